Context: an optimization exercise on an open-source flow, tuned for small area and a short achievable clock period. The choices shown serve that exercise and are no tape-out recipe.
RTL that was checked went through simulation tests only; none was proved equivalent to the original.
Order is by start time. A run may have started before the one above it ended, and the first run may already hold edits.
Not every run is shown, and edits may drop behaviour that the tests do not exercise.
Only the layout flow was run in runs 3 to 7, 16, 18, 19 and 26; the RTL was not checked for function there.
Power figures rest on the tool's default switching activity, not on a simulated workload.

--- flow/config.mk ---
export PLATFORM = sky130hd
export DESIGN_NAME = main
export DESIGN_NICKNAME = main
export VERILOG_FILES = /design/flow/design.v
export SDC_FILE = /design/flow/constraint.sdc
export NUM_CORES = 4
export LEC_CHECK = 0
export CAP_MARGIN = 20
export CORE_MARGIN = 2
export CORE_UTILIZATION = 40
export SLEW_MARGIN = 20
--- flow/constraint.sdc ---
create_clock -name core_clock -period 15.0 [get_ports {clk}]
set_input_delay 3.0000 -clock core_clock [delete_from_list [all_inputs] [get_ports {clk}]]
set_output_delay 3.0000 -clock core_clock [all_outputs]
set_load 0.01 [all_outputs]
--- flow/design.v ---
`timescale 1ns / 1ps
module main(
	 input clk, 
	 input [19:0] data,
	 output reg [7:0] result_Ra,
	 output reg [7:0] result_Rb,
	 output reg [7:0] result_Rc,
	 output reg [7:0] result_Rd,
	 output reg [15:0] result_bFloat,
	 output reg SF,
	 output reg ZF
    );
	 reg [7:0] Ra;
	 reg [7:0] Rb;
	 reg [7:0] Rc;
	 reg [7:0] Rd;
	 reg [15:0]result_mul;
	 parameter Ra_flag = 8'b00000001;
	 parameter Rb_flag = 8'b00000010;
	 parameter Rc_flag = 8'b00000100;
	 parameter Rd_flag = 8'b00001000;
	 parameter save_op = 4'b0001;
	 parameter save_reg = 4'b0010;
	 parameter sum_op = 4'b0011;
	 parameter sum_reg = 4'b0100;
	 parameter sub_op = 4'b0101;
	 parameter sub_reg = 4'b0110;
	 parameter mul_op = 4'b0111;
	 parameter mul_reg = 4'b1000;
	 parameter shift_r = 4'b1011;
	 parameter shift_l = 4'b1100;
	 parameter bFloat = 4'b1101;
	 integer i;
	 reg [12:0]floating_point_3digit;
	 reg [15:0] binary_floating_point;
	 reg [7:0] exp_value; 
	 reg [7:0] decimal_point;
	 reg condition;
	 always @ (posedge clk) begin
	    case(data[19:16])
			  save_op: begin
				   case(data[15:8])
					    Ra_flag: begin
						     Ra = data[7:0];
							  if (Ra[7] == 1)
									SF = 1;
							  else
									SF = 0;
							  if (Ra == 0)
									ZF = 1;
							  else
									ZF = 0;
						 end
						 Rb_flag: begin
						     Rb = data[7:0];
							  if (Rb[7] == 1)
									SF = 1;
							  else
									SF = 0;
							  if (Rb == 0)
									ZF = 1;
							  else
									ZF = 0;
						 end
						 Rc_flag: begin
						     Rc = data[7:0];
							  if (Rc[7] == 1)
									SF = 1;
							  else
									SF = 0;
							  if (Rc == 0)
									ZF = 1;
							  else
									ZF = 0;
						 end
						 Rd_flag: begin
						     Rd = data[7:0];
							  if (Rd[7] == 1)
									SF = 1;
							  else
									SF = 0;
							  if (Rd == 0)
									ZF = 1;
							  else
									ZF = 0;
						 end
					endcase
			  end
			  save_reg: begin
				   case(data[15:8])
						 Ra_flag: begin
						     case(data[7:0])
							      Rb_flag: begin
									    Ra = Rb;
									end
									Rc_flag: begin
									    Ra = Rc;
									end
									Rd_flag: begin
									    Ra = Rd;
									end
							  endcase
							  if (Ra[7] == 1)
									SF = 1;
							  else
									SF = 0;
							  if (Ra == 0)
									ZF = 1;
							  else
									ZF = 0;
						 end
						 Rb_flag: begin
						     case(data[7:0])
							      Ra_flag: begin
									    Rb = Ra;
									end
									Rc_flag: begin
									    Rb = Rc;
									end
									Rd_flag: begin
									    Rb = Rd;
									end
							  endcase
							  if (Rb[7] == 1)
									SF = 1;
							  else
									SF = 0;
							  if (Rb == 0)
									ZF = 1;
							  else
									ZF = 0;
						 end
						 Rc_flag: begin
						     case(data[7:0])
							      Ra_flag: begin
									    Rc = Ra;
									end
									Rb_flag: begin
									    Rc = Rb;
									end
									Rd_flag: begin
									    Rc = Rd;
									end
							  endcase
							  if (Rc[7] == 1)
									SF = 1;
							  else
									SF = 0;
							  if (Rc == 0)
									ZF = 1;
							  else
									ZF = 0;
						 end
						 Rd_flag: begin
						     case(data[7:0])
							      Ra_flag: begin
									    Rd = Ra;
									end
									Rb_flag: begin
									    Rd = Rb;
									end
									Rc_flag: begin
									    Rd = Rc;
									end
							  endcase
							  if (Rd[7] == 1)
									SF = 1;
							  else
									SF = 0;
							  if (Rd == 0)
									ZF = 1;
							  else
									ZF = 0;
						 end
					endcase
			  end
			  sum_op: begin
			      case(data[15:8])
						 Ra_flag: begin
						     Ra = Ra + data[7:0];
							  if (Ra[7] == 1)
									SF = 1;
							  else
									SF = 0;
							  if (Ra == 0)
									ZF = 1;
							  else
									ZF = 0;
						 end
						 Rb_flag: begin
						     Rb = Rb + data[7:0];
							  if (Rb[7] == 1)
									SF = 1;
							  else
									SF = 0;
							  if (Rb == 0)
									ZF = 1;
							  else
									ZF = 0;
						 end
						 Rc_flag: begin
						     Rc = Rc + data[7:0];
							  if (Rc[7] == 1)
									SF = 1;
							  else
									SF = 0;
							  if (Rc == 0)
									ZF = 1;
							  else
									ZF = 0;
						 end
						 Rd_flag: begin
						     Rd = Rd + data[7:0];
							  if (Rd[7] == 1)
									SF = 1;
							  else
									SF = 0;
							  if (Rd == 0)
									ZF = 1;
							  else
									ZF = 0;
						 end
					endcase
			  end
			  sum_reg: begin
			      case(data[15:8])
						 Ra_flag: begin
						     case(data[7:0])
									Ra_flag: begin
										 Ra = Ra + Ra;
									end
							      Rb_flag: begin
									    Ra = Ra + Rb;
									end
									Rc_flag: begin
									    Ra = Ra + Rc;
									end
									Rd_flag: begin
									    Ra = Ra + Rd;
									end
							  endcase
							  if (Ra[7] == 1)
									SF = 1;
							  else
									SF = 0;
							  if (Ra == 0)
									ZF = 1;
							  else
									ZF = 0;
						 end
						 Rb_flag: begin
						     case(data[7:0])
							      Ra_flag: begin
									    Rb = Rb + Ra;
									end
									Rc_flag: begin
									    Rb = Rb + Rc;
									end
									Rd_flag: begin
									    Rb = Rb + Rd;
									end
							  endcase
							  if (Rb[7] == 1)
									SF = 1;
							  else
									SF = 0;
							  if (Rb == 0)
									ZF = 1;
							  else
									ZF = 0;
						 end
						 Rc_flag: begin
						     case(data[7:0])
							      Ra_flag: begin
									    Rc = Rc + Ra;
									end
									Rb_flag: begin
									    Rc = Rc + Rb;
									end
									Rd_flag: begin
									    Rc = Rc + Rd;
									end
							  endcase
							  if (Rc[7] == 1)
									SF = 1;
							  else
									SF = 0;
							  if (Rc == 0)
									ZF = 1;
							  else
									ZF = 0;
						 end
						 Rd_flag: begin
						     case(data[7:0])
							      Ra_flag: begin
									    Rd = Rd + Ra;
									end
									Rb_flag: begin
									    Rd = Rd + Rb;
									end
									Rc_flag: begin
									    Rd = Rd + Rc;
									end
							  endcase
							  if (Rd[7] == 1)
									SF = 1;
							  else
									SF = 0;
							  if (Rd == 0)
									ZF = 1;
							  else
									ZF = 0;
						 end
					endcase
			  end
			  sub_op: begin
			      case(data[15:8])
						 Ra_flag: begin
						     Ra = Ra - data[7:0];
							  if (Ra[7] == 1)
									SF = 1;
							  else
									SF = 0;
							  if (Ra == 0)
									ZF = 1;
							  else
									ZF = 0;
						 end
						 Rb_flag: begin
						     Rb = Rb - data[7:0];
							  if (Rb[7] == 1)
									SF = 1;
							  else
									SF = 0;
							  if (Rb == 0)
									ZF = 1;
							  else
									ZF = 0;
						 end
						 Rc_flag: begin
						     Rc = Rc - data[7:0];
							  if (Rc[7] == 1)
									SF = 1;
							  else
									SF = 0;
							  if (Rc == 0)
									ZF = 1;
							  else
									ZF = 0;
						 end
						 Rd_flag: begin
						     Rd = Rd - data[7:0];
							  if (Rd[7] == 1)
									SF = 1;
							  else
									SF = 0;
							  if (Rd == 0)
									ZF = 1;
							  else
									ZF = 0;
						 end
					endcase
			  end
			  sub_reg: begin
			      case(data[15:8])
						 Ra_flag: begin
						     case(data[7:0])
							      Rb_flag: begin
									    Ra = Ra - Rb;
									end
									Rc_flag: begin
									    Ra = Ra - Rc;
									end
									Rd_flag: begin
									    Ra = Ra - Rd;
									end
							  endcase
							  if (Ra[7] == 1)
									SF = 1;
							  else
									SF = 0;
							  if (Ra == 0)
									ZF = 1;
							  else
									ZF = 0;
						 end
						 Rb_flag: begin
						     case(data[7:0])
							      Ra_flag: begin
									    Rb = Rb - Ra;
									end
									Rc_flag: begin
									    Rb = Rb - Rc;
									end
									Rd_flag: begin
									    Rb = Rb - Rd;
									end
							  endcase
							  if (Rb[7] == 1)
									SF = 1;
							  else
									SF = 0;
							  if (Rb == 0)
									ZF = 1;
							  else
									ZF = 0;
						 end
						 Rc_flag: begin
						     case(data[7:0])
							      Ra_flag: begin
									    Rc = Rc - Ra;
									end
									Rb_flag: begin
									    Rc = Rc - Rb;
									end
									Rd_flag: begin
									    Rc = Rc - Rd;
									end
							  endcase
							  if (Rc[7] == 1)
									SF = 1;
							  else
									SF = 0;
							  if (Rc == 0)
									ZF = 1;
							  else
									ZF = 0;
						 end
						 Rd_flag: begin
						     case(data[7:0])
							      Ra_flag: begin
									    Rd = Rd - Ra;
									end
									Rb_flag: begin
									    Rd = Rd - Rb;
									end
									Rc_flag: begin
									    Rd = Rd - Rc;
									end
							  endcase
							  if (Rd[7] == 1)
									SF = 1;
							  else
									SF = 0;
							  if (Rd == 0)
									ZF = 1;
							  else
									ZF = 0;
						 end
					endcase
			  end
			  mul_op: begin
			      case(data[15:8])
						 Ra_flag: begin
						     result_mul = Ra * data[7:0];
						 end
						 Rb_flag: begin
						     result_mul = Rb * data[7:0];
						 end
						 Rc_flag: begin
						     result_mul = Rc * data[7:0];
						 end
						 Rd_flag: begin
						     result_mul = Rd * data[7:0];
						 end
					endcase
					Ra = result_mul[7:0];
					Rd = result_mul[15:8];
					if (Rd[7] == 1)
						 SF = 1;
					else
						 SF = 0;
					if (Rd == 0 && Ra == 0)
						 ZF = 1;
					else
						 ZF = 0;
			  end
			  mul_reg: begin
			      case(data[15:8])
						 Ra_flag: begin
						     case(data[7:0])
							      Rb_flag: begin
									    result_mul = Ra * Rb;
									end
									Rc_flag: begin
									    result_mul = Ra * Rc;
									end
									Rd_flag: begin
									    result_mul = Ra * Rd;
									end
							  endcase
						 end
						 Rb_flag: begin
						     case(data[7:0])
							      Ra_flag: begin
									    result_mul = Rb * Ra;
									end
									Rc_flag: begin
									    result_mul = Rb * Rc;
									end
									Rd_flag: begin
									    result_mul = Rb * Rd;
									end
							  endcase
						 end
						 Rc_flag: begin
						     case(data[7:0])
							      Ra_flag: begin
									    result_mul = Rc * Ra;
									end
									Rb_flag: begin
									    result_mul = Rc * Rb;
									end
									Rd_flag: begin
									    result_mul = Rc * Rd;
									end
							  endcase
						 end
						 Rd_flag: begin
						     case(data[7:0])
							      Ra_flag: begin
									    result_mul = Rd * Ra;
									end
									Rb_flag: begin
									    result_mul = Rd * Rb;
									end
									Rc_flag: begin
									    result_mul = Rd * Rc;
									end
							  endcase
						 end
					endcase
					Ra = result_mul[7:0];
					Rd = result_mul[15:8];
					if (Rd[7] == 1)
						 SF = 1;
					else
						 SF = 0;
					if (Rd == 0 && Ra == 0)
						 ZF = 1;
					else
						 ZF = 0;
			  end
			  shift_r: begin
			      case(data[15:8])
						 Ra_flag: begin
						     for (i=0;i<255;i = i+1)
							      if (i < data[7:0]) Ra = Ra/2;
							  if (Ra[7] == 1)
									SF = 1;
							  else
									SF = 0;
							  if (Ra == 0)
									ZF = 1;
							  else
									ZF = 0;
						 end
						 Rb_flag: begin
						     for (i=0;i<255;i = i+1)
							      if (i < data[7:0]) Rb = Rb/2;
							  if (Rb[7] == 1)
									SF = 1;
							  else
									SF = 0;
							  if (Rb == 0)
									ZF = 1;
							  else
									ZF = 0;
						 end
						 Rc_flag: begin
						     for (i=0;i<255;i = i+1)
							      if (i < data[7:0]) Rc = Rc/2;
							  if (Rc[7] == 1)
									SF = 1;
							  else
									SF = 0;
							  if (Rc == 0)
									ZF = 1;
							  else
									ZF = 0;
						 end
						 Rd_flag: begin
						     for (i=0;i<255;i = i+1)
							      if (i < data[7:0]) Rd = Rd/2;
							  if (Rd[7] == 1)
									SF = 1;
							  else
									SF = 0;
							  if (Rd == 0)
									ZF = 1;
							  else
									ZF = 0;
						 end
					endcase
			  end
			  shift_l: begin
			      case(data[15:8])
						 Ra_flag: begin
						     for (i=0;i<255;i = i+1)
							      if (i < data[7:0]) Ra = Ra*2;
							  if (Ra[7] == 1)
									SF = 1;
							  else
									SF = 0;
							  if (Ra == 0)
									ZF = 1;
							  else
									ZF = 0;
						 end
						 Rb_flag: begin
						     for (i=0;i<255;i = i+1)
							      if (i < data[7:0]) Rb = Rb*2;
							  if (Rb[7] == 1)
									SF = 1;
							  else
									SF = 0;
							  if (Rb == 0)
									ZF = 1;
							  else
									ZF = 0;
						 end
						 Rc_flag: begin
						     for (i=0;i<255;i = i+1)
							      if (i < data[7:0]) Rc = Rc*2;
							  if (Rc[7] == 1)
									SF = 1;
							  else
									SF = 0;
							  if (Rc == 0)
									ZF = 1;
							  else
									ZF = 0;
						 end
						 Rd_flag: begin
						     for (i=0;i<255;i = i+1)
							      if (i < data[7:0]) Rd = Rd*2;
							  if (Rd[7] == 1)
									SF = 1;
							  else
									SF = 0;
							  if (Rd == 0)
									ZF = 1;
							  else
									ZF = 0;
						 end
					endcase
			  end
			  bFloat: begin
			      Rb[6:0] = 0;
					binary_floating_point = 0;
					exp_value = 0;
					Rc = 0;
					decimal_point = data[15:8];
					if(data[7:0] < 10) 
						floating_point_3digit = data[7:0] * 100;
					else if(data[7:0] < 100)
						floating_point_3digit = data[7:0] * 10;
					else
						floating_point_3digit = data[7:0];
					for(i = 0; i < 16; i = i + 1) begin 
						floating_point_3digit = floating_point_3digit * 2;				
						if (floating_point_3digit >= 1000) begin
							binary_floating_point[15 - i] = 1;
							floating_point_3digit = floating_point_3digit - 1000;
						end
						else
							binary_floating_point[15 - i] = 0;
					end
					SF = 0;
					if(decimal_point[7]) begin
						SF = 1;
						decimal_point = ~decimal_point + 1;
					end
					exp_value = -1; 
					for(i = 0; i < 8; i = i + 1)  
						if(decimal_point[i]) 
							exp_value = i;
					condition = 1;
					if(exp_value[7])
						for(i = 0; i < 8; i = i + 1)
							if(binary_floating_point[15 - i] == 0 & condition)  
								exp_value = -1 * i - 2;
							else
								condition = 0;
					Rc = 127 + exp_value; 
					case(exp_value) 
						8'b11111001: Rb[6 : 0] = binary_floating_point[8:2];
						8'b11111010: Rb[6 : 0] = binary_floating_point[9:3];
						8'b11111011: Rb[6 : 0] = binary_floating_point[10:4];
						8'b11111100: Rb[6 : 0] = binary_floating_point[11:5];
						8'b11111101: Rb[6 : 0] = binary_floating_point[12:6];
						8'b11111110: Rb[6 : 0] = binary_floating_point[13:7];
						8'b11111111: Rb[6 : 0] = binary_floating_point[14:8];
						0: begin 
							Rb[6 : 0] = binary_floating_point[15 : 9];
						end
						1: begin 
							Rb[6 : 6] = decimal_point[0:0]; 
							Rb[5 : 0] = binary_floating_point[15 : 10];
						end
						2: begin 
							Rb[6 : 5] = decimal_point[1:0]; 
							Rb[4 : 0] = binary_floating_point[15 : 11];
						end
						3: begin 
							Rb[6 : 4] = decimal_point[2:0]; 
							Rb[3 : 0] = binary_floating_point[15 : 12];
						end
						4: begin 
							Rb[6 : 3] = decimal_point[3:0]; 
							Rb[2 : 0] = binary_floating_point[15 : 13];
						end
						5: begin 
							Rb[6 : 2] = decimal_point[4:0]; 
							Rb[1 : 0] = binary_floating_point[15 : 14];
						end
						6: begin 
							Rb[6 : 1] = decimal_point[5:0]; 
							Rb[0 : 0] = binary_floating_point[15 : 15];
						end
					endcase
					if(decimal_point == 0 && data[7:0] == 0)begin  
						Rb[6:0] = 0;
						Rc = 0;
						ZF = 1;
					end
					else
						ZF = 0;
					Rb[7] = SF;
					result_bFloat[15] = SF;
					result_bFloat[14:7] = Rc;
					result_bFloat[6:0] = Rb[6:0];
			  end
			  default: begin
			  end
		 endcase
		 result_Ra = Ra;
		 result_Rb = Rb;
		 result_Rc = Rc;
		 result_Rd = Rd;
	 end
endmodule
--- flow/run.sh ---
#!/bin/bash
# synth_recipe.tcl (not shown) runs the flow's synth.tcl, then flattens the netlist and writes it again
# the make line also repeats each setting of config.mk as NAME=value (left out here)
make -C /OpenROAD-flow-scripts/flow DESIGN_CONFIG=/design/flow/config.mk WORK_HOME=/design/flow/orfs CLKGATE_MAP_FILE= SYNTH_SCRIPT=/design/flow/synth_recipe.tcl finish
==> impl_metrics.toml, run 1 <==
[status]
status = "complete, no violations"

[placed_design]
dp_hpwl_um = 214000
dpl-instance-area_sq_um = 60500
placed_cells = 9990
gp_congestion = 1.08
port_buffers = 70

[pwr]
power_frac_seq = 0.037
ir_worst_vdd_uv = 217
p_clk_frac = 0.043
pwr-share-comb = 0.921
swShare = 0.606
power.internal_mw = 2.51
power.total_mw = 6.38
power_switching_mw = 3.87
power_density_nw_per_um2 = 105
power_leakage_nw = 24.9

[global_routing]
grt_max_degree = 67
antenna_found_initial = 6
grt_pass1_wl_um = 421000
grt_pass1_vias = 63000
gr-usage-all-layers = 0.375
globalRouteOverflowTotal = 0

[synth]
netlist.area_leader.share = 0.133
synth_common_cells = "nand2_1 (887), a21oi_1 (773), nor2_1 (718)"
syn-instance-count = 8373
synth-main-ff-cell = "edfxtp_1"
synth.area.top_cells = "fa_1 (13%), ha_1 (12%), a21oi_1 (6.7%)"
yosys.area.top_type = "fa_1"
syn_area_sq_um = 57300
yosysSeqAreaShare = 0.0346
ys_ff_latch = 66
yosysMostFrequentCell = "nand2_1"
synth_edf_count = 66
avgSynthCellArea_sq_um = 6.85
synth.distinct_cells = 131
synthArstFlopShare = 0
ys_warn_count = 1
synth_fp_nets = 9331

[die]
die_area_sq_um = 146000
die_w_um = 383
io_pins = 71
core_area_sq_um = 142000
die-height_um = 383
start_util = 0.404
row_count = 138

[sta]
fin_skew_ps = 26.3
tns_ps = 0
max_freq_mhz = 70.5
finalHoldViolCount = 0
final-max-slew-violation-count = 0
worst_pin_slew_ps = 1400
hold_slack_ps = 868
min_period_ps = 14180
post-route-period-util = 0.945
slew_headroom = 0.0698
setup_viol = 0

[critical_path]
slowest_stage = "or4_1"
path_max_fanout = 34
path_class = "in2reg"
end_kind = "register"
start_kind = "input pin"
required_ps = 15120
critPathMaxStageDelay_ps = 580
cpMostUsedCell = "buf_4"
worst_ep_arrival_time_ps = 14300

[worst_hold_path]
hp-class = "reg2reg"

[clock_tree]
numCtsBuffers = 9
insertion_delay_ps = 400
holdBufCountCts = 0
cts_tree = "done"
cts.reportedPaths.clkPinSlew_ps = 70
htreeDepth = 3
cts.path.max_buffers = 2
cts_root_buf = "clkbuf_16"
clock-sinks = 66

[detailed_routing]
route.detailed.drc = 0
routed_wl_um = 285000
vias_per_cell = 6.73
wl_per_cell_um = 28.4
ant_nets = 0
dr.pass1.iters = 10
vias = 67400
first_iter_violations = 9230

[final_layout]
area_delta_synth_final_pct = 6.28
fin_cells = 10000
drive_above_1_share = 0.0662
post-route-cell-area_sq_um = 60900
fin_nets = 9074

[job]
drv_cap = 0
## final timing paths
path	from	to	slack, ps	depth (start not counted)
max	data[2]	result_Rb[0]	820	48
min	result_mul[5]	result_mul[5]	870	2
max reg2reg	result_Rc[3]	SF	5330	28
min reg2reg	result_mul[5]	result_mul[5]	870	2
## placed cells by master, fill, tap and decap left out, types with 30 or more instances in the layout
cell type        instances
xor2_1                  45
buf_4                  300
o221ai_1                49
o22ai_1                130
nor3_1                 175
nand2_1                885
a31oi_1                140
xnor2_1                225
a221oi_1                55
nand4_1                 37
and2_1                 374
a222oi_1                42
ha_1                   551
nand2b_1                51
o31ai_1                 82
o21a_1                  35
a221o_1                 30
nor4_1                  43
a21oi_1                759
inv_1                  670
and3_1                  36
o21bai_1               114
a21o_1                 103
nor2_1                 704
mux2i_1                 76
a22oi_1                124
fa_1                   382
clkdlybuf4s50_1         62
o211ai_1               198
a311oi_1                32
nand3_1                243
o21ai_0                542
edfxtp_1                66
a211oi_1               130
o311ai_0                40
a22o_1                  31
or2_2                   33
## routing by layer
layer / up-vias / track usage / part of all wire
met1: 32600 / 0.516 / 0.41
li1: 29700 / - / -
met2: 4355 / 0.572 / 0.43
met5: - / 0 / 0.000056
met4: 2 / 0.178 / 0.058
met3: 786 / 0.0575 / 0.10
## power by group through the flow
stage | combinational, mW | clock [mW] | sequential, mW
6_report | 5.87 | 0.274 | 0.233
5_1_grt | 6.41 | 0.280 | 0.233
4_1_cts | 5.72 | 0.272 | 0.232
3_5_place_dp | 5.68 | 0 | 0.236
3_3_place_gp | 5.64 | 0 | 0.236
2_1_floorplan | 3.98 | 0 | 0.242
## metrics by stage
step / worst slack (ps) / utilization
detailed placement: 93.6 / 0.426
global route: -22.6 / 0.429
finish: 822 / 0.429
global placement: 113 / 0.426
CTS: 417 / 0.428
floorplan: 45.4 / -
## critical path: cells and delay by family
family	cells	cell delay, ps
buffers and inverters	8	1610
adder cells (fa/ha/maj)	5	1450
AND/OR/NAND/NOR	8	1650
AO/OA/AOI/OAI	23	5260
multiplexers	2	770
XOR/XNOR	2	520
## area by class of cell
class,count,area [sq um]
inverter,679,2560
clock inverter,7,125
timing repair buffer,371,2960
antenna,3,7.51
sequential,66,1980
clock buffer,9,225
tap,1890,2360
fill,15100,81000
multi-input combinational,6989,50700
## flip-flops by register name, indices dropped and copies added (netlist names)
register,flops
ZF,1
result_Rd,8
result_Rb,8
result_mul,16
result_bFloat,16
result_Rc,8
SF,1
result_Ra,8
## cell families (layout without fill, tap and decap cells)
logic type,after synthesis,count (layout),share of synthesized area
adder cells (fa/ha/maj),937,937,0.254
flip-flops,66,66,0.0346
other,0,3,0
buffers and inverters,1318,1066,0.0878
XOR/XNOR,272,272,0.0418
multiplexers,104,104,0.0191
AO/OA/AOI/OAI,2942,2942,0.339
AND/OR/NAND/NOR,2734,2734,0.223
## what timing repair did
action,CTS,global route
endpoints found under the setup margin,0,14
buffers inserted,0,5
resized for setup,0,18
endpoints found under the hold margin,0,0
==> run 2, diff against run 1 <==
==> flow/design.v (replaced) <==
module main(
    input clk,
    input [19:0] data,
    output reg [7:0] result_Ra,
    output reg [7:0] result_Rb,
    output reg [7:0] result_Rc,
    output reg [7:0] result_Rd,
    output reg [15:0] result_bFloat,
    output reg SF,
    output reg ZF
    );
    reg [15:0] result_mul;
    wire [3:0] op = data[19:16];
    wire [7:0] f1 = data[15:8];
    wire [7:0] f2 = data[7:0];
    wire d_a = f1 == 8'h01, d_b = f1 == 8'h02, d_c = f1 == 8'h04, d_d = f1 == 8'h08;
    wire s_a = f2 == 8'h01, s_b = f2 == 8'h02, s_c = f2 == 8'h04, s_d = f2 == 8'h08;
    wire d_ok = d_a | d_b | d_c | d_d;
    wire s_ok = s_a | s_b | s_c | s_d;
    wire same = f1 == f2;
    wire op_save_op  = op == 4'b0001;
    wire op_save_reg = op == 4'b0010;
    wire op_sum_op   = op == 4'b0011;
    wire op_sum_reg  = op == 4'b0100;
    wire op_sub_op   = op == 4'b0101;
    wire op_sub_reg  = op == 4'b0110;
    wire op_mul_op   = op == 4'b0111;
    wire op_mul_reg  = op == 4'b1000;
    wire op_shr      = op == 4'b1011;
    wire op_shl      = op == 4'b1100;
    wire op_bf       = op == 4'b1101;
    wire [7:0] opa = ({8{f1[0]}} & result_Ra) | ({8{f1[1]}} & result_Rb) |
                     ({8{f1[2]}} & result_Rc) | ({8{f1[3]}} & result_Rd);
    wire [7:0] srcv = ({8{f2[0]}} & result_Ra) | ({8{f2[1]}} & result_Rb) |
                      ({8{f2[2]}} & result_Rc) | ({8{f2[3]}} & result_Rd);
    wire reg_form = op_save_reg | op_sum_reg | op_sub_reg | op_mul_reg;
    wire [7:0] opb = reg_form ? srcv : f2;
    wire keep = (op_save_reg | op_sum_reg | op_sub_reg) &
                (~s_ok | (same & ~(op_sum_reg & d_a)));
    wire [7:0] sum = opa + opb;
    wire [7:0] dif = opa - opb;
    wire [7:0] shr = (f2[7:3] != 0) ? 8'd0 : (opa >> f2[2:0]);
    wire [7:0] shl = (f2[7:3] != 0) ? 8'd0 : (opa << f2[2:0]);
    reg [7:0] alu;
    always @* begin
        if (keep) alu = opa;
        else if (op_save_op | op_save_reg) alu = opb;
        else if (op_sum_op | op_sum_reg) alu = sum;
        else if (op_sub_op | op_sub_reg) alu = dif;
        else if (op_shr) alu = shr;
        else alu = shl;
    end
    wire alu_op = op_save_op | op_save_reg | op_sum_op | op_sum_reg |
                  op_sub_op | op_sub_reg | op_shr | op_shl;
    wire alu_wr = alu_op & d_ok;
    wire mul_op = op_mul_op | op_mul_reg;
    wire mul_ld = d_ok & (op_mul_op | (op_mul_reg & s_ok & ~same));
    wire [15:0] prod = opa * opb;
    wire [15:0] pnew = mul_ld ? prod : result_mul;
    wire pzero = mul_ld ? (opa == 8'd0 || opb == 8'd0) : (result_mul == 16'd0);
    reg [6:0] bf_hi;      
    reg [10:0] bf_z;      
    always @* begin
        case (f2)
        8'd0: bf_hi = 7'h00;
        8'd1: bf_hi = 7'h0c;
        8'd2: bf_hi = 7'h19;
        8'd3: bf_hi = 7'h26;
        8'd4: bf_hi = 7'h33;
        8'd5: bf_hi = 7'h40;
        8'd6: bf_hi = 7'h4c;
        8'd7: bf_hi = 7'h59;
        8'd8: bf_hi = 7'h66;
        8'd9: bf_hi = 7'h73;
        8'd10: bf_hi = 7'h0c;
        8'd11: bf_hi = 7'h0e;
        8'd12: bf_hi = 7'h0f;
        8'd13: bf_hi = 7'h10;
        8'd14: bf_hi = 7'h11;
        8'd15: bf_hi = 7'h13;
        8'd16: bf_hi = 7'h14;
        8'd17: bf_hi = 7'h15;
        8'd18: bf_hi = 7'h17;
        8'd19: bf_hi = 7'h18;
        8'd20: bf_hi = 7'h19;
        8'd21: bf_hi = 7'h1a;
        8'd22: bf_hi = 7'h1c;
        8'd23: bf_hi = 7'h1d;
        8'd24: bf_hi = 7'h1e;
        8'd25: bf_hi = 7'h20;
        8'd26: bf_hi = 7'h21;
        8'd27: bf_hi = 7'h22;
        8'd28: bf_hi = 7'h23;
        8'd29: bf_hi = 7'h25;
        8'd30: bf_hi = 7'h26;
        8'd31: bf_hi = 7'h27;
        8'd32: bf_hi = 7'h28;
        8'd33: bf_hi = 7'h2a;
        8'd34: bf_hi = 7'h2b;
        8'd35: bf_hi = 7'h2c;
        8'd36: bf_hi = 7'h2e;
        8'd37: bf_hi = 7'h2f;
        8'd38: bf_hi = 7'h30;
        8'd39: bf_hi = 7'h31;
        8'd40: bf_hi = 7'h33;
        8'd41: bf_hi = 7'h34;
        8'd42: bf_hi = 7'h35;
        8'd43: bf_hi = 7'h37;
        8'd44: bf_hi = 7'h38;
        8'd45: bf_hi = 7'h39;
        8'd46: bf_hi = 7'h3a;
        8'd47: bf_hi = 7'h3c;
        8'd48: bf_hi = 7'h3d;
        8'd49: bf_hi = 7'h3e;
        8'd50: bf_hi = 7'h40;
        8'd51: bf_hi = 7'h41;
        8'd52: bf_hi = 7'h42;
        8'd53: bf_hi = 7'h43;
        8'd54: bf_hi = 7'h45;
        8'd55: bf_hi = 7'h46;
        8'd56: bf_hi = 7'h47;
        8'd57: bf_hi = 7'h48;
        8'd58: bf_hi = 7'h4a;
        8'd59: bf_hi = 7'h4b;
        8'd60: bf_hi = 7'h4c;
        8'd61: bf_hi = 7'h4e;
        8'd62: bf_hi = 7'h4f;
        8'd63: bf_hi = 7'h50;
        8'd64: bf_hi = 7'h51;
        8'd65: bf_hi = 7'h53;
        8'd66: bf_hi = 7'h54;
        8'd67: bf_hi = 7'h55;
        8'd68: bf_hi = 7'h57;
        8'd69: bf_hi = 7'h58;
        8'd70: bf_hi = 7'h59;
        8'd71: bf_hi = 7'h5a;
        8'd72: bf_hi = 7'h5c;
        8'd73: bf_hi = 7'h5d;
        8'd74: bf_hi = 7'h5e;
        8'd75: bf_hi = 7'h60;
        8'd76: bf_hi = 7'h61;
        8'd77: bf_hi = 7'h62;
        8'd78: bf_hi = 7'h63;
        8'd79: bf_hi = 7'h65;
        8'd80: bf_hi = 7'h66;
        8'd81: bf_hi = 7'h67;
        8'd82: bf_hi = 7'h68;
        8'd83: bf_hi = 7'h6a;
        8'd84: bf_hi = 7'h6b;
        8'd85: bf_hi = 7'h6c;
        8'd86: bf_hi = 7'h6e;
        8'd87: bf_hi = 7'h6f;
        8'd88: bf_hi = 7'h70;
        8'd89: bf_hi = 7'h71;
        8'd90: bf_hi = 7'h73;
        8'd91: bf_hi = 7'h74;
        8'd92: bf_hi = 7'h75;
        8'd93: bf_hi = 7'h77;
        8'd94: bf_hi = 7'h78;
        8'd95: bf_hi = 7'h79;
        8'd96: bf_hi = 7'h7a;
        8'd97: bf_hi = 7'h7c;
        8'd98: bf_hi = 7'h7d;
        8'd99: bf_hi = 7'h7e;
        8'd100: bf_hi = 7'h0c;
        8'd101: bf_hi = 7'h0c;
        8'd102: bf_hi = 7'h0d;
        8'd103: bf_hi = 7'h0d;
        8'd104: bf_hi = 7'h0d;
        8'd105: bf_hi = 7'h0d;
        8'd106: bf_hi = 7'h0d;
        8'd107: bf_hi = 7'h0d;
        8'd108: bf_hi = 7'h0d;
        8'd109: bf_hi = 7'h0d;
        8'd110: bf_hi = 7'h0e;
        8'd111: bf_hi = 7'h0e;
        8'd112: bf_hi = 7'h0e;
        8'd113: bf_hi = 7'h0e;
        8'd114: bf_hi = 7'h0e;
        8'd115: bf_hi = 7'h0e;
        8'd116: bf_hi = 7'h0e;
        8'd117: bf_hi = 7'h0e;
        8'd118: bf_hi = 7'h0f;
        8'd119: bf_hi = 7'h0f;
        8'd120: bf_hi = 7'h0f;
        8'd121: bf_hi = 7'h0f;
        8'd122: bf_hi = 7'h0f;
        8'd123: bf_hi = 7'h0f;
        8'd124: bf_hi = 7'h0f;
        8'd125: bf_hi = 7'h10;
        8'd126: bf_hi = 7'h10;
        8'd127: bf_hi = 7'h10;
        8'd128: bf_hi = 7'h10;
        8'd129: bf_hi = 7'h10;
        8'd130: bf_hi = 7'h10;
        8'd131: bf_hi = 7'h10;
        8'd132: bf_hi = 7'h10;
        8'd133: bf_hi = 7'h11;
        8'd134: bf_hi = 7'h11;
        8'd135: bf_hi = 7'h11;
        8'd136: bf_hi = 7'h11;
        8'd137: bf_hi = 7'h11;
        8'd138: bf_hi = 7'h11;
        8'd139: bf_hi = 7'h11;
        8'd140: bf_hi = 7'h11;
        8'd141: bf_hi = 7'h12;
        8'd142: bf_hi = 7'h12;
        8'd143: bf_hi = 7'h12;
        8'd144: bf_hi = 7'h12;
        8'd145: bf_hi = 7'h12;
        8'd146: bf_hi = 7'h12;
        8'd147: bf_hi = 7'h12;
        8'd148: bf_hi = 7'h12;
        8'd149: bf_hi = 7'h13;
        8'd150: bf_hi = 7'h13;
        8'd151: bf_hi = 7'h13;
        8'd152: bf_hi = 7'h13;
        8'd153: bf_hi = 7'h13;
        8'd154: bf_hi = 7'h13;
        8'd155: bf_hi = 7'h13;
        8'd156: bf_hi = 7'h13;
        8'd157: bf_hi = 7'h14;
        8'd158: bf_hi = 7'h14;
        8'd159: bf_hi = 7'h14;
        8'd160: bf_hi = 7'h14;
        8'd161: bf_hi = 7'h14;
        8'd162: bf_hi = 7'h14;
        8'd163: bf_hi = 7'h14;
        8'd164: bf_hi = 7'h14;
        8'd165: bf_hi = 7'h15;
        8'd166: bf_hi = 7'h15;
        8'd167: bf_hi = 7'h15;
        8'd168: bf_hi = 7'h15;
        8'd169: bf_hi = 7'h15;
        8'd170: bf_hi = 7'h15;
        8'd171: bf_hi = 7'h15;
        8'd172: bf_hi = 7'h16;
        8'd173: bf_hi = 7'h16;
        8'd174: bf_hi = 7'h16;
        8'd175: bf_hi = 7'h16;
        8'd176: bf_hi = 7'h16;
        8'd177: bf_hi = 7'h16;
        8'd178: bf_hi = 7'h16;
        8'd179: bf_hi = 7'h16;
        8'd180: bf_hi = 7'h17;
        8'd181: bf_hi = 7'h17;
        8'd182: bf_hi = 7'h17;
        8'd183: bf_hi = 7'h17;
        8'd184: bf_hi = 7'h17;
        8'd185: bf_hi = 7'h17;
        8'd186: bf_hi = 7'h17;
        8'd187: bf_hi = 7'h17;
        8'd188: bf_hi = 7'h18;
        8'd189: bf_hi = 7'h18;
        8'd190: bf_hi = 7'h18;
        8'd191: bf_hi = 7'h18;
        8'd192: bf_hi = 7'h18;
        8'd193: bf_hi = 7'h18;
        8'd194: bf_hi = 7'h18;
        8'd195: bf_hi = 7'h18;
        8'd196: bf_hi = 7'h19;
        8'd197: bf_hi = 7'h19;
        8'd198: bf_hi = 7'h19;
        8'd199: bf_hi = 7'h19;
        8'd200: bf_hi = 7'h19;
        8'd201: bf_hi = 7'h19;
        8'd202: bf_hi = 7'h19;
        8'd203: bf_hi = 7'h19;
        8'd204: bf_hi = 7'h1a;
        8'd205: bf_hi = 7'h1a;
        8'd206: bf_hi = 7'h1a;
        8'd207: bf_hi = 7'h1a;
        8'd208: bf_hi = 7'h1a;
        8'd209: bf_hi = 7'h1a;
        8'd210: bf_hi = 7'h1a;
        8'd211: bf_hi = 7'h1b;
        8'd212: bf_hi = 7'h1b;
        8'd213: bf_hi = 7'h1b;
        8'd214: bf_hi = 7'h1b;
        8'd215: bf_hi = 7'h1b;
        8'd216: bf_hi = 7'h1b;
        8'd217: bf_hi = 7'h1b;
        8'd218: bf_hi = 7'h1b;
        8'd219: bf_hi = 7'h1c;
        8'd220: bf_hi = 7'h1c;
        8'd221: bf_hi = 7'h1c;
        8'd222: bf_hi = 7'h1c;
        8'd223: bf_hi = 7'h1c;
        8'd224: bf_hi = 7'h1c;
        8'd225: bf_hi = 7'h1c;
        8'd226: bf_hi = 7'h1c;
        8'd227: bf_hi = 7'h1d;
        8'd228: bf_hi = 7'h1d;
        8'd229: bf_hi = 7'h1d;
        8'd230: bf_hi = 7'h1d;
        8'd231: bf_hi = 7'h1d;
        8'd232: bf_hi = 7'h1d;
        8'd233: bf_hi = 7'h1d;
        8'd234: bf_hi = 7'h1d;
        8'd235: bf_hi = 7'h1e;
        8'd236: bf_hi = 7'h1e;
        8'd237: bf_hi = 7'h1e;
        8'd238: bf_hi = 7'h1e;
        8'd239: bf_hi = 7'h1e;
        8'd240: bf_hi = 7'h1e;
        8'd241: bf_hi = 7'h1e;
        8'd242: bf_hi = 7'h1e;
        8'd243: bf_hi = 7'h1f;
        8'd244: bf_hi = 7'h1f;
        8'd245: bf_hi = 7'h1f;
        8'd246: bf_hi = 7'h1f;
        8'd247: bf_hi = 7'h1f;
        8'd248: bf_hi = 7'h1f;
        8'd249: bf_hi = 7'h1f;
        8'd250: bf_hi = 7'h20;
        8'd251: bf_hi = 7'h20;
        8'd252: bf_hi = 7'h20;
        8'd253: bf_hi = 7'h20;
        8'd254: bf_hi = 7'h20;
        8'd255: bf_hi = 7'h20;
        endcase
    end
    always @* begin
        case (f2)
        8'd0: bf_z = {4'd8, 7'h00};
        8'd1: bf_z = {4'd3, 7'h4c};
        8'd2: bf_z = {4'd2, 7'h4c};
        8'd3: bf_z = {4'd1, 7'h19};
        8'd4: bf_z = {4'd1, 7'h4c};
        8'd5: bf_z = {4'd0, 7'h00};
        8'd6: bf_z = {4'd0, 7'h19};
        8'd7: bf_z = {4'd0, 7'h33};
        8'd8: bf_z = {4'd0, 7'h4c};
        8'd9: bf_z = {4'd0, 7'h66};
        8'd10: bf_z = {4'd3, 7'h4c};
        8'd11: bf_z = {4'd3, 7'h61};
        8'd12: bf_z = {4'd3, 7'h75};
        8'd13: bf_z = {4'd2, 7'h05};
        8'd14: bf_z = {4'd2, 7'h0f};
        8'd15: bf_z = {4'd2, 7'h19};
        8'd16: bf_z = {4'd2, 7'h23};
        8'd17: bf_z = {4'd2, 7'h2e};
        8'd18: bf_z = {4'd2, 7'h38};
        8'd19: bf_z = {4'd2, 7'h42};
        8'd20: bf_z = {4'd2, 7'h4c};
        8'd21: bf_z = {4'd2, 7'h57};
        8'd22: bf_z = {4'd2, 7'h61};
        8'd23: bf_z = {4'd2, 7'h6b};
        8'd24: bf_z = {4'd2, 7'h75};
        8'd25: bf_z = {4'd1, 7'h00};
        8'd26: bf_z = {4'd1, 7'h05};
        8'd27: bf_z = {4'd1, 7'h0a};
        8'd28: bf_z = {4'd1, 7'h0f};
        8'd29: bf_z = {4'd1, 7'h14};
        8'd30: bf_z = {4'd1, 7'h19};
        8'd31: bf_z = {4'd1, 7'h1e};
        8'd32: bf_z = {4'd1, 7'h23};
        8'd33: bf_z = {4'd1, 7'h28};
        8'd34: bf_z = {4'd1, 7'h2e};
        8'd35: bf_z = {4'd1, 7'h33};
        8'd36: bf_z = {4'd1, 7'h38};
        8'd37: bf_z = {4'd1, 7'h3d};
        8'd38: bf_z = {4'd1, 7'h42};
        8'd39: bf_z = {4'd1, 7'h47};
        8'd40: bf_z = {4'd1, 7'h4c};
        8'd41: bf_z = {4'd1, 7'h51};
        8'd42: bf_z = {4'd1, 7'h57};
        8'd43: bf_z = {4'd1, 7'h5c};
        8'd44: bf_z = {4'd1, 7'h61};
        8'd45: bf_z = {4'd1, 7'h66};
        8'd46: bf_z = {4'd1, 7'h6b};
        8'd47: bf_z = {4'd1, 7'h70};
        8'd48: bf_z = {4'd1, 7'h75};
        8'd49: bf_z = {4'd1, 7'h7a};
        8'd50: bf_z = {4'd0, 7'h00};
        8'd51: bf_z = {4'd0, 7'h02};
        8'd52: bf_z = {4'd0, 7'h05};
        8'd53: bf_z = {4'd0, 7'h07};
        8'd54: bf_z = {4'd0, 7'h0a};
        8'd55: bf_z = {4'd0, 7'h0c};
        8'd56: bf_z = {4'd0, 7'h0f};
        8'd57: bf_z = {4'd0, 7'h11};
        8'd58: bf_z = {4'd0, 7'h14};
        8'd59: bf_z = {4'd0, 7'h17};
        8'd60: bf_z = {4'd0, 7'h19};
        8'd61: bf_z = {4'd0, 7'h1c};
        8'd62: bf_z = {4'd0, 7'h1e};
        8'd63: bf_z = {4'd0, 7'h21};
        8'd64: bf_z = {4'd0, 7'h23};
        8'd65: bf_z = {4'd0, 7'h26};
        8'd66: bf_z = {4'd0, 7'h28};
        8'd67: bf_z = {4'd0, 7'h2b};
        8'd68: bf_z = {4'd0, 7'h2e};
        8'd69: bf_z = {4'd0, 7'h30};
        8'd70: bf_z = {4'd0, 7'h33};
        8'd71: bf_z = {4'd0, 7'h35};
        8'd72: bf_z = {4'd0, 7'h38};
        8'd73: bf_z = {4'd0, 7'h3a};
        8'd74: bf_z = {4'd0, 7'h3d};
        8'd75: bf_z = {4'd0, 7'h40};
        8'd76: bf_z = {4'd0, 7'h42};
        8'd77: bf_z = {4'd0, 7'h45};
        8'd78: bf_z = {4'd0, 7'h47};
        8'd79: bf_z = {4'd0, 7'h4a};
        8'd80: bf_z = {4'd0, 7'h4c};
        8'd81: bf_z = {4'd0, 7'h4f};
        8'd82: bf_z = {4'd0, 7'h51};
        8'd83: bf_z = {4'd0, 7'h54};
        8'd84: bf_z = {4'd0, 7'h57};
        8'd85: bf_z = {4'd0, 7'h59};
        8'd86: bf_z = {4'd0, 7'h5c};
        8'd87: bf_z = {4'd0, 7'h5e};
        8'd88: bf_z = {4'd0, 7'h61};
        8'd89: bf_z = {4'd0, 7'h63};
        8'd90: bf_z = {4'd0, 7'h66};
        8'd91: bf_z = {4'd0, 7'h68};
        8'd92: bf_z = {4'd0, 7'h6b};
        8'd93: bf_z = {4'd0, 7'h6e};
        8'd94: bf_z = {4'd0, 7'h70};
        8'd95: bf_z = {4'd0, 7'h73};
        8'd96: bf_z = {4'd0, 7'h75};
        8'd97: bf_z = {4'd0, 7'h78};
        8'd98: bf_z = {4'd0, 7'h7a};
        8'd99: bf_z = {4'd0, 7'h7d};
        8'd100: bf_z = {4'd3, 7'h4c};
        8'd101: bf_z = {4'd3, 7'h4e};
        8'd102: bf_z = {4'd3, 7'h50};
        8'd103: bf_z = {4'd3, 7'h52};
        8'd104: bf_z = {4'd3, 7'h54};
        8'd105: bf_z = {4'd3, 7'h57};
        8'd106: bf_z = {4'd3, 7'h59};
        8'd107: bf_z = {4'd3, 7'h5b};
        8'd108: bf_z = {4'd3, 7'h5d};
        8'd109: bf_z = {4'd3, 7'h5f};
        8'd110: bf_z = {4'd3, 7'h61};
        8'd111: bf_z = {4'd3, 7'h63};
        8'd112: bf_z = {4'd3, 7'h65};
        8'd113: bf_z = {4'd3, 7'h67};
        8'd114: bf_z = {4'd3, 7'h69};
        8'd115: bf_z = {4'd3, 7'h6b};
        8'd116: bf_z = {4'd3, 7'h6d};
        8'd117: bf_z = {4'd3, 7'h6f};
        8'd118: bf_z = {4'd3, 7'h71};
        8'd119: bf_z = {4'd3, 7'h73};
        8'd120: bf_z = {4'd3, 7'h75};
        8'd121: bf_z = {4'd3, 7'h77};
        8'd122: bf_z = {4'd3, 7'h79};
        8'd123: bf_z = {4'd3, 7'h7b};
        8'd124: bf_z = {4'd3, 7'h7d};
        8'd125: bf_z = {4'd2, 7'h00};
        8'd126: bf_z = {4'd2, 7'h01};
        8'd127: bf_z = {4'd2, 7'h02};
        8'd128: bf_z = {4'd2, 7'h03};
        8'd129: bf_z = {4'd2, 7'h04};
        8'd130: bf_z = {4'd2, 7'h05};
        8'd131: bf_z = {4'd2, 7'h06};
        8'd132: bf_z = {4'd2, 7'h07};
        8'd133: bf_z = {4'd2, 7'h08};
        8'd134: bf_z = {4'd2, 7'h09};
        8'd135: bf_z = {4'd2, 7'h0a};
        8'd136: bf_z = {4'd2, 7'h0b};
        8'd137: bf_z = {4'd2, 7'h0c};
        8'd138: bf_z = {4'd2, 7'h0d};
        8'd139: bf_z = {4'd2, 7'h0e};
        8'd140: bf_z = {4'd2, 7'h0f};
        8'd141: bf_z = {4'd2, 7'h10};
        8'd142: bf_z = {4'd2, 7'h11};
        8'd143: bf_z = {4'd2, 7'h12};
        8'd144: bf_z = {4'd2, 7'h13};
        8'd145: bf_z = {4'd2, 7'h14};
        8'd146: bf_z = {4'd2, 7'h15};
        8'd147: bf_z = {4'd2, 7'h16};
        8'd148: bf_z = {4'd2, 7'h17};
        8'd149: bf_z = {4'd2, 7'h18};
        8'd150: bf_z = {4'd2, 7'h19};
        8'd151: bf_z = {4'd2, 7'h1a};
        8'd152: bf_z = {4'd2, 7'h1b};
        8'd153: bf_z = {4'd2, 7'h1c};
        8'd154: bf_z = {4'd2, 7'h1d};
        8'd155: bf_z = {4'd2, 7'h1e};
        8'd156: bf_z = {4'd2, 7'h1f};
        8'd157: bf_z = {4'd2, 7'h20};
        8'd158: bf_z = {4'd2, 7'h21};
        8'd159: bf_z = {4'd2, 7'h22};
        8'd160: bf_z = {4'd2, 7'h23};
        8'd161: bf_z = {4'd2, 7'h24};
        8'd162: bf_z = {4'd2, 7'h25};
        8'd163: bf_z = {4'd2, 7'h26};
        8'd164: bf_z = {4'd2, 7'h27};
        8'd165: bf_z = {4'd2, 7'h28};
        8'd166: bf_z = {4'd2, 7'h29};
        8'd167: bf_z = {4'd2, 7'h2b};
        8'd168: bf_z = {4'd2, 7'h2c};
        8'd169: bf_z = {4'd2, 7'h2d};
        8'd170: bf_z = {4'd2, 7'h2e};
        8'd171: bf_z = {4'd2, 7'h2f};
        8'd172: bf_z = {4'd2, 7'h30};
        8'd173: bf_z = {4'd2, 7'h31};
        8'd174: bf_z = {4'd2, 7'h32};
        8'd175: bf_z = {4'd2, 7'h33};
        8'd176: bf_z = {4'd2, 7'h34};
        8'd177: bf_z = {4'd2, 7'h35};
        8'd178: bf_z = {4'd2, 7'h36};
        8'd179: bf_z = {4'd2, 7'h37};
        8'd180: bf_z = {4'd2, 7'h38};
        8'd181: bf_z = {4'd2, 7'h39};
        8'd182: bf_z = {4'd2, 7'h3a};
        8'd183: bf_z = {4'd2, 7'h3b};
        8'd184: bf_z = {4'd2, 7'h3c};
        8'd185: bf_z = {4'd2, 7'h3d};
        8'd186: bf_z = {4'd2, 7'h3e};
        8'd187: bf_z = {4'd2, 7'h3f};
        8'd188: bf_z = {4'd2, 7'h40};
        8'd189: bf_z = {4'd2, 7'h41};
        8'd190: bf_z = {4'd2, 7'h42};
        8'd191: bf_z = {4'd2, 7'h43};
        8'd192: bf_z = {4'd2, 7'h44};
        8'd193: bf_z = {4'd2, 7'h45};
        8'd194: bf_z = {4'd2, 7'h46};
        8'd195: bf_z = {4'd2, 7'h47};
        8'd196: bf_z = {4'd2, 7'h48};
        8'd197: bf_z = {4'd2, 7'h49};
        8'd198: bf_z = {4'd2, 7'h4a};
        8'd199: bf_z = {4'd2, 7'h4b};
        8'd200: bf_z = {4'd2, 7'h4c};
        8'd201: bf_z = {4'd2, 7'h4d};
        8'd202: bf_z = {4'd2, 7'h4e};
        8'd203: bf_z = {4'd2, 7'h4f};
        8'd204: bf_z = {4'd2, 7'h50};
        8'd205: bf_z = {4'd2, 7'h51};
        8'd206: bf_z = {4'd2, 7'h52};
        8'd207: bf_z = {4'd2, 7'h53};
        8'd208: bf_z = {4'd2, 7'h54};
        8'd209: bf_z = {4'd2, 7'h56};
        8'd210: bf_z = {4'd2, 7'h57};
        8'd211: bf_z = {4'd2, 7'h58};
        8'd212: bf_z = {4'd2, 7'h59};
        8'd213: bf_z = {4'd2, 7'h5a};
        8'd214: bf_z = {4'd2, 7'h5b};
        8'd215: bf_z = {4'd2, 7'h5c};
        8'd216: bf_z = {4'd2, 7'h5d};
        8'd217: bf_z = {4'd2, 7'h5e};
        8'd218: bf_z = {4'd2, 7'h5f};
        8'd219: bf_z = {4'd2, 7'h60};
        8'd220: bf_z = {4'd2, 7'h61};
        8'd221: bf_z = {4'd2, 7'h62};
        8'd222: bf_z = {4'd2, 7'h63};
        8'd223: bf_z = {4'd2, 7'h64};
        8'd224: bf_z = {4'd2, 7'h65};
        8'd225: bf_z = {4'd2, 7'h66};
        8'd226: bf_z = {4'd2, 7'h67};
        8'd227: bf_z = {4'd2, 7'h68};
        8'd228: bf_z = {4'd2, 7'h69};
        8'd229: bf_z = {4'd2, 7'h6a};
        8'd230: bf_z = {4'd2, 7'h6b};
        8'd231: bf_z = {4'd2, 7'h6c};
        8'd232: bf_z = {4'd2, 7'h6d};
        8'd233: bf_z = {4'd2, 7'h6e};
        8'd234: bf_z = {4'd2, 7'h6f};
        8'd235: bf_z = {4'd2, 7'h70};
        8'd236: bf_z = {4'd2, 7'h71};
        8'd237: bf_z = {4'd2, 7'h72};
        8'd238: bf_z = {4'd2, 7'h73};
        8'd239: bf_z = {4'd2, 7'h74};
        8'd240: bf_z = {4'd2, 7'h75};
        8'd241: bf_z = {4'd2, 7'h76};
        8'd242: bf_z = {4'd2, 7'h77};
        8'd243: bf_z = {4'd2, 7'h78};
        8'd244: bf_z = {4'd2, 7'h79};
        8'd245: bf_z = {4'd2, 7'h7a};
        8'd246: bf_z = {4'd2, 7'h7b};
        8'd247: bf_z = {4'd2, 7'h7c};
        8'd248: bf_z = {4'd2, 7'h7d};
        8'd249: bf_z = {4'd2, 7'h7e};
        8'd250: bf_z = {4'd1, 7'h00};
        8'd251: bf_z = {4'd1, 7'h00};
        8'd252: bf_z = {4'd1, 7'h01};
        8'd253: bf_z = {4'd1, 7'h01};
        8'd254: bf_z = {4'd1, 7'h02};
        8'd255: bf_z = {4'd1, 7'h02};
        endcase
    end
    wire bs = f1[7];
    wire [7:0] mag = bs ? -f1 : f1;
    reg [2:0] e;
    always @* begin
        casez (mag)
        8'b1???????: e = 3'd7;
        8'b01??????: e = 3'd6;
        8'b001?????: e = 3'd5;
        8'b0001????: e = 3'd4;
        8'b00001???: e = 3'd3;
        8'b000001??: e = 3'd2;
        8'b0000001?: e = 3'd1;
        default:     e = 3'd0;
        endcase
    end
    wire [13:0] y = {mag[6:0], bf_hi};
    wire [13:0] ysh = y >> e;
    wire izero = f1 == 8'd0;
    wire bzero = izero & (f2 == 8'd0);
    wire [6:0] bman = bzero ? 7'd0 : izero ? bf_z[6:0] : ysh[6:0];
    wire [7:0] bexp = bzero ? 8'd0 : izero ? (8'd126 - {4'd0, bf_z[10:7]}) : (8'd127 + {5'd0, e});
    always @(posedge clk) begin
        if (alu_wr) begin
            if (d_a) result_Ra <= alu;
            if (d_b) result_Rb <= alu;
            if (d_c) result_Rc <= alu;
            if (d_d) result_Rd <= alu;
            SF <= alu[7];
            ZF <= alu == 8'd0;
        end
        if (mul_op) begin
            result_mul <= pnew;
            result_Ra <= pnew[7:0];
            result_Rd <= pnew[15:8];
            SF <= pnew[15];
            ZF <= pzero;
        end
        if (op_bf) begin
            result_Rb <= {bs, bman};
            result_Rc <= bexp;
            result_bFloat <= {bs, bexp, bman};
            SF <= bs;
            ZF <= bzero;
        end
    end
endmodule
==> run 2 against run 1 <==
  * Still clean on timing, DRC and antenna
  * Count of clock-buffer cells in the layout stayed put
  * Via count is 84% lower
  * First-iteration DRC count is 82% lower
  * Global-route usage is 10 points lower
==> impl_metrics.toml, run 2 <==
[status]
status = "complete, no violations"

[final_layout]
area_delta_synth_final_pct = 10.4
multi_input_area_sq_um = 7730
ff_latch_area_sq_um = 1950
largest_reg_flops = 16
n_fill_cell = 2630
drive_above_1_share = 0.0811
final_cell_mix = "nor2_1 (118), nand2_1 (112), inv_1 (92)"
n_antenna_cell = 0
fin_nets = 1460
final_common_cell = "nor2_1"
top_register = "result_mul"

[synth]
synth_edf_count = 65
yosysMostFrequentCell = "nor2_1"
synth_common_cells = "nor2_1 (118), nand2_1 (112), inv_1 (92)"
yosys.area.top_type = "edfxtp_1"
netlist.area_leader.share = 0.185
syn-instance-count = 1328
yosysSeqAreaShare = 0.185
synth.distinct_cells = 95
syn_area_sq_um = 10500
ys_warn_count = 1
synth_fp_nets = 1462
synthArstFlopShare = 0
synth.area.top_cells = "edfxtp_1 (19%), ha_1 (8.9%), fa_1 (7.2%)"
synth-main-ff-cell = "edfxtp_1"
ys_ff_latch = 65
avgSynthCellArea_sq_um = 7.94

[critical_path]
cp_cell_sequence = "clkdlybuf4s50_1 > nor3_1 > or3_1 > o21ai_1 > inv_1 > nand2_1 > fa_1 > fa_1 > inv_1 > fa_1 > inv_1 > fa_1 > inv_1 > ha_1 > o21a_1 > o31a_1 > o41ai_1 > o2111ai_1 > a21o_1 > a21oi_1 > xnor2_1 > a221oi_1 > a211o_1"
path_max_fanout = 25
worst_ep_arrival_time_ps = 10150
required_ps = 15090
path_class = "in2reg"
critPathMaxStageDelay_ps = 980
cp_num_buf_inv = 5
end_kind = "register"
critical_path.top_delay_family = "adder cells"
start_kind = "input pin"
slowest_stage = "clkdlybuf4s50_1"

[pwr]
power_leakage_nw = 4.50
ir_worst_vdd_uv = 152
power_switching_mw = 0.582
power_density_nw_per_um2 = 108
power_frac_seq = 0.174
p_clk_frac = 0.165
power.internal_mw = 0.677
swShare = 0.462
power.total_mw = 1.26
pwr-share-comb = 0.660

[global_routing]
grt_pass1_wl_um = 60300
gr-usage-all-layers = 0.276
grt_pass1_vias = 9984
globalRouteOverflowTotal = 0
grt_max_degree = 77
antenna_found_initial = 0

[clock_tree]
cts_tree = "done"
htreeDepth = 3
clock-sinks = 65
cts_setup_buffers = 0
ctsResizeCount = 0
insertion_delay_ps = 330
holdBufCountCts = 0
cts.path.max_buffers = 2
cts.reportedPaths.clkPinSlew_ps = 60
cts_root_buf = "clkbuf_16"
numCtsBuffers = 9

[sta]
rsz0062_at_grt = "false"
finalWorstSetupSlack_ps = 4940
worst_pin_slew_ps = 1110
post-route-period-util = 0.671
min_period_ps = 10060
fin_skew_ps = 5.20
slew_headroom = 0.253
max_freq_mhz = 99.4
setup_viol = 0
finalHoldViolCount = 0
tns_ps = 0
final-max-slew-violation-count = 0
hold_slack_ps = 607

[job]
drv_cap = 0

[die]
core_area_sq_um = 26000
io_pins = 71
start_util = 0.406
die_w_um = 166
die_area_sq_um = 27700
row_count = 59
die-height_um = 166

[detailed_routing]
dr.pass1.iters = 6
routed_wl_um = 39300
vias_per_cell = 6.47
route.detailed.drc = 0
first_iter_violations = 1694
wl_per_cell_um = 23.6
ant_nets = 0
vias = 10800

[worst_hold_path]
hp-class = "reg2reg"

[placed_design]
dp_hpwl_um = 29600
port_buffers = 70
gp_congestion = 0.980
pre_cts_ws_ps = 4640
-- run 2: cell count changes after synthesis, moves of 475 or more --
cell,delta
a21oi_1,-686
nand2_1,-775
clkbuf_1,-475
inv_1,-579
ha_1,-480
nor2_1,-600
-- run 2: cells by family (layout without fill, tap and decap cells) --
kind of cell | after synthesis | after routing | share of synthesized area
buf+inv | 209 | 212 | 0.0816
compound gates | 430 | 430 | 0.278
mux | 56 | 56 | 0.0684
flops | 65 | 65 | 0.185
simple gates | 416 | 416 | 0.192
fa+ha+maj | 113 | 113 | 0.161
xor+xnor | 39 | 39 | 0.0331
-- run 2: layout make-up --
class	count	share of cell area
multi-input combinational	1054	0.664
tap	335	0.0360
inverter	102	0.0333
clock buffer	9	0.0194
clock inverter	7	0.00591
timing repair buffer	94	0.0732
sequential	65	0.168
-- run 2: path summary, 6_finish.rpt --
kind                        from        endpoint  slack, ps  cells after the start
setup / recovery        data[18]              SF       4940                     23
hold / removal    result_mul[12]  result_mul[12]        610                      1
setup reg to reg    result_Ra[3]              SF       8550                     20
hold reg to reg   result_mul[12]  result_mul[12]        610                      1
-- run 2: routing by layer --
metal | global-route usage | wire, um | vias up
met3 | 0.0312 | 3180 | 105
met1 | 0.391 | 16800 | 5156
li1 | - | - | 4875
met2 | 0.435 | 17800 | 642
met4 | 0.0997 | 1540 | 0
met5 | 0 | 0 | -
-- run 2: power by group through the flow --
stage	sequential, mW	clock [mW]	combinational, mW
6_report	0.220	0.208	0.832
5_1_grt	0.220	0.219	0.930
4_1_cts	0.219	0.211	0.832
3_5_place_dp	0.223	0	0.824
3_3_place_gp	0.223	0	0.826
2_1_floorplan	0.222	0	0.608
-- run 2: worst register-to-register path, cell delays in order (launching register included) --
cell and delay [ps]:
edfxtp_1 470, a222oi_1 460, o22a_1 460, inv_1 140, ha_1 300, fa_1 460, fa_1 510, fa_1 500
inv_1 60, fa_1 530, inv_1 40, ha_1 330, o21a_1 120, o31a_1 130, o41ai_1 430, o2111ai_1 250
a21o_1 220, a21oi_1 170, xnor2_1 210, a221oi_1 160, a211o_1 280
-- run 2: through the flow --
step,utilization,instance area [sq um],std cells
3_3_place_gp,0.436,11300,1649
6_report,0.448,11600,1666
3_5_place_dp,0.436,11300,1649
5_1_grt,0.448,11600,1666
4_1_cts,0.448,11600,1665
2_1_floorplan,-,10500,1328
==> run 3, diff against run 2 <==
--- a/flow/design.v
+++ b/flow/design.v
@@ -16,17 +16,13 @@
     wire d_a = f1 == 8'h01, d_b = f1 == 8'h02, d_c = f1 == 8'h04, d_d = f1 == 8'h08;
-    wire s_a = f2 == 8'h01, s_b = f2 == 8'h02, s_c = f2 == 8'h04, s_d = f2 == 8'h08;
+    wire s_ok = f2 == 8'h01 || f2 == 8'h02 || f2 == 8'h04 || f2 == 8'h08;
     wire d_ok = d_a | d_b | d_c | d_d;
-    wire s_ok = s_a | s_b | s_c | s_d;
     wire same = f1 == f2;
-    wire op_save_op  = op == 4'b0001;
-    wire op_save_reg = op == 4'b0010;
-    wire op_sum_op   = op == 4'b0011;
-    wire op_sum_reg  = op == 4'b0100;
-    wire op_sub_op   = op == 4'b0101;
-    wire op_sub_reg  = op == 4'b0110;
-    wire op_mul_op   = op == 4'b0111;
-    wire op_mul_reg  = op == 4'b1000;
-    wire op_shr      = op == 4'b1011;
-    wire op_shl      = op == 4'b1100;
-    wire op_bf       = op == 4'b1101;
+    wire op_save = op == 4'b0001 || op == 4'b0010;
+    wire op_sum  = op == 4'b0011 || op == 4'b0100;
+    wire op_sub  = op == 4'b0101 || op == 4'b0110;
+    wire op_reg  = op == 4'b0010 || op == 4'b0100 || op == 4'b0110;
+    wire op_shr  = op == 4'b1011;
+    wire op_shl  = op == 4'b1100;
+    wire op_mul  = op == 4'b0111 || op == 4'b1000;
+    wire op_bf   = op == 4'b1101;
     wire [7:0] opa = ({8{f1[0]}} & result_Ra) | ({8{f1[1]}} & result_Rb) |
@@ -35,10 +31,8 @@
                       ({8{f2[2]}} & result_Rc) | ({8{f2[3]}} & result_Rd);
-    wire reg_form = op_save_reg | op_sum_reg | op_sub_reg | op_mul_reg;
-    wire [7:0] opb = reg_form ? srcv : f2;
-    wire keep = (op_save_reg | op_sum_reg | op_sub_reg) &
-                (~s_ok | (same & ~(op_sum_reg & d_a)));
-    wire [7:0] sum = opa + opb;
-    wire [7:0] dif = opa - opb;
-    wire [7:0] shr = (f2[7:3] != 0) ? 8'd0 : (opa >> f2[2:0]);
-    wire [7:0] shl = (f2[7:3] != 0) ? 8'd0 : (opa << f2[2:0]);
+    wire [7:0] opb = op[0] ? f2 : srcv;
+    wire keep = op_reg & (~s_ok | (same & ~(op == 4'b0100 & d_a)));
+    wire [7:0] addsub = opa + (opb ^ {8{op_sub}}) + {7'd0, op_sub};
+    wire big = f2[7:3] != 5'd0;
+    wire [7:0] shr = big ? 8'd0 : (opa >> f2[2:0]);
+    wire [7:0] shl = big ? 8'd0 : (opa << f2[2:0]);
     reg [7:0] alu;
@@ -46,15 +40,10 @@
         if (keep) alu = opa;
-        else if (op_save_op | op_save_reg) alu = opb;
-        else if (op_sum_op | op_sum_reg) alu = sum;
-        else if (op_sub_op | op_sub_reg) alu = dif;
+        else if (op_save) alu = opb;
         else if (op_shr) alu = shr;
-        else alu = shl;
+        else if (op_shl) alu = shl;
+        else alu = addsub;
     end
-    wire alu_op = op_save_op | op_save_reg | op_sum_op | op_sum_reg |
-                  op_sub_op | op_sub_reg | op_shr | op_shl;
-    wire alu_wr = alu_op & d_ok;
-    wire mul_op = op_mul_op | op_mul_reg;
-    wire mul_ld = d_ok & (op_mul_op | (op_mul_reg & s_ok & ~same));
+    wire alu_wr = (op_save | op_sum | op_sub | op_shr | op_shl) & d_ok;
+    wire mul_ld = op_mul & d_ok & (~op[3] | (s_ok & ~same));
     wire [15:0] prod = opa * opb;
-    wire [15:0] pnew = mul_ld ? prod : result_mul;
     wire pzero = mul_ld ? (opa == 8'd0 || opb == 8'd0) : (result_mul == 16'd0);
@@ -603,25 +592,22 @@
     wire [7:0] bexp = bzero ? 8'd0 : izero ? (8'd126 - {4'd0, bf_z[10:7]}) : (8'd127 + {5'd0, e});
+    wire wa = op_mul | (alu_wr & d_a);
+    wire wb = op_bf  | (alu_wr & d_b);
+    wire wc = op_bf  | (alu_wr & d_c);
+    wire wd = op_mul | (alu_wr & d_d);
+    wire wf = op_mul | op_bf | alu_wr;
+    wire [7:0] na0 = op_mul ? result_mul[7:0]  : alu;
+    wire [7:0] nd0 = op_mul ? result_mul[15:8] : alu;
+    wire sf0 = op_mul ? result_mul[15] : op_bf ? bs : alu[7];
+    wire zf0 = op_mul ? pzero : op_bf ? bzero : (alu == 8'd0);
     always @(posedge clk) begin
-        if (alu_wr) begin
-            if (d_a) result_Ra <= alu;
-            if (d_b) result_Rb <= alu;
-            if (d_c) result_Rc <= alu;
-            if (d_d) result_Rd <= alu;
-            SF <= alu[7];
-            ZF <= alu == 8'd0;
-        end
-        if (mul_op) begin
-            result_mul <= pnew;
-            result_Ra <= pnew[7:0];
-            result_Rd <= pnew[15:8];
-            SF <= pnew[15];
-            ZF <= pzero;
-        end
-        if (op_bf) begin
-            result_Rb <= {bs, bman};
-            result_Rc <= bexp;
-            result_bFloat <= {bs, bexp, bman};
-            SF <= bs;
-            ZF <= bzero;
+        if (mul_ld) result_mul <= prod;
+        if (wa) result_Ra <= mul_ld ? prod[7:0] : na0;
+        if (wd) result_Rd <= mul_ld ? prod[15:8] : nd0;
+        if (wb) result_Rb <= op_bf ? {bs, bman} : alu;
+        if (wc) result_Rc <= op_bf ? bexp : alu;
+        if (wf) begin
+            SF <= mul_ld ? prod[15] : sf0;
+            ZF <= zf0;
         end
+        if (op_bf) result_bFloat <= {bs, bexp, bman};
     end
==> flow/flow/run.sh (new file) <==
#!/bin/bash
# Own layout flow: the standard ORFS flow, with two changes:
#  - synthesis leaves adders to ABC (no full/half adder cell extraction), which gives faster logic;
#  - repair_timing aims for a setup slack margin, so the resizer works on the critical paths.
set -euo pipefail
MARGIN=${MARGIN:-8}
bash standard.sh ADDER_MAP_FILE= SETUP_SLACK_MARGIN=$MARGIN finish > standard_flow.log 2>&1
==> flow/standard.sh (new file) <==
#!/bin/bash
# synth_recipe.tcl (not shown) runs the flow's synth.tcl, then flattens the netlist and writes it again
# the make line also repeats each setting of config.mk as NAME=value (left out here)
make -C /OpenROAD-flow-scripts/flow DESIGN_CONFIG=/design/flow/config.mk WORK_HOME=/design/flow/orfs CLKGATE_MAP_FILE= SYNTH_SCRIPT=/design/flow/synth_recipe.tcl "${@:-finish}"
removed: flow/run.sh
==> run 3 against run 2 <==
  * First-iteration DRC count grew 17%
  * Clock skew grew 4.6 ps
  * Flip-flop and latch count is the same
  * Critical path depth shrank 4
  * Combinational power grew 71%
  * Area after synthesis shrank 0.20%
  * Critical endpoint is now result_Rd[5]
  * Sequential power grew 15%
  * Critical path type unchanged
  * Maximum frequency grew 42%
  * Design area grew 14%
  * Final cell count grew 16%
  * Core utilization grew 6.6 points
  * Sequential share of layout area shrank 2.1 points
==> impl_metrics.toml, run 3 <==
[synth]
synth_fp_nets = 1550
muxShareOfSynthArea = 0.0205
ys_warn_count = 1
synth.distinct_cells = 96
synth_common_cells = "nand2_1 (199), nor2_1 (178), a21oi_1 (161)"
synth-main-ff-cell = "edfxtp_1"
synth_top_family_by_area = "compound AO/OA/AOI/OAI gates"
syn_area_sq_um = 10500
yosys.area_share.simple = 0.220
yosysSeqAreaShare = 0.185
synth-adder-area-share = 0.0232
syn-instance-count = 1529
synthArstFlopShare = 0
netlist.area_leader.share = 0.185
synth_edf_count = 65
synth_compound_area_frac = 0.362
synth.area.top_cells = "edfxtp_1 (19%), a21oi_1 (7.7%), o21ai_0 (7.5%)"
avgSynthCellArea_sq_um = 6.88
yosysMostFrequentCell = "nand2_1"
yosys.area.top_type = "edfxtp_1"
ys_ff_latch = 65
synth-xor-area-share = 0.120

[clock_tree]
cts.reportedPaths.clkPinSlew_ps = 50
clock-sinks = 65
cts.path.max_buffers = 2
numCtsBuffers = 9
cts_tree = "done"
htreeDepth = 3
cts_root_buf = "clkbuf_16"
insertion_delay_ps = 340

[detailed_routing]
first_iter_violations = 1988
ant_nets = 0
route.detailed.drc = 0
routed_wl_um = 44400
met2_length_um = 19300
wl_met3_um = 4520
dr.max_layer_used = "met4"
wl_per_cell_um = 23.0
dr.pass1.iters = 8
vias_per_cell = 6.62
met1Wirelength_um = 17500
vias = 12800

[pwr]
p_clk_frac = 0.102
power_density_nw_per_um2 = 139
power_leakage_nw = 4.94
power_switching_mw = 0.860
pwr-share-comb = 0.762
power_frac_seq = 0.136
power.internal_mw = 0.997
swShare = 0.463
ir_worst_vdd_uv = 350

[sta]
tns_ps = 0
finalHoldViolCount = 0
max_freq_mhz = 141
rsz0062_at_grt = "true"
min_period_ps = 7080
setup_viol = 0
fin_skew_ps = 9.78
post-route-period-util = 0.472
worst_pin_slew_ps = 959
final-max-slew-violation-count = 0
slew_headroom = 0.359

[final_layout]
largest_reg_flops = 16
n_antenna_cell = 0
top_register = "result_mul"
final_common_cell = "nand2_1"
fin_cells = 1931
n_fill_cell = 2491
drive_above_1_share = 0.192
area_delta_synth_final_pct = 26.5
fin_util = 0.514
fin_nets = 1613
final_cell_mix = "nand2_1 (186), nor2_1 (166), o21ai_0 (154)"

[worst_hold_path]
hold_end = "result_Rd[6]"
hp-class = "reg2reg"
min-delay-start = "result_mul[14]"
holdPathStages = 2

[die]
die_w_um = 166
io_pins = 71
core_area_sq_um = 25900
start_util = 0.406
die-height_um = 166
die_area_sq_um = 27600
row_count = 59

[global_routing]
grt_pass1_wl_um = 67300
globalRouteOverflowTotal = 0
antenna_found_initial = 0
grt_pass1_vias = 11600
grt_max_degree = 83
gr-usage-all-layers = 0.303

[placed_design]
port_buffers = 70
dp_hpwl_um = 28700
gp_congestion = 0.943
placed_cells = 1826

[critical_path]
slowest_stage = "xnor3_1"
reg2regPathDepth = 22
cp_cell_sequence = "buf_12 > buf_12 > a22o_4 > o31a_4 > nand2_2 > xnor3_1 > buf_4 > xnor2_1 > xor2_1 > xnor2_1 > maj3_2 > buf_4 > xnor2_2 > o221ai_4 > a211oi_2 > maj3_2 > or2_4 > xnor2_2 > a22o_1"
end_kind = "register"
required_ps = 15090
r2r_end = "result_Rd[3]"
ff2ff_setup_slack_ps = 10280
path_class = "in2reg"
critPathMaxStageDelay_ps = 430
r2r_start = "result_Rb[2]"
path_max_fanout = 11
start_kind = "input pin"
worst_ep_arrival_time_ps = 7170

[job]
drv_cap = 0

[status]
status = "complete, no violations"
==> run 3: cell count changes after synthesis, sizes merged, moves of 21 or more <==
cell    before  now
nor2       119  180
xnor2       31   89
maj3         0   24
ha          75    0
clkbuf      55   88
fa          38    0
o21ai       86  172
nand2      113  200
mux2        25    4
inv         98   35
a21oi       87  161
==> run 3: power groups by stage <==
stage	combinational, mW	clock (mW)	sequential [mW]
floorplan	0.773	0	0.253
detailed placement	0.992	0	0.254
global placement	0.978	0	0.254
global route	1.50	0.198	0.252
finish	1.42	0.190	0.252
CTS	1.17	0.191	0.251
==> run 3: per-stage QoR <==
stage	setup WS, ps	power [mW]	cell area, sq um	hold slack [ps]
floorplan	7930	1.03	10600	588
global placement	6430	1.23	11300	615
detailed placement	6270	1.25	11300	646
CTS	8000	1.61	12800	658
global route	7790	1.95	13300	720
finish	7920	1.86	13300	645
==> run 3: worst max-delay path by stage <==
stage              endpoint     start  slack, ps  depth (start not counted)
2_1_floorplan  result_Rd[5]   data[1]       7930                         18
3_3_place_gp             SF  data[10]       6430                         17
3_5_place_dp             SF  data[10]       6270                         17
4_1_cts                  SF  data[16]       8000                         18
5_1_grt        result_Rd[3]   data[0]       7790                         24
6_report       result_Rd[5]   data[1]       7920                         19
==> run 3: cells by family (layout without fill, tap and decap cells) <==
group,Yosys count,count (layout)
buffers and inverters,173,238
AND/OR/NAND/NOR,528,528
AO/OA/AOI/OAI,593,595
XOR/XNOR,125,125
flip-flops,65,65
adder cells (fa/ha/maj),24,24
multiplexers,21,21
==> run 3: worst max-delay path, delay by kind of cell <==
kind	cells	cell delay (ps)
adder cells (fa/ha/maj)	2	650
XOR/XNOR	6	1360
AND/OR/NAND/NOR	2	330
AO/OA/AOI/OAI	5	1230
buffers and inverters	4	590
==> run 3: cell type report <==
| type | instances | area [sq um] | share of cell area |
|---|---|---|---|
| clock buffers | 9 | 225 | 0.0169 |
| repair buffers | 187 | 1950 | 0.146 |
| clock inverters | 6 | 36.3 | 0.00273 |
| well taps | 335 | 419 | 0.0315 |
| inverters | 36 | 136 | 0.0102 |
| flip-flops and latches | 65 | 1950 | 0.147 |
| multi-input cells | 1293 | 8600 | 0.646 |
==> run 3: per-layer routing <==
metal,vias to the layer above,track usage
li1,5772,-
met5,-,0.00696
met4,0,0.171
met1,5908,0.406
met2,858,0.458
met3,244,0.0574
==> run 3: what timing repair did <==
item | in CTS | in global routing
cloned | 12 | 0
resized for setup | 155 | 82
hold buffers | 0 | 0
setup endpoints to repair | 36 | 25
buffers inserted | 51 | 27
pin swaps | 41 | 40
==> run 4, diff against run 3 <==
==> flow/design.v (replaced) <==
module main(
    input clk,
    input [19:0] data,
    output reg [7:0] result_Ra,
    output reg [7:0] result_Rb,
    output reg [7:0] result_Rc,
    output reg [7:0] result_Rd,
    output reg [15:0] result_bFloat,
    output reg SF,
    output reg ZF
    );
    reg [15:0] result_mul;
    wire [3:0] op = data[19:16];
    wire [7:0] f1 = data[15:8];
    wire [7:0] f2 = data[7:0];
    wire d_a = f1 == 8'h01, d_b = f1 == 8'h02, d_c = f1 == 8'h04, d_d = f1 == 8'h08;
    wire s_ok = f2 == 8'h01 || f2 == 8'h02 || f2 == 8'h04 || f2 == 8'h08;
    wire d_ok = d_a | d_b | d_c | d_d;
    wire same = f1 == f2;
    wire op_save = op == 4'b0001 || op == 4'b0010;
    wire op_sum  = op == 4'b0011 || op == 4'b0100;
    wire op_sub  = op == 4'b0101 || op == 4'b0110;
    wire op_reg  = op == 4'b0010 || op == 4'b0100 || op == 4'b0110;
    wire op_shr  = op == 4'b1011;
    wire op_shl  = op == 4'b1100;
    wire op_mul  = op == 4'b0111 || op == 4'b1000;
    wire op_bf   = op == 4'b1101;
    wire [7:0] opa = ({8{f1[0]}} & result_Ra) | ({8{f1[1]}} & result_Rb) |
                     ({8{f1[2]}} & result_Rc) | ({8{f1[3]}} & result_Rd);
    wire [7:0] srcv = ({8{f2[0]}} & result_Ra) | ({8{f2[1]}} & result_Rb) |
                      ({8{f2[2]}} & result_Rc) | ({8{f2[3]}} & result_Rd);
    wire [7:0] opb = op[0] ? f2 : srcv;
    wire keep = op_reg & (~s_ok | (same & ~(op == 4'b0100 & d_a)));
    wire [7:0] addsub = opa + (opb ^ {8{op_sub}}) + {7'd0, op_sub};
    wire big = f2[7:3] != 5'd0;
    wire [7:0] shr = big ? 8'd0 : (opa >> f2[2:0]);
    wire [7:0] shl = big ? 8'd0 : (opa << f2[2:0]);
    reg [7:0] alu;
    always @* begin
        if (keep) alu = opa;
        else if (op_save) alu = opb;
        else if (op_shr) alu = shr;
        else if (op_shl) alu = shl;
        else alu = addsub;
    end
    wire alu_wr = (op_save | op_sum | op_sub | op_shr | op_shl) & d_ok;
    wire mul_ld = op_mul & d_ok & (~op[3] | (s_ok & ~same));
    wire [15:0] prod = opa * opb;
    wire pzero = mul_ld ? (opa == 8'd0 || opb == 8'd0) : (result_mul == 16'd0);
    wire ltA = f2 < 8'd10;
    wire ltB = f2 < 8'd100;
    reg [10:0] uA;                   
    always @* begin
        case (f2[3:0])
        4'd1: uA = 11'd204;
        4'd2: uA = 11'd409;
        4'd3: uA = 11'd614;
        4'd4: uA = 11'd819;
        4'd5: uA = 11'd1024;
        4'd6: uA = 11'd1228;
        4'd7: uA = 11'd1433;
        4'd8: uA = 11'd1638;
        4'd9: uA = 11'd1843;
        default: uA = 11'd0;
        endcase
    end
    wire [1:0] cB = f2[0] ? ((f2 > 8'd75) ? 2'd2 : (f2 > 8'd25) ? 2'd1 : 2'd0)
                          : ((f2 > 8'd50) ? 2'd2 : 2'd1);
    wire [10:0] uB = {f2[6:0], 4'd0} + {2'd0, f2[6:0], 2'd0} + {5'd0, f2[6:1]} - {9'd0, cB};
    wire t1 = f2 >= 8'd105, t2 = f2 >= 8'd125, t3 = f2 >= 8'd146, t4 = f2 >= 8'd167;
    wire t5 = f2 >= 8'd188, t6 = f2 >= 8'd209, t7 = f2 >= 8'd230, t8 = f2 >= 8'd250;
    wire [3:0] nC = {t8, t4 & ~t8, (t2 & ~t4) | (t6 & ~t8),
                     (t1 & ~t2) | (t3 & ~t4) | (t5 & ~t6) | (t7 & ~t8)};
    wire [10:0] uC = {2'd0, f2, 1'b0} + {7'd0, nC} + 11'd4;
    wire [10:0] u = ltA ? uA : ltB ? uB : uC;
    wire [6:0] bf_hi = u[10:4];      
    wire [1:0] zk = u[10] ? 2'd0 : u[9] ? 2'd1 : u[8] ? 2'd2 : 2'd3;
    wire [6:0] zm = u[10] ? u[9:3] : u[9] ? u[8:2] : u[8] ? u[7:1] : u[6:0];
    wire bs = f1[7];
    wire [7:0] mag = bs ? -f1 : f1;
    reg [2:0] e;
    always @* begin
        casez (mag)
        8'b1???????: e = 3'd7;
        8'b01??????: e = 3'd6;
        8'b001?????: e = 3'd5;
        8'b0001????: e = 3'd4;
        8'b00001???: e = 3'd3;
        8'b000001??: e = 3'd2;
        8'b0000001?: e = 3'd1;
        default:     e = 3'd0;
        endcase
    end
    wire [13:0] y = {mag[6:0], bf_hi};
    wire [13:0] ysh = y >> e;
    wire izero = f1 == 8'd0;
    wire bzero = izero & (f2 == 8'd0);
    wire [6:0] bman = bzero ? 7'd0 : izero ? zm : ysh[6:0];
    wire [7:0] bexp = bzero ? 8'd0 : izero ? (8'd126 - {6'd0, zk}) : (8'd127 + {5'd0, e});
    wire wa = op_mul | (alu_wr & d_a);
    wire wb = op_bf  | (alu_wr & d_b);
    wire wc = op_bf  | (alu_wr & d_c);
    wire wd = op_mul | (alu_wr & d_d);
    wire wf = op_mul | op_bf | alu_wr;
    wire [7:0] na0 = op_mul ? result_mul[7:0]  : alu;
    wire [7:0] nd0 = op_mul ? result_mul[15:8] : alu;
    wire sf0 = op_mul ? result_mul[15] : op_bf ? bs : alu[7];
    wire zf0 = op_mul ? pzero : op_bf ? bzero : (alu == 8'd0);
    always @(posedge clk) begin
        if (mul_ld) result_mul <= prod;
        if (wa) result_Ra <= mul_ld ? prod[7:0] : na0;
        if (wd) result_Rd <= mul_ld ? prod[15:8] : nd0;
        if (wb) result_Rb <= op_bf ? {bs, bman} : alu;
        if (wc) result_Rc <= op_bf ? bexp : alu;
        if (wf) begin
            SF <= mul_ld ? prod[15] : sf0;
            ZF <= zf0;
        end
        if (op_bf) result_bFloat <= {bs, bexp, bman};
    end
endmodule
==> flow/flow/run.sh (replaced) <==
#!/bin/bash
set -euo pipefail
bash standard.sh ADDER_MAP_FILE= finish > standard_flow.log 2>&1
==> run 4 against run 3 <==
  * Count of clock-buffer cells in the layout is 1 higher
  * Worst setup slack got worse by 1200 ps
  * Largest power group unchanged
  * Total power decreased by 23%
  * Highest routed layer unchanged
  * Clock power rose by 7%
  * Register-to-register slack lost 200 ps
  * Maximum frequency shrank 14%
  * Area after synthesis is 8.5% lower
  * Still clean on timing, DRC and antenna
  * Final cell count is 13% lower
  * Critical path type unchanged
  * Via count decreased by 20%
  * Worst hold slack improved by 1.3 ps
  * Non-clock buffer count down 97
==> impl_metrics.toml, run 4 <==
[synth]
avgSynthCellArea_sq_um = 7.12
netlist.area_leader.share = 0.200
yosys.area.top_type = "edfxtp_1"
synth.distinct_cells = 89
synth_common_cells = "nand2_1 (200), nor2_1 (169), xnor2_1 (98)"
yosysSeqAreaShare = 0.200
syn_area_sq_um = 9630
ys_ff_latch = 64
yosysMostFrequentCell = "nand2_1"
synth-main-ff-cell = "edfxtp_1"
syn-instance-count = 1353
synthArstFlopShare = 0
ys_warn_count = 1
synth_edf_count = 64
synth.area.top_cells = "edfxtp_1 (20%), xnor2_1 (8.9%), nand2_1 (7.8%)"
synth_fp_nets = 1374

[status]
status = "complete, no violations"

[sta]
min_period_ps = 8250
post-route-period-util = 0.550
max_freq_mhz = 121
setup_viol = 0
finalHoldViolCount = 0
fin_skew_ps = 5.64
rsz0062_at_grt = "false"
hold_slack_ps = 646
worst_pin_slew_ps = 1040
tns_ps = 0
final-max-slew-violation-count = 0
slew_headroom = 0.303

[critical_path]
required_ps = 15090
end_kind = "register"
cp_cell_sequence = "clkdlybuf4s50_1 > a21oi_1 > a21oi_2 > nand2_1 > xor3_1 > xor2_2 > xnor2_2 > xnor3_2 > xnor2_2 > xnor2_2 > nor3b_1 > or4_4 > a31o_2 > a21oi_4 > a211oi_1 > o21ba_1"
worst_ep_arrival_time_ps = 8340
cp_num_buf_inv = 1
slowest_stage = "clkdlybuf4s50_1"
ff2ff_setup_slack_ps = 10080
path_class = "in2reg"
crit_path_start = "data[16]"
cpMostUsedCell = "xnor2_2"
r2r_start = "result_Rd[4]"
reg2regPathDepth = 15
r2r_end = "result_Rd[5]"
critical_path.top_delay_family = "XOR/XNOR gates"
path_max_fanout = 29
start_kind = "input pin"
critPathMaxStageDelay_ps = 1130

[final_layout]
final_common_cell = "nand2_1"
final_cell_mix = "nand2_1 (200), nor2_1 (169), xnor2_1 (98)"
post-route-cell-area_sq_um = 10700
fin_nets = 1370
largest_reg_flops = 16
multi_input_area_sq_um = 7130
drive_above_1_share = 0.0679
n_fill_cell = 2410
top_register = "result_mul"
area_delta_synth_final_pct = 11.2
ff_latch_area_sq_um = 1920

[global_routing]
grt_max_degree = 70
gr-usage-all-layers = 0.257
antenna_found_initial = 1
grt_pass1_vias = 9143
grt_pass1_wl_um = 52100
globalRouteOverflowTotal = 0

[clock_tree]
numCtsBuffers = 9
cts_setup_buffers = 0
holdBufCountCts = 0
cts_root_buf = "clkbuf_16"
ctsResizeCount = 0
cts.reportedPaths.clkPinSlew_ps = 60
clock-sinks = 64
htreeDepth = 3
cts.path.max_buffers = 2
cts_tree = "done"
insertion_delay_ps = 330

[die]
die-height_um = 159
die_w_um = 159
row_count = 56
core_area_sq_um = 23500
die_area_sq_um = 25300
io_pins = 71
start_util = 0.409

[worst_hold_path]
hp-class = "reg2reg"
hold_end = "result_Ra[6]"
min-delay-start = "result_mul[6]"
holdPathStages = 2

[detailed_routing]
first_iter_violations = 1329
vias = 10200
vias_per_cell = 6.07
dr.pass1.iters = 6
route.detailed.drc = 0
routed_wl_um = 33600
wl_per_cell_um = 20.1
ant_nets = 0

[pwr]
power_density_nw_per_um2 = 134
power_leakage_nw = 3.89
power.total_mw = 1.44
ir_worst_vdd_uv = 195

[placed_design]
gp_congestion = 0.936
dpl-instance-area_sq_um = 10400
dp_hpwl_um = 25000
port_buffers = 70

[job]
drv_cap = 0
run 4: cell types whose count changed after synthesis, sizes merged, moves of 12 or more:
cell / before / now
o21ai: 172 / 102
a21oi: 161 / 97
clkbuf: 88 / 63
mux2i: 17 / 32
nor3: 40 / 26
xnor2: 89 / 103
a221oi: 16 / 4
run 4: worst reg2reg max path: stages, from the launching register on:
cell	delay (ps)
edfxtp_1	490
a222oi_1	150
a21oi_2	600
nand2_1	210
xor3_1	450
xor2_2	180
xnor2_2	230
xnor3_2	510
xnor2_2	170
xnor2_2	250
nor3b_1	100
or4_4	540
a31o_2	290
a21oi_4	200
a211oi_1	110
o21ba_1	190
run 4: final cells by class:
cell class              instances  share of cell area
clock inverters                 6             0.00561
inverters                      34              0.0119
clock buffers                  10              0.0214
flip-flops and latches         64               0.179
diodes                          1            0.000234
multi-input cells            1150               0.666
repair buffers                 90              0.0781
well taps                     319              0.0373
run 4: per-stage QoR:
step                      instances  setup slack, ps   util
final                          1674             6750  0.455
after global routing           1673             6390  0.455
after floorplan                1353             8130      -
after CTS                      1673             6780  0.455
after detailed placement       1657             6440  0.442
after global placement         1657             6580  0.442
run 4: worst max path at each step:
stage / to / slack (ps) / depth (start not counted)
floorplan: result_Rd[5] / 8130 / 16
global placement: result_Rd[5] / 6580 / 16
detailed placement: result_Rd[5] / 6440 / 16
CTS: result_Rd[5] / 6780 / 16
global route: result_Rd[7] / 6390 / 16
finish: result_Rd[5] / 6750 / 16
run 4: cells by family (layout without fill, tap and decap cells):
family	count (synthesis)	count (layout)	synth area share
AND/OR/NAND/NOR	526	526	0.243
AO/OA/AOI/OAI	414	414	0.284
XOR/XNOR	142	142	0.141
buffers and inverters	139	140	0.0608
flip-flops	64	64	0.200
multiplexers	37	37	0.0391
adder cells (fa/ha/maj)	31	31	0.0330
other	0	1	0
run 4: power breakdown:
part	internal, mW	total [mW]	switching (mW)
Combinational	0.386	0.984	0.598
Sequential	0.242	0.249	0.00700
Clock	0.128	0.203	0.0758
run 4: layer usage:
layer	part of all wire	wire, um	track usage
met1	0.42	14000	0.341
met2	0.46	15300	0.411
met3	0.091	3050	0.0495
met4	0.037	1240	0.104
met5	0	0	0
==> run 5, diff against run 4 <==
==> flow/flow/run.sh (replaced) <==
#!/bin/bash
set -euo pipefail
bash standard.sh ADDER_MAP_FILE= "BUFFER_PORTS_ARGS=-buffer_cell sky130_fd_sc_hd__buf_1" finish > standard_flow.log 2>&1
==> run 5 against run 4 <==
  * Die area unchanged
  * Worst hold slack better by 10 ps
  * Flip-flop and latch count unchanged
  * Wire length about the same
  * Largest cell class unchanged
  * Highest routed layer unchanged
==> impl_metrics.toml, run 5 <==
[status]
status = "complete, no violations"

[synth]
synth_edf_count = 64
yosysSeqAreaShare = 0.200
netlist.area_leader.share = 0.200
synth_common_cells = "nand2_1 (200), nor2_1 (169), xnor2_1 (98)"
ys_ff_latch = 64
synth.area.top_cells = "edfxtp_1 (20%), xnor2_1 (8.9%), nand2_1 (7.8%)"
ys_warn_count = 1
avgSynthCellArea_sq_um = 7.12
synth_fp_nets = 1374
synth.distinct_cells = 89
syn_area_sq_um = 9630
yosys.area.top_type = "edfxtp_1"
synthArstFlopShare = 0
synth-main-ff-cell = "edfxtp_1"
yosysMostFrequentCell = "nand2_1"
syn-instance-count = 1353

[pwr]
power_frac_seq = 0.172
power_switching_mw = 0.680
power_density_nw_per_um2 = 139
ir_worst_vdd_uv = 186
swShare = 0.471
power_leakage_nw = 3.74
pwr-share-comb = 0.674
power.internal_mw = 0.765
p_clk_frac = 0.153

[global_routing]
grt_max_degree = 69
grt_pass1_wl_um = 52500
grt_pass1_vias = 9343
antenna_found_initial = 3
gr-usage-all-layers = 0.257
globalRouteOverflowTotal = 0

[placed_design]
gp_congestion = 0.954
dpl-instance-area_sq_um = 10000
dp_hpwl_um = 24600
port_buffers = 70

[final_layout]
n_fill_cell = 2485
top_register = "result_mul"
drive_above_1_share = 0.0722
largest_reg_flops = 16
final_cell_mix = "nand2_1 (200), nor2_1 (169), xnor2_1 (98)"
post-route-cell-area_sq_um = 10400
area_delta_synth_final_pct = 7.72
fin_nets = 1374
final_common_cell = "nand2_1"

[detailed_routing]
routed_wl_um = 33600
vias = 10400
route.detailed.drc = 0
first_iter_violations = 1351
ant_nets = 0
dr.pass1.iters = 9
vias_per_cell = 6.16
wl_per_cell_um = 20.0

[sta]
setup_viol = 0
rsz0062_at_grt = "false"
worst_pin_slew_ps = 1020
slew_headroom = 0.321
tns_ps = 0
min_period_ps = 7900
post-route-period-util = 0.527
max_freq_mhz = 127
finalHoldViolCount = 0
fin_skew_ps = 6.54
final-max-slew-violation-count = 0

[clock_tree]
insertion_delay_ps = 330
cts_root_buf = "clkbuf_16"
holdBufCountCts = 0
cts.reportedPaths.clkPinSlew_ps = 60
clock-sinks = 64
cts_setup_buffers = 0
ctsResizeCount = 0
numCtsBuffers = 9
cts.path.max_buffers = 2
cts_tree = "done"
htreeDepth = 3

[critical_path]
end_kind = "register"
start_kind = "input pin"
path_max_fanout = 67
path_class = "in2reg"
required_ps = 15080
worst_ep_arrival_time_ps = 7990

[die]
start_util = 0.409
die_area_sq_um = 25300
die-height_um = 159
row_count = 56
io_pins = 71
die_w_um = 159
core_area_sq_um = 23500

[worst_hold_path]
hp-class = "reg2reg"

[job]
drv_cap = 0
-- run 5: cell counts after synthesis --
Identical to the previous run, type by type.
-- run 5: through the flow --
stage          setup slack, ps  total power, mW  utilization  hold WS, ps  cells
2_1_floorplan             8130             1.00            -          575   1353
3_3_place_gp              6650             1.20        0.426          632   1661
3_5_place_dp              6570             1.21        0.426          637   1661
4_1_cts                   6900             1.44        0.440          649   1677
5_1_grt                   6740             1.56        0.441          690   1680
6_report                  7100             1.44        0.441          656   1680
-- run 5: power by group through the flow --
| stage | Combinational [mW] | Sequential, mW | Clock [mW] |
|---|---|---|---|
| floorplan | 0.748 | 0.252 | 0 |
| global placement | 0.946 | 0.252 | 0 |
| detailed placement | 0.960 | 0.252 | 0 |
| CTS | 0.965 | 0.249 | 0.223 |
| global route | 1.07 | 0.249 | 0.231 |
| finish | 0.974 | 0.249 | 0.222 |
-- run 5: worst max-delay path, stage by stage --
cell and delay, ps:
clkbuf_2 80, buf_4 530, a22oi_1 240, a31oi_2 610
nand2_1 260, maj3_2 410, xor2_2 200, xnor2_2 240
xnor3_2 510, xnor2_2 170, xnor2_2 260, nor3b_1 90
or4_4 540, a31o_2 290, a21oi_4 200, a211oi_1 120
o21ba_1 200
-- run 5: worst paths after layout --
path / startpoint / endpoint / slack, ps / cells after the start
hold reg to reg: result_mul[0] / result_Ra[0] / 660 / 2
setup reg to reg: result_Rd[7] / result_Rd[5] / 10010 / 15
hold / removal: result_mul[0] / result_Ra[0] / 660 / 2
setup / recovery: data[2] / result_Rd[5] / 7100 / 17
-- run 5: logic make-up after synthesis --
kind of cell,Yosys count,share of synthesized area
xor gates and xnor gates,142,0.141
muxes,37,0.0391
adders and majority gates,31,0.0330
DFF,64,0.200
AOI/OAI and AO/OA,414,0.284
buffers and inverters,139,0.0608
and+or+nand+nor,526,0.243
-- run 5: cell type report --
class | instances | area (sq um) | share of cell area
multi-input combinational | 1150 | 7150 | 0.689
tap | 319 | 399 | 0.0385
clock inverter | 7 | 96.3 | 0.00929
clock buffer | 9 | 225 | 0.0217
inverter | 34 | 128 | 0.0123
sequential | 64 | 1920 | 0.185
antenna | 3 | 7.51 | 0.000724
timing repair buffer | 94 | 448 | 0.0432
-- run 5: metal layers --
layer,track usage,up-vias,share of wire
met5,0,-,0
met4,0.118,0,0.046
met3,0.0529,103,0.083
met2,0.408,508,0.45
met1,0.335,4840,0.42
li1,-,4901,-
==> run 6, diff against run 5 <==
==> flow/flow/run.sh (replaced) <==
#!/bin/bash
set -euo pipefail
bash standard.sh ADDER_MAP_FILE= "BUFFER_PORTS_ARGS=-buffer_cell sky130_fd_sc_hd__buf_1" SETUP_SLACK_MARGIN=7.5 finish > standard_flow.log 2>&1
==> run 6 against run 5 <==
  * Via count increased by 0.93%
  * Non-clock buffer count increased by 9
  * Clock power about the same
  * Combinational power increased by 2%
  * Worst hold slack improved by 5.3 ps
  * First-iteration DRC count decreased by 2.9%
  * Critical path type unchanged
  * Largest cell class unchanged
==> impl_metrics.toml, run 6 <==
[synth]
synth_fp_nets = 1374
yosysSeqAreaShare = 0.200
syn-instance-count = 1353
netlist.area_leader.share = 0.200
synth.distinct_cells = 89
synth-main-ff-cell = "edfxtp_1"
synthArstFlopShare = 0
synth.area.top_cells = "edfxtp_1 (20%), xnor2_1 (8.9%), nand2_1 (7.8%)"
yosysMostFrequentCell = "nand2_1"
ys_warn_count = 1
yosys.area.top_type = "edfxtp_1"
synth_common_cells = "nand2_1 (200), nor2_1 (169), xnor2_1 (98)"
ys_ff_latch = 64
synth_edf_count = 64
avgSynthCellArea_sq_um = 7.12
syn_area_sq_um = 9630

[worst_hold_path]
holdPathStages = 2
hold_end = "result_Ra[0]"
min-delay-start = "result_mul[0]"
hp-class = "reg2reg"

[global_routing]
grt_pass1_vias = 9363
grt_pass1_wl_um = 52500
antenna_found_initial = 3
grt_max_degree = 69
globalRouteOverflowTotal = 0
gr-usage-all-layers = 0.257

[final_layout]
post-route-cell-area_sq_um = 10600
largest_reg_flops = 16
fin_nets = 1384
final_cell_mix = "nand2_1 (194), nor2_1 (166), xnor2_1 (98)"
top_register = "result_mul"
drive_above_1_share = 0.0906
fin_util = 0.450
final_common_cell = "nand2_1"
area_delta_synth_final_pct = 10.1

[sta]
slew_headroom = 0.310
post-route-period-util = 0.487
finalHoldViolCount = 0
tns_ps = 0
max_freq_mhz = 137
rsz0062_at_grt = "false"
final-max-slew-violation-count = 0
min_period_ps = 7310
fin_skew_ps = 5.94
worst_pin_slew_ps = 1040
hold_slack_ps = 662
setup_viol = 0

[die]
core_area_sq_um = 23500
die_area_sq_um = 25300
die_w_um = 159
row_count = 56
die-height_um = 159
io_pins = 71
start_util = 0.409

[clock_tree]
holdBufCountCts = 0
cts_tree = "done"
cts.reportedPaths.clkPinSlew_ps = 60
numCtsBuffers = 9
clock-sinks = 64
cts.path.max_buffers = 2
htreeDepth = 3
insertion_delay_ps = 330
cts_root_buf = "clkbuf_16"

[critical_path]
worst_ep_arrival_time_ps = 7390
slowest_stage = "or4_4"
critical_path.top_delay_family = "compound AO/OA/AOI/OAI gates"
path_max_fanout = 28
required_ps = 15080
reg2regPathDepth = 15
r2r_start = "result_Rc[5]"
r2r_end = "result_Rd[5]"
end_kind = "register"
cp_num_buf_inv = 2
critPathMaxStageDelay_ps = 540
start_kind = "input pin"
ff2ff_setup_slack_ps = 10180
path_class = "in2reg"
cp_cell_sequence = "buf_1 > buf_4 > a22oi_1 > and2_1 > nor2_1 > xnor2_1 > xnor2_1 > o2bb2ai_1 > xnor3_2 > xnor2_2 > xnor2_2 > nor3b_1 > or4_4 > a31o_2 > a21oi_4 > a211oi_1 > o21ba_1"

[placed_design]
dpl-instance-area_sq_um = 10000
gp_congestion = 0.954
dp_hpwl_um = 24600
port_buffers = 70

[detailed_routing]
dr.pass1.iters = 7
vias_per_cell = 6.18
vias = 10400
wl_per_cell_um = 20.2
route.detailed.drc = 0
ant_nets = 0
first_iter_violations = 1312
routed_wl_um = 34100

[job]
drv_cap = 0

[pwr]
ir_worst_vdd_uv = 189
power.total_mw = 1.46
power_leakage_nw = 3.82
power_density_nw_per_um2 = 138

[status]
status = "complete, no violations"
-- run 6: cell type report --
cell class              instances  area [sq um]
diodes                          3          7.51
clock buffers                   9           225
clock inverters                 7          96.3
fillers                      2458         12900
inverters                      34           131
multi-input cells            1150          7230
flip-flops and latches         64          1920
well taps                     319           399
repair buffers                103           587
repair inverters                1          5.00
-- run 6: how the worst max path moves through the flow --
| stage | end | slack [ps] | depth (start not counted) | from |
|---|---|---|---|---|
| floorplan | result_Rd[5] | 8130 | 16 | data[10] |
| global placement | result_Rd[5] | 6650 | 17 | data[2] |
| detailed placement | result_Rd[5] | 6570 | 17 | data[2] |
| CTS | result_Rd[5] | 7490 | 17 | data[0] |
| global route | result_Rd[5] | 7470 | 17 | data[1] |
| finish | result_Rd[5] | 7690 | 17 | data[10] |
-- run 6: where the power goes --
group	switching (mW)	internal [mW]	total [mW]	leakage [nW]
registers	0.00697	0.242	0.249	0.582
logic	0.605	0.386	0.991	3.09
clock network	0.0760	0.145	0.221	0.149
total	0.688	0.773	1.46	3.82
-- run 6: logic make-up (layout without fill, tap and decap cells) --
kind of cell | after synthesis | in the layout | share of synthesized area
compound gates | 414 | 414 | 0.284
xor+xnor | 142 | 142 | 0.141
fa+ha+maj | 31 | 31 | 0.0330
buf+inv | 139 | 154 | 0.0608
flops | 64 | 64 | 0.200
mux | 37 | 37 | 0.0391
other cells | 0 | 3 | 0
simple gates | 526 | 526 | 0.243
-- run 6: routing by layer --
layer | up-vias | wire length (um) | global-route usage
met2 | 556 | 15200 | 0.406
met3 | 117 | 3130 | 0.0547
li1 | 4922 | - | -
met5 | - | 0 | 0
met4 | 0 | 1700 | 0.122
met1 | 4853 | 14000 | 0.334
-- run 6: stage by stage --
step                setup slack (ps)  std cells
floorplan                       8130       1353
global placement                6650       1661
detailed placement              6570       1661
CTS                             7490       1677
global route                    7470       1690
finish                          7690       1690
-- run 6: tightest hold or removal path, delay by kind of cell, from the launching register on --
family	cells	cell delay, ps
AOI/OAI and AO/OA	2	170
DFF	1	380
-- run 6: what timing repair did --
| item | CTS | global route |
|---|---|---|
| endpoints found under the setup margin | 23 | 29 |
| buffers inserted | 0 | 8 |
| pin swaps | 0 | 5 |
| gates cloned | 0 | 2 |
| resized for setup | 8 | 28 |
| hold endpoints to repair | 0 | 0 |
==> run 7, diff against run 6 <==
==> flow/flow/run.sh (replaced) <==
#!/bin/bash
set -euo pipefail
bash standard.sh ADDER_MAP_FILE= "BUFFER_PORTS_ARGS=-buffer_cell sky130_fd_sc_hd__buf_1" CORE_UTILIZATION=65 PLACE_DENSITY=0.8 finish > standard_flow.log 2>&1
==> run 7 against run 6 <==
  * Clock power increased by 6%
  * Critical endpoint is now result_Rd[6]
  * Highest routed layer is now met5
  * Area after synthesis unchanged
  * Count of clock-buffer cells in the layout unchanged
  * Synthesized cell count did not move
  * Combinational power shrank 2.8%
  * Flip-flop and latch count stayed put
  * Sequential power hardly changed
  * Maximum frequency is 8.4% lower
  * Critical path depth shrank 1
  * Non-clock buffer count down 15
  * Worst hold slack got worse by 35 ps
==> impl_metrics.toml, run 7 <==
[status]
status = "complete, no violations"

[die]
die-height_um = 126
die_area_sq_um = 15800
row_count = 44
die_w_um = 126
start_util = 0.665
io_pins = 71
core_area_sq_um = 14500

[final_layout]
n_antenna_cell = 0
n_fill_cell = 1250
drive_above_1_share = 0.0680
largest_reg_flops = 16
area_delta_synth_final_pct = 5.63
top_register = "result_mul"
fin_cells = 1536
fin_nets = 1368
final_cell_mix = "nand2_1 (200), nor2_1 (169), xnor2_1 (98)"
final_common_cell = "nand2_1"

[detailed_routing]
first_iter_violations = 1613
wl_per_cell_um = 20.8
dr.max_layer_used = "met5"
ant_nets = 0
dr.pass1.iters = 6
vias_per_cell = 6.81
routed_wl_um = 32000
vias = 10500
met2_length_um = 14500
route.detailed.drc = 0
wl_met3_um = 2820
met1Wirelength_um = 12600

[synth]
ys_ff_latch = 64
synth_common_cells = "nand2_1 (200), nor2_1 (169), xnor2_1 (98)"
avgSynthCellArea_sq_um = 7.12
netlist.area_leader.share = 0.200
yosys.area.top_type = "edfxtp_1"
synth.area.top_cells = "edfxtp_1 (20%), xnor2_1 (8.9%), nand2_1 (7.8%)"
synth-main-ff-cell = "edfxtp_1"
syn_area_sq_um = 9630
yosysMostFrequentCell = "nand2_1"
yosysSeqAreaShare = 0.200
synth_fp_nets = 1374
synth.distinct_cells = 89
ys_warn_count = 1
synthArstFlopShare = 0
syn-instance-count = 1353
synth_edf_count = 64

[critical_path]
end_kind = "register"
start_kind = "input pin"
required_ps = 15120
worst_ep_arrival_time_ps = 8090
path_class = "in2reg"
path_max_fanout = 42

[pwr]
power.total_mw = 1.45
power_leakage_nw = 3.72
power_density_nw_per_um2 = 142
ir_worst_vdd_uv = 238

[sta]
rsz0062_at_grt = "false"
finalHoldViolCount = 0
final-max-slew-violation-count = 0
max_freq_mhz = 125
min_period_ps = 7970
setup_viol = 0
slew_headroom = 0.250
fin_skew_ps = 7.15
post-route-period-util = 0.531
tns_ps = 0
worst_pin_slew_ps = 1120

[global_routing]
globalRouteOverflowTotal = 0
antenna_found_initial = 1
gr-usage-all-layers = 0.389
grt_pass1_wl_um = 50100
grt_max_degree = 70
grt_pass1_vias = 9486

[clock_tree]
cts.path.max_buffers = 2
insertion_delay_ps = 340
holdBufCountCts = 0
cts.reportedPaths.clkPinSlew_ps = 60
htreeDepth = 3
cts_tree = "done"
numCtsBuffers = 9
cts_root_buf = "clkbuf_16"
cts_setup_buffers = 0
ctsResizeCount = 0
clock-sinks = 64

[worst_hold_path]
hp-class = "reg2reg"

[placed_design]
port_buffers = 70
gp_congestion = 1.03
dp_hpwl_um = 22900
placed_cells = 1519

[job]
drv_cap = 0
[run 7: cell counts after synthesis]
Identical to the previous run, type by type.
[run 7: kinds of logic (layout without fill, tap and decap cells)]
| group | after synthesis | in the layout | synth area share |
|---|---|---|---|
| multiplexers | 37 | 37 | 0.0391 |
| adder cells (fa/ha/maj) | 31 | 31 | 0.0330 |
| XOR/XNOR | 142 | 142 | 0.141 |
| flip-flops | 64 | 64 | 0.200 |
| buffers and inverters | 139 | 138 | 0.0608 |
| AND/OR/NAND/NOR | 526 | 526 | 0.243 |
| AO/OA/AOI/OAI | 414 | 414 | 0.284 |
[run 7: worst max-delay path: stages]
cell and delay (ps):
clkbuf_2 650, nand2b_1 300, o221ai_1 830, nand2_1 240, xor2_1 230, xnor2_1 360
xnor2_2 190, xor2_1 290, xor2_1 210, maj3_4 230, a21oi_1 70, or4_4 550
o211ai_2 90, a21oi_1 140, o31a_1 330, o31ai_1 360
[run 7: where the power goes]
part / internal, mW / switching (mW) / total [mW]
logic: 0.376 / 0.587 / 0.963
registers: 0.242 / 0.00672 / 0.249
clock network: 0.147 / 0.0863 / 0.234
[run 7: per-stage QoR]
step                utilization  setup WS [ps]  hold WS, ps  cell area, sq um
CTS                       0.700           7140          624             10100
global placement          0.677           6930          594              9810
detailed placement        0.677           6860          620              9810
global route              0.702           6650          665             10200
floorplan                     -           8130          575              9630
finish                    0.702           7030          626             10200
[run 7: routing by layer]
layer  vias up  global-route usage
met3       148              0.0624
li1       4888                   -
met4         2               0.204
met1      4781               0.510
met5         -                   0
met2       644               0.620
[run 7: final timing paths]
path | startpoint | to | slack (ps) | depth (start not counted)
setup / recovery | data[3] | result_Rd[6] | 7030 | 16
hold / removal | result_mul[0] | result_Ra[0] | 630 | 2
setup reg to reg | result_Ra[5] | result_Rd[6] | 9950 | 15
hold reg to reg | result_mul[0] | result_Ra[0] | 630 | 2
[run 7: final cells by class]
type,instances,area (sq um),share of cell area
Clock buffer,9,225,0.0221
Timing Repair Buffer,88,423,0.0416
Multi-Input combinational cell,1150,7140,0.702
Sequential cell,64,1920,0.189
Inverter,34,128,0.0125
Tap cell,184,230,0.0226
Clock inverter,7,103,0.0101
==> run 8, diff against run 7 <==
--- a/flow/design.v
+++ b/flow/design.v
@@ -47,3 +47,98 @@
     wire mul_ld = op_mul & d_ok & (~op[3] | (s_ok & ~same));
-    wire [15:0] prod = opa * opb;
+    wire [15:0] mul_s, mul_c;
+    wire [7:0] pp0 = opa & {8{opb[0]}};
+    wire [7:0] pp1 = opa & {8{opb[1]}};
+    wire [7:0] pp2 = opa & {8{opb[2]}};
+    wire [7:0] pp3 = opa & {8{opb[3]}};
+    wire [7:0] pp4 = opa & {8{opb[4]}};
+    wire [7:0] pp5 = opa & {8{opb[5]}};
+    wire [7:0] pp6 = opa & {8{opb[6]}};
+    wire [7:0] pp7 = opa & {8{opb[7]}};
+    wire mt1 = pp0[6] ^ pp1[5];
+    wire mt2 = pp0[6] & pp1[5];
+    wire mt3 = pp0[7] ^ pp1[6] ^ pp2[5];
+    wire mt4 = (pp0[7] & pp1[6]) | (pp2[5] & (pp0[7] ^ pp1[6]));
+    wire mt5 = pp3[4] ^ pp4[3];
+    wire mt6 = pp3[4] & pp4[3];
+    wire mt7 = pp1[7] ^ pp2[6] ^ pp3[5];
+    wire mt8 = (pp1[7] & pp2[6]) | (pp3[5] & (pp1[7] ^ pp2[6]));
+    wire mt9 = pp4[4] ^ pp5[3];
+    wire mt10 = pp4[4] & pp5[3];
+    wire mt11 = pp2[7] ^ pp3[6] ^ pp4[5];
+    wire mt12 = (pp2[7] & pp3[6]) | (pp4[5] & (pp2[7] ^ pp3[6]));
+    wire mt13 = pp0[4] ^ pp1[3];
+    wire mt14 = pp0[4] & pp1[3];
+    wire mt15 = pp0[5] ^ pp1[4] ^ pp2[3];
+    wire mt16 = (pp0[5] & pp1[4]) | (pp2[3] & (pp0[5] ^ pp1[4]));
+    wire mt17 = pp3[2] ^ pp4[1];
+    wire mt18 = pp3[2] & pp4[1];
+    wire mt19 = pp2[4] ^ pp3[3] ^ pp4[2];
+    wire mt20 = (pp2[4] & pp3[3]) | (pp4[2] & (pp2[4] ^ pp3[3]));
+    wire mt21 = pp5[1] ^ pp6[0] ^ mt1;
+    wire mt22 = (pp5[1] & pp6[0]) | (mt1 & (pp5[1] ^ pp6[0]));
+    wire mt23 = pp5[2] ^ pp6[1] ^ pp7[0];
+    wire mt24 = (pp5[2] & pp6[1]) | (pp7[0] & (pp5[2] ^ pp6[1]));
+    wire mt25 = mt3 ^ mt5 ^ mt2;
+    wire mt26 = (mt3 & mt5) | (mt2 & (mt3 ^ mt5));
+    wire mt27 = pp6[2] ^ pp7[1] ^ mt7;
+    wire mt28 = (pp6[2] & pp7[1]) | (mt7 & (pp6[2] ^ pp7[1]));
+    wire mt29 = mt9 ^ mt4 ^ mt6;
+    wire mt30 = (mt9 & mt4) | (mt6 & (mt9 ^ mt4));
+    wire mt31 = pp5[4] ^ pp6[3] ^ pp7[2];
+    wire mt32 = (pp5[4] & pp6[3]) | (pp7[2] & (pp5[4] ^ pp6[3]));
+    wire mt33 = mt11 ^ mt8 ^ mt10;
+    wire mt34 = (mt11 & mt8) | (mt10 & (mt11 ^ mt8));
+    wire mt35 = pp3[7] ^ pp4[6] ^ pp5[5];
+    wire mt36 = (pp3[7] & pp4[6]) | (pp5[5] & (pp3[7] ^ pp4[6]));
+    wire mt37 = pp6[4] ^ pp7[3] ^ mt12;
+    wire mt38 = (pp6[4] & pp7[3]) | (mt12 & (pp6[4] ^ pp7[3]));
+    wire mt39 = pp4[7] ^ pp5[6] ^ pp6[5];
+    wire mt40 = (pp4[7] & pp5[6]) | (pp6[5] & (pp4[7] ^ pp5[6]));
+    wire mt41 = pp0[3] ^ pp1[2];
+    wire mt42 = pp0[3] & pp1[2];
+    wire mt43 = pp2[2] ^ pp3[1] ^ pp4[0];
+    wire mt44 = (pp2[2] & pp3[1]) | (pp4[0] & (pp2[2] ^ pp3[1]));
+    wire mt45 = pp5[0] ^ mt15 ^ mt17;
+    wire mt46 = (pp5[0] & mt15) | (mt17 & (pp5[0] ^ mt15));
+    wire mt47 = mt19 ^ mt21 ^ mt16;
+    wire mt48 = (mt19 & mt21) | (mt16 & (mt19 ^ mt21));
+    wire mt49 = mt23 ^ mt25 ^ mt20;
+    wire mt50 = (mt23 & mt25) | (mt20 & (mt23 ^ mt25));
+    wire mt51 = mt27 ^ mt29 ^ mt24;
+    wire mt52 = (mt27 & mt29) | (mt24 & (mt27 ^ mt29));
+    wire mt53 = mt31 ^ mt33 ^ mt28;
+    wire mt54 = (mt31 & mt33) | (mt28 & (mt31 ^ mt33));
+    wire mt55 = mt35 ^ mt37 ^ mt32;
+    wire mt56 = (mt35 & mt37) | (mt32 & (mt35 ^ mt37));
+    wire mt57 = pp7[4] ^ mt39 ^ mt36;
+    wire mt58 = (pp7[4] & mt39) | (mt36 & (pp7[4] ^ mt39));
+    wire mt59 = pp5[7] ^ pp6[6] ^ pp7[5];
+    wire mt60 = (pp5[7] & pp6[6]) | (pp7[5] & (pp5[7] ^ pp6[6]));
+    wire mt61 = pp0[2] ^ pp1[1];
+    wire mt62 = pp0[2] & pp1[1];
+    wire mt63 = pp2[1] ^ pp3[0] ^ mt41;
+    wire mt64 = (pp2[1] & pp3[0]) | (mt41 & (pp2[1] ^ pp3[0]));
+    wire mt65 = mt13 ^ mt43 ^ mt42;
+    wire mt66 = (mt13 & mt43) | (mt42 & (mt13 ^ mt43));
+    wire mt67 = mt14 ^ mt45 ^ mt44;
+    wire mt68 = (mt14 & mt45) | (mt44 & (mt14 ^ mt45));
+    wire mt69 = mt18 ^ mt47 ^ mt46;
+    wire mt70 = (mt18 & mt47) | (mt46 & (mt18 ^ mt47));
+    wire mt71 = mt22 ^ mt49 ^ mt48;
+    wire mt72 = (mt22 & mt49) | (mt48 & (mt22 ^ mt49));
+    wire mt73 = mt26 ^ mt51 ^ mt50;
+    wire mt74 = (mt26 & mt51) | (mt50 & (mt26 ^ mt51));
+    wire mt75 = mt30 ^ mt53 ^ mt52;
+    wire mt76 = (mt30 & mt53) | (mt52 & (mt30 ^ mt53));
+    wire mt77 = mt34 ^ mt55 ^ mt54;
+    wire mt78 = (mt34 & mt55) | (mt54 & (mt34 ^ mt55));
+    wire mt79 = mt38 ^ mt57 ^ mt56;
+    wire mt80 = (mt38 & mt57) | (mt56 & (mt38 ^ mt57));
+    wire mt81 = mt40 ^ mt59 ^ mt58;
+    wire mt82 = (mt40 & mt59) | (mt58 & (mt40 ^ mt59));
+    wire mt83 = pp6[7] ^ pp7[6] ^ mt60;
+    wire mt84 = (pp6[7] & pp7[6]) | (mt60 & (pp6[7] ^ pp7[6]));
+    assign mul_s = {1'b0, pp7[7], mt83, mt81, mt79, mt77, mt75, mt73, mt71, mt69, mt67, mt65, mt63, pp2[0], pp0[1], pp0[0]};
+    assign mul_c = {1'b0, mt84, mt82, mt80, mt78, mt76, mt74, mt72, mt70, mt68, mt66, mt64, mt62, mt61, pp1[0], 1'b0};
+    wire [15:0] prod = mul_s + mul_c;
     wire pzero = mul_ld ? (opa == 8'd0 || opb == 8'd0) : (result_mul == 16'd0);
==> flow/flow/run.sh (replaced) <==
#!/bin/bash
# Own layout flow: the standard ORFS flow (standard.sh) with these changes:
#  - synthesis leaves the adders to ABC instead of extracting full/half adder cells,
#    and ABC runs its area script (ABC_AREA=1), which here also gives the shorter paths;
#  - the port buffers are buf_1 cells instead of the slow clkdlybuf4s50_1 (the resizer
#    then sizes them as it does any cell).
set -euo pipefail
bash standard.sh ADDER_MAP_FILE= ABC_AREA=1 \
  "BUFFER_PORTS_ARGS=-buffer_cell sky130_fd_sc_hd__buf_1" finish > standard_flow.log 2>&1
==> run 8 against run 7 <==
  * Critical path type unchanged
  * Critical path depth up 10
  * Synthesized cell count up 18%
  * Still clean
  * Clock power down 13%
  * Total power down 23%
  * Via count up 0.74%
  * Final cell count up 28%
  * Flip-flop and latch count unchanged
  * Largest power group unchanged
  * Combinational power down about 30%
  * Wire length up 0.26%
  * Clock skew down 1.8 ps
==> impl_metrics.toml, run 8 <==
[synth]
synth_common_cells = "nand2_1 (568), inv_1 (164), nand3_1 (157)"
synth_edf_count = 64
netlist.area_leader.share = 0.229
synth.distinct_cells = 55
synthArstFlopShare = 0
yosys.area.top_type = "nand2_1"
synth_fp_nets = 1621
yosysSeqAreaShare = 0.206
avgSynthCellArea_sq_um = 5.83
yosysMostFrequentCell = "nand2_1"
ys_warn_count = 1
synth.area.top_cells = "nand2_1 (23%), edfxtp_1 (21%), nand3_1 (8.4%)"
synth-main-ff-cell = "edfxtp_1"
ys_ff_latch = 64
syn-instance-count = 1600
syn_area_sq_um = 9320

[clock_tree]
cts_tree = "done"
clock-sinks = 64
cts.path.max_buffers = 2
numCtsBuffers = 9
cts.reportedPaths.clkPinSlew_ps = 50
holdBufCountCts = 0
insertion_delay_ps = 330
htreeDepth = 3
cts_setup_buffers = 0
ctsResizeCount = 0
cts_root_buf = "clkbuf_16"

[global_routing]
grt_use_met3 = 0.0233
gr-usage-all-layers = 0.263
grt_use_met2 = 0.446
use_met1 = 0.354
grt_max_degree = 30
antenna_found_initial = 0
grt_pass1_wl_um = 51200
globalRouteOverflowTotal = 0
grt_busiest_layer = "met2"
grt_pass1_vias = 9688

[critical_path]
critPathMaxStageDelay_ps = 480
end_kind = "register"
path_class = "in2reg"
cp_num_buf_inv = 5
path_max_fanout = 12
cpMostUsedCell = "nand2_1"
critical_path.top_delay_family = "simple AND/OR/NAND/NOR gates"
start_kind = "input pin"
slowest_stage = "buf_1"
required_ps = 15090
worst_ep_arrival_time_ps = 6750

[pwr]
power_density_nw_per_um2 = 110
ir_worst_vdd_uv = 131
power_leakage_nw = 4.98

[die]
core_area_sq_um = 22800
die_area_sq_um = 24500
row_count = 55
die-height_um = 157
io_pins = 71
start_util = 0.409
die_w_um = 157

[sta]
rsz0062_at_grt = "false"
finalWorstSetupSlack_ps = 8330
min_period_ps = 6670
finalHoldViolCount = 0
tns_ps = 0
setup_viol = 0
max_freq_mhz = 150
fin_skew_ps = 5.31
worst_pin_slew_ps = 829
post-route-period-util = 0.445
final-max-slew-violation-count = 0
slew_headroom = 0.442
hold_slack_ps = 659

[placed_design]
pre_cts_ws_ps = 8050
gp_congestion = 0.965
dp_hpwl_um = 25800
port_buffers = 70

[final_layout]
n_antenna_cell = 0
fin_util = 0.442
largest_reg_flops = 16
final_common_cell = "nand2_1"
top_register = "result_mul"
ff_latch_area_sq_um = 1920
area_delta_synth_final_pct = 7.89
final_cell_mix = "nand2_1 (568), inv_1 (164), nand3_1 (157)"
multi_input_area_sq_um = 6340
n_fill_cell = 2542
drive_above_1_share = 0.104
fin_nets = 1670

[detailed_routing]
vias_per_cell = 5.36
ant_nets = 0
routed_wl_um = 32100
vias = 10500
first_iter_violations = 942
dr.pass1.iters = 6
route.detailed.drc = 0
wl_per_cell_um = 16.3

[job]
drv_cap = 0

[worst_hold_path]
hp-class = "reg2reg"

[status]
status = "complete, no violations"
## run 8: metrics by stage
step	power, mW	instance area, sq um	instances
global placement	0.893	9770	1951
CTS	1.10	10100	1967
detailed placement	0.900	9770	1951
floorplan	0.745	9320	1600
finish	1.11	10100	1967
global route	1.20	10100	1967
## run 8: final timing paths
kind             startpoint           end  slack (ps)  cells past startpoint
max reg2reg    result_Rb[6]  result_Rd[7]       11080                     23
min          result_mul[10]  result_Rd[2]         660                      2
min reg2reg  result_mul[10]  result_Rd[2]         660                      2
max                 data[4]  result_Rb[1]        8330                     26
## run 8: cells by family after synthesis
group | share of synthesized area
flip-flops | 0.206
AND/OR/NAND/NOR | 0.492
multiplexers | 0.00322
buffers and inverters | 0.114
AO/OA/AOI/OAI | 0.145
XOR/XNOR | 0.0403
## run 8: layout make-up
| cell class | count | share of cell area |
|---|---|---|
| clock inverters | 6 | 0.00597 |
| inverters | 208 | 0.0779 |
| clock buffers | 10 | 0.0228 |
| multi-input cells | 1287 | 0.631 |
| flip-flops and latches | 64 | 0.191 |
| repair buffers | 79 | 0.0328 |
| well taps | 313 | 0.0389 |
## run 8: per-layer routing
| layer | vias to the layer above | routed length, um |
|---|---|---|
| li1 | 5338 | - |
| met1 | 4766 | 14300 |
| met2 | 361 | 15000 |
| met3 | 75 | 1770 |
| met4 | 0 | 1010 |
| met5 | - | 0 |
## run 8: worst min-delay path, cell delays in order, from the launching register on
cell	delay (ps)
edfxtp_1	350
a21boi_0	100
o21ai_1	100
## run 8: power by group
part	internal, mW	switching (mW)	total (mW)	leakage, nW
Sequential	0.225	0.00546	0.230	0.584
Clock	0.128	0.0759	0.203	0.138
Combinational	0.208	0.465	0.673	4.26
Total	0.560	0.547	1.11	4.98
==> run 9, diff against run 8 <==
--- a/flow/flow/run.sh
+++ b/flow/flow/run.sh
@@ -7,3 +7,3 @@
 set -euo pipefail
-bash standard.sh ADDER_MAP_FILE= ABC_AREA=1 \
+bash standard.sh ADDER_MAP_FILE= ABC_AREA=1 SETUP_SLACK_MARGIN=8.7 \
   "BUFFER_PORTS_ARGS=-buffer_cell sky130_fd_sc_hd__buf_1" finish > standard_flow.log 2>&1
==> run 9 against run 8 <==
  * Wire length grew 1.2%
  * Maximum frequency grew 11%
  * Clock power is essentially flat
  * Design area grew 2.9%
  * Combinational power grew 2%
  * Sequential power is essentially flat
  * Sequential share of layout area shrank 0.55 points
  * Highest routed layer unchanged
  * Global-route usage grew 0.088 points
  * Largest power group unchanged
  * Flip-flop and latch count is the same
  * Total power grew 1.4%
  * Core utilization grew 1.3 points
  * Critical path depth is the same
==> impl_metrics.toml, run 9 <==
[global_routing]
grt_pass1_wl_um = 51500
grt_pass1_vias = 9717
gr-usage-all-layers = 0.263
globalRouteOverflowTotal = 0
grt_max_degree = 30
antenna_found_initial = 0

[synth]
synthArstFlopShare = 0
yosysMostFrequentCell = "nand2_1"
syn-instance-count = 1600
synth_fp_nets = 1621
synth_edf_count = 64
syn_area_sq_um = 9320
netlist.area_leader.share = 0.229
avgSynthCellArea_sq_um = 5.83
ys_ff_latch = 64
synth.distinct_cells = 55
synth_common_cells = "nand2_1 (568), inv_1 (164), nand3_1 (157)"
synth.area.top_cells = "nand2_1 (23%), edfxtp_1 (21%), nand3_1 (8.4%)"
yosys.area.top_type = "nand2_1"
yosysSeqAreaShare = 0.206
ys_warn_count = 1
synth-main-ff-cell = "edfxtp_1"

[placed_design]
dpl-instance-area_sq_um = 9770
dp_hpwl_um = 25800
pre_cts_ws_ps = 8050
gp_congestion = 0.965
port_buffers = 70
placed_cells = 1951

[pwr]
ir_worst_vdd_uv = 133
power_leakage_nw = 5.10
power_density_nw_per_um2 = 108
power.total_mw = 1.12

[detailed_routing]
vias = 10600
routed_wl_um = 32400
wl_per_cell_um = 16.4
vias_per_cell = 5.36
first_iter_violations = 961
route.detailed.drc = 0
ant_nets = 0
dr.pass1.iters = 6

[worst_hold_path]
hp-class = "reg2reg"

[critical_path]
ff2ff_setup_slack_ps = 11460
start_kind = "input pin"
path_max_fanout = 21
required_ps = 15090
worst_ep_arrival_time_ps = 6100
path_class = "in2reg"
end_kind = "register"

[clock_tree]
numCtsBuffers = 9
cts_root_buf = "clkbuf_16"
cts_tree = "done"
cts.reportedPaths.clkPinSlew_ps = 50
insertion_delay_ps = 330
clock-sinks = 64
cts.path.max_buffers = 2
htreeDepth = 3

[status]
status = "complete, no violations"

[sta]
worst_pin_slew_ps = 805
max_freq_mhz = 166
final-max-slew-violation-count = 0
tns_ps = 0
fin_skew_ps = 5.07
finalWorstSetupSlack_ps = 8990
rsz0062_at_grt = "false"
min_period_ps = 6010
slew_headroom = 0.459
setup_viol = 0
hold_slack_ps = 657
post-route-period-util = 0.401
finalHoldViolCount = 0

[final_layout]
n_antenna_cell = 0
top_register = "result_mul"
n_fill_cell = 2525
largest_reg_flops = 16
fin_nets = 1683
post-route-cell-area_sq_um = 10400
area_delta_synth_final_pct = 11.1
fin_cells = 1980
final_cell_mix = "nand2_1 (558), inv_1 (160), nand3_1 (155)"
drive_above_1_share = 0.130
final_common_cell = "nand2_1"
fin_util = 0.455

[die]
die-height_um = 157
start_util = 0.409
row_count = 55
core_area_sq_um = 22800
io_pins = 71
die_w_um = 157
die_area_sq_um = 24500

[job]
drv_cap = 0
## run 9: final timing paths
path,startpoint,end,cells past startpoint
setup / recovery,data[1],result_Rb[4],26
hold / removal,result_mul[10],result_Rd[2],2
setup reg to reg,result_Rd[3],result_Rd[5],24
hold reg to reg,result_mul[10],result_Rd[2],2
## run 9: where the power goes
part           switching (mW)  internal [mW]
clock                  0.0760          0.128
combinational           0.472          0.215
sequential            0.00545          0.225
total                   0.554          0.568
## run 9: final cells by class
class	instances	area [sq um]	share of cell area
clock inverter	6	60.1	0.00580
timing repair buffer	92	507	0.0489
inverter	208	803	0.0776
sequential	64	1920	0.186
clock buffer	10	229	0.0221
tap	313	392	0.0378
multi-input combinational	1287	6440	0.622
## run 9: cells by family (layout without fill, tap and decap cells)
logic type / count (synthesis) / count (layout) / synth area share
multiplexers: 3 / 3 / 0.00322
flip-flops: 64 / 64 / 0.206
AO/OA/AOI/OAI: 231 / 231 / 0.145
buffers and inverters: 249 / 316 / 0.114
AND/OR/NAND/NOR: 1011 / 1011 / 0.492
XOR/XNOR: 42 / 42 / 0.0403
## run 9: layer usage
| metal | up-vias | part of all wire | track usage |
|---|---|---|---|
| met4 | 0 | 0.028 | 0.0743 |
| met5 | - | 0 | 0 |
| li1 | 5371 | - | - |
| met3 | 67 | 0.048 | 0.0244 |
| met1 | 4867 | 0.45 | 0.355 |
| met2 | 316 | 0.47 | 0.450 |
## run 9: worst max-delay path, stage by stage
cell        delay, ps
buf_1             150
buf_12            200
clkinvlp_4        130
buf_4             150
nand2_1            90
nand2_1            60
nand2_1            50
nand2_1            70
xor2_1            150
or2_1             230
inv_1              90
o21ai_1            90
o21ai_0           150
inv_1              70
a21oi_1           170
o22ai_1           100
nand2_1           100
nand2_2           220
inv_1             250
nand2_1            70
nand3_1            90
nand2_1            60
nand2_1            90
nand3_1           110
nand2_1            80
nand2_1            50
## run 9: what timing repair did
action	in CTS	in global routing
cloned	0	1
endpoints found under the setup margin	31	48
hold buffers	0	0
pin swaps	0	4
gates resized for setup	11	50
buffers inserted	4	8
hold endpoints to repair	0	0
==> run 10, diff against run 9 <==
--- a/flow/flow/run.sh
+++ b/flow/flow/run.sh
@@ -7,3 +7,3 @@
 set -euo pipefail
-bash standard.sh ADDER_MAP_FILE= ABC_AREA=1 SETUP_SLACK_MARGIN=8.7 \
+bash standard.sh ADDER_MAP_FILE= ABC_AREA=1 SETUP_SLACK_MARGIN=9.3 \
   "BUFFER_PORTS_ARGS=-buffer_cell sky130_fd_sc_hd__buf_1" finish > standard_flow.log 2>&1
==> run 10 against run 9 <==
  * Still clean
  * Clock skew hardly changed
  * Via count up 11%
  * Count of clock-buffer cells in the layout is the same
  * Design area is 30% higher
  * Non-clock buffer count grew 131
  * Core utilization up 14 points
  * Final cell count grew 7.1%
  * Critical path type unchanged
  * Critical endpoint is now result_mul[14]
==> impl_metrics.toml, run 10 <==
[sta]
worst_pin_slew_ps = 803
max_freq_mhz = 170
slew_headroom = 0.461
tns_ps = 0
final-max-slew-violation-count = 0
min_period_ps = 5870
finalHoldViolCount = 0
setup_viol = 0
finalWorstSetupSlack_ps = 9130
fin_skew_ps = 5.52
post-route-period-util = 0.391
rsz0062_at_grt = "true"

[final_layout]
fin_nets = 1823
largest_reg_flops = 16
n_antenna_cell = 0
post-route-cell-area_sq_um = 13500
drive_above_1_share = 0.372
final_cell_mix = "nand2_1 (413), inv_1 (143), nand2_2 (141)"
area_delta_synth_final_pct = 44.9
fin_cells = 2120
final_common_cell = "nand2_1"
top_register = "result_mul"

[detailed_routing]
vias_per_cell = 5.57
route.detailed.drc = 0
routed_wl_um = 37800
dr.pass1.iters = 8
first_iter_violations = 1139
wl_per_cell_um = 17.8
ant_nets = 0
vias = 11800

[critical_path]
worst_ep_arrival_time_ps = 5970
ff2ff_setup_slack_ps = 11480
path_class = "in2reg"
cp-endpoint = "result_mul[14]"
start_kind = "input pin"
end_kind = "register"
crit_path_start = "data[2]"
r2r_start = "result_Rc[5]"
path_max_fanout = 6
required_ps = 15100
reg2regPathDepth = 23
r2r_end = "result_mul[14]"

[synth]
synth_edf_count = 64
synth.distinct_cells = 55
avgSynthCellArea_sq_um = 5.83
synth.area.top_cells = "nand2_1 (23%), edfxtp_1 (21%), nand3_1 (8.4%)"
synth_fp_nets = 1621
synth-main-ff-cell = "edfxtp_1"
syn_area_sq_um = 9320
netlist.area_leader.share = 0.229
muxShareOfSynthArea = 0.00322
syn-instance-count = 1600
yosysSeqAreaShare = 0.206
ys_warn_count = 1
synth-adder-area-share = 0
synth_compound_area_frac = 0.145
yosys.area.top_type = "nand2_1"
synthArstFlopShare = 0
synth_top_family_by_area = "simple AND/OR/NAND/NOR gates"
synth_common_cells = "nand2_1 (568), inv_1 (164), nand3_1 (157)"
yosysMostFrequentCell = "nand2_1"
yosys.area_share.simple = 0.492
synth-xor-area-share = 0.0403
ys_ff_latch = 64

[global_routing]
grt_pass1_vias = 10400
antenna_found_initial = 0
use_met1 = 0.366
grt_pass1_wl_um = 55900
globalRouteOverflowTotal = 0
gr-usage-all-layers = 0.289
grt_use_met2 = 0.505
grt_busiest_layer = "met2"
grt_max_degree = 29
grt_use_met3 = 0.0410

[die]
die_w_um = 157
core_area_sq_um = 22800
row_count = 55
start_util = 0.409
die-height_um = 157
io_pins = 71
die_area_sq_um = 24500

[pwr]
power.internal_mw = 0.714
power_switching_mw = 0.705
p_clk_frac = 0.144
power_density_nw_per_um2 = 105
power_leakage_nw = 6.33
ir_worst_vdd_uv = 148
swShare = 0.497
pwr-share-comb = 0.693
power_frac_seq = 0.163

[clock_tree]
insertion_delay_ps = 340
cts.path.max_buffers = 2
cts_root_buf = "clkbuf_16"
cts_tree = "done"
clock-sinks = 64
cts.reportedPaths.clkPinSlew_ps = 60
htreeDepth = 3
numCtsBuffers = 9

[placed_design]
placed_cells = 1951
dp_hpwl_um = 25800
port_buffers = 70
pre_cts_ws_ps = 8050
gp_congestion = 0.965
dpl-instance-area_sq_um = 9770

[status]
status = "complete, no violations"

[job]
drv_cap = 0

[worst_hold_path]
hp-class = "reg2reg"
## run 10: cell count changes in the layout (fill, tap and decap cells not counted), moves of 18 or more
cell / before / now
o21ai_0: 74 / 56
nor2_1: 127 / 103
nand2_2: 40 / 141
nand2_4: 10 / 52
buf_6: 1 / 19
nand3_1: 155 / 91
buf_4: 17 / 124
nand2_1: 558 / 413
nand3_2: 16 / 65
## run 10: per-stage QoR
step	util	hold WS, ps	total power [mW]
4_1_cts	0.507	662	1.23
2_1_floorplan	-	586	0.745
6_report	0.593	651	1.42
3_3_place_gp	0.429	658	0.893
5_1_grt	0.593	705	1.51
3_5_place_dp	0.429	651	0.900
## run 10: critical path, stage by stage
cell and delay (ps):
buf_8 100, buf_12 130, buf_12 140, a21oi_4 140, nand4_4 210, nand2_8 170
buf_4 130, nor2_1 60, nand3b_1 180, nand2_2 100, nand3_2 100, a21boi_1 150
nand3b_1 210, nand2_1 180, nand2_1 90, nand2_2 140, nand3_1 130, nor2_2 160
nand3_1 110, nand3_1 80, nand2_1 70, and2_1 150
## run 10: how the worst min path moves through the flow
| stage | start | endpoint | cells after the start |
|---|---|---|---|
| 6_report | result_mul[7] | result_Ra[7] | 2 |
| 3_3_place_gp | result_mul[4] | result_Ra[4] | 4 |
| 4_1_cts | result_mul[10] | result_Rd[2] | 2 |
| 5_1_grt | result_mul[7] | result_Ra[7] | 2 |
| 3_5_place_dp | result_mul[10] | result_Rd[2] | 2 |
| 2_1_floorplan | result_mul[12] | result_Rd[4] | 2 |
## run 10: routing by layer
metal  up-vias  part of all wire
met4         0             0.039
met1      5564              0.41
met3       106             0.062
li1       5662                 -
met2       485              0.49
met5         -                 0
## run 10: cell type report
| cell class | count | area, sq um |
|---|---|---|
| sequential | 64 | 1920 |
| multi-input combinational | 1294 | 8160 |
| tap | 313 | 392 |
| timing repair inverter | 2 | 11.3 |
| clock inverter | 6 | 60.1 |
| fill | 2150 | 9270 |
| timing repair buffer | 223 | 1840 |
| clock buffer | 10 | 229 |
| inverter | 208 | 892 |
## run 10: kinds of logic (layout without fill, tap and decap cells)
logic type,count (synthesis),in the layout
multiplexers,3,3
AO/OA/AOI/OAI,231,231
XOR/XNOR,42,42
flip-flops,64,64
buffers and inverters,249,449
AND/OR/NAND/NOR,1011,1018
## run 10: timing repair
action,4_1_cts,5_1_grt
hold buffers,0,0
hold endpoints to repair,0,0
gates resized for setup,236,345
setup buffers,49,90
gates cloned,11,3
setup endpoints to repair,73,49
pin swaps,44,111
## run 10: power groups by stage
stage          Clock, mW  Combinational, mW  Sequential [mW]
6_report           0.205              0.983            0.231
5_1_grt            0.211               1.07            0.231
4_1_cts            0.204              0.795            0.230
3_5_place_dp           0              0.666            0.234
3_3_place_gp           0              0.659            0.234
2_1_floorplan          0              0.511            0.234
==> run 11, diff against run 10 <==
--- a/flow/flow/run.sh
+++ b/flow/flow/run.sh
@@ -7,3 +7,3 @@
 set -euo pipefail
-bash standard.sh ADDER_MAP_FILE= ABC_AREA=1 SETUP_SLACK_MARGIN=9.3 \
+bash standard.sh ADDER_MAP_FILE= ABC_AREA=1 SETUP_SLACK_MARGIN=8.5 \
   "BUFFER_PORTS_ARGS=-buffer_cell sky130_fd_sc_hd__buf_1" finish > standard_flow.log 2>&1
==> run 11 against run 10 <==
  * Total power decreased by 22%
  * Non-clock buffer count decreased by 136
  * Sequential power about the same
  * Combinational power decreased by 31%
  * Clock skew decreased by 0.66 ps
  * First-iteration DRC count decreased by 16%
  * Flip-flop and latch count unchanged
  * Maximum frequency decreased by 4.6%
  * Sequential share of layout area increased by 4.6 points
  * Via count decreased by 10%
  * Area after synthesis unchanged
  * Critical path type unchanged
==> impl_metrics.toml, run 11 <==
[critical_path]
critical_path.top_delay_family = "simple AND/OR/NAND/NOR gates"
cpMostUsedCell = "nand2_1"
worst_ep_arrival_time_ps = 6240
path_class = "in2reg"
r2r_start = "result_Rb[6]"
slowest_stage = "clkinvlp_4"
required_ps = 15090
reg2regPathDepth = 20
path_max_fanout = 20
cp_num_buf_inv = 3
end_kind = "register"
r2r_end = "result_Rd[6]"
ff2ff_setup_slack_ps = 11400
critPathMaxStageDelay_ps = 320
start_kind = "input pin"

[placed_design]
placed_cells = 1951
pre_cts_ws_ps = 8050
dp_hpwl_um = 25800
gp_congestion = 0.965
port_buffers = 70

[synth]
netlist.area_leader.share = 0.229
synth_common_cells = "nand2_1 (568), inv_1 (164), nand3_1 (157)"
synth.area.top_cells = "nand2_1 (23%), edfxtp_1 (21%), nand3_1 (8.4%)"
syn-instance-count = 1600
syn_area_sq_um = 9320
synth_edf_count = 64
synthArstFlopShare = 0
ys_warn_count = 1
yosysSeqAreaShare = 0.206
yosys.area.top_type = "nand2_1"
synth-main-ff-cell = "edfxtp_1"
yosysMostFrequentCell = "nand2_1"
synth_fp_nets = 1621
avgSynthCellArea_sq_um = 5.83
ys_ff_latch = 64
synth.distinct_cells = 55

[pwr]
ir_worst_vdd_uv = 132
power_leakage_nw = 5.03
power_density_nw_per_um2 = 109

[clock_tree]
cts.reportedPaths.clkPinSlew_ps = 50
numCtsBuffers = 9
htreeDepth = 3
holdBufCountCts = 0
cts_root_buf = "clkbuf_16"
insertion_delay_ps = 330
cts.path.max_buffers = 2
cts_tree = "done"
clock-sinks = 64

[final_layout]
multi_input_area_sq_um = 6370
final_common_cell = "nand2_1"
fin_nets = 1679
top_register = "result_mul"
area_delta_synth_final_pct = 9.30
fin_cells = 1976
largest_reg_flops = 16
final_cell_mix = "nand2_1 (566), inv_1 (161), nand3_1 (157)"
n_fill_cell = 2535
drive_above_1_share = 0.118
n_antenna_cell = 0
ff_latch_area_sq_um = 1920

[detailed_routing]
first_iter_violations = 956
vias_per_cell = 5.35
dr.pass1.iters = 5
ant_nets = 0
vias = 10600
wl_per_cell_um = 16.3
route.detailed.drc = 0
routed_wl_um = 32200

[sta]
slew_headroom = 0.428
setup_viol = 0
min_period_ps = 6150
worst_pin_slew_ps = 850
finalHoldViolCount = 0
post-route-period-util = 0.410
fin_skew_ps = 4.86
max_freq_mhz = 162
finalWorstSetupSlack_ps = 8850
rsz0062_at_grt = "false"
final-max-slew-violation-count = 0
tns_ps = 0

[worst_hold_path]
hp-class = "reg2reg"
hold_end = "result_Rd[2]"
min-delay-start = "result_mul[10]"
holdPathStages = 2

[global_routing]
grt_pass1_wl_um = 51300
antenna_found_initial = 0
grt_pass1_vias = 9701
gr-usage-all-layers = 0.263
grt_max_degree = 30
globalRouteOverflowTotal = 0

[die]
die_area_sq_um = 24500
row_count = 55
start_util = 0.409
die_w_um = 157
die-height_um = 157
io_pins = 71
core_area_sq_um = 22800

[job]
drv_cap = 0

[status]
status = "complete, no violations"
[run 11: changes by cell type in the layout (fill, tap and decap cells not counted), moves of 14 or more]
cell and delta:
a21oi_1 +14, buf_4 -109, buf_6 -18, inv_1 +18
nand2_1 +153, nand2_2 -104, nand2_4 -47, nand3_1 +66
nand3_2 -51, nand3_4 -15, nor2_1 +24, nor2_4 -18
o21ai_0 +18, o21ai_2 -17
[run 11: repair_timing]
action	4_1_cts	5_1_grt
setup endpoints to repair	5	45
pin swaps	0	2
gates cloned	0	1
resized for setup	3	20
buffers inserted	1	7
[run 11: area by class of cell]
class,count,area share
multi-input combinational,1287,0.625
sequential,64,0.189
inverter,208,0.0783
timing repair buffer,87,0.0403
tap,313,0.0384
clock buffer,10,0.0225
clock inverter,6,0.00589
timing repair inverter,1,0.000491
[run 11: worst max-delay path by stage]
stage	endpoint	cells after the start	from	slack, ps
global route	result_Rb[5]	28	data[1]	8490
global placement	result_Rb[1]	27	data[2]	8050
detailed placement	result_Rb[1]	26	data[4]	8050
finish	result_Rb[4]	25	data[0]	8850
floorplan	result_mul[12]	29	data[0]	9470
CTS	result_Rb[1]	28	data[1]	8480
[run 11: worst reg2reg max path, cell delays in order, from the launching register on]
cell	delay (ps)
edfxtp_1	470
a21oi_1	160
nand4_1	270
nand2_2	310
nor2_1	110
nand2_1	110
nand2_1	80
o21ai_1	220
nand3_1	130
nand3_1	160
nand3_1	140
nand2_1	190
nand2_1	70
nand2_1	200
nand3_1	130
nor2_1	170
nand3_1	120
nand3_1	100
nand2_1	60
nand3_1	80
nand2_1	60
[run 11: metrics by stage]
| step | util | total power, mW | hold WS [ps] | area (sq um) |
|---|---|---|---|---|
| 6_report | 0.447 | 1.11 | 660 | 10200 |
| 3_5_place_dp | 0.429 | 0.900 | 651 | 9770 |
| 3_3_place_gp | 0.429 | 0.893 | 658 | 9770 |
| 4_1_cts | 0.442 | 1.10 | 662 | 10100 |
| 2_1_floorplan | - | 0.745 | 586 | 9320 |
| 5_1_grt | 0.447 | 1.21 | 722 | 10200 |
[run 11: where the power goes]
part	switching (mW)	total [mW]	leakage [nW]	internal [mW]
Sequential	0.00544	0.230	0.584	0.225
Combinational	0.467	0.677	4.31	0.210
Clock	0.0765	0.204	0.138	0.128
Total	0.549	1.11	5.03	0.563
[run 11: logic make-up (layout without fill, tap and decap cells)]
logic type / after synthesis / count (layout) / share of synthesized area
mux: 3 / 3 / 0.00322
flops: 64 / 64 / 0.206
xor+xnor: 42 / 42 / 0.0403
simple gates: 1011 / 1011 / 0.492
compound gates: 231 / 231 / 0.145
buf+inv: 249 / 312 / 0.114
[run 11: layer usage]
metal,vias up,GRT usage,routed length [um]
met5,-,0,0
met4,0,0.0782,914
met3,63,0.0241,1580
met2,341,0.446,15300
met1,4823,0.354,14500
li1,5354,-,-
==> run 12, diff against run 11 <==
--- a/flow/flow/run.sh
+++ b/flow/flow/run.sh
@@ -7,3 +7,3 @@
 set -euo pipefail
-bash standard.sh ADDER_MAP_FILE= ABC_AREA=1 SETUP_SLACK_MARGIN=8.5 \
+bash standard.sh ADDER_MAP_FILE= ABC_AREA=1 SETUP_SLACK_MARGIN=8.9 \
   "BUFFER_PORTS_ARGS=-buffer_cell sky130_fd_sc_hd__buf_1" finish > standard_flow.log 2>&1
==> run 12 against run 11 <==
  * Register-to-register slack better by 120 ps
  * Worst setup slack improved by 240 ps
  * Count of clock-buffer cells in the layout stayed put
  * Synthesized cell count did not move
  * Non-clock buffer count rose by 28
  * Combinational power rose by about 10%
  * Via count up 2.9%
  * Sequential power hardly changed
  * Sequential share of layout area decreased by 1.4 points
  * Global-route usage up 0.053 points
==> impl_metrics.toml, run 12 <==
[critical_path]
path_class = "in2reg"
end_kind = "register"
worst_ep_arrival_time_ps = 6000
path_max_fanout = 8
ff2ff_setup_slack_ps = 11520
start_kind = "input pin"
required_ps = 15090

[die]
core_area_sq_um = 22800
die_w_um = 157
die_area_sq_um = 24500
start_util = 0.409
row_count = 55
die-height_um = 157
io_pins = 71

[global_routing]
grt_pass1_vias = 9723
grt_pass1_wl_um = 51400
antenna_found_initial = 0
globalRouteOverflowTotal = 0
gr-usage-all-layers = 0.263
grt_max_degree = 30

[sta]
slew_headroom = 0.502
finalHoldViolCount = 0
max_freq_mhz = 169
final-max-slew-violation-count = 0
min_period_ps = 5910
tns_ps = 0
setup_viol = 0
post-route-period-util = 0.394
fin_skew_ps = 5.08
finalWorstSetupSlack_ps = 9090
worst_pin_slew_ps = 742
hold_slack_ps = 663
rsz0062_at_grt = "true"

[pwr]
power_leakage_nw = 5.36
ir_worst_vdd_uv = 134
power_density_nw_per_um2 = 107
power.total_mw = 1.18

[synth]
syn_area_sq_um = 9320
yosysMostFrequentCell = "nand2_1"
synth-main-ff-cell = "edfxtp_1"
synth-xor-area-share = 0.0403
yosysSeqAreaShare = 0.206
synth.area.top_cells = "nand2_1 (23%), edfxtp_1 (21%), nand3_1 (8.4%)"
muxShareOfSynthArea = 0.00322
ys_ff_latch = 64
yosys.area_share.simple = 0.492
synth_common_cells = "nand2_1 (568), inv_1 (164), nand3_1 (157)"
yosys.area.top_type = "nand2_1"
synth_fp_nets = 1621
ys_warn_count = 1
synth.distinct_cells = 55
synthArstFlopShare = 0
synth-adder-area-share = 0
synth_edf_count = 64
netlist.area_leader.share = 0.229
synth_top_family_by_area = "simple AND/OR/NAND/NOR gates"
synth_compound_area_frac = 0.145
syn-instance-count = 1600
avgSynthCellArea_sq_um = 5.83

[clock_tree]
numCtsBuffers = 9
cts.path.max_buffers = 2
clock-sinks = 64
cts_tree = "done"
cts_root_buf = "clkbuf_16"
insertion_delay_ps = 330
cts.reportedPaths.clkPinSlew_ps = 50
htreeDepth = 3

[final_layout]
fin_util = 0.484
final_common_cell = "nand2_1"
area_delta_synth_final_pct = 18.2
fin_cells = 2004
multi_input_area_sq_um = 6800
fin_nets = 1707
largest_reg_flops = 16
top_register = "result_mul"
drive_above_1_share = 0.182
final_cell_mix = "nand2_1 (534), inv_1 (157), nand3_1 (137)"
post-route-cell-area_sq_um = 11000
n_antenna_cell = 0
ff_latch_area_sq_um = 1920
n_fill_cell = 2444

[placed_design]
dpl-instance-area_sq_um = 9770
pre_cts_ws_ps = 8050
dp_hpwl_um = 25800
placed_cells = 1951
gp_congestion = 0.965
port_buffers = 70

[detailed_routing]
routed_wl_um = 33800
vias = 10900
route.detailed.drc = 0
wl_per_cell_um = 16.9
first_iter_violations = 993
dr.pass1.iters = 7
vias_per_cell = 5.43
ant_nets = 0

[worst_hold_path]
hp-class = "reg2reg"

[job]
drv_cap = 0

[status]
status = "complete, no violations"
[run 12: cell counts after synthesis]
Identical to the previous run, type by type.
[run 12: power breakdown]
part	leakage, nW	internal [mW]	switching (mW)	total (mW)
registers	0.584	0.225	0.00551	0.230
clock network	0.138	0.128	0.0770	0.205
logic	4.64	0.243	0.504	0.747
total	5.36	0.596	0.586	1.18
[run 12: cell families (layout without fill, tap and decap cells)]
group	count (synthesis)	in the layout
and+or+nand+nor	1011	1012
AOI/OAI and AO/OA	231	231
muxes	3	3
DFF	64	64
xor gates and xnor gates	42	42
buffers and inverters	249	339
[run 12: final cells by class]
cell class | count | area share
timing repair buffer | 115 | 0.0732
clock buffer | 10 | 0.0208
sequential | 64 | 0.174
tap | 313 | 0.0355
multi-input combinational | 1288 | 0.617
inverter | 208 | 0.0739
clock inverter | 6 | 0.00545
[run 12: worst max-delay path, cell delays in order]
cell        delay, ps
buf_4             150
buf_12            150
clkinvlp_4        120
buf_4             190
nand2_2           100
nor2_1             90
o31ai_2           250
nand2_1            90
o21ai_1           190
nand2_1           160
nor2_1            120
nand2_1            90
nand2_1            60
nand2_1           100
nand2_2           100
a21oi_1            70
a21oi_1           190
nand2_1            90
nand2_2           140
nand2_1            70
nand3_1            90
nand2_1            60
nand2_1            80
nand3_1           110
nand2_1            80
nand2_1            50
[run 12: repair_timing]
item,in CTS,in global routing
gates cloned,0,7
buffers inserted,4,26
pin swaps,0,23
setup endpoints to repair,59,47
gates resized for setup,20,154
hold buffers,0,0
[run 12: worst paths after layout]
check | start | to | cells after the start
worst min register to register | result_mul[10] | result_Rd[2] | 2
worst max register to register | result_Rc[2] | ZF | 25
worst min-delay path | result_mul[10] | result_Rd[2] | 2
worst max-delay path | data[1] | result_Rb[4] | 26
[run 12: layer usage]
layer / track usage / vias to the layer above / routed length, um
met5: 0 / - / 0
met4: 0.0769 / 0 / 1250
met3: 0.0238 / 88 / 2110
met2: 0.449 / 394 / 16000
met1: 0.354 / 4980 / 14500
li1: - / 5425 / -
==> run 13, diff against run 12 <==
--- a/flow/flow/run.sh
+++ b/flow/flow/run.sh
@@ -7,3 +7,3 @@
 set -euo pipefail
-bash standard.sh ADDER_MAP_FILE= ABC_AREA=1 SETUP_SLACK_MARGIN=8.9 \
+bash standard.sh ADDER_MAP_FILE= ABC_AREA=1 SETUP_SLACK_MARGIN=8.7 CORE_UTILIZATION=60 PLACE_DENSITY=0.75 \
   "BUFFER_PORTS_ARGS=-buffer_cell sky130_fd_sc_hd__buf_1" finish > standard_flow.log 2>&1
==> run 13 against run 12 <==
  * Worst setup slack worse by 170 ps
  * Total power down 2.6%
  * Sequential power is essentially flat
  * Worst hold slack got worse by 5.3 ps
  * Highest routed layer unchanged
==> impl_metrics.toml, run 13 <==
[critical_path]
cpMostUsedCell = "nand2_1"
start_kind = "input pin"
slowest_stage = "buf_8"
end_kind = "register"
required_ps = 15090
path_max_fanout = 21
worst_ep_arrival_time_ps = 6170
path_class = "in2reg"
critPathMaxStageDelay_ps = 200

[global_routing]
grt_pass1_vias = 9597
grt_max_degree = 30
grt_pass1_wl_um = 47300
gr-usage-all-layers = 0.357
globalRouteOverflowTotal = 0
antenna_found_initial = 0

[status]
status = "complete, no violations"

[synth]
syn_area_sq_um = 9320
synth-main-ff-cell = "edfxtp_1"
ys_warn_count = 1
yosysSeqAreaShare = 0.206
syn-instance-count = 1600
synth_common_cells = "nand2_1 (568), inv_1 (164), nand3_1 (157)"
synth.distinct_cells = 55
synth.area.top_cells = "nand2_1 (23%), edfxtp_1 (21%), nand3_1 (8.4%)"
yosysMostFrequentCell = "nand2_1"
synth_edf_count = 64
ys_ff_latch = 64
synth_fp_nets = 1621
yosys.area.top_type = "nand2_1"
synthArstFlopShare = 0
netlist.area_leader.share = 0.229
avgSynthCellArea_sq_um = 5.83

[job]
drv_cap = 0

[placed_design]
dpl-instance-area_sq_um = 9610
gp_congestion = 1.01
placed_cells = 1826
port_buffers = 70
dp_hpwl_um = 23600

[sta]
min_period_ps = 6080
worst_pin_slew_ps = 792
tns_ps = 0
finalHoldViolCount = 0
slew_headroom = 0.467
max_freq_mhz = 164
final-max-slew-violation-count = 0
post-route-period-util = 0.405
fin_skew_ps = 4.68
rsz0062_at_grt = "true"
setup_viol = 0

[die]
row_count = 45
die_area_sq_um = 16500
core_area_sq_um = 15200
die_w_um = 129
io_pins = 71
die-height_um = 129
start_util = 0.613

[final_layout]
area_delta_synth_final_pct = 9.65
n_antenna_cell = 0
drive_above_1_share = 0.127
final_cell_mix = "nand2_1 (564), inv_1 (160), nand3_1 (155)"
fin_cells = 1857
largest_reg_flops = 16
final_common_cell = "nand2_1"
post-route-cell-area_sq_um = 10200
top_register = "result_mul"
fin_nets = 1685

[clock_tree]
cts.path.max_buffers = 2
cts.reportedPaths.clkPinSlew_ps = 50
numCtsBuffers = 9
cts_tree = "done"
holdBufCountCts = 0
cts_root_buf = "clkbuf_16"
clock-sinks = 64
htreeDepth = 3
insertion_delay_ps = 330

[pwr]
power_density_nw_per_um2 = 113
ir_worst_vdd_uv = 114
power_leakage_nw = 5.12

[detailed_routing]
wl_per_cell_um = 16.2
route.detailed.drc = 0
vias = 10700
dr.pass1.iters = 6
first_iter_violations = 1199
routed_wl_um = 30100
vias_per_cell = 5.79
ant_nets = 0

[worst_hold_path]
hp-class = "reg2reg"
[run 13: cell counts after synthesis]
Identical to the previous run, type by type.
[run 13: final timing paths]
check / startpoint / endpoint / slack, ps / depth (start not counted)
setup / recovery: data[1] / result_Rb[5] / 8920 / 31
hold / removal: result_mul[2] / result_Ra[2] / 660 / 2
setup reg to reg: result_Rb[1] / SF / 11420 / 20
hold reg to reg: result_mul[2] / result_Ra[2] / 660 / 2
[run 13: area by class of cell]
class	count	area, sq um
Multi-Input combinational cell	1287	6410
Fill cell	1463	4980
Sequential cell	64	1920
Inverter	208	801
Timing Repair Buffer	94	504
Tap cell	188	235
Clock buffer	9	225
Clock inverter	7	120
[run 13: kinds of logic after synthesis]
| logic type | after synthesis | synth area share |
|---|---|---|
| multiplexers | 3 | 0.00322 |
| flip-flops | 64 | 0.206 |
| AO/OA/AOI/OAI | 231 | 0.145 |
| buffers and inverters | 249 | 0.114 |
| AND/OR/NAND/NOR | 1011 | 0.492 |
| XOR/XNOR | 42 | 0.0403 |
[run 13: metal layers]
| metal | wire length (um) | vias to the layer above | track usage |
|---|---|---|---|
| met4 | 1480 | 0 | 0.161 |
| met2 | 14000 | 500 | 0.609 |
| met1 | 12400 | 4785 | 0.451 |
| met5 | 0 | - | 0 |
| li1 | - | 5354 | - |
| met3 | 2200 | 107 | 0.0482 |
[run 13: critical path, delay by kind of cell]
family / cells / cell delay [ps]
and+or+nand+nor: 23 / 2260
AOI/OAI and AO/OA: 1 / 150
buffers and inverters: 7 / 720
[run 13: timing repair]
| action | in CTS | in global routing |
|---|---|---|
| cloned | 0 | 1 |
| pin swaps | 0 | 2 |
| gates resized for setup | 7 | 37 |
| setup endpoints to repair | 13 | 45 |
| setup buffers | 4 | 10 |
| endpoints found under the hold margin | 0 | 0 |
[run 13: stage by stage]
| stage | total power, mW | setup WS (ps) | util | hold slack (ps) |
|---|---|---|---|---|
| 2_1_floorplan | 0.745 | 9470 | - | 586 |
| 3_3_place_gp | 0.881 | 8210 | 0.632 | 647 |
| 3_5_place_dp | 0.891 | 8200 | 0.632 | 637 |
| 4_1_cts | 1.13 | 8720 | 0.658 | 653 |
| 5_1_grt | 1.24 | 8670 | 0.672 | 687 |
| 6_report | 1.15 | 8920 | 0.672 | 657 |
[run 13: power breakdown]
group	switching [mW]	internal, mW	total, mW
Sequential	0.00571	0.225	0.231
Combinational	0.467	0.214	0.681
Clock	0.0771	0.162	0.239
Total	0.550	0.602	1.15
==> run 14, diff against run 13 <==
--- a/flow/flow/run.sh
+++ b/flow/flow/run.sh
@@ -7,3 +7,3 @@
 set -euo pipefail
-bash standard.sh ADDER_MAP_FILE= ABC_AREA=1 SETUP_SLACK_MARGIN=8.7 CORE_UTILIZATION=60 PLACE_DENSITY=0.75 \
+bash standard.sh ADDER_MAP_FILE= ABC_AREA=1 SETUP_SLACK_MARGIN=8.7 CAP_MARGIN=0 SLEW_MARGIN=0 \
   "BUFFER_PORTS_ARGS=-buffer_cell sky130_fd_sc_hd__buf_1" finish > standard_flow.log 2>&1
==> run 14 against run 13 <==
  * Design area rose by 1.7%
  * Final cell count increased by 6.9%
  * Non-clock buffer count rose by 4
  * Sequential share of layout area is 0.32 points lower
  * Synthesized cell count unchanged
  * Clock power shrank 15%
  * Wire length increased by 7.8%
  * Core utilization is 22 points lower
  * Clock skew about the same
  * Area after synthesis unchanged
  * Register-to-register slack about the same
  * Worst hold slack gained 17 ps
==> impl_metrics.toml, run 14 <==
[sta]
finalHoldViolCount = 0
rsz0062_at_grt = "false"
slew_headroom = 0.162
setup_viol = 0
post-route-period-util = 0.401
max_freq_mhz = 166
min_period_ps = 6010
fin_skew_ps = 4.51
final-max-slew-violation-count = 0
finalWorstSetupSlack_ps = 8990
tns_ps = 0
worst_pin_slew_ps = 1240
hold_slack_ps = 674

[placed_design]
pre_cts_ws_ps = 8070
port_buffers = 70
dpl-instance-area_sq_um = 9770
dp_hpwl_um = 25800
placed_cells = 1951
gp_congestion = 0.965

[synth]
ys_warn_count = 1
syn_area_sq_um = 9320
synth-main-ff-cell = "edfxtp_1"
synth_fp_nets = 1621
netlist.area_leader.share = 0.229
yosys.area.top_type = "nand2_1"
synth_compound_area_frac = 0.145
synth_top_family_by_area = "simple AND/OR/NAND/NOR gates"
ys_ff_latch = 64
synth.distinct_cells = 55
synth-xor-area-share = 0.0403
synth-adder-area-share = 0
yosys.area_share.simple = 0.492
yosysSeqAreaShare = 0.206
muxShareOfSynthArea = 0.00322
avgSynthCellArea_sq_um = 5.83
synth_edf_count = 64
synthArstFlopShare = 0
synth.area.top_cells = "nand2_1 (23%), edfxtp_1 (21%), nand3_1 (8.4%)"
yosysMostFrequentCell = "nand2_1"
syn-instance-count = 1600
synth_common_cells = "nand2_1 (568), inv_1 (164), nand3_1 (157)"

[critical_path]
path_max_fanout = 21
ff2ff_setup_slack_ps = 11420
worst_ep_arrival_time_ps = 6080
cp_cell_sequence = "buf_1 > buf_12 > a21oi_1 > nand4_1 > nand3_1 > inv_2 > nand3_1 > a21boi_0 > inv_1 > nand3_1 > nand3_1 > nand3_1 > nand2_2 > nor2_2 > nor2_4 > nand2_1 > nor2_1 > nand3_1 > nand3_2 > nand2_1 > o21ai_1"
r2r_end = "result_Rd[7]"
reg2regPathDepth = 19
critPathMaxStageDelay_ps = 450
cpMostUsedCell = "nand3_1"
start_kind = "input pin"
r2r_start = "result_Rc[5]"
slowest_stage = "a21boi_0"
end_kind = "register"
required_ps = 15070
path_class = "in2reg"

[final_layout]
area_delta_synth_final_pct = 11.5
final_cell_mix = "nand2_1 (558), inv_1 (160), nand3_1 (155)"
top_register = "result_mul"
fin_nets = 1689
n_antenna_cell = 0
final_common_cell = "nand2_1"
fin_util = 0.456
largest_reg_flops = 16
drive_above_1_share = 0.133
post-route-cell-area_sq_um = 10400
fin_cells = 1986

[detailed_routing]
routed_wl_um = 32400
dr.pass1.iters = 6
ant_nets = 0
vias_per_cell = 5.33
wl_per_cell_um = 16.3
first_iter_violations = 954
vias = 10600
route.detailed.drc = 0

[status]
status = "complete, no violations"

[clock_tree]
htreeDepth = 3
cts_tree = "done"
clock-sinks = 64
cts_root_buf = "clkbuf_16"
numCtsBuffers = 9
cts.path.max_buffers = 2
insertion_delay_ps = 330
cts.reportedPaths.clkPinSlew_ps = 50

[die]
start_util = 0.409
core_area_sq_um = 22800
io_pins = 71
row_count = 55
die_area_sq_um = 24500
die_w_um = 157
die-height_um = 157

[global_routing]
grt_pass1_wl_um = 51500
antenna_found_initial = 0
grt_max_degree = 30
grt_pass1_vias = 9743
gr-usage-all-layers = 0.265
globalRouteOverflowTotal = 0

[worst_hold_path]
holdPathStages = 2
hp-class = "reg2reg"
min-delay-start = "result_mul[7]"
hold_end = "result_Ra[7]"

[job]
drv_cap = 0

[pwr]
ir_worst_vdd_uv = 122
power.total_mw = 1.12
power_density_nw_per_um2 = 108
power_leakage_nw = 5.12
==> run 14: cell count changes in the layout (fill, tap and decap cells not counted), sizes merged <==
| cell | delta |
|---|---|
| buf | +4 |
| clkbuf | +1 |
| clkinvlp | +1 |
| bufinv | -2 |
==> run 14: worst max-delay path by stage <==
stage / from / endpoint / slack [ps] / cells after the start
after floorplan: data[0] / result_mul[12] / 9470 / 29
after global placement: data[2] / result_Rb[1] / 8050 / 27
after detailed placement: data[0] / ZF / 8070 / 14
after CTS: data[8] / ZF / 8750 / 28
after global routing: data[3] / result_Rd[6] / 8690 / 24
final: data[1] / result_Rd[7] / 8990 / 21
==> run 14: where the power goes <==
group | switching, mW | leakage (nW) | internal (mW) | total [mW]
Sequential | 0.00546 | 0.584 | 0.225 | 0.231
Combinational | 0.470 | 4.40 | 0.217 | 0.687
Clock | 0.0744 | 0.138 | 0.127 | 0.202
Total | 0.550 | 5.12 | 0.569 | 1.12
==> run 14: what timing repair did <==
| action | 4_1_cts | 5_1_grt |
|---|---|---|
| resized for setup | 12 | 47 |
| hold buffers | 0 | 0 |
| pin swaps | 0 | 4 |
| buffers inserted | 4 | 14 |
| gates cloned | 0 | 1 |
| setup endpoints to repair | 30 | 44 |
==> run 14: layer usage <==
metal  GRT usage  share of wire  vias up  routed length, um
li1            -              -     5374                  -
met3      0.0294          0.053       53               1720
met1       0.352           0.44     4835              14300
met2       0.451           0.48      319              15600
met5           0              0        -                  0
met4      0.0778          0.025        0                803
==> run 14: kinds of logic after synthesis <==
group / count (synthesis)
DFF: 64
muxes: 3
AOI/OAI and AO/OA: 231
xor gates and xnor gates: 42
buffers and inverters: 249
and+or+nand+nor: 1011
==> run 14: final cells by class <==
| class | count | area (sq um) |
|---|---|---|
| Timing Repair Buffer | 98 | 553 |
| Sequential cell | 64 | 1920 |
| Multi-Input combinational cell | 1287 | 6440 |
| Clock inverter | 6 | 60.1 |
| Fill cell | 2516 | 12400 |
| Tap cell | 313 | 392 |
| Clock buffer | 10 | 229 |
| Inverter | 208 | 803 |
==> run 14: worst max-delay path, delay by kind of cell <==
kind | cells | cell delay (ps)
buf+inv | 4 | 450
compound gates | 3 | 680
simple gates | 14 | 1910
==> run 15, diff against run 14 <==
--- a/flow/flow/run.sh
+++ b/flow/flow/run.sh
@@ -5,5 +5,6 @@
 #  - the port buffers are buf_1 cells instead of the slow clkdlybuf4s50_1 (the resizer
-#    then sizes them as it does any cell).
+#    then sizes them as it does any cell);
+#  - repair_timing aims for 8.7 ns of setup slack, so it sizes up the critical paths.
 set -euo pipefail
-bash standard.sh ADDER_MAP_FILE= ABC_AREA=1 SETUP_SLACK_MARGIN=8.7 CAP_MARGIN=0 SLEW_MARGIN=0 \
+bash standard.sh ADDER_MAP_FILE= ABC_AREA=1 SETUP_SLACK_MARGIN=8.7 \
   "BUFFER_PORTS_ARGS=-buffer_cell sky130_fd_sc_hd__buf_1" finish > standard_flow.log 2>&1
==> run 15 against run 14 <==
  * Largest cell class unchanged
  * Total power rose by 0.21%
  * Area after synthesis did not move
  * Worst setup slack barely moved
  * Highest routed layer unchanged
  * Largest power group unchanged
  * Clock skew rose by 0.56 ps
  * Worst hold slack got worse by 17 ps
  * Register-to-register slack improved by 40 ps
  * Global-route usage fell by 0.11 points
  * Still clean on timing, DRC and antenna
  * Critical endpoint is now result_Rb[4]
  * Clock power barely moved
  * Combinational power barely moved
==> impl_metrics.toml, run 15 <==
[detailed_routing]
met1Wirelength_um = 14600
routed_wl_um = 32400
dr.max_layer_used = "met4"
ant_nets = 0
wl_per_cell_um = 16.4
met2_length_um = 15400
vias = 10600
first_iter_violations = 961
wl_met3_um = 1550
route.detailed.drc = 0
dr.pass1.iters = 6
vias_per_cell = 5.36

[global_routing]
grt_max_degree = 30
gr-usage-all-layers = 0.263
globalRouteOverflowTotal = 0
grt_pass1_vias = 9717
grt_pass1_wl_um = 51500
antenna_found_initial = 0

[critical_path]
slowest_stage = "inv_1"
path_max_fanout = 21
ff2ff_setup_slack_ps = 11460
r2r_end = "result_Rd[5]"
worst_ep_arrival_time_ps = 6100
end_kind = "register"
crit_path_start = "data[1]"
reg2regPathDepth = 24
r2r_start = "result_Rd[3]"
required_ps = 15090
cpMostUsedCell = "nand2_1"
start_kind = "input pin"
critPathMaxStageDelay_ps = 250
path_class = "in2reg"

[sta]
finalWorstSetupSlack_ps = 8990
final-max-slew-violation-count = 0
max_freq_mhz = 166
finalHoldViolCount = 0
min_period_ps = 6010
fin_skew_ps = 5.07
post-route-period-util = 0.401
hold_slack_ps = 657
worst_pin_slew_ps = 805
rsz0062_at_grt = "false"
setup_viol = 0
tns_ps = 0
slew_headroom = 0.459

[die]
io_pins = 71
die_w_um = 157
core_area_sq_um = 22800
row_count = 55
die-height_um = 157
die_area_sq_um = 24500
start_util = 0.409

[clock_tree]
cts.path.max_buffers = 2
holdBufCountCts = 0
cts.reportedPaths.clkPinSlew_ps = 50
numCtsBuffers = 9
cts_tree = "done"
htreeDepth = 3
clock-sinks = 64
cts_root_buf = "clkbuf_16"
insertion_delay_ps = 330

[placed_design]
gp_congestion = 0.965
dpl-instance-area_sq_um = 9770
pre_cts_ws_ps = 8050
dp_hpwl_um = 25800
placed_cells = 1951
port_buffers = 70

[final_layout]
area_delta_synth_final_pct = 11.1
n_antenna_cell = 0
fin_util = 0.455
n_fill_cell = 2525
largest_reg_flops = 16
fin_cells = 1980
top_register = "result_mul"
fin_nets = 1683
post-route-cell-area_sq_um = 10400
drive_above_1_share = 0.130
final_common_cell = "nand2_1"
final_cell_mix = "nand2_1 (558), inv_1 (160), nand3_1 (155)"

[synth]
synth-xor-area-share = 0.0403
synth-adder-area-share = 0
ys_warn_count = 1
synthArstFlopShare = 0
ys_ff_latch = 64
netlist.area_leader.share = 0.229
synth_edf_count = 64
muxShareOfSynthArea = 0.00322
synth.area.top_cells = "nand2_1 (23%), edfxtp_1 (21%), nand3_1 (8.4%)"
synth_common_cells = "nand2_1 (568), inv_1 (164), nand3_1 (157)"
yosys.area_share.simple = 0.492
syn_area_sq_um = 9320
avgSynthCellArea_sq_um = 5.83
yosysMostFrequentCell = "nand2_1"
synth_compound_area_frac = 0.145
yosysSeqAreaShare = 0.206
yosys.area.top_type = "nand2_1"
synth_fp_nets = 1621
synth_top_family_by_area = "simple AND/OR/NAND/NOR gates"
syn-instance-count = 1600
synth-main-ff-cell = "edfxtp_1"
synth.distinct_cells = 55

[pwr]
power_leakage_nw = 5.10
power_density_nw_per_um2 = 108
power.total_mw = 1.12
ir_worst_vdd_uv = 133

[worst_hold_path]
hp-class = "reg2reg"
hold_end = "result_Rd[2]"
holdPathStages = 2
min-delay-start = "result_mul[10]"

[job]
drv_cap = 0

[status]
status = "complete, no violations"
==> run 15: how the worst max path moves through the flow <==
stage / end / slack (ps) / depth (start not counted)
after CTS: result_Rd[6] / 8700 / 24
after floorplan: result_mul[12] / 9470 / 29
after global routing: result_Rb[6] / 8690 / 28
after detailed placement: result_Rb[1] / 8050 / 26
final: result_Rb[4] / 8990 / 26
after global placement: result_Rb[1] / 8050 / 27
==> run 15: final cells by class <==
class                      instances  area (sq um)  area share
clock buffer                      10           229      0.0221
inverter                         208           803      0.0776
timing repair buffer              92           507      0.0489
clock inverter                     6          60.1     0.00580
multi-input combinational       1287          6440       0.622
tap                              313           392      0.0378
sequential                        64          1920       0.186
==> run 15: critical path: cells and delay by family <==
| family | cells | cell delay [ps] |
|---|---|---|
| simple gates | 14 | 1370 |
| buf+inv | 7 | 1040 |
| compound gates | 4 | 510 |
| xor+xnor | 1 | 150 |
==> run 15: kinds of logic after synthesis <==
family	Yosys count
and+or+nand+nor	1011
AOI/OAI and AO/OA	231
muxes	3
buffers and inverters	249
DFF	64
xor gates and xnor gates	42
==> run 15: routing by layer <==
metal,vias up,global-route usage
met3,67,0.0244
met5,-,0
met4,0,0.0743
li1,5371,-
met2,316,0.450
met1,4867,0.355
==> run 15: power breakdown <==
part	total, mW	internal [mW]	leakage [nW]	switching [mW]
Sequential	0.230	0.225	0.584	0.00545
Clock	0.204	0.128	0.138	0.0760
Combinational	0.688	0.215	4.38	0.472
Total	1.12	0.568	5.10	0.554
==> run 15: repair_timing <==
action | in CTS | in global routing
buffers inserted | 4 | 8
gates cloned | 0 | 1
resized for setup | 11 | 50
setup endpoints to repair | 31 | 48
pin swaps | 0 | 4
==> run 16, diff against run 15 <==
--- a/flow/design.v
+++ b/flow/design.v
@@ -202,3 +202,15 @@
     wire sf0 = op_mul ? result_mul[15] : op_bf ? bs : alu[7];
-    wire zf0 = op_mul ? pzero : op_bf ? bzero : (alu == 8'd0);
+    wire zsum = (opa ^ opb) == {opa[6:0] | opb[6:0], 1'b0};
+    wire zshr = big | ((opa >> f2[2:0]) == 8'd0);
+    wire zshl = big | ((opa << f2[2:0]) == 8'd0);
+    reg zalu;
+    always @* begin
+        if (keep) zalu = opa == 8'd0;
+        else if (op_save) zalu = opb == 8'd0;
+        else if (op_shr) zalu = zshr;
+        else if (op_shl) zalu = zshl;
+        else if (op_sub) zalu = opa == opb;
+        else zalu = zsum;
+    end
+    wire zf0 = op_mul ? pzero : op_bf ? bzero : zalu;
     always @(posedge clk) begin
==> run 16 against run 15 <==
  * Clock skew is 2.9 ps higher
  * Final cell count is 2.9% higher
  * Via count is 4.3% higher
  * Count of clock-buffer cells in the layout is 1 lower
  * Sequential power hardly changed
  * Total power is 3.8% higher
  * Worst setup slack worse by 29 ps
  * Highest routed layer unchanged
  * Area after synthesis is 4.5% higher
  * First-iteration DRC count is 8.2% higher
  * Design area is 5.0% higher
  * Register-to-register slack worse by 80 ps
  * Die area is 4.3% higher
==> impl_metrics.toml, run 16 <==
[sta]
worst_pin_slew_ps = 917
max_freq_mhz = 166
fin_skew_ps = 7.97
rsz0062_at_grt = "true"
final-max-slew-violation-count = 0
finalHoldViolCount = 0
tns_ps = 0
setup_viol = 0
post-route-period-util = 0.403
slew_headroom = 0.382
min_period_ps = 6040
finalWorstSetupSlack_ps = 8960

[detailed_routing]
route.detailed.drc = 0
wl_per_cell_um = 17.2
dr.pass1.iters = 7
routed_wl_um = 35100
first_iter_violations = 1040
ant_nets = 0
vias = 11100
vias_per_cell = 5.44

[synth]
synth-main-ff-cell = "edfxtp_1"
synth_fp_nets = 1663
synth.area.top_cells = "nand2_1 (23%), edfxtp_1 (20%), nand3_1 (6.9%)"
synthArstFlopShare = 0
ys_ff_latch = 64
avgSynthCellArea_sq_um = 5.93
synth_edf_count = 64
synth.distinct_cells = 64
ys_warn_count = 1
synth_common_cells = "nand2_1 (587), inv_1 (176), nand3_1 (135)"
yosys.area.top_type = "nand2_1"
netlist.area_leader.share = 0.226
syn-instance-count = 1642
syn_area_sq_um = 9740
yosysSeqAreaShare = 0.197
yosysMostFrequentCell = "nand2_1"

[critical_path]
path_class = "in2reg"
required_ps = 15090
critPathMaxStageDelay_ps = 290
r2r_start = "result_Rd[5]"
end_kind = "register"
start_kind = "input pin"
worst_ep_arrival_time_ps = 6130
critical_path.top_delay_family = "simple AND/OR/NAND/NOR gates"
cpMostUsedCell = "nand3_1"
cp_cell_sequence = "buf_2 > clkinvlp_4 > nand2_2 > nand2_4 > o22ai_1 > nand3_1 > nand3_1 > nand3b_2 > nand2_1 > nand3_1 > nand2_1 > or2_1 > nand2_1 > nor2_2 > clkinv_1 > nor2_1 > nand3_1 > nand3_1 > nand2_1 > nand3_1 > nand2_1"
slowest_stage = "clkinvlp_4"
cp_num_buf_inv = 3
crit_path_start = "data[4]"
path_max_fanout = 12

[global_routing]
grt_pass1_vias = 10200
grt_max_degree = 28
gr-usage-all-layers = 0.265
antenna_found_initial = 1
globalRouteOverflowTotal = 0
grt_pass1_wl_um = 54300

[clock_tree]
htreeDepth = 3
cts.reportedPaths.clkPinSlew_ps = 50
cts.path.max_buffers = 2
cts_root_buf = "clkbuf_16"
clock-sinks = 64
numCtsBuffers = 9
insertion_delay_ps = 340
cts_tree = "done"
holdBufCountCts = 0

[placed_design]
dp_hpwl_um = 27300
gp_congestion = 0.940
placed_cells = 1996
port_buffers = 70
dpl-instance-area_sq_um = 10100
pre_cts_ws_ps = 7670

[final_layout]
area_delta_synth_final_pct = 11.6
post-route-cell-area_sq_um = 10900
final_cell_mix = "nand2_1 (581), inv_1 (172), nand3_1 (134)"
fin_nets = 1728
largest_reg_flops = 16
drive_above_1_share = 0.146
final_common_cell = "nand2_1"
fin_cells = 2037
top_register = "result_mul"

[worst_hold_path]
min-delay-start = "result_mul[3]"
hp-class = "reg2reg"

[pwr]
ir_worst_vdd_uv = 89.8
power.total_mw = 1.16
power_leakage_nw = 5.27
power_density_nw_per_um2 = 107

[die]
die_area_sq_um = 25600
die-height_um = 160
die_w_um = 160
core_area_sq_um = 24100
io_pins = 71
start_util = 0.404
row_count = 57

[status]
status = "complete, no violations"

[job]
drv_cap = 0
[run 16: changes by cell type after synthesis, moves of 12 or more]
cell,previous run,this run
inv_2,41,24
nor2_1,128,110
inv_1,164,176
nand3_1,157,135
o21ai_0,75,87
nand3_2,14,26
nand2_1,568,587
xor2_1,24,37
[run 16: layer usage]
| layer | wire length (um) | track usage | up-vias |
|---|---|---|---|
| met3 | 2330 | 0.0304 | 79 |
| met4 | 1400 | 0.109 | 0 |
| li1 | - | - | 5526 |
| met5 | 0 | 0 | - |
| met1 | 14700 | 0.338 | 5055 |
| met2 | 16700 | 0.454 | 421 |
[run 16: stage by stage]
step | hold WS [ps] | utilization
after global routing | 712 | 0.451
after global placement | 648 | 0.420
after floorplan | 592 | -
after detailed placement | 649 | 0.420
after CTS | 666 | 0.436
final | 670 | 0.451
[run 16: power by group]
group          internal [mW]  switching [mW]
Clock                  0.145          0.0783
Combinational          0.230           0.480
Sequential             0.226         0.00586
Total                  0.601           0.564
[run 16: layout make-up]
class	count	area [sq um]
flip-flops and latches	64	1920
well taps	324	405
inverters	206	805
repair buffers	104	612
multi-input cells	1322	6800
clock buffers	9	225
diodes	1	2.50
clock inverters	7	96.3
fillers	2663	13200
[run 16: worst paths after layout]
path / endpoint / slack, ps / cells after the start
worst max-delay path: result_Rd[6] / 8960 / 21
worst min-delay path: result_Ra[3] / 670 / 2
worst max register to register: result_Rd[3] / 11380 / 25
worst min register to register: result_Ra[3] / 670 / 2
[run 16: logic make-up (layout without fill, tap and decap cells)]
logic type,count (synthesis),count (layout),share of synthesized area
flip-flops,64,64,0.197
XOR/XNOR,47,47,0.0438
AND/OR/NAND/NOR,1020,1021,0.485
AO/OA/AOI/OAI,252,252,0.155
buffers and inverters,257,326,0.117
multiplexers,2,2,0.00206
other,0,1,0
[run 16: tightest hold or removal path, stage by stage (launching register included)]
cell      delay, ps
edfxtp_1        350
nand2_1          60
a31oi_1         150
[run 16: repair_timing]
item,in CTS,in global routing
endpoints found under the setup margin,36,41
cloned,0,3
pin swaps,1,8
buffers inserted,4,17
resized for setup,13,56
==> run 17, diff against run 16 <==
--- a/flow/design.v
+++ b/flow/design.v
@@ -202,15 +202,3 @@
     wire sf0 = op_mul ? result_mul[15] : op_bf ? bs : alu[7];
-    wire zsum = (opa ^ opb) == {opa[6:0] | opb[6:0], 1'b0};
-    wire zshr = big | ((opa >> f2[2:0]) == 8'd0);
-    wire zshl = big | ((opa << f2[2:0]) == 8'd0);
-    reg zalu;
-    always @* begin
-        if (keep) zalu = opa == 8'd0;
-        else if (op_save) zalu = opb == 8'd0;
-        else if (op_shr) zalu = zshr;
-        else if (op_shl) zalu = zshl;
-        else if (op_sub) zalu = opa == opb;
-        else zalu = zsum;
-    end
-    wire zf0 = op_mul ? pzero : op_bf ? bzero : zalu;
+    wire zf0 = op_mul ? pzero : op_bf ? bzero : (alu == 8'd0);
     always @(posedge clk) begin
==> flow/flow/run.sh (replaced) <==
#!/bin/bash
# Own layout flow: the standard ORFS flow (standard.sh) with these changes:
#  - synthesis leaves the adders to ABC instead of extracting full/half adder cells, and
#    ABC maps with flow/abc_map.script (area-recovering mapping under a delay target).
#    Only the ABC step differs from synth_recipe.tcl: the registers are mapped before it.
#  - the port buffers are buf_1 cells instead of the slow clkdlybuf4s50_1 (the resizer
#    then sizes them as it does any cell);
#  - repair_timing aims for 8.7 ns of setup slack, so it sizes up the critical paths.
set -euo pipefail
W=$PWD
mkdir -p "$W/own"
sed "s#^  log_cmd abc {\*}\$abc_args#  log_cmd abc -script $W/flow/abc_map.script {*}[lrange \$abc_args 2 end]#" \
  "$FLOW_HOME/scripts/synth.tcl" > "$W/own/synth_own.tcl"
grep -q "abc_map.script" "$W/own/synth_own.tcl"
sed "s#source \$::env(SCRIPTS_DIR)/synth.tcl#source $W/own/synth_own.tcl#" \
  "$W/synth_recipe.tcl" > "$W/own/synth_recipe_own.tcl"
grep -q "synth_own.tcl" "$W/own/synth_recipe_own.tcl"
bash standard.sh SYNTH_SCRIPT="$W/own/synth_recipe_own.tcl" ADDER_MAP_FILE= ABC_AREA=1 SETUP_SLACK_MARGIN=8.7 \
  "BUFFER_PORTS_ARGS=-buffer_cell sky130_fd_sc_hd__buf_1" finish > standard_flow.log 2>&1
==> flow/flow/abc_map.script (new file) <==
strash
dch
map -D 2600
topo
stime -c
buffer -c
upsize -c
dnsize -c
==> run 17 against run 16 <==
  * Critical path depth grew 2
  * Sequential power rose by 2%
  * Global-route usage up 3.9 points
  * Flip-flop and latch count did not move
  * Maximum frequency down 6.2%
  * Synthesized cell count shrank 17%
  * Total power grew 47%
  * Final cell count shrank 8.9%
  * Area after synthesis decreased by 9.8%
  * Worst hold slack got worse by 7.8 ps
  * Critical path type unchanged
==> impl_metrics.toml, run 17 <==
[sta]
max_freq_mhz = 155
finalHoldViolCount = 0
setup_viol = 0
fin_skew_ps = 4.85
hold_slack_ps = 662
final-max-slew-violation-count = 0
tns_ps = 0
post-route-period-util = 0.429
finalWorstSetupSlack_ps = 8560
min_period_ps = 6440
worst_pin_slew_ps = 867
slew_headroom = 0.418
rsz0062_at_grt = "true"

[synth]
synth_edf_count = 64
yosys.area_share.simple = 0.336
syn-instance-count = 1359
synthArstFlopShare = 0
synth_fp_nets = 1380
yosysSeqAreaShare = 0.219
synth_top_family_by_area = "simple AND/OR/NAND/NOR gates"
synth-xor-area-share = 0.0732
ys_warn_count = 1
synth-main-ff-cell = "edfxtp_1"
muxShareOfSynthArea = 0
syn_area_sq_um = 8780
ys_ff_latch = 64
synth-adder-area-share = 0.00356
synth_compound_area_frac = 0.268
yosysMostFrequentCell = "nand2_1"
yosys.area.top_type = "edfxtp_1"
netlist.area_leader.share = 0.219
synth_common_cells = "nand2_1 (294), nor2_1 (181), inv_1 (141)"
synth.distinct_cells = 86
avgSynthCellArea_sq_um = 6.46
synth.area.top_cells = "edfxtp_1 (22%), nand2_1 (13%), nor2_1 (7.7%)"

[critical_path]
slowest_stage = "a21o_2"
ff2ff_setup_slack_ps = 10900
r2r_start = "result_Rb[1]"
critPathMaxStageDelay_ps = 320
path_class = "in2reg"
start_kind = "input pin"
cp_cell_sequence = "buf_8 > buf_12 > a22oi_2 > o2111ai_4 > o21a_4 > buf_6 > buf_6 > nand4_4 > nand4_1 > a21o_2 > nand2_2 > nand2_2 > nand2_4 > xnor3_1 > and2_1 > o21ai_2 > nand3b_1 > nand2_4 > buf_4 > buf_4 > inv_1 > or2_1 > a32oi_2"
end_kind = "register"
required_ps = 15170
path_max_fanout = 6
worst_ep_arrival_time_ps = 6610
reg2regPathDepth = 21
r2r_end = "result_Rd[1]"

[detailed_routing]
ant_nets = 0
routed_wl_um = 38000
vias_per_cell = 6.00
first_iter_violations = 1052
vias = 11100
wl_per_cell_um = 20.5
route.detailed.drc = 0
dr.pass1.iters = 7

[pwr]
power_density_nw_per_um2 = 134
power_leakage_nw = 5.40
ir_worst_vdd_uv = 282

[die]
row_count = 54
die-height_um = 152
io_pins = 71
die_w_um = 152
start_util = 0.405
die_area_sq_um = 23200
core_area_sq_um = 21700

[clock_tree]
cts.path.max_buffers = 2
numCtsBuffers = 9
insertion_delay_ps = 330
htreeDepth = 3
cts_root_buf = "clkbuf_16"
cts.reportedPaths.clkPinSlew_ps = 50
cts_tree = "done"
clock-sinks = 64

[worst_hold_path]
hold_end = "result_Ra[3]"
hp-class = "reg2reg"
min-delay-start = "result_mul[3]"
holdPathStages = 2

[final_layout]
top_register = "result_mul"
multi_input_area_sq_um = 7430
ff_latch_area_sq_um = 1920
final_cell_mix = "nand2_1 (250), nor2_1 (149), buf_4 (135)"
n_fill_cell = 1977
final_common_cell = "nand2_1"
area_delta_synth_final_pct = 44.9
drive_above_1_share = 0.334
fin_nets = 1592
n_antenna_cell = 0
largest_reg_flops = 16

[placed_design]
dp_hpwl_um = 25100
pre_cts_ws_ps = 7380
port_buffers = 70
gp_congestion = 0.989

[global_routing]
grt_max_degree = 44
globalRouteOverflowTotal = 0
antenna_found_initial = 0
gr-usage-all-layers = 0.303
grt_pass1_wl_um = 56200
grt_pass1_vias = 10300

[job]
drv_cap = 0

[status]
status = "complete, no violations"
## run 17: cell types whose count changed after synthesis, moves of 11 or more
cell / previous run / this run
nand2_1: 587 / 294
a22oi_1: 1 / 15
nand3_1: 135 / 59
nand2_2: 45 / 9
nor2_1: 110 / 181
nand3_2: 26 / 3
inv_1: 176 / 141
buf_6: 14 / 3
a21oi_1: 49 / 72
nor2_2: 22 / 9
## run 17: how the worst max path moves through the flow
stage | end | cells past startpoint | slack, ps | startpoint
2_1_floorplan | result_Rd[5] | 21 | 8860 | data[11]
3_3_place_gp | result_Rb[6] | 27 | 7610 | data[2]
3_5_place_dp | result_Rb[6] | 27 | 7380 | data[2]
4_1_cts | result_Rd[1] | 20 | 8620 | data[3]
5_1_grt | result_Rd[2] | 23 | 8410 | data[1]
6_report | result_Rd[1] | 23 | 8560 | data[0]
## run 17: cell type report
class	instances	share of cell area
Timing Repair Buffer	245	0.161
Sequential cell	64	0.151
Tap cell	280	0.0275
Multi-Input combinational cell	1085	0.584
Inverter	166	0.0563
Clock inverter	5	0.00187
Clock buffer	11	0.0183
## run 17: critical path: cells and delay by family
kind,cells,cell delay [ps]
and+or+nand+nor,9,1270
buffers and inverters,7,780
AOI/OAI and AO/OA,6,1270
xor gates and xnor gates,1,260
## run 17: cells by family (layout without fill, tap and decap cells)
group / count (synthesis) / count (layout)
AO/OA/AOI/OAI: 358 / 360
XOR/XNOR: 67 / 67
adder cells (fa/ha/maj): 3 / 3
buffers and inverters: 212 / 427
flip-flops: 64 / 64
AND/OR/NAND/NOR: 655 / 655
## run 17: metal layers
| layer | track usage | routed length (um) | up-vias |
|---|---|---|---|
| li1 | - | - | 5122 |
| met1 | 0.371 | 14600 | 5199 |
| met2 | 0.513 | 17900 | 614 |
| met3 | 0.0441 | 2860 | 193 |
| met4 | 0.171 | 2700 | 0 |
| met5 | 0 | 0 | - |
## run 17: what timing repair did
| item | in CTS | in global routing |
|---|---|---|
| pin swaps | 75 | 88 |
| hold buffers | 0 | 0 |
| buffers inserted | 100 | 55 |
| gates resized for setup | 208 | 226 |
| gates cloned | 8 | 0 |
| hold endpoints to repair | 0 | 0 |
| endpoints found under the setup margin | 52 | 47 |
## run 17: power by group
group | total [mW] | internal, mW | switching [mW]
Clock | 0.182 | 0.110 | 0.0727
Combinational | 1.29 | 0.524 | 0.767
Sequential | 0.236 | 0.230 | 0.00635
## run 17: through the flow
step	instance area [sq um]	utilization	power (mW)	std cells
5_1_grt	12700	0.587	1.81	1856
3_3_place_gp	9260	0.427	1.04	1677
4_1_cts	11300	0.523	1.50	1801
2_1_floorplan	8780	-	0.850	1359
6_report	12700	0.587	1.71	1856
3_5_place_dp	9260	0.427	1.04	1677
==> run 18, diff against run 17 <==
--- a/flow/design.v
+++ b/flow/design.v
@@ -171,4 +171,14 @@
     wire [6:0] bf_hi = u[10:4];      
-    wire [1:0] zk = u[10] ? 2'd0 : u[9] ? 2'd1 : u[8] ? 2'd2 : 2'd3;
-    wire [6:0] zm = u[10] ? u[9:3] : u[9] ? u[8:2] : u[8] ? u[7:1] : u[6:0];
+    wire [1:0] zk = ltA ? ((f2[3:0] == 4'd1) ? 2'd3 : (f2[3:0] == 4'd2) ? 2'd2 : (f2[3:0] < 4'd5) ? 2'd1 : 2'd0)
+                  : ltB ? ((f2 < 8'd13) ? 2'd3 : (f2 < 8'd25) ? 2'd2 : (f2 < 8'd50) ? 2'd1 : 2'd0)
+                  : ((f2 < 8'd125) ? 2'd3 : (f2 < 8'd250) ? 2'd2 : 2'd1);
+    reg [6:0] zm;
+    always @* begin
+        case (zk)
+        2'd0: zm = u[9:3];
+        2'd1: zm = u[8:2];
+        2'd2: zm = u[7:1];
+        default: zm = u[6:0];
+        endcase
+    end
     wire bs = f1[7];
==> flow/flow/run.sh (replaced) <==
#!/bin/bash
# Own layout flow: the standard ORFS flow (standard.sh) with these changes:
#  - synthesis leaves the adders to ABC instead of extracting full/half adder cells,
#    and ABC runs its area script (ABC_AREA=1), which here also gives the shorter paths;
#  - the port buffers are buf_1 cells instead of the slow clkdlybuf4s50_1 (the resizer
#    then sizes them as it does any cell);
#  - repair_timing aims for 8.7 ns of setup slack, so it sizes up the critical paths.
set -euo pipefail
bash standard.sh ADDER_MAP_FILE= ABC_AREA=1 SETUP_SLACK_MARGIN=8.7 \
  "BUFFER_PORTS_ARGS=-buffer_cell sky130_fd_sc_hd__buf_1" finish > standard_flow.log 2>&1
removed: flow/flow/abc_map.script
==> run 18 against run 17 <==
  * Highest routed layer unchanged
  * Flip-flop and latch count stayed put
  * Clock power is 31% higher
  * Total power is 34% lower
  * First-iteration DRC count is 17% lower
  * Maximum frequency is 6.7% higher
  * Clock skew is 0.71 ps lower
  * Worst hold slack worse by 9.7 ps
  * Sequential power is 2% lower
  * Area after synthesis is 2.7% higher
  * Wire length is 16% lower
  * Critical path type unchanged
  * Core utilization is 11 points lower
==> impl_metrics.toml, run 18 <==
[final_layout]
n_antenna_cell = 0
fin_nets = 1689
final_common_cell = "nand2_1"
area_delta_synth_final_pct = 15.7
top_register = "result_mul"
drive_above_1_share = 0.132
largest_reg_flops = 16
final_cell_mix = "nand2_1 (558), inv_1 (169), nand3_1 (153)"

[detailed_routing]
routed_wl_um = 32100
first_iter_violations = 874
wl_per_cell_um = 16.4
route.detailed.drc = 0
dr.pass1.iters = 6
vias_per_cell = 5.48
vias = 10700
ant_nets = 0

[synth]
yosysMostFrequentCell = "nand2_1"
avgSynthCellArea_sq_um = 5.68
yosysSeqAreaShare = 0.213
synth_fp_nets = 1608
yosys.area.top_type = "nand2_1"
synthArstFlopShare = 0
synth-xor-area-share = 0.0445
synth-main-ff-cell = "edfxtp_1"
syn-instance-count = 1587
synth.distinct_cells = 56
netlist.area_leader.share = 0.239
synth_compound_area_frac = 0.148
synth.area.top_cells = "nand2_1 (24%), edfxtp_1 (21%), nand3_1 (9.1%)"
yosys.area_share.simple = 0.475
syn_area_sq_um = 9020
ys_warn_count = 1
synth_edf_count = 64
synth_common_cells = "nand2_1 (574), inv_1 (174), nand3_1 (164)"
muxShareOfSynthArea = 0.00111
synth_top_family_by_area = "simple AND/OR/NAND/NOR gates"
synth-adder-area-share = 0
ys_ff_latch = 64

[sta]
post-route-period-util = 0.402
final-max-slew-violation-count = 0
min_period_ps = 6040
fin_skew_ps = 4.13
finalHoldViolCount = 0
setup_viol = 0
slew_headroom = 0.372
tns_ps = 0
worst_pin_slew_ps = 931
rsz0062_at_grt = "true"
max_freq_mhz = 166

[die]
row_count = 54
die-height_um = 154
start_util = 0.411
die_area_sq_um = 23800
die_w_um = 154
io_pins = 71
core_area_sq_um = 22000

[critical_path]
critPathMaxStageDelay_ps = 250
crit_path_start = "data[1]"
cp_cell_sequence = "clkbuf_2 > buf_12 > a21oi_1 > nand4_2 > nand2_4 > buf_4 > nor2_1 > nand2_1 > nand4_1 > nand3_1 > nand3_1 > nand3_1 > nand3_2 > nand2_1 > nand3_1 > nand2_1 > inv_2 > nand2_1 > inv_2 > nand2_1 > nand2_2 > nand2_1 > nand3_1 > and2_1"
cpMostUsedCell = "nand2_1"
critical_path.top_delay_family = "simple AND/OR/NAND/NOR gates"
slowest_stage = "nand4_2"
path_class = "in2reg"
start_kind = "input pin"
worst_ep_arrival_time_ps = 6130
path_max_fanout = 12
r2r_start = "result_Rb[5]"
required_ps = 15100
end_kind = "register"
cp_num_buf_inv = 5

[placed_design]
gp_congestion = 0.953
dp_hpwl_um = 24800
port_buffers = 70

[clock_tree]
holdBufCountCts = 0
cts.path.max_buffers = 2
numCtsBuffers = 9
htreeDepth = 3
clock-sinks = 64
insertion_delay_ps = 340
cts_tree = "done"
cts.reportedPaths.clkPinSlew_ps = 50
cts_root_buf = "clkbuf_16"

[pwr]
power_frac_seq = 0.205
swShare = 0.467
ir_worst_vdd_uv = 95.6
power_switching_mw = 0.526
power_density_nw_per_um2 = 108
power.internal_mw = 0.601
power_leakage_nw = 5.17
power.total_mw = 1.13
p_clk_frac = 0.211
pwr-share-comb = 0.584

[global_routing]
grt_pass1_wl_um = 50000
antenna_found_initial = 0
globalRouteOverflowTotal = 0
grt_max_degree = 32
gr-usage-all-layers = 0.263
grt_pass1_vias = 9786

[worst_hold_path]
min-delay-start = "result_mul[9]"
hp-class = "reg2reg"

[status]
status = "complete, no violations"

[job]
drv_cap = 0
[run 18: cell type report]
cell class              count  area (sq um)
fillers                  2385         11500
repair buffers            115           724
well taps                 280           350
clock inverters             6           108
multi-input cells        1266          6270
flip-flops and latches     64          1920
inverters                 212           832
clock buffers              10           229
[run 18: worst paths after layout]
check / slack, ps / end / cells after the start
setup reg to reg: 11410 / result_mul[11] / 22
hold reg to reg: 650 / result_Rd[1] / 2
setup / recovery: 8960 / result_mul[11] / 24
hold / removal: 650 / result_Rd[1] / 2
[run 18: per-stage QoR]
stage               setup WS (ps)  utilization  cells  hold WS (ps)  instance area [sq um]
CTS                          8730        0.451   1926           648                   9900
global route                 8630        0.475   1953           682                  10400
finish                       8960        0.475   1953           653                  10400
floorplan                    9320            -   1587           586                   9020
global placement             8100        0.430   1902           620                   9450
detailed placement           8120        0.430   1902           637                   9450
[run 18: logic make-up after synthesis]
| logic type | count (synthesis) |
|---|---|
| muxes | 1 |
| AOI/OAI and AO/OA | 233 |
| xor gates and xnor gates | 45 |
| and+or+nand+nor | 987 |
| DFF | 64 |
| buffers and inverters | 257 |
[run 18: repair_timing]
item	in CTS	in global routing
setup buffers	8	25
endpoints found under the setup margin	31	53
resized for setup	14	89
gates cloned	0	2
pin swaps	3	12
[run 18: per-layer routing]
| layer | global-route usage | part of all wire |
|---|---|---|
| met5 | 0 | 0 |
| met4 | 0.107 | 0.037 |
| met3 | 0.0366 | 0.070 |
| met2 | 0.445 | 0.47 |
| met1 | 0.337 | 0.42 |
[run 18: tightest hold or removal path: cells and delay by family, from the launching register on]
kind / cells / cell delay (ps)
compound gates: 2 / 190
flops: 1 / 350
[run 18: power groups by stage]
stage          Sequential (mW)  Clock (mW)  Combinational, mW
2_1_floorplan            0.235           0              0.469
3_3_place_gp             0.235           0              0.608
3_5_place_dp             0.234           0              0.611
4_1_cts                  0.231       0.240              0.618
5_1_grt                  0.231       0.246              0.749
6_report                 0.231       0.238              0.658
==> run 19, diff against run 18 <==
==> flow/flow/run.sh (replaced) <==
#!/bin/bash
# Own layout flow: the standard ORFS flow (standard.sh) with these changes:
#  - synthesis leaves the adders to ABC instead of extracting full/half adder cells, and
#    ABC maps with flow/abc_map.script (area-recovering mapping under a delay target).
#    Only the ABC step differs from synth_recipe.tcl: the registers are mapped before it.
#  - the port buffers are buf_1 cells instead of the slow clkdlybuf4s50_1 (the resizer
#    then sizes them as it does any cell);
#  - repair_timing aims for 8.7 ns of setup slack, so it sizes up the critical paths.
set -euo pipefail
W=$PWD
mkdir -p "$W/own"
sed "s#^  log_cmd abc {\*}\$abc_args#  log_cmd abc -script $W/flow/abc_map.script {*}[lrange \$abc_args 2 end]#" \
  "$FLOW_HOME/scripts/synth.tcl" > "$W/own/synth_own.tcl"
grep -q "abc_map.script" "$W/own/synth_own.tcl"
sed "s#source \$::env(SCRIPTS_DIR)/synth.tcl#source $W/own/synth_own.tcl#" \
  "$W/synth_recipe.tcl" > "$W/own/synth_recipe_own.tcl"
grep -q "synth_own.tcl" "$W/own/synth_recipe_own.tcl"
bash standard.sh SYNTH_SCRIPT="$W/own/synth_recipe_own.tcl" ADDER_MAP_FILE= ABC_AREA=1 SETUP_SLACK_MARGIN=8.7 \
  "BUFFER_PORTS_ARGS=-buffer_cell sky130_fd_sc_hd__buf_1" finish > standard_flow.log 2>&1
==> flow/flow/abc_map.script (new file) <==
strash
balance
rewrite
refactor
balance
rewrite
rewrite -z
balance
refactor -z
rewrite -z
balance
dch -f
map -B 0.9
topo
stime -c
buffer -c
upsize -c
dnsize -c
==> run 19 against run 18 <==
  * Still clean
  * Wire length rose by 0.32%
  * Sequential share of layout area grew 0.16 points
  * Worst hold slack got worse by 55 ps
  * Maximum frequency down 0.38%
  * Sequential power about the same
  * Worst setup slack worse by 23 ps
  * Total power down 5.8%
  * Flip-flop and latch count unchanged
  * Count of clock-buffer cells in the layout is 1 lower
  * Clock skew is 0.69 ps higher
  * Non-clock buffer count is 16 lower
==> impl_metrics.toml, run 19 <==
[status]
status = "complete, no violations"

[synth]
syn-instance-count = 1604
synth_compound_area_frac = 0.152
synth_fp_nets = 1625
syn_area_sq_um = 9320
netlist.area_leader.share = 0.239
synth-adder-area-share = 0
synth-xor-area-share = 0.0281
avgSynthCellArea_sq_um = 5.81
yosysSeqAreaShare = 0.206
synth-main-ff-cell = "edfxtp_1"
muxShareOfSynthArea = 0
yosys.area.top_type = "nand2_1"
synth_edf_count = 64
synth.area.top_cells = "nand2_1 (24%), edfxtp_1 (21%), inv_1 (7.7%)"
synth_common_cells = "nand2_1 (593), inv_1 (191), nand3_1 (142)"
synth.distinct_cells = 62
yosys.area_share.simple = 0.487
ys_ff_latch = 64
ys_warn_count = 1
synth_top_family_by_area = "simple AND/OR/NAND/NOR gates"
synthArstFlopShare = 0
yosysMostFrequentCell = "nand2_1"

[clock_tree]
clock-sinks = 64
cts_root_buf = "clkbuf_16"
insertion_delay_ps = 330
cts.path.max_buffers = 2
cts_tree = "done"
cts.reportedPaths.clkPinSlew_ps = 60
numCtsBuffers = 9
htreeDepth = 3
holdBufCountCts = 0

[final_layout]
top_register = "result_mul"
area_delta_synth_final_pct = 11.1
fin_util = 0.454
final_cell_mix = "nand2_1 (583), inv_1 (189), nand3_1 (140)"
final_common_cell = "nand2_1"
drive_above_1_share = 0.121
largest_reg_flops = 16
fin_nets = 1688
fin_cells = 1986

[pwr]
power_leakage_nw = 5.26
power_density_nw_per_um2 = 103
ir_worst_vdd_uv = 138

[sta]
final-max-slew-violation-count = 0
fin_skew_ps = 4.83
max_freq_mhz = 165
slew_headroom = 0.320
finalHoldViolCount = 0
setup_viol = 0
rsz0062_at_grt = "true"
min_period_ps = 6060
post-route-period-util = 0.404
finalWorstSetupSlack_ps = 8940
tns_ps = 0
worst_pin_slew_ps = 1010

[die]
io_pins = 71
die_area_sq_um = 24500
start_util = 0.409
die_w_um = 157
core_area_sq_um = 22800
row_count = 55
die-height_um = 157

[global_routing]
grt_pass1_vias = 9414
grt_pass1_wl_um = 50000
grt_max_degree = 30
globalRouteOverflowTotal = 0
gr-usage-all-layers = 0.257
antenna_found_initial = 1

[worst_hold_path]
hold_end = "result_Rd[2]"
min-delay-start = "result_mul[10]"
holdPathStages = 2
hp-class = "reg2reg"

[placed_design]
port_buffers = 70
gp_congestion = 0.968
dp_hpwl_um = 25300
placed_cells = 1945
pre_cts_ws_ps = 8160

[detailed_routing]
vias = 10700
wl_met3_um = 2530
first_iter_violations = 1097
dr.max_layer_used = "met4"
route.detailed.drc = 0
met2_length_um = 15000
met1Wirelength_um = 13700
wl_per_cell_um = 16.2
routed_wl_um = 32200
vias_per_cell = 5.39
ant_nets = 0
dr.pass1.iters = 8

[critical_path]
path_class = "in2reg"
r2r_start = "result_Rb[6]"
ff2ff_setup_slack_ps = 11410
path_max_fanout = 12
reg2regPathDepth = 23
end_kind = "register"
required_ps = 15090
worst_ep_arrival_time_ps = 6150
start_kind = "input pin"
r2r_end = "result_Rd[6]"

[job]
drv_cap = 0
[run 19: kinds of logic (layout without fill, tap and decap cells)]
group,Yosys count,after routing
buffers and inverters,263,330
other,0,1
and+or+nand+nor,1012,1013
AOI/OAI and AO/OA,236,236
DFF,64,64
xor gates and xnor gates,29,29
[run 19: stage by stage]
stage          hold WS (ps)  total power [mW]  area, sq um
6_report                598              1.06        10300
2_1_floorplan           549             0.717         9320
3_5_place_dp            585             0.852         9670
4_1_cts                 599              1.04        10000
5_1_grt                 638              1.16        10300
3_3_place_gp            581             0.844         9670
[run 19: worst max path at each step]
stage / from / endpoint / slack [ps] / cells after the start
floorplan: data[0] / result_Rd[4] / 9470 / 30
global placement: data[10] / ZF / 8240 / 24
detailed placement: data[4] / result_Rd[5] / 8160 / 23
CTS: data[10] / result_Rd[5] / 8700 / 24
global route: data[1] / result_Rb[6] / 8630 / 28
finish: data[5] / result_Rd[6] / 8940 / 23
[run 19: routing by layer]
layer  vias to the layer above  track usage
met5                         -            0
met3                        69       0.0404
li1                       5358            -
met4                         0       0.0629
met1                      4814        0.345
met2                       468        0.431
[run 19: worst max-delay path, stage by stage]
cell and delay (ps):
buf_2 260, clkinvlp_4 300, nand2_2 230, nand2_8 120, nor2_2 140, nand2_2 90, nand2_1 70, o21ai_0 160
nand2_1 110, nand2_1 90, nand2_1 60, nand2_1 70, nand3_1 140, nand3b_1 240, nand3_1 230, nand2_2 120
nor2_1 130, nor3b_2 180, nand2_1 90, nand3_1 90, nand3_1 90, nand2_1 90, inv_1 40
[run 19: area by class of cell]
cell class / count / area (sq um)
well taps: 313 / 392
inverters: 215 / 836
repair buffers: 99 / 558
clock inverters: 7 / 38.8
clock buffers: 9 / 225
multi-input cells: 1278 / 6380
diodes: 1 / 2.50
flip-flops and latches: 64 / 1920
fillers: 2466 / 12400
[run 19: what timing repair did]
item                                    in CTS  in global routing
pin swaps                                    2                  8
setup buffers                                5                 17
gates resized for setup                      8                 61
endpoints found under the setup margin      24                 43
gates cloned                                 0                  2
[run 19: power breakdown]
part	total (mW)	switching (mW)	leakage [nW]	internal (mW)
Clock	0.185	0.0754	0.120	0.110
Sequential	0.231	0.00521	0.580	0.225
Combinational	0.646	0.441	4.56	0.205
Total	1.06	0.521	5.26	0.540
==> run 20, diff against run 19 <==
--- a/flow/design.v
+++ b/flow/design.v
@@ -171,14 +171,4 @@
     wire [6:0] bf_hi = u[10:4];      
-    wire [1:0] zk = ltA ? ((f2[3:0] == 4'd1) ? 2'd3 : (f2[3:0] == 4'd2) ? 2'd2 : (f2[3:0] < 4'd5) ? 2'd1 : 2'd0)
-                  : ltB ? ((f2 < 8'd13) ? 2'd3 : (f2 < 8'd25) ? 2'd2 : (f2 < 8'd50) ? 2'd1 : 2'd0)
-                  : ((f2 < 8'd125) ? 2'd3 : (f2 < 8'd250) ? 2'd2 : 2'd1);
-    reg [6:0] zm;
-    always @* begin
-        case (zk)
-        2'd0: zm = u[9:3];
-        2'd1: zm = u[8:2];
-        2'd2: zm = u[7:1];
-        default: zm = u[6:0];
-        endcase
-    end
+    wire [1:0] zk = u[10] ? 2'd0 : u[9] ? 2'd1 : u[8] ? 2'd2 : 2'd3;
+    wire [6:0] zm = u[10] ? u[9:3] : u[9] ? u[8:2] : u[8] ? u[7:1] : u[6:0];
     wire bs = f1[7];
==> flow/flow/run.sh (replaced) <==
#!/bin/bash
# Own layout flow: the standard ORFS flow (standard.sh) with these changes:
#  - synthesis leaves the adders to ABC instead of extracting full/half adder cells,
#    and ABC runs its area script (ABC_AREA=1), which here also gives the shorter paths;
#  - the port buffers are buf_1 cells instead of the slow clkdlybuf4s50_1 (the resizer
#    then sizes them as it does any cell);
#  - repair_timing aims for 8.7 ns of setup slack, so it sizes up the critical paths.
set -euo pipefail
bash standard.sh ADDER_MAP_FILE= ABC_AREA=1 SETUP_SLACK_MARGIN=8.7 CTS_BUF_LIST=sky130_fd_sc_hd__clkbuf_8 CTS_CLUSTER_SIZE=32 \
  "BUFFER_PORTS_ARGS=-buffer_cell sky130_fd_sc_hd__buf_1" finish > standard_flow.log 2>&1
removed: flow/flow/abc_map.script
==> run 20 against run 19 <==
  * Maximum frequency rose by 0.17%
  * Still clean
  * Final cell count fell by 0.30%
  * Critical path type unchanged
  * Sequential share of layout area rose by 0.25 points
==> impl_metrics.toml, run 20 <==
[clock_tree]
numCtsBuffers = 9
cts_tree = "done"
clock-sinks = 64
cts_root_buf = "clkbuf_8"
insertion_delay_ps = 350
cts.reportedPaths.clkPinSlew_ps = 70
cts.path.max_buffers = 2
htreeDepth = 3
holdBufCountCts = 0

[die]
die-height_um = 157
die_area_sq_um = 24500
die_w_um = 157
start_util = 0.409
core_area_sq_um = 22800
row_count = 55
io_pins = 71

[worst_hold_path]
hp-class = "reg2reg"

[final_layout]
area_delta_synth_final_pct = 9.56
top_register = "result_mul"
final_common_cell = "nand2_1"
n_fill_cell = 2542
final_cell_mix = "nand2_1 (562), inv_1 (161), nand3_1 (157)"
fin_nets = 1683
post-route-cell-area_sq_um = 10200
largest_reg_flops = 16
drive_above_1_share = 0.126
ff_latch_area_sq_um = 1920
n_antenna_cell = 0
multi_input_area_sq_um = 6400

[global_routing]
grt_pass1_vias = 9738
grt_pass1_wl_um = 51400
globalRouteOverflowTotal = 0
gr-usage-all-layers = 0.263
grt_max_degree = 30
antenna_found_initial = 0

[sta]
slew_headroom = 0.467
finalHoldViolCount = 0
rsz0062_at_grt = "false"
min_period_ps = 6050
tns_ps = 0
setup_viol = 0
max_freq_mhz = 165
hold_slack_ps = 656
worst_pin_slew_ps = 795
finalWorstSetupSlack_ps = 8950
final-max-slew-violation-count = 0
fin_skew_ps = 12.5
post-route-period-util = 0.403

[placed_design]
pre_cts_ws_ps = 8050
dpl-instance-area_sq_um = 9770
port_buffers = 70
gp_congestion = 0.965
dp_hpwl_um = 25800

[synth]
synth_edf_count = 64
synth_fp_nets = 1621
avgSynthCellArea_sq_um = 5.83
synth.distinct_cells = 55
yosysMostFrequentCell = "nand2_1"
ys_warn_count = 1
yosysSeqAreaShare = 0.206
ys_ff_latch = 64
yosys.area.top_type = "nand2_1"
syn_area_sq_um = 9320
synthArstFlopShare = 0
synth-main-ff-cell = "edfxtp_1"
synth_common_cells = "nand2_1 (568), inv_1 (164), nand3_1 (157)"
netlist.area_leader.share = 0.229
synth.area.top_cells = "nand2_1 (23%), edfxtp_1 (21%), nand3_1 (8.4%)"
syn-instance-count = 1600

[critical_path]
path_max_fanout = 21
start_kind = "input pin"
end_kind = "register"
cpMostUsedCell = "nand2_1"
required_ps = 15100
slowest_stage = "o31ai_2"
path_class = "in2reg"
critPathMaxStageDelay_ps = 230
worst_ep_arrival_time_ps = 6150

[detailed_routing]
routed_wl_um = 32300
wl_per_cell_um = 16.3
route.detailed.drc = 0
vias = 10700
ant_nets = 0
dr.pass1.iters = 7
vias_per_cell = 5.38
first_iter_violations = 1082

[pwr]
ir_worst_vdd_uv = 137
power_leakage_nw = 5.05
power_density_nw_per_um2 = 103
power.total_mw = 1.06

[status]
status = "complete, no violations"

[job]
drv_cap = 0
-- run 20: cell types whose count changed in the layout (fill, tap and decap cells not counted), sizes merged, moves of 6 or more --
| cell | before | now |
|---|---|---|
| xnor2 | 4 | 17 |
| o22ai | 15 | 8 |
| nor2 | 158 | 150 |
| nor3 | 8 | 17 |
| nand2 | 632 | 608 |
| buf | 91 | 84 |
| inv | 211 | 204 |
| nand4 | 20 | 33 |
| or2 | 7 | 13 |
-- run 20: what timing repair did --
action,CTS,global route
hold endpoints to repair,0,0
setup buffers,4,8
resized for setup,11,40
pin swaps,0,4
endpoints found under the setup margin,28,46
gates cloned,0,1
-- run 20: logic make-up (layout without fill, tap and decap cells) --
kind of cell	after synthesis	after routing	synth area share
and+or+nand+nor	1011	1011	0.492
buffers and inverters	249	316	0.114
AOI/OAI and AO/OA	231	231	0.145
DFF	64	64	0.206
xor gates and xnor gates	42	42	0.0403
muxes	3	3	0.00322
-- run 20: routing by layer --
layer  part of all wire  track usage  vias up
li1                   -            -     5364
met1               0.44        0.353     4904
met2               0.48        0.451      337
met3              0.054       0.0258       57
met4              0.025       0.0695        0
met5                  0            0        -
-- run 20: worst max-delay path: cells and delay by family --
family	cells	cell delay, ps
AND/OR/NAND/NOR	18	1810
AO/OA/AOI/OAI	4	660
buffers and inverters	4	660
-- run 20: path summary, 6_finish.rpt --
kind | start | end | slack (ps) | cells after the start
max reg2reg | result_Rd[3] | result_Rd[6] | 11460 | 22
min | result_mul[10] | result_Rd[2] | 660 | 2
max | data[1] | result_Rb[4] | 8950 | 26
min reg2reg | result_mul[10] | result_Rd[2] | 660 | 2
-- run 20: layout make-up --
class	count	share of cell area
Tap cell	313	0.0383
Multi-Input combinational cell	1287	0.627
Inverter	208	0.0787
Sequential cell	64	0.188
Clock inverter	7	0.00625
Timing Repair Buffer	92	0.0496
Clock buffer	9	0.0121
-- run 20: where the power goes --
part	internal [mW]	total (mW)	switching, mW
logic	0.214	0.685	0.471
registers	0.225	0.230	0.00545
clock network	0.0751	0.141	0.0658
-- run 20: metrics by stage --
stage / cells / util
after floorplan: 1600 / -
after global placement: 1951 / 0.429
after global routing: 1980 / 0.448
after CTS: 1971 / 0.440
after detailed placement: 1951 / 0.429
final: 1980 / 0.448
==> run 21, diff against run 20 <==
--- a/flow/flow/run.sh
+++ b/flow/flow/run.sh
@@ -8,3 +8,3 @@
 set -euo pipefail
-bash standard.sh ADDER_MAP_FILE= ABC_AREA=1 SETUP_SLACK_MARGIN=8.7 CTS_BUF_LIST=sky130_fd_sc_hd__clkbuf_8 CTS_CLUSTER_SIZE=32 \
+bash standard.sh ADDER_MAP_FILE= ABC_AREA=1 SETUP_SLACK_MARGIN=8.7 CTS_BUF_LIST=sky130_fd_sc_hd__clkbuf_4 \
   "BUFFER_PORTS_ARGS=-buffer_cell sky130_fd_sc_hd__buf_1" finish > standard_flow.log 2>&1
==> run 21 against run 20 <==
  * Global-route usage is 0.063 points lower
  * Final cell count is 0.25% lower
  * Synthesized cell count stayed put
  * Worst setup slack better by 58 ps
  * Design area is 1.6% lower
  * Clock power is 18% lower
  * Still clean
  * Maximum frequency is 0.97% higher
  * Critical path type unchanged
  * Worst hold slack better by 9.5 ps
  * Area after synthesis stayed put
  * Die area stayed put
  * Wire length is 0.63% lower
==> impl_metrics.toml, run 21 <==
[synth]
syn_area_sq_um = 9320
synth_fp_nets = 1621
synth-main-ff-cell = "edfxtp_1"
yosysSeqAreaShare = 0.206
syn-instance-count = 1600
synth.area.top_cells = "nand2_1 (23%), edfxtp_1 (21%), nand3_1 (8.4%)"
yosys.area.top_type = "nand2_1"
ys_warn_count = 1
synth.distinct_cells = 55
yosysMostFrequentCell = "nand2_1"
synth_common_cells = "nand2_1 (568), inv_1 (164), nand3_1 (157)"
avgSynthCellArea_sq_um = 5.83
synth_edf_count = 64
netlist.area_leader.share = 0.229
synthArstFlopShare = 0
ys_ff_latch = 64

[clock_tree]
numCtsBuffers = 9
cts_root_buf = "clkbuf_4"
htreeDepth = 3
clock-sinks = 64
cts.reportedPaths.clkPinSlew_ps = 100
cts.path.max_buffers = 2
insertion_delay_ps = 420
cts_tree = "done"

[placed_design]
dp_hpwl_um = 25800
placed_cells = 1951
port_buffers = 70
gp_congestion = 0.965

[pwr]
ir_worst_vdd_uv = 135
power.total_mw = 1.02
power_density_nw_per_um2 = 102
power_leakage_nw = 4.97

[sta]
hold_slack_ps = 666
final-max-slew-violation-count = 0
worst_pin_slew_ps = 802
tns_ps = 0
min_period_ps = 5990
rsz0062_at_grt = "true"
max_freq_mhz = 167
post-route-period-util = 0.399
fin_skew_ps = 20.1
finalHoldViolCount = 0
slew_headroom = 0.460
setup_viol = 0

[die]
core_area_sq_um = 22800
start_util = 0.409
die_w_um = 157
die_area_sq_um = 24500
io_pins = 71
row_count = 55
die-height_um = 157

[global_routing]
grt_max_degree = 30
grt_pass1_vias = 9743
gr-usage-all-layers = 0.262
grt_busiest_layer = "met2"
globalRouteOverflowTotal = 0
grt_use_met2 = 0.454
use_met1 = 0.349
antenna_found_initial = 1
grt_pass1_wl_um = 51300
grt_use_met3 = 0.0260

[detailed_routing]
route.detailed.drc = 0
ant_nets = 0
vias = 10600
vias_per_cell = 5.38
wl_per_cell_um = 16.3
routed_wl_um = 32100
dr.pass1.iters = 5
first_iter_violations = 948

[critical_path]
worst_ep_arrival_time_ps = 6170
ff2ff_setup_slack_ps = 11390
r2r_end = "result_Rd[7]"
required_ps = 15180
start_kind = "input pin"
path_class = "in2reg"
path_max_fanout = 21
reg2regPathDepth = 21
end_kind = "register"
r2r_start = "result_Rd[3]"

[final_layout]
area_delta_synth_final_pct = 7.76
fin_nets = 1677
largest_reg_flops = 16
fin_cells = 1975
n_fill_cell = 2557
fin_util = 0.441
final_cell_mix = "nand2_1 (565), inv_1 (161), nand3_1 (157)"
drive_above_1_share = 0.119
top_register = "result_mul"
final_common_cell = "nand2_1"

[worst_hold_path]
min-delay-start = "result_mul[10]"
hp-class = "reg2reg"
hold_end = "result_Rd[2]"
holdPathStages = 2

[status]
status = "complete, no violations"

[job]
drv_cap = 0
[run 21: cell counts after synthesis]
No cell type changed its count.
[run 21: report_power, final]
| part | internal [mW] | leakage (nW) | switching, mW | total (mW) |
|---|---|---|---|---|
| logic | 0.211 | 4.32 | 0.468 | 0.678 |
| clock network | 0.0517 | 0.0722 | 0.0635 | 0.115 |
| registers | 0.225 | 0.584 | 0.00547 | 0.230 |
| total | 0.487 | 4.97 | 0.536 | 1.02 |
[run 21: final cells by class]
class	instances	area, sq um	share of cell area
clock inverter	6	60.1	0.00598
sequential	64	1920	0.191
inverter	208	797	0.0793
tap	313	392	0.0390
clock buffer	10	75.1	0.00747
multi-input combinational	1287	6380	0.635
timing repair buffer	86	417	0.0415
antenna	1	2.50	0.000249
[run 21: critical path, stage by stage]
cell and delay (ps):
buf_1 110, buf_6 250, clkinvlp_4 170, buf_4 190, nand2_1 150, nor2_1 100
o31ai_2 230, nand2_1 80, o21ai_1 180, nand2_1 150, nor2_1 130, nand2_1 90
nand2_1 60, nand2_1 90, nand2_2 100, a21oi_1 70, a21oi_1 180, nand2_1 60
nand2_1 200, nand3_1 110, nand3_1 100, nand2_1 50, nand2_1 90, nand3_1 110
nand2_1 80, nand2_1 50
[run 21: through the flow]
stage	cell area, sq um	setup WS [ps]
CTS	9950	8710
finish	10000	9010
floorplan	9320	9470
global route	10000	8680
global placement	9770	8050
detailed placement	9770	8050
[run 21: metal layers]
layer	wire [um]	vias to the layer above
met1	14400	4900
met5	0	-
met2	15400	299
met4	774	0
li1	-	5365
met3	1530	55
[run 21: what timing repair did]
| item | CTS | global route |
|---|---|---|
| hold buffers | 0 | 0 |
| setup endpoints to repair | 16 | 44 |
| gates resized for setup | 7 | 24 |
| setup buffers | 4 | 3 |
| pin swaps | 0 | 2 |
[run 21: cells by family after synthesis]
| logic type | after synthesis | share of synthesized area |
|---|---|---|
| simple gates | 1011 | 0.492 |
| buf+inv | 249 | 0.114 |
| compound gates | 231 | 0.145 |
| flops | 64 | 0.206 |
| xor+xnor | 42 | 0.0403 |
| mux | 3 | 0.00322 |
[run 21: how the worst max path moves through the flow]
stage	slack (ps)	end	from
floorplan	9470	result_mul[12]	data[0]
global placement	8050	result_Rb[1]	data[2]
detailed placement	8050	result_Rb[1]	data[4]
CTS	8710	result_Rb[1]	data[6]
global route	8680	result_Rb[5]	data[4]
finish	9010	result_Rb[5]	data[1]
==> run 22, diff against run 21 <==
--- a/flow/flow/run.sh
+++ b/flow/flow/run.sh
@@ -8,3 +8,3 @@
 set -euo pipefail
-bash standard.sh ADDER_MAP_FILE= ABC_AREA=1 SETUP_SLACK_MARGIN=8.7 CTS_BUF_LIST=sky130_fd_sc_hd__clkbuf_4 \
+bash standard.sh ADDER_MAP_FILE= ABC_AREA=1 SETUP_SLACK_MARGIN=8.7 TNS_END_PERCENT=10 \
   "BUFFER_PORTS_ARGS=-buffer_cell sky130_fd_sc_hd__buf_1" finish > standard_flow.log 2>&1
==> run 22 against run 21 <==
  * Critical endpoint is now result_Rd[5]
  * Final cell count up 0.20%
  * Register-to-register slack worse by 40 ps
  * Critical path type unchanged
  * Still clean on timing, DRC and antenna
  * Critical path depth down 3
  * Wire length up 0.79%
  * Global-route usage up 0.13 points
  * First-iteration DRC count up 1.7%
  * Total power up 9.1%
  * Flip-flop and latch count unchanged
  * Maximum frequency down 1.1%
  * Via count down 0.24%
  * Sequential power about the same
  * Count of clock-buffer cells in the layout unchanged
==> impl_metrics.toml, run 22 <==
[status]
status = "complete, no violations"

[global_routing]
antenna_found_initial = 0
globalRouteOverflowTotal = 0
grt_max_degree = 30
grt_pass1_vias = 9720
grt_pass1_wl_um = 51500
gr-usage-all-layers = 0.263

[synth]
ys_ff_latch = 64
synth_fp_nets = 1621
yosysMostFrequentCell = "nand2_1"
ys_warn_count = 1
yosys.area.top_type = "nand2_1"
synth.area.top_cells = "nand2_1 (23%), edfxtp_1 (21%), nand3_1 (8.4%)"
synth.distinct_cells = 55
netlist.area_leader.share = 0.229
yosysSeqAreaShare = 0.206
syn-instance-count = 1600
syn_area_sq_um = 9320
synth_edf_count = 64
avgSynthCellArea_sq_um = 5.83
synthArstFlopShare = 0
synth_common_cells = "nand2_1 (568), inv_1 (164), nand3_1 (157)"
synth-main-ff-cell = "edfxtp_1"

[die]
row_count = 55
die_area_sq_um = 24500
core_area_sq_um = 22800
start_util = 0.409
die_w_um = 157
io_pins = 71
die-height_um = 157

[sta]
max_freq_mhz = 165
final-max-slew-violation-count = 0
rsz0062_at_grt = "true"
finalHoldViolCount = 0
tns_ps = 0
worst_pin_slew_ps = 821
slew_headroom = 0.448
setup_viol = 0
min_period_ps = 6060
hold_slack_ps = 658
post-route-period-util = 0.404
fin_skew_ps = 6.97

[final_layout]
largest_reg_flops = 16
final_common_cell = "nand2_1"
post-route-cell-area_sq_um = 10300
area_delta_synth_final_pct = 10.4
drive_above_1_share = 0.124
top_register = "result_mul"
fin_nets = 1682
final_cell_mix = "nand2_1 (564), inv_1 (160), nand3_1 (157)"
n_antenna_cell = 0

[critical_path]
critical_path.top_delay_family = "simple AND/OR/NAND/NOR gates"
worst_ep_arrival_time_ps = 6130
cp.depth = 23
cp_num_buf_inv = 2
start_kind = "input pin"
cpMostUsedCell = "nand2_1"
path_max_fanout = 16
required_ps = 15080
end_kind = "register"
r2r_start = "result_Rd[3]"
slowest_stage = "o21ai_0"
crit_path_start = "data[16]"
path_class = "in2reg"
critPathMaxStageDelay_ps = 380
cp_cell_sequence = "clkbuf_4 > o21ai_0 > nand2_4 > inv_1 > nor2_2 > a21oi_2 > nand3_1 > nand3_1 > nand2_1 > nand2_2 > nand3_2 > nand2_1 > nand3_1 > nand2_1 > nand2_1 > nand2_1 > nand2_1 > nor2_2 > nand3_1 > nand3b_1 > nand2_1 > nand3_1 > nand2_1"
reg2regPathDepth = 22

[clock_tree]
clock-sinks = 64
cts.path.max_buffers = 2
numCtsBuffers = 9
cts_tree = "done"
htreeDepth = 3
cts_root_buf = "clkbuf_16"
insertion_delay_ps = 330
cts.reportedPaths.clkPinSlew_ps = 50

[worst_hold_path]
holdPathStages = 2
min-delay-start = "result_mul[10]"
hp-class = "reg2reg"

[detailed_routing]
wl_met3_um = 1600
route.detailed.drc = 0
wl_per_cell_um = 16.4
ant_nets = 0
dr.max_layer_used = "met4"
first_iter_violations = 964
met1Wirelength_um = 14500
vias = 10600
met2_length_um = 15300
routed_wl_um = 32400
vias_per_cell = 5.35
dr.pass1.iters = 6

[pwr]
power_density_nw_per_um2 = 109
ir_worst_vdd_uv = 134
power_leakage_nw = 5.08

[placed_design]
dp_hpwl_um = 25800
gp_congestion = 0.965
port_buffers = 70
dpl-instance-area_sq_um = 9770

[job]
drv_cap = 0
-- run 22: worst min-delay path, delay by kind of cell, from the launching register on --
kind	cells	cell delay, ps
DFF	1	350
AOI/OAI and AO/OA	2	200
-- run 22: metal layers --
metal  global-route usage  up-vias
met3               0.0244       66
li1                     -     5363
met5                    0        -
met1                0.355     4864
met2                0.450      301
met4               0.0743        0
-- run 22: cells by family after synthesis --
group,synth area share
muxes,0.00322
buffers and inverters,0.114
AOI/OAI and AO/OA,0.145
and+or+nand+nor,0.492
xor gates and xnor gates,0.0403
DFF,0.206
-- run 22: layout make-up --
type                            instances  area (sq um)
Fill cell                            2530         12500
Timing Repair Buffer                   91           495
Clock inverter                          6          60.1
Clock buffer                           10           229
Sequential cell                        64          1920
Tap cell                              313           392
Inverter                              208           803
Multi-Input combinational cell       1287          6390
-- run 22: repair_timing --
item | CTS | global route
gates cloned | 0 | 1
setup buffers | 4 | 7
endpoints found under the setup margin | 31 | 49
pin swaps | 0 | 4
resized for setup | 10 | 36
hold buffers | 0 | 0
-- run 22: power breakdown --
part / leakage, nW / total (mW) / internal (mW) / switching, mW
Sequential: 0.584 / 0.230 / 0.225 / 0.00542
Clock: 0.138 / 0.204 / 0.128 / 0.0765
Combinational: 4.36 / 0.682 / 0.213 / 0.469
-- run 22: worst paths after layout --
path | endpoint | slack (ps)
setup / recovery | result_Rd[5] | 8940
hold / removal | result_Rd[2] | 660
setup reg to reg | result_Rd[5] | 11350
hold reg to reg | result_Rd[2] | 660
-- run 22: through the flow --
stage          cells  setup WS [ps]   util  power (mW)
6_report        1979           8940  0.452        1.12
5_1_grt         1979           8640  0.452        1.21
4_1_cts         1971           8590  0.444        1.10
3_5_place_dp    1951           8050  0.429       0.900
2_1_floorplan   1600           9470      -       0.745
3_3_place_gp    1951           8050  0.429       0.893
==> run 23, diff against run 22 <==
--- a/flow/flow/run.sh
+++ b/flow/flow/run.sh
@@ -8,3 +8,3 @@
 set -euo pipefail
-bash standard.sh ADDER_MAP_FILE= ABC_AREA=1 SETUP_SLACK_MARGIN=8.7 TNS_END_PERCENT=10 \
+bash standard.sh ADDER_MAP_FILE= ABC_AREA=1 SETUP_SLACK_MARGIN=8.7 GPL_TIMING_DRIVEN=0 \
   "BUFFER_PORTS_ARGS=-buffer_cell sky130_fd_sc_hd__buf_1" finish > standard_flow.log 2>&1
==> run 23 against run 22 <==
  * Wire length fell by 0.83%
  * Still clean on timing, DRC and antenna
  * Combinational power rose by 1%
  * Highest routed layer unchanged
  * Clock power increased by 9%
  * Sequential share of layout area is 0.27 points lower
  * Maximum frequency up 1.4%
==> impl_metrics.toml, run 23 <==
[sta]
post-route-period-util = 0.398
final-max-slew-violation-count = 0
tns_ps = 0
worst_pin_slew_ps = 817
setup_viol = 0
min_period_ps = 5970
finalHoldViolCount = 0
rsz0062_at_grt = "false"
fin_skew_ps = 6.97
max_freq_mhz = 167
slew_headroom = 0.452

[synth]
yosys.area.top_type = "nand2_1"
syn_area_sq_um = 9320
syn-instance-count = 1600
ys_warn_count = 1
netlist.area_leader.share = 0.229
avgSynthCellArea_sq_um = 5.83
ys_ff_latch = 64
yosysSeqAreaShare = 0.206
synth-main-ff-cell = "edfxtp_1"
synth.area.top_cells = "nand2_1 (23%), edfxtp_1 (21%), nand3_1 (8.4%)"
yosysMostFrequentCell = "nand2_1"
synthArstFlopShare = 0
synth.distinct_cells = 55
synth_edf_count = 64
synth_fp_nets = 1621
synth_common_cells = "nand2_1 (568), inv_1 (164), nand3_1 (157)"

[final_layout]
post-route-cell-area_sq_um = 10400
top_register = "result_mul"
final_cell_mix = "nand2_1 (566), inv_1 (163), nand3_1 (157)"
final_common_cell = "nand2_1"
ff_latch_area_sq_um = 1920
n_antenna_cell = 0
area_delta_synth_final_pct = 12.0
largest_reg_flops = 16
fin_nets = 1706
drive_above_1_share = 0.130
n_fill_cell = 2473
multi_input_area_sq_um = 6420

[global_routing]
grt_pass1_wl_um = 51500
antenna_found_initial = 0
grt_pass1_vias = 9875
grt_max_degree = 24
globalRouteOverflowTotal = 0
gr-usage-all-layers = 0.264

[die]
die_w_um = 157
core_area_sq_um = 22800
die-height_um = 157
row_count = 55
die_area_sq_um = 24500
io_pins = 71
start_util = 0.409

[detailed_routing]
dr.pass1.iters = 6
route.detailed.drc = 0
first_iter_violations = 1037
ant_nets = 0
wl_per_cell_um = 16.0
vias_per_cell = 5.37
routed_wl_um = 32100
vias = 10800

[critical_path]
required_ps = 15080
end_kind = "register"
critical_path.top_delay_family = "simple AND/OR/NAND/NOR gates"
cpMostUsedCell = "nand2_1"
slowest_stage = "buf_4"
cp_num_buf_inv = 5
cp_cell_sequence = "buf_1 > buf_4 > nand2_2 > nand4_4 > inv_2 > nor2_1 > nand2_1 > nand2_1 > nand2_1 > nand3_1 > a21boi_1 > nand3b_1 > nand2_1 > or2_1 > nand2_1 > inv_2 > nand2_1 > inv_1 > a21oi_1 > nand4_1 > nand3_1 > nand2_1"
start_kind = "input pin"
worst_ep_arrival_time_ps = 6050
path_class = "in2reg"
critPathMaxStageDelay_ps = 260
path_max_fanout = 10

[pwr]
power_leakage_nw = 5.18
power_density_nw_per_um2 = 109
ir_worst_vdd_uv = 120

[clock_tree]
cts_tree = "done"
cts.path.max_buffers = 2
htreeDepth = 3
cts_root_buf = "clkbuf_16"
holdBufCountCts = 0
insertion_delay_ps = 330
clock-sinks = 64
cts.reportedPaths.clkPinSlew_ps = 60
numCtsBuffers = 9

[status]
status = "complete, no violations"

[placed_design]
dp_hpwl_um = 26100
dpl-instance-area_sq_um = 9970
port_buffers = 68
gp_congestion = 0.976

[worst_hold_path]
hp-class = "reg2reg"

[job]
drv_cap = 0
-- run 23: changes by cell type in the layout (fill, tap and decap cells not counted), sizes merged --
cell | previous run | this run
buf | 83 | 98
bufinv | 1 | 2
clkbuf | 18 | 26
clkinvlp | 6 | 2
inv | 203 | 206
clkinv | 4 | 5
-- run 23: worst paths after layout --
path | from | to | slack [ps] | cells past startpoint
max | data[11] | result_Rd[6] | 9030 | 22
min | result_mul[12] | result_Rd[4] | 640 | 2
min reg2reg | result_mul[12] | result_Rd[4] | 640 | 2
max reg2reg | result_Rc[2] | ZF | 11440 | 23
-- run 23: timing repair --
item | CTS | global route
resized for setup | 0 | 32
setup buffers | 0 | 5
endpoints found under the setup margin | 0 | 31
-- run 23: power by group --
part / internal [mW] / switching (mW)
logic: 0.219 / 0.470
clock network: 0.145 / 0.0775
registers: 0.225 / 0.00521
total: 0.590 / 0.553
-- run 23: metal layers --
| layer | up-vias | share of wire | global-route usage |
|---|---|---|---|
| met3 | 73 | 0.069 | 0.0335 |
| met1 | 4862 | 0.43 | 0.348 |
| met2 | 415 | 0.47 | 0.457 |
| met4 | 0 | 0.029 | 0.0673 |
| li1 | 5405 | - | - |
| met5 | - | 0 | 0 |
-- run 23: final cells by class --
class,count,area share
multi-input combinational,1287,0.615
clock buffer,9,0.0216
clock inverter,7,0.00923
buffer,41,0.0281
timing repair buffer,74,0.0292
sequential,64,0.184
tap,313,0.0375
inverter,208,0.0750
-- run 23: kinds of logic after synthesis --
logic type,count (synthesis),synth area share
simple gates,1011,0.492
buf+inv,249,0.114
mux,3,0.00322
flops,64,0.206
xor+xnor,42,0.0403
compound gates,231,0.145
-- run 23: worst register-to-register path, stage by stage, from the launching register on --
cell	delay [ps]
edfxtp_1	490
o21ai_0	240
nand2_2	150
buf_4	220
xor2_1	160
or2_2	300
nand2_1	60
inv_1	50
nand2_1	90
nand2_2	90
nand2_1	90
nand2_1	70
nand2_1	80
nand2_1	60
nand2_1	80
nand2_1	50
o21ai_1	210
o211ai_1	110
o21ai_1	300
nor2_1	140
nand3_1	90
nand2_1	50
nand2_1	60
nand2_1	60
-- run 23: through the flow --
step                std cells  hold WS [ps]   util  setup slack, ps  power, mW
finish                   2003           643  0.458             9030       1.14
global route             2003           738  0.458             8700       1.25
CTS                      1998           642  0.452             8820       1.13
detailed placement       1982           631  0.438             8480      0.906
global placement         1981           634  0.438             8510      0.897
floorplan                1600           586      -             9470      0.745
==> run 24, diff against run 23 <==
==> flow/flow/run.sh (replaced) <==
#!/bin/bash
# Own layout flow: the standard ORFS flow (standard.sh) with these changes:
#  - synthesis leaves the adders to ABC instead of extracting full/half adder cells, and
#    ABC maps with flow/abc_map.script (area-recovering mapping under a delay target).
#    Only the ABC step differs from synth_recipe.tcl: the registers are mapped before it.
#  - the port buffers are buf_1 cells instead of the slow clkdlybuf4s50_1 (the resizer
#    then sizes them as it does any cell);
#  - repair_timing aims for 8.7 ns of setup slack, so it sizes up the critical paths.
set -euo pipefail
W=$PWD
mkdir -p "$W/own"
sed "s#^  log_cmd abc {\*}\$abc_args#  log_cmd abc -script $W/flow/abc_map.script {*}[lrange \$abc_args 2 end]#" \
  "$FLOW_HOME/scripts/synth.tcl" > "$W/own/synth_own.tcl"
grep -q "abc_map.script" "$W/own/synth_own.tcl"
sed "s#source \$::env(SCRIPTS_DIR)/synth.tcl#source $W/own/synth_own.tcl#" \
  "$W/synth_recipe.tcl" > "$W/own/synth_recipe_own.tcl"
grep -q "synth_own.tcl" "$W/own/synth_recipe_own.tcl"
bash standard.sh SYNTH_SCRIPT="$W/own/synth_recipe_own.tcl" ADDER_MAP_FILE= ABC_AREA=1 SETUP_SLACK_MARGIN=8.3 CTS_BUF_LIST=sky130_fd_sc_hd__clkbuf_8 \
  "BUFFER_PORTS_ARGS=-buffer_cell sky130_fd_sc_hd__buf_1" finish > standard_flow.log 2>&1
==> flow/flow/abc_map.script (new file) <==
strash
dch
map -D 2600
topo
stime -c
buffer -c
upsize -c
dnsize -c
==> run 24 against run 23 <==
  * Area after synthesis down 5.8%
  * Non-clock buffer count is 32 higher
  * Design area rose by 1.4%
  * Register-to-register slack lost 590 ps
==> impl_metrics.toml, run 24 <==
[critical_path]
slowest_stage = "a21boi_4"
critical_path.top_delay_family = "simple AND/OR/NAND/NOR gates"
end_kind = "register"
path_max_fanout = 7
cpMostUsedCell = "nand2_2"
worst_ep_arrival_time_ps = 6630
path_class = "in2reg"
cp_cell_sequence = "buf_2 > buf_12 > clkinvlp_4 > buf_8 > nand2_1 > a21boi_4 > buf_12 > nand2_1 > o21ai_1 > xor2_1 > nand3_1 > nand3b_2 > nand2_2 > xnor3_1 > nor2_2 > o21a_1 > nand3b_4 > nand2_2 > nor2_2 > a31oi_1 > nand3_1 > nand2_2 > a32oi_1"
cp_num_buf_inv = 5
required_ps = 15060
critPathMaxStageDelay_ps = 340
start_kind = "input pin"
ff2ff_setup_slack_ps = 10850

[synth]
yosysSeqAreaShare = 0.219
syn-instance-count = 1359
syn_area_sq_um = 8780
synthArstFlopShare = 0
synth.area.top_cells = "edfxtp_1 (22%), nand2_1 (13%), nor2_1 (7.7%)"
synth_fp_nets = 1380
synth.distinct_cells = 86
ys_ff_latch = 64
yosysMostFrequentCell = "nand2_1"
netlist.area_leader.share = 0.219
synth_edf_count = 64
synth-main-ff-cell = "edfxtp_1"
avgSynthCellArea_sq_um = 6.46
ys_warn_count = 1
yosys.area.top_type = "edfxtp_1"
synth_common_cells = "nand2_1 (294), nor2_1 (181), inv_1 (141)"

[sta]
slew_headroom = 0.396
finalWorstSetupSlack_ps = 8440
tns_ps = 0
worst_pin_slew_ps = 903
min_period_ps = 6560
fin_skew_ps = 9.21
final-max-slew-violation-count = 0
post-route-period-util = 0.438
rsz0062_at_grt = "true"
finalHoldViolCount = 0
setup_viol = 0
max_freq_mhz = 152

[pwr]
power_leakage_nw = 4.56
power_frac_seq = 0.180
swShare = 0.525
power.internal_mw = 0.622
power_density_nw_per_um2 = 124
pwr-share-comb = 0.726
ir_worst_vdd_uv = 176
power.total_mw = 1.31
power_switching_mw = 0.688
p_clk_frac = 0.094

[detailed_routing]
first_iter_violations = 1019
route.detailed.drc = 0
wl_per_cell_um = 19.4
vias = 10400
ant_nets = 0
dr.pass1.iters = 6
routed_wl_um = 34200
vias_per_cell = 5.90

[placed_design]
gp_congestion = 0.989
port_buffers = 70
pre_cts_ws_ps = 7380
dp_hpwl_um = 25100

[clock_tree]
numCtsBuffers = 9
htreeDepth = 3
clock-sinks = 64
insertion_delay_ps = 350
cts.reportedPaths.clkPinSlew_ps = 70
cts_root_buf = "clkbuf_8"
cts_tree = "done"
cts.path.max_buffers = 2

[final_layout]
largest_reg_flops = 16
drive_above_1_share = 0.191
n_antenna_cell = 0
final_common_cell = "nand2_1"
fin_nets = 1494
final_cell_mix = "nand2_1 (281), nor2_1 (169), inv_1 (139)"
top_register = "result_mul"
area_delta_synth_final_pct = 20.6

[job]
drv_cap = 0

[global_routing]
grt_pass1_wl_um = 51000
globalRouteOverflowTotal = 0
grt_pass1_vias = 9459
antenna_found_initial = 0
gr-usage-all-layers = 0.274
grt_max_degree = 44

[die]
start_util = 0.405
die-height_um = 152
core_area_sq_um = 21700
row_count = 54
io_pins = 71
die_area_sq_um = 23200
die_w_um = 152

[worst_hold_path]
hp-class = "reg2reg"

[status]
status = "complete, no violations"
-- run 24: repair_timing --
action,in CTS,in global routing
buffers inserted,14,45
pin swaps,5,31
setup endpoints to repair,40,45
gates resized for setup,23,133
endpoints found under the hold margin,0,0
hold buffers,0,0
cloned,0,6
-- run 24: power by group through the flow --
| stage | clock network (mW) | logic (mW) | registers [mW] |
|---|---|---|---|
| floorplan | 0 | 0.611 | 0.239 |
| global placement | 0 | 0.798 | 0.239 |
| detailed placement | 0 | 0.797 | 0.239 |
| CTS | 0.124 | 0.810 | 0.235 |
| global route | 0.132 | 1.04 | 0.236 |
| finish | 0.123 | 0.951 | 0.236 |
-- run 24: metrics by stage --
step           hold slack, ps  utilization  area [sq um]  instances
2_1_floorplan             563            -          8780       1359
3_3_place_gp              623        0.427          9260       1677
3_5_place_dp              639        0.427          9260       1677
4_1_cts                   657        0.443          9610       1707
5_1_grt                   697        0.488         10600       1758
6_report                  657        0.488         10600       1758
-- run 24: path summary, 6_finish.rpt --
path | end | cells past startpoint | start
setup / recovery | result_Rd[4] | 23 | data[3]
hold / removal | result_Ra[3] | 2 | result_mul[3]
setup reg to reg | result_Rd[3] | 19 | result_Rb[1]
hold reg to reg | result_Ra[3] | 2 | result_mul[3]
-- run 24: per-layer routing --
layer,GRT usage,vias to the layer above,wire length (um)
li1,-,4923,-
met1,0.344,4820,13700
met2,0.468,516,16100
met3,0.0353,116,2500
met4,0.127,0,1830
met5,0,-,0
-- run 24: worst reg2reg max path: cells and delay by family (launching register included) --
family	cells	cell delay, ps
compound gates	6	1360
simple gates	8	1080
flops	1	500
buf+inv	3	380
fa+ha+maj	1	370
xor+xnor	1	150
-- run 24: layout make-up --
type	instances	area [sq um]
Tap cell	280	350
Timing Repair Buffer	147	1040
Clock buffer	9	124
Fill cell	2282	11100
Multi-Input combinational cell	1085	6450
Sequential cell	64	1920
Inverter	166	676
Clock inverter	7	31.3
-- run 24: logic make-up (layout without fill, tap and decap cells) --
logic type / Yosys count / in the layout / synth area share
buffers and inverters: 212 / 329 / 0.100
adder cells (fa/ha/maj): 3 / 3 / 0.00356
flip-flops: 64 / 64 / 0.219
AND/OR/NAND/NOR: 655 / 655 / 0.336
AO/OA/AOI/OAI: 358 / 360 / 0.268
XOR/XNOR: 67 / 67 / 0.0732
==> run 25, diff against run 24 <==
--- a/flow/design.v
+++ b/flow/design.v
@@ -194,21 +194,24 @@
     wire [7:0] bexp = bzero ? 8'd0 : izero ? (8'd126 - {6'd0, zk}) : (8'd127 + {5'd0, e});
-    wire wa = op_mul | (alu_wr & d_a);
-    wire wb = op_bf  | (alu_wr & d_b);
-    wire wc = op_bf  | (alu_wr & d_c);
-    wire wd = op_mul | (alu_wr & d_d);
-    wire wf = op_mul | op_bf | alu_wr;
-    wire [7:0] na0 = op_mul ? result_mul[7:0]  : alu;
-    wire [7:0] nd0 = op_mul ? result_mul[15:8] : alu;
-    wire sf0 = op_mul ? result_mul[15] : op_bf ? bs : alu[7];
-    wire zf0 = op_mul ? pzero : op_bf ? bzero : (alu == 8'd0);
+    wire p_old = op_mul & ~mul_ld;                  
+    wire a_alu = alu_wr & d_a, b_alu = alu_wr & d_b, c_alu = alu_wr & d_c, d_alu = alu_wr & d_d;
+    wire a_hold = ~(op_mul | a_alu), d_hold = ~(op_mul | d_alu);
+    wire b_hold = ~(op_bf | b_alu), c_hold = ~(op_bf | c_alu);
+    wire f_hold = ~(op_mul | op_bf | alu_wr);
+    wire [7:0] ra_next = ({8{mul_ld}} & prod[7:0]) | ({8{p_old}} & result_mul[7:0]) |
+                         ({8{a_alu}} & alu) | ({8{a_hold}} & result_Ra);
+    wire [7:0] rd_next = ({8{mul_ld}} & prod[15:8]) | ({8{p_old}} & result_mul[15:8]) |
+                         ({8{d_alu}} & alu) | ({8{d_hold}} & result_Rd);
+    wire [7:0] rb_next = ({8{op_bf}} & {bs, bman}) | ({8{b_alu}} & alu) | ({8{b_hold}} & result_Rb);
+    wire [7:0] rc_next = ({8{op_bf}} & bexp) | ({8{c_alu}} & alu) | ({8{c_hold}} & result_Rc);
+    wire sf_next = (mul_ld & prod[15]) | (p_old & result_mul[15]) | (op_bf & bs) |
+                   (alu_wr & alu[7]) | (f_hold & SF);
+    wire zf_next = (op_mul & pzero) | (op_bf & bzero) | (alu_wr & (alu == 8'd0)) | (f_hold & ZF);
     always @(posedge clk) begin
         if (mul_ld) result_mul <= prod;
-        if (wa) result_Ra <= mul_ld ? prod[7:0] : na0;
-        if (wd) result_Rd <= mul_ld ? prod[15:8] : nd0;
-        if (wb) result_Rb <= op_bf ? {bs, bman} : alu;
-        if (wc) result_Rc <= op_bf ? bexp : alu;
-        if (wf) begin
-            SF <= mul_ld ? prod[15] : sf0;
-            ZF <= zf0;
-        end
+        result_Ra <= ra_next;
+        result_Rd <= rd_next;
+        result_Rb <= rb_next;
+        result_Rc <= rc_next;
+        SF <= sf_next;
+        ZF <= zf_next;
         if (op_bf) result_bFloat <= {bs, bexp, bman};
==> flow/flow/run.sh (replaced) <==
#!/bin/bash
# Own layout flow: the standard ORFS flow (standard.sh) with these changes:
#  - synthesis leaves the adders to ABC instead of extracting full/half adder cells,
#    and ABC runs its area script (ABC_AREA=1), which here also gives the shorter paths;
#  - the port buffers are buf_1 cells instead of the slow clkdlybuf4s50_1 (the resizer
#    then sizes them as it does any cell);
#  - repair_timing aims for 8.7 ns of setup slack, so it sizes up the critical paths.
set -euo pipefail
bash standard.sh ADDER_MAP_FILE= ABC_AREA=1 SETUP_SLACK_MARGIN=8.7 CTS_BUF_LIST=sky130_fd_sc_hd__clkbuf_8 \
  "BUFFER_PORTS_ARGS=-buffer_cell sky130_fd_sc_hd__buf_1" finish > standard_flow.log 2>&1
removed: flow/flow/abc_map.script
==> run 25 against run 24 <==
  * Die area up 3.4%
  * Still clean
  * Critical path depth up 3
  * Total power up 16%
  * Clock power up 26%
  * Wire length down 5.4%
  * Clock skew down 4.3 ps
  * First-iteration DRC count down 8.9%
  * Sequential share of layout area down 2.4 points
  * Flip-flop and latch count unchanged
  * Register-to-register slack better by 550 ps
==> impl_metrics.toml, run 25 <==
[status]
status = "complete, no violations"

[synth]
ys_ff_latch = 64
synth_common_cells = "nand2_1 (641), inv_1 (175), nand3_1 (146)"
synth-main-ff-cell = "dfxtp_1"
synthArstFlopShare = 0
yosysMostFrequentCell = "nand2_1"
ys_warn_count = 1
syn-instance-count = 1665
synth.distinct_cells = 57
synth_fp_nets = 1686
netlist.area_leader.share = 0.265
synth.area.top_cells = "nand2_1 (26%), edfxtp_1 (9.9%), nand3_1 (8.0%)"
syn_area_sq_um = 9090
yosys.area.top_type = "nand2_1"
yosysSeqAreaShare = 0.174
avgSynthCellArea_sq_um = 5.46
synth_edf_count = 30

[global_routing]
grt_max_degree = 34
grt_pass1_wl_um = 52300
globalRouteOverflowTotal = 0
antenna_found_initial = 0
gr-usage-all-layers = 0.270
grt_pass1_vias = 10300

[sta]
worst_pin_slew_ps = 957
slew_headroom = 0.355
post-route-period-util = 0.406
max_freq_mhz = 164
min_period_ps = 6090
finalHoldViolCount = 0
final-max-slew-violation-count = 0
setup_viol = 0
rsz0062_at_grt = "false"
tns_ps = 0
fin_skew_ps = 4.93

[detailed_routing]
routed_wl_um = 32300
first_iter_violations = 928
dr.pass1.iters = 5
route.detailed.drc = 0
ant_nets = 0
vias = 11000
vias_per_cell = 5.42
wl_per_cell_um = 16.0

[critical_path]
end_kind = "register"
path_max_fanout = 12
start_kind = "input pin"
required_ps = 15110
path_class = "in2reg"
worst_ep_arrival_time_ps = 6190

[final_layout]
fin_nets = 1754
n_fill_cell = 2489
final_cell_mix = "nand2_1 (637), inv_1 (174), nand3_1 (144)"
area_delta_synth_final_pct = 10.7
drive_above_1_share = 0.105
largest_reg_flops = 16
n_antenna_cell = 0
top_register = "result_mul"
multi_input_area_sq_um = 6550
final_common_cell = "nand2_1"
ff_latch_area_sq_um = 1580

[die]
die_area_sq_um = 23900
io_pins = 71
die-height_um = 155
start_util = 0.405
row_count = 55
die_w_um = 155
core_area_sq_um = 22400

[clock_tree]
cts.path.max_buffers = 2
clock-sinks = 64
cts_root_buf = "clkbuf_8"
cts.reportedPaths.clkPinSlew_ps = 70
numCtsBuffers = 9
cts_tree = "done"
htreeDepth = 3
insertion_delay_ps = 350
holdBufCountCts = 0

[placed_design]
dp_hpwl_um = 25600
port_buffers = 70
gp_congestion = 0.969

[pwr]
pwr-share-comb = 0.727
ir_worst_vdd_uv = 199
power_switching_mw = 0.850
power_frac_seq = 0.170
swShare = 0.561
power_density_nw_per_um2 = 151
power_leakage_nw = 5.05
power.total_mw = 1.51
p_clk_frac = 0.102
power.internal_mw = 0.665

[worst_hold_path]
hp-class = "reg2reg"

[job]
drv_cap = 0
==> run 25: cell types whose count changed in the layout (fill, tap and decap cells not counted), sizes merged, moves of 9 or more <==
cell    previous run  this run
inv              159       209
a211oi            11         2
a31oi             26         5
dfxtp              0        34
edfxtp            64        30
buf              134        95
nand2            304       666
nor2             191       147
xor2              45        29
nand3             62       161
o22ai             19         8
o21ai            127       102
==> run 25: through the flow <==
stage          utilization  std cells  setup slack (ps)  cell area, sq um  hold slack [ps]
3_3_place_gp         0.424       1985              8190              9520              478
6_report             0.448       2023              8910             10100              503
5_1_grt              0.448       2023              8700             10100              526
3_5_place_dp         0.424       1985              8180              9520              483
2_1_floorplan            -       1665              9410              9090              462
4_1_cts              0.437       2010              8710              9810              493
==> run 25: metal layers <==
metal,vias up,share of wire,track usage
met5,-,0,0
met4,0,0.032,0.0899
met3,67,0.068,0.0305
met2,435,0.46,0.458
met1,4933,0.44,0.357
li1,5532,-,-
==> run 25: area by class of cell <==
type,count,share of cell area
Multi-Input combinational cell,1343,0.651
Sequential cell,64,0.157
Inverter,214,0.0814
Timing Repair Buffer,100,0.0540
Tap cell,285,0.0355
Clock buffer,9,0.0123
Clock inverter,7,0.00796
Timing Repair inverter,1,0.000498
==> run 25: kinds of logic after synthesis <==
kind of cell	synth area share
AOI/OAI and AO/OA	0.160
DFF	0.174
buffers and inverters	0.117
and+or+nand+nor	0.505
xor gates and xnor gates	0.0432
==> run 25: power groups by stage <==
stage | clock network [mW] | registers (mW) | logic [mW]
2_1_floorplan | 0 | 0.258 | 0.794
3_5_place_dp | 0 | 0.260 | 1.05
4_1_cts | 0.156 | 0.256 | 1.07
5_1_grt | 0.164 | 0.259 | 1.25
3_3_place_gp | 0 | 0.260 | 1.04
6_report | 0.155 | 0.258 | 1.10
==> run 25: critical path: stages <==
cell        delay (ps)
buf_2              260
nand2_1            140
nand4_4            230
clkinvlp_4         230
buf_4              210
nor2_2             150
inv_2               60
nor2_2             120
nor2_1              70
nand3_1            130
nand2_1             70
nand2_1             90
nand2_1             60
nand2_1             70
nand3_1            130
nand2_1             90
nand2_1            110
nand2_1             80
nand2_1             80
nand2_1            100
nand3_1            110
o21ai_2            170
nand2_1            100
nand2_1             70
nand2_1            100
and2_1             160
==> run 25: timing repair <==
| item | CTS | global route |
|---|---|---|
| setup buffers | 9 | 12 |
| pin swaps | 3 | 1 |
| gates cloned | 0 | 1 |
| resized for setup | 5 | 41 |
| endpoints found under the setup margin | 19 | 45 |
==> run 25: final timing paths <==
kind / start / end / slack, ps / cells past startpoint
min: result_mul[6] / result_Ra[6] / 500 / 2
max: data[11] / result_mul[12] / 8910 / 26
max reg2reg: result_Rd[2] / result_mul[12] / 11400 / 25
min reg2reg: result_mul[6] / result_Ra[6] / 500 / 2
==> run 26, diff against run 25 <==
--- a/flow/design.v
+++ b/flow/design.v
@@ -56,88 +56,100 @@
     wire [7:0] pp7 = opa & {8{opb[7]}};
-    wire mt1 = pp0[6] ^ pp1[5];
-    wire mt2 = pp0[6] & pp1[5];
-    wire mt3 = pp0[7] ^ pp1[6] ^ pp2[5];
-    wire mt4 = (pp0[7] & pp1[6]) | (pp2[5] & (pp0[7] ^ pp1[6]));
-    wire mt5 = pp3[4] ^ pp4[3];
-    wire mt6 = pp3[4] & pp4[3];
-    wire mt7 = pp1[7] ^ pp2[6] ^ pp3[5];
-    wire mt8 = (pp1[7] & pp2[6]) | (pp3[5] & (pp1[7] ^ pp2[6]));
-    wire mt9 = pp4[4] ^ pp5[3];
-    wire mt10 = pp4[4] & pp5[3];
-    wire mt11 = pp2[7] ^ pp3[6] ^ pp4[5];
-    wire mt12 = (pp2[7] & pp3[6]) | (pp4[5] & (pp2[7] ^ pp3[6]));
-    wire mt13 = pp0[4] ^ pp1[3];
-    wire mt14 = pp0[4] & pp1[3];
-    wire mt15 = pp0[5] ^ pp1[4] ^ pp2[3];
-    wire mt16 = (pp0[5] & pp1[4]) | (pp2[3] & (pp0[5] ^ pp1[4]));
-    wire mt17 = pp3[2] ^ pp4[1];
-    wire mt18 = pp3[2] & pp4[1];
-    wire mt19 = pp2[4] ^ pp3[3] ^ pp4[2];
-    wire mt20 = (pp2[4] & pp3[3]) | (pp4[2] & (pp2[4] ^ pp3[3]));
-    wire mt21 = pp5[1] ^ pp6[0] ^ mt1;
-    wire mt22 = (pp5[1] & pp6[0]) | (mt1 & (pp5[1] ^ pp6[0]));
-    wire mt23 = pp5[2] ^ pp6[1] ^ pp7[0];
-    wire mt24 = (pp5[2] & pp6[1]) | (pp7[0] & (pp5[2] ^ pp6[1]));
-    wire mt25 = mt3 ^ mt5 ^ mt2;
-    wire mt26 = (mt3 & mt5) | (mt2 & (mt3 ^ mt5));
-    wire mt27 = pp6[2] ^ pp7[1] ^ mt7;
-    wire mt28 = (pp6[2] & pp7[1]) | (mt7 & (pp6[2] ^ pp7[1]));
-    wire mt29 = mt9 ^ mt4 ^ mt6;
-    wire mt30 = (mt9 & mt4) | (mt6 & (mt9 ^ mt4));
-    wire mt31 = pp5[4] ^ pp6[3] ^ pp7[2];
-    wire mt32 = (pp5[4] & pp6[3]) | (pp7[2] & (pp5[4] ^ pp6[3]));
-    wire mt33 = mt11 ^ mt8 ^ mt10;
-    wire mt34 = (mt11 & mt8) | (mt10 & (mt11 ^ mt8));
-    wire mt35 = pp3[7] ^ pp4[6] ^ pp5[5];
-    wire mt36 = (pp3[7] & pp4[6]) | (pp5[5] & (pp3[7] ^ pp4[6]));
-    wire mt37 = pp6[4] ^ pp7[3] ^ mt12;
-    wire mt38 = (pp6[4] & pp7[3]) | (mt12 & (pp6[4] ^ pp7[3]));
-    wire mt39 = pp4[7] ^ pp5[6] ^ pp6[5];
-    wire mt40 = (pp4[7] & pp5[6]) | (pp6[5] & (pp4[7] ^ pp5[6]));
-    wire mt41 = pp0[3] ^ pp1[2];
-    wire mt42 = pp0[3] & pp1[2];
-    wire mt43 = pp2[2] ^ pp3[1] ^ pp4[0];
-    wire mt44 = (pp2[2] & pp3[1]) | (pp4[0] & (pp2[2] ^ pp3[1]));
-    wire mt45 = pp5[0] ^ mt15 ^ mt17;
-    wire mt46 = (pp5[0] & mt15) | (mt17 & (pp5[0] ^ mt15));
-    wire mt47 = mt19 ^ mt21 ^ mt16;
-    wire mt48 = (mt19 & mt21) | (mt16 & (mt19 ^ mt21));
-    wire mt49 = mt23 ^ mt25 ^ mt20;
-    wire mt50 = (mt23 & mt25) | (mt20 & (mt23 ^ mt25));
-    wire mt51 = mt27 ^ mt29 ^ mt24;
-    wire mt52 = (mt27 & mt29) | (mt24 & (mt27 ^ mt29));
-    wire mt53 = mt31 ^ mt33 ^ mt28;
-    wire mt54 = (mt31 & mt33) | (mt28 & (mt31 ^ mt33));
-    wire mt55 = mt35 ^ mt37 ^ mt32;
-    wire mt56 = (mt35 & mt37) | (mt32 & (mt35 ^ mt37));
-    wire mt57 = pp7[4] ^ mt39 ^ mt36;
-    wire mt58 = (pp7[4] & mt39) | (mt36 & (pp7[4] ^ mt39));
-    wire mt59 = pp5[7] ^ pp6[6] ^ pp7[5];
-    wire mt60 = (pp5[7] & pp6[6]) | (pp7[5] & (pp5[7] ^ pp6[6]));
-    wire mt61 = pp0[2] ^ pp1[1];
-    wire mt62 = pp0[2] & pp1[1];
-    wire mt63 = pp2[1] ^ pp3[0] ^ mt41;
-    wire mt64 = (pp2[1] & pp3[0]) | (mt41 & (pp2[1] ^ pp3[0]));
-    wire mt65 = mt13 ^ mt43 ^ mt42;
-    wire mt66 = (mt13 & mt43) | (mt42 & (mt13 ^ mt43));
-    wire mt67 = mt14 ^ mt45 ^ mt44;
-    wire mt68 = (mt14 & mt45) | (mt44 & (mt14 ^ mt45));
-    wire mt69 = mt18 ^ mt47 ^ mt46;
-    wire mt70 = (mt18 & mt47) | (mt46 & (mt18 ^ mt47));
-    wire mt71 = mt22 ^ mt49 ^ mt48;
-    wire mt72 = (mt22 & mt49) | (mt48 & (mt22 ^ mt49));
-    wire mt73 = mt26 ^ mt51 ^ mt50;
-    wire mt74 = (mt26 & mt51) | (mt50 & (mt26 ^ mt51));
-    wire mt75 = mt30 ^ mt53 ^ mt52;
-    wire mt76 = (mt30 & mt53) | (mt52 & (mt30 ^ mt53));
-    wire mt77 = mt34 ^ mt55 ^ mt54;
-    wire mt78 = (mt34 & mt55) | (mt54 & (mt34 ^ mt55));
-    wire mt79 = mt38 ^ mt57 ^ mt56;
-    wire mt80 = (mt38 & mt57) | (mt56 & (mt38 ^ mt57));
-    wire mt81 = mt40 ^ mt59 ^ mt58;
-    wire mt82 = (mt40 & mt59) | (mt58 & (mt40 ^ mt59));
-    wire mt83 = pp6[7] ^ pp7[6] ^ mt60;
-    wire mt84 = (pp6[7] & pp7[6]) | (mt60 & (pp6[7] ^ pp7[6]));
-    assign mul_s = {1'b0, pp7[7], mt83, mt81, mt79, mt77, mt75, mt73, mt71, mt69, mt67, mt65, mt63, pp2[0], pp0[1], pp0[0]};
-    assign mul_c = {1'b0, mt84, mt82, mt80, mt78, mt76, mt74, mt72, mt70, mt68, mt66, mt64, mt62, mt61, pp1[0], 1'b0};
+    wire mt1 = pp0[2] ^ pp1[1] ^ pp2[0];
+    wire mt2 = (pp0[2] & pp1[1]) | (pp2[0] & (pp0[2] ^ pp1[1]));
+    wire mt3 = pp0[3] ^ pp1[2] ^ pp2[1];
+    wire mt4 = (pp0[3] & pp1[2]) | (pp2[1] & (pp0[3] ^ pp1[2]));
+    wire mt5 = pp0[4] ^ pp1[3] ^ pp2[2];
+    wire mt6 = (pp0[4] & pp1[3]) | (pp2[2] & (pp0[4] ^ pp1[3]));
+    wire mt7 = pp3[1] ^ pp4[0];
+    wire mt8 = pp3[1] & pp4[0];
+    wire mt9 = pp0[5] ^ pp1[4] ^ pp2[3];
+    wire mt10 = (pp0[5] & pp1[4]) | (pp2[3] & (pp0[5] ^ pp1[4]));
+    wire mt11 = pp3[2] ^ pp4[1] ^ pp5[0];
+    wire mt12 = (pp3[2] & pp4[1]) | (pp5[0] & (pp3[2] ^ pp4[1]));
+    wire mt13 = pp0[6] ^ pp1[5] ^ pp2[4];
+    wire mt14 = (pp0[6] & pp1[5]) | (pp2[4] & (pp0[6] ^ pp1[5]));
+    wire mt15 = pp3[3] ^ pp4[2] ^ pp5[1];
+    wire mt16 = (pp3[3] & pp4[2]) | (pp5[1] & (pp3[3] ^ pp4[2]));
+    wire mt17 = pp0[7] ^ pp1[6] ^ pp2[5];
+    wire mt18 = (pp0[7] & pp1[6]) | (pp2[5] & (pp0[7] ^ pp1[6]));
+    wire mt19 = pp3[4] ^ pp4[3] ^ pp5[2];
+    wire mt20 = (pp3[4] & pp4[3]) | (pp5[2] & (pp3[4] ^ pp4[3]));
+    wire mt21 = pp6[1] ^ pp7[0];
+    wire mt22 = pp6[1] & pp7[0];
+    wire mt23 = pp1[7] ^ pp2[6] ^ pp3[5];
+    wire mt24 = (pp1[7] & pp2[6]) | (pp3[5] & (pp1[7] ^ pp2[6]));
+    wire mt25 = pp4[4] ^ pp5[3] ^ pp6[2];
+    wire mt26 = (pp4[4] & pp5[3]) | (pp6[2] & (pp4[4] ^ pp5[3]));
+    wire mt27 = pp2[7] ^ pp3[6] ^ pp4[5];
+    wire mt28 = (pp2[7] & pp3[6]) | (pp4[5] & (pp2[7] ^ pp3[6]));
+    wire mt29 = pp5[4] ^ pp6[3] ^ pp7[2];
+    wire mt30 = (pp5[4] & pp6[3]) | (pp7[2] & (pp5[4] ^ pp6[3]));
+    wire mt31 = pp3[7] ^ pp4[6] ^ pp5[5];
+    wire mt32 = (pp3[7] & pp4[6]) | (pp5[5] & (pp3[7] ^ pp4[6]));
+    wire mt33 = pp6[4] ^ pp7[3];
+    wire mt34 = pp6[4] & pp7[3];
+    wire mt35 = pp4[7] ^ pp5[6] ^ pp6[5];
+    wire mt36 = (pp4[7] & pp5[6]) | (pp6[5] & (pp4[7] ^ pp5[6]));
+    wire mt37 = pp5[7] ^ pp6[6] ^ pp7[5];
+    wire mt38 = (pp5[7] & pp6[6]) | (pp7[5] & (pp5[7] ^ pp6[6]));
+    wire mt39 = mt2 ^ mt3 ^ pp3[0];
+    wire mt40 = (mt2 & mt3) | (pp3[0] & (mt2 ^ mt3));
+    wire mt41 = mt4 ^ mt5 ^ mt7;
+    wire mt42 = (mt4 & mt5) | (mt7 & (mt4 ^ mt5));
+    wire mt43 = mt6 ^ mt8 ^ mt9;
+    wire mt44 = (mt6 & mt8) | (mt9 & (mt6 ^ mt8));
+    wire mt45 = mt10 ^ mt12 ^ mt13;
+    wire mt46 = (mt10 & mt12) | (mt13 & (mt10 ^ mt12));
+    wire mt47 = mt15 ^ pp6[0];
+    wire mt48 = mt15 & pp6[0];
+    wire mt49 = mt14 ^ mt16 ^ mt17;
+    wire mt50 = (mt14 & mt16) | (mt17 & (mt14 ^ mt16));
+    wire mt51 = mt19 ^ mt21;
+    wire mt52 = mt19 & mt21;
+    wire mt53 = mt18 ^ mt20 ^ mt22;
+    wire mt54 = (mt18 & mt20) | (mt22 & (mt18 ^ mt20));
+    wire mt55 = mt23 ^ mt25 ^ pp7[1];
+    wire mt56 = (mt23 & mt25) | (pp7[1] & (mt23 ^ mt25));
+    wire mt57 = mt24 ^ mt26 ^ mt27;
+    wire mt58 = (mt24 & mt26) | (mt27 & (mt24 ^ mt26));
+    wire mt59 = mt28 ^ mt30 ^ mt31;
+    wire mt60 = (mt28 & mt30) | (mt31 & (mt28 ^ mt30));
+    wire mt61 = mt32 ^ mt34 ^ mt35;
+    wire mt62 = (mt32 & mt34) | (mt35 & (mt32 ^ mt34));
+    wire mt63 = mt38 ^ pp6[7] ^ pp7[6];
+    wire mt64 = (mt38 & pp6[7]) | (pp7[6] & (mt38 ^ pp6[7]));
+    wire mt65 = mt42 ^ mt43 ^ mt11;
+    wire mt66 = (mt42 & mt43) | (mt11 & (mt42 ^ mt43));
+    wire mt67 = mt44 ^ mt45 ^ mt47;
+    wire mt68 = (mt44 & mt45) | (mt47 & (mt44 ^ mt45));
+    wire mt69 = mt46 ^ mt48 ^ mt49;
+    wire mt70 = (mt46 & mt48) | (mt49 & (mt46 ^ mt48));
+    wire mt71 = mt50 ^ mt52 ^ mt53;
+    wire mt72 = (mt50 & mt52) | (mt53 & (mt50 ^ mt52));
+    wire mt73 = mt54 ^ mt56 ^ mt57;
+    wire mt74 = (mt54 & mt56) | (mt57 & (mt54 ^ mt56));
+    wire mt75 = mt58 ^ mt59 ^ mt33;
+    wire mt76 = (mt58 & mt59) | (mt33 & (mt58 ^ mt59));
+    wire mt77 = mt60 ^ mt61 ^ pp7[4];
+    wire mt78 = (mt60 & mt61) | (pp7[4] & (mt60 ^ mt61));
+    wire mt79 = mt62 ^ mt36 ^ mt37;
+    wire mt80 = (mt62 & mt36) | (mt37 & (mt62 ^ mt36));
+    wire mt81 = mt68 ^ mt69 ^ mt51;
+    wire mt82 = (mt68 & mt69) | (mt51 & (mt68 ^ mt69));
+    wire mt83 = mt70 ^ mt71 ^ mt55;
+    wire mt84 = (mt70 & mt71) | (mt55 & (mt70 ^ mt71));
+    wire mt85 = mt72 ^ mt73 ^ mt29;
+    wire mt86 = (mt72 & mt73) | (mt29 & (mt72 ^ mt73));
+    wire mt87 = mt86 ^ mt74 ^ mt75;
+    wire mt88 = (mt86 & mt74) | (mt75 & (mt86 ^ mt74));
+    wire mt89 = mt88 ^ mt76 ^ mt77;
+    wire mt90 = (mt88 & mt76) | (mt77 & (mt88 ^ mt76));
+    wire mt91 = mt90 ^ mt78 ^ mt79;
+    wire mt92 = (mt90 & mt78) | (mt79 & (mt90 ^ mt78));
+    wire mt93 = mt92 ^ mt80 ^ mt63;
+    wire mt94 = (mt92 & mt80) | (mt63 & (mt92 ^ mt80));
+    wire mt95 = mt94 ^ mt64 ^ pp7[7];
+    wire mt96 = (mt94 & mt64) | (pp7[7] & (mt94 ^ mt64));
+    assign mul_s = {mt96, mt95, mt93, mt91, mt89, mt87, mt84, mt82, mt81, mt66, mt65, mt40, mt39, mt1, pp0[1], pp0[0]};
+    assign mul_c = {1'b0, 1'b0, 1'b0, 1'b0, 1'b0, 1'b0, mt85, mt83, 1'b0, mt67, 1'b0, mt41, 1'b0, 1'b0, pp1[0], 1'b0};
     wire [15:0] prod = mul_s + mul_c;
==> run 26 against run 25 <==
  * Highest routed layer unchanged
  * Total power grew 34%
  * Largest power group unchanged
  * Worst hold slack worse by 17 ps
  * Via count increased by 1.1%
  * Non-clock buffer count up 91
  * Largest cell class unchanged
  * Final cell count decreased by 2.7%
  * Worst setup slack lost 310 ps
  * Critical path type unchanged
  * Global-route usage is 1.6 points higher
  * Flip-flop and latch count did not move
  * Die area fell by 4.0%
  * Clock power increased by 9.7%
  * Count of clock-buffer cells in the layout grew 1
  * Area after synthesis fell by 4.1%
  * Still clean on timing, DRC and antenna
==> impl_metrics.toml, run 26 <==
[global_routing]
grt_pass1_vias = 9528
grt_pass1_wl_um = 51300
globalRouteOverflowTotal = 0
grt_max_degree = 34
antenna_found_initial = 0
gr-usage-all-layers = 0.286

[final_layout]
drive_above_1_share = 0.299
top_register = "result_mul"
final_cell_mix = "nand2_1 (415), inv_1 (145), nor2_1 (126)"
area_delta_synth_final_pct = 38.0
fin_util = 0.556
n_antenna_cell = 0
fin_nets = 1704
largest_reg_flops = 16
final_common_cell = "nand2_1"

[sta]
finalHoldViolCount = 0
worst_pin_slew_ps = 830
rsz0062_at_grt = "true"
slew_headroom = 0.442
final-max-slew-violation-count = 0
max_freq_mhz = 156
min_period_ps = 6400
setup_viol = 0
tns_ps = 0
post-route-period-util = 0.426
fin_skew_ps = 9.37

[die]
row_count = 54
die_area_sq_um = 23000
die_w_um = 152
io_pins = 71
die-height_um = 152
start_util = 0.403
core_area_sq_um = 21600

[critical_path]
end_kind = "register"
critPathMaxStageDelay_ps = 220
cp_num_buf_inv = 6
cpMostUsedCell = "nand2_2"
worst_ep_arrival_time_ps = 6520
critical_path.top_delay_family = "simple AND/OR/NAND/NOR gates"
required_ps = 15120
start_kind = "input pin"
path_class = "in2reg"
slowest_stage = "clkinvlp_4"
path_max_fanout = 12

[synth]
yosysSeqAreaShare = 0.181
synthArstFlopShare = 0
synth_common_cells = "nand2_1 (511), nor2_1 (171), inv_1 (167)"
yosysMostFrequentCell = "nand2_1"
synth_fp_nets = 1542
synth-main-ff-cell = "dfxtp_1"
ys_warn_count = 1
netlist.area_leader.share = 0.220
yosys.area.top_type = "nand2_1"
synth.area.top_cells = "nand2_1 (22%), edfxtp_1 (10%), dfxtp_1 (7.8%)"
syn_area_sq_um = 8710
synth_edf_count = 30
avgSynthCellArea_sq_um = 5.73
synth.distinct_cells = 69
ys_ff_latch = 64
syn-instance-count = 1521

[detailed_routing]
dr.pass1.iters = 6
wl_per_cell_um = 18.8
ant_nets = 0
vias_per_cell = 5.64
vias = 11100
routed_wl_um = 36900
first_iter_violations = 1073
route.detailed.drc = 0

[pwr]
power_density_nw_per_um2 = 169
ir_worst_vdd_uv = 259
power.total_mw = 2.03
power_leakage_nw = 5.44

[clock_tree]
htreeDepth = 3
insertion_delay_ps = 360
cts.path.max_buffers = 2
cts.reportedPaths.clkPinSlew_ps = 80
cts_tree = "done"
clock-sinks = 64
cts_root_buf = "clkbuf_8"
numCtsBuffers = 9

[worst_hold_path]
hp-class = "reg2reg"

[placed_design]
gp_congestion = 0.998
dp_hpwl_um = 24600
port_buffers = 70

[status]
status = "complete, no violations"

[job]
drv_cap = 0
[run 26: worst paths after layout]
path / depth (start not counted) / start / to / slack [ps]
max: 26 / data[11] / result_mul[14] / 8600
min: 2 / result_mul[2] / result_Ra[2] / 490
max reg2reg: 25 / result_Rd[5] / result_mul[14] / 10860
min reg2reg: 2 / result_mul[2] / result_Ra[2] / 490
[run 26: cell type report]
cell class / count / area (sq um)
clock buffer: 10 / 138
clock inverter: 6 / 92.6
fill: 2126 / 9600
inverter: 195 / 821
multi-input combinational: 1222 / 7500
sequential: 64 / 1580
tap: 280 / 350
timing repair buffer: 191 / 1540
[run 26: tightest hold or removal path: stages, from the launching register on]
cell       delay, ps
edfxtp_1         340
nand2_1           50
o2111ai_1         60
[run 26: per-layer routing]
metal,up-vias,GRT usage,wire length [um]
li1,5315,-,-
met3,151,0.0437,2980
met4,0,0.0995,1970
met2,549,0.482,17300
met1,5078,0.371,14600
met5,-,0,0
[run 26: power by group]
group	switching (mW)	total, mW	leakage (nW)	internal (mW)
Clock	0.0717	0.170	0.109	0.0985
Combinational	0.956	1.59	4.77	0.629
Sequential	0.0363	0.273	0.555	0.237
[run 26: repair_timing]
action | in CTS | in global routing
gates resized for setup | 90 | 374
setup endpoints to repair | 50 | 41
pin swaps | 20 | 142
cloned | 2 | 6
hold endpoints to repair | 0 | 0
hold buffers | 0 | 0
setup buffers | 31 | 75
[run 26: cell families after synthesis]
family	count (synthesis)	share of synthesized area
AOI/OAI and AO/OA	273	0.201
and+or+nand+nor	881	0.436
DFF	64	0.181
xor gates and xnor gates	67	0.0682
buffers and inverters	236	0.113
[run 26: per-stage QoR]
step	area (sq um)	hold WS [ps]	cells	setup slack, ps
after floorplan	8710	457	1521	8870
after global placement	9150	468	1838	7680
after detailed placement	9150	470	1838	7620
after CTS	9980	485	1887	8650
after global routing	12000	514	1968	8440
final	12000	486	1968	8600
==> run 27, diff against run 26 <==
--- a/flow/design.v
+++ b/flow/design.v
@@ -56,101 +56,154 @@
     wire [7:0] pp7 = opa & {8{opb[7]}};
-    wire mt1 = pp0[2] ^ pp1[1] ^ pp2[0];
-    wire mt2 = (pp0[2] & pp1[1]) | (pp2[0] & (pp0[2] ^ pp1[1]));
-    wire mt3 = pp0[3] ^ pp1[2] ^ pp2[1];
-    wire mt4 = (pp0[3] & pp1[2]) | (pp2[1] & (pp0[3] ^ pp1[2]));
-    wire mt5 = pp0[4] ^ pp1[3] ^ pp2[2];
-    wire mt6 = (pp0[4] & pp1[3]) | (pp2[2] & (pp0[4] ^ pp1[3]));
-    wire mt7 = pp3[1] ^ pp4[0];
-    wire mt8 = pp3[1] & pp4[0];
-    wire mt9 = pp0[5] ^ pp1[4] ^ pp2[3];
-    wire mt10 = (pp0[5] & pp1[4]) | (pp2[3] & (pp0[5] ^ pp1[4]));
-    wire mt11 = pp3[2] ^ pp4[1] ^ pp5[0];
-    wire mt12 = (pp3[2] & pp4[1]) | (pp5[0] & (pp3[2] ^ pp4[1]));
-    wire mt13 = pp0[6] ^ pp1[5] ^ pp2[4];
-    wire mt14 = (pp0[6] & pp1[5]) | (pp2[4] & (pp0[6] ^ pp1[5]));
-    wire mt15 = pp3[3] ^ pp4[2] ^ pp5[1];
-    wire mt16 = (pp3[3] & pp4[2]) | (pp5[1] & (pp3[3] ^ pp4[2]));
-    wire mt17 = pp0[7] ^ pp1[6] ^ pp2[5];
-    wire mt18 = (pp0[7] & pp1[6]) | (pp2[5] & (pp0[7] ^ pp1[6]));
-    wire mt19 = pp3[4] ^ pp4[3] ^ pp5[2];
-    wire mt20 = (pp3[4] & pp4[3]) | (pp5[2] & (pp3[4] ^ pp4[3]));
-    wire mt21 = pp6[1] ^ pp7[0];
-    wire mt22 = pp6[1] & pp7[0];
-    wire mt23 = pp1[7] ^ pp2[6] ^ pp3[5];
-    wire mt24 = (pp1[7] & pp2[6]) | (pp3[5] & (pp1[7] ^ pp2[6]));
-    wire mt25 = pp4[4] ^ pp5[3] ^ pp6[2];
-    wire mt26 = (pp4[4] & pp5[3]) | (pp6[2] & (pp4[4] ^ pp5[3]));
-    wire mt27 = pp2[7] ^ pp3[6] ^ pp4[5];
-    wire mt28 = (pp2[7] & pp3[6]) | (pp4[5] & (pp2[7] ^ pp3[6]));
-    wire mt29 = pp5[4] ^ pp6[3] ^ pp7[2];
-    wire mt30 = (pp5[4] & pp6[3]) | (pp7[2] & (pp5[4] ^ pp6[3]));
-    wire mt31 = pp3[7] ^ pp4[6] ^ pp5[5];
-    wire mt32 = (pp3[7] & pp4[6]) | (pp5[5] & (pp3[7] ^ pp4[6]));
-    wire mt33 = pp6[4] ^ pp7[3];
-    wire mt34 = pp6[4] & pp7[3];
-    wire mt35 = pp4[7] ^ pp5[6] ^ pp6[5];
-    wire mt36 = (pp4[7] & pp5[6]) | (pp6[5] & (pp4[7] ^ pp5[6]));
-    wire mt37 = pp5[7] ^ pp6[6] ^ pp7[5];
-    wire mt38 = (pp5[7] & pp6[6]) | (pp7[5] & (pp5[7] ^ pp6[6]));
-    wire mt39 = mt2 ^ mt3 ^ pp3[0];
-    wire mt40 = (mt2 & mt3) | (pp3[0] & (mt2 ^ mt3));
-    wire mt41 = mt4 ^ mt5 ^ mt7;
-    wire mt42 = (mt4 & mt5) | (mt7 & (mt4 ^ mt5));
-    wire mt43 = mt6 ^ mt8 ^ mt9;
-    wire mt44 = (mt6 & mt8) | (mt9 & (mt6 ^ mt8));
-    wire mt45 = mt10 ^ mt12 ^ mt13;
-    wire mt46 = (mt10 & mt12) | (mt13 & (mt10 ^ mt12));
-    wire mt47 = mt15 ^ pp6[0];
-    wire mt48 = mt15 & pp6[0];
-    wire mt49 = mt14 ^ mt16 ^ mt17;
-    wire mt50 = (mt14 & mt16) | (mt17 & (mt14 ^ mt16));
-    wire mt51 = mt19 ^ mt21;
-    wire mt52 = mt19 & mt21;
-    wire mt53 = mt18 ^ mt20 ^ mt22;
-    wire mt54 = (mt18 & mt20) | (mt22 & (mt18 ^ mt20));
-    wire mt55 = mt23 ^ mt25 ^ pp7[1];
-    wire mt56 = (mt23 & mt25) | (pp7[1] & (mt23 ^ mt25));
-    wire mt57 = mt24 ^ mt26 ^ mt27;
-    wire mt58 = (mt24 & mt26) | (mt27 & (mt24 ^ mt26));
-    wire mt59 = mt28 ^ mt30 ^ mt31;
-    wire mt60 = (mt28 & mt30) | (mt31 & (mt28 ^ mt30));
-    wire mt61 = mt32 ^ mt34 ^ mt35;
-    wire mt62 = (mt32 & mt34) | (mt35 & (mt32 ^ mt34));
-    wire mt63 = mt38 ^ pp6[7] ^ pp7[6];
-    wire mt64 = (mt38 & pp6[7]) | (pp7[6] & (mt38 ^ pp6[7]));
-    wire mt65 = mt42 ^ mt43 ^ mt11;
-    wire mt66 = (mt42 & mt43) | (mt11 & (mt42 ^ mt43));
-    wire mt67 = mt44 ^ mt45 ^ mt47;
-    wire mt68 = (mt44 & mt45) | (mt47 & (mt44 ^ mt45));
-    wire mt69 = mt46 ^ mt48 ^ mt49;
-    wire mt70 = (mt46 & mt48) | (mt49 & (mt46 ^ mt48));
-    wire mt71 = mt50 ^ mt52 ^ mt53;
-    wire mt72 = (mt50 & mt52) | (mt53 & (mt50 ^ mt52));
-    wire mt73 = mt54 ^ mt56 ^ mt57;
-    wire mt74 = (mt54 & mt56) | (mt57 & (mt54 ^ mt56));
-    wire mt75 = mt58 ^ mt59 ^ mt33;
-    wire mt76 = (mt58 & mt59) | (mt33 & (mt58 ^ mt59));
-    wire mt77 = mt60 ^ mt61 ^ pp7[4];
-    wire mt78 = (mt60 & mt61) | (pp7[4] & (mt60 ^ mt61));
-    wire mt79 = mt62 ^ mt36 ^ mt37;
-    wire mt80 = (mt62 & mt36) | (mt37 & (mt62 ^ mt36));
-    wire mt81 = mt68 ^ mt69 ^ mt51;
-    wire mt82 = (mt68 & mt69) | (mt51 & (mt68 ^ mt69));
-    wire mt83 = mt70 ^ mt71 ^ mt55;
-    wire mt84 = (mt70 & mt71) | (mt55 & (mt70 ^ mt71));
-    wire mt85 = mt72 ^ mt73 ^ mt29;
-    wire mt86 = (mt72 & mt73) | (mt29 & (mt72 ^ mt73));
-    wire mt87 = mt86 ^ mt74 ^ mt75;
-    wire mt88 = (mt86 & mt74) | (mt75 & (mt86 ^ mt74));
-    wire mt89 = mt88 ^ mt76 ^ mt77;
-    wire mt90 = (mt88 & mt76) | (mt77 & (mt88 ^ mt76));
-    wire mt91 = mt90 ^ mt78 ^ mt79;
-    wire mt92 = (mt90 & mt78) | (mt79 & (mt90 ^ mt78));
-    wire mt93 = mt92 ^ mt80 ^ mt63;
-    wire mt94 = (mt92 & mt80) | (mt63 & (mt92 ^ mt80));
-    wire mt95 = mt94 ^ mt64 ^ pp7[7];
-    wire mt96 = (mt94 & mt64) | (pp7[7] & (mt94 ^ mt64));
-    assign mul_s = {mt96, mt95, mt93, mt91, mt89, mt87, mt84, mt82, mt81, mt66, mt65, mt40, mt39, mt1, pp0[1], pp0[0]};
-    assign mul_c = {1'b0, 1'b0, 1'b0, 1'b0, 1'b0, 1'b0, mt85, mt83, 1'b0, mt67, 1'b0, mt41, 1'b0, 1'b0, pp1[0], 1'b0};
-    wire [15:0] prod = mul_s + mul_c;
+    wire mt1 = pp0[6] ^ pp1[5];
+    wire mt2 = pp0[6] & pp1[5];
+    wire mt3 = pp0[7] ^ pp1[6] ^ pp2[5];
+    wire mt4 = (pp0[7] & pp1[6]) | (pp2[5] & (pp0[7] ^ pp1[6]));
+    wire mt5 = pp3[4] ^ pp4[3];
+    wire mt6 = pp3[4] & pp4[3];
+    wire mt7 = pp1[7] ^ pp2[6] ^ pp3[5];
+    wire mt8 = (pp1[7] & pp2[6]) | (pp3[5] & (pp1[7] ^ pp2[6]));
+    wire mt9 = pp4[4] ^ pp5[3];
+    wire mt10 = pp4[4] & pp5[3];
+    wire mt11 = pp2[7] ^ pp3[6] ^ pp4[5];
+    wire mt12 = (pp2[7] & pp3[6]) | (pp4[5] & (pp2[7] ^ pp3[6]));
+    wire mt13 = pp0[4] ^ pp1[3];
+    wire mt14 = pp0[4] & pp1[3];
+    wire mt15 = pp0[5] ^ pp1[4] ^ pp2[3];
+    wire mt16 = (pp0[5] & pp1[4]) | (pp2[3] & (pp0[5] ^ pp1[4]));
+    wire mt17 = pp3[2] ^ pp4[1];
+    wire mt18 = pp3[2] & pp4[1];
+    wire mt19 = pp2[4] ^ pp3[3] ^ pp4[2];
+    wire mt20 = (pp2[4] & pp3[3]) | (pp4[2] & (pp2[4] ^ pp3[3]));
+    wire mt21 = pp5[1] ^ pp6[0] ^ mt1;
+    wire mt22 = (pp5[1] & pp6[0]) | (mt1 & (pp5[1] ^ pp6[0]));
+    wire mt23 = pp5[2] ^ pp6[1] ^ pp7[0];
+    wire mt24 = (pp5[2] & pp6[1]) | (pp7[0] & (pp5[2] ^ pp6[1]));
+    wire mt25 = mt3 ^ mt5 ^ mt2;
+    wire mt26 = (mt3 & mt5) | (mt2 & (mt3 ^ mt5));
+    wire mt27 = pp6[2] ^ pp7[1] ^ mt7;
+    wire mt28 = (pp6[2] & pp7[1]) | (mt7 & (pp6[2] ^ pp7[1]));
+    wire mt29 = mt9 ^ mt4 ^ mt6;
+    wire mt30 = (mt9 & mt4) | (mt6 & (mt9 ^ mt4));
+    wire mt31 = pp5[4] ^ pp6[3] ^ pp7[2];
+    wire mt32 = (pp5[4] & pp6[3]) | (pp7[2] & (pp5[4] ^ pp6[3]));
+    wire mt33 = mt11 ^ mt8 ^ mt10;
+    wire mt34 = (mt11 & mt8) | (mt10 & (mt11 ^ mt8));
+    wire mt35 = pp3[7] ^ pp4[6] ^ pp5[5];
+    wire mt36 = (pp3[7] & pp4[6]) | (pp5[5] & (pp3[7] ^ pp4[6]));
+    wire mt37 = pp6[4] ^ pp7[3] ^ mt12;
+    wire mt38 = (pp6[4] & pp7[3]) | (mt12 & (pp6[4] ^ pp7[3]));
+    wire mt39 = pp4[7] ^ pp5[6] ^ pp6[5];
+    wire mt40 = (pp4[7] & pp5[6]) | (pp6[5] & (pp4[7] ^ pp5[6]));
+    wire mt41 = pp0[3] ^ pp1[2];
+    wire mt42 = pp0[3] & pp1[2];
+    wire mt43 = pp2[2] ^ pp3[1] ^ pp4[0];
+    wire mt44 = (pp2[2] & pp3[1]) | (pp4[0] & (pp2[2] ^ pp3[1]));
+    wire mt45 = pp5[0] ^ mt15 ^ mt17;
+    wire mt46 = (pp5[0] & mt15) | (mt17 & (pp5[0] ^ mt15));
+    wire mt47 = mt19 ^ mt21 ^ mt16;
+    wire mt48 = (mt19 & mt21) | (mt16 & (mt19 ^ mt21));
+    wire mt49 = mt23 ^ mt25 ^ mt20;
+    wire mt50 = (mt23 & mt25) | (mt20 & (mt23 ^ mt25));
+    wire mt51 = mt27 ^ mt29 ^ mt24;
+    wire mt52 = (mt27 & mt29) | (mt24 & (mt27 ^ mt29));
+    wire mt53 = mt31 ^ mt33 ^ mt28;
+    wire mt54 = (mt31 & mt33) | (mt28 & (mt31 ^ mt33));
+    wire mt55 = mt35 ^ mt37 ^ mt32;
+    wire mt56 = (mt35 & mt37) | (mt32 & (mt35 ^ mt37));
+    wire mt57 = pp7[4] ^ mt39 ^ mt36;
+    wire mt58 = (pp7[4] & mt39) | (mt36 & (pp7[4] ^ mt39));
+    wire mt59 = pp5[7] ^ pp6[6] ^ pp7[5];
+    wire mt60 = (pp5[7] & pp6[6]) | (pp7[5] & (pp5[7] ^ pp6[6]));
+    wire mt61 = pp0[2] ^ pp1[1];
+    wire mt62 = pp0[2] & pp1[1];
+    wire mt63 = pp2[1] ^ pp3[0] ^ mt41;
+    wire mt64 = (pp2[1] & pp3[0]) | (mt41 & (pp2[1] ^ pp3[0]));
+    wire mt65 = mt13 ^ mt43 ^ mt42;
+    wire mt66 = (mt13 & mt43) | (mt42 & (mt13 ^ mt43));
+    wire mt67 = mt14 ^ mt45 ^ mt44;
+    wire mt68 = (mt14 & mt45) | (mt44 & (mt14 ^ mt45));
+    wire mt69 = mt18 ^ mt47 ^ mt46;
+    wire mt70 = (mt18 & mt47) | (mt46 & (mt18 ^ mt47));
+    wire mt71 = mt22 ^ mt49 ^ mt48;
+    wire mt72 = (mt22 & mt49) | (mt48 & (mt22 ^ mt49));
+    wire mt73 = mt26 ^ mt51 ^ mt50;
+    wire mt74 = (mt26 & mt51) | (mt50 & (mt26 ^ mt51));
+    wire mt75 = mt30 ^ mt53 ^ mt52;
+    wire mt76 = (mt30 & mt53) | (mt52 & (mt30 ^ mt53));
+    wire mt77 = mt34 ^ mt55 ^ mt54;
+    wire mt78 = (mt34 & mt55) | (mt54 & (mt34 ^ mt55));
+    wire mt79 = mt38 ^ mt57 ^ mt56;
+    wire mt80 = (mt38 & mt57) | (mt56 & (mt38 ^ mt57));
+    wire mt81 = mt40 ^ mt59 ^ mt58;
+    wire mt82 = (mt40 & mt59) | (mt58 & (mt40 ^ mt59));
+    wire mt83 = pp6[7] ^ pp7[6] ^ mt60;
+    wire mt84 = (pp6[7] & pp7[6]) | (mt60 & (pp6[7] ^ pp7[6]));
+    assign mul_s = {1'b0, pp7[7], mt83, mt81, mt79, mt77, mt75, mt73, mt71, mt69, mt67, mt65, mt63, pp2[0], pp0[1], pp0[0]};
+    assign mul_c = {1'b0, mt84, mt82, mt80, mt78, mt76, mt74, mt72, mt70, mt68, mt66, mt64, mt62, mt61, pp1[0], 1'b0};
+    wire [15:0] ks_g0 = mul_s & mul_c, ks_p0 = mul_s ^ mul_c;
+    wire sg1_1 = ks_g0[1] | (ks_p0[1] & ks_g0[0]);
+    wire sp1_1 = ks_p0[1] & ks_p0[0];
+    wire sg1_3 = ks_g0[3] | (ks_p0[3] & ks_g0[2]);
+    wire sp1_3 = ks_p0[3] & ks_p0[2];
+    wire sg1_5 = ks_g0[5] | (ks_p0[5] & ks_g0[4]);
+    wire sp1_5 = ks_p0[5] & ks_p0[4];
+    wire sg1_7 = ks_g0[7] | (ks_p0[7] & ks_g0[6]);
+    wire sp1_7 = ks_p0[7] & ks_p0[6];
+    wire sg1_9 = ks_g0[9] | (ks_p0[9] & ks_g0[8]);
+    wire sp1_9 = ks_p0[9] & ks_p0[8];
+    wire sg1_11 = ks_g0[11] | (ks_p0[11] & ks_g0[10]);
+    wire sp1_11 = ks_p0[11] & ks_p0[10];
+    wire sg1_13 = ks_g0[13] | (ks_p0[13] & ks_g0[12]);
+    wire sp1_13 = ks_p0[13] & ks_p0[12];
+    wire sg1_15 = ks_g0[15] | (ks_p0[15] & ks_g0[14]);
+    wire sp1_15 = ks_p0[15] & ks_p0[14];
+    wire sg2_2 = ks_g0[2] | (ks_p0[2] & sg1_1);
+    wire sp2_2 = ks_p0[2] & sp1_1;
+    wire sg2_3 = sg1_3 | (sp1_3 & sg1_1);
+    wire sp2_3 = sp1_3 & sp1_1;
+    wire sg2_6 = ks_g0[6] | (ks_p0[6] & sg1_5);
+    wire sp2_6 = ks_p0[6] & sp1_5;
+    wire sg2_7 = sg1_7 | (sp1_7 & sg1_5);
+    wire sp2_7 = sp1_7 & sp1_5;
+    wire sg2_10 = ks_g0[10] | (ks_p0[10] & sg1_9);
+    wire sp2_10 = ks_p0[10] & sp1_9;
+    wire sg2_11 = sg1_11 | (sp1_11 & sg1_9);
+    wire sp2_11 = sp1_11 & sp1_9;
+    wire sg2_14 = ks_g0[14] | (ks_p0[14] & sg1_13);
+    wire sp2_14 = ks_p0[14] & sp1_13;
+    wire sg2_15 = sg1_15 | (sp1_15 & sg1_13);
+    wire sp2_15 = sp1_15 & sp1_13;
+    wire sg3_4 = ks_g0[4] | (ks_p0[4] & sg2_3);
+    wire sp3_4 = ks_p0[4] & sp2_3;
+    wire sg3_5 = sg1_5 | (sp1_5 & sg2_3);
+    wire sp3_5 = sp1_5 & sp2_3;
+    wire sg3_6 = sg2_6 | (sp2_6 & sg2_3);
+    wire sp3_6 = sp2_6 & sp2_3;
+    wire sg3_7 = sg2_7 | (sp2_7 & sg2_3);
+    wire sp3_7 = sp2_7 & sp2_3;
+    wire sg3_12 = ks_g0[12] | (ks_p0[12] & sg2_11);
+    wire sp3_12 = ks_p0[12] & sp2_11;
+    wire sg3_13 = sg1_13 | (sp1_13 & sg2_11);
+    wire sp3_13 = sp1_13 & sp2_11;
+    wire sg3_14 = sg2_14 | (sp2_14 & sg2_11);
+    wire sp3_14 = sp2_14 & sp2_11;
+    wire sg3_15 = sg2_15 | (sp2_15 & sg2_11);
+    wire sp3_15 = sp2_15 & sp2_11;
+    wire sg4_8 = ks_g0[8] | (ks_p0[8] & sg3_7);
+    wire sp4_8 = ks_p0[8] & sp3_7;
+    wire sg4_9 = sg1_9 | (sp1_9 & sg3_7);
+    wire sp4_9 = sp1_9 & sp3_7;
+    wire sg4_10 = sg2_10 | (sp2_10 & sg3_7);
+    wire sp4_10 = sp2_10 & sp3_7;
+    wire sg4_11 = sg2_11 | (sp2_11 & sg3_7);
+    wire sp4_11 = sp2_11 & sp3_7;
+    wire sg4_12 = sg3_12 | (sp3_12 & sg3_7);
+    wire sp4_12 = sp3_12 & sp3_7;
+    wire sg4_13 = sg3_13 | (sp3_13 & sg3_7);
+    wire sp4_13 = sp3_13 & sp3_7;
+    wire sg4_14 = sg3_14 | (sp3_14 & sg3_7);
+    wire sp4_14 = sp3_14 & sp3_7;
+    wire sg4_15 = sg3_15 | (sp3_15 & sg3_7);
+    wire sp4_15 = sp3_15 & sp3_7;
+    wire [15:0] prod = ks_p0 ^ {sg4_14, sg4_13, sg4_12, sg4_11, sg4_10, sg4_9, sg4_8, sg3_7, sg3_6, sg3_5, sg3_4, sg2_3, sg2_2, sg1_1, ks_g0[0], 1'b0};
     wire pzero = mul_ld ? (opa == 8'd0 || opb == 8'd0) : (result_mul == 16'd0);
==> run 27 against run 26 <==
  * Flip-flop and latch count unchanged
  * Total power down 27%
  * Wire length is 13% lower
  * Highest routed layer unchanged
  * Largest power group unchanged
  * Still clean
==> impl_metrics.toml, run 27 <==
[critical_path]
cpMostUsedCell = "nand2_1"
end_kind = "register"
start_kind = "input pin"
path_class = "in2reg"
critPathMaxStageDelay_ps = 350
reg2regPathDepth = 28
r2r_start = "result_Rb[0]"
r2r_end = "SF"
ff2ff_setup_slack_ps = 11560
worst_ep_arrival_time_ps = 6130
required_ps = 15110
path_max_fanout = 22
slowest_stage = "o41ai_2"

[die]
core_area_sq_um = 22600
io_pins = 71
row_count = 55
start_util = 0.406
die_w_um = 155
die_area_sq_um = 24200
die-height_um = 155

[clock_tree]
numCtsBuffers = 9
htreeDepth = 3
cts_root_buf = "clkbuf_8"
holdBufCountCts = 0
insertion_delay_ps = 350
clock-sinks = 64
cts_tree = "done"
cts.reportedPaths.clkPinSlew_ps = 80
cts.path.max_buffers = 2

[detailed_routing]
vias_per_cell = 5.40
met1Wirelength_um = 14600
vias = 10900
wl_per_cell_um = 16.0
wl_met3_um = 2210
ant_nets = 0
route.detailed.drc = 0
dr.pass1.iters = 5
routed_wl_um = 32300
first_iter_violations = 978
dr.max_layer_used = "met4"
met2_length_um = 14400

[synth]
synth_edf_count = 30
synthArstFlopShare = 0
synth.distinct_cells = 58
synth.area.top_cells = "nand2_1 (27%), edfxtp_1 (9.8%), nand3_1 (8.9%)"
synth_fp_nets = 1669
syn_area_sq_um = 9170
syn-instance-count = 1648
yosysMostFrequentCell = "nand2_1"
netlist.area_leader.share = 0.265
ys_warn_count = 1
ys_ff_latch = 64
yosys.area.top_type = "nand2_1"
synth-main-ff-cell = "dfxtp_1"
synth_common_cells = "nand2_1 (648), inv_1 (188), nand3_1 (164)"
avgSynthCellArea_sq_um = 5.57
yosysSeqAreaShare = 0.172

[final_layout]
largest_reg_flops = 16
final_common_cell = "nand2_1"
drive_above_1_share = 0.115
area_delta_synth_final_pct = 9.75
fin_nets = 1741
fin_util = 0.446
n_antenna_cell = 0
top_register = "result_mul"
final_cell_mix = "nand2_1 (644), inv_1 (185), nand3_1 (164)"

[worst_hold_path]
holdPathStages = 2
hold_end = "result_Ra[0]"
hp-class = "reg2reg"
min-delay-start = "result_mul[0]"

[sta]
finalHoldViolCount = 0
setup_viol = 0
hold_slack_ps = 498
final-max-slew-violation-count = 0
max_freq_mhz = 166
tns_ps = 0
fin_skew_ps = 9.16
rsz0062_at_grt = "true"
slew_headroom = 0.485
min_period_ps = 6020
post-route-period-util = 0.401
worst_pin_slew_ps = 764

[pwr]
power_density_nw_per_um2 = 147
ir_worst_vdd_uv = 132
power_leakage_nw = 5.10
power.total_mw = 1.48

[global_routing]
gr-usage-all-layers = 0.264
grt_pass1_wl_um = 51200
antenna_found_initial = 0
globalRouteOverflowTotal = 0
grt_max_degree = 32
grt_pass1_vias = 9747

[status]
status = "complete, no violations"

[job]
drv_cap = 0

[placed_design]
port_buffers = 70
gp_congestion = 0.986
dp_hpwl_um = 25600
## run 27: critical path, delay by kind of cell
family                 cells  cell delay, ps
and+or+nand+nor           19            1890
buffers and inverters      5             870
AOI/OAI and AO/OA          1             350
## run 27: cells by family (layout without fill, tap and decap cells)
kind of cell	after synthesis	after routing	synth area share
xor gates and xnor gates	40	40	0.0382
buffers and inverters	250	327	0.119
and+or+nand+nor	1073	1073	0.520
DFF	64	64	0.172
AOI/OAI and AO/OA	221	221	0.150
## run 27: per-stage QoR
stage               cells  setup slack (ps)  area [sq um]
global route         2010              8700         10100
global placement     1970              8210          9550
finish               2010              8980         10100
CTS                  1987              8700          9810
detailed placement   1970              8130          9550
floorplan            1648              9480          9170
## run 27: where the power goes
group | leakage, nW | switching, mW | internal [mW] | total, mW
logic | 4.43 | 0.715 | 0.333 | 1.05
clock network | 0.117 | 0.0724 | 0.0989 | 0.171
registers | 0.553 | 0.0322 | 0.226 | 0.258
total | 5.10 | 0.820 | 0.658 | 1.48
## run 27: timing repair
| action | CTS | global route |
|---|---|---|
| setup buffers | 0 | 23 |
| gates cloned | 1 | 0 |
| setup endpoints to repair | 18 | 46 |
| gates resized for setup | 8 | 31 |
| pin swaps | 0 | 3 |
## run 27: cell type report
class / count / area, sq um
clock buffers: 10 / 138
clock inverters: 6 / 91.3
fillers: 2501 / 12500
inverters: 208 / 788
multi-input cells: 1334 / 6570
flip-flops and latches: 64 / 1580
well taps: 285 / 357
repair buffers: 102 / 538
repair inverters: 1 / 5.00
## run 27: worst max path at each step
stage	start	end	slack (ps)	cells past startpoint
3_5_place_dp	data[16]	result_Rd[3]	8130	22
6_report	data[0]	result_bFloat[1]	8980	25
2_1_floorplan	data[3]	result_mul[13]	9480	29
4_1_cts	data[0]	result_bFloat[1]	8700	24
5_1_grt	data[9]	result_mul[13]	8700	29
3_3_place_gp	data[16]	result_Rd[3]	8210	22
## run 27: routing by layer
metal	track usage	up-vias
li1	-	5511
met1	0.351	4882
met4	0.0865	0
met2	0.436	389
met3	0.0462	68
met5	0	-
==> run 28, diff against run 27 <==
==> flow/design.v: back to that of run 25 <==
--- a/flow/flow/run.sh
+++ b/flow/flow/run.sh
@@ -8,3 +8,3 @@
 set -euo pipefail
-bash standard.sh ADDER_MAP_FILE= ABC_AREA=1 SETUP_SLACK_MARGIN=8.7 CTS_BUF_LIST=sky130_fd_sc_hd__clkbuf_8 \
+bash standard.sh ADDER_MAP_FILE= ABC_AREA=1 SETUP_SLACK_MARGIN=8.5 CTS_BUF_LIST=sky130_fd_sc_hd__clkbuf_8 SETUP_MOVE_SEQUENCE=unbuffer,sizeup,swap \
   "BUFFER_PORTS_ARGS=-buffer_cell sky130_fd_sc_hd__buf_1" finish > standard_flow.log 2>&1
==> run 28 against run 27 <==
  * Clock skew fell by 2.3 ps
  * Flip-flop and latch count did not move
  * Area after synthesis fell by 0.93%
  * Sequential power barely moved
  * Non-clock buffer count fell by 23
  * Via count barely moved
  * Sequential share of layout area rose by 0.24 points
  * Wire length fell by 0.91%
  * Worst hold slack improved by 1.1 ps
  * Critical path depth fell by 3
  * Register-to-register slack got worse by 380 ps
  * Synthesized cell count rose by 1.0%
  * Critical endpoint is now result_mul[12]
  * Largest power group unchanged
==> impl_metrics.toml, run 28 <==
[status]
status = "complete, no violations"

[pwr]
power_density_nw_per_um2 = 155
power_leakage_nw = 4.96
ir_worst_vdd_uv = 192

[final_layout]
n_antenna_cell = 0
largest_reg_flops = 16
fin_util = 0.442
fin_nets = 1732
final_cell_mix = "nand2_1 (629), inv_1 (174), nand3_1 (137)"
drive_above_1_share = 0.102
top_register = "result_mul"
fin_cells = 2001
final_common_cell = "nand2_1"
area_delta_synth_final_pct = 9.12

[clock_tree]
cts_tree = "done"
cts.reportedPaths.clkPinSlew_ps = 70
cts_root_buf = "clkbuf_8"
insertion_delay_ps = 350
cts.path.max_buffers = 2
clock-sinks = 64
numCtsBuffers = 9
htreeDepth = 3
cts_setup_buffers = 0

[die]
start_util = 0.405
io_pins = 71
row_count = 55
die-height_um = 155
core_area_sq_um = 22400
die_w_um = 155
die_area_sq_um = 23900

[critical_path]
path_max_fanout = 12
path_class = "in2reg"
ff2ff_setup_slack_ps = 11180
critPathMaxStageDelay_ps = 530
cp_cell_sequence = "buf_4 > nand2_1 > nand4_1 > inv_1 > nor2_1 > nand3_1 > nand2_1 > nor2_1 > a21oi_1 > o21ai_1 > a21oi_2 > nand2_1 > nand2_1 > nand2_1 > nand2_1 > nand2_1 > nand3_1 > o21ai_2 > nand2_1 > nand2_1 > nand2_1 > and2_1"
cp-endpoint = "result_mul[12]"
worst_ep_arrival_time_ps = 6360
cpMostUsedCell = "nand2_1"
r2r_end = "result_mul[13]"
end_kind = "register"
required_ps = 15100
start_kind = "input pin"
crit_path_start = "data[10]"
slowest_stage = "nand4_1"
r2r_start = "result_Rc[4]"
reg2regPathDepth = 23

[placed_design]
placed_cells = 1985
dp_hpwl_um = 25600
port_buffers = 70
gp_congestion = 0.969

[synth]
yosysMostFrequentCell = "nand2_1"
synth_fp_nets = 1686
synth.distinct_cells = 57
ys_ff_latch = 64
netlist.area_leader.share = 0.265
synth.area.top_cells = "nand2_1 (26%), edfxtp_1 (9.9%), nand3_1 (8.0%)"
synthArstFlopShare = 0
yosys.area.top_type = "nand2_1"
yosysSeqAreaShare = 0.174
synth_edf_count = 30
synth-main-ff-cell = "dfxtp_1"
synth_common_cells = "nand2_1 (641), inv_1 (175), nand3_1 (146)"
avgSynthCellArea_sq_um = 5.46
syn_area_sq_um = 9090
ys_warn_count = 1
syn-instance-count = 1665

[worst_hold_path]
holdPathStages = 2
hp-class = "reg2reg"

[sta]
fin_skew_ps = 6.90
post-route-period-util = 0.417
finalHoldViolCount = 0
final-max-slew-violation-count = 0
min_period_ps = 6260
max_freq_mhz = 160
slew_headroom = 0.374
tns_ps = 0
rsz0062_at_grt = "true"
worst_pin_slew_ps = 928
setup_viol = 0

[detailed_routing]
vias_per_cell = 5.42
dr.pass1.iters = 7
ant_nets = 0
first_iter_violations = 891
routed_wl_um = 32000
vias = 10900
wl_per_cell_um = 16.0
route.detailed.drc = 0

[global_routing]
grt_max_degree = 34
globalRouteOverflowTotal = 0
antenna_found_initial = 0
grt_pass1_vias = 10200
grt_pass1_wl_um = 52000
gr-usage-all-layers = 0.268

[job]
drv_cap = 0
-- run 28: cell count changes in the layout (fill, tap and decap cells not counted), sizes merged, moves of 5 or more --
cell and change:
or2 +5, o211ai -10, buf -20, xor2 +8, a21oi +12, nor2 +14, inv +7, nand3 -27
nand2 -28, o21ai +22, nand4 +9, nor3 +5
-- run 28: area by class of cell --
type / count / area, sq um
clock buffers: 9 / 124
clock inverters: 7 / 80.1
fillers: 2502 / 12500
inverters: 214 / 811
multi-input cells: 1343 / 6610
flip-flops and latches: 64 / 1580
well taps: 285 / 357
repair buffers: 79 / 357
-- run 28: worst max-delay path, delay by kind of cell --
kind                   cells  cell delay (ps)
and+or+nand+nor           16             2030
buffers and inverters      2              660
AOI/OAI and AO/OA          4              650
-- run 28: logic make-up (layout without fill, tap and decap cells) --
logic type      count (synthesis)  after routing  share of synthesized area
compound gates                247            247                      0.160
xor+xnor                       44             44                     0.0432
buf+inv                       258            309                      0.117
flops                          64             64                      0.174
simple gates                 1052           1052                      0.505
-- run 28: repair_timing --
action                                  CTS  global route
hold buffers                              0             0
endpoints found under the setup margin    0            42
gates resized for setup                   0            64
-- run 28: how the worst min path moves through the flow --
stage,slack [ps],from,endpoint
finish,500,result_mul[6],result_Ra[6]
global route,530,result_mul[10],result_Rd[2]
CTS,490,result_mul[6],result_Ra[6]
detailed placement,480,result_mul[6],result_Ra[6]
global placement,480,result_mul[2],result_Ra[2]
floorplan,460,result_mul[10],result_Rd[2]
-- run 28: power breakdown --
part,internal (mW),total [mW],switching (mW)
Clock,0.0909,0.155,0.0642
Sequential,0.229,0.257,0.0287
Combinational,0.347,1.13,0.781
Total,0.666,1.54,0.874
-- run 28: per-stage QoR --
stage / power [mW] / setup WS [ps] / hold slack [ps] / area (sq um)
floorplan: 1.05 / 9410 / 462 / 9090
CTS: 1.47 / 8540 / 493 / 9720
global placement: 1.30 / 8190 / 478 / 9520
global route: 1.69 / 8470 / 526 / 9910
detailed placement: 1.31 / 8180 / 483 / 9520
finish: 1.54 / 8740 / 499 / 9910
-- run 28: layer usage --
metal,share of wire,vias to the layer above,wire length [um],GRT usage
met5,0,-,0,0
met4,0.027,0,877,0.0802
met3,0.062,68,1970,0.0311
met2,0.46,399,14700,0.456
met1,0.45,4895,14400,0.358
li1,-,5491,-,-
==> run 29, diff against run 28 <==
==> flow/design.v: back to that of run 27 <==
==> flow/flow/run.sh (replaced) <==
#!/bin/bash
# Own layout flow: the standard ORFS flow (standard.sh) with these changes:
#  - synthesis leaves the adders to ABC instead of extracting full/half adder cells, and
#    ABC maps with flow/abc_map.script (area-recovering mapping under a delay target).
#    Only the ABC step differs from synth_recipe.tcl: the registers are mapped before it.
#  - the port buffers are buf_1 cells instead of the slow clkdlybuf4s50_1 (the resizer
#    then sizes them as it does any cell);
#  - repair_timing aims for 8.7 ns of setup slack, so it sizes up the critical paths.
set -euo pipefail
W=$PWD
mkdir -p "$W/own"
sed "s#^  log_cmd abc {\*}\$abc_args#  log_cmd abc -script $W/flow/abc_map.script {*}[lrange \$abc_args 2 end]#" \
  "$FLOW_HOME/scripts/synth.tcl" > "$W/own/synth_own.tcl"
grep -q "abc_map.script" "$W/own/synth_own.tcl"
sed "s#source \$::env(SCRIPTS_DIR)/synth.tcl#source $W/own/synth_own.tcl#" \
  "$W/synth_recipe.tcl" > "$W/own/synth_recipe_own.tcl"
grep -q "synth_own.tcl" "$W/own/synth_recipe_own.tcl"
bash standard.sh SYNTH_SCRIPT="$W/own/synth_recipe_own.tcl" ADDER_MAP_FILE= ABC_AREA=1 SETUP_SLACK_MARGIN=8.7 CTS_BUF_LIST=sky130_fd_sc_hd__clkbuf_8 \
  "BUFFER_PORTS_ARGS=-buffer_cell sky130_fd_sc_hd__buf_1" finish > standard_flow.log 2>&1
==> flow/flow/abc_map.script (new file) <==
strash
dch -f
map -B 0.9
strash
dch -f
map -B 0.9
topo
stime -c
buffer -c
upsize -c
dnsize -c
==> run 29 against run 28 <==
  * Total power decreased by 3.7%
  * Maximum frequency rose by 4.3%
  * Sequential power up 2%
  * Die area grew 0.70%
==> impl_metrics.toml, run 29 <==
[status]
status = "complete, no violations"

[die]
die_w_um = 155
core_area_sq_um = 22600
io_pins = 71
row_count = 55
start_util = 0.405
die-height_um = 155
die_area_sq_um = 24100

[sta]
fin_skew_ps = 15.0
post-route-period-util = 0.400
finalHoldViolCount = 0
worst_pin_slew_ps = 1160
setup_viol = 0
final-max-slew-violation-count = 0
max_freq_mhz = 167
min_period_ps = 6000
tns_ps = 0
rsz0062_at_grt = "false"
slew_headroom = 0.216

[pwr]
power.total_mw = 1.48
ir_worst_vdd_uv = 124
power_leakage_nw = 5.00
power_density_nw_per_um2 = 149

[synth]
synth_fp_nets = 1666
synth_common_cells = "nand2_1 (672), nand3_1 (175), inv_1 (170)"
synth_edf_count = 30
yosys.area.top_type = "nand2_1"
synth-main-ff-cell = "dfxtp_1"
syn_area_sq_um = 9150
syn-instance-count = 1645
synth.area.top_cells = "nand2_1 (28%), edfxtp_1 (9.8%), nand3_1 (9.6%)"
synthArstFlopShare = 0
ys_ff_latch = 64
netlist.area_leader.share = 0.276
yosysSeqAreaShare = 0.173
avgSynthCellArea_sq_um = 5.56
synth.distinct_cells = 62
yosysMostFrequentCell = "nand2_1"
ys_warn_count = 1

[worst_hold_path]
hold_end = "result_Ra[7]"
min-delay-start = "result_mul[7]"
holdPathStages = 2
hp-class = "reg2reg"

[final_layout]
largest_reg_flops = 16
fin_nets = 1725
n_antenna_cell = 0
drive_above_1_share = 0.114
final_common_cell = "nand2_1"
multi_input_area_sq_um = 6560
top_register = "result_mul"
area_delta_synth_final_pct = 8.59
ff_latch_area_sq_um = 1580
n_fill_cell = 2519
final_cell_mix = "nand2_1 (670), nand3_1 (175), inv_1 (165)"
fin_util = 0.440

[clock_tree]
cts_root_buf = "clkbuf_8"
htreeDepth = 3
cts.path.max_buffers = 2
insertion_delay_ps = 340
clock-sinks = 64
cts_tree = "done"
numCtsBuffers = 9
cts.reportedPaths.clkPinSlew_ps = 80
holdBufCountCts = 0

[detailed_routing]
first_iter_violations = 1077
routed_wl_um = 33100
vias_per_cell = 5.58
wl_per_cell_um = 16.6
ant_nets = 0
dr.pass1.iters = 6
vias = 11100
route.detailed.drc = 0

[global_routing]
grt_pass1_wl_um = 52100
antenna_found_initial = 0
globalRouteOverflowTotal = 0
grt_max_degree = 35
grt_pass1_vias = 10000
gr-usage-all-layers = 0.269

[critical_path]
path_max_fanout = 15
worst_ep_arrival_time_ps = 6060
path_class = "in2reg"
end_kind = "register"
reg2regPathDepth = 20
ff2ff_setup_slack_ps = 11490
slowest_stage = "o21ai_2"
cp_cell_sequence = "clkbuf_2 > nor2_2 > inv_2 > nor2_1 > inv_1 > nor2_1 > inv_2 > o21ai_2 > xor2_1 > inv_1 > nor2_1 > inv_1 > nor2_2 > nand2_2 > o21ai_2 > nor2_1 > nand2_1 > nor2_1 > nor3_1 > a31oi_1"
critPathMaxStageDelay_ps = 490
r2r_end = "result_Rb[4]"
start_kind = "input pin"
cpMostUsedCell = "nor2_1"
crit_path_start = "data[8]"
r2r_start = "result_Ra[0]"
required_ps = 15050

[placed_design]
dp_hpwl_um = 26100
gp_congestion = 0.994
port_buffers = 70

[job]
drv_cap = 0
==> run 29: layout make-up <==
cell class              count  share of cell area
clock buffers               9              0.0125
clock inverters             7              0.0101
inverters                 205              0.0796
multi-input cells        1335               0.660
flip-flops and latches     64               0.159
well taps                 285              0.0359
repair buffers             88              0.0426
repair inverters            1            0.000504
==> run 29: metrics by stage <==
stage | std cells | hold WS, ps | cell area [sq um] | worst slack, ps
finish | 1994 | 496 | 9940 | 9000
global route | 1994 | 520 | 9940 | 8700
CTS | 1981 | 504 | 9750 | 8700
detailed placement | 1965 | 495 | 9510 | 7880
global placement | 1965 | 491 | 9510 | 7970
floorplan | 1645 | 453 | 9150 | 9480
==> run 29: cell families after synthesis <==
group	Yosys count	synth area share
AND/OR/NAND/NOR	1101	0.541
buffers and inverters	246	0.119
AO/OA/AOI/OAI	202	0.136
flip-flops	64	0.173
XOR/XNOR	32	0.0314
==> run 29: worst max path at each step <==
stage,endpoint,slack [ps]
2_1_floorplan,result_mul[11],9480
3_5_place_dp,result_bFloat[0],7880
6_report,result_bFloat[9],9000
4_1_cts,result_bFloat[2],8700
5_1_grt,result_Ra[6],8700
3_3_place_gp,result_bFloat[0],7970
==> run 29: layer usage <==
layer | routed length, um | part of all wire | GRT usage
met4 | 1360 | 0.041 | 0.101
met2 | 14600 | 0.44 | 0.438
met3 | 2870 | 0.087 | 0.0471
met5 | 0 | 0 | 0
met1 | 14200 | 0.43 | 0.356
==> run 29: critical path: cells and delay by family <==
family,cells,cell delay [ps]
buffers and inverters,6,570
and+or+nand+nor,10,1530
xor gates and xnor gates,1,200
AOI/OAI and AO/OA,3,740
==> run 29: report_power, final <==
part / switching [mW] / internal (mW)
registers: 0.0328 / 0.228
logic: 0.727 / 0.325
clock network: 0.0748 / 0.0953
total: 0.834 / 0.649
==> run 29: repair_timing <==
item                                    4_1_cts  5_1_grt
resized for setup                             4       35
endpoints found under the setup margin       42       53
pin swaps                                     0        1
gates cloned                                  0        1
setup buffers                                 0       12
==> run 30, diff against run 29 <==
--- a/flow/flow/abc_map.script
+++ b/flow/flow/abc_map.script
@@ -1 +1,4 @@
+strash
+dch -f
+map -B 0.9
 strash
==> run 30 against run 29 <==
  * Via count is 4.2% lower
  * Area after synthesis is 1.8% lower
  * Core utilization is 0.33 points higher
  * Final cell count is 2.8% lower
  * Maximum frequency is 0.40% higher
  * Critical path depth is 1 higher
  * Register-to-register slack better by 70 ps
  * Clock power is 21% lower
  * Worst hold slack better by 18 ps
  * Total power is 4.0% lower
  * Count of clock-buffer cells in the layout stayed put
  * Worst setup slack better by 24 ps
  * Largest power group unchanged
==> impl_metrics.toml, run 30 <==
[global_routing]
globalRouteOverflowTotal = 0
antenna_found_initial = 0
grt_max_degree = 31
grt_pass1_vias = 9591
gr-usage-all-layers = 0.271
grt_pass1_wl_um = 51500

[critical_path]
path_max_fanout = 13
worst_ep_arrival_time_ps = 6090
required_ps = 15110
path_class = "in2reg"
end_kind = "register"
r2r_start = "result_Rc[7]"
start_kind = "input pin"
crit_path_start = "data[11]"

[pwr]
p_clk_frac = 0.094
power_density_nw_per_um2 = 146
power_frac_seq = 0.183
pwr-share-comb = 0.724
power_leakage_nw = 4.83
swShare = 0.564
ir_worst_vdd_uv = 173
power.internal_mw = 0.620
power_switching_mw = 0.803

[clock_tree]
cts.reportedPaths.clkPinSlew_ps = 90
htreeDepth = 3
cts.path.max_buffers = 2
cts_tree = "done"
numCtsBuffers = 9
cts_root_buf = "clkbuf_8"
clock-sinks = 64
insertion_delay_ps = 360

[detailed_routing]
route.detailed.drc = 0
vias_per_cell = 5.50
wl_per_cell_um = 16.9
dr.pass1.iters = 5
first_iter_violations = 1042
routed_wl_um = 32700
vias = 10700
ant_nets = 0

[final_layout]
fin_cells = 1938
area_delta_synth_final_pct = 8.43
top_register = "result_mul"
final_cell_mix = "nand2_1 (650), nand3_1 (163), inv_1 (157)"
largest_reg_flops = 16
n_antenna_cell = 0
fin_nets = 1674
drive_above_1_share = 0.110
n_fill_cell = 2405
final_common_cell = "nand2_1"

[worst_hold_path]
hp-class = "reg2reg"
min-delay-start = "result_mul[2]"

[synth]
ys_ff_latch = 64
syn-instance-count = 1598
avgSynthCellArea_sq_um = 5.62
ys_warn_count = 1
yosysSeqAreaShare = 0.176
synthArstFlopShare = 0
yosysMostFrequentCell = "nand2_1"
syn_area_sq_um = 8980
synth_common_cells = "nand2_1 (653), nand3_1 (165), inv_1 (159)"
synth-main-ff-cell = "dfxtp_1"
yosys.area.top_type = "nand2_1"
synth.area.top_cells = "nand2_1 (27%), edfxtp_1 (10%), nand3_1 (9.2%)"
netlist.area_leader.share = 0.273
synth.distinct_cells = 66
synth_edf_count = 30
synth_fp_nets = 1619

[die]
row_count = 54
core_area_sq_um = 22000
die_area_sq_um = 23700
die_w_um = 154
io_pins = 71
start_util = 0.409
die-height_um = 154

[sta]
final-max-slew-violation-count = 0
tns_ps = 0
post-route-period-util = 0.399
worst_pin_slew_ps = 857
setup_viol = 0
fin_skew_ps = 19.5
slew_headroom = 0.423
finalHoldViolCount = 0
min_period_ps = 5980
hold_slack_ps = 514
finalWorstSetupSlack_ps = 9020
rsz0062_at_grt = "true"
max_freq_mhz = 167

[status]
status = "complete, no violations"

[placed_design]
dp_hpwl_um = 25800
placed_cells = 1914
port_buffers = 70
pre_cts_ws_ps = 7990
gp_congestion = 0.931

[job]
drv_cap = 0
run 30: changes by cell type in the layout (fill, tap and decap cells not counted), sizes merged, moves of 4 or more:
cell and delta:
a22oi +5, nand2 -34, o2111ai -5, nand3b +4, nand3 -15, a21boi -5
a21oi +11, inv -16
run 30: logic make-up (layout without fill, tap and decap cells):
kind of cell               after synthesis  count (layout)  share of synthesized area
AOI/OAI and AO/OA                      208             208                      0.146
DFF                                     64              64                      0.176
xor gates and xnor gates                35              35                     0.0366
adders and majority gates                1               1                    0.00111
muxes                                    1               1                    0.00111
buffers and inverters                  228             288                      0.111
and+or+nand+nor                       1061            1061                      0.528
run 30: final timing paths:
check,to,slack [ps],cells after the start
worst min register to register,result_Ra[2],510,2
worst max register to register,result_mul[14],11560,20
worst max-delay path,result_mul[14],9020,21
worst min-delay path,result_Ra[2],510,2
run 30: power by group through the flow:
stage	combinational (mW)	sequential, mW	clock (mW)
6_report	1.03	0.260	0.134
3_3_place_gp	0.986	0.262	0
3_5_place_dp	0.996	0.262	0
2_1_floorplan	0.770	0.259	0
4_1_cts	1.00	0.258	0.136
5_1_grt	1.17	0.261	0.143
run 30: layer usage:
layer | GRT usage | wire (um)
met5 | 0 | 0
met2 | 0.453 | 15200
met4 | 0.0832 | 925
met1 | 0.364 | 14300
met3 | 0.0349 | 2320
run 30: repair_timing:
item,CTS,global route
setup buffers,0,7
pin swaps,0,4
hold endpoints to repair,0,0
hold buffers,0,0
resized for setup,5,42
gates cloned,0,1
endpoints found under the setup margin,15,45
run 30: final cells by class:
class,count,area (sq um),area share
multi-input cells,1306,6500,0.667
flip-flops and latches,64,1580,0.162
inverters,187,708,0.0727
repair buffers,84,427,0.0438
well taps,280,350,0.0360
clock buffers,9,124,0.0127
clock inverters,7,48.8,0.00501
repair inverters,1,5.00,0.000514
run 30: per-stage QoR:
stage	total power, mW	utilization	instance area, sq um
after global routing	1.57	0.444	9740
after CTS	1.39	0.435	9540
final	1.42	0.444	9740
after detailed placement	1.26	0.426	9360
after floorplan	1.03	-	8980
after global placement	1.25	0.426	9360
run 30: critical path, stage by stage:
cell and delay [ps]:
buf_2 310, nand2_1 90, nand2_1 120, nor2_4 50
buf_12 140, inv_2 180, nand3_1 140, inv_1 100
nand2_1 80, nand3_1 130, nand3_1 130, nand3_1 150
nand2_1 110, xnor2_2 350, xor2_2 310, inv_1 70
nor2_1 190, nand3_1 150, nand3_1 110, nand2_1 60
and2_1 140
==> run 31, diff against run 30 <==
==> flow/flow/abc_map.script (replaced) <==
strash
dch -f
map -B 0.7
strash
dch -f
map -B 0.7
strash
dch -f
map -B 0.7
topo
stime -c
buffer -c
upsize -c
dnsize -c
==> run 31 against run 30 <==
  * Sequential power barely moved
  * Combinational power fell by 5%
  * Worst hold slack improved by 12 ps
  * Area after synthesis fell by 4.6%
  * Synthesized cell count fell by 1.4%
  * Critical path type unchanged
==> impl_metrics.toml, run 31 <==
[synth]
netlist.area_leader.share = 0.280
synth_common_cells = "nand2_1 (640), nand3_1 (192), inv_1 (161)"
yosys.area.top_type = "nand2_1"
synth.distinct_cells = 56
ys_warn_count = 1
yosysSeqAreaShare = 0.185
avgSynthCellArea_sq_um = 5.44
yosysMostFrequentCell = "nand2_1"
ys_ff_latch = 64
synth.area.top_cells = "nand2_1 (28%), nand3_1 (11%), edfxtp_1 (11%)"
synth_fp_nets = 1597
syn_area_sq_um = 8570
synth_edf_count = 30
synthArstFlopShare = 0
synth-main-ff-cell = "dfxtp_1"
syn-instance-count = 1576

[die]
row_count = 53
start_util = 0.408
die_area_sq_um = 22600
die-height_um = 150
die_w_um = 150
core_area_sq_um = 21000
io_pins = 71

[detailed_routing]
vias_per_cell = 5.68
ant_nets = 0
routed_wl_um = 33200
wl_per_cell_um = 17.2
dr.pass1.iters = 5
vias = 10900
route.detailed.drc = 0
first_iter_violations = 1348

[global_routing]
grt_busiest_layer = "met2"
use_met1 = 0.394
grt_use_met3 = 0.0361
grt_use_met2 = 0.458
grt_pass1_wl_um = 51100
gr-usage-all-layers = 0.286
antenna_found_initial = 0
grt_pass1_vias = 9584
globalRouteOverflowTotal = 0
grt_max_degree = 33

[clock_tree]
clock-sinks = 64
cts_root_buf = "clkbuf_8"
cts.path.max_buffers = 2
cts_tree = "done"
htreeDepth = 3
insertion_delay_ps = 340
cts.reportedPaths.clkPinSlew_ps = 70
numCtsBuffers = 9

[critical_path]
path_max_fanout = 15
slowest_stage = "nor2_2"
worst_ep_arrival_time_ps = 6290
critPathMaxStageDelay_ps = 290
start_kind = "input pin"
path_class = "in2reg"
cpMostUsedCell = "nand2_1"
end_kind = "register"
required_ps = 15200

[sta]
setup_viol = 0
final-max-slew-violation-count = 0
tns_ps = 0
worst_pin_slew_ps = 976
hold_slack_ps = 526
slew_headroom = 0.342
post-route-period-util = 0.406
finalHoldViolCount = 0
fin_skew_ps = 12.4
max_freq_mhz = 164
rsz0062_at_grt = "true"
min_period_ps = 6090

[final_layout]
n_antenna_cell = 0
area_delta_synth_final_pct = 12.0
largest_reg_flops = 16
final_common_cell = "nand2_1"
fin_cells = 1928
final_cell_mix = "nand2_1 (633), nand3_1 (188), inv_1 (154)"
top_register = "result_mul"
drive_above_1_share = 0.0811
fin_nets = 1669

[pwr]
power.total_mw = 1.38
power_density_nw_per_um2 = 144
ir_worst_vdd_uv = 133
power_leakage_nw = 4.76

[worst_hold_path]
hp-class = "reg2reg"

[placed_design]
dp_hpwl_um = 25500
port_buffers = 70
placed_cells = 1890
gp_congestion = 0.980

[status]
status = "complete, no violations"

[job]
drv_cap = 0
[run 31: logic make-up (layout without fill, tap and decap cells)]
kind of cell / Yosys count / after routing / share of synthesized area
xor+xnor: 26 / 26 / 0.0275
simple gates: 1033 / 1033 / 0.517
buf+inv: 216 / 293 / 0.102
flops: 64 / 64 / 0.185
compound gates: 237 / 237 / 0.169
[run 31: cell type report]
type	count	area, sq um
multi-input combinational	1296	6250
inverter	178	688
sequential	64	1580
tap	275	344
timing repair buffer	99	542
clock buffer	9	124
clock inverter	7	70.1
fill	2351	11400
[run 31: what timing repair did]
action	CTS	global route
setup endpoints to repair	41	47
hold buffers	0	0
cloned	0	1
setup buffers	3	18
endpoints found under the hold margin	0	0
gates resized for setup	11	52
pin swaps	2	5
[run 31: report_power, final]
part / total, mW / switching, mW / leakage (nW) / internal [mW]
clock network: 0.148 / 0.0714 / 0.0960 / 0.0768
registers: 0.258 / 0.0314 / 0.554 / 0.227
logic: 0.976 / 0.663 / 4.11 / 0.313
[run 31: path summary, 6_finish.rpt]
kind | start | end | slack [ps] | cells past startpoint
hold / removal | result_mul[1] | result_Ra[1] | 530 | 2
hold reg to reg | result_mul[1] | result_Ra[1] | 530 | 2
setup / recovery | data[2] | result_bFloat[2] | 8910 | 25
setup reg to reg | result_Rb[1] | ZF | 11410 | 19
[run 31: metrics by stage]
step	util	setup WS (ps)	area, sq um
detailed placement	0.430	7650	9030
global placement	0.430	7770	9030
global route	0.456	8660	9600
finish	0.456	8910	9600
CTS	0.441	8690	9270
floorplan	-	9360	8570
[run 31: worst max-delay path, delay by kind of cell]
family	cells	cell delay, ps
buffers and inverters	7	800
AO/OA/AOI/OAI	3	460
AND/OR/NAND/NOR	15	1990
[run 31: metal layers]
layer / up-vias / wire (um)
met3: 91 / 2990
met1: 4933 / 14300
met5: - / 0
met4: 0 / 1130
li1: 5396 / -
met2: 528 / 14800
==> run 32, diff against run 31 <==
==> flow/flow/abc_map.script (replaced) <==
strash
dch -f
map -B 0.5
strash
dch -f
map -B 0.5
strash
dch -f
map -B 0.5
topo
stime -c
buffer -c
upsize -c
dnsize -c
==> run 32 against run 31 <==
  * Synthesized cell count down 0.70%
  * Combinational power about the same
  * Flip-flop and latch count unchanged
  * Area after synthesis up 3.3%
  * Total power up 2.3%
  * Register-to-register slack worse by 40 ps
==> impl_metrics.toml, run 32 <==
[synth]
synth-main-ff-cell = "dfxtp_1"
netlist.area_leader.share = 0.252
syn-instance-count = 1565
syn_area_sq_um = 8850
ys_ff_latch = 64
synth.distinct_cells = 64
avgSynthCellArea_sq_um = 5.66
yosysMostFrequentCell = "nand2_1"
synth.area.top_cells = "nand2_1 (25%), edfxtp_1 (10%), nand3_1 (9.4%)"
synth_fp_nets = 1586
synth_common_cells = "nand2_1 (595), nand3_1 (167), inv_1 (151)"
yosysSeqAreaShare = 0.179
ys_warn_count = 1
synth_edf_count = 30
yosys.area.top_type = "nand2_1"
synthArstFlopShare = 0

[sta]
finalHoldViolCount = 0
final-max-slew-violation-count = 0
rsz0062_at_grt = "false"
min_period_ps = 6050
post-route-period-util = 0.403
fin_skew_ps = 10.4
tns_ps = 0
max_freq_mhz = 165
setup_viol = 0
worst_pin_slew_ps = 1180
slew_headroom = 0.206

[critical_path]
slowest_stage = "nor2_2"
r2r_end = "ZF"
r2r_start = "result_Ra[0]"
end_kind = "register"
required_ps = 15290
reg2regPathDepth = 21
cp_cell_sequence = "buf_2 > nand2_1 > nand4_1 > inv_1 > nor2_2 > a21oi_1 > nand3b_1 > nand2_1 > nand3_1 > nand2_1 > nand2_2 > nand2_1 > nand2_1 > nand2_1 > nand3_1 > nand3_1 > a21oi_1 > o21ai_1 > o21ai_1 > nor3_1 > nand3_1 > nand2_1"
cpMostUsedCell = "nand2_1"
path_max_fanout = 14
ff2ff_setup_slack_ps = 11370
worst_ep_arrival_time_ps = 6340
path_class = "in2reg"
start_kind = "input pin"
critPathMaxStageDelay_ps = 410

[die]
core_area_sq_um = 21800
die_area_sq_um = 23300
die_w_um = 153
io_pins = 71
die-height_um = 153
row_count = 54
start_util = 0.407

[detailed_routing]
vias = 11000
wl_per_cell_um = 17.3
dr.pass1.iters = 6
routed_wl_um = 33100
first_iter_violations = 1230
route.detailed.drc = 0
vias_per_cell = 5.72
ant_nets = 0

[global_routing]
grt_pass1_wl_um = 52500
grt_pass1_vias = 9660
antenna_found_initial = 0
grt_max_degree = 34
gr-usage-all-layers = 0.276
globalRouteOverflowTotal = 0

[clock_tree]
insertion_delay_ps = 350
cts_root_buf = "clkbuf_8"
cts.reportedPaths.clkPinSlew_ps = 70
cts.path.max_buffers = 2
cts_tree = "done"
numCtsBuffers = 9
htreeDepth = 3
clock-sinks = 64

[placed_design]
gp_congestion = 0.952
port_buffers = 70
dpl-instance-area_sq_um = 9260
dp_hpwl_um = 26000

[final_layout]
post-route-cell-area_sq_um = 9730
drive_above_1_share = 0.0929
final_cell_mix = "nand2_1 (593), nand3_1 (167), inv_1 (151)"
fin_nets = 1653
largest_reg_flops = 16
multi_input_area_sq_um = 6420
fin_util = 0.447
n_antenna_cell = 0
ff_latch_area_sq_um = 1580
final_common_cell = "nand2_1"
n_fill_cell = 2400
top_register = "result_mul"
area_delta_synth_final_pct = 9.85

[pwr]
ir_worst_vdd_uv = 113
power_density_nw_per_um2 = 145
power_leakage_nw = 4.66

[worst_hold_path]
holdPathStages = 2
hp-class = "reg2reg"
min-delay-start = "result_mul[2]"
hold_end = "result_Ra[2]"

[job]
drv_cap = 0

[status]
status = "complete, no violations"
[run 32: cell type report]
| type | count | area share |
|---|---|---|
| Multi-Input combinational cell | 1287 | 0.661 |
| Sequential cell | 64 | 0.163 |
| Inverter | 172 | 0.0677 |
| Timing Repair Buffer | 97 | 0.0534 |
| Tap cell | 280 | 0.0360 |
| Clock buffer | 9 | 0.0127 |
| Clock inverter | 7 | 0.00656 |
| Timing Repair inverter | 1 | 0.000515 |
[run 32: kinds of logic (layout without fill, tap and decap cells)]
kind of cell | after synthesis | count (layout) | synth area share
AO/OA/AOI/OAI | 244 | 244 | 0.176
XOR/XNOR | 32 | 32 | 0.0325
buffers and inverters | 214 | 286 | 0.103
flip-flops | 64 | 64 | 0.179
AND/OR/NAND/NOR | 1011 | 1011 | 0.510
[run 32: worst max-delay path by stage]
stage                  start              to  slack (ps)  cells after the start
detailed placement   data[4]              ZF        7540                     13
global placement     data[4]              ZF        7660                     13
CTS                 data[16]  result_mul[12]        8700                     22
finish              data[10]              ZF        8950                     22
floorplan            data[2]  result_mul[12]        9480                     20
global route         data[3]    result_Rb[1]        8690                     27
[run 32: power by group]
group	internal (mW)	total [mW]	leakage (nW)	switching, mW
Clock	0.0752	0.143	0.0978	0.0683
Combinational	0.317	1.01	4.01	0.695
Sequential	0.226	0.259	0.555	0.0326
Total	0.619	1.41	4.66	0.796
[run 32: timing repair]
item                       CTS  global route
resized for setup           10            37
cloned                       0             1
buffers inserted             6            14
setup endpoints to repair   34            47
pin swaps                    3             4
hold buffers                 0             0
[run 32: stage by stage]
| stage | setup WS [ps] | hold slack (ps) | power, mW | instances |
|---|---|---|---|---|
| floorplan | 9480 | 465 | 0.979 | 1565 |
| global placement | 7660 | 489 | 1.21 | 1880 |
| CTS | 8700 | 516 | 1.38 | 1902 |
| detailed placement | 7540 | 494 | 1.22 | 1880 |
| finish | 8950 | 516 | 1.41 | 1917 |
| global route | 8690 | 556 | 1.54 | 1917 |
[run 32: routing by layer]
metal / up-vias / wire length [um] / global-route usage
met1: 4976 / 14300 / 0.387
met3: 75 / 2980 / 0.0330
met5: - / 0 / 0
met2: 532 / 14800 / 0.448
li1: 5385 / - / -
met4: 0 / 976 / 0.0794
[run 32: critical path: cells and delay by family]
kind | cells | cell delay (ps)
and+or+nand+nor | 16 | 2170
AOI/OAI and AO/OA | 4 | 690
buffers and inverters | 2 | 480

-- afterwards: timing with drivers on the ports --
The results above use ideal ports. As a check the final layouts listed here were re-extracted and re-timed, cells and wires unchanged. Step 1 assumes that a clkbuf_16 drives the clock port and a buf_2 every other input. Step 2, shift: input delay + t, output delay - t, t = (earliest + latest rising clock arrival at the registers) / 2. This alone moves slack from input paths to output paths. a / b / c = no drivers / after step 1 / after step 2; a / b = the first two.
| run | t, ns | setup slack, ns | slew at the worst register clock pin (ns) | worst slew at a driven data input, ns |
|---|---|---|---|---|
| run 1 | 0.458 | 0.822 / 0.834 / 0.376 | 0.08 / 0.08 | 0.14 |
| run 2 | 0.371 | 4.940 / 4.943 / 4.572 | 0.06 / 0.06 | 0.05 |
| run 3 | 0.379 | 7.915 / 7.911 / 7.532 | 0.06 / 0.06 | 0.07 |
| run 4 | 0.368 | 6.747 / 6.729 / 6.360 | 0.06 / 0.06 | 0.06 |
| run 5 | 0.362 | 7.097 / 7.110 / 6.747 | 0.06 / 0.06 | 0.09 |
| run 6 | 0.362 | 7.694 / 7.712 / 7.350 | 0.06 / 0.06 | 0.09 |
| run 7 | 0.370 | 7.028 / 7.013 / 6.643 | 0.06 / 0.06 | 0.07 |
| run 8 | 0.367 | 8.332 / 8.346 / 7.979 | 0.06 / 0.06 | 0.06 |
| run 9 | 0.367 | 8.989 / 8.963 / 8.596 | 0.05 / 0.05 | 0.08 |
| run 10 | 0.375 | 9.130 / 9.131 / 8.756 | 0.06 / 0.06 | 0.11 |
| run 11 | 0.367 | 8.845 / 8.848 / 8.481 | 0.06 / 0.06 | 0.06 |
| run 12 | 0.367 | 9.087 / 9.056 / 8.688 | 0.06 / 0.06 | 0.07 |
| run 13 | 0.368 | 8.919 / 8.904 / 8.536 | 0.06 / 0.06 | 0.07 |
| run 14 | 0.367 | 8.989 / 8.979 / 8.611 | 0.05 / 0.05 | 0.06 |
| run 15 | 0.367 | 8.989 / 8.963 / 8.596 | 0.05 / 0.05 | 0.08 |
| run 16 | 0.374 | 8.960 / 8.962 / 8.587 | 0.06 / 0.06 | 0.09 |
| run 17 | 0.366 | 8.559 / 8.548 / 8.181 | 0.05 / 0.05 | 0.07 |
| run 18 | 0.375 | 8.965 / 8.977 / 8.602 | 0.05 / 0.05 | 0.07 |
| run 19 | 0.364 | 8.942 / 8.962 / 8.597 | 0.06 / 0.06 | 0.08 |
| run 20 | 0.371 | 8.952 / 8.920 / 8.549 | 0.07 / 0.07 | 0.07 |
| run 21 | 0.444 | 9.010 / 8.976 / 8.532 | 0.12 / 0.12 | 0.07 |
| run 22 | 0.368 | 8.943 / 8.919 / 8.551 | 0.06 / 0.06 | 0.07 |
| run 23 | 0.363 | 9.028 / 9.040 / 8.677 | 0.06 / 0.06 | 0.08 |
| run 24 | 0.381 | 8.436 / 8.448 / 8.067 | 0.07 / 0.07 | 0.06 |
| run 25 | 0.379 | 8.912 / 8.919 / 8.540 | 0.07 / 0.07 | 0.08 |
| run 26 | 0.387 | 8.603 / 8.593 / 8.206 | 0.08 / 0.08 | 0.10 |
| run 27 | 0.377 | 8.980 / 8.991 / 8.614 | 0.08 / 0.08 | 0.07 |
| run 28 | 0.378 | 8.740 / 8.752 / 8.375 | 0.07 / 0.07 | 0.07 |
| run 29 | 0.370 | 8.996 / 8.999 / 8.629 | 0.08 / 0.08 | 0.06 |
| run 30 | 0.385 | 9.020 / 9.034 / 8.649 | 0.09 / 0.09 | 0.04 |
| run 31 | 0.368 | 8.914 / 8.925 / 8.556 | 0.08 / 0.08 | 0.08 |
| run 32 | 0.376 | 8.950 / 8.934 / 8.558 | 0.07 / 0.07 | 0.06 |
After both steps setup and hold are still met in every run listed. For run 21, which loses most, drivers alone change the setup slack by -0.034 ns; drivers and shift together by -0.478 ns.
